From an optimization exercise on the open Yosys and OpenROAD flow, aimed at small area and a short achievable clock period; shortcuts taken in it are not production practice.
Where RTL was checked, it was by simulation tests only, not by an equivalence proof against the original.
Order is by start time. A run may have started before the one above it ended, and the first run may already hold edits.
Not every run is shown, and edits may drop behaviour that the tests do not exercise.
Function not checked in runs 2 to 11, 14, 33, 34, 36, 37, 45, 47, 48, 50, 51 and 56: the RTL went through the layout flow alone.

File: flow/run.sh
#!/bin/bash
# synth_recipe.tcl (not shown) runs the flow's synth.tcl, then flattens the netlist and writes it again
# the make line also repeats each setting of config.mk as NAME=value (left out here)
make -C /OpenROAD-flow-scripts/flow DESIGN_CONFIG=/design/flow/config.mk WORK_HOME=/design/flow/orfs CLKGATE_MAP_FILE= SYNTH_SCRIPT=/design/flow/synth_recipe.tcl finish
File: flow/config.mk
export PLATFORM = sky130hd
export DESIGN_NAME = sqrt_16s
export DESIGN_NICKNAME = sqrt_16s
export VERILOG_FILES = /design/flow/design.v
export SDC_FILE = /design/flow/constraint.sdc
export NUM_CORES = 4
export LEC_CHECK = 0
export CAP_MARGIN = 20
export CORE_MARGIN = 2
export CORE_UTILIZATION = 40
export SLEW_MARGIN = 20
File: flow/constraint.sdc
create_clock -name core_clock -period 3.0 [get_ports {clk}]
set_input_delay 0.6000 -clock core_clock [delete_from_list [all_inputs] [get_ports {clk}]]
set_output_delay 0.6000 -clock core_clock [all_outputs]
set_load 0.01 [all_outputs]
File: flow/design.v
module sqrt_stage
#(
    parameter integer DATA_W = 16,
    parameter integer STAGE  = 1
)
(
    input               clk,
    input  [DATA_W-1:0] data_i,
    input   [STAGE-1:0] rem_i,
    input   [STAGE-1:0] res_i,
    input               vld_i,
    output [DATA_W-1:0] data_o,
    output    [STAGE:0] rem_o,
    output    [STAGE:0] res_o,
    output              vld_o
);
    wire [STAGE+1:0] w_A = { rem_i, data_i[DATA_W-1:DATA_W-2] };
    wire [STAGE+1:0] w_B = { res_i, 2'b01 };
    wire [STAGE+1:0] w_diff = w_A - w_B;
    reg [DATA_W-1:0] r_data;  
    reg    [STAGE:0] r_rem;   
    reg    [STAGE:0] r_res;   
    reg              r_vld;   
    always@(posedge clk) begin
        if (vld_i) begin
            r_data <= { data_i[DATA_W-3:0], 2'b00 };
            if (w_diff[STAGE+1]) begin
                r_rem <=  w_A[STAGE:0];
                r_res <= { res_i, 1'b0 };
            end
            else begin
                r_rem <= w_diff[STAGE:0];
                r_res <= { res_i, 1'b1 };
            end
        end
        r_vld <= vld_i;
    end
    assign data_o = r_data;
    assign rem_o  = r_rem;
    assign res_o  = r_res;
    assign vld_o  = r_vld;
endmodule
module sqrt_16s
#(
    parameter [15:0] OFFSET = 16'h0000
)
(
    input         clk,
    input  [15:0] data_i,
    input         vld_i,
    output [15:0] data_o,
    output        vld_o
);
wire [31:0] w_data_p0 = { data_i, OFFSET };
wire [31:0] w_data_p1;
wire  [1:0] w_rem_p1;
wire  [1:0] w_res_p1;
wire        w_vld_p1;
sqrt_stage
#(
    .DATA_W (32),
    .STAGE  (1)
)
U_sqrt_p1
(
    .clk    (clk),
    .data_i (w_data_p0),
    .rem_i  (1'b0),
    .res_i  (1'b0),
    .vld_i  (vld_i),
    .data_o (w_data_p1),
    .rem_o  (w_rem_p1),
    .res_o  (w_res_p1),
    .vld_o  (w_vld_p1)
);
wire [31:0] w_data_p2;
wire  [2:0] w_rem_p2;
wire  [2:0] w_res_p2;
wire        w_vld_p2;
sqrt_stage
#(
    .DATA_W (32),
    .STAGE  (2)
)
U_sqrt_p2
(
    .clk    (clk),
    .data_i (w_data_p1),
    .rem_i  (w_rem_p1),
    .res_i  (w_res_p1),
    .vld_i  (w_vld_p1),
    .data_o (w_data_p2),
    .rem_o  (w_rem_p2),
    .res_o  (w_res_p2),
    .vld_o  (w_vld_p2)
);
wire [31:0] w_data_p3;
wire  [3:0] w_rem_p3;
wire  [3:0] w_res_p3;
wire        w_vld_p3;
sqrt_stage
#(
    .DATA_W (32),
    .STAGE  (3)
)
U_sqrt_p3
(
    .clk    (clk),
    .data_i (w_data_p2),
    .rem_i  (w_rem_p2),
    .res_i  (w_res_p2),
    .vld_i  (w_vld_p2),
    .data_o (w_data_p3),
    .rem_o  (w_rem_p3),
    .res_o  (w_res_p3),
    .vld_o  (w_vld_p3)
);
wire [31:0] w_data_p4;
wire  [4:0] w_rem_p4;
wire  [4:0] w_res_p4;
wire        w_vld_p4;
sqrt_stage
#(
    .DATA_W (32),
    .STAGE  (4)
)
U_sqrt_p4
(
    .clk    (clk),
    .data_i (w_data_p3),
    .rem_i  (w_rem_p3),
    .res_i  (w_res_p3),
    .vld_i  (w_vld_p3),
    .data_o (w_data_p4),
    .rem_o  (w_rem_p4),
    .res_o  (w_res_p4),
    .vld_o  (w_vld_p4)
);
wire [31:0] w_data_p5;
wire  [5:0] w_rem_p5;
wire  [5:0] w_res_p5;
wire        w_vld_p5;
sqrt_stage
#(
    .DATA_W (32),
    .STAGE  (5)
)
U_sqrt_p5
(
    .clk    (clk),
    .data_i (w_data_p4),
    .rem_i  (w_rem_p4),
    .res_i  (w_res_p4),
    .vld_i  (w_vld_p4),
    .data_o (w_data_p5),
    .rem_o  (w_rem_p5),
    .res_o  (w_res_p5),
    .vld_o  (w_vld_p5)
);
wire [31:0] w_data_p6;
wire  [6:0] w_rem_p6;
wire  [6:0] w_res_p6;
wire        w_vld_p6;
sqrt_stage
#(
    .DATA_W (32),
    .STAGE  (6)
)
U_sqrt_p6
(
    .clk    (clk),
    .data_i (w_data_p5),
    .rem_i  (w_rem_p5),
    .res_i  (w_res_p5),
    .vld_i  (w_vld_p5),
    .data_o (w_data_p6),
    .rem_o  (w_rem_p6),
    .res_o  (w_res_p6),
    .vld_o  (w_vld_p6)
);
wire [31:0] w_data_p7;
wire  [7:0] w_rem_p7;
wire  [7:0] w_res_p7;
wire        w_vld_p7;
sqrt_stage
#(
    .DATA_W (32),
    .STAGE  (7)
)
U_sqrt_p7
(
    .clk    (clk),
    .data_i (w_data_p6),
    .rem_i  (w_rem_p6),
    .res_i  (w_res_p6),
    .vld_i  (w_vld_p6),
    .data_o (w_data_p7),
    .rem_o  (w_rem_p7),
    .res_o  (w_res_p7),
    .vld_o  (w_vld_p7)
);
wire [31:0] w_data_p8;
wire  [8:0] w_rem_p8;
wire  [8:0] w_res_p8;
wire        w_vld_p8;
sqrt_stage
#(
    .DATA_W (32),
    .STAGE  (8)
)
U_sqrt_p8
(
    .clk    (clk),
    .data_i (w_data_p7),
    .rem_i  (w_rem_p7),
    .res_i  (w_res_p7),
    .vld_i  (w_vld_p7),
    .data_o (w_data_p8),
    .rem_o  (w_rem_p8),
    .res_o  (w_res_p8),
    .vld_o  (w_vld_p8)
);
wire [31:0] w_data_p9;
wire  [9:0] w_rem_p9;
wire  [9:0] w_res_p9;
wire        w_vld_p9;
sqrt_stage
#(
    .DATA_W (32),
    .STAGE  (9)
)
U_sqrt_p9
(
    .clk    (clk),
    .data_i (w_data_p8),
    .rem_i  (w_rem_p8),
    .res_i  (w_res_p8),
    .vld_i  (w_vld_p8),
    .data_o (w_data_p9),
    .rem_o  (w_rem_p9),
    .res_o  (w_res_p9),
    .vld_o  (w_vld_p9)
);
wire [31:0] w_data_p10;
wire [10:0] w_rem_p10;
wire [10:0] w_res_p10;
wire        w_vld_p10;
sqrt_stage
#(
    .DATA_W (32),
    .STAGE  (10)
)
U_sqrt_p10
(
    .clk    (clk),
    .data_i (w_data_p9),
    .rem_i  (w_rem_p9),
    .res_i  (w_res_p9),
    .vld_i  (w_vld_p9),
    .data_o (w_data_p10),
    .rem_o  (w_rem_p10),
    .res_o  (w_res_p10),
    .vld_o  (w_vld_p10)
);
wire [31:0] w_data_p11;
wire [11:0] w_rem_p11;
wire [11:0] w_res_p11;
wire        w_vld_p11;
sqrt_stage
#(
    .DATA_W (32),
    .STAGE  (11)
)
U_sqrt_p11
(
    .clk    (clk),
    .data_i (w_data_p10),
    .rem_i  (w_rem_p10),
    .res_i  (w_res_p10),
    .vld_i  (w_vld_p10),
    .data_o (w_data_p11),
    .rem_o  (w_rem_p11),
    .res_o  (w_res_p11),
    .vld_o  (w_vld_p11)
);
wire [31:0] w_data_p12;
wire [12:0] w_rem_p12;
wire [12:0] w_res_p12;
wire        w_vld_p12;
sqrt_stage
#(
    .DATA_W (32),
    .STAGE  (12)
)
U_sqrt_p12
(
    .clk    (clk),
    .data_i (w_data_p11),
    .rem_i  (w_rem_p11),
    .res_i  (w_res_p11),
    .vld_i  (w_vld_p11),
    .data_o (w_data_p12),
    .rem_o  (w_rem_p12),
    .res_o  (w_res_p12),
    .vld_o  (w_vld_p12)
);
wire [31:0] w_data_p13;
wire [13:0] w_rem_p13;
wire [13:0] w_res_p13;
wire        w_vld_p13;
sqrt_stage
#(
    .DATA_W (32),
    .STAGE  (13)
)
U_sqrt_p13
(
    .clk    (clk),
    .data_i (w_data_p12),
    .rem_i  (w_rem_p12),
    .res_i  (w_res_p12),
    .vld_i  (w_vld_p12),
    .data_o (w_data_p13),
    .rem_o  (w_rem_p13),
    .res_o  (w_res_p13),
    .vld_o  (w_vld_p13)
);
wire [31:0] w_data_p14;
wire [14:0] w_rem_p14;
wire [14:0] w_res_p14;
wire        w_vld_p14;
sqrt_stage
#(
    .DATA_W (32),
    .STAGE  (14)
)
U_sqrt_p14
(
    .clk    (clk),
    .data_i (w_data_p13),
    .rem_i  (w_rem_p13),
    .res_i  (w_res_p13),
    .vld_i  (w_vld_p13),
    .data_o (w_data_p14),
    .rem_o  (w_rem_p14),
    .res_o  (w_res_p14),
    .vld_o  (w_vld_p14)
);
wire [31:0] w_data_p15;
wire [15:0] w_rem_p15;
wire [15:0] w_res_p15;
wire        w_vld_p15;
sqrt_stage
#(
    .DATA_W (32),
    .STAGE  (15)
)
U_sqrt_p15
(
    .clk    (clk),
    .data_i (w_data_p14),
    .rem_i  (w_rem_p14),
    .res_i  (w_res_p14),
    .vld_i  (w_vld_p14),
    .data_o (w_data_p15),
    .rem_o  (w_rem_p15),
    .res_o  (w_res_p15),
    .vld_o  (w_vld_p15)
);
/*verilator lint_off UNUSED*/
wire [31:0] w_data_p16;
wire [16:0] w_rem_p16;
wire [16:0] w_res_p16;
wire        w_vld_p16;
/*verilator lint_on UNUSED*/
sqrt_stage
#(
    .DATA_W (32),
    .STAGE  (16)
)
U_sqrt_p16
(
    .clk    (clk),
    .data_i (w_data_p15),
    .rem_i  (w_rem_p15),
    .res_i  (w_res_p15),
    .vld_i  (w_vld_p15),
    .data_o (w_data_p16),
    .rem_o  (w_rem_p16),
    .res_o  (w_res_p16),
    .vld_o  (w_vld_p16)
);
assign data_o = w_res_p16[15:0];
assign vld_o  = w_vld_p16;
endmodule
==> flow_summary_export.csv, run 1 <==
group,metric,value,unit
synthesis,syn_nets,1448,
synthesis,synth_edf_count,320,
sta,max_slew.worst_pin.slew,1010,ps
cts,clk_pin_slew,60,ps
setup_path,critical_path.max_stage_delay,440,ps
floorplan,core,42000,um2
placement,place.gp.congestion,0.820,
setup_path,cpLargestDelayFamily,"compound AO/OA/AOI/OAI gates",
synthesis,synth_xor_area_share,4.55,%
synthesis,synth_top_cell_area_share,56.2,%
synthesis,synth_cell_type_count,68,
placement,place_area,18200,um2
routing,wl_met2,14400,um
sta,hold_viol,0,
floorplan,die_h,211,um
run,drv_cap,0,
cts,cts_buffers,37,
sta,hold_ws,416,ps
cts,cts_tree,"yes",
sta,fmax,344,MHz
routing,wl_met1,12800,um
synthesis,synth_cells,1297,
status,status,"timing/DRC/antenna clean",
setup_path,worstSetupStartpointType,"flop",
setup_path,cp.required,3290,ps
cells_and_area,nNetsFinal,1535,
setup_path,path_buf_inv,1,
cts,htreeDepth,2,
setup_path,endpoint_kind,"flop",
sta,skew,9.14,ps
synthesis,avgSynthCellArea,13.2,um2
synthesis,synth_top_cell_by_area,"edfxtp_1",
floorplan,start_util,40.7,%
synthesis,synth_flop_cell,"edfxtp_1",
routing,initialDrtViolationCount,424,
sta,rsz0062_at_grt,"true",
sta,setup_viol,0,
routing,drt-vias-per-instance,5.05,
routing,met3_length,980,um
synthesis,synth_compound_area_share,9.33,%
synthesis,syn-cell-area,17100,um2
synthesis,async_flop_share,0,%
global_route,grt_pass1_wl,49100,um
setup_path,crit_chain,"ha_2 > fa_2 > a211oi_2 > o21bai_1 > or4_4 > a221oi_4 > xnor2_2 > buf_4 > mux2_4",
synthesis,synth-simple-area-share,6.40,%
global_route,grt-ovfl-total,0,
setup_path,critPathMaxFanout,3,
synthesis,synthTopCellsByArea,"edfxtp_1, ha_1, mux2_2",
floorplan,die_area,44400,um2
floorplan,die_w,211,um
floorplan,rows,75,
routing,routed-via-count,9851,
min_path,hold_path_class,"flop to flop",
cts,cts_sinks,336,
routing,dr.pass1.iters,5,
setup_path,crit_type,"flop to flop",
cells_and_area,layout_common_cells,"edfxtp_1, inv_1, ha_1",
cells_and_area,area_growth,13.8,%
placement,hpwl,21600,um
setup_path,critPathSlowestCell,"or4_4",
cts,insertion_delay,540,ps
synthesis,seq_area_frac_synth,58.1,%
cells_and_area,design_area,19500,um2
routing,drc_errors,0,
cells_and_area,drive_gt1_share,14.0,%
floorplan,pin_count,35,
global_route,grt_start_max_net_pins,32,
synthesis,ys_ff_latch,336,
sta,final.period_utilization,96.8,%
global_route,grt_pass1_vias,10172,
synthesis,synth_top_family_by_area,"adder cells",
routing,antenna_left,0,
cts,cts_hold_buf,0,
synthesis,yosysWarnings,16,
routing,routed_wl,29100,um
cts,cts_root_buf,"clkbuf_16",
global_route,antenna_found_initial,0,
routing,top_layer_used,"met4",
synthesis,synthAdderAreaFrac,10.0,%
sta,finalMaxSlewViolations,0,
cts,cts_buffer_depth,3,
cells_and_area,diodes,0,
routing,post_drt_wl_per_cell,14.9,um
sta,layout_min_cycle_time,2900,ps
setup_path,cp.arrival,3190,ps
global_route,grt_usage,13.6,%
synthesis,yosys-mux-area-fraction,7.44,%
placement,io_buffers,34,
sta,relSlewSlack,32.8,%
cells_and_area,mostFrequentLayoutCell,"edfxtp_1",
-- kinds of logic after synthesis --
group	count (synthesis)
AO/OA/AOI/OAI	230
XOR/XNOR	88
adder cells (fa/ha/maj)	133
buffers and inverters	182
flip-flops	336
multiplexers	112
AND/OR/NAND/NOR	216
-- synth_stat cells, types with 14 or more instances --
library cell / instances
nor2_1: 63
nand3_1: 17
xor2_1: 14
mux2_2: 85
edfxtp_1: 320
nor3_1: 22
a21o_1: 25
xnor2_1: 73
nor2b_1: 21
nand2_1: 39
mux2i_1: 18
inv_1: 167
a21oi_1: 51
ha_1: 126
dfxtp_1: 16
o21ai_0: 46
o21a_1: 23
-- final cells by class --
type	count	area, um2
Sequential cell	336	9930
Inverter	170	641
Tap cell	539	674
Multi-Input combinational cell	779	6490
Clock buffer	50	985
Fill cell	3761	22600
Clock inverter	17	188
Timing Repair Buffer	60	548
-- metal layers --
metal,GRT usage (%),vias to the layer above
li1,-,4948
met1,16.4,4687
met2,24.2,154
met3,2.68,62
met4,5.17,0
met5,0,-
-- final timing paths --
path / startpoint / endpoint / slack, ps / cells after the start
worst max-delay path: U_sqrt_p10.r_rem[0] / U_sqrt_p11.r_rem[9] / 100 / 9
worst min register to register: U_sqrt_p1.r_data[28] / U_sqrt_p2.r_data[30] / 420 / 0
worst max register to register: U_sqrt_p10.r_rem[0] / U_sqrt_p11.r_rem[9] / 100 / 9
worst min-delay path: U_sqrt_p1.r_data[28] / U_sqrt_p2.r_data[30] / 420 / 0
-- metrics by stage --
| step | std cells | utilization (%) | TNS, ps | setup slack, ps |
|---|---|---|---|---|
| after detailed placement | 1881 | 43.4 | 0 | 5.81 |
| after global placement | 1881 | 43.4 | 0 | 33.4 |
| after CTS | 1948 | 46.2 | 0 | 11.5 |
| final | 1951 | 46.3 | 0 | 95.9 |
| after floorplan | 1297 | - | 0 | 22.5 |
| after global routing | 1951 | 46.3 | -412 | -54.0 |
-- flip-flops by register name, summed over array words and instances, names as in the netlist, 13 cells and up --
signal / flops
U_sqrt_p14.r_rem: 14
U_sqrt_p13.r_rem: 13
U_sqrt_p13.r_res: 13
U_sqrt_p16.r_res: 16
U_sqrt_p1.r_data: 14
U_sqrt_p14.r_res: 14
U_sqrt_p15.r_rem: 15
U_sqrt_p15.r_res: 15
-- what timing repair did --
item	4_1_cts	5_1_grt
pin swaps	0	6
endpoints found under the setup margin	13	35
gates resized for setup	1	6
buffers inserted	0	3
Power of run 1 is not shown: the default activity estimate is doubtful for this run.
==> run 2, diff against run 1 <==
==> flow/design.v (replaced) <==
module sqrt_16s (
    input         clk,
    input  [15:0] data_i,
    input         vld_i,
    output [15:0] data_o,
    output        vld_o
);
    wire [2:0] a1 = {data_i[15:14]};
    wire [2:0] b1 = 2'b01;
    wire [2:0] d1 = a1 - b1;
    wire [0:0] q1 = ~d1[2];
    wire [1:0] r1 = d1[2] ? a1[1:0] : d1[1:0];
    wire [13:0] x1 = data_i[13:0];
    wire [3:0] a2 = {r1, x1[13:12]};
    wire [3:0] b2 = {q1, 2'b01};
    wire [3:0] d2 = a2 - b2;
    wire [1:0] q2 = {q1, ~d2[3]};
    wire [2:0] r2 = d2[3] ? a2[2:0] : d2[2:0];
    wire [11:0] x2 = x1[11:0];
    wire [4:0] a3 = {r2, x2[11:10]};
    wire [4:0] b3 = {q2, 2'b01};
    wire [4:0] d3 = a3 - b3;
    wire [2:0] q3 = {q2, ~d3[4]};
    wire [3:0] r3 = d3[4] ? a3[3:0] : d3[3:0];
    wire [9:0] x3 = x2[9:0];
    reg  [2:0] q_r3;
    always @(posedge clk) q_r3 <= q3;
    reg  [3:0] r_r3;
    always @(posedge clk) r_r3 <= r3;
    reg  [9:0] x_r3;
    always @(posedge clk) x_r3 <= x3;
    reg         v_r3;
    always @(posedge clk) v_r3 <= vld_i;
    wire [5:0] a4 = {r_r3, x_r3[9:8]};
    wire [5:0] b4 = {q_r3, 2'b01};
    wire [5:0] d4 = a4 - b4;
    wire [3:0] q4 = {q_r3, ~d4[5]};
    wire [4:0] r4 = d4[5] ? a4[4:0] : d4[4:0];
    wire [7:0] x4 = x_r3[7:0];
    wire [6:0] a5 = {r4, x4[7:6]};
    wire [6:0] b5 = {q4, 2'b01};
    wire [6:0] d5 = a5 - b5;
    wire [4:0] q5 = {q4, ~d5[6]};
    wire [5:0] r5 = d5[6] ? a5[5:0] : d5[5:0];
    wire [5:0] x5 = x4[5:0];
    wire [7:0] a6 = {r5, x5[5:4]};
    wire [7:0] b6 = {q5, 2'b01};
    wire [7:0] d6 = a6 - b6;
    wire [5:0] q6 = {q5, ~d6[7]};
    wire [6:0] r6 = d6[7] ? a6[6:0] : d6[6:0];
    wire [3:0] x6 = x5[3:0];
    reg  [5:0] q_r6;
    always @(posedge clk) q_r6 <= q6;
    reg  [6:0] r_r6;
    always @(posedge clk) r_r6 <= r6;
    reg  [3:0] x_r6;
    always @(posedge clk) x_r6 <= x6;
    reg         v_r6;
    always @(posedge clk) v_r6 <= v_r3;
    wire [8:0] a7 = {r_r6, x_r6[3:2]};
    wire [8:0] b7 = {q_r6, 2'b01};
    wire [8:0] d7 = a7 - b7;
    wire [6:0] q7 = {q_r6, ~d7[8]};
    wire [7:0] r7 = d7[8] ? a7[7:0] : d7[7:0];
    wire [1:0] x7 = x_r6[1:0];
    wire [9:0] a8 = {r7, x7[1:0]};
    wire [9:0] b8 = {q7, 2'b01};
    wire [9:0] d8 = a8 - b8;
    wire [7:0] q8 = {q7, ~d8[9]};
    wire [8:0] r8 = d8[9] ? a8[8:0] : d8[8:0];
    wire [10:0] a9 = {r8, 2'b00};
    wire [10:0] b9 = {q8, 2'b01};
    wire [10:0] d9 = a9 - b9;
    wire [8:0] q9 = {q8, ~d9[10]};
    wire [9:0] r9 = d9[10] ? a9[9:0] : d9[9:0];
    reg  [8:0] q_r9;
    always @(posedge clk) q_r9 <= q9;
    reg  [9:0] r_r9;
    always @(posedge clk) r_r9 <= r9;
    reg         v_r9;
    always @(posedge clk) v_r9 <= v_r6;
    wire [11:0] a10 = {r_r9, 2'b00};
    wire [11:0] b10 = {q_r9, 2'b01};
    wire [11:0] d10 = a10 - b10;
    wire [9:0] q10 = {q_r9, ~d10[11]};
    wire [10:0] r10 = d10[11] ? a10[10:0] : d10[10:0];
    wire [12:0] a11 = {r10, 2'b00};
    wire [12:0] b11 = {q10, 2'b01};
    wire [12:0] d11 = a11 - b11;
    wire [10:0] q11 = {q10, ~d11[12]};
    wire [11:0] r11 = d11[12] ? a11[11:0] : d11[11:0];
    wire [13:0] a12 = {r11, 2'b00};
    wire [13:0] b12 = {q11, 2'b01};
    wire [13:0] d12 = a12 - b12;
    wire [11:0] q12 = {q11, ~d12[13]};
    wire [12:0] r12 = d12[13] ? a12[12:0] : d12[12:0];
    reg  [11:0] q_r12;
    always @(posedge clk) q_r12 <= q12;
    reg  [12:0] r_r12;
    always @(posedge clk) r_r12 <= r12;
    reg         v_r12;
    always @(posedge clk) v_r12 <= v_r9;
    wire [14:0] a13 = {r_r12, 2'b00};
    wire [14:0] b13 = {q_r12, 2'b01};
    wire [14:0] d13 = a13 - b13;
    wire [12:0] q13 = {q_r12, ~d13[14]};
    wire [13:0] r13 = d13[14] ? a13[13:0] : d13[13:0];
    wire [15:0] a14 = {r13, 2'b00};
    wire [15:0] b14 = {q13, 2'b01};
    wire [15:0] d14 = a14 - b14;
    wire [13:0] q14 = {q13, ~d14[15]};
    wire [14:0] r14 = d14[15] ? a14[14:0] : d14[14:0];
    reg  [13:0] q_r14;
    always @(posedge clk) q_r14 <= q14;
    reg  [14:0] r_r14;
    always @(posedge clk) r_r14 <= r14;
    reg         v_r14;
    always @(posedge clk) v_r14 <= v_r12;
    wire [16:0] a15 = {r_r14, 2'b00};
    wire [16:0] b15 = {q_r14, 2'b01};
    wire [16:0] d15 = a15 - b15;
    wire [14:0] q15 = {q_r14, ~d15[16]};
    wire [15:0] r15 = d15[16] ? a15[15:0] : d15[15:0];
    wire [17:0] a16 = {r15, 2'b00};
    wire [17:0] b16 = {q15, 2'b01};
    wire [17:0] d16 = a16 - b16;
    wire [15:0] q16 = {q15, ~d16[17]};
    reg  [15:0] q_r16;
    always @(posedge clk) q_r16 <= q16;
    reg         v_r16;
    always @(posedge clk) v_r16 <= v_r14;
    assign data_o = q_r16;
    assign vld_o  = v_r16;
endmodule
==> run 2 against run 1 <==
Non-clock buffer count up 368. Sequential share of layout area decreased by 33 points. Final cell count down 15%. Flip-flop and latch count down 210. Setup slack worse by 2500 ps. Clock-buffer cell count down 28. Register-to-register slack got worse by 2500 ps. Routed wire length decreased by 19%. The layout now fails its checks (negative setup slack). Worst hold slack got worse by 89 ps. Largest cell class is now multi-input gates. First-iteration DRC count is 42% lower. Via count fell by 17%.
==> flow_summary_export.csv, run 2 <==
group,metric,value,unit
synthesis,synth_flop_cell,"dfxtp_1",
setup_path,cpLargestDelayFamily,"compound AO/OA/AOI/OAI gates",
synthesis,syn_nets,1087,
synthesis,syn-cell-area,8730,um2
routing,drt-vias-per-instance,4.92,
sta,hold_viol,0,
synthesis,yosysWarnings,1,
floorplan,die_area,23000,um2
sta,final.period_utilization,180,%
cts,cts_buffer_depth,2,
placement,placedCellCount,1574,
synthesis,yosys-top-cells-count,"dfxtp_1, ha_1, inv_1",
global_route,grt-ovfl-total,0,
global_route,antenna_found_initial,0,
min_path,hold_path_class,"flop to flop",
setup_path,crit_chain,"inv_4 > ha_4 > a211oi_4 > o21ai_2 > a2111o_1 > and3_4 > mux2_4 > ha_4 > a211oi_4 > o211ai_1 > buf_4 > a41oi_4 > xnor2_4 > mux2_4 > ha_4 > a21oi_4 > o21ai_1 > a211o_1 > o31a_1 > a21o_1 > a21oi_2 > xnor2_2 > buf_4 > mux2_2",
synthesis,synth_top_cell_area_share,28.9,%
cells_and_area,area_growth,61.7,%
synthesis,synthTopCellsByArea,"dfxtp_1, ha_1, mux2_2",
routing,routed_wl,23400,um
sta,fin_ws,-2410,ps
cells_and_area,nNetsFinal,1520,
cts,cts_sinks,126,
global_route,grt_pass1_wl,36900,um
synthesis,synth_cells,942,
cells_and_area,nFillCells,1733,
routing,initialDrtViolationCount,248,
setup_path,endpoint_kind,"flop",
routing,drc_errors,0,
global_route,grt_pass1_vias,8369,
setup_path,critPathSlowestCell,"a2111o_1",
global_route,grt_usage,20.2,%
cts,cts_root_buf,"clkbuf_16",
setup_path,crit_type,"flop to flop",
cells_and_area,stdcell_count,1668,
sta,finalMaxSlewViolations,0,
cells_and_area,top_regs,"q_r16: 16 flops, q_r14: 14 flops, r_r14: 14 flops",
setup_path,cp.arrival,5720,ps
cells_and_area,mostFrequentLayoutCell,"buf_4",
setup_path,critical_path.max_stage_delay,380,ps
floorplan,pin_count,35,
sta,rsz0062_at_grt,"true",
cts,cts_tree,"yes",
cells_and_area,regMostFlops,"q_r16",
floorplan,rows,54,
routing,dr.pass1.iters,4,
status,status,"failed layout checks",
routing,routed-via-count,8200,
synthesis,synth_cell_type_count,78,
floorplan,die_w,152,um
cts,cts_buffers,17,
setup_path,crit_path_frequent_cell,"ha_4",
setup_path,worstSetupStartpointType,"flop",
floorplan,start_util,40.4,%
run,drv_cap,0,
cells_and_area,diodes,0,
setup_path,path_buf_inv,3,
synthesis,seq_area_frac_synth,28.9,%
placement,hpwl,17000,um
routing,antenna_left,0,
synthesis,synth_top_cell_by_area,"dfxtp_1",
floorplan,die_h,152,um
floorplan,core,21600,um2
routing,post_drt_wl_per_cell,14.1,um
cts,insertion_delay,420,ps
placement,place.gp.congestion,0.820,
synthesis,synth_edf_count,0,
sta,relSlewSlack,68.2,%
synthesis,avgSynthCellArea,9.27,um2
sta,max_slew.worst_pin.slew,464,ps
placement,dp_slack,-2640,ps
sta,layout_min_cycle_time,5410,ps
cells_and_area,layout_common_cells,"buf_4, dfxtp_1, ha_1",
synthesis,synth_most_common_cell,"dfxtp_1",
cells_and_area,largest_register_ffs,16,
setup_path,cp.required,3310,ps
sta,fmax,185,MHz
sta,setup_viol,50,
status,so_faults,"negative setup slack",
cts,clk_pin_slew,60,ps
setup_path,critPathMaxFanout,7,
placement,io_buffers,34,
cts,htreeDepth,4,
sta,skew,10.5,ps
synthesis,ys_ff_latch,126,
synthesis,async_flop_share,0,%
global_route,grt_start_max_net_pins,17,
cts,cts_hold_buf,0,
cells_and_area,fin_util,65.3,%
cells_and_area,drive_gt1_share,47.8,%
run 2: cell types whose count changed after synthesis, sizes merged, moves of 10 or more:
cell,change
dfxtp,+110
nor2,-10
inv,-73
nor2b,-12
o21a,-16
mux2,-28
a21o,+11
a21oi,+15
edfxtp,-320
xor2,+17
run 2: through the flow:
step	hold slack, ps	instance area (um2)	setup TNS, ps
floorplan	310	9380	-105890
finish	326	14100	-99180
global placement	311	12400	-107300
detailed placement	312	12400	-109550
CTS	326	13800	-99910
global route	332	14100	-110540
run 2: repair_timing:
| item | 4_1_cts | 5_1_grt |
|---|---|---|
| endpoints found under the setup margin | 49 | 50 |
| gates resized for setup | 79 | 54 |
| setup buffers | 50 | 16 |
| pin swaps | 68 | 32 |
run 2: final timing paths:
| path | from | to | slack [ps] | cells after the start |
|---|---|---|---|---|
| hold / removal | x_r3[0] | x_r6[0] | 330 | 0 |
| setup / recovery | q_r9[1] | r_r12[12] | -2410 | 24 |
| setup reg to reg | q_r9[1] | r_r12[12] | -2410 | 24 |
| hold reg to reg | x_r3[0] | x_r6[0] | 330 | 0 |
run 2: routing by layer:
| metal | part of all wire, % | wire [um] | global-route usage (%) |
|---|---|---|---|
| met1 | 42 | 9840 | 22.1 |
| met4 | 3.4 | 805 | 9.31 |
| met3 | 2.3 | 534 | 3.98 |
| met5 | 0 | 0 | 0 |
| met2 | 52 | 12300 | 37.5 |
run 2: kinds of logic after synthesis:
family / count (synthesis) / share of synthesized area [%]
fa+ha+maj: 127 / 18.6
xor+xnor: 101 / 10.6
compound gates: 212 / 16.2
flops: 126 / 28.9
simple gates: 188 / 10.7
buf+inv: 111 / 4.95
mux: 77 / 10.0
run 2: area by class of cell:
| type | count | area [um2] | area share (%) |
|---|---|---|---|
| Clock buffer | 22 | 474 | 3.36 |
| Clock inverter | 10 | 150 | 1.06 |
| Inverter | 97 | 377 | 2.67 |
| Multi-Input combinational cell | 705 | 6800 | 48.2 |
| Sequential cell | 126 | 2540 | 18.0 |
| Tap cell | 280 | 350 | 2.48 |
| Timing Repair Buffer | 428 | 3420 | 24.2 |
Power of run 2 is left out: the tool's default activity adds up to more than one toggle a clock period on the data nets, which glitch-free logic cannot reach.
==> run 3, diff against run 2 <==
==> flow/design.v (replaced) <==
module sqrt_16s (
    input         clk,
    input  [15:0] data_i,
    input         vld_i,
    output [15:0] data_o,
    output        vld_o
);
    wire [2:0] a1 = {data_i[15:14]};
    wire [2:0] b1 = 2'b01;
    wire [2:0] d1 = a1 - b1;
    wire [0:0] q1 = ~d1[2];
    wire [1:0] r1 = d1[2] ? a1[1:0] : d1[1:0];
    wire [13:0] x1 = data_i[13:0];
    reg         q_r1;
    always @(posedge clk) q_r1 <= q1;
    reg  [1:0] r_r1;
    always @(posedge clk) r_r1 <= r1;
    reg  [13:0] x_r1;
    always @(posedge clk) x_r1 <= x1;
    reg         v_r1;
    always @(posedge clk) v_r1 <= vld_i;
    wire [3:0] a2 = {r_r1, x_r1[13:12]};
    wire [3:0] b2 = {q_r1, 2'b01};
    wire [3:0] d2 = a2 - b2;
    wire [1:0] q2 = {q_r1, ~d2[3]};
    wire [2:0] r2 = d2[3] ? a2[2:0] : d2[2:0];
    wire [11:0] x2 = x_r1[11:0];
    reg  [1:0] q_r2;
    always @(posedge clk) q_r2 <= q2;
    reg  [2:0] r_r2;
    always @(posedge clk) r_r2 <= r2;
    reg  [11:0] x_r2;
    always @(posedge clk) x_r2 <= x2;
    reg         v_r2;
    always @(posedge clk) v_r2 <= v_r1;
    wire [4:0] a3 = {r_r2, x_r2[11:10]};
    wire [4:0] b3 = {q_r2, 2'b01};
    wire [4:0] d3 = a3 - b3;
    wire [2:0] q3 = {q_r2, ~d3[4]};
    wire [3:0] r3 = d3[4] ? a3[3:0] : d3[3:0];
    wire [9:0] x3 = x_r2[9:0];
    reg  [2:0] q_r3;
    always @(posedge clk) q_r3 <= q3;
    reg  [3:0] r_r3;
    always @(posedge clk) r_r3 <= r3;
    reg  [9:0] x_r3;
    always @(posedge clk) x_r3 <= x3;
    reg         v_r3;
    always @(posedge clk) v_r3 <= v_r2;
    wire [5:0] a4 = {r_r3, x_r3[9:8]};
    wire [5:0] b4 = {q_r3, 2'b01};
    wire [5:0] d4 = a4 - b4;
    wire [3:0] q4 = {q_r3, ~d4[5]};
    wire [4:0] r4 = d4[5] ? a4[4:0] : d4[4:0];
    wire [7:0] x4 = x_r3[7:0];
    reg  [3:0] q_r4;
    always @(posedge clk) q_r4 <= q4;
    reg  [4:0] r_r4;
    always @(posedge clk) r_r4 <= r4;
    reg  [7:0] x_r4;
    always @(posedge clk) x_r4 <= x4;
    reg         v_r4;
    always @(posedge clk) v_r4 <= v_r3;
    wire [6:0] a5 = {r_r4, x_r4[7:6]};
    wire [6:0] b5 = {q_r4, 2'b01};
    wire [6:0] d5 = a5 - b5;
    wire [4:0] q5 = {q_r4, ~d5[6]};
    wire [5:0] r5 = d5[6] ? a5[5:0] : d5[5:0];
    wire [5:0] x5 = x_r4[5:0];
    reg  [4:0] q_r5;
    always @(posedge clk) q_r5 <= q5;
    reg  [5:0] r_r5;
    always @(posedge clk) r_r5 <= r5;
    reg  [5:0] x_r5;
    always @(posedge clk) x_r5 <= x5;
    reg         v_r5;
    always @(posedge clk) v_r5 <= v_r4;
    wire [7:0] a6 = {r_r5, x_r5[5:4]};
    wire [7:0] b6 = {q_r5, 2'b01};
    wire [7:0] d6 = a6 - b6;
    wire [5:0] q6 = {q_r5, ~d6[7]};
    wire [6:0] r6 = d6[7] ? a6[6:0] : d6[6:0];
    wire [3:0] x6 = x_r5[3:0];
    reg  [5:0] q_r6;
    always @(posedge clk) q_r6 <= q6;
    reg  [6:0] r_r6;
    always @(posedge clk) r_r6 <= r6;
    reg  [3:0] x_r6;
    always @(posedge clk) x_r6 <= x6;
    reg         v_r6;
    always @(posedge clk) v_r6 <= v_r5;
    wire [8:0] a7 = {r_r6, x_r6[3:2]};
    wire [8:0] b7 = {q_r6, 2'b01};
    wire [8:0] d7 = a7 - b7;
    wire [6:0] q7 = {q_r6, ~d7[8]};
    wire [7:0] r7 = d7[8] ? a7[7:0] : d7[7:0];
    wire [1:0] x7 = x_r6[1:0];
    reg  [6:0] q_r7;
    always @(posedge clk) q_r7 <= q7;
    reg  [7:0] r_r7;
    always @(posedge clk) r_r7 <= r7;
    reg  [1:0] x_r7;
    always @(posedge clk) x_r7 <= x7;
    reg         v_r7;
    always @(posedge clk) v_r7 <= v_r6;
    wire [9:0] a8 = {r_r7, x_r7[1:0]};
    wire [9:0] b8 = {q_r7, 2'b01};
    wire [9:0] d8 = a8 - b8;
    wire [7:0] q8 = {q_r7, ~d8[9]};
    wire [8:0] r8 = d8[9] ? a8[8:0] : d8[8:0];
    reg  [7:0] q_r8;
    always @(posedge clk) q_r8 <= q8;
    reg  [8:0] r_r8;
    always @(posedge clk) r_r8 <= r8;
    reg         v_r8;
    always @(posedge clk) v_r8 <= v_r7;
    wire [10:0] a9 = {r_r8, 2'b00};
    wire [10:0] b9 = {q_r8, 2'b01};
    wire [10:0] d9 = a9 - b9;
    wire [8:0] q9 = {q_r8, ~d9[10]};
    wire [9:0] r9 = d9[10] ? a9[9:0] : d9[9:0];
    reg  [8:0] q_r9;
    always @(posedge clk) q_r9 <= q9;
    reg  [9:0] r_r9;
    always @(posedge clk) r_r9 <= r9;
    reg         v_r9;
    always @(posedge clk) v_r9 <= v_r8;
    wire [11:0] a10 = {r_r9, 2'b00};
    wire [11:0] b10 = {q_r9, 2'b01};
    wire [11:0] d10 = a10 - b10;
    wire [9:0] q10 = {q_r9, ~d10[11]};
    wire [10:0] r10 = d10[11] ? a10[10:0] : d10[10:0];
    reg  [9:0] q_r10;
    always @(posedge clk) q_r10 <= q10;
    reg  [10:0] r_r10;
    always @(posedge clk) r_r10 <= r10;
    reg         v_r10;
    always @(posedge clk) v_r10 <= v_r9;
    wire [12:0] a11 = {r_r10, 2'b00};
    wire [12:0] b11 = {q_r10, 2'b01};
    wire [12:0] d11 = a11 - b11;
    wire [10:0] q11 = {q_r10, ~d11[12]};
    wire [11:0] r11 = d11[12] ? a11[11:0] : d11[11:0];
    reg  [10:0] q_r11;
    always @(posedge clk) q_r11 <= q11;
    reg  [11:0] r_r11;
    always @(posedge clk) r_r11 <= r11;
    reg         v_r11;
    always @(posedge clk) v_r11 <= v_r10;
    wire [13:0] a12 = {r_r11, 2'b00};
    wire [13:0] b12 = {q_r11, 2'b01};
    wire [13:0] d12 = a12 - b12;
    wire [11:0] q12 = {q_r11, ~d12[13]};
    wire [12:0] r12 = d12[13] ? a12[12:0] : d12[12:0];
    reg  [11:0] q_r12;
    always @(posedge clk) q_r12 <= q12;
    reg  [12:0] r_r12;
    always @(posedge clk) r_r12 <= r12;
    reg         v_r12;
    always @(posedge clk) v_r12 <= v_r11;
    wire [14:0] a13 = {r_r12, 2'b00};
    wire [14:0] b13 = {q_r12, 2'b01};
    wire [14:0] d13 = a13 - b13;
    wire [12:0] q13 = {q_r12, ~d13[14]};
    wire [13:0] r13 = d13[14] ? a13[13:0] : d13[13:0];
    reg  [12:0] q_r13;
    always @(posedge clk) q_r13 <= q13;
    reg  [13:0] r_r13;
    always @(posedge clk) r_r13 <= r13;
    reg         v_r13;
    always @(posedge clk) v_r13 <= v_r12;
    wire [15:0] a14 = {r_r13, 2'b00};
    wire [15:0] b14 = {q_r13, 2'b01};
    wire [15:0] d14 = a14 - b14;
    wire [13:0] q14 = {q_r13, ~d14[15]};
    wire [14:0] r14 = d14[15] ? a14[14:0] : d14[14:0];
    reg  [13:0] q_r14;
    always @(posedge clk) q_r14 <= q14;
    reg  [14:0] r_r14;
    always @(posedge clk) r_r14 <= r14;
    reg         v_r14;
    always @(posedge clk) v_r14 <= v_r13;
    wire [16:0] a15 = {r_r14, 2'b00};
    wire [16:0] b15 = {q_r14, 2'b01};
    wire [16:0] d15 = a15 - b15;
    wire [14:0] q15 = {q_r14, ~d15[16]};
    wire [15:0] r15 = d15[16] ? a15[15:0] : d15[15:0];
    reg  [14:0] q_r15;
    always @(posedge clk) q_r15 <= q15;
    reg  [15:0] r_r15;
    always @(posedge clk) r_r15 <= r15;
    reg         v_r15;
    always @(posedge clk) v_r15 <= v_r14;
    wire [17:0] a16 = {r_r15, 2'b00};
    wire [17:0] b16 = {q_r15, 2'b01};
    wire [17:0] d16 = a16 - b16;
    wire [15:0] q16 = {q_r15, ~d16[17]};
    reg  [15:0] q_r16;
    always @(posedge clk) q_r16 <= q16;
    reg         v_r16;
    always @(posedge clk) v_r16 <= v_r15;
    assign data_o = q_r16;
    assign vld_o  = v_r16;
endmodule
--- a/flow/config.mk
+++ b/flow/config.mk
@@ -6,4 +6,5 @@
 export NUM_CORES = 4
 export LEC_CHECK = 0
+export ABC_AREA = 1
 export CAP_MARGIN = 20
 export CORE_MARGIN = 2
==> run 3 against run 2 <==
The run now finishes clean. Final cell count grew 47%. First-iteration DRC count up 83%. Maximum frequency increased by 130%. Design area increased by 19%. Clock skew is 0.98 ps lower. Highest routed layer unchanged.
==> flow_summary_export.csv, run 3 <==
group,metric,value,unit
sta,finalMaxSlewViolations,0,
cells_and_area,area_growth,13.8,%
synthesis,synth_top_cell_area_share,45.4,%
setup_path,rrSetupSlack,610,ps
cts,htreeDepth,2,
cells_and_area,fin_util,46.2,%
cells_and_area,stdcell_count,2444,
setup_path,crit_start,"r_r10[0]",
synthesis,yosysWarnings,1,
sta,setup_viol,0,
synthesis,synth_most_common_cell,"nand2_1",
synthesis,synth_top_cell_by_area,"dfxtp_1",
routing,antenna_left,0,
floorplan,die_area,38600,um2
routing,post_drt_wl_per_cell,12.4,um
floorplan,rows,70,
setup_path,r2r-end,"r_r11[8]",
placement,place.gp.congestion,0.884,
sta,rsz0062_at_grt,"false",
global_route,grt-ovfl-total,0,
run,drv_cap,0,
setup_path,cp.arrival,2850,ps
cells_and_area,layout_common_cells,"nand2_1, dfxtp_1, inv_1",
placement,placedCellCount,2379,
cts,clk_pin_slew,60,ps
placement,hpwl,24100,um
sta,layout_min_cycle_time,2390,ps
sta,hold_ws,321,ps
routing,routed_wl,30300,um
global_route,grt_usage,16.4,%
floorplan,die_h,197,um
sta,relSlewSlack,65.7,%
routing,drc_errors,0,
routing,routed-via-count,11397,
min_path,hold_path_class,"flop to flop",
floorplan,core,36500,um2
synthesis,syn-cell-area,14800,um2
setup_path,endpoint_kind,"flop",
cells_and_area,drive_gt1_share,5.47,%
cells_and_area,top_regs,"q_r16: 16 flops, q_r15: 15 flops, r_r15: 15 flops",
cts,cts_tree,"yes",
cts,cts_resized,0,
synthesis,synth_cells,1888,
synthesis,yosys-top-cells-count,"nand2_1, dfxtp_1, inv_1",
synthesis,seq_area_frac_synth,45.4,%
cells_and_area,regMostFlops,"q_r16",
cts,insertion_delay,530,ps
cts,cts_hold_buf,0,
synthesis,synthTopCellsByArea,"dfxtp_1, nand2_1, ha_1",
synthesis,ys_ff_latch,336,
synthesis,syn_nets,2039,
cells_and_area,mostFrequentLayoutCell,"nand2_1",
sta,final.period_utilization,79.6,%
cts,cts_root_buf,"clkbuf_16",
cts,cts_sinks,336,
cells_and_area,diodes,0,
synthesis,synth_cell_type_count,37,
setup_path,worstSetupStartpointType,"flop",
cts,cts_buffers,37,
sta,fmax,419,MHz
sta,hold_viol,0,
global_route,antenna_found_initial,0,
sta,setup_tns,0,ps
setup_path,cp.required,3470,ps
min_path,min_from,"x_r3[4]",
floorplan,start_util,40.6,%
cts,cts_buffer_depth,3,
global_route,grt_pass1_vias,11264,
synthesis,synth_flop_cell,"dfxtp_1",
cts,cts_setup_buffers,0,
synthesis,synth_edf_count,0,
status,status,"timing/DRC/antenna clean",
setup_path,r2r-start,"r_r10[0]",
synthesis,async_flop_share,0,%
floorplan,pin_count,35,
floorplan,die_w,197,um
setup_path,critPathMaxFanout,11,
min_path,hold_depth,0,
routing,initialDrtViolationCount,453,
sta,max_slew.worst_pin.slew,513,ps
cells_and_area,largest_register_ffs,16,
min_path,holdPathEnd,"x_r4[4]",
cells_and_area,nNetsFinal,2101,
routing,drt-vias-per-instance,4.66,
setup_path,reg2reg_depth,11,
synthesis,avgSynthCellArea,7.85,um2
placement,io_buffers,34,
setup_path,crit_type,"flop to flop",
global_route,grt_start_max_net_pins,16,
routing,dr.pass1.iters,6,
sta,skew,9.53,ps
global_route,grt_pass1_wl,52000,um
[run 3: logic make-up after synthesis]
| family | synth area share (%) |
|---|---|
| simple gates | 26.2 |
| fa+ha+maj | 11.6 |
| buf+inv | 8.47 |
| flops | 45.4 |
| xor+xnor | 3.90 |
| compound gates | 4.52 |
[run 3: worst max-delay path by stage]
| stage | endpoint | cells after the start |
|---|---|---|
| finish | r_r11[8] | 11 |
| detailed placement | r_r13[13] | 11 |
| global route | r_r11[6] | 12 |
| global placement | r_r13[4] | 11 |
| CTS | r_r13[13] | 11 |
| floorplan | r_r13[7] | 12 |
[run 3: layout make-up]
| cell class | instances | area, um2 |
|---|---|---|
| clock buffers | 43 | 978 |
| clock inverters | 22 | 221 |
| fillers | 3612 | 19700 |
| inverters | 310 | 1160 |
| multi-input cells | 1230 | 6840 |
| flip-flops and latches | 336 | 6730 |
| well taps | 468 | 586 |
| repair buffers | 35 | 348 |
[run 3: stage by stage]
| stage | setup slack, ps | area, um2 |
|---|---|---|
| after floorplan | 1070 | 14800 |
| after global placement | 722 | 15700 |
| after detailed placement | 636 | 15700 |
| after CTS | 633 | 16900 |
| after global routing | 337 | 16900 |
| final | 612 | 16900 |
[run 3: critical path, stage by stage (launching register included)]
cell      delay (ps)
dfxtp_1          360
ha_1             280
fa_1             420
nand2_1           90
nand2_1           80
nand3b_1          90
nand2_1           80
nand2_1           90
nand3_1          280
nand2_1          390
nand2_1           90
nand2_1           70
[run 3: metal layers]
layer  GRT usage, %  share of wire (%)
met5              0                  0
met4           6.85                3.4
met3           2.70                3.6
met2           29.4                 48
met1           19.5                 45
Power of run 3 is left out for the same reason.
==> run 4, diff against run 3 <==
--- a/flow/config.mk
+++ b/flow/config.mk
@@ -10,3 +10,4 @@
 export CORE_MARGIN = 2
 export CORE_UTILIZATION = 40
+export SETUP_SLACK_MARGIN = 1.6
 export SLEW_MARGIN = 20
==> run 4 against run 3 <==
Non-clock buffer count rose by 154. Die area did not move. Routed wire length rose by 26%. Maximum frequency rose by 27%. Highest routed layer unchanged. Setup slack improved by 510 ps. Via count rose by 11%. Utilization rose by 14 points. Synthesized cell count did not move. Global-route usage rose by 2.9 points. Critical endpoint is now r_r13[7]. Critical path type unchanged. Clock-buffer cell count rose by 14. Design area rose by 31%. Clock skew rose by 8.2 ps.
==> flow_summary_export.csv, run 4 <==
group,metric,value,unit
status,status,"timing/DRC/antenna clean",
min_path,min_from,"x_r1[3]",
cts,insertion_delay,560,ps
sta,final.period_utilization,62.7,%
setup_path,cp-endpoint,"r_r13[7]",
global_route,grt_start_max_net_pins,15,
setup_path,r2r-end,"r_r13[7]",
cts,cts_sinks,336,
synthesis,synth_most_common_cell,"nand2_1",
synthesis,synth_cells,1888,
global_route,grt_usage,19.4,%
synthesis,synth_cell_type_count,37,
sta,max_slew.worst_pin.slew,395,ps
synthesis,async_flop_share,0,%
setup_path,crit_type,"flop to flop",
routing,drc_errors,0,
setup_path,cp.required,3490,ps
sta,setup_tns,0,ps
global_route,antenna_found_initial,0,
cells_and_area,regMostFlops,"q_r16",
synthesis,syn_nets,2039,
cts,htreeDepth,2,
floorplan,rows,70,
global_route,grt_pass1_vias,12699,
synthesis,syn-cell-area,14800,um2
synthesis,synthTopCellsByArea,"dfxtp_1, nand2_1, ha_1",
cells_and_area,nNetsFinal,2274,
floorplan,core,36500,um2
routing,post_drt_wl_per_cell,14.5,um
sta,hold_viol,0,
sta,rsz0062_at_grt,"true",
setup_path,worstSetupStartpointType,"flop",
setup_path,r2r-start,"r_r12[0]",
cells_and_area,top_regs,"q_r16: 16 flops, q_r15: 15 flops, r_r15: 15 flops",
min_path,hold_path_class,"flop to flop",
synthesis,seq_area_frac_synth,45.4,%
cts,cts_root_buf,"clkbuf_16",
cells_and_area,fin_util,60.6,%
synthesis,yosys-top-cells-count,"nand2_1, dfxtp_1, inv_1",
sta,skew,17.8,ps
routing,routed-via-count,12613,
setup_path,rrSetupSlack,1120,ps
synthesis,synth_top_cell_by_area,"dfxtp_1",
setup_path,reg2reg_depth,12,
cells_and_area,area_growth,49.2,%
routing,drt-vias-per-instance,4.82,
setup_path,crit_start,"r_r12[0]",
routing,initialDrtViolationCount,444,
floorplan,die_area,38600,um2
cells_and_area,layout_common_cells,"nand2_1, inv_1, dfxtp_1",
cts,clk_pin_slew,60,ps
synthesis,yosysWarnings,1,
min_path,hold_depth,0,
cells_and_area,diodes,0,
global_route,grt-ovfl-total,0,
sta,finalMaxSlewViolations,0,
sta,hold_ws,320,ps
cts,cts_buffers,37,
floorplan,pin_count,35,
global_route,grt_pass1_wl,60500,um
placement,hpwl,24600,um
setup_path,endpoint_kind,"flop",
floorplan,die_h,197,um
synthesis,synth_flop_cell,"dfxtp_1",
cells_and_area,largest_register_ffs,16,
synthesis,synth_top_cell_area_share,45.4,%
synthesis,avgSynthCellArea,7.85,um2
cts,cts_buffer_depth,3,
setup_path,cp.arrival,2380,ps
placement,io_buffers,34,
synthesis,synth_edf_count,0,
setup_path,critPathMaxFanout,5,
cts,cts_tree,"yes",
routing,routed_wl,38100,um
cells_and_area,mostFrequentLayoutCell,"nand2_1",
run,drv_cap,0,
sta,layout_min_cycle_time,1880,ps
placement,place.gp.congestion,0.842,
sta,fmax,531,MHz
routing,dr.pass1.iters,5,
sta,relSlewSlack,73.6,%
floorplan,start_util,40.6,%
synthesis,ys_ff_latch,336,
sta,setup_viol,0,
floorplan,die_w,197,um
cells_and_area,drive_gt1_share,44.4,%
routing,antenna_left,0,
## run 4: changes by cell type in the layout (fill, tap and decap cells not counted), sizes merged
cell	delta
clkinv	-6
nand3	+3
clkbuf	+14
nand2	+16
clkdlybuf4s50	-17
buf	+171
clkinvlp	-3
inv	-3
## run 4: worst min path at each step
stage                   end
finish              x_r2[3]
global route        x_r3[5]
CTS                 x_r6[0]
detailed placement  x_r6[0]
global placement       v_r6
floorplan             v_r10
## run 4: cell families after synthesis
logic type	Yosys count	share of synthesized area, %
simple gates	910	26.2
fa+ha+maj	133	11.6
buf+inv	322	8.47
xor+xnor	66	3.90
compound gates	121	4.52
flops	336	45.4
## run 4: timing repair
action	in CTS	in global routing
endpoints found under the setup margin	157	157
resized for setup	507	303
hold buffers	0	0
pin swaps	184	172
buffers inserted	115	37
cloned	19	2
## run 4: cell type report
| class | instances | area, um2 |
|---|---|---|
| Clock buffer | 57 | 1100 |
| Clock inverter | 10 | 158 |
| Fill cell | 2945 | 14400 |
| Inverter | 310 | 1170 |
| Multi-Input combinational cell | 1249 | 10600 |
| Sequential cell | 336 | 6920 |
| Tap cell | 468 | 586 |
| Timing Repair Buffer | 189 | 1600 |
## run 4: worst max-delay path, cell delays in order, from the launching register on
cell and delay, ps:
dfxtp_4 360, ha_4 140, inv_2 40, fa_2 350
inv_2 80, nand3_2 80, nand3_4 110, nand3_4 90
nand4_1 130, buf_6 170, buf_6 140, nand3_2 70
nand2_1 70
## run 4: through the flow
step	worst slack [ps]	cell area (um2)	instances
after floorplan	1270	15900	1888
after global placement	547	16700	2379
after detailed placement	457	16700	2379
after CTS	1170	20600	2580
after global routing	1030	22100	2619
final	1120	22100	2619
## run 4: metal layers
metal  global-route usage, %  routed length, um
met3                    3.56               1260
met5                       0                  0
met1                    21.3              15200
met2                    36.4              20400
met4                    7.97               1240
Power of run 4 is left out for the same reason.
## Run 5: large edit since run 4, in outline
flow/design.v: 204 -> 809 lines; modules unchanged: 0
  sqrt_16s: edited, 204 -> 809 lines, shown in part
==> module sqrt_16s, changes in run 5, first 50 of 872 lines <==
@@ -6,11 +6,18 @@
     output        vld_o
 );
-    wire [2:0] a1 = {data_i[15:14]};
-    wire [2:0] b1 = 2'b01;
-    wire [2:0] d1 = a1 - b1;
-    wire [0:0] q1 = ~d1[2];
-    wire [1:0] r1 = d1[2] ? a1[1:0] : d1[1:0];
+    wire [2:0] a1 = {1'b0, data_i[15:14]};
+    wire [2:0] b1 = 3'b001;
+    wire [2:0] g1_0 = ~a1 & b1;
+    wire [2:0] p1_0 = ~(a1 ^ b1);
+    wire g1_1_1 = g1_0[1] | (p1_0[1] & g1_0[0]);
+    wire p1_1_1 = p1_0[1] & p1_0[0];
+    wire g1_2_2 = g1_0[2] | (p1_0[2] & g1_1_1);
+    wire p1_2_2 = p1_0[2] & p1_1_1;
+    wire s1 = g1_2_2;
+    wire [1:0] c1 = {g1_0[0], 1'b0};
+    wire [1:0] r1 = a1[1:0] ^ ({2{~s1}} & (b1[1:0] ^ c1));
+    wire [0:0] q1 = ~s1;
     wire [13:0] x1 = data_i[13:0];
-    reg         q_r1;
+    reg  [0:0] q_r1;
     always @(posedge clk) q_r1 <= q1;
     reg  [1:0] r_r1;
@@ -18,11 +25,22 @@
     reg  [13:0] x_r1;
     always @(posedge clk) x_r1 <= x1;
-    reg         v_r1;
+    reg  [0:0] v_r1;
     always @(posedge clk) v_r1 <= vld_i;
     wire [3:0] a2 = {r_r1, x_r1[13:12]};
-    wire [3:0] b2 = {q_r1, 2'b01};
-    wire [3:0] d2 = a2 - b2;
-    wire [1:0] q2 = {q_r1, ~d2[3]};
-    wire [2:0] r2 = d2[3] ? a2[2:0] : d2[2:0];
+    wire [3:0] b2 = {1'b0, q_r1, 2'b01};
+    wire [3:0] g2_0 = ~a2 & b2;
+    wire [3:0] p2_0 = ~(a2 ^ b2);
+    wire g2_1_1 = g2_0[1] | (p2_0[1] & g2_0[0]);
+    wire p2_1_1 = p2_0[1] & p2_0[0];
+    wire g2_1_3 = g2_0[3] | (p2_0[3] & g2_0[2]);
+    wire p2_1_3 = p2_0[3] & p2_0[2];
+    wire g2_2_2 = g2_0[2] | (p2_0[2] & g2_1_1);
+    wire p2_2_2 = p2_0[2] & p2_1_1;
+    wire g2_2_3 = g2_1_3 | (p2_1_3 & g2_1_1);
+    wire p2_2_3 = p2_1_3 & p2_1_1;
+    wire s2 = g2_2_3;
+    wire [2:0] c2 = {g2_1_1, g2_0[0], 1'b0};
+    wire [2:0] r2 = a2[2:0] ^ ({3{~s2}} & (b2[2:0] ^ c2));
--- a/flow/config.mk
+++ b/flow/config.mk
@@ -10,4 +10,3 @@
 export CORE_MARGIN = 2
 export CORE_UTILIZATION = 40
-export SETUP_SLACK_MARGIN = 1.6
 export SLEW_MARGIN = 20
==> run 5 against run 4 <==
Still clean. Area after synthesis is 8.4% lower. Routed wire length is 44% lower. Design area is 29% lower. Worst hold slack barely moved. Via count fell by 24%. Critical endpoint is now r_r14[12]. Highest routed layer unchanged.
==> flow_summary_export.csv, run 5 <==
group,metric,value,unit
routing,routed_wl,21300,um
routing,antenna_left,0,
setup_path,cp.arrival,2550,ps
synthesis,syn_nets,1737,
setup_path,critical_path.max_stage_delay,410,ps
cells_and_area,regMostFlops,"q_r16",
synthesis,synth_top_cell_by_area,"dfxtp_1",
sta,setup_tns,0,ps
floorplan,pin_count,35,
run,drv_cap,0,
routing,drt-vias-per-instance,4.46,
setup_path,crit_path_frequent_cell,"nand2_1",
cts,cts_sinks,329,
routing,drc_errors,0,
floorplan,die_h,188,um
cts,cts_tree,"yes",
routing,routed-via-count,9561,
global_route,grt_pass1_wl,38200,um
cells_and_area,top_regs,"q_r16: 16 flops, q_r15: 15 flops",
cells_and_area,mostFrequentLayoutCell,"nand2_1",
cells_and_area,design_area,15700,um2
placement,place.gp.congestion,0.822,
synthesis,yosysWarnings,1,
global_route,grt_pass1_vias,9473,
sta,layout_min_cycle_time,2160,ps
setup_path,worstSetupStartpointType,"flop",
synthesis,syn-cell-area,13600,um2
cts,cts_buffers,38,
sta,relSlewSlack,63.7,%
cts,clk_pin_slew,60,ps
cells_and_area,diodes,0,
routing,dr.pass1.iters,5,
setup_path,crit_chain,"inv_1 > ha_1 > nand2_1 > nand2_1 > nand2_1 > nand2_1 > nand2_1 > nand2_1 > nor2_1 > buf_4 > nand3_1 > nand2_1 > nand2_1",
synthesis,ys_ff_latch,329,
setup_path,endpoint_kind,"flop",
cts,cts_resized,0,
setup_path,crit_type,"flop to flop",
cells_and_area,nFillCells,3147,
global_route,antenna_found_initial,0,
setup_path,critPathSlowestCell,"nor2_1",
global_route,grt-ovfl-total,0,
floorplan,die_w,188,um
cells_and_area,area_growth,15.6,%
global_route,grt_start_max_net_pins,28,
cts,cts_hold_buf,0,
cts,htreeDepth,2,
sta,max_slew.worst_pin.slew,544,ps
floorplan,rows,67,
placement,dp_slack,805,ps
sta,skew,24.6,ps
floorplan,core,33400,um2
cts,cts_root_buf,"clkbuf_16",
synthesis,avgSynthCellArea,8.46,um2
synthesis,synth_edf_count,0,
synthesis,synth_top_cell_area_share,48.5,%
synthesis,synth_most_common_cell,"nand2_1",
sta,setup_viol,0,
synthesis,synth_flop_cell,"dfxtp_1",
setup_path,critPathMaxFanout,13,
sta,finalMaxSlewViolations,0,
cts,cts_buffer_depth,3,
synthesis,synth_cells,1605,
status,status,"timing/DRC/antenna clean",
synthesis,seq_area_frac_synth,48.5,%
cells_and_area,largest_register_ffs,16,
synthesis,synthTopCellsByArea,"dfxtp_1, nand2_1, ha_1",
placement,hpwl,16300,um
cts,cts_setup_buffers,0,
synthesis,yosys-top-cells-count,"nand2_1, dfxtp_1, inv_1",
synthesis,synth_cell_type_count,34,
cells_and_area,drive_gt1_share,6.42,%
sta,fin_ws,838,ps
cts,insertion_delay,510,ps
min_path,hold_path_class,"flop to flop",
synthesis,async_flop_share,0,%
placement,place_area,14400,um2
placement,io_buffers,34,
sta,hold_viol,0,
sta,rsz0062_at_grt,"false",
setup_path,cpLargestDelayFamily,"simple AND/OR/NAND/NOR gates",
cells_and_area,nNetsFinal,1804,
floorplan,start_util,40.6,%
sta,fmax,463,MHz
routing,post_drt_wl_per_cell,9.95,um
sta,final.period_utilization,72.1,%
global_route,grt_usage,12.6,%
floorplan,die_area,35400,um2
routing,initialDrtViolationCount,223,
cells_and_area,layout_common_cells,"nand2_1, dfxtp_1, inv_1",
sta,hold_ws,320,ps
setup_path,path_buf_inv,2,
setup_path,cp.required,3390,ps
## run 5: cell types whose count changed after synthesis, moves of 11 or more
cell | previous run | this run
inv_1 | 309 | 271
nand2_1 | 566 | 445
nand3_1 | 182 | 83
nor2_1 | 87 | 62
o21ai_0 | 22 | 11
nand3b_1 | 4 | 38
xor2_1 | 45 | 82
nand2_2 | 24 | 12
ha_1 | 126 | 114
xnor2_1 | 21 | 7
a21oi_1 | 71 | 51
nand4_1 | 26 | 42
## run 5: layout make-up
type | instances | area, um2 | share of cell area (%)
multi-input combinational | 992 | 5870 | 37.4
timing repair buffer | 35 | 348 | 2.22
clock inverter | 20 | 280 | 1.79
sequential | 329 | 6590 | 41.9
tap | 448 | 561 | 3.57
inverter | 276 | 1040 | 6.60
clock buffer | 45 | 1020 | 6.48
## run 5: routing by layer
layer | vias up | track usage, % | share of wire [%]
li1 | 5161 | - | -
met1 | 4231 | 12.4 | 41
met2 | 112 | 25.0 | 51
met3 | 57 | 2.42 | 3.6
met4 | 0 | 5.78 | 3.7
met5 | - | 0 | 0
## run 5: kinds of logic (layout without fill, tap and decap cells)
kind of cell / after synthesis / count (layout) / synth area share (%)
simple gates: 706 / 706 / 23.3
flops: 329 / 329 / 48.5
buf+inv: 284 / 376 / 8.26
fa+ha+maj: 114 / 114 / 10.5
xor+xnor: 89 / 89 / 5.74
compound gates: 83 / 83 / 3.72
## run 5: stage by stage
stage / cells / util (%)
after CTS: 2145 / 46.9
final: 2145 / 46.9
after floorplan: 1605 / -
after detailed placement: 2080 / 43.1
after global placement: 2080 / 43.1
after global routing: 2145 / 46.9
## run 5: path summary, 6_finish.rpt
path                            startpoint         to  slack, ps  cells after the start
worst min register to register    x_r1[10]   x_r2[10]        320                      0
worst max-delay path              r_r13[7]  r_r14[12]        840                     13
worst max register to register    r_r13[7]  r_r14[12]        840                     13
worst min-delay path              x_r1[10]   x_r2[10]        320                      0
Power of run 5 is not shown: the default activity estimate is doubtful for this run.
--- run 6: outline of the changes from run 5 ---
flow/design.v: 809 -> 731 lines; modules unchanged: 0
  sqrt_16s: edited, 809 -> 731 lines, shown in part
==> module sqrt_16s, changes in run 6, first 45 of 746 lines <==
@@ -12,7 +12,7 @@
     wire g1_1_1 = g1_0[1] | (p1_0[1] & g1_0[0]);
     wire p1_1_1 = p1_0[1] & p1_0[0];
-    wire g1_2_2 = g1_0[2] | (p1_0[2] & g1_1_1);
-    wire p1_2_2 = p1_0[2] & p1_1_1;
-    wire s1 = g1_2_2;
+    wire g1_4_2 = g1_0[2] | (p1_0[2] & g1_1_1);
+    wire p1_4_2 = p1_0[2] & p1_1_1;
+    wire s1 = g1_4_2;
     wire [1:0] c1 = {g1_0[0], 1'b0};
     wire [1:0] r1 = a1[1:0] ^ ({2{~s1}} & (b1[1:0] ^ c1));
@@ -35,8 +35,8 @@
     wire g2_1_3 = g2_0[3] | (p2_0[3] & g2_0[2]);
     wire p2_1_3 = p2_0[3] & p2_0[2];
-    wire g2_2_2 = g2_0[2] | (p2_0[2] & g2_1_1);
-    wire p2_2_2 = p2_0[2] & p2_1_1;
     wire g2_2_3 = g2_1_3 | (p2_1_3 & g2_1_1);
     wire p2_2_3 = p2_1_3 & p2_1_1;
+    wire g2_4_2 = g2_0[2] | (p2_0[2] & g2_1_1);
+    wire p2_4_2 = p2_0[2] & p2_1_1;
     wire s2 = g2_2_3;
     wire [2:0] c2 = {g2_1_1, g2_0[0], 1'b0};
@@ -60,12 +60,12 @@
     wire g3_1_3 = g3_0[3] | (p3_0[3] & g3_0[2]);
     wire p3_1_3 = p3_0[3] & p3_0[2];
-    wire g3_2_2 = g3_0[2] | (p3_0[2] & g3_1_1);
-    wire p3_2_2 = p3_0[2] & p3_1_1;
     wire g3_2_3 = g3_1_3 | (p3_1_3 & g3_1_1);
     wire p3_2_3 = p3_1_3 & p3_1_1;
-    wire g3_3_4 = g3_0[4] | (p3_0[4] & g3_2_3);
-    wire p3_3_4 = p3_0[4] & p3_2_3;
-    wire s3 = g3_3_4;
-    wire [3:0] c3 = {g3_2_2, g3_1_1, g3_0[0], 1'b0};
+    wire g3_6_2 = g3_0[2] | (p3_0[2] & g3_1_1);
+    wire p3_6_2 = p3_0[2] & p3_1_1;
+    wire g3_6_4 = g3_0[4] | (p3_0[4] & g3_2_3);
+    wire p3_6_4 = p3_0[4] & p3_2_3;
+    wire s3 = g3_6_4;
+    wire [3:0] c3 = {g3_6_2, g3_1_1, g3_0[0], 1'b0};
     wire [3:0] r3 = a3[3:0] ^ ({4{~s3}} & (b3[3:0] ^ c3));
     wire [2:0] q3 = {q_r2, ~s3};
@@ -89,14 +89,14 @@
     wire g4_1_5 = g4_0[5] | (p4_0[5] & g4_0[4]);
     wire p4_1_5 = p4_0[5] & p4_0[4];
-    wire g4_2_2 = g4_0[2] | (p4_0[2] & g4_1_1);
==> run 6 against run 5 <==
Synthesized cell count down 16%. Clock skew down 9.8 ps. Utilization about the same. Non-clock buffer count down 1. Routed wire length down 12%. Clock-buffer cell count up 8. Final cell count down 14%. Sequential share of layout area up 2.5 points. Global-route usage down 0.70 points. Setup slack better by 120 ps.
==> flow_summary_export.csv, run 6 <==
group,metric,value,unit
global_route,grt_usage,11.9,%
setup_path,cp.arrival,2430,ps
cts,cts_sinks,329,
floorplan,start_util,40.7,%
cells_and_area,largest_register_ffs,16,
synthesis,ys_ff_latch,329,
routing,top_layer_used,"met4",
floorplan,die_h,183,um
placement,placedCellCount,1785,
sta,fmax,491,MHz
synthesis,avgSynthCellArea,9.49,um2
cts,cts_resized,0,
cells_and_area,fin_util,46.9,%
synthesis,synth_cells,1353,
cells_and_area,drive_gt1_share,7.97,%
sta,rsz0062_at_grt,"false",
setup_path,critical_path.max_stage_delay,340,ps
cells_and_area,area_growth,15.4,%
min_path,min_from,"x_r1[4]",
floorplan,core,31600,um2
routing,wl_met1,7830,um
cts,insertion_delay,510,ps
routing,routed-via-count,8164,
cts,clk_pin_slew,60,ps
status,status,"timing/DRC/antenna clean",
setup_path,cpLargestDelayFamily,"compound AO/OA/AOI/OAI gates",
run,drv_cap,0,
setup_path,critPathSlowestCell,"dfxtp_1",
setup_path,reg2reg_depth,9,
placement,hpwl,14200,um
synthesis,synth_flop_cell,"dfxtp_1",
synthesis,synth_top_cell_by_area,"dfxtp_1",
global_route,grt_pass1_vias,7917,
global_route,antenna_found_initial,0,
cts,cts_buffers,35,
routing,initialDrtViolationCount,209,
cells_and_area,regMostFlops,"q_r16",
min_path,hold_depth,0,
sta,max_slew.worst_pin.slew,604,ps
cts,cts_root_buf,"clkbuf_16",
cells_and_area,top_regs,"q_r16: 16 flops, q_r15: 15 flops",
routing,wl_met2,9450,um
cells_and_area,mostFrequentLayoutCell,"dfxtp_1",
cells_and_area,diodes,0,
cells_and_area,nFillCells,2963,
setup_path,endpoint_kind,"flop",
synthesis,synth_cell_type_count,44,
setup_path,cp.required,3400,ps
floorplan,die_w,183,um
synthesis,synthTopCellsByArea,"dfxtp_1, ha_1, xor2_1",
synthesis,synth_top_cell_area_share,51.3,%
min_path,hold_path_class,"flop to flop",
routing,antenna_left,0,
synthesis,synth_most_common_cell,"dfxtp_1",
global_route,grt_pass1_wl,33300,um
placement,io_buffers,34,
synthesis,async_flop_share,0,%
cells_and_area,nNetsFinal,1552,
sta,finalMaxSlewViolations,0,
synthesis,synth_edf_count,0,
sta,setup_viol,0,
cts,cts_setup_buffers,0,
synthesis,seq_area_frac_synth,51.3,%
setup_path,worstSetupStartpointType,"flop",
synthesis,yosysWarnings,1,
min_path,holdPathEnd,"x_r2[4]",
cells_and_area,stdcell_count,1845,
sta,hold_viol,0,
routing,drc_errors,0,
cts,cts_tree,"yes",
floorplan,rows,65,
global_route,grt_start_max_net_pins,17,
floorplan,pin_count,35,
cts,htreeDepth,2,
cts,cts_hold_buf,0,
sta,setup_tns,0,ps
synthesis,yosys-top-cells-count,"dfxtp_1, nand2_1, inv_1",
routing,drt-vias-per-instance,4.42,
synthesis,syn_nets,1485,
sta,hold_ws,320,ps
setup_path,critPathMaxFanout,10,
setup_path,crit_type,"flop to flop",
setup_path,rrSetupSlack,960,ps
sta,skew,14.8,ps
synthesis,syn-cell-area,12800,um2
setup_path,crit_chain,"inv_1 > ha_1 > a21oi_4 > o21ai_4 > a21boi_4 > o21ai_4 > a21boi_4 > nand2_1 > xor2_1",
cts,cts_buffer_depth,3,
routing,dr.pass1.iters,5,
setup_path,path_buf_inv,1,
routing,post_drt_wl_per_cell,10.1,um
global_route,grt-ovfl-total,0,
sta,layout_min_cycle_time,2040,ps
floorplan,die_area,33500,um2
placement,place.gp.congestion,0.804,
setup_path,r2r-end,"r_r12[6]",
cells_and_area,layout_common_cells,"dfxtp_1, nand2_1, inv_1",
setup_path,r2r-start,"r_r11[3]",
routing,met3_length,717,um
routing,routed_wl,18700,um
sta,relSlewSlack,59.6,%
sta,final.period_utilization,68.0,%
run 6: cell types whose count changed in the layout (fill, tap and decap cells not counted), moves of 16 or more:
cell	delta
xor2_1	+38
nand4_1	-21
nor2_1	-25
or2_2	+16
inv_1	-47
nand3_1	-25
nand3b_1	-28
nand2_1	-194
run 6: stage by stage:
| step | instance area, um2 | setup slack (ps) |
|---|---|---|
| finish | 14800 | 961 |
| global route | 14800 | 759 |
| CTS | 14800 | 947 |
| detailed placement | 13600 | 958 |
| global placement | 13600 | 1000 |
| floorplan | 12800 | 1210 |
run 6: per-layer routing:
layer,GRT usage [%],vias to the layer above
met5,0,-
met4,5.60,0
met1,12.3,3629
met2,22.6,103
li1,-,4374
met3,2.74,58
run 6: worst reg2reg max path, cell delays in order, from the launching register on:
cell      delay [ps]
dfxtp_1          340
inv_1             50
ha_1             340
a21oi_4          180
o21ai_4           90
a21boi_4         230
o21ai_4          100
a21boi_4         310
nand2_1          120
xor2_1           150
run 6: cell type report:
class | count | area (um2) | area share, %
clock buffer | 53 | 1030 | 6.98
sequential | 329 | 6590 | 44.5
timing repair buffer | 34 | 340 | 2.30
tap | 402 | 503 | 3.40
multi-input combinational | 793 | 5350 | 36.2
clock inverter | 7 | 139 | 0.938
inverter | 227 | 852 | 5.75
run 6: kinds of logic after synthesis:
family / Yosys count / share of synthesized area [%]
and+or+nand+nor: 434 / 15.4
DFF: 329 / 51.3
buffers and inverters: 231 / 6.99
xor gates and xnor gates: 135 / 9.21
adders and majority gates: 114 / 11.1
AOI/OAI and AO/OA: 110 / 6.00
run 6: worst max-delay path by stage:
stage,from,endpoint,slack (ps),cells after the start
finish,r_r11[3],r_r12[6],960,9
CTS,r_r12[3],r_r13[5],950,13
global placement,r_r4[0],r_r5[1],1000,12
global route,r_r4[0],r_r5[1],760,12
floorplan,r_r11[3],r_r12[4],1210,9
detailed placement,r_r12[3],r_r13[5],960,13
Power of run 6 is not shown: the default activity estimate is doubtful for this run.
## Run 7: large edit since run 6, in outline
flow/design.v: 731 -> 809 lines; modules unchanged: 0
  sqrt_16s: edited, 731 -> 809 lines, shown in part
==> module sqrt_16s, changes in run 7, first 46 of 853 lines <==
@@ -9,10 +9,10 @@
     wire [2:0] b1 = 3'b001;
     wire [2:0] g1_0 = ~a1 & b1;
-    wire [2:0] p1_0 = ~(a1 ^ b1);
+    wire [2:0] p1_0 = ~a1 | b1;
     wire g1_1_1 = g1_0[1] | (p1_0[1] & g1_0[0]);
     wire p1_1_1 = p1_0[1] & p1_0[0];
-    wire g1_4_2 = g1_0[2] | (p1_0[2] & g1_1_1);
-    wire p1_4_2 = p1_0[2] & p1_1_1;
-    wire s1 = g1_4_2;
+    wire g1_2_2 = g1_0[2] | (p1_0[2] & g1_1_1);
+    wire p1_2_2 = p1_0[2] & p1_1_1;
+    wire s1 = g1_2_2;
     wire [1:0] c1 = {g1_0[0], 1'b0};
     wire [1:0] r1 = a1[1:0] ^ ({2{~s1}} & (b1[1:0] ^ c1));
@@ -30,13 +30,13 @@
     wire [3:0] b2 = {1'b0, q_r1, 2'b01};
     wire [3:0] g2_0 = ~a2 & b2;
-    wire [3:0] p2_0 = ~(a2 ^ b2);
+    wire [3:0] p2_0 = ~a2 | b2;
     wire g2_1_1 = g2_0[1] | (p2_0[1] & g2_0[0]);
     wire p2_1_1 = p2_0[1] & p2_0[0];
     wire g2_1_3 = g2_0[3] | (p2_0[3] & g2_0[2]);
     wire p2_1_3 = p2_0[3] & p2_0[2];
+    wire g2_2_2 = g2_0[2] | (p2_0[2] & g2_1_1);
+    wire p2_2_2 = p2_0[2] & p2_1_1;
     wire g2_2_3 = g2_1_3 | (p2_1_3 & g2_1_1);
     wire p2_2_3 = p2_1_3 & p2_1_1;
-    wire g2_4_2 = g2_0[2] | (p2_0[2] & g2_1_1);
-    wire p2_4_2 = p2_0[2] & p2_1_1;
     wire s2 = g2_2_3;
     wire [2:0] c2 = {g2_1_1, g2_0[0], 1'b0};
@@ -55,17 +55,17 @@
     wire [4:0] b3 = {1'b0, q_r2, 2'b01};
     wire [4:0] g3_0 = ~a3 & b3;
-    wire [4:0] p3_0 = ~(a3 ^ b3);
+    wire [4:0] p3_0 = ~a3 | b3;
     wire g3_1_1 = g3_0[1] | (p3_0[1] & g3_0[0]);
     wire p3_1_1 = p3_0[1] & p3_0[0];
     wire g3_1_3 = g3_0[3] | (p3_0[3] & g3_0[2]);
     wire p3_1_3 = p3_0[3] & p3_0[2];
+    wire g3_2_2 = g3_0[2] | (p3_0[2] & g3_1_1);
+    wire p3_2_2 = p3_0[2] & p3_1_1;
     wire g3_2_3 = g3_1_3 | (p3_1_3 & g3_1_1);
     wire p3_2_3 = p3_1_3 & p3_1_1;
-    wire g3_6_2 = g3_0[2] | (p3_0[2] & g3_1_1);
==> run 7 against run 6 <==
Still clean. Setup slack better by 97 ps. Global-route usage up 1.1 points. Area after synthesis down 0.93%. Routed wire length up 11%. Design area down 0.34%. Clock-buffer cell count down 6. Utilization up 0.084 points. Register-to-register slack better by 210 ps. Final cell count up 14%. Maximum frequency up 5.0%. Via count up 16%. Sequential share of layout area up 0.15 points. Critical path type is now flop to primary output. Highest routed layer unchanged.
==> flow_summary_export.csv, run 7 <==
group,metric,value,unit
status,status,"timing/DRC/antenna clean",
setup_path,crit_type,"flop to primary output",
sta,layout_min_cycle_time,1940,ps
floorplan,start_util,40.5,%
global_route,antenna_found_initial,0,
min_path,hold_path_class,"flop to flop",
synthesis,yosys-top-cells-count,"nand2_1, dfxtp_1, inv_1",
synthesis,syn-cell-area,12700,um2
cts,htreeDepth,2,
setup_path,critical_path.max_stage_delay,530,ps
sta,max_slew.worst_pin.slew,503,ps
sta,finalMaxSlewViolations,0,
synthesis,synthAdderAreaFrac,0.689,%
cts,cts_setup_buffers,0,
synthesis,yosysWarnings,1,
cts,clk_pin_slew,60,ps
min_path,holdPathEnd,"x_r2[10]",
floorplan,pin_count,35,
synthesis,synth-simple-area-share,27.0,%
global_route,grt_pass1_wl,36500,um
routing,drt-vias-per-instance,4.51,
floorplan,die_w,182,um
floorplan,die_area,33200,um2
setup_path,critPathMaxFanout,1,
cells_and_area,area_growth,16.0,%
floorplan,die_h,182,um
sta,hold_ws,323,ps
sta,rsz0062_at_grt,"false",
cts,cts_buffer_depth,3,
setup_path,cp.arrival,1340,ps
routing,routed_wl,20800,um
sta,relSlewSlack,66.4,%
placement,hpwl,15600,um
setup_path,reg2reg_depth,11,
routing,post_drt_wl_per_cell,9.86,um
global_route,grt_use_met1,13.9,%
global_route,grt_use_met2,24.5,%
placement,io_buffers,34,
cells_and_area,stdcell_count,2106,
setup_path,rrSetupSlack,1170,ps
placement,place.gp.congestion,0.820,
setup_path,r2r-end,"r_r15[5]",
cells_and_area,top_regs,"q_r16: 16 flops, q_r15: 15 flops",
cells_and_area,largest_register_ffs,16,
synthesis,async_flop_share,0,%
cells_and_area,fin_util,47.0,%
routing,initialDrtViolationCount,314,
cells_and_area,mostFrequentLayoutCell,"nand2_1",
setup_path,cp.required,2400,ps
setup_path,crit_chain,"clkdlybuf4s50_1",
global_route,grt_usage,13.0,%
setup_path,path_buf_inv,1,
routing,drc_errors,0,
cts,cts_sinks,329,
sta,setup_tns,0,ps
cells_and_area,diodes,0,
sta,hold_viol,0,
synthesis,synth_top_cell_area_share,51.8,%
cts,insertion_delay,510,ps
synthesis,synth_flop_cell,"dfxtp_1",
cts,cts_root_buf,"clkbuf_16",
global_route,use_met3,2.26,%
sta,setup_viol,0,
synthesis,synth_top_family_by_area,"simple AND/OR/NAND/NOR gates",
min_path,min_from,"x_r1[10]",
synthesis,synth_compound_area_share,5.42,%
floorplan,rows,65,
synthesis,synth_most_common_cell,"nand2_1",
cts,cts_resized,0,
sta,fmax,515,MHz
cells_and_area,regMostFlops,"q_r16",
synthesis,synthTopCellsByArea,"dfxtp_1, nand2_1, inv_1",
setup_path,critPathSlowestCell,"clkdlybuf4s50_1",
synthesis,yosys-mux-area-fraction,0,%
synthesis,synth_edf_count,0,
routing,routed-via-count,9491,
global_route,grt-ovfl-total,0,
routing,dr.pass1.iters,5,
cells_and_area,nNetsFinal,1704,
global_route,grt_pass1_vias,8832,
cts,cts_tree,"yes",
sta,skew,16.7,ps
synthesis,syn_nets,1636,
synthesis,ys_ff_latch,329,
cts,cts_hold_buf,0,
setup_path,endpoint_kind,"primary output",
synthesis,synth_cell_type_count,39,
sta,final.period_utilization,64.7,%
routing,antenna_left,0,
placement,placedCellCount,2042,
min_path,hold_depth,0,
global_route,grt_start_max_net_pins,24,
synthesis,avgSynthCellArea,7.89,um2
cells_and_area,drive_gt1_share,8.80,%
synthesis,synth_xor_area_share,6.88,%
setup_path,cpLargestDelayFamily,"buffers and inverters",
synthesis,seq_area_frac_synth,51.8,%
cts,cts_buffers,37,
run,drv_cap,0,
floorplan,core,31400,um2
cells_and_area,layout_common_cells,"nand2_1, dfxtp_1, inv_1",
global_route,grt_busiest_layer,"met2",
synthesis,synth_top_cell_by_area,"dfxtp_1",
synthesis,synth_cells,1611,
setup_path,worstSetupStartpointType,"flop",
setup_path,r2r-start,"q_r14[8]",
-- run 7: cell types whose count changed after synthesis, moves of 7 or more --
cell | before | now
nand4_1 | 21 | 40
o21ai_0 | 10 | 39
a21oi_1 | 58 | 35
ha_1 | 114 | 7
nand3_1 | 58 | 115
a21o_1 | 10 | 0
inv_1 | 224 | 239
inv_2 | 3 | 26
o21ai_1 | 0 | 10
nand2_1 | 251 | 482
nor2_1 | 37 | 90
or2_2 | 21 | 12
xor2_1 | 120 | 90
xnor2_1 | 15 | 8
-- run 7: layout make-up --
class                   count  area, um2
flip-flops and latches    329       6590
fillers                  2975      16600
clock inverters            17        204
well taps                 402        503
multi-input cells        1011       5080
inverters                 266        998
clock buffers              47       1040
repair buffers             34        340
-- run 7: how the worst max path moves through the flow --
stage | cells after the start | to | from
finish | 1 | data_o[9] | q_r16[9]
global route | 9 | r_r12[5] | q_r11[1]
CTS | 1 | data_o[9] | q_r16[9]
detailed placement | 11 | r_r15[5] | q_r14[8]
global placement | 11 | r_r15[4] | q_r14[8]
floorplan | 10 | r_r4[1] | x_r3[8]
-- run 7: logic make-up (layout without fill, tap and decap cells) --
logic type,Yosys count,count (layout)
fa+ha+maj,7,7
simple gates,791,791
compound gates,114,114
xor+xnor,99,99
flops,329,329
buf+inv,271,364
-- run 7: metal layers --
| layer | part of all wire, % | wire length [um] | vias up |
|---|---|---|---|
| met4 | 3.9 | 818 | 0 |
| met2 | 51 | 10600 | 119 |
| li1 | - | - | 5116 |
| met1 | 42 | 8800 | 4192 |
| met5 | 0 | 0 | - |
| met3 | 2.9 | 594 | 64 |
-- run 7: metrics by stage --
step,instance area (um2),setup WS [ps]
after floorplan,12700,1400
after global placement,13500,1200
after detailed placement,13500,1160
after CTS,14800,1020
after global routing,14800,894
final,14800,1060
Power of run 7 is not shown: the default activity estimate is doubtful for this run.
--- run 8: outline of the changes from run 7 ---
flow/design.v: 809 -> 731 lines; modules unchanged: 0
  sqrt_16s: edited, 809 -> 731 lines, shown in part
==> module sqrt_16s, changes in run 8, first 45 of 746 lines <==
@@ -12,7 +12,7 @@
     wire g1_1_1 = g1_0[1] | (p1_0[1] & g1_0[0]);
     wire p1_1_1 = p1_0[1] & p1_0[0];
-    wire g1_2_2 = g1_0[2] | (p1_0[2] & g1_1_1);
-    wire p1_2_2 = p1_0[2] & p1_1_1;
-    wire s1 = g1_2_2;
+    wire g1_4_2 = g1_0[2] | (p1_0[2] & g1_1_1);
+    wire p1_4_2 = p1_0[2] & p1_1_1;
+    wire s1 = g1_4_2;
     wire [1:0] c1 = {g1_0[0], 1'b0};
     wire [1:0] r1 = a1[1:0] ^ ({2{~s1}} & (b1[1:0] ^ c1));
@@ -35,8 +35,8 @@
     wire g2_1_3 = g2_0[3] | (p2_0[3] & g2_0[2]);
     wire p2_1_3 = p2_0[3] & p2_0[2];
-    wire g2_2_2 = g2_0[2] | (p2_0[2] & g2_1_1);
-    wire p2_2_2 = p2_0[2] & p2_1_1;
     wire g2_2_3 = g2_1_3 | (p2_1_3 & g2_1_1);
     wire p2_2_3 = p2_1_3 & p2_1_1;
+    wire g2_4_2 = g2_0[2] | (p2_0[2] & g2_1_1);
+    wire p2_4_2 = p2_0[2] & p2_1_1;
     wire s2 = g2_2_3;
     wire [2:0] c2 = {g2_1_1, g2_0[0], 1'b0};
@@ -60,12 +60,12 @@
     wire g3_1_3 = g3_0[3] | (p3_0[3] & g3_0[2]);
     wire p3_1_3 = p3_0[3] & p3_0[2];
-    wire g3_2_2 = g3_0[2] | (p3_0[2] & g3_1_1);
-    wire p3_2_2 = p3_0[2] & p3_1_1;
     wire g3_2_3 = g3_1_3 | (p3_1_3 & g3_1_1);
     wire p3_2_3 = p3_1_3 & p3_1_1;
-    wire g3_3_4 = g3_0[4] | (p3_0[4] & g3_2_3);
-    wire p3_3_4 = p3_0[4] & p3_2_3;
-    wire s3 = g3_3_4;
-    wire [3:0] c3 = {g3_2_2, g3_1_1, g3_0[0], 1'b0};
+    wire g3_6_2 = g3_0[2] | (p3_0[2] & g3_1_1);
+    wire p3_6_2 = p3_0[2] & p3_1_1;
+    wire g3_6_4 = g3_0[4] | (p3_0[4] & g3_2_3);
+    wire p3_6_4 = p3_0[4] & p3_2_3;
+    wire s3 = g3_6_4;
+    wire [3:0] c3 = {g3_6_2, g3_1_1, g3_0[0], 1'b0};
     wire [3:0] r3 = a3[3:0] ^ ({4{~s3}} & (b3[3:0] ^ c3));
     wire [2:0] q3 = {q_r2, ~s3};
@@ -89,14 +89,14 @@
     wire g4_1_5 = g4_0[5] | (p4_0[5] & g4_0[4]);
     wire p4_1_5 = p4_0[5] & p4_0[4];
-    wire g4_2_2 = g4_0[2] | (p4_0[2] & g4_1_1);
==> run 8 against run 7 <==
Via count fell by 9.1%. Global-route usage fell by 0.22 points. Worst hold slack got worse by 0.87 ps. Die area fell by 2.7%. Critical path type unchanged. Maximum frequency fell by 0.81%. Clock skew rose by 12 ps. Flip-flop and latch count did not move. First-iteration DRC count fell by 1.6%. Final cell count fell by 7.9%.
==> flow_summary_export.csv, run 8 <==
group,metric,value,unit
setup_path,crit_chain,"clkdlybuf4s50_1",
synthesis,synth_cells,1450,
cells_and_area,regMostFlops,"q_r16",
synthesis,yosysWarnings,1,
global_route,use_met3,2.17,%
synthesis,synth_edf_count,0,
placement,dp_slack,1070,ps
floorplan,pin_count,35,
sta,finalMaxSlewViolations,0,
synthesis,synth_compound_area_share,6.46,%
cells_and_area,area_growth,16.5,%
routing,dr.pass1.iters,6,
sta,rsz0062_at_grt,"false",
cts,cts_sinks,329,
sta,fin_ws,1040,ps
synthesis,synth_top_cell_by_area,"dfxtp_1",
sta,setup_viol,0,
cts,cts_resized,0,
sta,skew,29.0,ps
synthesis,syn_nets,1475,
placement,place_area,13100,um2
setup_path,crit_type,"flop to primary output",
setup_path,path_buf_inv,1,
floorplan,die_h,180,um
global_route,grt_use_met2,24.9,%
sta,final.period_utilization,65.2,%
run,drv_cap,0,
placement,io_buffers,34,
global_route,grt_pass1_wl,35400,um
synthesis,avgSynthCellArea,8.53,um2
sta,relSlewSlack,71.2,%
cts,htreeDepth,2,
synthesis,synth_top_family_by_area,"simple AND/OR/NAND/NOR gates",
synthesis,ys_ff_latch,329,
setup_path,cpLargestDelayFamily,"buffers and inverters",
setup_path,critical_path.max_stage_delay,530,ps
cells_and_area,largest_register_ffs,16,
setup_path,critPathSlowestCell,"clkdlybuf4s50_1",
cts,cts_buffers,38,
cts,cts_root_buf,"clkbuf_16",
synthesis,async_flop_share,0,%
sta,max_slew.worst_pin.slew,428,ps
floorplan,rows,64,
cells_and_area,design_area,14400,um2
cts,cts_tree,"yes",
synthesis,synth-simple-area-share,22.5,%
setup_path,worstSetupStartpointType,"flop",
cells_and_area,nNetsFinal,1544,
routing,antenna_left,0,
sta,fmax,511,MHz
global_route,grt-ovfl-total,0,
synthesis,synth_cell_type_count,53,
sta,setup_tns,0,ps
synthesis,yosys-top-cells-count,"dfxtp_1, nand2_1, inv_1",
global_route,antenna_found_initial,0,
setup_path,critPathMaxFanout,1,
cells_and_area,mostFrequentLayoutCell,"dfxtp_1",
cts,clk_pin_slew,60,ps
cts,insertion_delay,530,ps
synthesis,synth_flop_cell,"dfxtp_1",
cts,cts_setup_buffers,0,
floorplan,start_util,40.6,%
floorplan,die_area,32400,um2
status,status,"timing/DRC/antenna clean",
placement,place.gp.congestion,0.771,
routing,initialDrtViolationCount,309,
min_path,hold_path_class,"flop to flop",
synthesis,synth_top_cell_area_share,53.2,%
synthesis,seq_area_frac_synth,53.2,%
setup_path,endpoint_kind,"primary output",
global_route,grt_pass1_vias,8281,
synthesis,synth_most_common_cell,"dfxtp_1",
global_route,grt_usage,12.7,%
floorplan,core,30500,um2
synthesis,yosys-mux-area-fraction,0,%
setup_path,cp.arrival,1360,ps
cts,cts_buffer_depth,3,
synthesis,synthAdderAreaFrac,1.04,%
routing,drc_errors,0,
global_route,grt_busiest_layer,"met2",
global_route,grt_use_met1,13.4,%
routing,routed_wl,20000,um
floorplan,die_w,180,um
setup_path,cp.required,2400,ps
placement,hpwl,15000,um
routing,drt-vias-per-instance,4.45,
cells_and_area,layout_common_cells,"dfxtp_1, nand2_1, inv_1",
sta,hold_ws,322,ps
sta,hold_viol,0,
sta,layout_min_cycle_time,1960,ps
cells_and_area,nFillCells,2910,
cells_and_area,drive_gt1_share,10.3,%
routing,routed-via-count,8630,
synthesis,synth_xor_area_share,8.49,%
synthesis,synthTopCellsByArea,"dfxtp_1, nand2_1, inv_1",
global_route,grt_start_max_net_pins,17,
cells_and_area,top_regs,"q_r16: 16 flops, q_r15: 15 flops",
synthesis,syn-cell-area,12400,um2
cells_and_area,diodes,0,
cts,cts_hold_buf,0,
routing,post_drt_wl_per_cell,10.3,um
-- run 8: cell types whose count changed after synthesis, moves of 13 or more --
cell / before / now
nand2_1: 482 / 326
inv_2: 26 / 10
xnor2_1: 8 / 21
nand4_1: 40 / 15
o21ai_0: 39 / 60
nand3_1: 115 / 86
-- run 8: area by class of cell --
class | instances | area [um2] | share of cell area, %
clock inverters | 14 | 218 | 1.51
well taps | 396 | 495 | 3.44
inverters | 250 | 941 | 6.53
clock buffers | 50 | 1070 | 7.40
repair buffers | 34 | 340 | 2.36
flip-flops and latches | 329 | 6590 | 45.7
multi-input cells | 866 | 4770 | 33.1
-- run 8: worst reg2reg max path, stage by stage, from the launching register on --
cell and delay (ps):
dfxtp_1 300, inv_1 80, nand2_1 120, a21oi_2 180
nand2_2 90, a21oi_4 200, nand3_2 90, nand2_1 90
nand2_1 110, nand2_2 90, inv_2 90, ha_1 200
xor2_1 140
-- run 8: layer usage --
metal  share of wire, %  routed length (um)
met5                  0                   0
met2                 53               10600
met1                 41                8170
met4                2.9                 579
met3                3.0                 602
-- run 8: kinds of logic (layout without fill, tap and decap cells) --
family	Yosys count	after routing
XOR/XNOR	119	119
AND/OR/NAND/NOR	604	604
flip-flops	329	329
buffers and inverters	255	348
AO/OA/AOI/OAI	132	132
adder cells (fa/ha/maj)	11	11
-- run 8: per-stage QoR --
step | std cells | utilization (%)
final | 1939 | 47.2
after global routing | 1939 | 47.2
after CTS | 1939 | 47.2
after detailed placement | 1875 | 43.0
after global placement | 1875 | 43.0
after floorplan | 1450 | -
-- run 8: final timing paths --
check / cells past startpoint / startpoint / slack, ps / to
worst max-delay path: 1 / q_r16[7] / 1040 / data_o[7]
worst min register to register: 0 / x_r4[0] / 320 / x_r5[0]
worst min-delay path: 0 / x_r4[0] / 320 / x_r5[0]
worst max register to register: 12 / x_r7[0] / 1120 / r_r8[1]
Power of run 8 is not shown: the default activity estimate is doubtful for this run.
==> run 9, diff against run 8 <==
--- a/flow/config.mk
+++ b/flow/config.mk
@@ -10,3 +10,4 @@
 export CORE_MARGIN = 2
 export CORE_UTILIZATION = 40
+export CTS_BUF_LIST = sky130_fd_sc_hd__clkbuf_4 sky130_fd_sc_hd__clkbuf_8
 export SLEW_MARGIN = 20
==> run 9 against run 8 <==
Final cell count grew 2.0%. Worst hold slack gained 0.82 ps. Clock skew grew 0.78 ps. Routed wire length grew 0.63%. Setup slack lost 60 ps. Maximum frequency shrank 3.0%. Register-to-register slack is essentially flat. Critical path type unchanged. Die area is the same. Utilization grew 0.18 points. Area after synthesis is the same.
==> flow_summary_export.csv, run 9 <==
group,metric,value,unit
setup_path,r2r-end,"r_r8[1]",
cts,htreeDepth,2,
routing,initialDrtViolationCount,334,
floorplan,die_area,32400,um2
setup_path,path_buf_inv,1,
cts,clk_pin_slew,60,ps
synthesis,synth_top_cell_area_share,53.2,%
routing,routed-via-count,8691,
cts,insertion_delay,590,ps
sta,finalMaxSlewViolations,0,
cts,cts_tree,"yes",
setup_path,cpLargestDelayFamily,"buffers and inverters",
cells_and_area,drive_gt1_share,12.8,%
floorplan,die_h,180,um
synthesis,synth_most_common_cell,"dfxtp_1",
cts,cts_buffers,55,
cts,cts_setup_buffers,0,
global_route,grt_start_max_net_pins,17,
sta,fmax,496,MHz
setup_path,reg2reg_depth,12,
cells_and_area,nNetsFinal,1561,
cells_and_area,top_regs,"q_r16: 16 flops, q_r15: 15 flops",
floorplan,core,30500,um2
sta,hold_viol,0,
min_path,hold_depth,0,
status,status,"timing/DRC/antenna clean",
min_path,hold_path_class,"flop to flop",
placement,place.gp.congestion,0.771,
cts,cts_root_buf,"clkbuf_8",
global_route,grt_pass1_vias,8380,
global_route,antenna_found_initial,0,
synthesis,yosys-top-cells-count,"dfxtp_1, nand2_1, inv_1",
cts,cts_sinks,329,
cells_and_area,regMostFlops,"q_r16",
global_route,grt_usage,12.8,%
floorplan,pin_count,35,
setup_path,rrSetupSlack,1120,ps
placement,io_buffers,34,
sta,final.period_utilization,67.2,%
setup_path,cp.required,2400,ps
synthesis,synth_flop_cell,"dfxtp_1",
synthesis,synth_top_cell_by_area,"dfxtp_1",
global_route,grt_pass1_wl,35600,um
setup_path,path_depth,1,
cts,cts_resized,0,
sta,max_slew.worst_pin.slew,430,ps
sta,setup_tns,0,ps
sta,skew,29.8,ps
synthesis,seq_area_frac_synth,53.2,%
synthesis,ys_ff_latch,329,
setup_path,cp-endpoint,"data_o[7]",
synthesis,yosysWarnings,1,
routing,drc_errors,0,
global_route,grt-ovfl-total,0,
setup_path,critical_path.max_stage_delay,530,ps
floorplan,start_util,40.6,%
synthesis,synth_cell_type_count,53,
setup_path,crit_start,"q_r16[7]",
routing,antenna_left,0,
sta,relSlewSlack,71.0,%
sta,layout_min_cycle_time,2020,ps
setup_path,endpoint_kind,"primary output",
cells_and_area,mostFrequentLayoutCell,"dfxtp_1",
synthesis,syn-cell-area,12400,um2
synthesis,syn_nets,1475,
placement,hpwl,15000,um
floorplan,rows,64,
setup_path,r2r-start,"x_r7[0]",
cells_and_area,layout_common_cells,"dfxtp_1, nand2_1, inv_1",
routing,drt-vias-per-instance,4.39,
routing,post_drt_wl_per_cell,10.2,um
cells_and_area,diodes,0,
cells_and_area,largest_register_ffs,16,
setup_path,critPathSlowestCell,"clkdlybuf4s50_1",
run,drv_cap,0,
synthesis,async_flop_share,0,%
cts,cts_hold_buf,0,
routing,routed_wl,20100,um
cells_and_area,area_growth,17.0,%
cts,cts_buffer_depth,3,
setup_path,critPathMaxFanout,1,
setup_path,worstSetupStartpointType,"flop",
synthesis,synth_cells,1450,
sta,rsz0062_at_grt,"false",
synthesis,avgSynthCellArea,8.53,um2
setup_path,crit_chain,"clkdlybuf4s50_1",
synthesis,synthTopCellsByArea,"dfxtp_1, nand2_1, inv_1",
floorplan,die_w,180,um
setup_path,crit_type,"flop to primary output",
routing,dr.pass1.iters,5,
sta,setup_viol,0,
synthesis,synth_edf_count,0,
setup_path,cp.arrival,1420,ps
[run 9: cell families (layout without fill, tap and decap cells)]
kind of cell	count (synthesis)	after routing	share of synthesized area, %
compound gates	132	132	6.46
flops	329	329	53.2
buf+inv	255	387	8.23
xor+xnor	119	119	8.49
fa+ha+maj	11	11	1.04
simple gates	604	604	22.5
[run 9: cell type report]
type | instances | area, um2
clock inverter | 13 | 188
clock buffer | 90 | 1150
inverter | 250 | 941
timing repair buffer | 34 | 340
tap | 396 | 495
multi-input combinational | 866 | 4770
sequential | 329 | 6590
fill | 2901 | 16000
[run 9: metrics by stage]
stage                     hold WS (ps)  cell area (um2)  utilization [%]  std cells  setup WS [ps]
after floorplan                    310            12400                -       1450           1400
after CTS                          319            14500             47.4       1978            919
after detailed placement           312            13100             43.0       1875           1070
after global routing               326            14500             47.4       1978            904
after global placement             310            13100             43.0       1875           1070
final                              323            14500             47.4       1978            983
[run 9: worst min-delay path by stage]
stage | from | endpoint | slack, ps
after floorplan | v_r9 | v_r10 | 310
after global placement | v_r2 | v_r3 | 310
after detailed placement | v_r9 | v_r10 | 310
after CTS | x_r4[0] | x_r5[0] | 320
after global routing | v_r6 | v_r7 | 330
final | v_r6 | v_r7 | 320
[run 9: per-layer routing]
layer / part of all wire (%) / wire length (um) / GRT usage, %
met1: 41 / 8180 / 13.4
met2: 52 / 10500 / 24.6
met3: 4.1 / 818 / 2.94
met4: 2.7 / 544 / 4.94
met5: 0 / 0 / 0
Power of run 9 is not shown: the default activity estimate is doubtful for this run.
==> run 10, diff against run 9 <==
--- a/flow/config.mk
+++ b/flow/config.mk
@@ -10,4 +10,4 @@
 export CORE_MARGIN = 2
 export CORE_UTILIZATION = 40
-export CTS_BUF_LIST = sky130_fd_sc_hd__clkbuf_4 sky130_fd_sc_hd__clkbuf_8
+export SETUP_SLACK_MARGIN = 1.1
 export SLEW_MARGIN = 20
==> run 10 against run 9 <==
Largest cell class unchanged. Final cell count is 1.8% lower. Sequential share of layout area is 0.11 points lower. Critical path type is now flop to flop. Die area stayed put. Routed wire length is 0.33% higher. Flip-flop and latch count stayed put.
==> flow_summary_export.csv, run 10 <==
group,metric,value,unit
status,status,"timing/DRC/antenna clean",
cts,cts_tree,"yes",
sta,setup_viol,0,
cells_and_area,top_regs,"q_r16: 16 flops, q_r15: 15 flops",
setup_path,critPathSlowestCell,"dfxtp_1",
sta,final.period_utilization,59.0,%
routing,drt-vias-per-instance,4.46,
cells_and_area,regMostFlops,"q_r16",
cells_and_area,fin_util,47.6,%
synthesis,synth_flop_cell,"dfxtp_1",
cts,cts_sinks,329,
routing,dr.pass1.iters,4,
synthesis,synthTopCellsByArea,"dfxtp_1, nand2_1, inv_1",
sta,hold_ws,322,ps
cells_and_area,drive_gt1_share,11.4,%
global_route,grt-ovfl-total,0,
setup_path,critical_path.max_stage_delay,380,ps
placement,io_buffers,34,
sta,fin_ws,1230,ps
run,drv_cap,0,
sta,relSlewSlack,63.0,%
synthesis,avgSynthCellArea,8.53,um2
setup_path,cp.arrival,2170,ps
synthesis,yosys-top-cells-count,"dfxtp_1, nand2_1, inv_1",
synthesis,ys_ff_latch,329,
synthesis,synth_top_cell_by_area,"dfxtp_1",
routing,drc_errors,0,
synthesis,async_flop_share,0,%
cells_and_area,mostFrequentLayoutCell,"dfxtp_1",
cts,cts_root_buf,"clkbuf_16",
setup_path,cp.required,3400,ps
global_route,grt_busiest_layer,"met2",
min_path,hold_path_class,"flop to flop",
cells_and_area,layout_common_cells,"dfxtp_1, nand2_1, inv_1",
sta,hold_viol,0,
cells_and_area,diodes,0,
sta,layout_min_cycle_time,1770,ps
floorplan,die_h,180,um
cells_and_area,nNetsFinal,1547,
global_route,grt_use_met2,24.9,%
global_route,grt_usage,12.7,%
synthesis,synth_top_cell_area_share,53.2,%
global_route,grt_start_max_net_pins,17,
cells_and_area,largest_register_ffs,16,
synthesis,synth_edf_count,0,
sta,skew,28.3,ps
setup_path,crit_chain,"nand2_1 > a21oi_2 > nand2_2 > a21oi_4 > nand3_2 > nand2_2 > nand2_2 > nand2_2 > inv_4 > ha_1 > xor2_1",
routing,antenna_left,0,
setup_path,crit_start,"q_r7[0]",
sta,rsz0062_at_grt,"true",
placement,hpwl,15000,um
routing,routed-via-count,8654,
setup_path,reg2reg_depth,11,
global_route,grt_pass1_wl,35400,um
global_route,grt_use_met1,13.3,%
sta,setup_tns,0,ps
floorplan,die_area,32400,um2
synthesis,synth_cell_type_count,53,
sta,fmax,565,MHz
floorplan,core,30500,um2
global_route,use_met3,2.19,%
sta,max_slew.worst_pin.slew,555,ps
synthesis,synth_cells,1450,
floorplan,start_util,40.6,%
global_route,antenna_found_initial,0,
cts,cts_buffer_depth,3,
setup_path,r2r-start,"q_r7[0]",
routing,post_drt_wl_per_cell,10.4,um
cells_and_area,area_growth,17.3,%
global_route,grt_pass1_vias,8290,
cts,cts_buffers,38,
routing,initialDrtViolationCount,317,
floorplan,die_w,180,um
routing,routed_wl,20100,um
min_path,holdPathEnd,"x_r5[0]",
min_path,min_from,"x_r4[0]",
placement,place.gp.congestion,0.771,
setup_path,rrSetupSlack,1230,ps
cts,cts_hold_buf,0,
floorplan,pin_count,35,
cts,clk_pin_slew,60,ps
setup_path,endpoint_kind,"flop",
cts,insertion_delay,530,ps
setup_path,critPathMaxFanout,7,
setup_path,worstSetupStartpointType,"flop",
placement,dp_slack,1070,ps
setup_path,crit_path_frequent_cell,"nand2_2",
synthesis,syn-cell-area,12400,um2
min_path,hold_depth,0,
sta,finalMaxSlewViolations,0,
cts,htreeDepth,2,
setup_path,r2r-end,"r_r8[1]",
synthesis,synth_most_common_cell,"dfxtp_1",
synthesis,seq_area_frac_synth,53.2,%
synthesis,yosysWarnings,1,
setup_path,crit_type,"flop to flop",
synthesis,syn_nets,1475,
floorplan,rows,64,
==> run 10: cell count changes in the layout (fill, tap and decap cells not counted), sizes merged <==
| cell | change |
|---|---|
| buf | +3 |
| clkbuf | -40 |
| clkdlybuf4s50 | -17 |
| dlygate4sd2 | +17 |
| inv | -1 |
| clkinv | +2 |
==> run 10: per-layer routing <==
metal / up-vias / wire length, um
met1: 3902 / 8260
met3: 40 / 592
met4: 0 / 565
met2: 100 / 10700
li1: 4612 / -
met5: - / 0
==> run 10: worst max path at each step <==
| stage | depth (start not counted) | endpoint | slack (ps) |
|---|---|---|---|
| after detailed placement | 12 | r_r8[1] | 1070 |
| after global routing | 14 | r_r14[14] | 1060 |
| after CTS | 12 | r_r8[1] | 1120 |
| after global placement | 12 | r_r8[1] | 1070 |
| final | 11 | r_r8[1] | 1230 |
| after floorplan | 12 | r_r8[1] | 1400 |
==> run 10: area by class of cell <==
type,instances,area [um2]
Timing Repair Buffer,37,342
Fill cell,2908,16000
Clock inverter,14,218
Sequential cell,329,6590
Inverter,250,948
Tap cell,396,495
Multi-Input combinational cell,866,4850
Clock buffer,50,1070
==> run 10: critical path, delay by kind of cell, from the launching register on <==
kind | cells | cell delay, ps
buf+inv | 1 | 70
compound gates | 2 | 340
xor+xnor | 1 | 140
simple gates | 6 | 530
fa+ha+maj | 1 | 190
flops | 1 | 380
==> run 10: metrics by stage <==
stage | cell area [um2] | instances
final | 14500 | 1942
after global routing | 14500 | 1942
after CTS | 14400 | 1940
after detailed placement | 13100 | 1875
after global placement | 13100 | 1875
after floorplan | 12400 | 1450
==> run 10: cells by family after synthesis <==
logic type,Yosys count,synth area share (%)
buffers and inverters,255,8.23
XOR/XNOR,119,8.49
flip-flops,329,53.2
adder cells (fa/ha/maj),11,1.04
AO/OA/AOI/OAI,132,6.46
AND/OR/NAND/NOR,604,22.5
==> run 10: timing repair <==
action	4_1_cts	5_1_grt
setup buffers	1	2
gates resized for setup	19	28
pin swaps	2	3
setup endpoints to repair	18	43
Power of run 10 is not shown: the default activity estimate is doubtful for this run.
==> run 11, diff against run 10 <==
--- a/flow/design.v
+++ b/flow/design.v
@@ -6,100 +6,270 @@
     output        vld_o
 );
-    wire [2:0] a1 = {1'b0, data_i[15:14]};
-    wire [2:0] b1 = 3'b001;
-    wire [2:0] g1_0 = ~a1 & b1;
-    wire [2:0] p1_0 = ~a1 | b1;
-    wire g1_1_1 = g1_0[1] | (p1_0[1] & g1_0[0]);
-    wire p1_1_1 = p1_0[1] & p1_0[0];
-    wire g1_4_2 = g1_0[2] | (p1_0[2] & g1_1_1);
-    wire p1_4_2 = p1_0[2] & p1_1_1;
-    wire s1 = g1_4_2;
-    wire [1:0] c1 = {g1_0[0], 1'b0};
-    wire [1:0] r1 = a1[1:0] ^ ({2{~s1}} & (b1[1:0] ^ c1));
-    wire [0:0] q1 = ~s1;
-    wire [13:0] x1 = data_i[13:0];
-    reg  [0:0] q_r1;
-    always @(posedge clk) q_r1 <= q1;
-    reg  [1:0] r_r1;
-    always @(posedge clk) r_r1 <= r1;
-    reg  [13:0] x_r1;
-    always @(posedge clk) x_r1 <= x1;
-    reg  [0:0] v_r1;
-    always @(posedge clk) v_r1 <= vld_i;
-    wire [3:0] a2 = {r_r1, x_r1[13:12]};
-    wire [3:0] b2 = {1'b0, q_r1, 2'b01};
-    wire [3:0] g2_0 = ~a2 & b2;
-    wire [3:0] p2_0 = ~a2 | b2;
-    wire g2_1_1 = g2_0[1] | (p2_0[1] & g2_0[0]);
-    wire p2_1_1 = p2_0[1] & p2_0[0];
-    wire g2_1_3 = g2_0[3] | (p2_0[3] & g2_0[2]);
-    wire p2_1_3 = p2_0[3] & p2_0[2];
-    wire g2_2_3 = g2_1_3 | (p2_1_3 & g2_1_1);
-    wire p2_2_3 = p2_1_3 & p2_1_1;
-    wire g2_4_2 = g2_0[2] | (p2_0[2] & g2_1_1);
-    wire p2_4_2 = p2_0[2] & p2_1_1;
-    wire s2 = g2_2_3;
-    wire [2:0] c2 = {g2_1_1, g2_0[0], 1'b0};
-    wire [2:0] r2 = a2[2:0] ^ ({3{~s2}} & (b2[2:0] ^ c2));
-    wire [1:0] q2 = {q_r1, ~s2};
-    wire [11:0] x2 = x_r1[11:0];
-    reg  [1:0] q_r2;
-    always @(posedge clk) q_r2 <= q2;
-    reg  [2:0] r_r2;
-    always @(posedge clk) r_r2 <= r2;
-    reg  [11:0] x_r2;
-    always @(posedge clk) x_r2 <= x2;
-    reg  [0:0] v_r2;
-    always @(posedge clk) v_r2 <= v_r1;
-    wire [4:0] a3 = {r_r2, x_r2[11:10]};
-    wire [4:0] b3 = {1'b0, q_r2, 2'b01};
-    wire [4:0] g3_0 = ~a3 & b3;
-    wire [4:0] p3_0 = ~a3 | b3;
-    wire g3_1_1 = g3_0[1] | (p3_0[1] & g3_0[0]);
-    wire p3_1_1 = p3_0[1] & p3_0[0];
-    wire g3_1_3 = g3_0[3] | (p3_0[3] & g3_0[2]);
-    wire p3_1_3 = p3_0[3] & p3_0[2];
-    wire g3_2_3 = g3_1_3 | (p3_1_3 & g3_1_1);
-    wire p3_2_3 = p3_1_3 & p3_1_1;
-    wire g3_6_2 = g3_0[2] | (p3_0[2] & g3_1_1);
-    wire p3_6_2 = p3_0[2] & p3_1_1;
-    wire g3_6_4 = g3_0[4] | (p3_0[4] & g3_2_3);
-    wire p3_6_4 = p3_0[4] & p3_2_3;
-    wire s3 = g3_6_4;
-    wire [3:0] c3 = {g3_6_2, g3_1_1, g3_0[0], 1'b0};
-    wire [3:0] r3 = a3[3:0] ^ ({4{~s3}} & (b3[3:0] ^ c3));
-    wire [2:0] q3 = {q_r2, ~s3};
-    wire [9:0] x3 = x_r2[9:0];
-    reg  [2:0] q_r3;
-    always @(posedge clk) q_r3 <= q3;
-    reg  [3:0] r_r3;
-    always @(posedge clk) r_r3 <= r3;
-    reg  [9:0] x_r3;
-    always @(posedge clk) x_r3 <= x3;
-    reg  [0:0] v_r3;
-    always @(posedge clk) v_r3 <= v_r2;
-    wire [5:0] a4 = {r_r3, x_r3[9:8]};
-    wire [5:0] b4 = {1'b0, q_r3, 2'b01};
-    wire [5:0] g4_0 = ~a4 & b4;
-    wire [5:0] p4_0 = ~a4 | b4;
-    wire g4_1_1 = g4_0[1] | (p4_0[1] & g4_0[0]);
-    wire p4_1_1 = p4_0[1] & p4_0[0];
-    wire g4_1_3 = g4_0[3] | (p4_0[3] & g4_0[2]);
-    wire p4_1_3 = p4_0[3] & p4_0[2];
-    wire g4_1_5 = g4_0[5] | (p4_0[5] & g4_0[4]);
-    wire p4_1_5 = p4_0[5] & p4_0[4];
-    wire g4_2_3 = g4_1_3 | (p4_1_3 & g4_1_1);
-    wire p4_2_3 = p4_1_3 & p4_1_1;
-    wire g4_5_5 = g4_1_5 | (p4_1_5 & g4_2_3);
-    wire p4_5_5 = p4_1_5 & p4_2_3;
-    wire g4_6_2 = g4_0[2] | (p4_0[2] & g4_1_1);
-    wire p4_6_2 = p4_0[2] & p4_1_1;
-    wire g4_6_4 = g4_0[4] | (p4_0[4] & g4_2_3);
-    wire p4_6_4 = p4_0[4] & p4_2_3;
-    wire s4 = g4_5_5;
-    wire [4:0] c4 = {g4_2_3, g4_6_2, g4_1_1, g4_0[0], 1'b0};
-    wire [4:0] r4 = a4[4:0] ^ ({5{~s4}} & (b4[4:0] ^ c4));
-    wire [3:0] q4 = {q_r3, ~s4};
-    wire [7:0] x4 = x_r3[7:0];
+    function [8:0] tbl4;
+        input [7:0] v;
+        case (v)
+            8'd0: tbl4 = {4'd0, 5'd0};
+            8'd1: tbl4 = {4'd1, 5'd0};
+            8'd2: tbl4 = {4'd1, 5'd1};
+            8'd3: tbl4 = {4'd1, 5'd2};
+            8'd4: tbl4 = {4'd2, 5'd0};
+            8'd5: tbl4 = {4'd2, 5'd1};
+            8'd6: tbl4 = {4'd2, 5'd2};
+            8'd7: tbl4 = {4'd2, 5'd3};
+            8'd8: tbl4 = {4'd2, 5'd4};
+            8'd9: tbl4 = {4'd3, 5'd0};
+            8'd10: tbl4 = {4'd3, 5'd1};
+            8'd11: tbl4 = {4'd3, 5'd2};
+            8'd12: tbl4 = {4'd3, 5'd3};
+            8'd13: tbl4 = {4'd3, 5'd4};
+            8'd14: tbl4 = {4'd3, 5'd5};
+            8'd15: tbl4 = {4'd3, 5'd6};
+            8'd16: tbl4 = {4'd4, 5'd0};
+            8'd17: tbl4 = {4'd4, 5'd1};
+            8'd18: tbl4 = {4'd4, 5'd2};
+            8'd19: tbl4 = {4'd4, 5'd3};
+            8'd20: tbl4 = {4'd4, 5'd4};
+            8'd21: tbl4 = {4'd4, 5'd5};
+            8'd22: tbl4 = {4'd4, 5'd6};
+            8'd23: tbl4 = {4'd4, 5'd7};
+            8'd24: tbl4 = {4'd4, 5'd8};
+            8'd25: tbl4 = {4'd5, 5'd0};
+            8'd26: tbl4 = {4'd5, 5'd1};
+            8'd27: tbl4 = {4'd5, 5'd2};
+            8'd28: tbl4 = {4'd5, 5'd3};
+            8'd29: tbl4 = {4'd5, 5'd4};
+            8'd30: tbl4 = {4'd5, 5'd5};
+            8'd31: tbl4 = {4'd5, 5'd6};
+            8'd32: tbl4 = {4'd5, 5'd7};
+            8'd33: tbl4 = {4'd5, 5'd8};
+            8'd34: tbl4 = {4'd5, 5'd9};
+            8'd35: tbl4 = {4'd5, 5'd10};
+            8'd36: tbl4 = {4'd6, 5'd0};
+            8'd37: tbl4 = {4'd6, 5'd1};
+            8'd38: tbl4 = {4'd6, 5'd2};
+            8'd39: tbl4 = {4'd6, 5'd3};
+            8'd40: tbl4 = {4'd6, 5'd4};
+            8'd41: tbl4 = {4'd6, 5'd5};
+            8'd42: tbl4 = {4'd6, 5'd6};
+            8'd43: tbl4 = {4'd6, 5'd7};
+            8'd44: tbl4 = {4'd6, 5'd8};
+            8'd45: tbl4 = {4'd6, 5'd9};
+            8'd46: tbl4 = {4'd6, 5'd10};
+            8'd47: tbl4 = {4'd6, 5'd11};
+            8'd48: tbl4 = {4'd6, 5'd12};
+            8'd49: tbl4 = {4'd7, 5'd0};
+            8'd50: tbl4 = {4'd7, 5'd1};
+            8'd51: tbl4 = {4'd7, 5'd2};
+            8'd52: tbl4 = {4'd7, 5'd3};
+            8'd53: tbl4 = {4'd7, 5'd4};
+            8'd54: tbl4 = {4'd7, 5'd5};
+            8'd55: tbl4 = {4'd7, 5'd6};
+            8'd56: tbl4 = {4'd7, 5'd7};
+            8'd57: tbl4 = {4'd7, 5'd8};
+            8'd58: tbl4 = {4'd7, 5'd9};
+            8'd59: tbl4 = {4'd7, 5'd10};
+            8'd60: tbl4 = {4'd7, 5'd11};
+            8'd61: tbl4 = {4'd7, 5'd12};
+            8'd62: tbl4 = {4'd7, 5'd13};
+            8'd63: tbl4 = {4'd7, 5'd14};
+            8'd64: tbl4 = {4'd8, 5'd0};
+            8'd65: tbl4 = {4'd8, 5'd1};
+            8'd66: tbl4 = {4'd8, 5'd2};
+            8'd67: tbl4 = {4'd8, 5'd3};
+            8'd68: tbl4 = {4'd8, 5'd4};
+            8'd69: tbl4 = {4'd8, 5'd5};
+            8'd70: tbl4 = {4'd8, 5'd6};
+            8'd71: tbl4 = {4'd8, 5'd7};
+            8'd72: tbl4 = {4'd8, 5'd8};
+            8'd73: tbl4 = {4'd8, 5'd9};
+            8'd74: tbl4 = {4'd8, 5'd10};
+            8'd75: tbl4 = {4'd8, 5'd11};
+            8'd76: tbl4 = {4'd8, 5'd12};
+            8'd77: tbl4 = {4'd8, 5'd13};
+            8'd78: tbl4 = {4'd8, 5'd14};
+            8'd79: tbl4 = {4'd8, 5'd15};
+            8'd80: tbl4 = {4'd8, 5'd16};
+            8'd81: tbl4 = {4'd9, 5'd0};
+            8'd82: tbl4 = {4'd9, 5'd1};
+            8'd83: tbl4 = {4'd9, 5'd2};
+            8'd84: tbl4 = {4'd9, 5'd3};
+            8'd85: tbl4 = {4'd9, 5'd4};
+            8'd86: tbl4 = {4'd9, 5'd5};
+            8'd87: tbl4 = {4'd9, 5'd6};
+            8'd88: tbl4 = {4'd9, 5'd7};
+            8'd89: tbl4 = {4'd9, 5'd8};
+            8'd90: tbl4 = {4'd9, 5'd9};
+            8'd91: tbl4 = {4'd9, 5'd10};
+            8'd92: tbl4 = {4'd9, 5'd11};
+            8'd93: tbl4 = {4'd9, 5'd12};
+            8'd94: tbl4 = {4'd9, 5'd13};
+            8'd95: tbl4 = {4'd9, 5'd14};
+            8'd96: tbl4 = {4'd9, 5'd15};
+            8'd97: tbl4 = {4'd9, 5'd16};
+            8'd98: tbl4 = {4'd9, 5'd17};
+            8'd99: tbl4 = {4'd9, 5'd18};
+            8'd100: tbl4 = {4'd10, 5'd0};
+            8'd101: tbl4 = {4'd10, 5'd1};
+            8'd102: tbl4 = {4'd10, 5'd2};
+            8'd103: tbl4 = {4'd10, 5'd3};
+            8'd104: tbl4 = {4'd10, 5'd4};
+            8'd105: tbl4 = {4'd10, 5'd5};
+            8'd106: tbl4 = {4'd10, 5'd6};
+            8'd107: tbl4 = {4'd10, 5'd7};
+            8'd108: tbl4 = {4'd10, 5'd8};
+            8'd109: tbl4 = {4'd10, 5'd9};
+            8'd110: tbl4 = {4'd10, 5'd10};
+            8'd111: tbl4 = {4'd10, 5'd11};
+            8'd112: tbl4 = {4'd10, 5'd12};
+            8'd113: tbl4 = {4'd10, 5'd13};
+            8'd114: tbl4 = {4'd10, 5'd14};
+            8'd115: tbl4 = {4'd10, 5'd15};
+            8'd116: tbl4 = {4'd10, 5'd16};
+            8'd117: tbl4 = {4'd10, 5'd17};
+            8'd118: tbl4 = {4'd10, 5'd18};
+            8'd119: tbl4 = {4'd10, 5'd19};
+            8'd120: tbl4 = {4'd10, 5'd20};
+            8'd121: tbl4 = {4'd11, 5'd0};
+            8'd122: tbl4 = {4'd11, 5'd1};
+            8'd123: tbl4 = {4'd11, 5'd2};
+            8'd124: tbl4 = {4'd11, 5'd3};
+            8'd125: tbl4 = {4'd11, 5'd4};
+            8'd126: tbl4 = {4'd11, 5'd5};
+            8'd127: tbl4 = {4'd11, 5'd6};
+            8'd128: tbl4 = {4'd11, 5'd7};
+            8'd129: tbl4 = {4'd11, 5'd8};
+            8'd130: tbl4 = {4'd11, 5'd9};
+            8'd131: tbl4 = {4'd11, 5'd10};
+            8'd132: tbl4 = {4'd11, 5'd11};
+            8'd133: tbl4 = {4'd11, 5'd12};
+            8'd134: tbl4 = {4'd11, 5'd13};
+            8'd135: tbl4 = {4'd11, 5'd14};
+            8'd136: tbl4 = {4'd11, 5'd15};
+            8'd137: tbl4 = {4'd11, 5'd16};
+            8'd138: tbl4 = {4'd11, 5'd17};
+            8'd139: tbl4 = {4'd11, 5'd18};
+            8'd140: tbl4 = {4'd11, 5'd19};
+            8'd141: tbl4 = {4'd11, 5'd20};
+            8'd142: tbl4 = {4'd11, 5'd21};
+            8'd143: tbl4 = {4'd11, 5'd22};
+            8'd144: tbl4 = {4'd12, 5'd0};
+            8'd145: tbl4 = {4'd12, 5'd1};
+            8'd146: tbl4 = {4'd12, 5'd2};
+            8'd147: tbl4 = {4'd12, 5'd3};
+            8'd148: tbl4 = {4'd12, 5'd4};
+            8'd149: tbl4 = {4'd12, 5'd5};
+            8'd150: tbl4 = {4'd12, 5'd6};
+            8'd151: tbl4 = {4'd12, 5'd7};
+            8'd152: tbl4 = {4'd12, 5'd8};
+            8'd153: tbl4 = {4'd12, 5'd9};
+            8'd154: tbl4 = {4'd12, 5'd10};
+            8'd155: tbl4 = {4'd12, 5'd11};
+            8'd156: tbl4 = {4'd12, 5'd12};
+            8'd157: tbl4 = {4'd12, 5'd13};
+            8'd158: tbl4 = {4'd12, 5'd14};
+            8'd159: tbl4 = {4'd12, 5'd15};
+            8'd160: tbl4 = {4'd12, 5'd16};
+            8'd161: tbl4 = {4'd12, 5'd17};
+            8'd162: tbl4 = {4'd12, 5'd18};
+            8'd163: tbl4 = {4'd12, 5'd19};
+            8'd164: tbl4 = {4'd12, 5'd20};
+            8'd165: tbl4 = {4'd12, 5'd21};
+            8'd166: tbl4 = {4'd12, 5'd22};
+            8'd167: tbl4 = {4'd12, 5'd23};
+            8'd168: tbl4 = {4'd12, 5'd24};
+            8'd169: tbl4 = {4'd13, 5'd0};
+            8'd170: tbl4 = {4'd13, 5'd1};
+            8'd171: tbl4 = {4'd13, 5'd2};
+            8'd172: tbl4 = {4'd13, 5'd3};
+            8'd173: tbl4 = {4'd13, 5'd4};
+            8'd174: tbl4 = {4'd13, 5'd5};
+            8'd175: tbl4 = {4'd13, 5'd6};
+            8'd176: tbl4 = {4'd13, 5'd7};
+            8'd177: tbl4 = {4'd13, 5'd8};
+            8'd178: tbl4 = {4'd13, 5'd9};
+            8'd179: tbl4 = {4'd13, 5'd10};
+            8'd180: tbl4 = {4'd13, 5'd11};
+            8'd181: tbl4 = {4'd13, 5'd12};
+            8'd182: tbl4 = {4'd13, 5'd13};
+            8'd183: tbl4 = {4'd13, 5'd14};
+            8'd184: tbl4 = {4'd13, 5'd15};
+            8'd185: tbl4 = {4'd13, 5'd16};
+            8'd186: tbl4 = {4'd13, 5'd17};
+            8'd187: tbl4 = {4'd13, 5'd18};
+            8'd188: tbl4 = {4'd13, 5'd19};
+            8'd189: tbl4 = {4'd13, 5'd20};
+            8'd190: tbl4 = {4'd13, 5'd21};
+            8'd191: tbl4 = {4'd13, 5'd22};
+            8'd192: tbl4 = {4'd13, 5'd23};
+            8'd193: tbl4 = {4'd13, 5'd24};
+            8'd194: tbl4 = {4'd13, 5'd25};
+            8'd195: tbl4 = {4'd13, 5'd26};
+            8'd196: tbl4 = {4'd14, 5'd0};
+            8'd197: tbl4 = {4'd14, 5'd1};
+            8'd198: tbl4 = {4'd14, 5'd2};
+            8'd199: tbl4 = {4'd14, 5'd3};
+            8'd200: tbl4 = {4'd14, 5'd4};
+            8'd201: tbl4 = {4'd14, 5'd5};
+            8'd202: tbl4 = {4'd14, 5'd6};
+            8'd203: tbl4 = {4'd14, 5'd7};
+            8'd204: tbl4 = {4'd14, 5'd8};
+            8'd205: tbl4 = {4'd14, 5'd9};
+            8'd206: tbl4 = {4'd14, 5'd10};
+            8'd207: tbl4 = {4'd14, 5'd11};
+            8'd208: tbl4 = {4'd14, 5'd12};
+            8'd209: tbl4 = {4'd14, 5'd13};
+            8'd210: tbl4 = {4'd14, 5'd14};
+            8'd211: tbl4 = {4'd14, 5'd15};
+            8'd212: tbl4 = {4'd14, 5'd16};
+            8'd213: tbl4 = {4'd14, 5'd17};
+            8'd214: tbl4 = {4'd14, 5'd18};
+            8'd215: tbl4 = {4'd14, 5'd19};
+            8'd216: tbl4 = {4'd14, 5'd20};
+            8'd217: tbl4 = {4'd14, 5'd21};
+            8'd218: tbl4 = {4'd14, 5'd22};
+            8'd219: tbl4 = {4'd14, 5'd23};
+            8'd220: tbl4 = {4'd14, 5'd24};
+            8'd221: tbl4 = {4'd14, 5'd25};
+            8'd222: tbl4 = {4'd14, 5'd26};
+            8'd223: tbl4 = {4'd14, 5'd27};
+            8'd224: tbl4 = {4'd14, 5'd28};
+            8'd225: tbl4 = {4'd15, 5'd0};
+            8'd226: tbl4 = {4'd15, 5'd1};
+            8'd227: tbl4 = {4'd15, 5'd2};
+            8'd228: tbl4 = {4'd15, 5'd3};
+            8'd229: tbl4 = {4'd15, 5'd4};
+            8'd230: tbl4 = {4'd15, 5'd5};
+            8'd231: tbl4 = {4'd15, 5'd6};
+            8'd232: tbl4 = {4'd15, 5'd7};
+            8'd233: tbl4 = {4'd15, 5'd8};
+            8'd234: tbl4 = {4'd15, 5'd9};
+            8'd235: tbl4 = {4'd15, 5'd10};
+            8'd236: tbl4 = {4'd15, 5'd11};
+            8'd237: tbl4 = {4'd15, 5'd12};
+            8'd238: tbl4 = {4'd15, 5'd13};
+            8'd239: tbl4 = {4'd15, 5'd14};
+            8'd240: tbl4 = {4'd15, 5'd15};
+            8'd241: tbl4 = {4'd15, 5'd16};
+            8'd242: tbl4 = {4'd15, 5'd17};
+            8'd243: tbl4 = {4'd15, 5'd18};
+            8'd244: tbl4 = {4'd15, 5'd19};
+            8'd245: tbl4 = {4'd15, 5'd20};
+            8'd246: tbl4 = {4'd15, 5'd21};
+            8'd247: tbl4 = {4'd15, 5'd22};
+            8'd248: tbl4 = {4'd15, 5'd23};
+            8'd249: tbl4 = {4'd15, 5'd24};
+            8'd250: tbl4 = {4'd15, 5'd25};
+            8'd251: tbl4 = {4'd15, 5'd26};
+            8'd252: tbl4 = {4'd15, 5'd27};
+            8'd253: tbl4 = {4'd15, 5'd28};
+            8'd254: tbl4 = {4'd15, 5'd29};
+            8'd255: tbl4 = {4'd15, 5'd30};
+            default: tbl4 = 9'bx;
+        endcase
+    endfunction
+    wire [8:0] t4 = tbl4(data_i[15:8]);
+    wire [3:0] q4 = t4[8:5];
+    wire [4:0] r4 = t4[4:0];
+    wire [7:0] x4 = data_i[7:0];
     reg  [3:0] q_r4;
     always @(posedge clk) q_r4 <= q4;
@@ -109,5 +279,5 @@
     always @(posedge clk) x_r4 <= x4;
     reg  [0:0] v_r4;
-    always @(posedge clk) v_r4 <= v_r3;
+    always @(posedge clk) v_r4 <= vld_i;
     wire [6:0] a5 = {r_r4, x_r4[7:6]};
     wire [6:0] b5 = {1'b0, q_r4, 2'b01};
--- a/flow/config.mk
+++ b/flow/config.mk
@@ -10,4 +10,4 @@
 export CORE_MARGIN = 2
 export CORE_UTILIZATION = 40
-export SETUP_SLACK_MARGIN = 1.1
+export SETUP_SLACK_MARGIN = 1.4
 export SLEW_MARGIN = 20
==> run 11 against run 10 <==
Flip-flop and latch count is 54 lower. Sequential share of layout area is 9.5 points lower. Setup slack better by 47 ps. Die area is 4.5% lower. Area after synthesis is 4.6% lower. Global-route usage is 2.2 points higher. Clock-buffer cell count is 9 lower. Register-to-register slack better by 50 ps. Synthesized cell count is 4.7% higher. Maximum frequency is 2.7% higher. Worst hold slack worse by 1.5 ps.
==> flow_summary_export.csv, run 11 <==
group,metric,value,unit
sta,setup_viol,0,
cts,cts_tree,"yes",
setup_path,cp.required,3430,ps
floorplan,die_h,176,um
synthesis,async_flop_share,0,%
cts,cts_root_buf,"clkbuf_16",
cts,cts_buffer_depth,3,
floorplan,rows,62,
cts,htreeDepth,1,
sta,relSlewSlack,58.4,%
sta,rsz0062_at_grt,"true",
sta,hold_viol,0,
cells_and_area,layout_common_cells,"nand2_1, inv_1, dfxtp_1",
cells_and_area,area_growth,32.4,%
min_path,min_from,"x_r5[1]",
floorplan,die_w,176,um
synthesis,seq_area_frac_synth,46.6,%
synthesis,yosysWarnings,1,
sta,layout_min_cycle_time,1720,ps
setup_path,critPathSlowestCell,"dfxtp_1",
cts,cts_hold_buf,0,
cts,cts_buffers,29,
routing,drt-vias-per-instance,4.69,
placement,hpwl,15600,um
routing,routed-via-count,9773,
synthesis,synth_edf_count,0,
setup_path,crit_type,"flop to flop",
cells_and_area,fin_util,54.2,%
global_route,grt_use_met1,15.3,%
setup_path,crit_path_frequent_cell,"nand2_4",
synthesis,synth_top_cell_by_area,"dfxtp_1",
synthesis,syn_nets,1546,
routing,post_drt_wl_per_cell,11.8,um
sta,final.period_utilization,57.5,%
cells_and_area,nNetsFinal,1707,
synthesis,yosys-top-cells-count,"nand2_1, dfxtp_1, inv_1",
routing,routed_wl,24600,um
run,drv_cap,0,
synthesis,syn-cell-area,11800,um2
synthesis,synth_most_common_cell,"nand2_1",
sta,setup_tns,0,ps
setup_path,endpoint_kind,"flop",
floorplan,pin_count,35,
setup_path,r2r-start,"r_r11[2]",
setup_path,cp.arrival,2160,ps
min_path,hold_path_class,"flop to flop",
synthesis,synth_cell_type_count,54,
sta,finalMaxSlewViolations,0,
routing,drc_errors,0,
global_route,grt_busiest_layer,"met2",
placement,io_buffers,34,
cells_and_area,diodes,0,
cells_and_area,stdcell_count,2085,
cts,clk_pin_slew,60,ps
cells_and_area,seqCellArea,5610,um2
global_route,grt_pass1_vias,9093,
cells_and_area,regMostFlops,"q_r16",
global_route,use_met3,2.27,%
synthesis,synth_top_cell_area_share,46.6,%
cts,insertion_delay,540,ps
synthesis,synthTopCellsByArea,"dfxtp_1, nand2_1, inv_1",
global_route,grt_pass1_wl,39000,um
cells_and_area,multi_input_area,6460,um2
floorplan,core,28900,um2
cells_and_area,mostFrequentLayoutCell,"nand2_1",
synthesis,ys_ff_latch,275,
cells_and_area,largest_register_ffs,16,
routing,initialDrtViolationCount,434,
setup_path,crit_chain,"inv_1 > nand3_1 > o21ai_2 > nand2_2 > nand3_4 > nand3_4 > nand2_4 > nand2_4 > nand2_4 > clkinvlp_4 > or2_1",
setup_path,worstSetupStartpointType,"flop",
sta,fmax,580,MHz
global_route,grt_usage,15.0,%
cells_and_area,top_regs,"q_r16: 16 flops, q_r15: 15 flops",
cells_and_area,nFillCells,2579,
setup_path,crit_start,"r_r11[2]",
synthesis,synth_cells,1518,
placement,place.gp.congestion,0.799,
synthesis,synth_flop_cell,"dfxtp_1",
floorplan,start_util,40.9,%
routing,antenna_left,0,
setup_path,critPathMaxFanout,4,
setup_path,critical_path.max_stage_delay,300,ps
synthesis,avgSynthCellArea,7.78,um2
cells_and_area,drive_gt1_share,35.4,%
floorplan,die_area,30900,um2
global_route,grt_start_max_net_pins,24,
routing,dr.pass1.iters,5,
placement,placedCellCount,1923,
global_route,grt_use_met2,30.2,%
global_route,antenna_found_initial,0,
global_route,grt-ovfl-total,0,
cts,cts_sinks,275,
sta,max_slew.worst_pin.slew,624,ps
status,status,"timing/DRC/antenna clean",
sta,skew,18.8,ps
[run 11: cell types whose count changed after synthesis, moves of 5 or more]
cell / delta
nand2_1: +34
dfxtp_1: -54
o21ai_0: +16
a21oi_1: +18
clkbuf_1: +6
xor2_1: -8
nand3_1: +24
o211ai_1: +5
inv_1: +5
[run 11: layout make-up]
cell class	count	area share (%)
inverter	258	6.39
timing repair inverter	2	0.120
clock buffer	41	5.25
tap	384	3.07
multi-input combinational	973	41.3
timing repair buffer	140	7.18
clock inverter	12	0.800
sequential	275	35.9
[run 11: kinds of logic after synthesis]
logic type               count (synthesis)  share of synthesized area (%)
flip-flops                             275                           46.6
AND/OR/NAND/NOR                        656                           25.0
adder cells (fa/ha/maj)                 13                           1.31
buffers and inverters                  274                           9.18
XOR/XNOR                               109                           8.15
AO/OA/AOI/OAI                          191                           9.72
[run 11: metrics by stage]
stage / hold slack (ps) / cell area [um2] / setup slack (ps)
after floorplan: 310 / 11800 / 1280
after global placement: 310 / 12600 / 507
after detailed placement: 312 / 12600 / 491
after CTS: 324 / 14400 / 1310
after global routing: 329 / 15600 / 1200
final: 320 / 15600 / 1280
[run 11: what timing repair did]
action	in CTS	in global routing
endpoints found under the setup margin	123	126
pin swaps	56	116
gates resized for setup	234	330
gates cloned	6	0
buffers inserted	60	43
[run 11: per-layer routing]
layer / wire length, um / vias up
met5: 0 / -
li1: - / 5097
met2: 13400 / 174
met1: 9480 / 4424
met3: 782 / 78
met4: 944 / 0
[run 11: path summary, 6_finish.rpt]
| path | slack, ps | cells after the start | endpoint |
|---|---|---|---|
| worst max-delay path | 1280 | 11 | r_r12[2] |
| worst min-delay path | 320 | 0 | x_r6[1] |
| worst max register to register | 1280 | 11 | r_r12[2] |
| worst min register to register | 320 | 0 | x_r6[1] |
[run 11: worst max-delay path, delay by kind of cell, from the launching register on]
| kind | cells | cell delay [ps] |
|---|---|---|
| simple gates | 8 | 900 |
| flops | 1 | 300 |
| buf+inv | 2 | 300 |
| compound gates | 1 | 110 |
Power of run 11 is not shown: the default activity estimate is doubtful for this run.
==> run 12, diff against run 11 <==
--- a/flow/design.v
+++ b/flow/design.v
@@ -6,270 +6,109 @@
     output        vld_o
 );
-    function [8:0] tbl4;
-        input [7:0] v;
+    function [6:0] tbl3;
+        input [5:0] v;
         case (v)
-            8'd0: tbl4 = {4'd0, 5'd0};
-            8'd1: tbl4 = {4'd1, 5'd0};
-            8'd2: tbl4 = {4'd1, 5'd1};
-            8'd3: tbl4 = {4'd1, 5'd2};
-            8'd4: tbl4 = {4'd2, 5'd0};
-            8'd5: tbl4 = {4'd2, 5'd1};
-            8'd6: tbl4 = {4'd2, 5'd2};
-            8'd7: tbl4 = {4'd2, 5'd3};
-            8'd8: tbl4 = {4'd2, 5'd4};
-            8'd9: tbl4 = {4'd3, 5'd0};
-            8'd10: tbl4 = {4'd3, 5'd1};
-            8'd11: tbl4 = {4'd3, 5'd2};
-            8'd12: tbl4 = {4'd3, 5'd3};
-            8'd13: tbl4 = {4'd3, 5'd4};
-            8'd14: tbl4 = {4'd3, 5'd5};
-            8'd15: tbl4 = {4'd3, 5'd6};
-            8'd16: tbl4 = {4'd4, 5'd0};
-            8'd17: tbl4 = {4'd4, 5'd1};
-            8'd18: tbl4 = {4'd4, 5'd2};
-            8'd19: tbl4 = {4'd4, 5'd3};
-            8'd20: tbl4 = {4'd4, 5'd4};
-            8'd21: tbl4 = {4'd4, 5'd5};
-            8'd22: tbl4 = {4'd4, 5'd6};
-            8'd23: tbl4 = {4'd4, 5'd7};
-            8'd24: tbl4 = {4'd4, 5'd8};
-            8'd25: tbl4 = {4'd5, 5'd0};
-            8'd26: tbl4 = {4'd5, 5'd1};
-            8'd27: tbl4 = {4'd5, 5'd2};
-            8'd28: tbl4 = {4'd5, 5'd3};
-            8'd29: tbl4 = {4'd5, 5'd4};
-            8'd30: tbl4 = {4'd5, 5'd5};
-            8'd31: tbl4 = {4'd5, 5'd6};
-            8'd32: tbl4 = {4'd5, 5'd7};
-            8'd33: tbl4 = {4'd5, 5'd8};
-            8'd34: tbl4 = {4'd5, 5'd9};
-            8'd35: tbl4 = {4'd5, 5'd10};
-            8'd36: tbl4 = {4'd6, 5'd0};
-            8'd37: tbl4 = {4'd6, 5'd1};
-            8'd38: tbl4 = {4'd6, 5'd2};
-            8'd39: tbl4 = {4'd6, 5'd3};
-            8'd40: tbl4 = {4'd6, 5'd4};
-            8'd41: tbl4 = {4'd6, 5'd5};
-            8'd42: tbl4 = {4'd6, 5'd6};
-            8'd43: tbl4 = {4'd6, 5'd7};
-            8'd44: tbl4 = {4'd6, 5'd8};
-            8'd45: tbl4 = {4'd6, 5'd9};
-            8'd46: tbl4 = {4'd6, 5'd10};
-            8'd47: tbl4 = {4'd6, 5'd11};
-            8'd48: tbl4 = {4'd6, 5'd12};
-            8'd49: tbl4 = {4'd7, 5'd0};
-            8'd50: tbl4 = {4'd7, 5'd1};
-            8'd51: tbl4 = {4'd7, 5'd2};
-            8'd52: tbl4 = {4'd7, 5'd3};
-            8'd53: tbl4 = {4'd7, 5'd4};
-            8'd54: tbl4 = {4'd7, 5'd5};
-            8'd55: tbl4 = {4'd7, 5'd6};
-            8'd56: tbl4 = {4'd7, 5'd7};
-            8'd57: tbl4 = {4'd7, 5'd8};
-            8'd58: tbl4 = {4'd7, 5'd9};
-            8'd59: tbl4 = {4'd7, 5'd10};
-            8'd60: tbl4 = {4'd7, 5'd11};
-            8'd61: tbl4 = {4'd7, 5'd12};
-            8'd62: tbl4 = {4'd7, 5'd13};
-            8'd63: tbl4 = {4'd7, 5'd14};
-            8'd64: tbl4 = {4'd8, 5'd0};
-            8'd65: tbl4 = {4'd8, 5'd1};
-            8'd66: tbl4 = {4'd8, 5'd2};
-            8'd67: tbl4 = {4'd8, 5'd3};
-            8'd68: tbl4 = {4'd8, 5'd4};
-            8'd69: tbl4 = {4'd8, 5'd5};
-            8'd70: tbl4 = {4'd8, 5'd6};
-            8'd71: tbl4 = {4'd8, 5'd7};
-            8'd72: tbl4 = {4'd8, 5'd8};
-            8'd73: tbl4 = {4'd8, 5'd9};
-            8'd74: tbl4 = {4'd8, 5'd10};
-            8'd75: tbl4 = {4'd8, 5'd11};
-            8'd76: tbl4 = {4'd8, 5'd12};
-            8'd77: tbl4 = {4'd8, 5'd13};
-            8'd78: tbl4 = {4'd8, 5'd14};
-            8'd79: tbl4 = {4'd8, 5'd15};
-            8'd80: tbl4 = {4'd8, 5'd16};
-            8'd81: tbl4 = {4'd9, 5'd0};
-            8'd82: tbl4 = {4'd9, 5'd1};
-            8'd83: tbl4 = {4'd9, 5'd2};
-            8'd84: tbl4 = {4'd9, 5'd3};
-            8'd85: tbl4 = {4'd9, 5'd4};
-            8'd86: tbl4 = {4'd9, 5'd5};
-            8'd87: tbl4 = {4'd9, 5'd6};
-            8'd88: tbl4 = {4'd9, 5'd7};
-            8'd89: tbl4 = {4'd9, 5'd8};
-            8'd90: tbl4 = {4'd9, 5'd9};
-            8'd91: tbl4 = {4'd9, 5'd10};
-            8'd92: tbl4 = {4'd9, 5'd11};
-            8'd93: tbl4 = {4'd9, 5'd12};
-            8'd94: tbl4 = {4'd9, 5'd13};
-            8'd95: tbl4 = {4'd9, 5'd14};
-            8'd96: tbl4 = {4'd9, 5'd15};
-            8'd97: tbl4 = {4'd9, 5'd16};
-            8'd98: tbl4 = {4'd9, 5'd17};
-            8'd99: tbl4 = {4'd9, 5'd18};
-            8'd100: tbl4 = {4'd10, 5'd0};
-            8'd101: tbl4 = {4'd10, 5'd1};
-            8'd102: tbl4 = {4'd10, 5'd2};
-            8'd103: tbl4 = {4'd10, 5'd3};
-            8'd104: tbl4 = {4'd10, 5'd4};
-            8'd105: tbl4 = {4'd10, 5'd5};
-            8'd106: tbl4 = {4'd10, 5'd6};
-            8'd107: tbl4 = {4'd10, 5'd7};
-            8'd108: tbl4 = {4'd10, 5'd8};
-            8'd109: tbl4 = {4'd10, 5'd9};
-            8'd110: tbl4 = {4'd10, 5'd10};
-            8'd111: tbl4 = {4'd10, 5'd11};
-            8'd112: tbl4 = {4'd10, 5'd12};
-            8'd113: tbl4 = {4'd10, 5'd13};
-            8'd114: tbl4 = {4'd10, 5'd14};
-            8'd115: tbl4 = {4'd10, 5'd15};
-            8'd116: tbl4 = {4'd10, 5'd16};
-            8'd117: tbl4 = {4'd10, 5'd17};
-            8'd118: tbl4 = {4'd10, 5'd18};
-            8'd119: tbl4 = {4'd10, 5'd19};
-            8'd120: tbl4 = {4'd10, 5'd20};
-            8'd121: tbl4 = {4'd11, 5'd0};
-            8'd122: tbl4 = {4'd11, 5'd1};
-            8'd123: tbl4 = {4'd11, 5'd2};
-            8'd124: tbl4 = {4'd11, 5'd3};
-            8'd125: tbl4 = {4'd11, 5'd4};
-            8'd126: tbl4 = {4'd11, 5'd5};
-            8'd127: tbl4 = {4'd11, 5'd6};
-            8'd128: tbl4 = {4'd11, 5'd7};
-            8'd129: tbl4 = {4'd11, 5'd8};
-            8'd130: tbl4 = {4'd11, 5'd9};
-            8'd131: tbl4 = {4'd11, 5'd10};
-            8'd132: tbl4 = {4'd11, 5'd11};
-            8'd133: tbl4 = {4'd11, 5'd12};
-            8'd134: tbl4 = {4'd11, 5'd13};
-            8'd135: tbl4 = {4'd11, 5'd14};
-            8'd136: tbl4 = {4'd11, 5'd15};
-            8'd137: tbl4 = {4'd11, 5'd16};
-            8'd138: tbl4 = {4'd11, 5'd17};
-            8'd139: tbl4 = {4'd11, 5'd18};
-            8'd140: tbl4 = {4'd11, 5'd19};
-            8'd141: tbl4 = {4'd11, 5'd20};
-            8'd142: tbl4 = {4'd11, 5'd21};
-            8'd143: tbl4 = {4'd11, 5'd22};
-            8'd144: tbl4 = {4'd12, 5'd0};
-            8'd145: tbl4 = {4'd12, 5'd1};
-            8'd146: tbl4 = {4'd12, 5'd2};
-            8'd147: tbl4 = {4'd12, 5'd3};
-            8'd148: tbl4 = {4'd12, 5'd4};
-            8'd149: tbl4 = {4'd12, 5'd5};
-            8'd150: tbl4 = {4'd12, 5'd6};
-            8'd151: tbl4 = {4'd12, 5'd7};
-            8'd152: tbl4 = {4'd12, 5'd8};
-            8'd153: tbl4 = {4'd12, 5'd9};
-            8'd154: tbl4 = {4'd12, 5'd10};
-            8'd155: tbl4 = {4'd12, 5'd11};
-            8'd156: tbl4 = {4'd12, 5'd12};
-            8'd157: tbl4 = {4'd12, 5'd13};
-            8'd158: tbl4 = {4'd12, 5'd14};
-            8'd159: tbl4 = {4'd12, 5'd15};
-            8'd160: tbl4 = {4'd12, 5'd16};
-            8'd161: tbl4 = {4'd12, 5'd17};
-            8'd162: tbl4 = {4'd12, 5'd18};
-            8'd163: tbl4 = {4'd12, 5'd19};
-            8'd164: tbl4 = {4'd12, 5'd20};
-            8'd165: tbl4 = {4'd12, 5'd21};
-            8'd166: tbl4 = {4'd12, 5'd22};
-            8'd167: tbl4 = {4'd12, 5'd23};
-            8'd168: tbl4 = {4'd12, 5'd24};
-            8'd169: tbl4 = {4'd13, 5'd0};
-            8'd170: tbl4 = {4'd13, 5'd1};
-            8'd171: tbl4 = {4'd13, 5'd2};
-            8'd172: tbl4 = {4'd13, 5'd3};
-            8'd173: tbl4 = {4'd13, 5'd4};
-            8'd174: tbl4 = {4'd13, 5'd5};
-            8'd175: tbl4 = {4'd13, 5'd6};
-            8'd176: tbl4 = {4'd13, 5'd7};
-            8'd177: tbl4 = {4'd13, 5'd8};
-            8'd178: tbl4 = {4'd13, 5'd9};
-            8'd179: tbl4 = {4'd13, 5'd10};
-            8'd180: tbl4 = {4'd13, 5'd11};
-            8'd181: tbl4 = {4'd13, 5'd12};
-            8'd182: tbl4 = {4'd13, 5'd13};
-            8'd183: tbl4 = {4'd13, 5'd14};
-            8'd184: tbl4 = {4'd13, 5'd15};
-            8'd185: tbl4 = {4'd13, 5'd16};
-            8'd186: tbl4 = {4'd13, 5'd17};
-            8'd187: tbl4 = {4'd13, 5'd18};
-            8'd188: tbl4 = {4'd13, 5'd19};
-            8'd189: tbl4 = {4'd13, 5'd20};
-            8'd190: tbl4 = {4'd13, 5'd21};
-            8'd191: tbl4 = {4'd13, 5'd22};
-            8'd192: tbl4 = {4'd13, 5'd23};
-            8'd193: tbl4 = {4'd13, 5'd24};
-            8'd194: tbl4 = {4'd13, 5'd25};
-            8'd195: tbl4 = {4'd13, 5'd26};
-            8'd196: tbl4 = {4'd14, 5'd0};
-            8'd197: tbl4 = {4'd14, 5'd1};
-            8'd198: tbl4 = {4'd14, 5'd2};
-            8'd199: tbl4 = {4'd14, 5'd3};
-            8'd200: tbl4 = {4'd14, 5'd4};
-            8'd201: tbl4 = {4'd14, 5'd5};
-            8'd202: tbl4 = {4'd14, 5'd6};
-            8'd203: tbl4 = {4'd14, 5'd7};
-            8'd204: tbl4 = {4'd14, 5'd8};
-            8'd205: tbl4 = {4'd14, 5'd9};
-            8'd206: tbl4 = {4'd14, 5'd10};
-            8'd207: tbl4 = {4'd14, 5'd11};
-            8'd208: tbl4 = {4'd14, 5'd12};
-            8'd209: tbl4 = {4'd14, 5'd13};
-            8'd210: tbl4 = {4'd14, 5'd14};
-            8'd211: tbl4 = {4'd14, 5'd15};
-            8'd212: tbl4 = {4'd14, 5'd16};
-            8'd213: tbl4 = {4'd14, 5'd17};
-            8'd214: tbl4 = {4'd14, 5'd18};
-            8'd215: tbl4 = {4'd14, 5'd19};
-            8'd216: tbl4 = {4'd14, 5'd20};
-            8'd217: tbl4 = {4'd14, 5'd21};
-            8'd218: tbl4 = {4'd14, 5'd22};
-            8'd219: tbl4 = {4'd14, 5'd23};
-            8'd220: tbl4 = {4'd14, 5'd24};
-            8'd221: tbl4 = {4'd14, 5'd25};
-            8'd222: tbl4 = {4'd14, 5'd26};
-            8'd223: tbl4 = {4'd14, 5'd27};
-            8'd224: tbl4 = {4'd14, 5'd28};
-            8'd225: tbl4 = {4'd15, 5'd0};
-            8'd226: tbl4 = {4'd15, 5'd1};
-            8'd227: tbl4 = {4'd15, 5'd2};
-            8'd228: tbl4 = {4'd15, 5'd3};
-            8'd229: tbl4 = {4'd15, 5'd4};
-            8'd230: tbl4 = {4'd15, 5'd5};
-            8'd231: tbl4 = {4'd15, 5'd6};
-            8'd232: tbl4 = {4'd15, 5'd7};
-            8'd233: tbl4 = {4'd15, 5'd8};
-            8'd234: tbl4 = {4'd15, 5'd9};
-            8'd235: tbl4 = {4'd15, 5'd10};
-            8'd236: tbl4 = {4'd15, 5'd11};
-            8'd237: tbl4 = {4'd15, 5'd12};
-            8'd238: tbl4 = {4'd15, 5'd13};
-            8'd239: tbl4 = {4'd15, 5'd14};
-            8'd240: tbl4 = {4'd15, 5'd15};
-            8'd241: tbl4 = {4'd15, 5'd16};
-            8'd242: tbl4 = {4'd15, 5'd17};
-            8'd243: tbl4 = {4'd15, 5'd18};
-            8'd244: tbl4 = {4'd15, 5'd19};
-            8'd245: tbl4 = {4'd15, 5'd20};
-            8'd246: tbl4 = {4'd15, 5'd21};
-            8'd247: tbl4 = {4'd15, 5'd22};
-            8'd248: tbl4 = {4'd15, 5'd23};
-            8'd249: tbl4 = {4'd15, 5'd24};
-            8'd250: tbl4 = {4'd15, 5'd25};
-            8'd251: tbl4 = {4'd15, 5'd26};
-            8'd252: tbl4 = {4'd15, 5'd27};
-            8'd253: tbl4 = {4'd15, 5'd28};
-            8'd254: tbl4 = {4'd15, 5'd29};
-            8'd255: tbl4 = {4'd15, 5'd30};
-            default: tbl4 = 9'bx;
+            6'd0: tbl3 = {3'd0, 4'd0};
+            6'd1: tbl3 = {3'd1, 4'd0};
+            6'd2: tbl3 = {3'd1, 4'd1};
+            6'd3: tbl3 = {3'd1, 4'd2};
+            6'd4: tbl3 = {3'd2, 4'd0};
+            6'd5: tbl3 = {3'd2, 4'd1};
+            6'd6: tbl3 = {3'd2, 4'd2};
+            6'd7: tbl3 = {3'd2, 4'd3};
+            6'd8: tbl3 = {3'd2, 4'd4};
+            6'd9: tbl3 = {3'd3, 4'd0};
+            6'd10: tbl3 = {3'd3, 4'd1};
+            6'd11: tbl3 = {3'd3, 4'd2};
+            6'd12: tbl3 = {3'd3, 4'd3};
+            6'd13: tbl3 = {3'd3, 4'd4};
+            6'd14: tbl3 = {3'd3, 4'd5};
+            6'd15: tbl3 = {3'd3, 4'd6};
+            6'd16: tbl3 = {3'd4, 4'd0};
+            6'd17: tbl3 = {3'd4, 4'd1};
+            6'd18: tbl3 = {3'd4, 4'd2};
+            6'd19: tbl3 = {3'd4, 4'd3};
+            6'd20: tbl3 = {3'd4, 4'd4};
+            6'd21: tbl3 = {3'd4, 4'd5};
+            6'd22: tbl3 = {3'd4, 4'd6};
+            6'd23: tbl3 = {3'd4, 4'd7};
+            6'd24: tbl3 = {3'd4, 4'd8};
+            6'd25: tbl3 = {3'd5, 4'd0};
+            6'd26: tbl3 = {3'd5, 4'd1};
+            6'd27: tbl3 = {3'd5, 4'd2};
+            6'd28: tbl3 = {3'd5, 4'd3};
+            6'd29: tbl3 = {3'd5, 4'd4};
+            6'd30: tbl3 = {3'd5, 4'd5};
+            6'd31: tbl3 = {3'd5, 4'd6};
+            6'd32: tbl3 = {3'd5, 4'd7};
+            6'd33: tbl3 = {3'd5, 4'd8};
+            6'd34: tbl3 = {3'd5, 4'd9};
+            6'd35: tbl3 = {3'd5, 4'd10};
+            6'd36: tbl3 = {3'd6, 4'd0};
+            6'd37: tbl3 = {3'd6, 4'd1};
+            6'd38: tbl3 = {3'd6, 4'd2};
+            6'd39: tbl3 = {3'd6, 4'd3};
+            6'd40: tbl3 = {3'd6, 4'd4};
+            6'd41: tbl3 = {3'd6, 4'd5};
+            6'd42: tbl3 = {3'd6, 4'd6};
+            6'd43: tbl3 = {3'd6, 4'd7};
+            6'd44: tbl3 = {3'd6, 4'd8};
+            6'd45: tbl3 = {3'd6, 4'd9};
+            6'd46: tbl3 = {3'd6, 4'd10};
+            6'd47: tbl3 = {3'd6, 4'd11};
+            6'd48: tbl3 = {3'd6, 4'd12};
+            6'd49: tbl3 = {3'd7, 4'd0};
+            6'd50: tbl3 = {3'd7, 4'd1};
+            6'd51: tbl3 = {3'd7, 4'd2};
+            6'd52: tbl3 = {3'd7, 4'd3};
+            6'd53: tbl3 = {3'd7, 4'd4};
+            6'd54: tbl3 = {3'd7, 4'd5};
+            6'd55: tbl3 = {3'd7, 4'd6};
+            6'd56: tbl3 = {3'd7, 4'd7};
+            6'd57: tbl3 = {3'd7, 4'd8};
+            6'd58: tbl3 = {3'd7, 4'd9};
+            6'd59: tbl3 = {3'd7, 4'd10};
+            6'd60: tbl3 = {3'd7, 4'd11};
+            6'd61: tbl3 = {3'd7, 4'd12};
+            6'd62: tbl3 = {3'd7, 4'd13};
+            6'd63: tbl3 = {3'd7, 4'd14};
+            default: tbl3 = 7'bx;
         endcase
     endfunction
-    wire [8:0] t4 = tbl4(data_i[15:8]);
-    wire [3:0] q4 = t4[8:5];
-    wire [4:0] r4 = t4[4:0];
-    wire [7:0] x4 = data_i[7:0];
+    wire [6:0] t3 = tbl3(data_i[15:10]);
+    wire [2:0] q3 = t3[6:4];
+    wire [3:0] r3 = t3[3:0];
+    wire [9:0] x3 = data_i[9:0];
+    reg  [2:0] q_r3;
+    always @(posedge clk) q_r3 <= q3;
+    reg  [3:0] r_r3;
+    always @(posedge clk) r_r3 <= r3;
+    reg  [9:0] x_r3;
+    always @(posedge clk) x_r3 <= x3;
+    reg  [0:0] v_r3;
+    always @(posedge clk) v_r3 <= vld_i;
+    wire [5:0] a4 = {r_r3, x_r3[9:8]};
+    wire [5:0] b4 = {1'b0, q_r3, 2'b01};
+    wire [5:0] g4_0 = ~a4 & b4;
+    wire [5:0] p4_0 = ~a4 | b4;
+    wire g4_1_1 = g4_0[1] | (p4_0[1] & g4_0[0]);
+    wire p4_1_1 = p4_0[1] & p4_0[0];
+    wire g4_1_3 = g4_0[3] | (p4_0[3] & g4_0[2]);
+    wire p4_1_3 = p4_0[3] & p4_0[2];
+    wire g4_1_5 = g4_0[5] | (p4_0[5] & g4_0[4]);
+    wire p4_1_5 = p4_0[5] & p4_0[4];
+    wire g4_2_3 = g4_1_3 | (p4_1_3 & g4_1_1);
+    wire p4_2_3 = p4_1_3 & p4_1_1;
+    wire g4_5_5 = g4_1_5 | (p4_1_5 & g4_2_3);
+    wire p4_5_5 = p4_1_5 & p4_2_3;
+    wire g4_6_2 = g4_0[2] | (p4_0[2] & g4_1_1);
+    wire p4_6_2 = p4_0[2] & p4_1_1;
+    wire g4_6_4 = g4_0[4] | (p4_0[4] & g4_2_3);
+    wire p4_6_4 = p4_0[4] & p4_2_3;
+    wire s4 = g4_5_5;
+    wire [4:0] c4 = {g4_2_3, g4_6_2, g4_1_1, g4_0[0], 1'b0};
+    wire [4:0] r4 = a4[4:0] ^ ({5{~s4}} & (b4[4:0] ^ c4));
+    wire [3:0] q4 = {q_r3, ~s4};
+    wire [7:0] x4 = x_r3[7:0];
     reg  [3:0] q_r4;
     always @(posedge clk) q_r4 <= q4;
@@ -279,5 +118,5 @@
     always @(posedge clk) x_r4 <= x4;
     reg  [0:0] v_r4;
-    always @(posedge clk) v_r4 <= vld_i;
+    always @(posedge clk) v_r4 <= v_r3;
     wire [6:0] a5 = {r_r4, x_r4[7:6]};
     wire [6:0] b5 = {1'b0, q_r4, 2'b01};
==> run 12 against run 11 <==
Final cell count is 3.9% lower. Highest routed layer unchanged. Still clean on timing, DRC and antenna. Clock skew is 0.92 ps higher. Worst hold slack worse by 11 ps. Synthesized cell count is 4.5% lower. Maximum frequency is 4.2% higher. First-iteration DRC count is 31% lower. Setup slack better by 69 ps. Area after synthesis is 0.52% lower. Flip-flop and latch count is 18 higher. Die area is 0.51% lower. Critical endpoint is now r_r7[1]. Sequential share of layout area is 2.5 points higher.
==> flow_summary_export.csv, run 12 <==
group,metric,value,unit
status,status,"timing/DRC/antenna clean",
global_route,grt_usage,13.6,%
synthesis,yosysWarnings,1,
setup_path,worstSetupStartpointType,"flop",
setup_path,crit_type,"flop to flop",
cells_and_area,top_regs,"q_r16: 16 flops, q_r15: 15 flops",
cells_and_area,diodes,0,
synthesis,synth_top_cell_by_area,"dfxtp_1",
synthesis,synth_cell_type_count,48,
synthesis,synth_cells,1449,
placement,hpwl,13900,um
sta,layout_min_cycle_time,1660,ps
sta,skew,19.8,ps
floorplan,pin_count,35,
sta,setup_tns,0,ps
sta,max_slew.worst_pin.slew,649,ps
floorplan,start_util,40.8,%
synthesis,seq_area_frac_synth,50.0,%
cells_and_area,largest_register_ffs,16,
sta,fin_ws,1340,ps
routing,dr.pass1.iters,6,
synthesis,synth_most_common_cell,"nand2_1",
setup_path,critical_path.max_stage_delay,310,ps
global_route,grt-ovfl-total,0,
routing,drc_errors,0,
setup_path,path_buf_inv,1,
routing,wl_met1,8220,um
cts,cts_root_buf,"clkbuf_16",
routing,wl_met2,12400,um
setup_path,cpLargestDelayFamily,"simple AND/OR/NAND/NOR gates",
floorplan,core,28800,um2
routing,top_layer_used,"met4",
floorplan,die_w,175,um
routing,routed-via-count,9141,
sta,fmax,604,MHz
floorplan,die_area,30700,um2
routing,antenna_left,0,
synthesis,synth_flop_cell,"dfxtp_1",
setup_path,cp.required,3430,ps
sta,finalMaxSlewViolations,0,
sta,hold_viol,0,
global_route,antenna_found_initial,0,
synthesis,ys_ff_latch,293,
routing,drt-vias-per-instance,4.56,
cells_and_area,mostFrequentLayoutCell,"nand2_1",
routing,initialDrtViolationCount,299,
cts,htreeDepth,1,
sta,setup_viol,0,
setup_path,endpoint_kind,"flop",
cts,cts_buffers,30,
sta,relSlewSlack,56.7,%
cells_and_area,nNetsFinal,1625,
placement,io_buffers,34,
synthesis,async_flop_share,0,%
cells_and_area,layout_common_cells,"nand2_1, dfxtp_1, inv_1",
synthesis,synth_edf_count,0,
cts,cts_buffer_depth,3,
cts,clk_pin_slew,60,ps
synthesis,synthTopCellsByArea,"dfxtp_1, nand2_1, inv_1",
routing,met3_length,590,um
floorplan,rows,62,
cells_and_area,drive_gt1_share,34.4,%
setup_path,critPathSlowestCell,"dfxtp_2",
setup_path,crit_path_frequent_cell,"nand2_2",
synthesis,avgSynthCellArea,8.10,um2
global_route,grt_pass1_wl,35600,um
synthesis,syn-cell-area,11700,um2
routing,routed_wl,22000,um
placement,place.gp.congestion,0.780,
synthesis,synth_top_cell_area_share,50.0,%
cts,insertion_delay,550,ps
setup_path,crit_chain,"inv_2 > nand2_2 > a21oi_4 > nand2_2 > a21oi_4 > nand3_2 > nand2_2 > nand2_4 > ha_4 > xor2_1",
min_path,hold_path_class,"flop to flop",
sta,final.period_utilization,55.2,%
setup_path,cp.arrival,2090,ps
floorplan,die_h,175,um
cts,cts_tree,"yes",
cells_and_area,area_growth,32.0,%
sta,rsz0062_at_grt,"true",
cells_and_area,regMostFlops,"q_r16",
run,drv_cap,0,
global_route,grt_start_max_net_pins,15,
cts,cts_hold_buf,0,
placement,dp_slack,813,ps
synthesis,syn_nets,1476,
setup_path,critPathMaxFanout,6,
cts,cts_sinks,293,
routing,post_drt_wl_per_cell,11.0,um
synthesis,yosys-top-cells-count,"nand2_1, dfxtp_1, inv_1",
global_route,grt_pass1_vias,8680,
run 12: what timing repair did:
action,CTS,global route
pin swaps,61,142
gates resized for setup,241,294
endpoints found under the setup margin,112,123
cloned,6,0
endpoints found under the hold margin,0,0
buffers inserted,41,43
run 12: kinds of logic (layout without fill, tap and decap cells):
logic type	Yosys count	count (layout)	synth area share (%)
simple gates	613	617	23.5
flops	293	293	50.0
buf+inv	258	425	8.69
compound gates	159	159	8.03
xor+xnor	114	114	8.57
fa+ha+maj	12	12	1.21
run 12: final cells by class:
| type | instances | area, um2 |
|---|---|---|
| tap | 384 | 480 |
| clock inverter | 10 | 131 |
| multi-input combinational | 902 | 6140 |
| timing repair buffer | 118 | 927 |
| fill | 2524 | 13300 |
| timing repair inverter | 2 | 22.5 |
| inverter | 251 | 970 |
| clock buffer | 44 | 885 |
| sequential | 293 | 5950 |
run 12: final timing paths:
check        depth (start not counted)    start  slack [ps]  endpoint
max                                 10  r_r6[0]        1340   r_r7[1]
min                                  0    v_r13         310     v_r14
max reg2reg                         10  r_r6[0]        1340   r_r7[1]
min reg2reg                          0    v_r13         310     v_r14
run 12: per-stage QoR:
step	std cells	hold slack (ps)	area (um2)	util (%)
final	2004	310	15500	53.9
after global routing	2004	328	15500	53.9
after CTS	1961	324	14300	49.6
after detailed placement	1860	312	12500	43.4
after global placement	1860	310	12500	43.4
after floorplan	1449	310	11700	-
run 12: per-layer routing:
layer	track usage [%]	vias up
li1	-	4804
met1	12.7	4153
met2	28.1	125
met3	2.16	59
met4	6.28	0
met5	0	-
Power of run 12 is not shown: the default activity estimate is doubtful for this run.
==> run 13, diff against run 12 <==
--- a/flow/config.mk
+++ b/flow/config.mk
@@ -10,4 +10,4 @@
 export CORE_MARGIN = 2
 export CORE_UTILIZATION = 40
-export SETUP_SLACK_MARGIN = 1.4
+export SETUP_SLACK_MARGIN = 1.1
 export SLEW_MARGIN = 20
==> run 13 against run 12 <==
Flip-flop and latch count unchanged. Sequential share of layout area is 4.7 points higher. Clock skew increased by 1.0 ps. Routed wire length shrank 17%. Synthesized cell count unchanged. Non-clock buffer count down 81. Utilization shrank 6.6 points.
==> flow_summary_export.csv, run 13 <==
group,metric,value,unit
global_route,grt_start_max_net_pins,17,
floorplan,die_area,30700,um2
global_route,use_met3,2.08,%
floorplan,die_h,175,um
floorplan,die_w,175,um
synthesis,synth_edf_count,0,
placement,hpwl,13900,um
cts,cts_hold_buf,0,
synthesis,synth_most_common_cell,"nand2_1",
synthesis,synth_cell_type_count,48,
setup_path,endpoint_kind,"flop",
cells_and_area,mostFrequentLayoutCell,"nand2_1",
setup_path,cp.arrival,2190,ps
synthesis,async_flop_share,0,%
synthesis,synth_flop_cell,"dfxtp_1",
cells_and_area,largest_register_ffs,16,
synthesis,yosys-top-cells-count,"nand2_1, dfxtp_1, inv_1",
routing,drc_errors,0,
setup_path,cp.required,3430,ps
floorplan,core,28800,um2
cts,cts_buffers,30,
setup_path,crit_start,"x_r7[0]",
cells_and_area,fin_util,47.3,%
sta,finalMaxSlewViolations,0,
sta,final.period_utilization,58.7,%
routing,initialDrtViolationCount,260,
floorplan,pin_count,35,
cells_and_area,area_growth,15.9,%
cts,htreeDepth,1,
min_path,hold_path_class,"flop to flop",
setup_path,crit_type,"flop to flop",
cells_and_area,layout_common_cells,"nand2_1, dfxtp_1, inv_1",
synthesis,synth_cells,1449,
sta,hold_viol,0,
global_route,grt_use_met1,12.2,%
cts,cts_buffer_depth,3,
status,status,"timing/DRC/antenna clean",
cells_and_area,regMostFlops,"q_r16",
synthesis,avgSynthCellArea,8.10,um2
sta,rsz0062_at_grt,"true",
floorplan,rows,62,
routing,dr.pass1.iters,4,
setup_path,reg2reg_depth,12,
run,drv_cap,0,
synthesis,syn_nets,1476,
sta,skew,20.8,ps
synthesis,seq_area_frac_synth,50.0,%
floorplan,start_util,40.8,%
sta,setup_tns,0,ps
cells_and_area,nNetsFinal,1538,
cts,insertion_delay,550,ps
cts,clk_pin_slew,60,ps
setup_path,worstSetupStartpointType,"flop",
cells_and_area,top_regs,"q_r16: 16 flops, q_r15: 15 flops",
synthesis,yosysWarnings,1,
sta,max_slew.worst_pin.slew,675,ps
cts,cts_tree,"yes",
cells_and_area,diodes,0,
cts,cts_sinks,293,
global_route,grt_pass1_vias,8134,
sta,fmax,568,MHz
sta,setup_viol,0,
global_route,antenna_found_initial,0,
synthesis,synth_top_cell_area_share,50.0,%
setup_path,r2r-end,"r_r8[1]",
cts,cts_root_buf,"clkbuf_16",
sta,layout_min_cycle_time,1760,ps
global_route,grt_pass1_wl,32900,um
routing,antenna_left,0,
synthesis,synthTopCellsByArea,"dfxtp_1, nand2_1, inv_1",
routing,routed-via-count,8471,
placement,dp_slack,813,ps
setup_path,cp-endpoint,"r_r8[1]",
sta,fin_ws,1240,ps
sta,relSlewSlack,55.0,%
synthesis,ys_ff_latch,293,
global_route,grt_use_met2,25.5,%
routing,drt-vias-per-instance,4.42,
global_route,grt_usage,12.4,%
global_route,grt-ovfl-total,0,
setup_path,rrSetupSlack,1240,ps
global_route,grt_busiest_layer,"met2",
setup_path,critPathMaxFanout,7,
synthesis,synth_top_cell_by_area,"dfxtp_1",
synthesis,syn-cell-area,11700,um2
placement,place.gp.congestion,0.780,
setup_path,r2r-start,"x_r7[0]",
cells_and_area,drive_gt1_share,9.65,%
routing,post_drt_wl_per_cell,9.52,um
placement,io_buffers,34,
routing,routed_wl,18200,um
[run 13: cell counts after synthesis]
Identical to the previous run, type by type.
[run 13: worst min path at each step]
stage / cells after the start / slack, ps / end / from
floorplan: 0 / 310 / v_r10 / v_r9
global placement: 0 / 310 / x_r6[1] / x_r5[1]
detailed placement: 0 / 310 / x_r4[5] / x_r3[5]
CTS: 0 / 320 / v_r8 / v_r7
global route: 0 / 330 / v_r8 / v_r7
finish: 0 / 310 / v_r14 / v_r13
[run 13: cell type report]
cell class                 instances  area [um2]
multi-input combinational        898        4950
inverter                         251         952
tap                              384         480
sequential                       293        5870
fill                            2722       15200
clock buffer                      44         885
clock inverter                    10         131
timing repair buffer              37         342
[run 13: critical path: stages (launching register included)]
cell	delay [ps]
dfxtp_1	300
inv_1	80
nand2_2	70
a21oi_2	170
nand2_2	90
a21oi_4	200
nand3_2	100
nand2_2	80
nand2_1	80
nand2_2	80
inv_2	80
ha_1	190
xor2_1	130
[run 13: per-layer routing]
layer,vias up,routed length [um]
li1,4612,-
met1,3712,7230
met2,105,9840
met3,42,571
met4,0,599
met5,-,0
[run 13: through the flow]
stage / instance area (um2) / hold slack (ps) / instances
5_1_grt: 13600 / 326 / 1917
3_5_place_dp: 12500 / 312 / 1860
4_1_cts: 13500 / 324 / 1914
2_1_floorplan: 11700 / 310 / 1449
6_report: 13600 / 311 / 1917
3_3_place_gp: 12500 / 310 / 1860
[run 13: repair_timing]
item                       in CTS  in global routing
gates resized for setup        17                 26
setup endpoints to repair      17                 40
pin swaps                       0                  4
setup buffers                   0                  3
[run 13: cell families after synthesis]
kind of cell / synth area share, %
AOI/OAI and AO/OA: 8.03
xor gates and xnor gates: 8.57
adders and majority gates: 1.21
buffers and inverters: 8.69
DFF: 50.0
and+or+nand+nor: 23.5
Power of run 13 is not shown: the default activity estimate is doubtful for this run.
==> run 14, diff against run 13 <==
==> flow/design.v: back to that of run 11 <==
==> run 14 against run 13 <==
Still clean on timing, DRC and antenna. Worst hold slack better by 13 ps. Non-clock buffer count up 10. Design area up 0.33%. Maximum frequency down 0.72%.
==> flow_summary_export.csv, run 14 <==
group,metric,value,unit
status,status,"timing/DRC/antenna clean",
sta,fmax,564,MHz
cts,insertion_delay,550,ps
synthesis,synth_most_common_cell,"nand2_1",
synthesis,synth_flop_cell,"dfxtp_1",
setup_path,critPathMaxFanout,7,
cells_and_area,layout_common_cells,"nand2_1, dfxtp_1, inv_1",
cells_and_area,top_regs,"q_r16: 16 flops, q_r15: 15 flops",
cts,cts_tree,"yes",
setup_path,critical_path.max_stage_delay,390,ps
global_route,grt_usage,13.7,%
synthesis,synthTopCellsByArea,"dfxtp_1, nand2_1, inv_1",
cells_and_area,nNetsFinal,1609,
global_route,antenna_found_initial,0,
cts,cts_sinks,275,
sta,setup_viol,0,
sta,rsz0062_at_grt,"false",
cts,cts_root_buf,"clkbuf_16",
synthesis,synth_top_cell_by_area,"dfxtp_1",
floorplan,die_h,176,um
global_route,grt-ovfl-total,0,
synthesis,synth_cell_type_count,54,
sta,finalMaxSlewViolations,0,
synthesis,synth_edf_count,0,
sta,final.period_utilization,59.1,%
setup_path,worstSetupStartpointType,"flop",
cts,clk_pin_slew,60,ps
sta,layout_min_cycle_time,1770,ps
min_path,holdPathEnd,"v_r15",
cells_and_area,largest_register_ffs,16,
synthesis,avgSynthCellArea,7.78,um2
setup_path,r2r-end,"r_r8[1]",
setup_path,crit_chain,"nor2_1 > a21oi_4 > nand2_2 > a21oi_4 > nand3_2 > nand2_2 > nand2_2 > nand2_4 > inv_4 > ha_1 > xor2_1",
synthesis,synth_top_cell_area_share,46.6,%
min_path,hold_path_class,"flop to flop",
setup_path,cp.arrival,2190,ps
setup_path,path_buf_inv,1,
setup_path,crit_path_frequent_cell,"nand2_2",
routing,drt-vias-per-instance,4.57,
floorplan,core,28900,um2
synthesis,yosys-top-cells-count,"nand2_1, dfxtp_1, inv_1",
floorplan,die_w,176,um
sta,skew,28.9,ps
setup_path,reg2reg_depth,11,
setup_path,r2r-start,"q_r7[0]",
min_path,min_from,"v_r14",
routing,routed_wl,21200,um
synthesis,async_flop_share,0,%
cells_and_area,nFillCells,2845,
global_route,grt_start_max_net_pins,20,
synthesis,ys_ff_latch,275,
cells_and_area,diodes,0,
routing,post_drt_wl_per_cell,10.7,um
placement,hpwl,15800,um
setup_path,crit_type,"flop to flop",
routing,initialDrtViolationCount,410,
floorplan,pin_count,35,
cells_and_area,regMostFlops,"q_r16",
routing,drc_errors,0,
setup_path,rrSetupSlack,1230,ps
cells_and_area,mostFrequentLayoutCell,"nand2_1",
setup_path,crit_start,"q_r7[0]",
setup_path,endpoint_kind,"flop",
setup_path,cpLargestDelayFamily,"simple AND/OR/NAND/NOR gates",
synthesis,syn_nets,1546,
floorplan,die_area,30900,um2
sta,hold_viol,0,
routing,routed-via-count,9094,
sta,max_slew.worst_pin.slew,839,ps
sta,setup_tns,0,ps
synthesis,synth_cells,1518,
floorplan,start_util,40.9,%
placement,io_buffers,34,
cells_and_area,seqCellArea,5510,um2
synthesis,seq_area_frac_synth,46.6,%
routing,antenna_left,0,
global_route,grt_pass1_vias,8568,
sta,relSlewSlack,44.1,%
setup_path,cp.required,3420,ps
cts,cts_buffers,29,
cts,cts_buffer_depth,3,
setup_path,critPathSlowestCell,"dfxtp_1",
synthesis,syn-cell-area,11800,um2
run,drv_cap,0,
cells_and_area,area_growth,15.7,%
cells_and_area,multi_input_area,5330,um2
floorplan,rows,62,
synthesis,yosysWarnings,1,
min_path,hold_depth,0,
cts,htreeDepth,1,
routing,dr.pass1.iters,5,
global_route,grt_pass1_wl,36000,um
placement,place.gp.congestion,0.856,
cells_and_area,drive_gt1_share,10.8,%
## run 14: cell count changes in the layout (fill, tap and decap cells not counted), sizes merged, moves of 4 or more
cell           change
xor2               -4
o21ai             +11
buf               +10
nand3             +18
nand4              +4
inv                +8
o211ai             +5
clkdlybuf4s50      -5
dfxtp             -18
nand2             +20
a21oi              +6
## run 14: logic make-up (layout without fill, tap and decap cells)
kind of cell,after synthesis,in the layout,share of synthesized area [%]
AO/OA/AOI/OAI,191,191,9.72
XOR/XNOR,109,109,8.15
adder cells (fa/ha/maj),13,13,1.31
buffers and inverters,274,359,9.18
flip-flops,275,275,46.6
AND/OR/NAND/NOR,656,657,25.0
## run 14: worst max path at each step
stage	endpoint	slack, ps	cells past startpoint
2_1_floorplan	r_r4[2]	1220	9
3_3_place_gp	r_r4[2]	360	9
4_1_cts	r_r7[1]	1110	9
3_5_place_dp	r_r4[1]	380	10
6_report	r_r8[1]	1230	11
5_1_grt	r_r8[1]	1060	12
## run 14: metal layers
layer	global-route usage [%]	wire length, um	share of wire [%]	vias to the layer above
li1	-	-	-	4882
met5	0	0	0	-
met1	14.1	8650	41	4029
met2	27.6	11200	53	131
met4	4.51	612	2.9	0
met3	2.23	719	3.4	52
## run 14: final cells by class
class	count	share of cell area, %
clock buffer	41	6.16
clock inverter	13	0.770
inverter	258	7.16
multi-input combinational	970	39.0
sequential	275	40.3
tap	384	3.52
timing repair buffer	47	3.04
## run 14: metrics by stage
stage / utilization (%) / setup slack, ps / area, um2 / std cells / hold slack [ps]
after CTS: 46.7 / 1110 / 13500 / 1980 / 326
final: 47.3 / 1230 / 13700 / 1988 / 324
after detailed placement: 43.5 / 384 / 12600 / 1926 / 312
after floorplan: - / 1220 / 11800 / 1518 / 310
after global routing: 47.3 / 1060 / 13700 / 1988 / 331
after global placement: 43.5 / 359 / 12600 / 1926 / 310
## run 14: timing repair
| action | in CTS | in global routing |
|---|---|---|
| buffers inserted | 0 | 7 |
| setup endpoints to repair | 23 | 35 |
| cloned | 0 | 1 |
| pin swaps | 1 | 7 |
| hold buffers | 0 | 0 |
| resized for setup | 27 | 33 |
Power of run 14 is not shown: the default activity estimate is doubtful for this run.
==> run 15, diff against run 14 <==
==> flow/design.v: back to that of run 12 <==
--- a/flow/config.mk
+++ b/flow/config.mk
@@ -10,4 +10,7 @@
 export CORE_MARGIN = 2
 export CORE_UTILIZATION = 40
+export CTS_BUF_LIST = sky130_fd_sc_hd__clkbuf_8
+export CTS_CLUSTER_DIAMETER = 60
+export CTS_CLUSTER_SIZE = 25
 export SETUP_SLACK_MARGIN = 1.1
 export SLEW_MARGIN = 20
==> run 15 against run 14 <==
Setup slack gained 4.7 ps. Final cell count shrank 3.8%. Non-clock buffer count shrank 9. Critical path type unchanged. Critical endpoint is now r_r5[1].
==> flow_summary_export.csv, run 15 <==
group,metric,value,unit
cts,clk_pin_slew,110,ps
routing,antenna_left,0,
routing,routed_wl,18100,um
routing,top_layer_used,"met4",
cts,insertion_delay,570,ps
sta,skew,19.5,ps
placement,hpwl,13900,um
cells_and_area,diodes,0,
routing,initialDrtViolationCount,299,
cells_and_area,multi_input_area,4960,um2
run,drv_cap,0,
cells_and_area,stdcell_count,1912,
sta,rsz0062_at_grt,"false",
floorplan,pin_count,35,
placement,placedCellCount,1860,
placement,place.gp.congestion,0.780,
floorplan,die_area,30700,um2
sta,setup_viol,0,
routing,drc_errors,0,
cells_and_area,seqCellArea,5880,um2
global_route,grt_usage,12.4,%
cells_and_area,nNetsFinal,1535,
setup_path,cp.required,3500,ps
routing,routed-via-count,8488,
cells_and_area,mostFrequentLayoutCell,"nand2_1",
synthesis,synth_cells,1449,
floorplan,core,28800,um2
global_route,grt_pass1_vias,8107,
setup_path,cp.arrival,2270,ps
routing,drt-vias-per-instance,4.44,
global_route,grt_start_max_net_pins,23,
cts,cts_buffers,26,
floorplan,die_w,175,um
sta,max_slew.worst_pin.slew,752,ps
status,status,"timing/DRC/antenna clean",
synthesis,yosys-top-cells-count,"nand2_1, dfxtp_1, inv_1",
routing,wl_met2,9700,um
cts,cts_hold_buf,0,
cells_and_area,layout_common_cells,"nand2_1, dfxtp_1, inv_1",
synthesis,syn-cell-area,11700,um2
cells_and_area,nFillCells,2747,
sta,setup_tns,0,ps
synthesis,syn_nets,1476,
synthesis,yosysWarnings,1,
synthesis,avgSynthCellArea,8.10,um2
synthesis,synth_top_cell_by_area,"dfxtp_1",
synthesis,synth_cell_type_count,48,
setup_path,crit_type,"flop to flop",
cts,cts_root_buf,"clkbuf_8",
cts,cts_sinks,293,
sta,relSlewSlack,49.9,%
setup_path,critPathMaxFanout,5,
setup_path,endpoint_kind,"flop",
synthesis,seq_area_frac_synth,50.0,%
sta,fmax,566,MHz
sta,final.period_utilization,58.9,%
sta,layout_min_cycle_time,1770,ps
synthesis,synth_most_common_cell,"nand2_1",
cells_and_area,fin_util,46.1,%
global_route,antenna_found_initial,0,
global_route,grt_pass1_wl,32700,um
cells_and_area,drive_gt1_share,10.3,%
routing,dr.pass1.iters,4,
cts,htreeDepth,1,
sta,finalMaxSlewViolations,0,
cts,cts_tree,"yes",
floorplan,die_h,175,um
floorplan,start_util,40.8,%
synthesis,synth_edf_count,0,
routing,post_drt_wl_per_cell,9.48,um
floorplan,rows,62,
cts,cts_buffer_depth,3,
synthesis,ys_ff_latch,293,
setup_path,worstSetupStartpointType,"flop",
cells_and_area,top_regs,"q_r16: 16 flops, q_r15: 15 flops",
min_path,hold_path_class,"flop to flop",
routing,met3_length,609,um
synthesis,async_flop_share,0,%
synthesis,synth_flop_cell,"dfxtp_1",
cells_and_area,largest_register_ffs,16,
placement,io_buffers,34,
routing,wl_met1,7160,um
global_route,grt-ovfl-total,0,
cells_and_area,area_growth,12.9,%
synthesis,synth_top_cell_area_share,50.0,%
synthesis,synthTopCellsByArea,"dfxtp_1, nand2_1, inv_1",
sta,hold_viol,0,
cells_and_area,regMostFlops,"q_r16",
==> run 15: path summary, 6_finish.rpt <==
check / cells after the start / to / slack [ps] / from
worst min register to register: 0 / v_r14 / 330 / v_r13
worst min-delay path: 0 / v_r14 / 330 / v_r13
worst max-delay path: 9 / r_r5[1] / 1230 / x_r4[7]
worst max register to register: 9 / r_r5[1] / 1230 / x_r4[7]
==> run 15: worst max-delay path: stages (launching register included) <==
cell     delay (ps)
dfxtp_1         370
nor2_1           70
o21ai_1          80
nand2_1         100
maj3_1          400
nand3_1          90
nand3_1          70
nand2_1         180
ha_1            200
xor2_1          150
==> run 15: per-layer routing <==
layer  GRT usage (%)  vias to the layer above
li1                -                     4609
met3            2.27                       43
met1            12.1                     3729
met5               0                        -
met2            25.1                      107
met4            4.90                        0
==> run 15: cells by family after synthesis <==
kind of cell | Yosys count | share of synthesized area (%)
AOI/OAI and AO/OA | 159 | 8.03
xor gates and xnor gates | 114 | 8.57
adders and majority gates | 12 | 1.21
buffers and inverters | 258 | 8.69
DFF | 293 | 50.0
and+or+nand+nor | 613 | 23.5
==> run 15: cell type report <==
cell class,instances,share of cell area (%)
clock buffers,28,2.91
clock inverters,20,1.97
inverters,251,7.18
multi-input cells,898,37.4
flip-flops and latches,293,44.3
well taps,384,3.62
repair buffers,38,2.63
==> run 15: metrics by stage <==
stage               area, um2  worst slack (ps)  hold WS, ps
CTS                     13100              1150          334
global placement        12500               900          310
finish                  13300              1230          325
detailed placement      12500               813          312
global route            13300              1080          328
floorplan               11700              1400          310
==> run 15: what timing repair did <==
action                     in CTS  in global routing
setup endpoints to repair      17                 43
cloned                          0                  0
setup buffers                   0                  4
resized for setup              17                 33
pin swaps                       0                  6
Power of run 15 is not shown: the default activity estimate is doubtful for this run.
==> run 16, diff against run 15 <==
--- a/flow/config.mk
+++ b/flow/config.mk
@@ -12,5 +12,5 @@
 export CTS_BUF_LIST = sky130_fd_sc_hd__clkbuf_8
 export CTS_CLUSTER_DIAMETER = 60
-export CTS_CLUSTER_SIZE = 25
-export SETUP_SLACK_MARGIN = 1.1
+export CTS_CLUSTER_SIZE = 20
+export SETUP_SLACK_MARGIN = 1.3
 export SLEW_MARGIN = 20
==> run 16 against run 15 <==
Still clean. Routed wire length is 16% higher. Setup slack improved by 110 ps. First-iteration DRC count fell by 7.4%. Synthesized cell count is the same. Critical path type unchanged. Largest cell class unchanged.
==> flow_summary_export.csv, run 16 <==
group,metric,value,unit
status,status,"timing/DRC/antenna clean",
global_route,grt_start_max_net_pins,21,
sta,hold_viol,0,
routing,dr.pass1.iters,4,
cts,cts_sinks,293,
synthesis,yosysWarnings,1,
synthesis,yosys-top-cells-count,"nand2_1, dfxtp_1, inv_1",
synthesis,seq_area_frac_synth,50.0,%
sta,max_slew.worst_pin.slew,650,ps
sta,fin_ws,1340,ps
setup_path,critPathMaxFanout,7,
synthesis,synthTopCellsByArea,"dfxtp_1, nand2_1, inv_1",
cells_and_area,largest_register_ffs,16,
floorplan,die_area,30700,um2
setup_path,critPathSlowestCell,"dfxtp_2",
floorplan,die_h,175,um
setup_path,crit_type,"flop to flop",
cells_and_area,area_growth,23.7,%
setup_path,cp.required,3470,ps
sta,skew,25.6,ps
placement,place.gp.congestion,0.780,
floorplan,rows,62,
setup_path,endpoint_kind,"flop",
setup_path,path_buf_inv,1,
synthesis,synth_top_cell_area_share,50.0,%
synthesis,avgSynthCellArea,8.10,um2
floorplan,core,28800,um2
floorplan,die_w,175,um
sta,fmax,604,MHz
global_route,grt_pass1_wl,33200,um
setup_path,crit_chain,"nor2_4 > nand2_2 > o21ai_4 > nand2_2 > a21oi_4 > nand2_2 > nand2_2 > a21oi_4 > buf_12 > ha_4 > xor2_1",
cts,cts_hold_buf,0,
cts,clk_pin_slew,100,ps
cells_and_area,top_regs,"q_r16: 16 flops, q_r15: 15 flops",
synthesis,synth_edf_count,0,
cells_and_area,nFillCells,2676,
placement,io_buffers,34,
setup_path,crit_path_frequent_cell,"nand2_2",
cells_and_area,mostFrequentLayoutCell,"nand2_1",
cts,cts_tree,"yes",
setup_path,r2r-start,"x_r5[4]",
routing,initialDrtViolationCount,277,
cells_and_area,drive_gt1_share,25.9,%
setup_path,critical_path.max_stage_delay,350,ps
synthesis,synth_cells,1449,
cells_and_area,nNetsFinal,1609,
routing,routed-via-count,9001,
synthesis,synth_top_cell_by_area,"dfxtp_1",
synthesis,synth_flop_cell,"dfxtp_1",
sta,relSlewSlack,56.6,%
setup_path,cpLargestDelayFamily,"simple AND/OR/NAND/NOR gates",
routing,drt-vias-per-instance,4.53,
cts,insertion_delay,570,ps
setup_path,crit_start,"x_r5[4]",
synthesis,async_flop_share,0,%
setup_path,worstSetupStartpointType,"flop",
synthesis,syn_nets,1476,
routing,antenna_left,0,
sta,finalMaxSlewViolations,0,
global_route,antenna_found_initial,0,
sta,setup_viol,0,
routing,drc_errors,0,
global_route,grt_usage,12.5,%
synthesis,syn-cell-area,11700,um2
sta,layout_min_cycle_time,1660,ps
global_route,grt_pass1_vias,8249,
floorplan,pin_count,35,
synthesis,synth_cell_type_count,48,
routing,wl_met1,7870,um
routing,top_layer_used,"met4",
sta,rsz0062_at_grt,"true",
cts,cts_root_buf,"clkbuf_8",
placement,hpwl,13900,um
sta,final.period_utilization,55.2,%
cells_and_area,layout_common_cells,"nand2_1, dfxtp_1, inv_1",
cts,cts_buffer_depth,3,
cells_and_area,regMostFlops,"q_r16",
routing,met3_length,604,um
min_path,min_from,"x_r3[4]",
synthesis,ys_ff_latch,293,
cts,htreeDepth,1,
cells_and_area,diodes,0,
routing,routed_wl,21000,um
sta,setup_tns,0,ps
setup_path,cp.arrival,2130,ps
routing,wl_met2,11900,um
run,drv_cap,0,
global_route,grt-ovfl-total,0,
floorplan,start_util,40.8,%
synthesis,synth_most_common_cell,"nand2_1",
routing,post_drt_wl_per_cell,10.6,um
placement,dp_slack,813,ps
min_path,hold_path_class,"flop to flop",
cts,cts_buffers,26,
run 16: worst paths after layout:
path	to	cells after the start	slack, ps
max	r_r6[1]	11	1340
max reg2reg	r_r6[1]	11	1340
min reg2reg	x_r4[4]	0	330
min	x_r4[4]	0	330
run 16: cell families (layout without fill, tap and decap cells):
group	Yosys count	count (layout)	synth area share [%]
adders and majority gates	12	12	1.21
DFF	293	293	50.0
and+or+nand+nor	613	618	23.5
xor gates and xnor gates	114	114	8.57
buffers and inverters	258	405	8.69
AOI/OAI and AO/OA	159	159	8.03
run 16: timing repair:
item	in CTS	in global routing
endpoints found under the setup margin	74	100
hold endpoints to repair	0	0
buffers inserted	15	56
pin swaps	19	82
gates resized for setup	110	247
gates cloned	1	6
run 16: layout make-up:
class                      count  area (um2)  share of cell area, %
timing repair inverter         2        12.5                 0.0861
timing repair buffer         105         820                   5.64
tap                          384         480                   3.31
multi-input combinational    903        5740                   39.5
inverter                     251         962                   6.62
sequential                   293        5930                   40.8
clock inverter                18         181                   1.25
clock buffer                  29         399                   2.75
run 16: metal layers:
metal,track usage (%),vias to the layer above
li1,-,4773
met1,12.1,4066
met2,25.7,112
met3,2.27,50
met4,5.03,0
met5,0,-
run 16: through the flow:
| step | hold slack (ps) | instance area, um2 | instances | util (%) |
|---|---|---|---|---|
| 2_1_floorplan | 310 | 11700 | 1449 | - |
| 3_3_place_gp | 310 | 12500 | 1860 | 43.4 |
| 3_5_place_dp | 312 | 12500 | 1860 | 43.4 |
| 4_1_cts | 322 | 13200 | 1923 | 46.0 |
| 5_1_grt | 322 | 14500 | 1985 | 50.5 |
| 6_report | 327 | 14500 | 1985 | 50.5 |
Power of run 16 is not shown: the default activity estimate is doubtful for this run.
==> run 17, diff against run 16 <==
==> flow/flow/run.sh (new file) <==
#!/bin/bash
bash standard.sh > standard.log 2>&1
==> flow/standard.sh (new file) <==
#!/bin/bash
# synth_recipe.tcl (not shown) runs the flow's synth.tcl, then flattens the netlist and writes it again
# the make line also repeats each setting of config.mk as NAME=value (left out here)
make -C /OpenROAD-flow-scripts/flow DESIGN_CONFIG=/design/flow/config.mk WORK_HOME=/design/flow/orfs CLKGATE_MAP_FILE= SYNTH_SCRIPT=/design/flow/synth_recipe.tcl "${@:-finish}"
--- a/flow/config.mk
+++ b/flow/config.mk
@@ -10,7 +10,4 @@
 export CORE_MARGIN = 2
 export CORE_UTILIZATION = 40
-export CTS_BUF_LIST = sky130_fd_sc_hd__clkbuf_8
-export CTS_CLUSTER_DIAMETER = 60
-export CTS_CLUSTER_SIZE = 20
-export SETUP_SLACK_MARGIN = 1.3
+export SETUP_SLACK_MARGIN = 1.1
 export SLEW_MARGIN = 20
removed: flow/run.sh
==> run 17 against run 16 <==
Still clean. Setup slack worse by 100 ps. Worst hold slack got worse by 16 ps. Design area down 6.3%. Clock-buffer cell count increased by 15. Non-clock buffer count shrank 68. Sequential share of layout area rose by 2.3 points. Clock skew is 4.9 ps lower. Die area is the same. Area after synthesis unchanged. Utilization down 3.2 points. Register-to-register slack worse by 100 ps. Highest routed layer unchanged.
==> flow_summary_export.csv, run 17 <==
group,metric,value,unit
synthesis,synthTopCellsByArea,"dfxtp_1, nand2_1, inv_1",
cts,cts_buffers,30,
sta,fin_ws,1240,ps
cts,cts_root_buf,"clkbuf_16",
sta,setup_viol,0,
synthesis,synth_edf_count,0,
cts,clk_pin_slew,60,ps
cts,cts_hold_buf,0,
cells_and_area,nNetsFinal,1538,
routing,initialDrtViolationCount,260,
sta,finalMaxSlewViolations,0,
sta,fmax,568,MHz
placement,place.gp.congestion,0.780,
floorplan,die_h,175,um
cells_and_area,top_regs,"q_r16: 16 flops, q_r15: 15 flops",
cts,insertion_delay,550,ps
synthesis,yosysWarnings,1,
cells_and_area,mostFrequentLayoutCell,"nand2_1",
floorplan,die_area,30700,um2
sta,layout_min_cycle_time,1760,ps
sta,hold_ws,311,ps
cts,cts_sinks,293,
placement,hpwl,13900,um
setup_path,reg2reg_depth,12,
placement,dp_slack,813,ps
routing,routed_wl,18200,um
sta,setup_tns,0,ps
cells_and_area,area_growth,15.9,%
synthesis,synth_top_family_by_area,"simple AND/OR/NAND/NOR gates",
global_route,grt_pass1_wl,32900,um
cts,cts_buffer_depth,3,
global_route,grt-ovfl-total,0,
sta,relSlewSlack,55.0,%
synthesis,synth_top_cell_by_area,"dfxtp_1",
global_route,grt_start_max_net_pins,17,
cells_and_area,nFillCells,2722,
synthesis,synthAdderAreaFrac,1.21,%
synthesis,synth_flop_cell,"dfxtp_1",
placement,io_buffers,34,
status,status,"timing/DRC/antenna clean",
floorplan,core,28800,um2
synthesis,synth_top_cell_area_share,50.0,%
floorplan,pin_count,35,
setup_path,rrSetupSlack,1240,ps
cells_and_area,largest_register_ffs,16,
setup_path,endpoint_kind,"flop",
sta,skew,20.8,ps
sta,max_slew.worst_pin.slew,675,ps
routing,drc_errors,0,
run,drv_cap,0,
synthesis,syn-cell-area,11700,um2
global_route,grt_pass1_vias,8134,
routing,dr.pass1.iters,4,
synthesis,ys_ff_latch,293,
floorplan,start_util,40.8,%
setup_path,r2r-end,"r_r8[1]",
sta,final.period_utilization,58.7,%
setup_path,cp.arrival,2190,ps
min_path,min_from,"v_r13",
floorplan,die_w,175,um
routing,post_drt_wl_per_cell,9.52,um
synthesis,avgSynthCellArea,8.10,um2
synthesis,async_flop_share,0,%
cts,cts_tree,"yes",
setup_path,crit_type,"flop to flop",
cts,htreeDepth,1,
cells_and_area,diodes,0,
routing,antenna_left,0,
min_path,holdPathEnd,"v_r14",
cells_and_area,layout_common_cells,"nand2_1, dfxtp_1, inv_1",
setup_path,cp.required,3430,ps
synthesis,yosys-mux-area-fraction,0,%
setup_path,r2r-start,"x_r7[0]",
cells_and_area,regMostFlops,"q_r16",
sta,rsz0062_at_grt,"true",
setup_path,critPathMaxFanout,7,
sta,hold_viol,0,
min_path,hold_path_class,"flop to flop",
synthesis,synth-simple-area-share,23.5,%
synthesis,seq_area_frac_synth,50.0,%
synthesis,syn_nets,1476,
synthesis,synth_xor_area_share,8.57,%
routing,routed-via-count,8471,
global_route,grt_usage,12.4,%
synthesis,synth_cell_type_count,48,
synthesis,synth_most_common_cell,"nand2_1",
setup_path,worstSetupStartpointType,"flop",
floorplan,rows,62,
cells_and_area,drive_gt1_share,9.65,%
global_route,antenna_found_initial,0,
synthesis,synth_compound_area_share,8.03,%
synthesis,synth_cells,1449,
synthesis,yosys-top-cells-count,"nand2_1, dfxtp_1, inv_1",
routing,drt-vias-per-instance,4.42,
min_path,hold_depth,0,
-- run 17: cell counts after synthesis --
No cell type changed its count.
-- run 17: logic make-up after synthesis --
kind of cell,Yosys count
DFF,293
buffers and inverters,258
and+or+nand+nor,613
AOI/OAI and AO/OA,159
xor gates and xnor gates,114
adders and majority gates,12
-- run 17: area by class of cell --
cell class	count	area (um2)	area share [%]
inverter	251	952	6.99
sequential	293	5870	43.1
clock inverter	10	131	0.965
tap	384	480	3.53
clock buffer	44	885	6.50
multi-input combinational	898	4950	36.4
timing repair buffer	37	342	2.51
-- run 17: critical path: stages, from the launching register on --
cell and delay (ps):
dfxtp_1 300, inv_1 80, nand2_2 70, a21oi_2 170, nand2_2 90, a21oi_4 200, nand3_2 100, nand2_2 80
nand2_1 80, nand2_2 80, inv_2 80, ha_1 190, xor2_1 130
-- run 17: routing by layer --
layer	up-vias	GRT usage (%)	routed length, um
met4	0	4.62	599
met5	-	0	0
met2	105	25.5	9840
li1	4612	-	-
met3	42	2.08	571
met1	3712	12.2	7230
-- run 17: repair_timing --
item                                    in CTS  in global routing
pin swaps                                    0                  4
gates resized for setup                     17                 26
endpoints found under the setup margin      17                 40
setup buffers                                0                  3
hold endpoints to repair                     0                  0
-- run 17: how the worst max path moves through the flow --
stage               depth (start not counted)  startpoint  slack [ps]       to
detailed placement                          7  data_i[10]         810  r_r3[2]
CTS                                        10     r_r6[0]        1160  r_r7[1]
finish                                     12     x_r7[0]        1240  r_r8[1]
floorplan                                  12     r_r7[0]        1400  r_r8[1]
global route                               10     r_r7[5]        1070  r_r8[1]
global placement                            7  data_i[10]         900  r_r3[2]
-- run 17: metrics by stage --
stage | util (%) | instance area (um2) | cells
floorplan | - | 11700 | 1449
global placement | 43.4 | 12500 | 1860
detailed placement | 43.4 | 12500 | 1860
CTS | 46.8 | 13500 | 1914
global route | 47.3 | 13600 | 1917
finish | 47.3 | 13600 | 1917
Power of run 17 is not shown: the default activity estimate is doubtful for this run.
==> run 18, diff against run 17 <==
==> flow/run.sh (new file) <==
#!/bin/bash
# synth_recipe.tcl (not shown) runs the flow's synth.tcl, then flattens the netlist and writes it again
# the make line also repeats each setting of config.mk as NAME=value (left out here)
make -C /OpenROAD-flow-scripts/flow DESIGN_CONFIG=/design/flow/config.mk WORK_HOME=/design/flow/orfs CLKGATE_MAP_FILE= SYNTH_SCRIPT=/design/flow/synth_recipe.tcl finish
--- a/flow/config.mk
+++ b/flow/config.mk
@@ -10,4 +10,4 @@
 export CORE_MARGIN = 2
 export CORE_UTILIZATION = 40
-export SETUP_SLACK_MARGIN = 1.1
+export SETUP_SLACK_MARGIN = 1.2
 export SLEW_MARGIN = 20
removed: flow/flow/run.sh
removed: flow/standard.sh
==> run 18 against run 17 <==
Area after synthesis did not move. First-iteration DRC count rose by 3.5%. Critical endpoint is now data_o[7]. Die area did not move. Critical path depth fell by 11. Utilization rose by 1.1 points.
==> flow_summary_export.csv, run 18 <==
group,metric,value,unit
global_route,grt_usage,12.4,%
sta,hold_ws,312,ps
placement,place.gp.congestion,0.780,
min_path,hold_depth,0,
routing,dr.pass1.iters,4,
cts,cts_sinks,293,
setup_path,worstSetupStartpointType,"flop",
floorplan,rows,62,
cts,insertion_delay,550,ps
routing,post_drt_wl_per_cell,9.74,um
floorplan,core,28800,um2
setup_path,cp.required,2400,ps
setup_path,path_depth,1,
setup_path,cpLargestDelayFamily,"flip-flops",
synthesis,syn-cell-area,11700,um2
sta,setup_viol,0,
synthesis,async_flop_share,0,%
synthesis,avgSynthCellArea,8.10,um2
synthesis,synthTopCellsByArea,"dfxtp_1, nand2_1, inv_1",
global_route,grt_pass1_vias,8138,
synthesis,synth_edf_count,0,
cts,cts_buffer_depth,3,
synthesis,synth_cells,1449,
floorplan,pin_count,35,
floorplan,die_h,175,um
sta,fmax,583,MHz
setup_path,cp.arrival,1110,ps
sta,rsz0062_at_grt,"true",
sta,relSlewSlack,28.1,%
cells_and_area,drive_gt1_share,14.1,%
synthesis,ys_ff_latch,293,
cells_and_area,design_area,13900,um2
routing,drc_errors,0,
placement,hpwl,13900,um
global_route,grt-ovfl-total,0,
routing,routed-via-count,8634,
floorplan,start_util,40.8,%
routing,antenna_left,0,
cts,cts_tree,"yes",
sta,skew,20.3,ps
setup_path,crit_type,"flop to primary output",
floorplan,die_w,175,um
synthesis,synth_top_cell_by_area,"dfxtp_1",
cts,cts_hold_buf,0,
setup_path,critPathMaxFanout,1,
setup_path,critical_path.max_stage_delay,300,ps
routing,routed_wl,18900,um
sta,layout_min_cycle_time,1710,ps
status,status,"timing/DRC/antenna clean",
global_route,antenna_found_initial,0,
cts,htreeDepth,1,
sta,finalMaxSlewViolations,0,
synthesis,synth_cell_type_count,48,
synthesis,seq_area_frac_synth,50.0,%
cells_and_area,largest_register_ffs,16,
cts,cts_root_buf,"clkbuf_16",
min_path,hold_path_class,"flop to flop",
synthesis,yosys-top-cells-count,"nand2_1, dfxtp_1, inv_1",
placement,place_area,12500,um2
cells_and_area,nNetsFinal,1556,
global_route,grt_start_max_net_pins,17,
setup_path,crit_chain,"dlygate4sd2_1",
setup_path,path_buf_inv,1,
cts,clk_pin_slew,60,ps
cts,cts_buffers,30,
synthesis,synth_top_cell_area_share,50.0,%
cells_and_area,top_regs,"q_r16: 16 flops, q_r15: 15 flops",
setup_path,reg2reg_depth,5,
synthesis,synth_flop_cell,"dfxtp_1",
synthesis,syn_nets,1476,
cells_and_area,mostFrequentLayoutCell,"nand2_1",
synthesis,synth_most_common_cell,"nand2_1",
sta,hold_viol,0,
setup_path,endpoint_kind,"primary output",
synthesis,yosysWarnings,1,
cells_and_area,layout_common_cells,"nand2_1, dfxtp_1, inv_1",
sta,max_slew.worst_pin.slew,1080,ps
routing,initialDrtViolationCount,269,
run,drv_cap,0,
global_route,grt_pass1_wl,32900,um
cells_and_area,diodes,0,
setup_path,critPathSlowestCell,"dfxtp_1",
cells_and_area,area_growth,18.7,%
cells_and_area,nFillCells,2696,
placement,io_buffers,34,
routing,drt-vias-per-instance,4.46,
floorplan,die_area,30700,um2
sta,final.period_utilization,57.1,%
cells_and_area,regMostFlops,"q_r16",
sta,setup_tns,0,ps
## run 18: stage by stage
step | cells | worst slack (ps) | utilization [%]
2_1_floorplan | 1449 | 1400 | -
3_3_place_gp | 1860 | 900 | 43.4
3_5_place_dp | 1860 | 813 | 43.4
4_1_cts | 1914 | 1210 | 46.9
5_1_grt | 1935 | 1160 | 48.4
6_report | 1935 | 1290 | 48.4
## run 18: cells by family after synthesis
family | after synthesis | synth area share (%)
AOI/OAI and AO/OA | 159 | 8.03
buffers and inverters | 258 | 8.69
xor gates and xnor gates | 114 | 8.57
adders and majority gates | 12 | 1.21
DFF | 293 | 50.0
and+or+nand+nor | 613 | 23.5
## run 18: layout make-up
cell class	count	area [um2]	area share, %
Sequential cell	293	5880	42.2
Inverter	251	960	6.89
Multi-Input combinational cell	900	5140	36.8
Tap cell	384	480	3.45
Timing Repair Buffer	53	462	3.31
Clock inverter	10	131	0.943
Clock buffer	44	885	6.35
## run 18: final timing paths
| path | endpoint | from | slack, ps |
|---|---|---|---|
| min reg2reg | v_r14 | v_r13 | 310 |
| max reg2reg | r_r13[7] | q_r12[11] | 1300 |
| max | data_o[7] | q_r16[7] | 1290 |
| min | v_r14 | v_r13 | 310 |
## run 18: metal layers
metal / share of wire, % / wire length (um) / global-route usage (%) / vias to the layer above
met3: 3.1 / 578 / 2.08 / 48
met5: 0 / 0 / 0 / -
met4: 3.5 / 659 / 4.62 / 0
li1: - / - / - / 4662
met1: 39 / 7380 / 12.2 / 3820
met2: 54 / 10200 / 25.5 / 104
## run 18: what timing repair did
action,CTS,global route
gates resized for setup,19,90
hold endpoints to repair,0,0
buffers inserted,0,19
endpoints found under the setup margin,20,89
gates cloned,0,2
pin swaps,0,27
Power of run 18 is not shown: the default activity estimate is doubtful for this run.
==> run 19, diff against run 18 <==
==> flow/flow/run.sh (new file) <==
#!/bin/bash
# The standard layout, with buf_2 port buffers and a clock tree without dummy loads.
bash standard.sh \
  "BUFFER_PORTS_ARGS=-buffer_cell sky130_fd_sc_hd__buf_2" \
  "CTS_ARGS=-sink_clustering_enable -repair_clock_nets -dont_use_dummy_load -buf_list sky130_fd_sc_hd__clkbuf_8 -sink_clustering_size 20 -sink_clustering_max_diameter 60" \
  RECOVER_POWER=100 \
  finish > standard.log 2>&1
==> flow/standard.sh (new file) <==
#!/bin/bash
# synth_recipe.tcl (not shown) runs the flow's synth.tcl, then flattens the netlist and writes it again
# the make line also repeats each setting of config.mk as NAME=value (left out here)
make -C /OpenROAD-flow-scripts/flow DESIGN_CONFIG=/design/flow/config.mk WORK_HOME=/design/flow/orfs CLKGATE_MAP_FILE= SYNTH_SCRIPT=/design/flow/synth_recipe.tcl "${@:-finish}"
removed: flow/run.sh
==> run 19 against run 18 <==
Clock skew increased by 24 ps. Utilization down 4.3 points. Register-to-register slack worse by 510 ps. Non-clock buffer count decreased by 1. Via count is 0.78% lower. Die area did not move. Area after synthesis is the same. Flip-flop and latch count stayed put. Critical endpoint is now r_r14[10].
==> flow_summary_export.csv, run 19 <==
group,metric,value,unit
status,status,"timing/DRC/antenna clean",
setup_path,reg2reg_depth,11,
cells_and_area,diodes,0,
synthesis,synth_cells,1449,
sta,finalMaxSlewViolations,0,
routing,initialDrtViolationCount,314,
sta,final.period_utilization,73.7,%
cts,cts_buffers,23,
global_route,grt_busiest_layer,"met2",
synthesis,synth_most_common_cell,"nand2_1",
global_route,grt_pass1_vias,7864,
synthesis,ys_ff_latch,293,
setup_path,cp-endpoint,"r_r14[10]",
setup_path,critPathMaxFanout,14,
floorplan,die_h,175,um
synthesis,synth_top_cell_by_area,"dfxtp_1",
sta,setup_viol,0,
sta,hold_viol,0,
sta,skew,44.2,ps
floorplan,pin_count,35,
global_route,grt_pass1_wl,33000,um
cells_and_area,mostFrequentLayoutCell,"nand2_1",
placement,hpwl,14700,um
synthesis,syn_nets,1476,
floorplan,start_util,40.8,%
cts,cts_tree,"yes",
cells_and_area,seqCellArea,5880,um2
global_route,grt_use_met1,13.0,%
run,drv_cap,0,
cts,htreeDepth,1,
synthesis,seq_area_frac_synth,50.0,%
synthesis,yosys-top-cells-count,"nand2_1, dfxtp_1, inv_1",
synthesis,avgSynthCellArea,8.10,um2
cts,clk_pin_slew,110,ps
setup_path,endpoint_kind,"flop",
routing,drt-vias-per-instance,4.50,
floorplan,rows,62,
routing,drc_errors,0,
synthesis,syn-cell-area,11700,um2
cts,cts_hold_buf,0,
sta,fmax,453,MHz
cts,insertion_delay,550,ps
setup_path,crit_start,"q_r13[7]",
sta,setup_tns,0,ps
routing,routed_wl,19700,um
cells_and_area,area_growth,8.18,%
cells_and_area,largest_register_ffs,16,
global_route,grt_usage,12.6,%
synthesis,synth_flop_cell,"dfxtp_1",
min_path,hold_path_class,"input port to flop",
sta,relSlewSlack,53.2,%
routing,dr.pass1.iters,4,
placement,place.gp.congestion,0.826,
synthesis,synth_top_cell_area_share,50.0,%
synthesis,async_flop_share,0,%
routing,antenna_left,0,
routing,routed-via-count,8567,
setup_path,cp.arrival,2630,ps
setup_path,worstSetupStartpointType,"flop",
sta,rsz0062_at_grt,"true",
floorplan,die_area,30700,um2
floorplan,core,28800,um2
cells_and_area,top_regs,"q_r16: 16 flops, q_r15: 15 flops",
setup_path,r2r-start,"q_r13[7]",
setup_path,rrSetupSlack,790,ps
cells_and_area,multi_input_area,4790,um2
cells_and_area,nFillCells,2869,
global_route,use_met3,2.08,%
sta,max_slew.worst_pin.slew,695,ps
synthesis,synthTopCellsByArea,"dfxtp_1, nand2_1, inv_1",
sta,layout_min_cycle_time,2210,ps
cts,cts_root_buf,"clkbuf_8",
synthesis,synth_cell_type_count,48,
floorplan,die_w,175,um
synthesis,synth_edf_count,0,
cells_and_area,layout_common_cells,"nand2_1, dfxtp_1, inv_1",
cts,cts_sinks,293,
cells_and_area,nNetsFinal,1549,
cells_and_area,fin_util,44.1,%
cells_and_area,regMostFlops,"q_r16",
global_route,grt_start_max_net_pins,21,
placement,io_buffers,34,
cts,cts_buffer_depth,3,
setup_path,crit_type,"flop to flop",
cells_and_area,drive_gt1_share,8.88,%
synthesis,yosysWarnings,1,
global_route,grt-ovfl-total,0,
global_route,antenna_found_initial,0,
setup_path,cp.required,3420,ps
routing,post_drt_wl_per_cell,10.3,um
global_route,grt_use_met2,25.3,%
sta,hold_ws,151,ps
setup_path,r2r-end,"r_r14[10]",
-- run 19: how the worst min path moves through the flow --
stage | from | endpoint | slack, ps | cells past startpoint
after floorplan | v_r9 | v_r10 | 310 | 0
after global placement | x_r5[1] | x_r6[1] | 310 | 0
after detailed placement | x_r5[2] | x_r6[2] | 310 | 0
after CTS | vld_i | v_r3 | 110 | 1
after global routing | data_i[2] | x_r3[2] | 100 | 1
final | data_i[0] | x_r3[0] | 150 | 1
-- run 19: cell families after synthesis --
kind of cell | Yosys count | synth area share, %
AO/OA/AOI/OAI | 159 | 8.03
flip-flops | 293 | 50.0
AND/OR/NAND/NOR | 613 | 23.5
adder cells (fa/ha/maj) | 12 | 1.21
XOR/XNOR | 114 | 8.57
buffers and inverters | 258 | 8.69
-- run 19: layer usage --
layer	share of wire [%]	routed length, um
met5	0	0
met4	3.4	676
met3	2.9	574
met2	53	10500
met1	40	7940
-- run 19: what timing repair did --
action,4_1_cts,5_1_grt
setup endpoints to repair,6,84
gates resized for setup,4,97
gates cloned,0,3
setup buffers,0,18
pin swaps,2,26
-- run 19: area by class of cell --
cell class | instances | share of cell area, %
clock buffer | 23 | 2.49
multi-input combinational | 900 | 37.7
tap | 384 | 3.78
sequential | 293 | 46.3
inverter | 251 | 7.48
timing repair inverter | 1 | 0.0394
timing repair buffer | 52 | 2.21
-- run 19: through the flow --
stage / instances / worst slack, ps / cell area [um2]
floorplan: 1449 / 1400 / 11700
global placement: 1860 / 1220 / 12300
detailed placement: 1860 / 1160 / 12300
CTS: 1883 / 1170 / 12600
global route: 1904 / 585 / 12700
finish: 1904 / 790 / 12700
-- run 19: worst max-delay path, stage by stage, from the launching register on --
cell and delay (ps):
dfxtp_1 330, inv_1 110, nand2_2 70, a21oi_1 270
nor2_2 50, nor2_1 230, inv_2 40, a21oi_1 210
nand2_4 110, clkinvlp_2 350, nand3_1 140, xor2_1 160
Power of run 19 is not shown: the default activity estimate is doubtful for this run.
==> run 20, diff against run 19 <==
--- a/flow/flow/run.sh
+++ b/flow/flow/run.sh
@@ -4,4 +4,3 @@
   "BUFFER_PORTS_ARGS=-buffer_cell sky130_fd_sc_hd__buf_2" \
   "CTS_ARGS=-sink_clustering_enable -repair_clock_nets -dont_use_dummy_load -buf_list sky130_fd_sc_hd__clkbuf_8 -sink_clustering_size 20 -sink_clustering_max_diameter 60" \
-  RECOVER_POWER=100 \
   finish > standard.log 2>&1
==> run 20 against run 19 <==
Design area up 3.0%. Critical endpoint is now r_r7[1]. Die area did not move. Largest cell class unchanged. Final cell count unchanged.
==> flow_summary_export.csv, run 20 <==
group,metric,value,unit
setup_path,crit_type,"flop to flop",
global_route,grt_use_met1,13.0,%
synthesis,syn_nets,1476,
routing,antenna_left,0,
cells_and_area,largest_register_ffs,16,
placement,io_buffers,34,
setup_path,cp.arrival,2160,ps
cells_and_area,regMostFlops,"q_r16",
setup_path,r2r-start,"x_r6[2]",
sta,fmax,573,MHz
global_route,grt_pass1_wl,33000,um
setup_path,crit_chain,"inv_1 > nand2_1 > a21oi_2 > nand2_2 > a21oi_4 > nand3_1 > nand2_2 > nand2_4 > ha_1 > xor2_1",
cells_and_area,diodes,0,
synthesis,synth_cell_type_count,48,
placement,hpwl,14700,um
routing,routed_wl,19700,um
setup_path,critPathSlowestCell,"dfxtp_1",
routing,post_drt_wl_per_cell,10.3,um
global_route,use_met3,2.08,%
min_path,min_from,"data_i[0]",
setup_path,cp.required,3410,ps
routing,top_layer_used,"met4",
cts,cts_buffers,23,
synthesis,synth_most_common_cell,"nand2_1",
run,drv_cap,0,
cells_and_area,nNetsFinal,1549,
sta,max_slew.worst_pin.slew,712,ps
synthesis,synth_edf_count,0,
routing,drc_errors,0,
floorplan,die_h,175,um
cts,cts_root_buf,"clkbuf_8",
synthesis,synth_flop_cell,"dfxtp_1",
synthesis,synth_top_cell_by_area,"dfxtp_1",
cells_and_area,nFillCells,2792,
synthesis,yosys-top-cells-count,"nand2_1, dfxtp_1, inv_1",
min_path,hold_path_class,"input port to flop",
sta,layout_min_cycle_time,1750,ps
global_route,grt_pass1_vias,7864,
sta,skew,45.2,ps
sta,relSlewSlack,52.6,%
floorplan,pin_count,35,
routing,drt-vias-per-instance,4.49,
floorplan,start_util,40.8,%
cells_and_area,top_regs,"q_r16: 16 flops, q_r15: 15 flops",
synthesis,yosysWarnings,1,
setup_path,r2r-end,"r_r7[1]",
routing,initialDrtViolationCount,322,
min_path,holdPathEnd,"x_r3[0]",
global_route,antenna_found_initial,0,
setup_path,reg2reg_depth,10,
placement,place.gp.congestion,0.826,
min_path,hold_depth,1,
cts,cts_buffer_depth,3,
cts,htreeDepth,1,
sta,finalMaxSlewViolations,0,
cts,clk_pin_slew,110,ps
synthesis,synth_cells,1449,
cells_and_area,area_growth,11.4,%
floorplan,rows,62,
setup_path,critical_path.max_stage_delay,310,ps
floorplan,core,28800,um2
setup_path,worstSetupStartpointType,"flop",
sta,setup_viol,0,
floorplan,die_w,175,um
cells_and_area,drive_gt1_share,15.5,%
placement,placedCellCount,1860,
synthesis,synth_top_cell_area_share,50.0,%
synthesis,ys_ff_latch,293,
synthesis,async_flop_share,0,%
global_route,grt_busiest_layer,"met2",
synthesis,synthTopCellsByArea,"dfxtp_1, nand2_1, inv_1",
routing,wl_met2,10500,um
cts,cts_sinks,293,
synthesis,seq_area_frac_synth,50.0,%
global_route,grt_usage,12.6,%
global_route,grt_use_met2,25.3,%
status,status,"timing/DRC/antenna clean",
cts,cts_tree,"yes",
sta,setup_tns,0,ps
cells_and_area,stdcell_count,1904,
global_route,grt-ovfl-total,0,
sta,hold_viol,0,
routing,dr.pass1.iters,4,
synthesis,avgSynthCellArea,8.10,um2
cells_and_area,mostFrequentLayoutCell,"nand2_1",
routing,wl_met1,7920,um
routing,routed-via-count,8542,
cells_and_area,layout_common_cells,"nand2_1, dfxtp_1, inv_1",
synthesis,syn-cell-area,11700,um2
setup_path,rrSetupSlack,1250,ps
setup_path,critPathMaxFanout,11,
global_route,grt_start_max_net_pins,21,
sta,rsz0062_at_grt,"true",
cts,insertion_delay,550,ps
floorplan,die_area,30700,um2
sta,final.period_utilization,58.2,%
setup_path,endpoint_kind,"flop",
routing,met3_length,552,um
setup_path,crit_path_frequent_cell,"nand2_2",
run 20: changes by cell type in the layout (fill, tap and decap cells not counted), sizes merged:
cell / previous run / this run
buf: 32 / 52
clkbuf: 43 / 23
clkinvlp: 3 / 1
inv: 249 / 251
run 20: per-stage QoR:
stage	util, %	hold slack (ps)	instance area (um2)	worst slack (ps)
6_report	45.5	150	13100	1250
5_1_grt	45.5	97.9	13100	1090
3_5_place_dp	42.8	312	12300	1160
2_1_floorplan	-	310	11700	1400
3_3_place_gp	42.8	310	12300	1220
4_1_cts	43.9	105	12600	1170
run 20: critical path, delay by kind of cell, from the launching register on:
kind                       cells  cell delay (ps)
xor gates and xnor gates       1              140
and+or+nand+nor                5              520
AOI/OAI and AO/OA              2              370
DFF                            1              310
buffers and inverters          1               70
adders and majority gates      1              210
run 20: what timing repair did:
action / 4_1_cts / 5_1_grt
setup buffers: 0 / 18
pin swaps: 2 / 26
gates resized for setup: 4 / 97
hold buffers: 0 / 0
endpoints found under the setup margin: 6 / 84
gates cloned: 0 / 3
run 20: layout make-up:
cell class	count	area, um2	area share (%)
flip-flops and latches	293	5900	45.1
multi-input cells	900	5120	39.1
inverters	251	957	7.32
well taps	384	480	3.67
clock buffers	23	317	2.42
repair buffers	52	305	2.33
repair inverters	1	7.51	0.0574
run 20: kinds of logic (layout without fill, tap and decap cells):
family / after synthesis / after routing / share of synthesized area [%]
XOR/XNOR: 114 / 114 / 8.57
flip-flops: 293 / 293 / 50.0
AO/OA/AOI/OAI: 159 / 159 / 8.03
AND/OR/NAND/NOR: 613 / 615 / 23.5
adder cells (fa/ha/maj): 12 / 12 / 1.21
buffers and inverters: 258 / 327 / 8.69
run 20: worst max-delay path by stage:
stage,to,slack (ps),start
final,r_r7[1],1250,x_r6[2]
after floorplan,r_r8[1],1400,r_r7[0]
after CTS,r_r7[1],1170,r_r6[0]
after global routing,r_r7[1],1090,x_r6[2]
after detailed placement,r_r7[1],1160,q_r6[0]
after global placement,r_r8[1],1220,q_r7[0]
Power of run 20 is not shown: the default activity estimate is doubtful for this run.
==> run 21, diff against run 20 <==
--- a/flow/design.v
+++ b/flow/design.v
@@ -80,14 +80,6 @@
     wire [3:0] r3 = t3[3:0];
     wire [9:0] x3 = data_i[9:0];
-    reg  [2:0] q_r3;
-    always @(posedge clk) q_r3 <= q3;
-    reg  [3:0] r_r3;
-    always @(posedge clk) r_r3 <= r3;
-    reg  [9:0] x_r3;
-    always @(posedge clk) x_r3 <= x3;
-    reg  [0:0] v_r3;
-    always @(posedge clk) v_r3 <= vld_i;
-    wire [5:0] a4 = {r_r3, x_r3[9:8]};
-    wire [5:0] b4 = {1'b0, q_r3, 2'b01};
+    wire [5:0] a4 = {r3, x3[9:8]};
+    wire [5:0] b4 = {1'b0, q3, 2'b01};
     wire [5:0] g4_0 = ~a4 & b4;
     wire [5:0] p4_0 = ~a4 | b4;
@@ -109,6 +101,6 @@
     wire [4:0] c4 = {g4_2_3, g4_6_2, g4_1_1, g4_0[0], 1'b0};
     wire [4:0] r4 = a4[4:0] ^ ({5{~s4}} & (b4[4:0] ^ c4));
-    wire [3:0] q4 = {q_r3, ~s4};
-    wire [7:0] x4 = x_r3[7:0];
+    wire [3:0] q4 = {q3, ~s4};
+    wire [7:0] x4 = x3[7:0];
     reg  [3:0] q_r4;
     always @(posedge clk) q_r4 <= q4;
@@ -118,5 +110,5 @@
     always @(posedge clk) x_r4 <= x4;
     reg  [0:0] v_r4;
-    always @(posedge clk) v_r4 <= v_r3;
+    always @(posedge clk) v_r4 <= vld_i;
     wire [6:0] a5 = {r_r4, x_r4[7:6]};
     wire [6:0] b5 = {1'b0, q_r4, 2'b01};
==> flow/flow/run.sh (replaced) <==
#!/bin/bash
# The standard layout, with buf_2 port buffers and a clock tree without dummy loads.
bash standard.sh \
  "BUFFER_PORTS_ARGS=-buffer_cell sky130_fd_sc_hd__buf_2" \
  "CTS_ARGS=-sink_clustering_enable -repair_clock_nets -dont_use_dummy_load -buf_list sky130_fd_sc_hd__clkbuf_16 -sink_clustering_size 24 -sink_clustering_max_diameter 60" \
  finish > standard.log 2>&1
==> run 21 against run 20 <==
Routed wire length is 1.9% lower. Flip-flop and latch count fell by 18. Global-route usage decreased by 0.44 points. Sequential share of layout area down 3.1 points. Still clean on timing, DRC and antenna. Worst hold slack better by 49 ps. Setup slack worse by 35 ps. Synthesized cell count is 0.41% lower. Final cell count decreased by 0.21%. Clock skew grew 1.2 ps. Via count is 0.55% higher. Design area is 0.81% higher.
==> flow_summary_export.csv, run 21 <==
group,metric,value,unit
setup_path,path_buf_inv,1,
cells_and_area,mostFrequentLayoutCell,"nand2_1",
sta,setup_viol,0,
floorplan,die_w,173,um
synthesis,synth_flop_cell,"dfxtp_1",
sta,rsz0062_at_grt,"true",
setup_path,crit_type,"input port to flop",
sta,hold_viol,0,
sta,relSlewSlack,41.6,%
synthesis,yosysWarnings,1,
status,status,"timing/DRC/antenna clean",
synthesis,synth_cell_type_count,41,
synthesis,synth_top_cell_area_share,48.4,%
cts,cts_buffers,21,
cells_and_area,diodes,0,
synthesis,syn_nets,1470,
setup_path,worstSetupStartpointType,"input port",
routing,initialDrtViolationCount,276,
cells_and_area,seqCellArea,5540,um2
routing,dr.pass1.iters,4,
floorplan,core,27900,um2
global_route,grt-ovfl-total,0,
cts,cts_buffer_depth,3,
synthesis,synthTopCellsByArea,"dfxtp_1, nand2_1, inv_1",
synthesis,seq_area_frac_synth,48.4,%
cells_and_area,regMostFlops,"q_r16",
cells_and_area,nNetsFinal,1551,
cells_and_area,drive_gt1_share,17.8,%
setup_path,r2r-end,"r_r8[1]",
setup_path,reg2reg_depth,12,
cells_and_area,multi_input_area,5270,um2
setup_path,r2r-start,"r_r7[0]",
setup_path,crit_start,"data_i[11]",
routing,drt-vias-per-instance,4.52,
cts,cts_root_buf,"clkbuf_16",
synthesis,synth_top_cell_by_area,"dfxtp_1",
floorplan,die_area,29800,um2
placement,io_buffers,34,
global_route,antenna_found_initial,0,
sta,finalMaxSlewViolations,0,
setup_path,critical_path.max_stage_delay,250,ps
min_path,hold_depth,1,
cells_and_area,top_regs,"q_r16: 16 flops, q_r15: 15 flops",
setup_path,rrSetupSlack,1280,ps
cells_and_area,area_growth,16.0,%
sta,fmax,562,MHz
placement,place.gp.congestion,0.821,
routing,antenna_left,0,
synthesis,ys_ff_latch,275,
cells_and_area,design_area,13200,um2
floorplan,rows,61,
synthesis,async_flop_share,0,%
synthesis,yosys-top-cells-count,"nand2_1, dfxtp_1, inv_1",
sta,skew,46.4,ps
setup_path,cp-endpoint,"r_r4[1]",
synthesis,synth_cells,1443,
min_path,hold_path_class,"input port to flop",
setup_path,path_depth,13,
synthesis,syn-cell-area,11400,um2
routing,post_drt_wl_per_cell,10.2,um
routing,routed_wl,19300,um
synthesis,avgSynthCellArea,7.88,um2
global_route,grt_usage,12.2,%
cells_and_area,layout_common_cells,"nand2_1, dfxtp_1, inv_1",
placement,dp_slack,636,ps
floorplan,pin_count,35,
routing,routed-via-count,8589,
sta,setup_tns,0,ps
synthesis,synth_most_common_cell,"nand2_1",
cts,clk_pin_slew,80,ps
cts,insertion_delay,510,ps
setup_path,cp.arrival,2130,ps
global_route,grt_pass1_vias,8022,
sta,hold_ws,199,ps
global_route,grt_pass1_wl,31500,um
cells_and_area,largest_register_ffs,16,
sta,max_slew.worst_pin.slew,876,ps
sta,layout_min_cycle_time,1780,ps
cts,cts_tree,"yes",
sta,fin_ws,1220,ps
synthesis,synth_edf_count,0,
global_route,grt_start_max_net_pins,24,
setup_path,cp.required,3350,ps
setup_path,critPathMaxFanout,6,
placement,hpwl,13900,um
setup_path,critPathSlowestCell,"or2_4",
floorplan,die_h,173,um
placement,place_area,12000,um2
cells_and_area,nFillCells,2672,
routing,drc_errors,0,
run,drv_cap,0,
cts,cts_sinks,275,
setup_path,crit_chain,"buf_8 > ha_4 > or2_4 > o21ai_2 > nand3_1 > o211ai_1 > nand2_1 > nand2_2 > nand2_2 > nand3_2 > nand2_4 > ha_4 > xor2_1",
cts,cts_hold_buf,0,
setup_path,cpLargestDelayFamily,"simple AND/OR/NAND/NOR gates",
setup_path,endpoint_kind,"flop",
cts,htreeDepth,1,
floorplan,start_util,40.8,%
sta,final.period_utilization,59.4,%
[run 21: cell count changes after synthesis, sizes merged, moves of 2 or more]
cell    change
nand2      +21
nor2        -6
o211ai      +2
clkbuf      -2
o21ai       -5
dfxtp      -18
a21oi       -8
nand3      +11
buf         +2
xor2        -3
inv         +2
a31oi       -2
[run 21: final cells by class]
class / count / area share (%)
repair inverters: 1 / 0.0474
repair buffers: 60 / 2.91
flip-flops and latches: 275 / 42.0
well taps: 378 / 3.59
inverters: 253 / 7.57
multi-input cells: 912 / 39.9
clock buffers: 21 / 3.98
[run 21: per-stage QoR]
stage,std cells,utilization [%]
CTS,1871,45.3
detailed placement,1848,43.2
floorplan,1443,-
global placement,1848,43.2
finish,1900,47.3
global route,1900,47.3
[run 21: worst min path at each step]
stage                    to      start
detailed placement    v_r14      v_r13
floorplan             v_r10       v_r9
global placement      v_r11      v_r10
finish              x_r4[1]  data_i[1]
CTS                 x_r4[3]  data_i[3]
global route        x_r4[4]  data_i[4]
[run 21: timing repair]
item	in CTS	in global routing
cloned	0	5
pin swaps	6	44
buffers inserted	2	24
resized for setup	14	120
endpoints found under the hold margin	0	0
setup endpoints to repair	25	88
[run 21: cells by family after synthesis]
group / count (synthesis) / share of synthesized area [%]
AND/OR/NAND/NOR: 639 / 25.0
flip-flops: 275 / 48.4
buffers and inverters: 260 / 8.99
AO/OA/AOI/OAI: 146 / 7.74
XOR/XNOR: 111 / 8.55
adder cells (fa/ha/maj): 12 / 1.25
[run 21: layer usage]
metal	GRT usage [%]	wire (um)
met1	11.0	7440
met2	25.8	10700
met3	1.91	501
met4	5.48	686
met5	0	0
Power of run 21 is not shown: the default activity estimate is doubtful for this run.
==> run 22, diff against run 21 <==
==> flow/flow/run.sh (replaced) <==
#!/bin/bash
# The standard layout, with buf_2 port buffers and a clock tree without dummy loads.
bash standard.sh \
  "BUFFER_PORTS_ARGS=-buffer_cell sky130_fd_sc_hd__buf_2" \
  "CTS_ARGS=-sink_clustering_enable -repair_clock_nets -dont_use_dummy_load -buf_list sky130_fd_sc_hd__clkbuf_8 -sink_clustering_size 14 -sink_clustering_max_diameter 50" \
  finish > standard.log 2>&1
==> run 22 against run 21 <==
Clock skew grew 5.2 ps. First-iteration DRC count rose by 4.7%. Global-route usage decreased by 0.090 points. Critical endpoint unchanged. Design area fell by 2.0%. Register-to-register slack lost 30 ps. Maximum frequency grew 1.7%. Routed wire length down 0.93%. Flip-flop and latch count unchanged. Sequential share of layout area rose by 0.80 points. Still clean. Area after synthesis unchanged. Setup slack better by 30 ps.
==> flow_summary_export.csv, run 22 <==
group,metric,value,unit
synthesis,synth_most_common_cell,"nand2_1",
synthesis,synth_cell_type_count,41,
synthesis,syn_nets,1470,
setup_path,worstSetupStartpointType,"input port",
routing,antenna_left,0,
cells_and_area,largest_register_ffs,16,
synthesis,avgSynthCellArea,7.88,um2
setup_path,critPathMaxFanout,6,
sta,relSlewSlack,28.1,%
cells_and_area,multi_input_area,5190,um2
sta,hold_viol,0,
cells_and_area,nNetsFinal,1554,
global_route,grt_pass1_wl,31300,um
floorplan,rows,61,
floorplan,die_w,173,um
cells_and_area,mostFrequentLayoutCell,"nand2_1",
placement,place_area,12000,um2
synthesis,synthTopCellsByArea,"dfxtp_1, nand2_1, inv_1",
floorplan,core,27900,um2
global_route,grt-ovfl-total,0,
sta,skew,51.6,ps
floorplan,start_util,40.8,%
global_route,antenna_found_initial,0,
sta,fmax,571,MHz
routing,routed-via-count,8586,
status,status,"timing/DRC/antenna clean",
min_path,min_from,"data_i[6]",
synthesis,syn-cell-area,11400,um2
cts,cts_root_buf,"clkbuf_8",
cts,htreeDepth,1,
setup_path,endpoint_kind,"flop",
sta,rsz0062_at_grt,"true",
floorplan,die_h,173,um
sta,max_slew.worst_pin.slew,1080,ps
synthesis,synth_edf_count,0,
cts,cts_tree,"yes",
placement,hpwl,13900,um
cts,cts_sinks,275,
setup_path,crit_chain,"buf_2 > ha_4 > or2_4 > o21ai_1 > nand3_1 > o211ai_1 > nand2_1 > nand2_2 > nand2_2 > nand3_2 > nand2_4 > ha_4 > xor2_1",
cts,insertion_delay,550,ps
synthesis,async_flop_share,0,%
cts,cts_buffers,28,
cells_and_area,nFillCells,2703,
cts,cts_hold_buf,0,
setup_path,r2r-start,"q_r5[0]",
cells_and_area,diodes,0,
cells_and_area,top_regs,"q_r16: 16 flops, q_r15: 15 flops",
setup_path,cp.arrival,2210,ps
floorplan,pin_count,35,
routing,drc_errors,0,
floorplan,die_area,29800,um2
routing,drt-vias-per-instance,4.51,
synthesis,synth_top_cell_area_share,48.4,%
cells_and_area,area_growth,13.7,%
cts,cts_buffer_depth,3,
synthesis,synth_flop_cell,"dfxtp_1",
cells_and_area,design_area,12900,um2
cells_and_area,drive_gt1_share,16.5,%
setup_path,cp.required,3460,ps
setup_path,crit_type,"input port to flop",
global_route,grt_start_max_net_pins,17,
sta,final.period_utilization,58.4,%
placement,io_buffers,34,
synthesis,yosys-top-cells-count,"nand2_1, dfxtp_1, inv_1",
routing,routed_wl,19100,um
cells_and_area,layout_common_cells,"nand2_1, dfxtp_1, inv_1",
setup_path,critical_path.max_stage_delay,240,ps
global_route,grt_pass1_vias,8013,
synthesis,yosysWarnings,1,
cells_and_area,seqCellArea,5530,um2
synthesis,seq_area_frac_synth,48.4,%
routing,dr.pass1.iters,4,
placement,place.gp.congestion,0.821,
setup_path,critPathSlowestCell,"or2_4",
cells_and_area,regMostFlops,"q_r16",
routing,initialDrtViolationCount,289,
cts,clk_pin_slew,90,ps
min_path,hold_path_class,"input port to flop",
sta,layout_min_cycle_time,1750,ps
sta,finalMaxSlewViolations,0,
synthesis,synth_cells,1443,
synthesis,ys_ff_latch,275,
synthesis,synth_top_cell_by_area,"dfxtp_1",
sta,setup_tns,0,ps
global_route,grt_usage,12.1,%
run,drv_cap,0,
sta,setup_viol,0,
setup_path,crit_start,"data_i[10]",
routing,post_drt_wl_per_cell,10.1,um
==> run 22: kinds of logic after synthesis <==
kind of cell	share of synthesized area, %
buffers and inverters	8.99
AND/OR/NAND/NOR	25.0
AO/OA/AOI/OAI	7.74
flip-flops	48.4
XOR/XNOR	8.55
adder cells (fa/ha/maj)	1.25
==> run 22: worst max-delay path: cells and delay by family <==
kind / cells / cell delay (ps)
AND/OR/NAND/NOR: 7 / 760
adder cells (fa/ha/maj): 2 / 350
AO/OA/AOI/OAI: 2 / 190
buffers and inverters: 1 / 180
XOR/XNOR: 1 / 130
==> run 22: repair_timing <==
action / in CTS / in global routing
endpoints found under the setup margin: 21 / 91
pin swaps: 6 / 37
buffers inserted: 2 / 21
gates resized for setup: 9 / 93
cloned: 0 / 4
==> run 22: layout make-up <==
class / count / area share [%]
flip-flops and latches: 275 / 42.8
multi-input cells: 911 / 40.2
inverters: 253 / 7.68
well taps: 378 / 3.66
clock buffers: 28 / 2.98
repair buffers: 57 / 2.67
repair inverters: 1 / 0.0484
==> run 22: through the flow <==
step	hold slack [ps]	util (%)	setup WS, ps	cells
after global placement	310	43.2	678	1848
after floorplan	310	-	1050	1443
after global routing	103	46.4	1110	1903
after detailed placement	312	43.2	636	1848
final	143	46.4	1250	1903
after CTS	103	44.7	1200	1878
==> run 22: path summary, 6_finish.rpt <==
kind / slack (ps) / end / cells after the start
worst min-delay path: 140 / x_r4[6] / 1
worst max register to register: 1250 / r_r6[1] / 11
worst min register to register: 300 / v_r14 / 0
worst max-delay path: 1250 / r_r4[1] / 13
==> run 22: metal layers <==
layer / global-route usage, % / up-vias / share of wire [%]
met4: 5.16 / 0 / 3.5
met2: 25.4 / 100 / 54
met3: 2.18 / 51 / 3.2
li1: - / 4615 / -
met1: 11.1 / 3820 / 39
met5: 0 / - / 0
Power of run 22 is not shown: the default activity estimate is doubtful for this run.
==> run 23, diff against run 22 <==
--- a/flow/config.mk
+++ b/flow/config.mk
@@ -10,4 +10,4 @@
 export CORE_MARGIN = 2
 export CORE_UTILIZATION = 40
-export SETUP_SLACK_MARGIN = 1.2
+export SETUP_SLACK_MARGIN = 1.3
 export SLEW_MARGIN = 20
==> run 23 against run 22 <==
Sequential share of layout area is 2.5 points lower. Critical endpoint is now r_r6[1]. Non-clock buffer count is 47 higher. Synthesized cell count stayed put. Routed wire length is 6.1% higher. Via count is 3.5% higher. Largest cell class is now multi-input gates.
==> flow_summary_export.csv, run 23 <==
group,metric,value,unit
cts,cts_buffers,28,
cells_and_area,diodes,0,
synthesis,avgSynthCellArea,7.88,um2
cts,htreeDepth,1,
placement,place.gp.congestion,0.821,
synthesis,synth_top_family_by_area,"simple AND/OR/NAND/NOR gates",
cells_and_area,nNetsFinal,1602,
cts,cts_buffer_depth,3,
cells_and_area,regMostFlops,"q_r16",
synthesis,synth_cell_type_count,41,
sta,setup_viol,0,
synthesis,async_flop_share,0,%
setup_path,critPathMaxFanout,5,
synthesis,synth_flop_cell,"dfxtp_1",
placement,io_buffers,34,
global_route,antenna_found_initial,0,
routing,initialDrtViolationCount,280,
floorplan,die_w,173,um
routing,antenna_left,0,
cells_and_area,seqCellArea,5570,um2
synthesis,synth_cells,1443,
sta,max_slew.worst_pin.slew,656,ps
sta,rsz0062_at_grt,"true",
synthesis,seq_area_frac_synth,48.4,%
cells_and_area,nFillCells,2621,
sta,fmax,598,MHz
floorplan,rows,61,
setup_path,crit_type,"flop to flop",
synthesis,synth_edf_count,0,
routing,drc_errors,0,
cells_and_area,layout_common_cells,"nand2_1, dfxtp_1, inv_1",
global_route,grt_pass1_vias,8219,
routing,drt-vias-per-instance,4.56,
synthesis,synth_xor_area_share,8.55,%
floorplan,core,27900,um2
global_route,grt_usage,12.4,%
sta,final.period_utilization,55.7,%
routing,routed_wl,20300,um
global_route,grt_pass1_wl,32100,um
synthesis,synthAdderAreaFrac,1.25,%
synthesis,synth-simple-area-share,25.0,%
synthesis,syn_nets,1470,
cells_and_area,area_growth,21.7,%
cts,cts_root_buf,"clkbuf_8",
cells_and_area,largest_register_ffs,16,
synthesis,yosysWarnings,1,
synthesis,yosys-mux-area-fraction,0,%
sta,layout_min_cycle_time,1670,ps
routing,dr.pass1.iters,4,
routing,routed-via-count,8887,
synthesis,syn-cell-area,11400,um2
min_path,hold_path_class,"input port to flop",
synthesis,synth_top_cell_by_area,"dfxtp_1",
synthesis,synth_compound_area_share,7.74,%
placement,hpwl,13900,um
cts,cts_hold_buf,0,
sta,finalMaxSlewViolations,0,
cells_and_area,drive_gt1_share,26.8,%
sta,setup_tns,0,ps
cts,cts_tree,"yes",
floorplan,die_h,173,um
setup_path,endpoint_kind,"flop",
run,drv_cap,0,
setup_path,cp.arrival,2120,ps
synthesis,synth_top_cell_area_share,48.4,%
cts,cts_sinks,275,
cts,insertion_delay,560,ps
sta,hold_viol,0,
synthesis,synthTopCellsByArea,"dfxtp_1, nand2_1, inv_1",
synthesis,synth_most_common_cell,"nand2_1",
routing,post_drt_wl_per_cell,10.4,um
cells_and_area,multi_input_area,5650,um2
cts,clk_pin_slew,80,ps
setup_path,cp.required,3450,ps
status,status,"timing/DRC/antenna clean",
global_route,grt-ovfl-total,0,
global_route,grt_start_max_net_pins,17,
floorplan,die_area,29800,um2
synthesis,yosys-top-cells-count,"nand2_1, dfxtp_1, inv_1",
sta,skew,51.6,ps
setup_path,worstSetupStartpointType,"flop",
floorplan,pin_count,35,
floorplan,start_util,40.8,%
synthesis,ys_ff_latch,275,
sta,relSlewSlack,56.3,%
cells_and_area,mostFrequentLayoutCell,"nand2_1",
cells_and_area,top_regs,"q_r16: 16 flops, q_r15: 15 flops",
## run 23: cell type report
cell class,count,share of cell area (%)
multi-input combinational,912,40.8
clock buffer,28,2.78
timing repair buffer,104,5.45
timing repair inverter,1,0.0452
tap,378,3.42
inverter,253,7.21
sequential,275,40.2
## run 23: worst paths after layout
| path | startpoint | endpoint | slack (ps) | cells past startpoint |
|---|---|---|---|---|
| setup reg to reg | x_r5[5] | r_r6[1] | 1330 | 11 |
| setup / recovery | x_r5[5] | r_r6[1] | 1330 | 11 |
| hold / removal | data_i[7] | x_r4[7] | 140 | 1 |
| hold reg to reg | v_r13 | v_r14 | 300 | 0 |
## run 23: per-layer routing
layer / share of wire, % / track usage (%) / vias up
met3: 3.3 / 2.15 / 62
met2: 55 / 26.2 / 123
li1: - / - / 4726
met1: 38 / 11.2 / 3976
met5: 0 / 0 / -
met4: 4.0 / 5.31 / 0
## run 23: metrics by stage
step	std cells	utilization, %	setup WS (ps)	instance area, um2	hold WS, ps
2_1_floorplan	1443	-	1050	11500	310
3_3_place_gp	1848	43.2	678	12000	310
3_5_place_dp	1848	43.2	636	12000	312
4_1_cts	1900	45.9	1280	12800	103
5_1_grt	1951	49.7	1220	13800	104
6_report	1951	49.7	1330	13800	139
## run 23: repair_timing
item	CTS	global route
pin swaps	24	93
cloned	0	5
gates resized for setup	69	216
setup endpoints to repair	79	105
buffers inserted	24	46
## run 23: kinds of logic (layout without fill, tap and decap cells)
family / after synthesis / after routing
buf+inv: 260 / 386
fa+ha+maj: 12 / 12
xor+xnor: 111 / 111
compound gates: 146 / 146
flops: 275 / 275
simple gates: 639 / 643
## run 23: critical path, stage by stage (launching register included)
cell and delay, ps:
dfxtp_2 340, nor2_4 120, nand2_2 70, o21ai_4 80
nand2_2 100, a21oi_4 170, nand2_2 90, nand2_4 80
a21oi_4 70, buf_12 150, ha_4 150, xor2_1 130
Power of run 23 is not shown: the default activity estimate is doubtful for this run.
==> run 24, diff against run 23 <==
--- a/flow/config.mk
+++ b/flow/config.mk
@@ -10,4 +10,4 @@
 export CORE_MARGIN = 2
 export CORE_UTILIZATION = 40
-export SETUP_SLACK_MARGIN = 1.3
+export SETUP_SLACK_MARGIN = 0.9
 export SLEW_MARGIN = 20
==> run 24 against run 23 <==
Still clean. Global-route usage fell by 0.064 points. Clock skew fell by 13 ps. Register-to-register slack got worse by 210 ps. Critical path depth grew 1. Maximum frequency is 11% lower. Design area decreased by 11%. Worst hold slack got worse by 8.2 ps. Area after synthesis did not move. Setup slack worse by 210 ps.
==> flow_summary_export.csv, run 24 <==
group,metric,value,unit
status,status,"timing/DRC/antenna clean",
placement,io_buffers,34,
synthesis,syn_nets,1470,
cts,insertion_delay,560,ps
synthesis,synth_edf_count,0,
setup_path,cp.arrival,2330,ps
floorplan,die_h,173,um
sta,hold_viol,0,
synthesis,seq_area_frac_synth,48.4,%
synthesis,synth_top_cell_by_area,"dfxtp_1",
synthesis,synth_cell_type_count,41,
synthesis,avgSynthCellArea,7.88,um2
sta,relSlewSlack,67.2,%
setup_path,crit_type,"flop to flop",
cts,cts_hold_buf,0,
synthesis,synth_most_common_cell,"nand2_1",
setup_path,critPathMaxFanout,7,
sta,max_slew.worst_pin.slew,491,ps
cells_and_area,diodes,0,
sta,fin_ws,1120,ps
setup_path,cp.required,3450,ps
cts,clk_pin_slew,80,ps
sta,rsz0062_at_grt,"false",
synthesis,yosysWarnings,1,
floorplan,start_util,40.8,%
placement,hpwl,14100,um
sta,layout_min_cycle_time,1880,ps
global_route,antenna_found_initial,0,
setup_path,rrSetupSlack,1120,ps
setup_path,cp-endpoint,"r_r8[1]",
routing,antenna_left,0,
cts,cts_resized,0,
synthesis,synth_cells,1443,
placement,place.gp.congestion,0.820,
cts,cts_buffer_depth,3,
floorplan,pin_count,35,
synthesis,synth_top_cell_area_share,48.4,%
cts,cts_setup_buffers,0,
cells_and_area,top_regs,"q_r16: 16 flops, q_r15: 15 flops",
sta,setup_tns,0,ps
cells_and_area,regMostFlops,"q_r16",
floorplan,die_area,29800,um2
synthesis,synthTopCellsByArea,"dfxtp_1, nand2_1, inv_1",
min_path,hold_path_class,"input port to flop",
cts,cts_root_buf,"clkbuf_8",
cts,cts_buffers,30,
cells_and_area,drive_gt1_share,10.1,%
global_route,grt_pass1_wl,31900,um
sta,final.period_utilization,62.6,%
routing,initialDrtViolationCount,346,
synthesis,async_flop_share,0,%
global_route,grt_start_max_net_pins,17,
synthesis,yosys-top-cells-count,"nand2_1, dfxtp_1, inv_1",
setup_path,endpoint_kind,"flop",
run,drv_cap,0,
cts,cts_sinks,275,
routing,routed_wl,18300,um
synthesis,ys_ff_latch,275,
setup_path,reg2reg_depth,12,
cts,cts_tree,"yes",
setup_path,r2r-start,"x_r7[0]",
sta,finalMaxSlewViolations,0,
floorplan,rows,61,
global_route,grt-ovfl-total,0,
routing,drt-vias-per-instance,4.43,
placement,dp_slack,622,ps
routing,drc_errors,0,
global_route,grt_pass1_vias,7689,
floorplan,core,27900,um2
cells_and_area,largest_register_ffs,16,
setup_path,worstSetupStartpointType,"flop",
floorplan,die_w,173,um
cells_and_area,nNetsFinal,1529,
sta,setup_viol,0,
sta,fmax,532,MHz
global_route,grt_usage,12.3,%
routing,post_drt_wl_per_cell,9.74,um
cts,htreeDepth,1,
cells_and_area,area_growth,8.67,%
cells_and_area,mostFrequentLayoutCell,"nand2_1",
synthesis,synth_flop_cell,"dfxtp_1",
sta,skew,38.6,ps
placement,placedCellCount,1848,
synthesis,syn-cell-area,11400,um2
routing,dr.pass1.iters,5,
setup_path,crit_start,"x_r7[0]",
setup_path,r2r-end,"r_r8[1]",
cells_and_area,stdcell_count,1878,
routing,routed-via-count,8316,
cells_and_area,layout_common_cells,"nand2_1, dfxtp_1, inv_1",
[run 24: cell types whose count changed in the layout (fill, tap and decap cells not counted), sizes merged]
cell and change:
buf -69, clkbuf +1, inv -1, nand2 -4
[run 24: how the worst min path moves through the flow]
stage	slack [ps]	cells past startpoint	start	to
after CTS	90	1	vld_i	v_r4
after global routing	80	1	vld_i	v_r4
after global placement	310	0	v_r12	v_r13
after detailed placement	310	0	v_r11	v_r12
after floorplan	310	0	v_r9	v_r10
final	130	1	vld_i	v_r4
[run 24: area by class of cell]
class,instances,area [um2]
clock buffers,30,413
fillers,2736,15500
inverters,253,950
multi-input cells,908,4840
flip-flops and latches,275,5510
well taps,378,473
repair buffers,34,170
[run 24: cell families (layout without fill, tap and decap cells)]
group / count (synthesis) / after routing / synth area share (%)
AO/OA/AOI/OAI: 146 / 146 / 7.74
AND/OR/NAND/NOR: 639 / 639 / 25.0
buffers and inverters: 260 / 317 / 8.99
adder cells (fa/ha/maj): 12 / 12 / 1.25
flip-flops: 275 / 275 / 48.4
XOR/XNOR: 111 / 111 / 8.55
[run 24: layer usage]
metal / up-vias / track usage [%] / wire, um
met5: - / 0 / 0
met4: 0 / 3.60 / 451
met3: 34 / 2.09 / 594
met2: 103 / 24.6 / 9470
met1: 3627 / 13.1 / 7770
li1: 4552 / - / -
[run 24: stage by stage]
| stage | hold slack [ps] | utilization, % | instance area (um2) |
|---|---|---|---|
| detailed placement | 312 | 42.9 | 11900 |
| floorplan | 310 | - | 11400 |
| global placement | 310 | 42.9 | 11900 |
| finish | 131 | 44.3 | 12400 |
| CTS | 91.0 | 44.3 | 12400 |
| global route | 83.8 | 44.3 | 12400 |
[run 24: critical path: stages (launching register included)]
cell and delay (ps):
dfxtp_1 320, inv_1 70, nand2_1 90, a21oi_2 150, nand2_1 120, a21oi_4 200
nand3_1 130, nand2_1 100, nand2_1 110, nand2_2 90, inv_2 80, ha_1 190
xor2_1 140
Power of run 24 is not shown: the default activity estimate is doubtful for this run.
==> run 25, diff against run 24 <==
--- a/flow/config.mk
+++ b/flow/config.mk
@@ -10,4 +10,4 @@
 export CORE_MARGIN = 2
 export CORE_UTILIZATION = 40
-export SETUP_SLACK_MARGIN = 0.9
+export SETUP_SLACK_MARGIN = 1.0
 export SLEW_MARGIN = 20
==> run 25 against run 24 <==
Still clean. Non-clock buffer count grew 2. Clock-buffer cell count is the same. Die area is the same. Utilization grew 0.34 points. Worst hold slack gained 7.3 ps. Register-to-register slack gained 40 ps. Via count grew 0.40%. Setup slack gained 41 ps. Design area grew 0.76%. Sequential share of layout area shrank 0.33 points. Critical path depth is the same.
==> flow_summary_export.csv, run 25 <==
group,metric,value,unit
status,status,"timing/DRC/antenna clean",
synthesis,async_flop_share,0,%
sta,hold_viol,0,
cells_and_area,drive_gt1_share,11.1,%
sta,rsz0062_at_grt,"true",
cts,cts_buffers,30,
floorplan,rows,61,
synthesis,ys_ff_latch,275,
synthesis,synth_edf_count,0,
cts,cts_buffer_depth,3,
routing,routed_wl,18200,um
global_route,grt_usage,12.4,%
cts,htreeDepth,1,
setup_path,reg2reg_depth,12,
cells_and_area,nNetsFinal,1531,
synthesis,synthTopCellsByArea,"dfxtp_1, nand2_1, inv_1",
floorplan,pin_count,35,
cts,cts_tree,"yes",
synthesis,synth_top_cell_by_area,"dfxtp_1",
setup_path,worstSetupStartpointType,"flop",
sta,setup_viol,0,
synthesis,synth_most_common_cell,"nand2_1",
routing,drt-vias-per-instance,4.44,
global_route,grt_pass1_wl,32100,um
run,drv_cap,0,
floorplan,die_h,173,um
min_path,hold_depth,1,
setup_path,cp.required,3450,ps
sta,finalMaxSlewViolations,0,
cells_and_area,diodes,0,
global_route,grt_pass1_vias,7821,
sta,max_slew.worst_pin.slew,587,ps
placement,dp_slack,670,ps
cells_and_area,mostFrequentLayoutCell,"nand2_1",
synthesis,synth_cells,1443,
floorplan,die_area,29800,um2
floorplan,die_w,173,um
cts,clk_pin_slew,80,ps
cells_and_area,regMostFlops,"q_r16",
cts,cts_sinks,275,
sta,hold_ws,138,ps
cts,insertion_delay,560,ps
setup_path,rrSetupSlack,1160,ps
routing,routed-via-count,8349,
setup_path,endpoint_kind,"flop",
min_path,holdPathEnd,"x_r4[2]",
synthesis,avgSynthCellArea,7.88,um2
cells_and_area,area_growth,9.50,%
sta,final.period_utilization,61.3,%
synthesis,yosys-top-cells-count,"nand2_1, dfxtp_1, inv_1",
routing,drc_errors,0,
cells_and_area,layout_common_cells,"nand2_1, dfxtp_1, inv_1",
setup_path,cp.arrival,2290,ps
placement,hpwl,14100,um
setup_path,crit_type,"flop to flop",
floorplan,start_util,40.8,%
min_path,min_from,"data_i[2]",
floorplan,core,27900,um2
cells_and_area,nFillCells,2728,
placement,place.gp.congestion,0.794,
routing,post_drt_wl_per_cell,9.69,um
cells_and_area,fin_util,44.7,%
min_path,hold_path_class,"input port to flop",
synthesis,syn-cell-area,11400,um2
setup_path,critPathMaxFanout,7,
cells_and_area,top_regs,"q_r16: 16 flops, q_r15: 15 flops",
global_route,antenna_found_initial,0,
sta,skew,39.5,ps
sta,relSlewSlack,60.9,%
cells_and_area,multi_input_area,4920,um2
placement,io_buffers,34,
cells_and_area,seqCellArea,5510,um2
routing,antenna_left,0,
sta,layout_min_cycle_time,1840,ps
synthesis,synth_cell_type_count,41,
synthesis,synth_flop_cell,"dfxtp_1",
synthesis,synth_top_cell_area_share,48.4,%
routing,initialDrtViolationCount,291,
setup_path,r2r-start,"x_r7[0]",
cells_and_area,largest_register_ffs,16,
sta,fmax,544,MHz
sta,fin_ws,1160,ps
routing,dr.pass1.iters,4,
sta,setup_tns,0,ps
setup_path,r2r-end,"r_r8[1]",
synthesis,yosysWarnings,1,
synthesis,seq_area_frac_synth,48.4,%
cts,cts_root_buf,"clkbuf_8",
synthesis,syn_nets,1470,
global_route,grt-ovfl-total,0,
global_route,grt_start_max_net_pins,17,
[run 25: cell counts after synthesis]
Identical to the previous run, type by type.
[run 25: repair_timing]
| action | in CTS | in global routing |
|---|---|---|
| hold buffers | 0 | 0 |
| endpoints found under the setup margin | 0 | 18 |
| resized for setup | 0 | 12 |
| buffers inserted | 0 | 2 |
[run 25: cell type report]
class / count / area share (%)
clock buffers: 30 / 3.32
inverters: 253 / 7.63
multi-input cells: 908 / 39.5
flip-flops and latches: 275 / 44.2
well taps: 378 / 3.80
repair buffers: 36 / 1.49
[run 25: per-layer routing]
layer	vias up	global-route usage [%]	wire length [um]
met5	-	0	0
met2	106	23.7	9120
met4	0	4.67	595
li1	4570	-	-
met3	43	2.07	523
met1	3630	13.6	7980
[run 25: per-stage QoR]
step	area, um2	cells
floorplan	11400	1443
global placement	12000	1848
detailed placement	12000	1848
CTS	12400	1878
global route	12400	1880
finish	12400	1880
[run 25: worst max-delay path by stage]
stage / startpoint / endpoint / slack [ps] / depth (start not counted)
after floorplan: data_i[10] / r_r4[1] / 1020 / 12
after global placement: data_i[11] / r_r4[1] / 750 / 13
after detailed placement: data_i[11] / r_r4[1] / 670 / 13
after CTS: x_r7[0] / r_r8[1] / 1080 / 12
after global routing: x_r7[0] / r_r8[1] / 980 / 12
final: x_r7[0] / r_r8[1] / 1160 / 12
[run 25: logic make-up after synthesis]
logic type      count (synthesis)  synth area share, %
buf+inv                       260                 8.99
compound gates                146                 7.74
simple gates                  639                 25.0
fa+ha+maj                      12                 1.25
xor+xnor                      111                 8.55
flops                         275                 48.4
[run 25: critical path, cell delays in order (launching register included)]
cell and delay, ps:
dfxtp_1 320, inv_1 70, nand2_1 90, a21oi_2 180, nand2_2 90, a21oi_4 210, nand3_2 110, nand2_2 90
nand2_2 80, nand2_2 80, inv_2 80, ha_1 200, xor2_1 140
Power of run 25 is not shown: the default activity estimate is doubtful for this run.
==> run 26, diff against run 25 <==
--- a/flow/config.mk
+++ b/flow/config.mk
@@ -10,4 +10,4 @@
 export CORE_MARGIN = 2
 export CORE_UTILIZATION = 40
-export SETUP_SLACK_MARGIN = 1.0
+export SETUP_SLACK_MARGIN = 1.1
 export SLEW_MARGIN = 20
==> run 26 against run 25 <==
Area after synthesis is the same. First-iteration DRC count grew 9.3%. Design area grew 1.4%. Synthesized cell count is the same. Critical path type unchanged. Setup slack gained 79 ps. Still clean on timing, DRC and antenna.
==> flow_summary_export.csv, run 26 <==
group,metric,value,unit
sta,layout_min_cycle_time,1760,ps
placement,place.gp.congestion,0.793,
routing,dr.pass1.iters,6,
floorplan,core,27900,um2
cts,cts_sinks,275,
floorplan,die_w,173,um
cts,cts_tree,"yes",
routing,post_drt_wl_per_cell,10.1,um
cells_and_area,diodes,0,
setup_path,r2r-end,"r_r8[1]",
cts,cts_buffers,29,
sta,final.period_utilization,58.6,%
cells_and_area,layout_common_cells,"nand2_1, dfxtp_1, inv_1",
routing,routed-via-count,8364,
min_path,min_from,"vld_i",
setup_path,worstSetupStartpointType,"flop",
synthesis,syn-cell-area,11400,um2
setup_path,reg2reg_depth,12,
global_route,grt_start_max_net_pins,17,
cts,cts_buffer_depth,3,
setup_path,cp.required,3440,ps
cells_and_area,area_growth,11.0,%
synthesis,yosysWarnings,1,
routing,routed_wl,18900,um
synthesis,synth_edf_count,0,
min_path,holdPathEnd,"v_r4",
cts,htreeDepth,1,
cells_and_area,seqCellArea,5510,um2
sta,skew,71.2,ps
cells_and_area,nNetsFinal,1534,
synthesis,synth_cell_type_count,41,
synthesis,synthTopCellsByArea,"dfxtp_1, nand2_1, inv_1",
placement,dp_slack,663,ps
global_route,grt_pass1_vias,7819,
placement,hpwl,14500,um
sta,relSlewSlack,51.4,%
sta,finalMaxSlewViolations,0,
global_route,antenna_found_initial,0,
setup_path,critPathMaxFanout,7,
synthesis,syn_nets,1470,
synthesis,async_flop_share,0,%
cells_and_area,mostFrequentLayoutCell,"nand2_1",
global_route,grt_usage,12.7,%
cts,cts_hold_buf,0,
cts,clk_pin_slew,90,ps
cts,cts_root_buf,"clkbuf_8",
floorplan,pin_count,35,
global_route,grt_pass1_wl,32800,um
synthesis,synth_top_cell_by_area,"dfxtp_1",
sta,setup_tns,0,ps
cells_and_area,nFillCells,2741,
sta,setup_viol,0,
floorplan,die_h,173,um
setup_path,cp.arrival,2200,ps
cells_and_area,drive_gt1_share,12.8,%
sta,rsz0062_at_grt,"false",
cells_and_area,top_regs,"q_r16: 16 flops, q_r15: 15 flops",
sta,hold_viol,0,
cells_and_area,largest_register_ffs,16,
synthesis,ys_ff_latch,275,
status,status,"timing/DRC/antenna clean",
sta,fin_ws,1240,ps
floorplan,die_area,29800,um2
cells_and_area,regMostFlops,"q_r16",
setup_path,rrSetupSlack,1240,ps
run,drv_cap,0,
sta,max_slew.worst_pin.slew,729,ps
synthesis,synth_cells,1443,
cells_and_area,multi_input_area,5050,um2
routing,initialDrtViolationCount,318,
synthesis,synth_flop_cell,"dfxtp_1",
setup_path,crit_type,"flop to flop",
synthesis,synth_most_common_cell,"nand2_1",
synthesis,seq_area_frac_synth,48.4,%
cts,insertion_delay,580,ps
setup_path,endpoint_kind,"flop",
sta,fmax,569,MHz
routing,drt-vias-per-instance,4.44,
floorplan,rows,61,
global_route,grt-ovfl-total,0,
routing,antenna_left,0,
synthesis,yosys-top-cells-count,"nand2_1, dfxtp_1, inv_1",
synthesis,avgSynthCellArea,7.88,um2
synthesis,synth_top_cell_area_share,48.4,%
routing,drc_errors,0,
placement,io_buffers,34,
min_path,hold_depth,1,
floorplan,start_util,40.8,%
min_path,hold_path_class,"input port to flop",
setup_path,r2r-start,"x_r7[0]",
## run 26: cell counts after synthesis
No cell type changed its count.
## run 26: what timing repair did
action | CTS | global route
setup endpoints to repair | 0 | 72
setup buffers | 0 | 6
gates resized for setup | 0 | 51
## run 26: logic make-up (layout without fill, tap and decap cells)
family,Yosys count,count (layout),share of synthesized area (%)
DFF,275,275,48.4
adders and majority gates,12,12,1.25
buffers and inverters,260,322,8.99
xor gates and xnor gates,111,111,8.55
and+or+nand+nor,639,639,25.0
AOI/OAI and AO/OA,146,146,7.74
## run 26: worst max path at each step
stage                           from       end  cells past startpoint
after floorplan           data_i[10]   r_r4[1]                     12
after global placement    data_i[11]   r_r4[1]                     13
after detailed placement  data_i[11]   r_r4[1]                     13
after CTS                    q_r7[0]   r_r8[1]                     11
after global routing        q_r11[4]  r_r12[2]                     12
final                        x_r7[0]   r_r8[1]                     12
## run 26: worst max-delay path, cell delays in order (launching register included)
cell and delay [ps]:
dfxtp_1 310, inv_2 60, nand2_2 60, a21oi_2 170
nand2_2 100, a21oi_4 210, nand3_2 120, nand2_2 100
nand2_4 70, nand2_4 80, inv_4 60, ha_1 190
xor2_1 140
## run 26: metrics by stage
stage	hold slack (ps)	area [um2]	util [%]	instances
2_1_floorplan	310	11400	-	1443
3_3_place_gp	310	12000	43.1	1848
3_5_place_dp	312	12000	43.1	1848
4_1_cts	113	12400	44.5	1877
5_1_grt	110	12600	45.3	1883
6_report	149	12600	45.3	1883
## run 26: layout make-up
class / count / share of cell area [%]
well taps: 378 / 3.75
repair buffers: 40 / 1.70
flip-flops and latches: 275 / 43.7
multi-input cells: 908 / 40.0
clock buffers: 29 / 3.16
inverters: 253 / 7.68
## run 26: per-layer routing
metal	share of wire, %	global-route usage, %
met1	43	13.7
met2	51	24.5
met3	2.8	2.02
met4	3.9	5.13
met5	0	0
Power of run 26 is not shown: the default activity estimate is doubtful for this run.
==> run 27, diff against run 26 <==
--- a/flow/config.mk
+++ b/flow/config.mk
@@ -9,5 +9,5 @@
 export CAP_MARGIN = 20
 export CORE_MARGIN = 2
-export CORE_UTILIZATION = 40
+export CORE_UTILIZATION = 60
 export SETUP_SLACK_MARGIN = 1.1
 export SLEW_MARGIN = 20
==> run 27 against run 26 <==
Still clean. Global-route usage up 6.9 points. Routed wire length down 0.73%. Setup slack worse by 28 ps. First-iteration DRC count down 20%. Register-to-register slack worse by 30 ps. Die area down 33%. Maximum frequency down 1.6%. Synthesized cell count unchanged. Utilization up 21 points. Flip-flop and latch count unchanged. Non-clock buffer count unchanged. Sequential share of layout area up 0.66 points. Largest cell class unchanged.
==> flow_summary_export.csv, run 27 <==
group,metric,value,unit
status,status,"timing/DRC/antenna clean",
cells_and_area,largest_register_ffs,16,
synthesis,synth_top_cell_area_share,48.4,%
cts,cts_setup_buffers,0,
setup_path,r2r-start,"q_r6[0]",
sta,setup_tns,0,ps
sta,hold_viol,0,
setup_path,worstSetupStartpointType,"flop",
floorplan,start_util,61.0,%
routing,post_drt_wl_per_cell,10.8,um
cells_and_area,area_growth,9.34,%
setup_path,endpoint_kind,"flop",
synthesis,yosysWarnings,1,
synthesis,synth_cell_type_count,41,
run,drv_cap,0,
synthesis,async_flop_share,0,%
floorplan,pin_count,35,
synthesis,synth_cells,1443,
global_route,grt_pass1_wl,33000,um
sta,max_slew.worst_pin.slew,658,ps
sta,final.period_utilization,59.6,%
synthesis,synth_edf_count,0,
floorplan,die_area,20100,um2
sta,skew,51.2,ps
routing,routed-via-count,8434,
setup_path,crit_start,"q_r6[0]",
setup_path,cp.arrival,2210,ps
cts,cts_hold_buf,0,
cts,cts_tree,"yes",
setup_path,reg2reg_depth,9,
min_path,holdPathEnd,"x_r4[4]",
setup_path,crit_type,"flop to flop",
routing,drt-vias-per-instance,4.85,
floorplan,rows,50,
sta,relSlewSlack,56.2,%
cts,cts_buffer_depth,3,
placement,hpwl,14300,um
synthesis,synth_top_cell_by_area,"dfxtp_1",
cts,htreeDepth,1,
cells_and_area,layout_common_cells,"nand2_1, dfxtp_1, inv_1",
setup_path,cp.required,3420,ps
synthesis,synthTopCellsByArea,"dfxtp_1, nand2_1, inv_1",
placement,io_buffers,34,
floorplan,core,18600,um2
global_route,grt_usage,19.5,%
cts,cts_root_buf,"clkbuf_8",
cts,insertion_delay,570,ps
sta,setup_viol,0,
cts,cts_resized,3,
synthesis,yosys-top-cells-count,"nand2_1, dfxtp_1, inv_1",
cells_and_area,fin_util,66.7,%
cells_and_area,diodes,0,
placement,place.gp.congestion,0.814,
routing,antenna_left,0,
synthesis,syn-cell-area,11400,um2
synthesis,ys_ff_latch,275,
setup_path,critPathMaxFanout,11,
cts,clk_pin_slew,80,ps
setup_path,r2r-end,"r_r7[1]",
min_path,min_from,"data_i[4]",
sta,layout_min_cycle_time,1790,ps
sta,finalMaxSlewViolations,0,
min_path,hold_path_class,"input port to flop",
floorplan,die_h,142,um
synthesis,avgSynthCellArea,7.88,um2
synthesis,synth_flop_cell,"dfxtp_1",
floorplan,die_w,142,um
synthesis,synth_most_common_cell,"nand2_1",
cts,cts_buffers,29,
global_route,grt-ovfl-total,0,
cells_and_area,nFillCells,1566,
synthesis,seq_area_frac_synth,48.4,%
global_route,grt_pass1_vias,7952,
cells_and_area,drive_gt1_share,13.0,%
routing,initialDrtViolationCount,253,
cells_and_area,mostFrequentLayoutCell,"nand2_1",
global_route,grt_start_max_net_pins,17,
routing,routed_wl,18800,um
global_route,antenna_found_initial,0,
routing,dr.pass1.iters,4,
cells_and_area,regMostFlops,"q_r16",
sta,rsz0062_at_grt,"true",
synthesis,syn_nets,1470,
setup_path,rrSetupSlack,1210,ps
sta,fmax,560,MHz
setup_path,cp-endpoint,"r_r7[1]",
cts,cts_sinks,275,
cells_and_area,nNetsFinal,1534,
min_path,hold_depth,1,
routing,drc_errors,0,
cells_and_area,top_regs,"q_r16: 16 flops, q_r15: 15 flops",
==> run 27: changes by cell type in the layout (fill, tap and decap cells not counted), moves of 2 or more <==
| cell | previous run | this run |
|---|---|---|
| nand2_2 | 28 | 32 |
| o21ai_1 | 7 | 10 |
| a21oi_1 | 35 | 33 |
| dfxtp_1 | 268 | 270 |
| dfxtp_2 | 7 | 5 |
| nand2_1 | 346 | 344 |
| o21ai_0 | 65 | 63 |
| o21ai_4 | 3 | 1 |
==> run 27: cells by family (layout without fill, tap and decap cells) <==
group                      count (synthesis)  count (layout)  share of synthesized area (%)
buffers and inverters                    260             322                           8.99
xor gates and xnor gates                 111             111                           8.55
adders and majority gates                 12              12                           1.25
and+or+nand+nor                          639             639                           25.0
DFF                                      275             275                           48.4
AOI/OAI and AO/OA                        146             146                           7.74
==> run 27: metrics by stage <==
step / hold WS (ps) / setup WS (ps) / cell area [um2] / cells
floorplan: 310 / 1050 / 11400 / 1443
finish: 123 / 1210 / 12400 / 1739
global route: 89.6 / 1070 / 12400 / 1739
global placement: 312 / 742 / 11800 / 1704
CTS: 75.7 / 1100 / 12200 / 1733
detailed placement: 312 / 694 / 11800 / 1704
==> run 27: worst max-delay path, stage by stage, from the launching register on <==
cell and delay (ps):
dfxtp_1 400, nand2_1 100, a21oi_2 170, nand2_1 110, a21oi_4 180, nand3_1 80, nand2_1 110, nand2_4 110
ha_1 210, xor2_1 150
==> run 27: layer usage <==
| layer | vias to the layer above | global-route usage [%] | share of wire [%] |
|---|---|---|---|
| met3 | 27 | 3.31 | 3.5 |
| met1 | 3716 | 21.2 | 42 |
| met5 | - | 0 | 0 |
| met2 | 105 | 38.5 | 53 |
| li1 | 4586 | - | - |
| met4 | 0 | 5.95 | 1.8 |
==> run 27: final cells by class <==
class / instances / area (um2) / area share [%]
flip-flops and latches: 275 / 5510 / 44.3
multi-input cells: 908 / 5040 / 40.6
inverters: 253 / 970 / 7.80
clock buffers: 29 / 399 / 3.21
well taps: 234 / 293 / 2.36
repair buffers: 40 / 215 / 1.73
Power of run 27 is not shown: the default activity estimate is doubtful for this run.
==> run 28, diff against run 27 <==
--- a/flow/config.mk
+++ b/flow/config.mk
@@ -9,5 +9,5 @@
 export CAP_MARGIN = 20
 export CORE_MARGIN = 2
-export CORE_UTILIZATION = 60
+export CORE_UTILIZATION = 75
 export SETUP_SLACK_MARGIN = 1.1
 export SLEW_MARGIN = 20
==> run 28 against run 27 <==
Setup slack worse by 120 ps. Routed wire length up 11%. Register-to-register slack got worse by 120 ps. Flip-flop and latch count unchanged. Global-route usage up 5.5 points. Final cell count fell by 2.9%. Die area decreased by 19%. Utilization is 17 points higher. Maximum frequency decreased by 6.4%.
==> flow_summary_export.csv, run 28 <==
group,metric,value,unit
synthesis,yosys-mux-area-fraction,0,%
sta,fmax,524,MHz
sta,relSlewSlack,61.9,%
setup_path,critPathMaxFanout,9,
min_path,hold_path_class,"input port to flop",
routing,post_drt_wl_per_cell,12.3,um
routing,antenna_left,0,
global_route,antenna_found_initial,0,
synthesis,async_flop_share,0,%
global_route,grt_pass1_wl,34500,um
floorplan,die_area,16200,um2
cts,cts_buffer_depth,3,
synthesis,synthAdderAreaFrac,1.25,%
min_path,hold_depth,1,
setup_path,cp.required,3430,ps
cells_and_area,nNetsFinal,1534,
floorplan,die_w,127,um
sta,finalMaxSlewViolations,0,
synthesis,synthTopCellsByArea,"dfxtp_1, nand2_1, inv_1",
synthesis,synth_top_cell_by_area,"dfxtp_1",
routing,dr.pass1.iters,5,
routing,routed-via-count,8797,
sta,setup_tns,0,ps
setup_path,crit_type,"flop to flop",
sta,max_slew.worst_pin.slew,571,ps
floorplan,pin_count,35,
cts,insertion_delay,540,ps
cts,cts_root_buf,"clkbuf_8",
floorplan,die_h,127,um
synthesis,yosys-top-cells-count,"nand2_1, dfxtp_1, inv_1",
synthesis,synth_cells,1443,
cells_and_area,largest_register_ffs,16,
global_route,grt_pass1_vias,8507,
floorplan,start_util,77.6,%
synthesis,ys_ff_latch,275,
synthesis,synth_top_cell_area_share,48.4,%
floorplan,core,14600,um2
setup_path,reg2reg_depth,10,
sta,final.period_utilization,63.6,%
cells_and_area,regMostFlops,"q_r16",
cts,cts_tree,"yes",
cts,cts_sinks,275,
cells_and_area,diodes,0,
cells_and_area,area_growth,8.36,%
cts,htreeDepth,1,
placement,io_buffers,34,
floorplan,rows,44,
routing,drt-vias-per-instance,5.21,
synthesis,synth-simple-area-share,25.0,%
cells_and_area,top_regs,"q_r16: 16 flops, q_r15: 15 flops",
routing,initialDrtViolationCount,440,
synthesis,syn_nets,1470,
run,drv_cap,0,
setup_path,rrSetupSlack,1090,ps
cts,cts_buffers,25,
synthesis,synth_xor_area_share,8.55,%
placement,hpwl,15000,um
sta,hold_viol,0,
global_route,grt-ovfl-total,0,
setup_path,worstSetupStartpointType,"flop",
cts,clk_pin_slew,80,ps
routing,routed_wl,20800,um
synthesis,yosysWarnings,1,
global_route,grt_usage,25.0,%
synthesis,synth_edf_count,0,
synthesis,seq_area_frac_synth,48.4,%
synthesis,avgSynthCellArea,7.88,um2
synthesis,synth_compound_area_share,7.74,%
cells_and_area,mostFrequentLayoutCell,"nand2_1",
sta,rsz0062_at_grt,"true",
synthesis,synth_flop_cell,"dfxtp_1",
placement,place.gp.congestion,0.849,
synthesis,synth_top_family_by_area,"simple AND/OR/NAND/NOR gates",
status,status,"timing/DRC/antenna clean",
setup_path,endpoint_kind,"flop",
routing,drc_errors,0,
synthesis,synth_most_common_cell,"nand2_1",
sta,layout_min_cycle_time,1910,ps
cells_and_area,drive_gt1_share,12.5,%
sta,setup_viol,0,
synthesis,syn-cell-area,11400,um2
cells_and_area,layout_common_cells,"nand2_1, dfxtp_1, inv_1",
global_route,grt_start_max_net_pins,17,
sta,skew,29.6,ps
setup_path,cp.arrival,2340,ps
synthesis,synth_cell_type_count,41,
==> run 28: changes by cell type in the layout (fill, tap and decap cells not counted), moves of 4 or more <==
| cell | change |
|---|---|
| nand2_1 | +5 |
| buf_4 | +4 |
| clkbuf_8 | -4 |
| nand2_2 | -4 |
==> run 28: layout make-up <==
| cell class | instances | area [um2] |
|---|---|---|
| multi-input combinational | 908 | 5030 |
| fill | 900 | 2320 |
| clock buffer | 25 | 344 |
| timing repair buffer | 44 | 245 |
| sequential | 275 | 5510 |
| inverter | 253 | 962 |
| tap | 184 | 230 |
==> run 28: worst max-delay path, stage by stage (launching register included) <==
cell,delay (ps)
dfxtp_1,340
inv_1,90
nand2_1,140
a21oi_2,250
nand2_2,120
a21oi_4,220
nand3_1,90
nand2_1,120
nand2_4,110
ha_1,200
xor2_1,140
==> run 28: timing repair <==
item	4_1_cts	5_1_grt
hold buffers	0	0
pin swaps	1	10
setup buffers	1	9
resized for setup	6	33
endpoints found under the setup margin	6	68
==> run 28: kinds of logic (layout without fill, tap and decap cells) <==
logic type | count (synthesis) | in the layout
compound gates | 146 | 146
simple gates | 639 | 639
fa+ha+maj | 12 | 12
flops | 275 | 275
buf+inv | 260 | 322
xor+xnor | 111 | 111
==> run 28: worst paths after layout <==
| path | from | endpoint |
|---|---|---|
| setup reg to reg | x_r6[2] | r_r7[1] |
| setup / recovery | x_r6[2] | r_r7[1] |
| hold reg to reg | v_r8 | v_r9 |
| hold / removal | data_i[0] | x_r4[0] |
==> run 28: metal layers <==
layer | vias to the layer above | GRT usage (%) | share of wire (%)
li1 | 4585 | - | -
met2 | 160 | 51.1 | 55
met5 | - | 0 | 0
met1 | 4012 | 26.0 | 39
met3 | 40 | 3.14 | 3.2
met4 | 0 | 8.40 | 2.2
==> run 28: metrics by stage <==
stage	worst slack, ps	util (%)	hold slack (ps)	cells	instance area (um2)
after floorplan	1050	-	310	1443	11400
final	1090	84.1	153	1689	12300
after detailed placement	716	80.3	313	1654	11800
after global placement	757	80.3	311	1654	11800
after global routing	969	84.1	131	1689	12300
after CTS	1120	82.9	132	1680	12100
Power of run 28 is not shown: the default activity estimate is doubtful for this run.
==> run 29, diff against run 28 <==
--- a/flow/flow/run.sh
+++ b/flow/flow/run.sh
@@ -1,4 +1,5 @@
 #!/bin/bash
-# The standard layout, with buf_2 port buffers and a clock tree without dummy loads.
+# The standard layout (standard.sh: ORFS synthesis to final), with buf_2
+# cells as the port buffers and a clock tree of clkbuf_8 without dummy loads.
 bash standard.sh \
   "BUFFER_PORTS_ARGS=-buffer_cell sky130_fd_sc_hd__buf_2" \
--- a/flow/config.mk
+++ b/flow/config.mk
@@ -9,5 +9,6 @@
 export CAP_MARGIN = 20
 export CORE_MARGIN = 2
-export CORE_UTILIZATION = 75
+export CORE_UTILIZATION = 40
+export PLACE_DENSITY = 0.8
 export SETUP_SLACK_MARGIN = 1.1
 export SLEW_MARGIN = 20
==> run 29 against run 28 <==
Still clean. Flip-flop and latch count stayed put. Synthesized cell count stayed put. Critical endpoint is now r_r8[0]. Area after synthesis stayed put. Worst hold slack better by 8.8 ps. Clock-buffer cell count stayed put. Design area is 2.0% higher. Utilization is 39 points lower. Non-clock buffer count is 4 lower. First-iteration DRC count is 27% lower. Clock skew is 22 ps higher. Critical path depth is 2 higher. Via count is 2.0% lower.
==> flow_summary_export.csv, run 29 <==
group,metric,value,unit
cells_and_area,diodes,0,
synthesis,yosysWarnings,1,
synthesis,synth_cell_type_count,41,
floorplan,die_area,29800,um2
cells_and_area,area_growth,10.5,%
cts,clk_pin_slew,80,ps
setup_path,r2r-start,"x_r7[1]",
cts,cts_buffer_depth,3,
synthesis,avgSynthCellArea,7.88,um2
global_route,grt_busiest_layer,"met2",
setup_path,endpoint_kind,"flop",
setup_path,crit_type,"flop to flop",
setup_path,critPathMaxFanout,7,
cells_and_area,nFillCells,2622,
routing,initialDrtViolationCount,321,
synthesis,ys_ff_latch,275,
floorplan,start_util,40.8,%
floorplan,core,27900,um2
cts,cts_buffers,25,
placement,hpwl,14100,um
run,drv_cap,0,
cts,cts_root_buf,"clkbuf_8",
global_route,grt_start_max_net_pins,17,
cells_and_area,layout_common_cells,"nand2_1, dfxtp_1, inv_1",
synthesis,syn_nets,1470,
sta,setup_viol,0,
placement,dp_slack,671,ps
synthesis,synth_top_cell_area_share,48.4,%
sta,fin_ws,1220,ps
sta,final.period_utilization,59.5,%
sta,setup_tns,0,ps
sta,max_slew.worst_pin.slew,679,ps
cells_and_area,design_area,12600,um2
synthesis,synth_top_cell_by_area,"dfxtp_1",
floorplan,pin_count,35,
cells_and_area,nNetsFinal,1530,
global_route,grt_use_met2,26.4,%
cells_and_area,largest_register_ffs,16,
synthesis,yosys-top-cells-count,"nand2_1, dfxtp_1, inv_1",
synthesis,synthTopCellsByArea,"dfxtp_1, nand2_1, inv_1",
sta,hold_ws,161,ps
routing,routed_wl,18600,um
cts,cts_hold_buf,0,
cells_and_area,regMostFlops,"q_r16",
floorplan,rows,61,
sta,relSlewSlack,54.7,%
sta,hold_viol,0,
routing,drt-vias-per-instance,4.59,
placement,place_area,12000,um2
placement,io_buffers,34,
cells_and_area,drive_gt1_share,12.9,%
cells_and_area,top_regs,"q_r16: 16 flops, q_r15: 15 flops",
sta,layout_min_cycle_time,1780,ps
sta,fmax,560,MHz
sta,finalMaxSlewViolations,0,
routing,drc_errors,0,
global_route,antenna_found_initial,0,
min_path,hold_path_class,"input port to flop",
synthesis,synth_edf_count,0,
floorplan,die_w,173,um
global_route,use_met3,1.96,%
cells_and_area,mostFrequentLayoutCell,"nand2_1",
setup_path,worstSetupStartpointType,"flop",
sta,rsz0062_at_grt,"true",
setup_path,crit_start,"x_r7[1]",
routing,dr.pass1.iters,5,
sta,skew,51.9,ps
placement,place.gp.congestion,0.828,
floorplan,die_h,173,um
synthesis,seq_area_frac_synth,48.4,%
routing,antenna_left,0,
synthesis,synth_cells,1443,
routing,post_drt_wl_per_cell,9.92,um
min_path,min_from,"data_i[4]",
setup_path,cp.arrival,2220,ps
cts,cts_tree,"yes",
cts,htreeDepth,1,
status,status,"timing/DRC/antenna clean",
cts,insertion_delay,550,ps
global_route,grt-ovfl-total,0,
synthesis,syn-cell-area,11400,um2
setup_path,cp.required,3440,ps
global_route,grt_use_met1,11.9,%
global_route,grt_usage,12.5,%
synthesis,synth_most_common_cell,"nand2_1",
routing,routed-via-count,8625,
synthesis,async_flop_share,0,%
cts,cts_sinks,275,
global_route,grt_pass1_vias,8374,
synthesis,synth_flop_cell,"dfxtp_1",
global_route,grt_pass1_wl,32900,um
-- run 29: area by class of cell --
cell class / count / area [um2] / area share, %
sequential: 275 / 5520 / 43.9
clock buffer: 25 / 344 / 2.74
tap: 378 / 473 / 3.76
multi-input combinational: 908 / 5040 / 40.2
inverter: 253 / 970 / 7.72
timing repair buffer: 40 / 215 / 1.71
-- run 29: per-layer routing --
layer  part of all wire (%)  wire length, um  vias up
met5                      0                0        -
met4                    3.3              610        0
met3                    3.2              588       52
met2                     56            10400      132
met1                     38             7090     3866
li1                       -                -     4575
-- run 29: kinds of logic (layout without fill, tap and decap cells) --
| group | count (synthesis) | count (layout) | synth area share (%) |
|---|---|---|---|
| AND/OR/NAND/NOR | 639 | 639 | 25.0 |
| flip-flops | 275 | 275 | 48.4 |
| buffers and inverters | 260 | 318 | 8.99 |
| AO/OA/AOI/OAI | 146 | 146 | 7.74 |
| XOR/XNOR | 111 | 111 | 8.55 |
| adder cells (fa/ha/maj) | 12 | 12 | 1.25 |
-- run 29: final timing paths --
kind	end	slack, ps	cells past startpoint
worst max-delay path	r_r8[0]	1220	12
worst min-delay path	x_r4[4]	160	1
worst max register to register	r_r8[0]	1220	12
worst min register to register	v_r15	270	0
-- run 29: repair_timing --
action / 4_1_cts / 5_1_grt
resized for setup: 1 / 52
setup endpoints to repair: 4 / 68
pin swaps: 0 / 16
endpoints found under the hold margin: 0 / 0
setup buffers: 0 / 6
-- run 29: stage by stage --
step / std cells / utilization [%]
floorplan: 1443 / -
global placement: 1848 / 43.1
detailed placement: 1848 / 43.1
CTS: 1873 / 44.3
global route: 1879 / 45.1
finish: 1879 / 45.1
-- run 29: worst max-delay path: stages (launching register included) --
cell and delay, ps:
dfxtp_2 320, inv_1 50, nand2_2 60, a21oi_2 180, nand2_2 100, a21oi_4 200, nand3_2 110, nand2_2 80
nand2_1 70, nand2_2 110, inv_4 60, ha_2 310, inv_1 30
Power of run 29 is not shown: the default activity estimate is doubtful for this run.
==> run 30, diff against run 29 <==
--- a/flow/config.mk
+++ b/flow/config.mk
@@ -10,5 +10,5 @@
 export CORE_MARGIN = 2
 export CORE_UTILIZATION = 40
-export PLACE_DENSITY = 0.8
+export PLACE_DENSITY = 0.4
 export SETUP_SLACK_MARGIN = 1.1
 export SLEW_MARGIN = 20
==> run 30 against run 29 <==
Still clean. Synthesized cell count unchanged. Setup slack gained 8.0 ps. Design area is 1.8% higher. Critical path depth grew 3. Clock skew up 7.6 ps. Via count is 3.0% lower. Flip-flop and latch count did not move. Utilization grew 0.83 points. Clock-buffer cell count is 9 higher. Die area is the same. Global-route usage rose by 1.6 points. Final cell count rose by 0.96%.
==> flow_summary_export.csv, run 30 <==
group,metric,value,unit
routing,antenna_left,0,
cells_and_area,area_growth,12.6,%
synthesis,synthTopCellsByArea,"dfxtp_1, nand2_1, inv_1",
cts,cts_buffer_depth,3,
routing,post_drt_wl_per_cell,10.9,um
floorplan,rows,61,
sta,finalMaxSlewViolations,0,
cells_and_area,mostFrequentLayoutCell,"nand2_1",
setup_path,cp.arrival,2200,ps
min_path,min_from,"data_i[1]",
setup_path,critical_path.max_stage_delay,170,ps
synthesis,synth_top_cell_area_share,48.4,%
placement,hpwl,15900,um
sta,skew,59.5,ps
min_path,hold_depth,1,
cts,insertion_delay,530,ps
setup_path,cpLargestDelayFamily,"simple AND/OR/NAND/NOR gates",
cells_and_area,top_regs,"q_r16: 16 flops, q_r15: 15 flops",
setup_path,r2r-start,"q_r13[0]",
cts,cts_hold_buf,0,
cells_and_area,regMostFlops,"q_r16",
synthesis,synth_cells,1443,
synthesis,async_flop_share,0,%
global_route,antenna_found_initial,0,
global_route,grt_pass1_wl,35500,um
min_path,hold_path_class,"input port to flop",
setup_path,cp.required,3420,ps
setup_path,critPathMaxFanout,6,
setup_path,critPathSlowestCell,"o21ai_2",
synthesis,yosys-top-cells-count,"nand2_1, dfxtp_1, inv_1",
setup_path,path_buf_inv,2,
sta,setup_viol,0,
synthesis,synth_top_cell_by_area,"dfxtp_1",
synthesis,synth_cell_type_count,41,
sta,fin_ws,1220,ps
sta,final.period_utilization,59.2,%
routing,initialDrtViolationCount,280,
status,status,"timing/DRC/antenna clean",
cells_and_area,largest_register_ffs,16,
setup_path,crit_type,"input port to flop",
setup_path,reg2reg_depth,10,
cells_and_area,drive_gt1_share,14.1,%
placement,placedCellCount,1848,
cts,cts_tree,"yes",
floorplan,pin_count,35,
routing,drc_errors,0,
cts,htreeDepth,2,
synthesis,syn-cell-area,11400,um2
setup_path,rrSetupSlack,1230,ps
sta,rsz0062_at_grt,"true",
routing,dr.pass1.iters,7,
global_route,grt_start_max_net_pins,17,
floorplan,core,27900,um2
sta,setup_tns,0,ps
setup_path,crit_chain,"buf_2 > inv_4 > ha_4 > nand2_2 > nor2_2 > nor2_2 > nand2_2 > nand2_4 > o21ai_2 > nand3_2 > nand2_2 > nand3_2 > nand2_4 > ha_4 > xor2_1",
cts,cts_root_buf,"clkbuf_8",
floorplan,start_util,40.8,%
synthesis,synth_most_common_cell,"nand2_1",
cells_and_area,nNetsFinal,1548,
routing,routed_wl,20600,um
synthesis,yosysWarnings,1,
synthesis,synth_edf_count,0,
routing,drt-vias-per-instance,4.41,
cells_and_area,fin_util,45.9,%
cells_and_area,layout_common_cells,"nand2_1, dfxtp_1, inv_1",
cts,cts_buffers,34,
sta,relSlewSlack,68.5,%
cells_and_area,stdcell_count,1897,
floorplan,die_h,173,um
synthesis,avgSynthCellArea,7.88,um2
setup_path,endpoint_kind,"flop",
setup_path,crit_path_frequent_cell,"nand2_2",
global_route,grt_pass1_vias,7809,
routing,routed-via-count,8370,
global_route,grt_usage,14.1,%
run,drv_cap,0,
sta,max_slew.worst_pin.slew,472,ps
placement,place.gp.congestion,0.770,
cts,clk_pin_slew,80,ps
sta,hold_viol,0,
setup_path,worstSetupStartpointType,"input port",
placement,dp_slack,669,ps
synthesis,ys_ff_latch,275,
floorplan,die_w,173,um
sta,layout_min_cycle_time,1780,ps
cts,cts_sinks,275,
min_path,holdPathEnd,"x_r4[1]",
setup_path,r2r-end,"r_r14[9]",
synthesis,seq_area_frac_synth,48.4,%
synthesis,syn_nets,1470,
placement,io_buffers,34,
sta,fmax,563,MHz
global_route,grt-ovfl-total,0,
cells_and_area,diodes,0,
synthesis,synth_flop_cell,"dfxtp_1",
floorplan,die_area,29800,um2
==> run 30: cell counts after synthesis <==
No cell type changed its count.
==> run 30: worst max-delay path by stage <==
| stage | start | to | slack (ps) | cells after the start |
|---|---|---|---|---|
| after global placement | data_i[11] | r_r4[1] | 720 | 13 |
| after CTS | q_r13[0] | r_r14[10] | 1100 | 10 |
| after floorplan | data_i[10] | r_r4[1] | 1050 | 12 |
| final | data_i[11] | r_r4[1] | 1220 | 15 |
| after detailed placement | data_i[11] | r_r4[1] | 670 | 13 |
| after global routing | q_r13[0] | r_r14[9] | 1050 | 10 |
==> run 30: logic make-up after synthesis <==
logic type               after synthesis  share of synthesized area [%]
adder cells (fa/ha/maj)               12                           1.25
XOR/XNOR                             111                           8.55
flip-flops                           275                           48.4
AND/OR/NAND/NOR                      639                           25.0
AO/OA/AOI/OAI                        146                           7.74
buffers and inverters                260                           8.99
==> run 30: cell type report <==
class | count | area [um2]
repair buffers | 49 | 283
well taps | 378 | 473
multi-input cells | 908 | 5080
inverters | 253 | 975
flip-flops and latches | 275 | 5520
fillers | 2814 | 15100
clock buffers | 34 | 468
==> run 30: routing by layer <==
layer  wire [um]  GRT usage (%)  vias up  share of wire, %
li1            -              -     4598                 -
met1        9420           16.8     3642                46
met2        9900           25.2       87                48
met3         724           2.57       43               3.5
met4         602           5.16        0               2.9
met5           0              0        -                 0
==> run 30: what timing repair did <==
action	4_1_cts	5_1_grt
resized for setup	7	58
setup endpoints to repair	28	75
setup buffers	1	14
gates cloned	0	0
pin swaps	1	19
endpoints found under the hold margin	0	0
==> run 30: metrics by stage <==
stage / area [um2] / hold slack [ps]
after global routing: 12800 / 136
after detailed placement: 12000 / 312
after global placement: 12000 / 310
after floorplan: 11400 / 310
after CTS: 12500 / 136
final: 12800 / 177
Power of run 30 is not shown: the default activity estimate is doubtful for this run.
==> run 31, diff against run 30 <==
--- a/flow/config.mk
+++ b/flow/config.mk
@@ -10,5 +10,5 @@
 export CORE_MARGIN = 2
 export CORE_UTILIZATION = 40
-export PLACE_DENSITY = 0.4
+export GPL_TIMING_DRIVEN = 0
 export SETUP_SLACK_MARGIN = 1.1
 export SLEW_MARGIN = 20
==> run 31 against run 30 <==
First-iteration DRC count up 18%. Register-to-register slack about the same. Largest cell class unchanged. Sequential share of layout area grew 0.079 points.
==> flow_summary_export.csv, run 31 <==
group,metric,value,unit
synthesis,ys_ff_latch,275,
sta,rsz0062_at_grt,"true",
setup_path,endpoint_kind,"flop",
cells_and_area,nFillCells,2705,
sta,final.period_utilization,59.2,%
floorplan,rows,61,
setup_path,crit_chain,"inv_1 > nand2_2 > a21oi_4 > nand2_2 > a21oi_4 > nand3_2 > nand2_1 > nand2_2 > nand2_2 > inv_2 > ha_1 > xor2_1",
routing,routed_wl,18700,um
placement,place.gp.congestion,0.831,
global_route,grt_usage,12.6,%
cells_and_area,area_growth,12.2,%
sta,layout_min_cycle_time,1770,ps
synthesis,synth_top_cell_area_share,48.4,%
synthesis,yosysWarnings,1,
floorplan,pin_count,35,
setup_path,worstSetupStartpointType,"flop",
global_route,grt_pass1_vias,8017,
global_route,grt-ovfl-total,0,
run,drv_cap,0,
cells_and_area,seqCellArea,5510,um2
setup_path,critPathMaxFanout,7,
routing,routed-via-count,8490,
synthesis,synth_edf_count,0,
min_path,hold_path_class,"input port to flop",
cts,cts_root_buf,"clkbuf_8",
floorplan,core,27900,um2
sta,skew,65.1,ps
sta,relSlewSlack,45.2,%
cells_and_area,stdcell_count,1899,
synthesis,seq_area_frac_synth,48.4,%
cts,insertion_delay,590,ps
placement,place_area,12100,um2
floorplan,start_util,40.8,%
setup_path,critical_path.max_stage_delay,300,ps
cts,cts_buffers,30,
routing,initialDrtViolationCount,331,
cts,htreeDepth,1,
sta,fmax,563,MHz
cts,cts_tree,"yes",
cts,cts_buffer_depth,3,
routing,drt-vias-per-instance,4.47,
synthesis,synth_cell_type_count,41,
setup_path,reg2reg_depth,12,
cells_and_area,diodes,0,
global_route,grt_pass1_wl,32300,um
synthesis,async_flop_share,0,%
cells_and_area,multi_input_area,5040,um2
min_path,hold_depth,1,
sta,hold_viol,0,
synthesis,syn-cell-area,11400,um2
synthesis,synth_top_cell_by_area,"dfxtp_1",
cells_and_area,layout_common_cells,"nand2_1, dfxtp_1, inv_1",
synthesis,synth_most_common_cell,"nand2_1",
routing,drc_errors,0,
cells_and_area,drive_gt1_share,13.7,%
setup_path,cp.arrival,2210,ps
setup_path,cp.required,3430,ps
floorplan,die_w,173,um
floorplan,die_area,29800,um2
cells_and_area,design_area,12800,um2
cts,cts_hold_buf,0,
routing,dr.pass1.iters,4,
setup_path,crit_type,"flop to flop",
cells_and_area,mostFrequentLayoutCell,"nand2_1",
cells_and_area,largest_register_ffs,16,
synthesis,synthTopCellsByArea,"dfxtp_1, nand2_1, inv_1",
routing,antenna_left,0,
setup_path,crit_path_frequent_cell,"nand2_2",
synthesis,synth_flop_cell,"dfxtp_1",
status,status,"timing/DRC/antenna clean",
cells_and_area,regMostFlops,"q_r16",
synthesis,syn_nets,1470,
global_route,antenna_found_initial,0,
synthesis,synth_cells,1443,
cts,cts_sinks,275,
floorplan,die_h,173,um
setup_path,critPathSlowestCell,"dfxtp_1",
global_route,grt_start_max_net_pins,16,
sta,max_slew.worst_pin.slew,822,ps
synthesis,avgSynthCellArea,7.88,um2
placement,io_buffers,33,
sta,finalMaxSlewViolations,0,
cells_and_area,nNetsFinal,1550,
placement,hpwl,14400,um
synthesis,yosys-top-cells-count,"nand2_1, dfxtp_1, inv_1",
sta,setup_tns,0,ps
sta,setup_viol,0,
placement,placedCellCount,1854,
cts,clk_pin_slew,90,ps
cells_and_area,top_regs,"q_r16: 16 flops, q_r15: 15 flops",
sta,hold_ws,148,ps
routing,post_drt_wl_per_cell,9.84,um
[run 31: critical path: cells and delay by family, from the launching register on]
| family | cells | cell delay [ps] |
|---|---|---|
| and+or+nand+nor | 6 | 540 |
| AOI/OAI and AO/OA | 2 | 370 |
| DFF | 1 | 300 |
| adders and majority gates | 1 | 190 |
| buffers and inverters | 2 | 150 |
| xor gates and xnor gates | 1 | 140 |
[run 31: path summary, 6_finish.rpt]
path / to / from / slack, ps
setup / recovery: r_r8[1] / x_r7[0] / 1230
hold / removal: v_r4 / vld_i / 150
hold reg to reg: v_r11 / v_r10 / 280
setup reg to reg: r_r8[1] / x_r7[0] / 1230
[run 31: logic make-up after synthesis]
family,after synthesis,share of synthesized area [%]
buf+inv,260,8.99
flops,275,48.4
simple gates,639,25.0
compound gates,146,7.74
fa+ha+maj,12,1.25
xor+xnor,111,8.55
[run 31: layout make-up]
class / instances / share of cell area (%)
Multi-Input combinational cell: 908 / 39.5
Tap cell: 378 / 3.71
Inverter: 253 / 7.56
Clock buffer: 30 / 3.24
Timing Repair Buffer: 48 / 2.18
Buffer: 7 / 0.628
Sequential cell: 275 / 43.2
[run 31: layer usage]
layer	vias up	routed length (um)	GRT usage, %
met4	0	998	6.59
met3	62	580	2.09
met2	111	9460	24.5
li1	4598	-	-
met1	3719	7650	12.7
met5	-	0	0
[run 31: what timing repair did]
| item | 4_1_cts | 5_1_grt |
|---|---|---|
| setup endpoints to repair | 1 | 56 |
| hold endpoints to repair | 0 | 0 |
| pin swaps | 0 | 17 |
| setup buffers | 0 | 15 |
| resized for setup | 1 | 46 |
[run 31: stage by stage]
step	setup WS, ps	utilization (%)
detailed placement	686	43.3
floorplan	1050	-
CTS	1120	44.8
finish	1230	45.8
global placement	697	43.3
global route	1080	45.8
Power of run 31 is not shown: the default activity estimate is doubtful for this run.
==> run 32, diff against run 31 <==
--- a/flow/config.mk
+++ b/flow/config.mk
@@ -10,5 +10,4 @@
 export CORE_MARGIN = 2
 export CORE_UTILIZATION = 40
-export GPL_TIMING_DRIVEN = 0
-export SETUP_SLACK_MARGIN = 1.1
+export SETUP_SLACK_MARGIN = 1.15
 export SLEW_MARGIN = 20
==> run 32 against run 31 <==
Still clean on timing, DRC and antenna. Setup slack gained 31 ps. Flip-flop and latch count is the same. Clock skew shrank 19 ps. Final cell count shrank 0.16%. Routed wire length grew 2.1%. Design area grew 0.82%.
==> flow_summary_export.csv, run 32 <==
group,metric,value,unit
global_route,grt_pass1_vias,7843,
cts,insertion_delay,560,ps
sta,max_slew.worst_pin.slew,1060,ps
floorplan,die_h,173,um
cts,clk_pin_slew,90,ps
synthesis,synth_cells,1443,
cts,htreeDepth,1,
placement,io_buffers,34,
floorplan,die_area,29800,um2
global_route,grt_pass1_wl,32300,um
sta,fmax,574,MHz
cts,cts_buffers,28,
global_route,antenna_found_initial,0,
routing,drc_errors,0,
routing,drt-vias-per-instance,4.46,
sta,finalMaxSlewViolations,0,
synthesis,synth_xor_area_share,8.55,%
synthesis,synth_top_family_by_area,"simple AND/OR/NAND/NOR gates",
synthesis,async_flop_share,0,%
floorplan,start_util,40.8,%
sta,relSlewSlack,29.5,%
setup_path,cp.required,3440,ps
synthesis,synth_compound_area_share,7.74,%
synthesis,synth_edf_count,0,
placement,hpwl,13900,um
global_route,grt_usage,12.5,%
placement,place.gp.congestion,0.815,
synthesis,synthTopCellsByArea,"dfxtp_1, nand2_1, inv_1",
synthesis,syn_nets,1470,
synthesis,synth_cell_type_count,41,
synthesis,yosys-mux-area-fraction,0,%
cells_and_area,mostFrequentLayoutCell,"nand2_1",
sta,rsz0062_at_grt,"true",
synthesis,synthAdderAreaFrac,1.25,%
min_path,hold_path_class,"input port to flop",
global_route,grt_start_max_net_pins,17,
synthesis,synth-simple-area-share,25.0,%
setup_path,cp.arrival,2190,ps
placement,dp_slack,609,ps
run,drv_cap,0,
sta,hold_viol,0,
status,status,"timing/DRC/antenna clean",
routing,post_drt_wl_per_cell,10.1,um
sta,setup_tns,0,ps
routing,dr.pass1.iters,4,
cts,cts_buffer_depth,3,
synthesis,yosysWarnings,1,
cells_and_area,largest_register_ffs,16,
routing,routed-via-count,8464,
cells_and_area,drive_gt1_share,15.2,%
cells_and_area,top_regs,"q_r16: 16 flops, q_r15: 15 flops",
synthesis,synth_top_cell_by_area,"dfxtp_1",
setup_path,endpoint_kind,"flop",
routing,routed_wl,19100,um
cells_and_area,layout_common_cells,"nand2_1, dfxtp_1, inv_1",
sta,fin_ws,1260,ps
routing,initialDrtViolationCount,261,
cells_and_area,regMostFlops,"q_r16",
cts,cts_tree,"yes",
floorplan,core,27900,um2
floorplan,die_w,173,um
synthesis,syn-cell-area,11400,um2
synthesis,seq_area_frac_synth,48.4,%
sta,setup_viol,0,
synthesis,synth_top_cell_area_share,48.4,%
sta,skew,46.0,ps
cts,cts_hold_buf,0,
routing,antenna_left,0,
cells_and_area,diodes,0,
synthesis,avgSynthCellArea,7.88,um2
setup_path,worstSetupStartpointType,"flop",
setup_path,critPathMaxFanout,5,
floorplan,rows,61,
setup_path,crit_type,"flop to flop",
cts,cts_sinks,275,
cells_and_area,area_growth,13.2,%
synthesis,synth_flop_cell,"dfxtp_1",
floorplan,pin_count,35,
synthesis,yosys-top-cells-count,"nand2_1, dfxtp_1, inv_1",
synthesis,synth_most_common_cell,"nand2_1",
cells_and_area,nNetsFinal,1547,
synthesis,ys_ff_latch,275,
sta,layout_min_cycle_time,1740,ps
global_route,grt-ovfl-total,0,
sta,final.period_utilization,58.1,%
cts,cts_root_buf,"clkbuf_8",
run 32: path summary, 6_finish.rpt:
| check | to | depth (start not counted) | slack, ps | startpoint |
|---|---|---|---|---|
| max reg2reg | r_r7[1] | 10 | 1260 | x_r6[2] |
| max | r_r7[1] | 10 | 1260 | x_r6[2] |
| min | x_r4[7] | 1 | 140 | data_i[7] |
| min reg2reg | v_r16 | 0 | 330 | v_r15 |
run 32: layer usage:
metal  vias up  routed length [um]  GRT usage, %  part of all wire, %
met3        32                 594          2.44                  3.1
li1       4605                   -             -                    -
met5         -                   0             0                    0
met2        85               10000          24.8                   52
met4         0                 398          4.10                  2.1
met1      3742                8100          12.9                   42
run 32: area by class of cell:
type	instances	area, um2
Timing Repair Buffer	50	295
Multi-Input combinational cell	911	5190
Clock buffer	28	385
Fill cell	2707	15000
Timing Repair inverter	1	5.00
Inverter	253	993
Sequential cell	275	5520
Tap cell	378	473
run 32: timing repair:
| action | 4_1_cts | 5_1_grt |
|---|---|---|
| pin swaps | 3 | 24 |
| buffers inserted | 0 | 16 |
| gates resized for setup | 10 | 85 |
| setup endpoints to repair | 11 | 86 |
| gates cloned | 0 | 4 |
run 32: per-stage QoR:
| step | instance area [um2] | cells | hold WS [ps] | util [%] |
|---|---|---|---|---|
| 2_1_floorplan | 11500 | 1443 | 310 | - |
| 3_3_place_gp | 12000 | 1848 | 310 | 43.2 |
| 3_5_place_dp | 12000 | 1848 | 313 | 43.2 |
| 4_1_cts | 12400 | 1876 | 107 | 44.7 |
| 5_1_grt | 12900 | 1896 | 109 | 46.2 |
| 6_report | 12900 | 1896 | 136 | 46.2 |
run 32: kinds of logic after synthesis:
kind of cell | after synthesis
simple gates | 639
flops | 275
buf+inv | 260
compound gates | 146
xor+xnor | 111
fa+ha+maj | 12
run 32: critical path: stages, from the launching register on:
cell and delay (ps):
dfxtp_1 310, inv_2 80, nand2_2 70, a21oi_2 180, nand2_2 90, a21oi_4 230
nand3_2 130, nand2_4 140, nand2_8 90, ha_4 170, xor2_1 140
Power of run 32 is not shown: the default activity estimate is doubtful for this run.
==> run 33, diff against run 32 <==
--- a/flow/design.v
+++ b/flow/design.v
@@ -105,11 +105,11 @@
     reg  [3:0] q_r4;
     always @(posedge clk) q_r4 <= q4;
-    reg  [4:0] r_r4;
-    always @(posedge clk) r_r4 <= r4;
+    reg  [4:0] nr_r4;
+    always @(posedge clk) nr_r4 <= ~r4;
     reg  [7:0] x_r4;
     always @(posedge clk) x_r4 <= x4;
     reg  [0:0] v_r4;
     always @(posedge clk) v_r4 <= vld_i;
-    wire [6:0] a5 = {r_r4, x_r4[7:6]};
+    wire [6:0] a5 = {(~nr_r4), x_r4[7:6]};
     wire [6:0] b5 = {1'b0, q_r4, 2'b01};
     wire [6:0] g5_0 = ~a5 & b5;
@@ -138,11 +138,11 @@
     reg  [4:0] q_r5;
     always @(posedge clk) q_r5 <= q5;
-    reg  [5:0] r_r5;
-    always @(posedge clk) r_r5 <= r5;
+    reg  [5:0] nr_r5;
+    always @(posedge clk) nr_r5 <= ~r5;
     reg  [5:0] x_r5;
     always @(posedge clk) x_r5 <= x5;
     reg  [0:0] v_r5;
     always @(posedge clk) v_r5 <= v_r4;
-    wire [7:0] a6 = {r_r5, x_r5[5:4]};
+    wire [7:0] a6 = {(~nr_r5), x_r5[5:4]};
     wire [7:0] b6 = {1'b0, q_r5, 2'b01};
     wire [7:0] g6_0 = ~a6 & b6;
@@ -177,11 +177,11 @@
     reg  [5:0] q_r6;
     always @(posedge clk) q_r6 <= q6;
-    reg  [6:0] r_r6;
-    always @(posedge clk) r_r6 <= r6;
+    reg  [6:0] nr_r6;
+    always @(posedge clk) nr_r6 <= ~r6;
     reg  [3:0] x_r6;
     always @(posedge clk) x_r6 <= x6;
     reg  [0:0] v_r6;
     always @(posedge clk) v_r6 <= v_r5;
-    wire [8:0] a7 = {r_r6, x_r6[3:2]};
+    wire [8:0] a7 = {(~nr_r6), x_r6[3:2]};
     wire [8:0] b7 = {1'b0, q_r6, 2'b01};
     wire [8:0] g7_0 = ~a7 & b7;
@@ -218,11 +218,11 @@
     reg  [6:0] q_r7;
     always @(posedge clk) q_r7 <= q7;
-    reg  [7:0] r_r7;
-    always @(posedge clk) r_r7 <= r7;
+    reg  [7:0] nr_r7;
+    always @(posedge clk) nr_r7 <= ~r7;
     reg  [1:0] x_r7;
     always @(posedge clk) x_r7 <= x7;
     reg  [0:0] v_r7;
     always @(posedge clk) v_r7 <= v_r6;
-    wire [9:0] a8 = {r_r7, x_r7[1:0]};
+    wire [9:0] a8 = {(~nr_r7), x_r7[1:0]};
     wire [9:0] b8 = {1'b0, q_r7, 2'b01};
     wire [9:0] g8_0 = ~a8 & b8;
@@ -262,9 +262,9 @@
     reg  [7:0] q_r8;
     always @(posedge clk) q_r8 <= q8;
-    reg  [8:0] r_r8;
-    always @(posedge clk) r_r8 <= r8;
+    reg  [8:0] nr_r8;
+    always @(posedge clk) nr_r8 <= ~r8;
     reg  [0:0] v_r8;
     always @(posedge clk) v_r8 <= v_r7;
-    wire [10:0] a9 = {r_r8, 2'b00};
+    wire [10:0] a9 = {(~nr_r8), 2'b00};
     wire [10:0] b9 = {1'b0, q_r8, 2'b01};
     wire [10:0] g9_0 = ~a9 & b9;
@@ -306,9 +306,9 @@
     reg  [8:0] q_r9;
     always @(posedge clk) q_r9 <= q9;
-    reg  [9:0] r_r9;
-    always @(posedge clk) r_r9 <= r9;
+    reg  [9:0] nr_r9;
+    always @(posedge clk) nr_r9 <= ~r9;
     reg  [0:0] v_r9;
     always @(posedge clk) v_r9 <= v_r8;
-    wire [11:0] a10 = {r_r9, 2'b00};
+    wire [11:0] a10 = {(~nr_r9), 2'b00};
     wire [11:0] b10 = {1'b0, q_r9, 2'b01};
     wire [11:0] g10_0 = ~a10 & b10;
@@ -356,9 +356,9 @@
     reg  [9:0] q_r10;
     always @(posedge clk) q_r10 <= q10;
-    reg  [10:0] r_r10;
-    always @(posedge clk) r_r10 <= r10;
+    reg  [10:0] nr_r10;
+    always @(posedge clk) nr_r10 <= ~r10;
     reg  [0:0] v_r10;
     always @(posedge clk) v_r10 <= v_r9;
-    wire [12:0] a11 = {r_r10, 2'b00};
+    wire [12:0] a11 = {(~nr_r10), 2'b00};
     wire [12:0] b11 = {1'b0, q_r10, 2'b01};
     wire [12:0] g11_0 = ~a11 & b11;
@@ -408,9 +408,9 @@
     reg  [10:0] q_r11;
     always @(posedge clk) q_r11 <= q11;
-    reg  [11:0] r_r11;
-    always @(posedge clk) r_r11 <= r11;
+    reg  [11:0] nr_r11;
+    always @(posedge clk) nr_r11 <= ~r11;
     reg  [0:0] v_r11;
     always @(posedge clk) v_r11 <= v_r10;
-    wire [13:0] a12 = {r_r11, 2'b00};
+    wire [13:0] a12 = {(~nr_r11), 2'b00};
     wire [13:0] b12 = {1'b0, q_r11, 2'b01};
     wire [13:0] g12_0 = ~a12 & b12;
@@ -464,9 +464,9 @@
     reg  [11:0] q_r12;
     always @(posedge clk) q_r12 <= q12;
-    reg  [12:0] r_r12;
-    always @(posedge clk) r_r12 <= r12;
+    reg  [12:0] nr_r12;
+    always @(posedge clk) nr_r12 <= ~r12;
     reg  [0:0] v_r12;
     always @(posedge clk) v_r12 <= v_r11;
-    wire [14:0] a13 = {r_r12, 2'b00};
+    wire [14:0] a13 = {(~nr_r12), 2'b00};
     wire [14:0] b13 = {1'b0, q_r12, 2'b01};
     wire [14:0] g13_0 = ~a13 & b13;
@@ -522,9 +522,9 @@
     reg  [12:0] q_r13;
     always @(posedge clk) q_r13 <= q13;
-    reg  [13:0] r_r13;
-    always @(posedge clk) r_r13 <= r13;
+    reg  [13:0] nr_r13;
+    always @(posedge clk) nr_r13 <= ~r13;
     reg  [0:0] v_r13;
     always @(posedge clk) v_r13 <= v_r12;
-    wire [15:0] a14 = {r_r13, 2'b00};
+    wire [15:0] a14 = {(~nr_r13), 2'b00};
     wire [15:0] b14 = {1'b0, q_r13, 2'b01};
     wire [15:0] g14_0 = ~a14 & b14;
@@ -588,9 +588,9 @@
     reg  [13:0] q_r14;
     always @(posedge clk) q_r14 <= q14;
-    reg  [14:0] r_r14;
-    always @(posedge clk) r_r14 <= r14;
+    reg  [14:0] nr_r14;
+    always @(posedge clk) nr_r14 <= ~r14;
     reg  [0:0] v_r14;
     always @(posedge clk) v_r14 <= v_r13;
-    wire [16:0] a15 = {r_r14, 2'b00};
+    wire [16:0] a15 = {(~nr_r14), 2'b00};
     wire [16:0] b15 = {1'b0, q_r14, 2'b01};
     wire [16:0] g15_0 = ~a15 & b15;
@@ -656,9 +656,9 @@
     reg  [14:0] q_r15;
     always @(posedge clk) q_r15 <= q15;
-    reg  [15:0] r_r15;
-    always @(posedge clk) r_r15 <= r15;
+    reg  [15:0] nr_r15;
+    always @(posedge clk) nr_r15 <= ~r15;
     reg  [0:0] v_r15;
     always @(posedge clk) v_r15 <= v_r14;
-    wire [17:0] a16 = {r_r15, 2'b00};
+    wire [17:0] a16 = {(~nr_r15), 2'b00};
     wire [17:0] b16 = {1'b0, q_r15, 2'b01};
     wire [17:0] g16_0 = ~a16 & b16;
--- a/flow/config.mk
+++ b/flow/config.mk
@@ -10,4 +10,4 @@
 export CORE_MARGIN = 2
 export CORE_UTILIZATION = 40
-export SETUP_SLACK_MARGIN = 1.15
+export SETUP_SLACK_MARGIN = 1.1
 export SLEW_MARGIN = 20
==> run 33 against run 32 <==
Design area fell by 1.6%. Still clean on timing, DRC and antenna. Largest cell class unchanged. Maximum frequency fell by 1.1%. Flip-flop and latch count rose by 7. Final cell count fell by 2.4%. Via count fell by 0.44%. Die area fell by 0.15%. Critical endpoint is now nr_r4[0].
==> flow_summary_export.csv, run 33 <==
group,metric,value,unit
min_path,hold_path_class,"input port to flop",
setup_path,worstSetupStartpointType,"input port",
synthesis,async_flop_share,0,%
cts,cts_sinks,282,
cts,cts_root_buf,"clkbuf_8",
placement,io_buffers,34,
floorplan,die_w,172,um
floorplan,rows,61,
status,status,"timing/DRC/antenna clean",
setup_path,endpoint_kind,"flop",
cells_and_area,top_regs,"q_r16: 16 flops, nr_r15: 15 flops, q_r15: 15 flops",
cells_and_area,nFillCells,2674,
sta,fmax,567,MHz
routing,drc_errors,0,
routing,routed_wl,17900,um
cells_and_area,largest_register_ffs,16,
cts,insertion_delay,530,ps
setup_path,cp.arrival,2150,ps
cells_and_area,nNetsFinal,1502,
cts,cts_buffer_depth,3,
routing,post_drt_wl_per_cell,9.66,um
sta,max_slew.worst_pin.slew,682,ps
sta,setup_viol,0,
sta,finalMaxSlewViolations,0,
sta,skew,54.0,ps
setup_path,cp.required,3390,ps
routing,routed-via-count,8427,
cells_and_area,drive_gt1_share,13.6,%
synthesis,syn-cell-area,11400,um2
global_route,grt_usage,12.6,%
cts,cts_hold_buf,0,
sta,layout_min_cycle_time,1760,ps
placement,place.gp.congestion,0.796,
setup_path,crit_type,"input port to flop",
synthesis,ys_ff_latch,282,
cells_and_area,layout_common_cells,"nand2_1, dfxtp_1, inv_1",
cts,clk_pin_slew,80,ps
sta,relSlewSlack,54.4,%
synthesis,seq_area_frac_synth,49.7,%
synthesis,synth_cells,1404,
synthesis,syn_nets,1431,
floorplan,die_h,172,um
routing,antenna_left,0,
sta,rsz0062_at_grt,"true",
cells_and_area,regMostFlops,"q_r16",
global_route,grt_start_max_net_pins,25,
synthesis,yosysWarnings,1,
floorplan,pin_count,35,
routing,initialDrtViolationCount,246,
synthesis,synth_cell_type_count,48,
sta,setup_tns,0,ps
cells_and_area,mostFrequentLayoutCell,"nand2_1",
synthesis,yosys-top-cells-count,"nand2_1, dfxtp_1, inv_1",
cts,cts_buffers,34,
synthesis,synth_most_common_cell,"nand2_1",
placement,hpwl,13300,um
floorplan,start_util,40.7,%
synthesis,avgSynthCellArea,8.08,um2
floorplan,die_area,29700,um2
setup_path,critPathMaxFanout,8,
cells_and_area,area_growth,11.5,%
global_route,grt_pass1_vias,7885,
cts,cts_tree,"yes",
synthesis,synth_edf_count,0,
synthesis,synth_flop_cell,"dfxtp_1",
routing,drt-vias-per-instance,4.55,
cells_and_area,diodes,0,
run,drv_cap,0,
synthesis,synthTopCellsByArea,"dfxtp_1, nand2_1, xor2_1",
sta,hold_viol,0,
sta,final.period_utilization,58.8,%
cts,htreeDepth,2,
synthesis,synth_top_cell_by_area,"dfxtp_1",
synthesis,synth_top_cell_area_share,49.7,%
global_route,grt-ovfl-total,0,
floorplan,core,27900,um2
routing,dr.pass1.iters,4,
global_route,antenna_found_initial,0,
global_route,grt_pass1_wl,31500,um
## run 33: cell types whose count changed after synthesis, sizes merged, moves of 6 or more
cell / previous run / this run
inv: 253 / 153
nor2: 82 / 132
nand3: 118 / 89
a21oi: 44 / 67
o21ai: 78 / 55
xnor2: 21 / 44
xor2: 90 / 74
nand2: 385 / 395
dfxtp: 275 / 282
nand3b: 11 / 18
a31oi: 1 / 7
o21a: 1 / 7
## run 33: worst paths after layout
kind	start	endpoint	slack, ps	depth (start not counted)
worst max-delay path	data_i[11]	nr_r4[0]	1240	12
worst min-delay path	data_i[3]	x_r4[3]	180	1
worst max register to register	q_r11[3]	nr_r12[3]	1250	13
worst min register to register	v_r12	v_r13	290	0
## run 33: final cells by class
type,count,area [um2],share of cell area [%]
flip-flops and latches,282,5660,44.7
repair buffers,45,253,2.00
multi-input cells,959,5200,41.1
inverters,153,599,4.73
well taps,378,473,3.74
clock buffers,34,468,3.70
## run 33: metrics by stage
stage	util [%]	hold slack [ps]	cell area (um2)	cells	worst slack, ps
final	45.4	177	12700	1851	1240
after global routing	45.4	134	12700	1851	1060
after CTS	44.7	138	12500	1839	1140
after detailed placement	43.0	312	12000	1805	708
after global placement	43.0	310	12000	1805	758
after floorplan	-	310	11500	1404	1060
## run 33: per-layer routing
metal  global-route usage (%)  vias to the layer above  wire, um
li1                         -                     4551         -
met1                     12.3                     3745      7090
met2                     25.1                       93      9550
met3                     2.88                       38       706
met4                     5.48                        0       532
met5                        0                        -         0
## run 33: cells by family after synthesis
| group | share of synthesized area (%) |
|---|---|
| fa+ha+maj | 1.09 |
| compound gates | 7.89 |
| simple gates | 26.0 |
| buf+inv | 6.11 |
| flops | 49.7 |
| xor+xnor | 9.17 |
## run 33: critical path, stage by stage
cell and delay [ps]:
buf_2 140, inv_4 100, ha_4 160, nand2_1 70
o21ai_0 80, nand2_1 80, nand2_2 100, nand3_1 90
nand3_2 90, nand3_2 110, a21oi_4 290, ha_4 240
## run 33: repair_timing
item	4_1_cts	5_1_grt
buffers inserted	0	11
pin swaps	0	10
gates resized for setup	4	39
cloned	0	1
setup endpoints to repair	6	58
Power of run 33 is not shown: the default activity estimate is doubtful for this run.
==> run 34, diff against run 33 <==
==> flow/design.v: back to that of run 11 <==
==> run 34 against run 33 <==
Utilization down 0.65 points. Global-route usage grew 1.0 points. Final cell count is 5.9% higher. Die area increased by 3.9%. Register-to-register slack lost 50 ps. Routed wire length grew 16%. Area after synthesis increased by 4.0%. Sequential share of layout area shrank 2.1 points. Setup slack worse by 35 ps. Worst hold slack worse by 34 ps. Synthesized cell count up 8.1%. Highest routed layer unchanged.
==> flow_summary_export.csv, run 34 <==
group,metric,value,unit
status,status,"timing/DRC/antenna clean",
setup_path,cp.required,3430,ps
routing,initialDrtViolationCount,352,
synthesis,synth_top_cell_by_area,"dfxtp_1",
cells_and_area,fin_util,44.8,%
synthesis,synth_cell_type_count,54,
synthesis,async_flop_share,0,%
cts,cts_tree,"yes",
placement,place.gp.congestion,0.830,
synthesis,synth_cells,1518,
cells_and_area,regMostFlops,"q_r16",
placement,io_buffers,34,
cts,cts_hold_buf,0,
setup_path,worstSetupStartpointType,"flop",
cells_and_area,drive_gt1_share,11.3,%
cells_and_area,top_regs,"q_r16: 16 flops, q_r15: 15 flops",
cells_and_area,area_growth,9.52,%
cts,cts_buffers,30,
synthesis,syn_nets,1546,
floorplan,core,28900,um2
routing,post_drt_wl_per_cell,10.6,um
synthesis,yosysWarnings,1,
synthesis,synth_flop_cell,"dfxtp_1",
floorplan,start_util,40.9,%
global_route,grt_use_met2,26.9,%
cells_and_area,design_area,12900,um2
synthesis,avgSynthCellArea,7.78,um2
synthesis,yosys-top-cells-count,"nand2_1, dfxtp_1, inv_1",
run,drv_cap,0,
global_route,use_met3,2.14,%
floorplan,die_h,176,um
sta,finalMaxSlewViolations,0,
setup_path,critPathMaxFanout,7,
setup_path,cp.arrival,2230,ps
cts,clk_pin_slew,80,ps
global_route,antenna_found_initial,0,
synthesis,synthTopCellsByArea,"dfxtp_1, nand2_1, inv_1",
placement,place_area,12400,um2
global_route,grt_pass1_wl,35600,um
synthesis,synth_top_cell_area_share,46.6,%
global_route,grt_start_max_net_pins,24,
synthesis,ys_ff_latch,275,
cts,cts_root_buf,"clkbuf_8",
routing,drt-vias-per-instance,4.59,
cts,cts_buffer_depth,3,
cells_and_area,seqCellArea,5520,um2
placement,hpwl,16000,um
cts,htreeDepth,1,
floorplan,die_area,30900,um2
synthesis,synth_most_common_cell,"nand2_1",
sta,setup_tns,0,ps
cells_and_area,diodes,0,
global_route,grt_use_met1,14.3,%
synthesis,synth_edf_count,0,
routing,antenna_left,0,
cells_and_area,mostFrequentLayoutCell,"nand2_1",
sta,final.period_utilization,59.9,%
global_route,grt_usage,13.6,%
routing,routed_wl,20800,um
cells_and_area,layout_common_cells,"nand2_1, dfxtp_1, inv_1",
cts,insertion_delay,570,ps
synthesis,syn-cell-area,11800,um2
sta,setup_viol,0,
cts,cts_sinks,275,
floorplan,pin_count,35,
routing,drc_errors,0,
sta,relSlewSlack,52.9,%
floorplan,rows,62,
setup_path,endpoint_kind,"flop",
placement,dp_slack,798,ps
sta,layout_min_cycle_time,1800,ps
routing,dr.pass1.iters,5,
floorplan,die_w,176,um
global_route,grt_pass1_vias,8447,
global_route,grt_busiest_layer,"met2",
cells_and_area,stdcell_count,1960,
sta,fin_ws,1200,ps
sta,hold_ws,143,ps
min_path,hold_path_class,"input port to flop",
placement,placedCellCount,1924,
routing,routed-via-count,9000,
cells_and_area,nNetsFinal,1606,
synthesis,seq_area_frac_synth,46.6,%
setup_path,crit_type,"flop to flop",
sta,rsz0062_at_grt,"false",
sta,skew,43.3,ps
cells_and_area,nFillCells,2886,
cells_and_area,largest_register_ffs,16,
sta,hold_viol,0,
sta,max_slew.worst_pin.slew,706,ps
global_route,grt-ovfl-total,0,
cells_and_area,multi_input_area,5300,um2
sta,fmax,556,MHz
[run 34: cell count changes after synthesis, moves of 7 or more]
cell | previous run | this run
dfxtp_1 | 282 | 275
o21ai_0 | 45 | 76
xnor2_1 | 44 | 19
nand3_1 | 84 | 110
nand3b_1 | 18 | 11
nand2_1 | 367 | 360
nor2_1 | 128 | 83
nand3_2 | 5 | 15
inv_1 | 145 | 244
xor2_1 | 73 | 89
a21oi_1 | 60 | 49
[run 34: cell type report]
class / count / area share, %
Inverter: 258 / 7.57
Multi-Input combinational cell: 969 / 41.0
Tap cell: 384 / 3.72
Timing Repair Buffer: 44 / 1.90
Clock buffer: 30 / 3.19
Sequential cell: 275 / 42.7
[run 34: logic make-up (layout without fill, tap and decap cells)]
| logic type | Yosys count | count (layout) | synth area share, % |
|---|---|---|---|
| fa+ha+maj | 13 | 13 | 1.31 |
| compound gates | 191 | 191 | 9.72 |
| buf+inv | 274 | 332 | 9.18 |
| flops | 275 | 275 | 46.6 |
| simple gates | 656 | 656 | 25.0 |
| xor+xnor | 109 | 109 | 8.15 |
[run 34: worst paths after layout]
check	slack, ps	cells after the start	end	from
max	1200	12	r_r8[0]	x_r7[0]
min	140	1	x_r4[1]	data_i[1]
max reg2reg	1200	12	r_r8[0]	x_r7[0]
min reg2reg	330	0	v_r7	v_r6
[run 34: worst max-delay path: stages, from the launching register on]
cell and delay [ps]:
dfxtp_1 310, inv_1 80, nand2_2 70, a21oi_2 170
nand2_2 100, a21oi_4 200, nand3_2 120, nand2_2 90
nand2_2 70, nand2_2 90, inv_4 60, ha_1 280
inv_1 40
[run 34: what timing repair did]
item                                    4_1_cts  5_1_grt
endpoints found under the hold margin         0        0
endpoints found under the setup margin        0       34
gates resized for setup                       0       28
setup buffers                                 0        6
[run 34: metal layers]
layer,vias to the layer above,share of wire (%)
li1,4855,-
met1,3993,42
met2,104,52
met3,48,2.9
met4,0,3.6
met5,-,0
Power of run 34 is not shown: the default activity estimate is doubtful for this run.
==> run 35, diff against run 34 <==
==> flow/design.v: back to that of run 12 <==
==> run 35 against run 34 <==
Still clean. Non-clock buffer count decreased by 5. Register-to-register slack got worse by 20 ps. Sequential share of layout area increased by 3.0 points. Worst hold slack got worse by 16 ps. Global-route usage decreased by 0.90 points. Flip-flop and latch count increased by 18. Design area decreased by 0.66%. Setup slack got worse by 18 ps. Maximum frequency decreased by 0.99%. Critical path type unchanged. Highest routed layer unchanged.
==> flow_summary_export.csv, run 35 <==
group,metric,value,unit
synthesis,synth_top_cell_area_share,50.0,%
sta,layout_min_cycle_time,1820,ps
synthesis,synth_top_family_by_area,"simple AND/OR/NAND/NOR gates",
synthesis,ys_ff_latch,293,
setup_path,worstSetupStartpointType,"flop",
synthesis,synth_compound_area_share,8.03,%
sta,final.period_utilization,60.5,%
cts,insertion_delay,570,ps
synthesis,async_flop_share,0,%
global_route,grt_pass1_vias,7964,
sta,fmax,551,MHz
floorplan,core,28800,um2
global_route,grt_start_max_net_pins,17,
sta,skew,32.9,ps
floorplan,die_w,175,um
global_route,grt_pass1_wl,33300,um
sta,setup_tns,0,ps
cts,cts_sinks,293,
setup_path,r2r-end,"r_r8[1]",
synthesis,synthTopCellsByArea,"dfxtp_1, nand2_1, inv_1",
sta,rsz0062_at_grt,"true",
routing,drc_errors,0,
synthesis,synth_cell_type_count,48,
setup_path,cp.arrival,2260,ps
global_route,grt_usage,12.7,%
sta,relSlewSlack,75.1,%
synthesis,avgSynthCellArea,8.10,um2
synthesis,synth_top_cell_by_area,"dfxtp_1",
setup_path,crit_start,"q_r7[0]",
setup_path,endpoint_kind,"flop",
cts,cts_tree,"yes",
placement,hpwl,14700,um
setup_path,rrSetupSlack,1180,ps
sta,hold_viol,0,
placement,io_buffers,34,
synthesis,syn-cell-area,11700,um2
floorplan,die_area,30700,um2
cells_and_area,top_regs,"q_r16: 16 flops, q_r15: 15 flops",
cells_and_area,mostFrequentLayoutCell,"nand2_1",
synthesis,synth_most_common_cell,"nand2_1",
floorplan,rows,62,
synthesis,synthAdderAreaFrac,1.21,%
synthesis,seq_area_frac_synth,50.0,%
cells_and_area,regMostFlops,"q_r16",
run,drv_cap,0,
routing,dr.pass1.iters,4,
status,status,"timing/DRC/antenna clean",
cells_and_area,area_growth,9.37,%
sta,setup_viol,0,
sta,finalMaxSlewViolations,0,
synthesis,synth-simple-area-share,23.5,%
sta,max_slew.worst_pin.slew,370,ps
min_path,hold_path_class,"input port to flop",
cells_and_area,nNetsFinal,1541,
cells_and_area,layout_common_cells,"nand2_1, dfxtp_1, inv_1",
routing,drt-vias-per-instance,4.47,
setup_path,cp.required,3450,ps
routing,routed-via-count,8480,
routing,antenna_left,0,
routing,routed_wl,19400,um
cts,cts_buffer_depth,3,
synthesis,yosysWarnings,1,
cells_and_area,largest_register_ffs,16,
synthesis,yosys-top-cells-count,"nand2_1, dfxtp_1, inv_1",
floorplan,die_h,175,um
cts,clk_pin_slew,80,ps
setup_path,reg2reg_depth,11,
routing,initialDrtViolationCount,326,
cells_and_area,drive_gt1_share,11.1,%
setup_path,cp-endpoint,"r_r8[1]",
cts,cts_buffers,31,
cts,htreeDepth,1,
setup_path,critPathMaxFanout,7,
cts,cts_root_buf,"clkbuf_8",
synthesis,synth_flop_cell,"dfxtp_1",
synthesis,syn_nets,1476,
synthesis,synth_xor_area_share,8.57,%
global_route,antenna_found_initial,0,
setup_path,r2r-start,"q_r7[0]",
setup_path,crit_type,"flop to flop",
routing,post_drt_wl_per_cell,10.2,um
global_route,grt-ovfl-total,0,
floorplan,pin_count,35,
synthesis,yosys-mux-area-fraction,0,%
synthesis,synth_cells,1449,
synthesis,synth_edf_count,0,
min_path,hold_depth,1,
floorplan,start_util,40.8,%
placement,place.gp.congestion,0.826,
cells_and_area,diodes,0,
[run 35: cell types whose count changed in the layout (fill, tap and decap cells not counted), moves of 5 or more]
cell     previous run  this run
inv_1             244       237
nand3_1           110        92
dfxtp_1           267       291
o21ai_0            75        68
a21oi_1            48        43
nand2_1           354       335
dfxtp_2             8         2
buf_4              10         5
[run 35: logic make-up (layout without fill, tap and decap cells)]
family          Yosys count  count (layout)
simple gates            613             613
buf+inv                 258             321
compound gates          159             159
xor+xnor                114             114
flops                   293             293
fa+ha+maj                12              12
[run 35: worst min path at each step]
| stage | start | endpoint | slack, ps |
|---|---|---|---|
| 6_report | vld_i | v_r3 | 130 |
| 5_1_grt | data_i[2] | x_r3[2] | 70 |
| 4_1_cts | vld_i | v_r3 | 70 |
| 3_5_place_dp | x_r5[2] | x_r6[2] | 310 |
| 3_3_place_gp | x_r5[1] | x_r6[1] | 310 |
| 2_1_floorplan | v_r9 | v_r10 | 310 |
[run 35: critical path: stages (launching register included)]
cell and delay [ps]:
dfxtp_1 400, nand2_1 110, a21oi_4 150, nand2_2 100
a21oi_4 210, nand3_2 110, nand2_2 80, nand2_2 60
nand2_2 100, inv_4 70, ha_1 190, xor2_1 140
[run 35: what timing repair did]
action	CTS	global route
resized for setup	0	17
setup buffers	0	5
setup endpoints to repair	0	16
hold buffers	0	0
[run 35: per-stage QoR]
step                instance area (um2)  cells  hold WS [ps]  utilization (%)  setup WS (ps)
floorplan                         11700   1449           310                -           1400
global placement                  12300   1860           310             42.8           1220
detailed placement                12300   1860           312             42.8           1160
CTS                               12700   1891          69.5             44.3           1160
global route                      12800   1896          73.9             44.6           1070
finish                            12800   1896           127             44.6           1180
[run 35: layer usage]
layer	track usage [%]	vias to the layer above	wire, um
met2	25.3	101	10200
met5	0	-	0
li1	-	4598	-
met4	4.86	0	640
met3	2.21	40	580
met1	13.1	3741	7970
[run 35: cell type report]
cell class / instances / area [um2]
Timing Repair Buffer: 39 / 208
Tap cell: 384 / 480
Fill cell: 2829 / 15900
Inverter: 251 / 950
Clock buffer: 31 / 427
Multi-Input combinational cell: 898 / 4910
Sequential cell: 293 / 5870
Power of run 35 is not shown: the default activity estimate is doubtful for this run.
==> run 36: too many edits to list; what changed since run 35 <==
flow/design.v: 740 -> 810 lines; modules unchanged: 0
  sqrt_16s: edited, 740 -> 810 lines, shown in part
==> module sqrt_16s, changes in run 36, first 49 of 734 lines <==
@@ -80,14 +80,6 @@
     wire [3:0] r3 = t3[3:0];
     wire [9:0] x3 = data_i[9:0];
-    reg  [2:0] q_r3;
-    always @(posedge clk) q_r3 <= q3;
-    reg  [3:0] r_r3;
-    always @(posedge clk) r_r3 <= r3;
-    reg  [9:0] x_r3;
-    always @(posedge clk) x_r3 <= x3;
-    reg  [0:0] v_r3;
-    always @(posedge clk) v_r3 <= vld_i;
-    wire [5:0] a4 = {r_r3, x_r3[9:8]};
-    wire [5:0] b4 = {1'b0, q_r3, 2'b01};
+    wire [5:0] a4 = {r3, x3[9:8]};
+    wire [5:0] b4 = {1'b0, q3, 2'b01};
     wire [5:0] g4_0 = ~a4 & b4;
     wire [5:0] p4_0 = ~a4 | b4;
@@ -98,17 +90,17 @@
     wire g4_1_5 = g4_0[5] | (p4_0[5] & g4_0[4]);
     wire p4_1_5 = p4_0[5] & p4_0[4];
+    wire g4_2_2 = g4_0[2] | (p4_0[2] & g4_1_1);
+    wire p4_2_2 = p4_0[2] & p4_1_1;
     wire g4_2_3 = g4_1_3 | (p4_1_3 & g4_1_1);
     wire p4_2_3 = p4_1_3 & p4_1_1;
-    wire g4_5_5 = g4_1_5 | (p4_1_5 & g4_2_3);
-    wire p4_5_5 = p4_1_5 & p4_2_3;
-    wire g4_6_2 = g4_0[2] | (p4_0[2] & g4_1_1);
-    wire p4_6_2 = p4_0[2] & p4_1_1;
-    wire g4_6_4 = g4_0[4] | (p4_0[4] & g4_2_3);
-    wire p4_6_4 = p4_0[4] & p4_2_3;
-    wire s4 = g4_5_5;
-    wire [4:0] c4 = {g4_2_3, g4_6_2, g4_1_1, g4_0[0], 1'b0};
+    wire g4_3_4 = g4_0[4] | (p4_0[4] & g4_2_3);
+    wire p4_3_4 = p4_0[4] & p4_2_3;
+    wire g4_3_5 = g4_1_5 | (p4_1_5 & g4_2_3);
+    wire p4_3_5 = p4_1_5 & p4_2_3;
+    wire s4 = g4_3_5;
+    wire [4:0] c4 = {g4_2_3, g4_2_2, g4_1_1, g4_0[0], 1'b0};
     wire [4:0] r4 = a4[4:0] ^ ({5{~s4}} & (b4[4:0] ^ c4));
-    wire [3:0] q4 = {q_r3, ~s4};
-    wire [7:0] x4 = x_r3[7:0];
+    wire [3:0] q4 = {q3, ~s4};
+    wire [7:0] x4 = x3[7:0];
     reg  [3:0] q_r4;
     always @(posedge clk) q_r4 <= q4;
@@ -118,5 +110,5 @@
     always @(posedge clk) x_r4 <= x4;
     reg  [0:0] v_r4;
-    always @(posedge clk) v_r4 <= v_r3;
==> run 36 against run 35 <==
Worst hold slack gained 20 ps. Maximum frequency shrank 1.8%. Highest routed layer unchanged. Synthesized cell count grew 6.3%. Still clean on timing, DRC and antenna.
==> flow_summary_export.csv, run 36 <==
group,metric,value,unit
setup_path,endpoint_kind,"flop",
sta,skew,63.2,ps
cells_and_area,regMostFlops,"q_r16",
synthesis,synthTopCellsByArea,"dfxtp_1, nand2_1, inv_1",
floorplan,die_h,177,um
routing,post_drt_wl_per_cell,9.66,um
cts,cts_buffers,31,
global_route,grt_use_met1,13.5,%
floorplan,pin_count,35,
synthesis,synth_top_cell_area_share,46.2,%
setup_path,path_buf_inv,4,
placement,place.gp.congestion,0.807,
setup_path,worstSetupStartpointType,"input port",
synthesis,synth_edf_count,0,
status,status,"timing/DRC/antenna clean",
cells_and_area,largest_register_ffs,16,
floorplan,rows,63,
global_route,grt_busiest_layer,"met2",
floorplan,die_area,31200,um2
routing,initialDrtViolationCount,261,
routing,drc_errors,0,
synthesis,seq_area_frac_synth,46.2,%
floorplan,core,29500,um2
setup_path,cpLargestDelayFamily,"simple AND/OR/NAND/NOR gates",
sta,setup_tns,0,ps
sta,final.period_utilization,61.6,%
run,drv_cap,0,
synthesis,avgSynthCellArea,7.74,um2
floorplan,die_w,177,um
cells_and_area,drive_gt1_share,14.0,%
placement,dp_slack,624,ps
synthesis,synth_top_cell_by_area,"dfxtp_1",
setup_path,cp.arrival,2300,ps
placement,place_area,12500,um2
global_route,use_met3,2.15,%
cts,clk_pin_slew,80,ps
cts,cts_buffer_depth,3,
synthesis,ys_ff_latch,275,
routing,routed_wl,19300,um
setup_path,crit_chain,"clkbuf_4 > clkinvlp_4 > ha_4 > inv_4 > nor2_4 > nor2_4 > o21ai_4 > nand2_2 > nand2_2 > nand2_2 > nand2_4 > nand3_2 > nand2_4 > ha_2 > inv_1",
floorplan,start_util,40.5,%
cts,cts_sinks,275,
sta,max_slew.worst_pin.slew,391,ps
synthesis,async_flop_share,0,%
cells_and_area,mostFrequentLayoutCell,"nand2_1",
global_route,grt_start_max_net_pins,19,
cells_and_area,diodes,0,
global_route,grt_use_met2,24.6,%
synthesis,synth_cell_type_count,57,
setup_path,cp.required,3450,ps
min_path,hold_path_class,"input port to flop",
sta,hold_viol,0,
cts,htreeDepth,1,
cts,insertion_delay,590,ps
sta,finalMaxSlewViolations,0,
cells_and_area,design_area,13200,um2
global_route,antenna_found_initial,0,
cells_and_area,layout_common_cells,"nand2_1, dfxtp_1, inv_1",
setup_path,critPathSlowestCell,"ha_2",
sta,setup_viol,0,
global_route,grt_usage,12.6,%
setup_path,critPathMaxFanout,6,
synthesis,yosys-top-cells-count,"nand2_1, dfxtp_1, inv_1",
cells_and_area,area_growth,10.3,%
global_route,grt-ovfl-total,0,
routing,routed-via-count,9022,
cts,cts_root_buf,"clkbuf_8",
placement,hpwl,14900,um
setup_path,crit_type,"input port to flop",
routing,drt-vias-per-instance,4.51,
cells_and_area,fin_util,44.6,%
cells_and_area,nFillCells,2960,
sta,fmax,541,MHz
cts,cts_hold_buf,0,
routing,antenna_left,0,
synthesis,synth_most_common_cell,"nand2_1",
synthesis,yosysWarnings,1,
synthesis,synth_flop_cell,"dfxtp_1",
sta,relSlewSlack,73.8,%
sta,rsz0062_at_grt,"true",
setup_path,crit_path_frequent_cell,"nand2_2",
synthesis,syn_nets,1568,
sta,layout_min_cycle_time,1850,ps
cells_and_area,nNetsFinal,1640,
global_route,grt_pass1_vias,8292,
synthesis,synth_cells,1541,
setup_path,critical_path.max_stage_delay,310,ps
routing,dr.pass1.iters,5,
synthesis,syn-cell-area,11900,um2
global_route,grt_pass1_wl,33700,um
cells_and_area,top_regs,"q_r16: 16 flops, q_r15: 15 flops",
placement,io_buffers,34,
cts,cts_tree,"yes",
sta,fin_ws,1150,ps
run 36: changes by cell type in the layout (fill, tap and decap cells not counted), moves of 7 or more:
cell     previous run  this run
nand2_1           335       397
nor2_1             80       108
dfxtp_1           291       273
nand3_1            92       107
o21ai_0            68        53
xor2_1             93        78
a21oi_1            43        36
buf_4               5        12
inv_2              11        18
nand4_2             0         7
nor2_4              0         7
run 36: logic make-up after synthesis:
| group | share of synthesized area [%] |
|---|---|
| XOR/XNOR | 6.76 |
| AO/OA/AOI/OAI | 7.92 |
| adder cells (fa/ha/maj) | 1.31 |
| AND/OR/NAND/NOR | 28.6 |
| flip-flops | 46.2 |
| buffers and inverters | 9.21 |
run 36: metrics by stage:
stage               hold WS (ps)  instances
CTS                          102       1988
floorplan                    310       1541
global placement             310       1957
global route                 106       2001
finish                       147       2001
detailed placement           312       1957
run 36: cell type report:
| type | instances | area, um2 | area share [%] |
|---|---|---|---|
| Timing Repair Buffer | 47 | 283 | 2.15 |
| Inverter | 266 | 1020 | 7.75 |
| Sequential cell | 275 | 5510 | 41.9 |
| Tap cell | 390 | 488 | 3.71 |
| Multi-Input combinational cell | 992 | 5430 | 41.3 |
| Clock buffer | 31 | 427 | 3.24 |
run 36: timing repair:
item,4_1_cts,5_1_grt
gates resized for setup,0,32
endpoints found under the setup margin,0,17
setup buffers,0,13
run 36: final timing paths:
path | slack [ps] | start | cells past startpoint | end
hold reg to reg | 270 | v_r9 | 0 | v_r10
hold / removal | 150 | data_i[4] | 1 | x_r4[4]
setup reg to reg | 1170 | r_r7[0] | 12 | r_r8[0]
setup / recovery | 1150 | data_i[10] | 15 | r_r4[0]
run 36: metal layers:
metal | vias up | part of all wire (%)
met1 | 3962 | 43
li1 | 4918 | -
met5 | - | 0
met4 | 0 | 3.5
met3 | 44 | 3.1
met2 | 98 | 51
Power of run 36 is not shown: the default activity estimate is doubtful for this run.
--- run 37: outline of the changes from run 36 ---
flow/design.v: 810 -> 711 lines; modules unchanged: 0
  sqrt_16s: edited, 810 -> 711 lines, shown in part
==> module sqrt_16s as of run 37, first 52 of 711 lines <==
module sqrt_16s (
    input         clk,
    input  [15:0] data_i,
    input         vld_i,
    output [15:0] data_o,
    output        vld_o
);
    function [4:0] tbl2;
        input [3:0] v;
        case (v)
            4'd0: tbl2 = {2'd0, 3'd0};
            4'd1: tbl2 = {2'd1, 3'd0};
            4'd2: tbl2 = {2'd1, 3'd1};
            4'd3: tbl2 = {2'd1, 3'd2};
            4'd4: tbl2 = {2'd2, 3'd0};
            4'd5: tbl2 = {2'd2, 3'd1};
            4'd6: tbl2 = {2'd2, 3'd2};
            4'd7: tbl2 = {2'd2, 3'd3};
            4'd8: tbl2 = {2'd2, 3'd4};
            4'd9: tbl2 = {2'd3, 3'd0};
            4'd10: tbl2 = {2'd3, 3'd1};
            4'd11: tbl2 = {2'd3, 3'd2};
            4'd12: tbl2 = {2'd3, 3'd3};
            4'd13: tbl2 = {2'd3, 3'd4};
            4'd14: tbl2 = {2'd3, 3'd5};
            4'd15: tbl2 = {2'd3, 3'd6};
            default: tbl2 = 5'bx;
        endcase
    endfunction
    wire [4:0] t2 = tbl2(data_i[15:12]);
    wire [1:0] q2 = t2[4:3];
    wire [2:0] r2 = t2[2:0];
    wire [11:0] x2 = data_i[11:0];
    wire [4:0] a3 = {r2, x2[11:10]};
    wire [4:0] b3 = {1'b0, q2, 2'b01};
    wire [4:0] g3_0 = ~a3 & b3;
    wire [4:0] p3_0 = ~a3 | b3;
    wire g3_1_1 = g3_0[1] | (p3_0[1] & g3_0[0]);
    wire p3_1_1 = p3_0[1] & p3_0[0];
    wire g3_1_3 = g3_0[3] | (p3_0[3] & g3_0[2]);
    wire p3_1_3 = p3_0[3] & p3_0[2];
    wire g3_2_3 = g3_1_3 | (p3_1_3 & g3_1_1);
    wire p3_2_3 = p3_1_3 & p3_1_1;
    wire g3_6_2 = g3_0[2] | (p3_0[2] & g3_1_1);
    wire p3_6_2 = p3_0[2] & p3_1_1;
    wire g3_6_4 = g3_0[4] | (p3_0[4] & g3_2_3);
    wire p3_6_4 = p3_0[4] & p3_2_3;
    wire s3 = g3_6_4;
    wire [3:0] c3 = {g3_6_2, g3_1_1, g3_0[0], 1'b0};
    wire [3:0] r3 = a3[3:0] ^ ({4{~s3}} & (b3[3:0] ^ c3));
    wire [2:0] q3 = {q2, ~s3};
    wire [9:0] x3 = x2[9:0];
==> run 37 against run 36 <==
Critical path depth is 4 lower. Largest cell class unchanged. Critical endpoint is now r_r3[0]. First-iteration DRC count is 4.6% higher. Utilization grew 0.19 points. Clock-buffer cell count grew 4.
==> flow_summary_export.csv, run 37 <==
group,metric,value,unit
sta,fmax,563,MHz
sta,final.period_utilization,59.2,%
cells_and_area,area_growth,10.3,%
placement,place.gp.congestion,0.766,
cts,insertion_delay,530,ps
min_path,hold_path_class,"input port to flop",
setup_path,critPathSlowestCell,"ha_4",
cells_and_area,nNetsFinal,1516,
setup_path,critical_path.max_stage_delay,310,ps
routing,routed-via-count,8333,
routing,antenna_left,0,
routing,routed_wl,18100,um
run,drv_cap,0,
floorplan,die_w,175,um
cells_and_area,regMostFlops,"q_r16",
placement,io_buffers,34,
min_path,hold_depth,1,
routing,drt-vias-per-instance,4.46,
setup_path,r2r-end,"r_r8[1]",
sta,skew,59.4,ps
setup_path,critPathMaxFanout,4,
synthesis,avgSynthCellArea,8.21,um2
global_route,grt_start_max_net_pins,17,
cells_and_area,stdcell_count,1870,
min_path,holdPathEnd,"x_r3[7]",
sta,hold_viol,0,
synthesis,yosys-top-cells-count,"nand2_1, dfxtp_1, inv_1",
placement,placedCellCount,1832,
placement,place_area,12300,um2
global_route,antenna_found_initial,0,
sta,rsz0062_at_grt,"true",
cts,cts_hold_buf,0,
cells_and_area,drive_gt1_share,12.8,%
routing,drc_errors,0,
sta,hold_ws,161,ps
cells_and_area,diodes,0,
global_route,grt-ovfl-total,0,
setup_path,rrSetupSlack,1250,ps
floorplan,die_h,175,um
synthesis,synth_top_cell_area_share,50.3,%
synthesis,synth_cells,1420,
synthesis,ys_ff_latch,293,
cts,cts_buffer_depth,3,
sta,setup_viol,0,
sta,fin_ws,1220,ps
placement,hpwl,13700,um
synthesis,synth_cell_type_count,50,
sta,max_slew.worst_pin.slew,595,ps
setup_path,crit_type,"input port to flop",
setup_path,crit_chain,"buf_2 > inv_12 > ha_4 > o21a_1 > nand2_1 > a21oi_1 > or2_1 > nand2_1 > nand3_2 > ha_4 > inv_2",
setup_path,r2r-start,"q_r7[0]",
cells_and_area,top_regs,"q_r16: 16 flops, q_r15: 15 flops",
cts,htreeDepth,2,
synthesis,synth_most_common_cell,"nand2_1",
routing,post_drt_wl_per_cell,9.69,um
cells_and_area,layout_common_cells,"nand2_1, dfxtp_1, inv_1",
synthesis,synth_edf_count,0,
setup_path,cp.arrival,2190,ps
cells_and_area,design_area,12900,um2
routing,initialDrtViolationCount,273,
floorplan,pin_count,35,
synthesis,yosysWarnings,1,
cells_and_area,largest_register_ffs,16,
sta,setup_tns,0,ps
synthesis,syn_nets,1448,
cells_and_area,fin_util,44.8,%
synthesis,synthTopCellsByArea,"dfxtp_1, nand2_1, inv_1",
sta,layout_min_cycle_time,1780,ps
cts,cts_sinks,293,
cts,cts_buffers,35,
synthesis,async_flop_share,0,%
floorplan,die_area,30500,um2
cts,clk_pin_slew,80,ps
setup_path,reg2reg_depth,11,
global_route,grt_usage,12.3,%
synthesis,synth_flop_cell,"dfxtp_1",
synthesis,synth_top_cell_by_area,"dfxtp_1",
floorplan,rows,62,
setup_path,cp.required,3410,ps
min_path,min_from,"data_i[7]",
global_route,grt_pass1_vias,7951,
floorplan,core,28700,um2
setup_path,endpoint_kind,"flop",
cts,cts_tree,"yes",
setup_path,worstSetupStartpointType,"input port",
synthesis,syn-cell-area,11700,um2
sta,finalMaxSlewViolations,0,
global_route,grt_pass1_wl,32000,um
cts,cts_root_buf,"clkbuf_8",
sta,relSlewSlack,60.3,%
cells_and_area,mostFrequentLayoutCell,"nand2_1",
status,status,"timing/DRC/antenna clean",
placement,dp_slack,665,ps
routing,dr.pass1.iters,9,
synthesis,seq_area_frac_synth,50.3,%
floorplan,start_util,40.6,%
run 37: layout make-up:
cell class | count | area (um2)
timing repair buffer | 37 | 193
inverter | 250 | 966
clock buffer | 35 | 482
tap | 384 | 480
sequential | 293 | 5870
fill | 2790 | 15800
multi-input combinational | 871 | 4870
run 37: cells by family (layout without fill, tap and decap cells):
| group | Yosys count | in the layout | share of synthesized area, % |
|---|---|---|---|
| XOR/XNOR | 116 | 116 | 8.78 |
| flip-flops | 293 | 293 | 50.3 |
| AO/OA/AOI/OAI | 139 | 139 | 7.22 |
| buffers and inverters | 256 | 322 | 8.70 |
| AND/OR/NAND/NOR | 602 | 602 | 23.6 |
| adder cells (fa/ha/maj) | 14 | 14 | 1.44 |
run 37: per-layer routing:
| metal | GRT usage (%) | vias up | routed length (um) |
|---|---|---|---|
| met5 | 0 | - | 0 |
| met4 | 5.49 | 0 | 707 |
| met3 | 3.33 | 59 | 727 |
| met2 | 23.7 | 113 | 9440 |
| met1 | 12.3 | 3669 | 7250 |
| li1 | - | 4492 | - |
run 37: critical path, delay by kind of cell:
| family | cells | cell delay [ps] |
|---|---|---|
| fa+ha+maj | 2 | 460 |
| simple gates | 4 | 580 |
| compound gates | 2 | 300 |
| buf+inv | 3 | 240 |
run 37: worst max path at each step:
stage | from | slack (ps) | endpoint | cells after the start
3_3_place_gp | data_i[13] | 740 | r_r3[1] | 11
5_1_grt | x_r5[4] | 1070 | r_r6[1] | 10
4_1_cts | r_r11[5] | 1180 | r_r12[4] | 12
3_5_place_dp | data_i[13] | 670 | r_r3[1] | 11
6_report | data_i[13] | 1220 | r_r3[0] | 11
2_1_floorplan | data_i[13] | 1030 | r_r3[1] | 10
run 37: repair_timing:
| item | in CTS | in global routing |
|---|---|---|
| setup endpoints to repair | 0 | 29 |
| buffers inserted | 0 | 3 |
| gates resized for setup | 0 | 21 |
Power of run 37 is not shown: the default activity estimate is doubtful for this run.
==> run 38, diff against run 37 <==
==> flow/design.v: back to that of run 21 <==
--- a/flow/config.mk
+++ b/flow/config.mk
@@ -10,4 +10,5 @@
 export CORE_MARGIN = 2
 export CORE_UTILIZATION = 40
-export SETUP_SLACK_MARGIN = 1.1
+export PLACE_DENSITY = 0.8
+export SETUP_SLACK_MARGIN = 1.2
 export SLEW_MARGIN = 20
==> run 38 against run 37 <==
Sequential share of layout area down 2.9 points. Non-clock buffer count up 18. Synthesized cell count up 1.6%. Critical path depth down 1.
==> flow_summary_export.csv, run 38 <==
group,metric,value,unit
status,status,"timing/DRC/antenna clean",
cells_and_area,fin_util,46.4,%
cts,cts_sinks,275,
routing,drt-vias-per-instance,4.66,
setup_path,cp.arrival,2140,ps
global_route,grt_pass1_vias,8428,
global_route,grt_pass1_wl,32600,um
synthesis,synthTopCellsByArea,"dfxtp_1, nand2_1, inv_1",
synthesis,synth_cells,1443,
synthesis,yosysWarnings,1,
setup_path,critPathSlowestCell,"dfxtp_1",
min_path,hold_path_class,"input port to flop",
synthesis,synth_top_cell_by_area,"dfxtp_1",
routing,routed-via-count,8855,
setup_path,rrSetupSlack,1270,ps
floorplan,rows,61,
setup_path,critical_path.max_stage_delay,360,ps
sta,final.period_utilization,57.8,%
sta,hold_ws,135,ps
global_route,antenna_found_initial,0,
global_route,grt_usage,12.4,%
synthesis,seq_area_frac_synth,48.4,%
cells_and_area,largest_register_ffs,16,
setup_path,worstSetupStartpointType,"flop",
placement,dp_slack,619,ps
cells_and_area,area_growth,13.7,%
setup_path,crit_chain,"inv_1 > nand2_2 > a21oi_1 > a21oi_1 > o21ai_0 > nor2_1 > nand2_2 > nand2_8 > nand3_1 > xor2_1",
floorplan,start_util,40.8,%
sta,max_slew.worst_pin.slew,921,ps
global_route,grt-ovfl-total,0,
synthesis,yosys-top-cells-count,"nand2_1, dfxtp_1, inv_1",
floorplan,pin_count,35,
global_route,grt_start_max_net_pins,17,
sta,setup_viol,0,
placement,place.gp.congestion,0.832,
sta,skew,46.8,ps
sta,fin_ws,1270,ps
setup_path,reg2reg_depth,10,
floorplan,die_w,173,um
cells_and_area,nNetsFinal,1551,
cells_and_area,drive_gt1_share,16.6,%
cells_and_area,stdcell_count,1900,
setup_path,r2r-start,"r_r14[10]",
cells_and_area,design_area,12900,um2
routing,initialDrtViolationCount,404,
min_path,min_from,"data_i[5]",
synthesis,synth_edf_count,0,
sta,setup_tns,0,ps
run,drv_cap,0,
cts,clk_pin_slew,80,ps
synthesis,synth_cell_type_count,41,
sta,finalMaxSlewViolations,0,
synthesis,avgSynthCellArea,7.88,um2
cts,htreeDepth,1,
setup_path,endpoint_kind,"flop",
sta,rsz0062_at_grt,"true",
cells_and_area,multi_input_area,5230,um2
setup_path,cp.required,3410,ps
cells_and_area,layout_common_cells,"nand2_1, dfxtp_1, inv_1",
min_path,holdPathEnd,"x_r4[5]",
setup_path,crit_type,"flop to flop",
placement,hpwl,14000,um
setup_path,r2r-end,"r_r15[12]",
cts,cts_root_buf,"clkbuf_8",
cells_and_area,diodes,0,
synthesis,syn_nets,1470,
synthesis,ys_ff_latch,275,
floorplan,core,27900,um2
min_path,hold_depth,1,
synthesis,synth_most_common_cell,"nand2_1",
sta,fmax,577,MHz
cells_and_area,mostFrequentLayoutCell,"nand2_1",
cells_and_area,nFillCells,2580,
floorplan,die_h,173,um
floorplan,die_area,29800,um2
synthesis,synth_flop_cell,"dfxtp_1",
routing,routed_wl,19600,um
cts,cts_buffers,27,
placement,placedCellCount,1848,
cells_and_area,seqCellArea,5530,um2
sta,hold_viol,0,
routing,drc_errors,0,
synthesis,syn-cell-area,11400,um2
sta,relSlewSlack,38.6,%
routing,antenna_left,0,
routing,dr.pass1.iters,6,
sta,layout_min_cycle_time,1730,ps
placement,place_area,12000,um2
synthesis,async_flop_share,0,%
cts,cts_buffer_depth,3,
cells_and_area,top_regs,"q_r16: 16 flops, q_r15: 15 flops",
synthesis,synth_top_cell_area_share,48.4,%
routing,post_drt_wl_per_cell,10.3,um
cts,insertion_delay,560,ps
placement,io_buffers,34,
cells_and_area,regMostFlops,"q_r16",
setup_path,critPathMaxFanout,8,
cts,cts_tree,"yes",
==> run 38: changes by cell type after synthesis, sizes merged, moves of 3 or more <==
cell,before,now
inv,250,253
xor2,94,90
a21oi,41,44
dfxtp,293,275
nand2,356,385
nand3,105,118
==> run 38: critical path: cells and delay by family, from the launching register on <==
kind | cells | cell delay (ps)
and+or+nand+nor | 5 | 610
AOI/OAI and AO/OA | 3 | 420
DFF | 1 | 360
xor gates and xnor gates | 1 | 150
buffers and inverters | 1 | 90
==> run 38: kinds of logic (layout without fill, tap and decap cells) <==
group / Yosys count / count (layout) / share of synthesized area, %
xor gates and xnor gates: 111 / 111 / 8.55
DFF: 275 / 275 / 48.4
adders and majority gates: 12 / 12 / 1.25
AOI/OAI and AO/OA: 146 / 146 / 7.74
buffers and inverters: 260 / 336 / 8.99
and+or+nand+nor: 639 / 642 / 25.0
==> run 38: cell type report <==
| class | count | share of cell area [%] |
|---|---|---|
| multi-input combinational | 911 | 40.4 |
| sequential | 275 | 42.7 |
| timing repair inverter | 1 | 0.0484 |
| inverter | 253 | 7.68 |
| tap | 378 | 3.66 |
| timing repair buffer | 55 | 2.57 |
| clock buffer | 27 | 2.87 |
==> run 38: worst max-delay path by stage <==
stage | startpoint | end | slack (ps)
2_1_floorplan | data_i[10] | r_r4[1] | 1050
3_3_place_gp | data_i[11] | r_r4[1] | 700
3_5_place_dp | data_i[11] | r_r4[1] | 620
4_1_cts | x_r7[1] | r_r8[1] | 1200
5_1_grt | q_r9[3] | r_r10[3] | 1130
6_report | r_r14[10] | r_r15[12] | 1270
==> run 38: per-layer routing <==
metal	GRT usage [%]	wire [um]
met1	11.4	7120
met2	26.0	11100
met3	1.80	631
met4	5.80	670
met5	0	0
==> run 38: what timing repair did <==
| item | CTS | global route |
|---|---|---|
| endpoints found under the setup margin | 17 | 96 |
| pin swaps | 4 | 40 |
| gates cloned | 0 | 4 |
| hold buffers | 0 | 0 |
| gates resized for setup | 9 | 104 |
| buffers inserted | 2 | 19 |
Power of run 38 is not shown: the default activity estimate is doubtful for this run.
==> run 39, diff against run 38 <==
==> flow/flow/run.sh (replaced) <==
#!/bin/bash
# The standard layout (standard.sh: ORFS synthesis to final), with buf_2
# cells as the port buffers and a clock tree of clkbuf_8 without dummy loads.
bash standard.sh \
  "BUFFER_PORTS_ARGS=-buffer_cell sky130_fd_sc_hd__buf_2" \
  "CTS_ARGS=-sink_clustering_enable -repair_clock_nets -dont_use_dummy_load -buf_list sky130_fd_sc_hd__clkbuf_8 -sink_clustering_size 10 -sink_clustering_max_diameter 40" \
  finish > standard.log 2>&1
--- a/flow/config.mk
+++ b/flow/config.mk
@@ -10,5 +10,4 @@
 export CORE_MARGIN = 2
 export CORE_UTILIZATION = 40
-export PLACE_DENSITY = 0.8
-export SETUP_SLACK_MARGIN = 1.2
+export SETUP_SLACK_MARGIN = 1.1
 export SLEW_MARGIN = 20
==> run 39 against run 38 <==
Still clean on timing, DRC and antenna. Global-route usage is 0.55 points higher. Clock-buffer cell count is 12 higher. Synthesized cell count stayed put. Maximum frequency is 3.8% lower. Critical path type is now input port to flop.
==> flow_summary_export.csv, run 39 <==
group,metric,value,unit
sta,final.period_utilization,60.1,%
sta,max_slew.worst_pin.slew,677,ps
routing,drc_errors,0,
global_route,grt_busiest_layer,"met2",
synthesis,synth_flop_cell,"dfxtp_1",
cells_and_area,diodes,0,
routing,initialDrtViolationCount,290,
synthesis,synth_cell_type_count,41,
synthesis,synth_cells,1443,
floorplan,pin_count,35,
floorplan,die_area,29800,um2
min_path,holdPathEnd,"x_r4[3]",
floorplan,die_h,173,um
global_route,grt_pass1_wl,32900,um
synthesis,syn_nets,1470,
floorplan,die_w,173,um
placement,hpwl,14500,um
cells_and_area,largest_register_ffs,16,
floorplan,rows,61,
global_route,use_met3,2.57,%
cts,cts_buffer_depth,3,
routing,post_drt_wl_per_cell,10.0,um
synthesis,synth_top_cell_by_area,"dfxtp_1",
sta,hold_viol,0,
cells_and_area,layout_common_cells,"nand2_1, dfxtp_1, inv_1",
cts,clk_pin_slew,60,ps
cts,insertion_delay,530,ps
global_route,grt_use_met2,24.4,%
setup_path,critPathMaxFanout,6,
setup_path,crit_start,"data_i[11]",
cts,cts_buffers,39,
sta,setup_tns,0,ps
floorplan,core,27900,um2
setup_path,endpoint_kind,"flop",
run,drv_cap,0,
setup_path,cp.required,3430,ps
placement,place.gp.congestion,0.793,
synthesis,synthTopCellsByArea,"dfxtp_1, nand2_1, inv_1",
setup_path,crit_type,"input port to flop",
global_route,antenna_found_initial,0,
sta,relSlewSlack,54.8,%
setup_path,cp.arrival,2230,ps
cells_and_area,top_regs,"q_r16: 16 flops, q_r15: 15 flops",
cells_and_area,mostFrequentLayoutCell,"nand2_1",
synthesis,seq_area_frac_synth,48.4,%
routing,dr.pass1.iters,4,
setup_path,worstSetupStartpointType,"input port",
routing,drt-vias-per-instance,4.44,
min_path,min_from,"data_i[3]",
global_route,grt_usage,12.9,%
cells_and_area,area_growth,12.5,%
synthesis,yosys-top-cells-count,"nand2_1, dfxtp_1, inv_1",
sta,hold_ws,186,ps
global_route,grt_pass1_vias,7823,
cts,cts_sinks,275,
sta,setup_viol,0,
global_route,grt-ovfl-total,0,
cells_and_area,drive_gt1_share,13.4,%
cts,cts_tree,"yes",
min_path,hold_path_class,"input port to flop",
floorplan,start_util,40.8,%
sta,fmax,555,MHz
synthesis,synth_most_common_cell,"nand2_1",
synthesis,async_flop_share,0,%
synthesis,synth_edf_count,0,
setup_path,r2r-end,"r_r8[1]",
sta,layout_min_cycle_time,1800,ps
synthesis,synth_top_cell_area_share,48.4,%
cells_and_area,regMostFlops,"q_r16",
routing,routed_wl,19000,um
cts,cts_root_buf,"clkbuf_8",
routing,routed-via-count,8409,
global_route,grt_start_max_net_pins,17,
synthesis,ys_ff_latch,275,
cts,htreeDepth,2,
synthesis,syn-cell-area,11400,um2
sta,finalMaxSlewViolations,0,
sta,rsz0062_at_grt,"false",
synthesis,yosysWarnings,1,
setup_path,reg2reg_depth,12,
global_route,grt_use_met1,13.8,%
routing,antenna_left,0,
setup_path,r2r-start,"x_r7[0]",
sta,skew,43.4,ps
setup_path,rrSetupSlack,1220,ps
synthesis,avgSynthCellArea,7.88,um2
cells_and_area,nNetsFinal,1544,
min_path,hold_depth,1,
status,status,"timing/DRC/antenna clean",
placement,io_buffers,34,
cts,cts_hold_buf,0,
## run 39: cell families (layout without fill, tap and decap cells)
kind of cell | Yosys count | count (layout) | share of synthesized area, %
xor+xnor | 111 | 111 | 8.55
fa+ha+maj | 12 | 12 | 1.25
flops | 275 | 275 | 48.4
simple gates | 639 | 639 | 25.0
buf+inv | 260 | 332 | 8.99
compound gates | 146 | 146 | 7.74
## run 39: how the worst max path moves through the flow
stage / end / slack [ps]
after floorplan: r_r4[1] / 1050
after global placement: r_r4[1] / 740
after detailed placement: r_r4[1] / 660
after CTS: r_r8[1] / 1110
after global routing: r_r8[1] / 1090
final: r_r4[1] / 1200
## run 39: critical path, stage by stage
cell and delay, ps:
clkbuf_4 160, inv_4 90, ha_4 150, nand2_2 90
nor2_4 90, nor2_2 40, nand2_2 70, nand2_4 70
o21ai_4 160, nand3_2 100, nand2_2 110, nand3_2 90
nand2_4 120, ha_4 130, xor2_1 150
## run 39: final cells by class
| class | instances | area, um2 |
|---|---|---|
| Fill cell | 2739 | 15100 |
| Clock buffer | 39 | 537 |
| Multi-Input combinational cell | 908 | 5070 |
| Inverter | 253 | 970 |
| Tap cell | 378 | 473 |
| Timing Repair Buffer | 40 | 220 |
| Sequential cell | 275 | 5510 |
## run 39: stage by stage
step	utilization (%)	setup slack, ps	std cells	cell area, um2
3_3_place_gp	43.1	743	1848	12000
2_1_floorplan	-	1050	1443	11400
5_1_grt	45.9	1090	1893	12800
6_report	45.9	1200	1893	12800
3_5_place_dp	43.1	663	1848	12000
4_1_cts	45.0	1110	1887	12500
## run 39: per-layer routing
metal | up-vias | routed length, um | part of all wire (%)
li1 | 4587 | - | -
met1 | 3656 | 7940 | 42
met2 | 116 | 9720 | 51
met3 | 50 | 685 | 3.6
met4 | 0 | 663 | 3.5
met5 | - | 0 | 0
## run 39: timing repair
| item | in CTS | in global routing |
|---|---|---|
| resized for setup | 2 | 53 |
| setup endpoints to repair | 1 | 74 |
| buffers inserted | 0 | 6 |
| pin swaps | 1 | 14 |
Power of run 39 is not shown: the default activity estimate is doubtful for this run.
==> run 40, diff against run 39 <==
==> flow/flow/run.sh (replaced) <==
#!/bin/bash
# The standard layout (standard.sh: ORFS synthesis to final), with buf_2
# cells as the port buffers and a clock tree of clkbuf_8 without dummy loads.
bash standard.sh \
  "BUFFER_PORTS_ARGS=-buffer_cell sky130_fd_sc_hd__buf_2" \
  "CTS_ARGS=-sink_clustering_enable -repair_clock_nets -dont_use_dummy_load -buf_list sky130_fd_sc_hd__clkbuf_8 -sink_clustering_size 18 -sink_clustering_max_diameter 50" \
  finish > standard.log 2>&1
==> run 40 against run 39 <==
Register-to-register slack about the same. Via count down 0.65%. Die area is the same. Still clean. Worst hold slack lost 42 ps. Maximum frequency increased by 2.1%. Final cell count down 0.53%. Clock-buffer cell count fell by 10. Area after synthesis stayed put. Global-route usage is 0.22 points lower. Utilization shrank 0.59 points. Non-clock buffer count did not move. First-iteration DRC count is 22% higher.
==> flow_summary_export.csv, run 40 <==
group,metric,value,unit
global_route,grt_usage,12.7,%
global_route,grt_start_max_net_pins,19,
min_path,hold_path_class,"input port to flop",
synthesis,syn-cell-area,11400,um2
synthesis,synth_most_common_cell,"nand2_1",
synthesis,syn_nets,1470,
cts,insertion_delay,590,ps
sta,hold_ws,144,ps
min_path,hold_depth,1,
cells_and_area,diodes,0,
run,drv_cap,0,
cts,clk_pin_slew,90,ps
cells_and_area,area_growth,11.0,%
cells_and_area,mostFrequentLayoutCell,"nand2_1",
cts,cts_root_buf,"clkbuf_8",
setup_path,critPathMaxFanout,7,
floorplan,die_w,173,um
cells_and_area,multi_input_area,5050,um2
global_route,antenna_found_initial,0,
global_route,grt-ovfl-total,0,
synthesis,synth_edf_count,0,
synthesis,seq_area_frac_synth,48.4,%
synthesis,synth_cell_type_count,41,
routing,routed_wl,18900,um
placement,hpwl,14500,um
synthesis,synthTopCellsByArea,"dfxtp_1, nand2_1, inv_1",
status,status,"timing/DRC/antenna clean",
cells_and_area,largest_register_ffs,16,
sta,setup_tns,0,ps
synthesis,async_flop_share,0,%
synthesis,yosysWarnings,1,
global_route,grt_pass1_wl,32800,um
cells_and_area,nFillCells,2734,
setup_path,crit_type,"flop to flop",
cts,cts_buffers,29,
floorplan,die_area,29800,um2
sta,final.period_utilization,58.9,%
sta,layout_min_cycle_time,1770,ps
synthesis,synth_cells,1443,
setup_path,worstSetupStartpointType,"flop",
routing,post_drt_wl_per_cell,10.0,um
synthesis,avgSynthCellArea,7.88,um2
sta,fmax,566,MHz
floorplan,pin_count,35,
setup_path,cp.arrival,2210,ps
cells_and_area,layout_common_cells,"nand2_1, dfxtp_1, inv_1",
floorplan,start_util,40.8,%
cts,htreeDepth,1,
cts,cts_sinks,275,
sta,setup_viol,0,
sta,skew,71.4,ps
synthesis,synth_top_cell_area_share,48.4,%
cts,cts_tree,"yes",
setup_path,rrSetupSlack,1230,ps
routing,antenna_left,0,
routing,initialDrtViolationCount,353,
placement,placedCellCount,1848,
sta,rsz0062_at_grt,"true",
cells_and_area,stdcell_count,1883,
synthesis,synth_top_cell_by_area,"dfxtp_1",
sta,hold_viol,0,
setup_path,endpoint_kind,"flop",
cts,cts_buffer_depth,3,
setup_path,cp.required,3440,ps
setup_path,reg2reg_depth,12,
sta,max_slew.worst_pin.slew,728,ps
placement,io_buffers,34,
routing,dr.pass1.iters,5,
cells_and_area,fin_util,45.3,%
cells_and_area,seqCellArea,5510,um2
routing,routed-via-count,8354,
cells_and_area,drive_gt1_share,12.9,%
floorplan,core,27900,um2
placement,place.gp.congestion,0.793,
sta,relSlewSlack,51.5,%
cells_and_area,regMostFlops,"q_r16",
cells_and_area,nNetsFinal,1534,
global_route,grt_pass1_vias,7825,
routing,drc_errors,0,
synthesis,ys_ff_latch,275,
cells_and_area,top_regs,"q_r16: 16 flops, q_r15: 15 flops",
floorplan,rows,61,
floorplan,die_h,173,um
routing,drt-vias-per-instance,4.44,
synthesis,synth_flop_cell,"dfxtp_1",
synthesis,yosys-top-cells-count,"nand2_1, dfxtp_1, inv_1",
sta,finalMaxSlewViolations,0,
-- run 40: metrics by stage --
| stage | setup WS (ps) | cell area (um2) |
|---|---|---|
| finish | 1230 | 12600 |
| global route | 1090 | 12600 |
| CTS | 1100 | 12400 |
| detailed placement | 663 | 12000 |
| global placement | 743 | 12000 |
| floorplan | 1050 | 11400 |
-- run 40: timing repair --
action / in CTS / in global routing
gates resized for setup: 0 / 51
hold buffers: 0 / 0
endpoints found under the setup margin: 0 / 75
buffers inserted: 0 / 6
-- run 40: routing by layer --
metal | wire length (um) | track usage [%]
met1 | 7990 | 13.7
met2 | 9560 | 24.4
met3 | 542 | 2.09
met4 | 759 | 5.27
met5 | 0 | 0
-- run 40: worst max-delay path, stage by stage (launching register included) --
cell     delay (ps)
dfxtp_1         310
inv_2            60
nand2_2          60
a21oi_2         170
nand2_2         100
a21oi_4         210
nand3_2         120
nand2_2         100
nand2_4          70
nand2_4          80
inv_4            60
ha_1            190
xor2_1          140
-- run 40: logic make-up (layout without fill, tap and decap cells) --
| family | Yosys count | count (layout) | synth area share [%] |
|---|---|---|---|
| AOI/OAI and AO/OA | 146 | 146 | 7.74 |
| xor gates and xnor gates | 111 | 111 | 8.55 |
| adders and majority gates | 12 | 12 | 1.25 |
| buffers and inverters | 260 | 322 | 8.99 |
| DFF | 275 | 275 | 48.4 |
| and+or+nand+nor | 639 | 639 | 25.0 |
-- run 40: final timing paths --
| check | startpoint | end |
|---|---|---|
| max | x_r7[0] | r_r8[1] |
| min | data_i[0] | x_r4[0] |
| max reg2reg | x_r7[0] | r_r8[1] |
| min reg2reg | v_r14 | v_r15 |
-- run 40: final cells by class --
type                            count  area share (%)
Clock buffer                       29            3.16
Inverter                          253            7.68
Sequential cell                   275            43.7
Multi-Input combinational cell    908            40.0
Timing Repair Buffer               40            1.70
Tap cell                          378            3.75
Power of run 40 is not shown: the default activity estimate is doubtful for this run.
==> run 41, diff against run 40 <==
==> flow/flow/run.sh (replaced) <==
#!/bin/bash
# The standard layout (standard.sh: ORFS synthesis to final), with buf_2
# cells as the port buffers and a clock tree of clkbuf_8 without dummy loads.
bash standard.sh \
  "BUFFER_PORTS_ARGS=-buffer_cell sky130_fd_sc_hd__buf_2" \
  "CTS_ARGS=-sink_clustering_enable -repair_clock_nets -dont_use_dummy_load -buf_list {sky130_fd_sc_hd__clkbuf_4 sky130_fd_sc_hd__clkbuf_8} -sink_clustering_size 14 -sink_clustering_max_diameter 50" \
  finish > standard.log 2>&1
==> run 41 against run 40 <==
Critical endpoint unchanged. Critical path type unchanged. Flip-flop and latch count stayed put. Final cell count stayed put. Setup slack better by 7.6 ps. Die area stayed put. Critical path depth stayed put. Non-clock buffer count stayed put. Clock skew hardly changed. Clock-buffer cell count stayed put. Global-route usage hardly changed. Register-to-register slack hardly changed. Synthesized cell count stayed put.
==> flow_summary_export.csv, run 41 <==
group,metric,value,unit
status,status,"timing/DRC/antenna clean",
cells_and_area,nFillCells,2741,
cts,cts_buffers,29,
synthesis,synth_flop_cell,"dfxtp_1",
synthesis,synth_cell_type_count,41,
setup_path,worstSetupStartpointType,"flop",
synthesis,synth_cells,1443,
global_route,grt_usage,12.7,%
cells_and_area,mostFrequentLayoutCell,"nand2_1",
cells_and_area,area_growth,11.0,%
cells_and_area,stdcell_count,1883,
global_route,grt-ovfl-total,0,
cts,cts_sinks,275,
sta,final.period_utilization,58.6,%
sta,finalMaxSlewViolations,0,
cells_and_area,diodes,0,
floorplan,die_area,29800,um2
global_route,grt_pass1_vias,7819,
cells_and_area,top_regs,"q_r16: 16 flops, q_r15: 15 flops",
cts,cts_buffer_depth,3,
synthesis,synth_compound_area_share,7.74,%
cts,clk_pin_slew,90,ps
synthesis,syn_nets,1470,
cells_and_area,nNetsFinal,1534,
synthesis,synth_most_common_cell,"nand2_1",
routing,drc_errors,0,
synthesis,synth_top_cell_area_share,48.4,%
floorplan,rows,61,
synthesis,synthAdderAreaFrac,1.25,%
synthesis,synth_xor_area_share,8.55,%
setup_path,crit_type,"flop to flop",
cells_and_area,largest_register_ffs,16,
synthesis,syn-cell-area,11400,um2
setup_path,cp.required,3440,ps
sta,layout_min_cycle_time,1760,ps
routing,drt-vias-per-instance,4.44,
cts,cts_tree,"yes",
synthesis,ys_ff_latch,275,
synthesis,synth_top_cell_by_area,"dfxtp_1",
synthesis,avgSynthCellArea,7.88,um2
run,drv_cap,0,
sta,setup_viol,0,
floorplan,pin_count,35,
routing,post_drt_wl_per_cell,10.1,um
synthesis,synthTopCellsByArea,"dfxtp_1, nand2_1, inv_1",
sta,skew,71.2,ps
synthesis,async_flop_share,0,%
setup_path,endpoint_kind,"flop",
global_route,grt_use_met2,24.5,%
sta,rsz0062_at_grt,"false",
min_path,hold_path_class,"input port to flop",
floorplan,die_h,173,um
global_route,use_met3,2.02,%
cts,cts_hold_buf,0,
synthesis,synth_edf_count,0,
setup_path,critPathMaxFanout,7,
floorplan,start_util,40.8,%
placement,place.gp.congestion,0.793,
routing,dr.pass1.iters,6,
cells_and_area,regMostFlops,"q_r16",
routing,antenna_left,0,
global_route,antenna_found_initial,0,
synthesis,yosysWarnings,1,
global_route,grt_pass1_wl,32800,um
global_route,grt_use_met1,13.7,%
setup_path,cp.arrival,2200,ps
synthesis,synth-simple-area-share,25.0,%
sta,fmax,569,MHz
cells_and_area,multi_input_area,5050,um2
synthesis,yosys-mux-area-fraction,0,%
sta,setup_tns,0,ps
sta,hold_viol,0,
routing,initialDrtViolationCount,318,
placement,hpwl,14500,um
cts,insertion_delay,580,ps
synthesis,yosys-top-cells-count,"nand2_1, dfxtp_1, inv_1",
cells_and_area,drive_gt1_share,12.8,%
cells_and_area,seqCellArea,5510,um2
global_route,grt_busiest_layer,"met2",
routing,routed_wl,18900,um
floorplan,core,27900,um2
sta,relSlewSlack,51.4,%
routing,routed-via-count,8364,
sta,max_slew.worst_pin.slew,729,ps
floorplan,die_w,173,um
cells_and_area,layout_common_cells,"nand2_1, dfxtp_1, inv_1",
placement,io_buffers,34,
cts,cts_root_buf,"clkbuf_8",
synthesis,synth_top_family_by_area,"simple AND/OR/NAND/NOR gates",
global_route,grt_start_max_net_pins,17,
placement,placedCellCount,1848,
synthesis,seq_area_frac_synth,48.4,%
cts,htreeDepth,1,
run 41: critical path, stage by stage (launching register included):
cell	delay, ps
dfxtp_1	310
inv_2	60
nand2_2	60
a21oi_2	170
nand2_2	100
a21oi_4	210
nand3_2	120
nand2_2	100
nand2_4	70
nand2_4	80
inv_4	60
ha_1	190
xor2_1	140
run 41: cell families (layout without fill, tap and decap cells):
group | after synthesis | in the layout
and+or+nand+nor | 639 | 639
adders and majority gates | 12 | 12
DFF | 275 | 275
AOI/OAI and AO/OA | 146 | 146
buffers and inverters | 260 | 322
xor gates and xnor gates | 111 | 111
run 41: worst paths after layout:
path | start | end | slack, ps | cells past startpoint
worst max-delay path | x_r7[0] | r_r8[1] | 1240 | 12
worst min-delay path | vld_i | v_r4 | 150 | 1
worst max register to register | x_r7[0] | r_r8[1] | 1240 | 12
worst min register to register | v_r14 | v_r15 | 310 | 0
run 41: cell type report:
| class | count | share of cell area, % |
|---|---|---|
| tap | 378 | 3.75 |
| timing repair buffer | 40 | 1.70 |
| multi-input combinational | 908 | 40.0 |
| sequential | 275 | 43.7 |
| clock buffer | 29 | 3.16 |
| inverter | 253 | 7.68 |
run 41: metal layers:
metal | part of all wire, % | routed length, um
met5 | 0 | 0
met4 | 3.9 | 737
met3 | 2.8 | 532
met2 | 51 | 9600
met1 | 43 | 8060
run 41: per-stage QoR:
step | area (um2) | hold slack, ps | util [%] | setup slack, ps
global placement | 12000 | 310 | 43.1 | 743
CTS | 12400 | 113 | 44.5 | 1110
floorplan | 11400 | 310 | - | 1050
finish | 12600 | 149 | 45.3 | 1240
detailed placement | 12000 | 312 | 43.1 | 663
global route | 12600 | 110 | 45.3 | 1080
run 41: what timing repair did:
action | 4_1_cts | 5_1_grt
endpoints found under the setup margin | 0 | 72
buffers inserted | 0 | 6
gates resized for setup | 0 | 51
Power of run 41 is not shown: the default activity estimate is doubtful for this run.
==> run 42, diff against run 41 <==
==> flow/flow/run.sh (replaced) <==
#!/bin/bash
# The standard layout (standard.sh: ORFS synthesis to final), with buf_2
# cells as the port buffers and a clock tree of clkbuf_8 without dummy loads.
bash standard.sh \
  "BUFFER_PORTS_ARGS=-buffer_cell sky130_fd_sc_hd__buf_2" \
  "CTS_ARGS=-sink_clustering_enable -repair_clock_nets -dont_use_dummy_load -buf_list sky130_fd_sc_hd__clkbuf_8 -sink_clustering_size 14 -sink_clustering_max_diameter 50" \
  finish > standard.log 2>&1
--- a/flow/config.mk
+++ b/flow/config.mk
@@ -10,4 +10,4 @@
 export CORE_MARGIN = 2
 export CORE_UTILIZATION = 40
-export SETUP_SLACK_MARGIN = 1.1
+export SETUP_SLACK_MARGIN = 1.05
 export SLEW_MARGIN = 20
==> run 42 against run 41 <==
Setup slack worse by 29 ps. Final cell count down 0.27%. Clock-buffer cell count unchanged. Critical endpoint unchanged. Design area down 0.84%. Die area unchanged. Largest cell class unchanged. Still clean. Worst hold slack better by 2.5 ps.
==> flow_summary_export.csv, run 42 <==
group,metric,value,unit
routing,post_drt_wl_per_cell,9.99,um
synthesis,syn_nets,1470,
synthesis,yosys-top-cells-count,"nand2_1, dfxtp_1, inv_1",
setup_path,worstSetupStartpointType,"flop",
cells_and_area,diodes,0,
cells_and_area,area_growth,10.1,%
cells_and_area,nFillCells,2753,
setup_path,crit_path_frequent_cell,"nand2_2",
synthesis,synth_edf_count,0,
sta,hold_viol,0,
setup_path,crit_chain,"inv_2 > nand2_2 > a21oi_2 > nand2_2 > a21oi_4 > nand3_2 > nand2_2 > nand2_2 > nand2_2 > inv_2 > ha_1 > xor2_1",
min_path,hold_path_class,"input port to flop",
cells_and_area,top_regs,"q_r16: 16 flops, q_r15: 15 flops",
synthesis,syn-cell-area,11400,um2
synthesis,synthTopCellsByArea,"dfxtp_1, nand2_1, inv_1",
placement,hpwl,14500,um
floorplan,die_w,173,um
floorplan,die_h,173,um
synthesis,ys_ff_latch,275,
setup_path,crit_type,"flop to flop",
setup_path,critical_path.max_stage_delay,310,ps
sta,setup_tns,0,ps
cts,clk_pin_slew,90,ps
placement,io_buffers,34,
cells_and_area,largest_register_ffs,16,
cts,cts_hold_buf,0,
cts,cts_buffer_depth,3,
cts,cts_buffers,29,
sta,relSlewSlack,51.5,%
cts,cts_sinks,275,
global_route,grt_pass1_wl,32800,um
routing,routed-via-count,8335,
synthesis,synth_cells,1443,
setup_path,critPathMaxFanout,7,
synthesis,synth_top_cell_area_share,48.4,%
setup_path,cp.arrival,2220,ps
routing,initialDrtViolationCount,343,
sta,fmax,559,MHz
synthesis,avgSynthCellArea,7.88,um2
synthesis,synth_cell_type_count,41,
sta,setup_viol,0,
floorplan,core,27900,um2
cells_and_area,drive_gt1_share,11.7,%
sta,finalMaxSlewViolations,0,
global_route,grt_usage,12.7,%
global_route,grt-ovfl-total,0,
floorplan,die_area,29800,um2
floorplan,rows,61,
routing,dr.pass1.iters,5,
cts,insertion_delay,580,ps
routing,routed_wl,18800,um
cells_and_area,nNetsFinal,1529,
global_route,antenna_found_initial,0,
sta,final.period_utilization,59.6,%
cts,cts_tree,"yes",
global_route,grt_start_max_net_pins,17,
sta,rsz0062_at_grt,"true",
setup_path,endpoint_kind,"flop",
setup_path,critPathSlowestCell,"dfxtp_1",
cts,cts_root_buf,"clkbuf_8",
cts,htreeDepth,1,
cells_and_area,mostFrequentLayoutCell,"nand2_1",
global_route,grt_pass1_vias,7819,
sta,max_slew.worst_pin.slew,728,ps
synthesis,synth_most_common_cell,"nand2_1",
cells_and_area,layout_common_cells,"nand2_1, dfxtp_1, inv_1",
routing,antenna_left,0,
synthesis,synth_flop_cell,"dfxtp_1",
floorplan,start_util,40.8,%
sta,skew,71.2,ps
setup_path,rrSetupSlack,1210,ps
synthesis,async_flop_share,0,%
routing,drt-vias-per-instance,4.44,
routing,drc_errors,0,
sta,layout_min_cycle_time,1790,ps
floorplan,pin_count,35,
status,status,"timing/DRC/antenna clean",
synthesis,yosysWarnings,1,
setup_path,cp.required,3440,ps
placement,place.gp.congestion,0.793,
run,drv_cap,0,
cells_and_area,regMostFlops,"q_r16",
synthesis,synth_top_cell_by_area,"dfxtp_1",
synthesis,seq_area_frac_synth,48.4,%
## run 42: cell counts after synthesis
No cell type changed its count.
## run 42: final timing paths
path                start       to  depth (start not counted)
setup reg to reg  x_r7[0]  r_r8[1]                         12
hold reg to reg     v_r14    v_r15                          0
setup / recovery  x_r7[0]  r_r8[1]                         12
hold / removal      vld_i     v_r4                          1
## run 42: kinds of logic after synthesis
group / count (synthesis) / synth area share (%)
compound gates: 146 / 7.74
xor+xnor: 111 / 8.55
fa+ha+maj: 12 / 1.25
buf+inv: 260 / 8.99
flops: 275 / 48.4
simple gates: 639 / 25.0
## run 42: metrics by stage
stage	setup slack, ps	util [%]	hold slack (ps)	instance area [um2]	std cells
finish	1210	44.9	151	12500	1878
detailed placement	663	43.1	312	12000	1848
floorplan	1050	-	310	11400	1443
global placement	743	43.1	310	12000	1848
CTS	1110	44.5	113	12400	1877
global route	1050	44.9	110	12500	1878
## run 42: worst max-delay path, delay by kind of cell, from the launching register on
| family | cells | cell delay (ps) |
|---|---|---|
| compound gates | 2 | 380 |
| xor+xnor | 1 | 140 |
| simple gates | 6 | 530 |
| flops | 1 | 310 |
| buf+inv | 2 | 140 |
| fa+ha+maj | 1 | 190 |
## run 42: cell type report
cell class / count / area, um2 / share of cell area, %
Multi-Input combinational cell: 908 / 5000 / 39.9
Timing Repair Buffer: 35 / 178 / 1.42
Clock buffer: 29 / 399 / 3.19
Inverter: 253 / 962 / 7.69
Tap cell: 378 / 473 / 3.78
Sequential cell: 275 / 5510 / 44.0
## run 42: metal layers
metal,track usage (%),part of all wire [%]
met5,0,0
met4,5.13,4.2
met3,2.02,2.7
met2,24.5,51
met1,13.7,43
## run 42: what timing repair did
action,in CTS,in global routing
gates resized for setup,0,28
endpoints found under the setup margin,0,43
buffers inserted,0,1
endpoints found under the hold margin,0,0
Power of run 42 is not shown: the default activity estimate is doubtful for this run.
==> run 43, diff against run 42 <==
--- a/flow/config.mk
+++ b/flow/config.mk
@@ -10,4 +10,5 @@
 export CORE_MARGIN = 2
 export CORE_UTILIZATION = 40
-export SETUP_SLACK_MARGIN = 1.05
+export GPL_ROUTABILITY_DRIVEN = 0
+export SETUP_SLACK_MARGIN = 1.1
 export SLEW_MARGIN = 20
==> run 43 against run 42 <==
Still clean. Die area is the same. Worst hold slack lost 2.5 ps. Design area grew 0.85%. Non-clock buffer count grew 5. Sequential share of layout area shrank 0.33 points. Routed wire length grew 0.85%. Clock-buffer cell count is the same. Area after synthesis is the same. Final cell count grew 0.27%. Critical endpoint unchanged.
==> flow_summary_export.csv, run 43 <==
group,metric,value,unit
status,status,"timing/DRC/antenna clean",
sta,rsz0062_at_grt,"false",
placement,io_buffers,34,
synthesis,ys_ff_latch,275,
routing,routed-via-count,8364,
routing,top_layer_used,"met4",
cts,cts_buffers,29,
sta,setup_tns,0,ps
cts,clk_pin_slew,90,ps
synthesis,syn-cell-area,11400,um2
placement,hpwl,14500,um
floorplan,start_util,40.8,%
synthesis,synthTopCellsByArea,"dfxtp_1, nand2_1, inv_1",
routing,dr.pass1.iters,6,
synthesis,seq_area_frac_synth,48.4,%
setup_path,cp-endpoint,"r_r8[1]",
global_route,grt_usage,12.7,%
global_route,grt_pass1_vias,7819,
cells_and_area,mostFrequentLayoutCell,"nand2_1",
routing,wl_met1,8060,um
routing,wl_met2,9600,um
setup_path,cp.required,3440,ps
setup_path,crit_type,"flop to flop",
setup_path,crit_start,"x_r7[0]",
cells_and_area,layout_common_cells,"nand2_1, dfxtp_1, inv_1",
sta,max_slew.worst_pin.slew,729,ps
sta,layout_min_cycle_time,1760,ps
synthesis,yosysWarnings,1,
cells_and_area,area_growth,11.0,%
setup_path,cpLargestDelayFamily,"simple AND/OR/NAND/NOR gates",
cells_and_area,top_regs,"q_r16: 16 flops, q_r15: 15 flops",
sta,skew,71.2,ps
setup_path,path_buf_inv,2,
global_route,grt_start_max_net_pins,17,
setup_path,endpoint_kind,"flop",
cells_and_area,nNetsFinal,1534,
routing,met3_length,532,um
sta,relSlewSlack,51.4,%
cts,cts_hold_buf,0,
synthesis,synth_cell_type_count,41,
cts,htreeDepth,1,
synthesis,synth_edf_count,0,
synthesis,synth_most_common_cell,"nand2_1",
setup_path,rrSetupSlack,1240,ps
placement,placedCellCount,1848,
cells_and_area,drive_gt1_share,12.8,%
cells_and_area,largest_register_ffs,16,
floorplan,rows,61,
min_path,hold_path_class,"input port to flop",
routing,routed_wl,18900,um
cts,cts_buffer_depth,3,
setup_path,path_depth,12,
floorplan,core,27900,um2
setup_path,cp.arrival,2200,ps
synthesis,yosys-top-cells-count,"nand2_1, dfxtp_1, inv_1",
synthesis,synth_cells,1443,
setup_path,crit_chain,"inv_2 > nand2_2 > a21oi_2 > nand2_2 > a21oi_4 > nand3_2 > nand2_2 > nand2_4 > nand2_4 > inv_4 > ha_1 > xor2_1",
floorplan,pin_count,35,
sta,fmax,569,MHz
cells_and_area,stdcell_count,1883,
floorplan,die_area,29800,um2
synthesis,synth_top_cell_area_share,48.4,%
sta,hold_viol,0,
setup_path,critical_path.max_stage_delay,310,ps
global_route,grt-ovfl-total,0,
cells_and_area,fin_util,45.3,%
cells_and_area,diodes,0,
cts,cts_tree,"yes",
setup_path,reg2reg_depth,12,
sta,finalMaxSlewViolations,0,
cts,cts_sinks,275,
routing,drt-vias-per-instance,4.44,
cts,insertion_delay,580,ps
setup_path,critPathMaxFanout,7,
cells_and_area,regMostFlops,"q_r16",
sta,setup_viol,0,
setup_path,r2r-start,"x_r7[0]",
floorplan,die_w,173,um
min_path,hold_depth,1,
setup_path,r2r-end,"r_r8[1]",
routing,initialDrtViolationCount,318,
run,drv_cap,0,
routing,post_drt_wl_per_cell,10.1,um
synthesis,avgSynthCellArea,7.88,um2
floorplan,die_h,173,um
synthesis,syn_nets,1470,
cts,cts_root_buf,"clkbuf_8",
routing,antenna_left,0,
setup_path,critPathSlowestCell,"dfxtp_1",
global_route,antenna_found_initial,0,
global_route,grt_pass1_wl,32800,um
setup_path,worstSetupStartpointType,"flop",
routing,drc_errors,0,
synthesis,async_flop_share,0,%
synthesis,synth_top_cell_by_area,"dfxtp_1",
sta,final.period_utilization,58.6,%
setup_path,crit_path_frequent_cell,"nand2_2",
synthesis,synth_flop_cell,"dfxtp_1",
-- run 43: cell counts after synthesis --
Identical to the previous run, type by type.
-- run 43: worst min-delay path by stage --
stage / startpoint / endpoint / slack, ps
floorplan: v_r9 / v_r10 / 310
global placement: x_r5[3] / x_r6[3] / 310
detailed placement: x_r5[2] / x_r6[2] / 310
CTS: data_i[3] / x_r4[3] / 110
global route: vld_i / v_r4 / 110
finish: vld_i / v_r4 / 150
-- run 43: logic make-up after synthesis --
group / after synthesis / share of synthesized area (%)
simple gates: 639 / 25.0
flops: 275 / 48.4
buf+inv: 260 / 8.99
compound gates: 146 / 7.74
xor+xnor: 111 / 8.55
fa+ha+maj: 12 / 1.25
-- run 43: stage by stage --
stage               hold slack [ps]  instance area, um2  worst slack, ps
floorplan                       310               11400             1050
detailed placement              312               12000              663
CTS                             113               12400             1110
finish                          149               12600             1240
global placement                310               12000              743
global route                    110               12600             1080
-- run 43: area by class of cell --
type | count | area (um2)
Multi-Input combinational cell | 908 | 5050
Inverter | 253 | 970
Timing Repair Buffer | 40 | 215
Sequential cell | 275 | 5510
Tap cell | 378 | 473
Fill cell | 2741 | 15200
Clock buffer | 29 | 399
-- run 43: worst reg2reg max path, stage by stage, from the launching register on --
cell     delay [ps]
dfxtp_1         310
inv_2            60
nand2_2          60
a21oi_2         170
nand2_2         100
a21oi_4         210
nand3_2         120
nand2_2         100
nand2_4          70
nand2_4          80
inv_4            60
ha_1            190
xor2_1          140
-- run 43: layer usage --
metal / GRT usage [%] / vias up
li1: - / 4567
met1: 13.7 / 3661
met2: 24.5 / 98
met3: 2.02 / 38
met4: 5.13 / 0
met5: 0 / -
-- run 43: what timing repair did --
action,in CTS,in global routing
gates resized for setup,0,51
endpoints found under the setup margin,0,72
buffers inserted,0,6
Power of run 43 is not shown: the default activity estimate is doubtful for this run.
==> run 44, diff against run 43 <==
--- a/flow/config.mk
+++ b/flow/config.mk
@@ -9,6 +9,5 @@
 export CAP_MARGIN = 20
 export CORE_MARGIN = 2
-export CORE_UTILIZATION = 40
-export GPL_ROUTABILITY_DRIVEN = 0
+export CORE_UTILIZATION = 50
 export SETUP_SLACK_MARGIN = 1.1
 export SLEW_MARGIN = 20
==> run 44 against run 43 <==
Global-route usage up 3.0 points. Area after synthesis unchanged. Clock-buffer cell count increased by 1. Design area is 1.0% lower. Still clean on timing, DRC and antenna. Via count barely moved.
==> flow_summary_export.csv, run 44 <==
group,metric,value,unit
global_route,grt_start_max_net_pins,17,
cts,insertion_delay,570,ps
floorplan,die_area,24000,um2
setup_path,rrSetupSlack,1190,ps
min_path,hold_path_class,"input port to flop",
synthesis,synth_cell_type_count,41,
sta,rsz0062_at_grt,"true",
sta,hold_viol,0,
placement,place.gp.congestion,0.808,
routing,antenna_left,0,
routing,post_drt_wl_per_cell,10.2,um
synthesis,async_flop_share,0,%
cells_and_area,drive_gt1_share,12.6,%
sta,relSlewSlack,50.3,%
sta,max_slew.worst_pin.slew,746,ps
cts,htreeDepth,1,
cells_and_area,top_regs,"q_r16: 16 flops, q_r15: 15 flops",
synthesis,yosysWarnings,1,
cells_and_area,largest_register_ffs,16,
sta,finalMaxSlewViolations,0,
placement,hpwl,14100,um
cells_and_area,regMostFlops,"q_r16",
min_path,holdPathEnd,"v_r4",
synthesis,ys_ff_latch,275,
routing,routed_wl,18200,um
sta,fin_ws,1190,ps
cts,cts_buffers,30,
synthesis,synth_top_cell_area_share,48.4,%
min_path,min_from,"vld_i",
cts,cts_tree,"yes",
setup_path,crit_path_frequent_cell,"nand2_2",
synthesis,syn-cell-area,11400,um2
setup_path,crit_chain,"inv_1 > nand2_2 > a21oi_4 > nand2_2 > a21oi_4 > nand3_2 > nand2_2 > nand2_2 > nand2_2 > inv_4 > ha_2 > inv_1",
min_path,hold_depth,1,
cells_and_area,diodes,0,
setup_path,cp.required,3420,ps
routing,dr.pass1.iters,4,
setup_path,r2r-end,"r_r8[0]",
sta,skew,70.3,ps
routing,drt-vias-per-instance,4.67,
cts,cts_root_buf,"clkbuf_8",
synthesis,synth_top_cell_by_area,"dfxtp_1",
synthesis,synth_edf_count,0,
placement,io_buffers,34,
synthesis,avgSynthCellArea,7.88,um2
setup_path,endpoint_kind,"flop",
sta,setup_tns,0,ps
sta,final.period_utilization,60.3,%
run,drv_cap,0,
status,status,"timing/DRC/antenna clean",
setup_path,crit_type,"flop to flop",
cts,clk_pin_slew,80,ps
synthesis,synth_flop_cell,"dfxtp_1",
floorplan,pin_count,35,
synthesis,syn_nets,1470,
setup_path,cpLargestDelayFamily,"simple AND/OR/NAND/NOR gates",
cells_and_area,mostFrequentLayoutCell,"nand2_1",
setup_path,critPathSlowestCell,"dfxtp_2",
setup_path,critical_path.max_stage_delay,320,ps
synthesis,yosys-top-cells-count,"nand2_1, dfxtp_1, inv_1",
global_route,grt_pass1_wl,31900,um
global_route,antenna_found_initial,0,
routing,routed-via-count,8368,
synthesis,synth_cells,1443,
placement,dp_slack,679,ps
synthesis,synthTopCellsByArea,"dfxtp_1, nand2_1, inv_1",
cells_and_area,nNetsFinal,1535,
floorplan,core,22500,um2
setup_path,critPathMaxFanout,7,
floorplan,die_h,155,um
cells_and_area,area_growth,9.93,%
floorplan,rows,55,
routing,initialDrtViolationCount,300,
sta,fmax,553,MHz
cells_and_area,layout_common_cells,"nand2_1, dfxtp_1, inv_1",
floorplan,die_w,155,um
synthesis,seq_area_frac_synth,48.4,%
setup_path,path_buf_inv,3,
synthesis,synth_most_common_cell,"nand2_1",
sta,layout_min_cycle_time,1810,ps
cts,cts_buffer_depth,3,
routing,drc_errors,0,
floorplan,start_util,50.5,%
cts,cts_sinks,275,
setup_path,r2r-start,"x_r7[1]",
sta,setup_viol,0,
setup_path,worstSetupStartpointType,"flop",
global_route,grt_usage,15.7,%
global_route,grt-ovfl-total,0,
global_route,grt_pass1_vias,7858,
setup_path,reg2reg_depth,12,
setup_path,cp.arrival,2220,ps
-- run 44: cell counts after synthesis --
No cell type changed its count.
-- run 44: per-layer routing --
layer | vias to the layer above | share of wire [%] | GRT usage, %
met3 | 37 | 2.9 | 2.75
met2 | 94 | 51 | 31.3
met4 | 0 | 2.7 | 4.37
met5 | - | 0 | 0
met1 | 3667 | 43 | 16.7
li1 | 4570 | - | -
-- run 44: worst max-delay path by stage --
stage                    start      end  slack, ps  depth (start not counted)
global placement    data_i[10]  r_r4[1]        730                         13
global route           x_r7[1]  r_r8[0]       1070                         12
detailed placement  data_i[10]  r_r4[1]        680                         13
CTS                    x_r6[2]  r_r7[1]       1110                         10
finish                 x_r7[1]  r_r8[0]       1190                         12
floorplan           data_i[10]  r_r4[1]       1050                         12
-- run 44: cell families after synthesis --
logic type	synth area share [%]
buffers and inverters	8.99
XOR/XNOR	8.55
adder cells (fa/ha/maj)	1.25
AND/OR/NAND/NOR	25.0
flip-flops	48.4
AO/OA/AOI/OAI	7.74
-- run 44: area by class of cell --
class	count	area (um2)
well taps	285	357
fillers	2068	10000
clock buffers	30	413
flip-flops and latches	275	5510
repair buffers	40	215
inverters	253	970
multi-input cells	908	5030
-- run 44: metrics by stage --
| step | cells | util (%) | hold slack [ps] | instance area [um2] |
|---|---|---|---|---|
| floorplan | 1443 | - | 310 | 11400 |
| global placement | 1755 | 52.8 | 309 | 11900 |
| detailed placement | 1755 | 52.8 | 312 | 11900 |
| CTS | 1785 | 54.7 | 77.5 | 12300 |
| global route | 1791 | 55.5 | 87.3 | 12500 |
| finish | 1791 | 55.5 | 122 | 12500 |
-- run 44: repair_timing --
action,in CTS,in global routing
setup buffers,0,6
hold buffers,0,0
gates resized for setup,1,44
setup endpoints to repair,1,71
pin swaps,0,9
Power of run 44 is not shown: the default activity estimate is doubtful for this run.
==> run 45, diff against run 44 <==
==> flow/design.v: back to that of run 33 <==
==> flow/flow/run.sh (replaced) <==
#!/bin/bash
# The standard layout (standard.sh: ORFS synthesis to final), with buf_2
# cells as the port buffers and a clock tree of clkbuf_8 without dummy loads.
bash standard.sh \
  "BUFFER_PORTS_ARGS=-buffer_cell sky130_fd_sc_hd__buf_2" \
  "CTS_ARGS=-sink_clustering_enable -repair_clock_nets -dont_use_dummy_load -buf_list sky130_fd_sc_hd__clkbuf_8 -sink_clustering_size 18 -sink_clustering_max_diameter 50" \
  finish > standard.log 2>&1
--- a/flow/config.mk
+++ b/flow/config.mk
@@ -9,5 +9,5 @@
 export CAP_MARGIN = 20
 export CORE_MARGIN = 2
-export CORE_UTILIZATION = 50
+export CORE_UTILIZATION = 40
 export SETUP_SLACK_MARGIN = 1.1
 export SLEW_MARGIN = 20
==> run 45 against run 44 <==
Die area rose by 24%. First-iteration DRC count fell by 21%. Final cell count rose by 3.1%. Flip-flop and latch count rose by 7. Sequential share of layout area rose by 0.78 points. Maximum frequency rose by 2.4%. Via count rose by 0.27%. Critical path depth did not move. Critical path type unchanged. Clock skew fell by 11 ps. Area after synthesis fell by 0.15%. Highest routed layer unchanged. Utilization fell by 10 points.
==> flow_summary_export.csv, run 45 <==
group,metric,value,unit
floorplan,die_h,172,um
routing,routed-via-count,8391,
cells_and_area,largest_register_ffs,16,
cts,htreeDepth,1,
cells_and_area,nNetsFinal,1498,
setup_path,cpLargestDelayFamily,"simple AND/OR/NAND/NOR gates",
synthesis,synth_flop_cell,"dfxtp_1",
sta,setup_viol,0,
sta,relSlewSlack,51.4,%
setup_path,worstSetupStartpointType,"flop",
sta,setup_tns,0,ps
placement,place.gp.congestion,0.796,
routing,initialDrtViolationCount,237,
synthesis,synth_cells,1404,
synthesis,syn-cell-area,11400,um2
global_route,grt_usage,12.4,%
cells_and_area,layout_common_cells,"nand2_1, dfxtp_1, inv_1",
setup_path,crit_type,"flop to flop",
sta,final.period_utilization,58.9,%
global_route,grt-ovfl-total,0,
setup_path,critPathSlowestCell,"dfxtp_2",
synthesis,synthTopCellsByArea,"dfxtp_1, nand2_1, xor2_1",
routing,drc_errors,0,
synthesis,synth_edf_count,0,
routing,routed_wl,17800,um
synthesis,yosysWarnings,1,
setup_path,path_buf_inv,1,
floorplan,rows,61,
synthesis,seq_area_frac_synth,49.7,%
sta,layout_min_cycle_time,1770,ps
min_path,hold_path_class,"input port to flop",
global_route,antenna_found_initial,0,
routing,post_drt_wl_per_cell,9.63,um
setup_path,crit_chain,"nor2_2 > inv_1 > nand2_1 > nand2_1 > a21oi_2 > nand2_1 > nand2_1 > nand2_1 > nand2_2 > a21boi_4 > ha_1 > xnor2_1",
floorplan,start_util,40.7,%
synthesis,synth_most_common_cell,"nand2_1",
cts,cts_buffers,31,
setup_path,endpoint_kind,"flop",
placement,hpwl,13300,um
synthesis,synth_cell_type_count,48,
setup_path,cp.arrival,2220,ps
synthesis,avgSynthCellArea,8.08,um2
floorplan,die_area,29700,um2
sta,rsz0062_at_grt,"true",
synthesis,yosys-top-cells-count,"nand2_1, dfxtp_1, inv_1",
cts,cts_sinks,282,
synthesis,synth_top_cell_by_area,"dfxtp_1",
cells_and_area,top_regs,"q_r16: 16 flops, nr_r15: 15 flops, q_r15: 15 flops",
cells_and_area,area_growth,11.2,%
sta,hold_viol,0,
global_route,grt_pass1_vias,7868,
placement,io_buffers,34,
cts,cts_root_buf,"clkbuf_8",
cells_and_area,mostFrequentLayoutCell,"nand2_1",
cts,insertion_delay,590,ps
sta,fmax,566,MHz
setup_path,critPathMaxFanout,7,
synthesis,synth_top_cell_area_share,49.7,%
setup_path,crit_path_frequent_cell,"nand2_1",
cts,clk_pin_slew,100,ps
synthesis,ys_ff_latch,282,
routing,drt-vias-per-instance,4.54,
cts,cts_hold_buf,0,
setup_path,cp.required,3450,ps
floorplan,core,27900,um2
sta,skew,58.8,ps
setup_path,critical_path.max_stage_delay,350,ps
cells_and_area,drive_gt1_share,13.5,%
routing,dr.pass1.iters,4,
run,drv_cap,0,
cells_and_area,diodes,0,
synthesis,syn_nets,1431,
global_route,grt_pass1_wl,31300,um
status,status,"timing/DRC/antenna clean",
cells_and_area,regMostFlops,"q_r16",
floorplan,pin_count,35,
global_route,grt_start_max_net_pins,25,
routing,antenna_left,0,
cts,cts_tree,"yes",
floorplan,die_w,172,um
sta,max_slew.worst_pin.slew,726,ps
synthesis,async_flop_share,0,%
sta,finalMaxSlewViolations,0,
cts,cts_buffer_depth,3,
-- run 45: cell families after synthesis --
logic type | after synthesis | share of synthesized area [%]
and+or+nand+nor | 677 | 26.0
buffers and inverters | 164 | 6.11
xor gates and xnor gates | 118 | 9.17
adders and majority gates | 10 | 1.09
DFF | 282 | 49.7
AOI/OAI and AO/OA | 153 | 7.89
-- run 45: area by class of cell --
type                            count  area, um2
Inverter                          153        602
Clock buffer                       31        427
Multi-Input combinational cell    959       5210
Timing Repair Buffer               44        245
Tap cell                          378        473
Sequential cell                   282       5670
Fill cell                        2693      15200
-- run 45: worst paths after layout --
| kind | slack (ps) | startpoint | to | cells past startpoint |
|---|---|---|---|---|
| max reg2reg | 1230 | x_r7[1] | nr_r8[1] | 12 |
| min | 110 | data_i[1] | x_r4[1] | 1 |
| min reg2reg | 290 | v_r12 | v_r13 | 0 |
| max | 1230 | x_r7[1] | nr_r8[1] | 12 |
-- run 45: worst register-to-register path, stage by stage, from the launching register on --
cell and delay [ps]:
dfxtp_2 350, nor2_2 110, inv_1 50, nand2_1 50
nand2_1 90, a21oi_2 180, nand2_1 90, nand2_1 90
nand2_1 80, nand2_2 110, a21boi_4 100, ha_1 200
xnor2_1 120
-- run 45: what timing repair did --
item | 4_1_cts | 5_1_grt
setup endpoints to repair | 6 | 60
gates cloned | 0 | 1
buffers inserted | 0 | 10
pin swaps | 0 | 11
resized for setup | 4 | 43
-- run 45: stage by stage --
stage | cell area, um2 | utilization (%) | setup slack, ps | hold WS, ps | std cells
2_1_floorplan | 11500 | - | 1060 | 310 | 1404
3_3_place_gp | 12000 | 43.0 | 758 | 310 | 1805
3_5_place_dp | 12000 | 43.0 | 708 | 312 | 1805
4_1_cts | 12400 | 44.6 | 1100 | 67.1 | 1836
5_1_grt | 12600 | 45.3 | 1050 | 56.9 | 1847
6_report | 12600 | 45.3 | 1230 | 109 | 1847
-- run 45: metal layers --
layer  vias to the layer above  wire length [um]  track usage (%)
li1                       4543                 -                -
met1                      3706              7010             12.1
met2                        96              9410             25.1
met3                        46               619             2.29
met4                         0               753             5.04
met5                         -                 0                0
Power of run 45 is not shown: the default activity estimate is doubtful for this run.
==> run 46, diff against run 45 <==
==> flow/design.v: back to that of run 21 <==
==> flow/flow/run.sh (replaced) <==
#!/bin/bash
# The standard layout (standard.sh: ORFS from synthesis to the final layout) with:
#  - ADDER_MAP_FILE empty: Yosys does not extract full/half-adder cells, so ABC maps
#    all the logic itself (the registers are the same as in the standard synthesis);
#  - buf_2 cells as the input and output port buffers;
#  - a clock tree of clkbuf_8 cells without dummy loads.
# Everything ORFS prints goes to standard.log in this folder; each step's own log stays
# under orfs/logs/.
bash standard.sh \
  "ADDER_MAP_FILE=" \
  "BUFFER_PORTS_ARGS=-buffer_cell sky130_fd_sc_hd__buf_2" \
  "CTS_ARGS=-sink_clustering_enable -repair_clock_nets -dont_use_dummy_load -buf_list sky130_fd_sc_hd__clkbuf_8 -sink_clustering_size 14 -sink_clustering_max_diameter 50" \
  finish > standard.log 2>&1
==> run 46 against run 45 <==
Setup slack worse by 13 ps. Critical path depth unchanged. Die area down 0.67%. Global-route usage up 0.43 points. Area after synthesis down 0.68%. Synthesized cell count up 1.1%. Sequential share of layout area down 0.15 points. Flip-flop and latch count down 7. Clock-buffer cell count down 4. Utilization down 1.0 points. Non-clock buffer count down 4. Critical path type unchanged. Largest cell class unchanged.
==> flow_summary_export.csv, run 46 <==
group,metric,value,unit
synthesis,ys_ff_latch,275,
synthesis,synthTopCellsByArea,"dfxtp_1, nand2_1, inv_1",
routing,post_drt_wl_per_cell,9.92,um
setup_path,rrSetupSlack,1220,ps
min_path,hold_path_class,"input port to flop",
min_path,min_from,"data_i[6]",
global_route,antenna_found_initial,0,
synthesis,synth_cells,1420,
setup_path,reg2reg_depth,12,
cts,cts_tree,"yes",
global_route,grt_use_met1,12.9,%
setup_path,cpLargestDelayFamily,"simple AND/OR/NAND/NOR gates",
setup_path,worstSetupStartpointType,"flop",
cells_and_area,regMostFlops,"q_r16",
cts,cts_buffer_depth,3,
synthesis,synth_edf_count,0,
cells_and_area,drive_gt1_share,10.9,%
synthesis,avgSynthCellArea,7.94,um2
setup_path,crit_path_frequent_cell,"nand2_1",
synthesis,synth_top_cell_by_area,"dfxtp_1",
setup_path,critPathSlowestCell,"dfxtp_1",
sta,final.period_utilization,59.4,%
routing,routed_wl,18400,um
routing,routed-via-count,8226,
global_route,grt-ovfl-total,0,
cts,cts_buffers,27,
cells_and_area,nNetsFinal,1500,
cts,cts_root_buf,"clkbuf_8",
setup_path,cp.arrival,2220,ps
global_route,grt_use_met2,26.2,%
synthesis,synth_cell_type_count,46,
sta,setup_tns,0,ps
global_route,use_met3,2.22,%
sta,fmax,562,MHz
cells_and_area,mostFrequentLayoutCell,"nand2_1",
global_route,grt_usage,12.8,%
floorplan,die_h,172,um
run,drv_cap,0,
sta,relSlewSlack,70.1,%
routing,initialDrtViolationCount,288,
synthesis,synth_most_common_cell,"nand2_1",
floorplan,die_area,29500,um2
cells_and_area,area_growth,9.16,%
sta,skew,46.5,ps
synthesis,seq_area_frac_synth,48.8,%
global_route,grt_pass1_wl,31700,um
floorplan,rows,61,
global_route,grt_start_max_net_pins,20,
synthesis,yosys-top-cells-count,"nand2_1, dfxtp_1, inv_1",
placement,hpwl,14400,um
sta,max_slew.worst_pin.slew,444,ps
setup_path,critical_path.max_stage_delay,340,ps
floorplan,pin_count,35,
routing,dr.pass1.iters,4,
setup_path,r2r-start,"q_r11[3]",
setup_path,cp.required,3440,ps
setup_path,critPathMaxFanout,7,
global_route,grt_pass1_vias,7664,
setup_path,endpoint_kind,"flop",
setup_path,crit_chain,"inv_1 > nand2_1 > inv_1 > o21ai_0 > nand2_1 > nand3b_4 > nand3_1 > nand2_2 > a21boi_4 > buf_4 > nand2_1 > xor2_1",
routing,antenna_left,0,
cells_and_area,diodes,0,
floorplan,die_w,172,um
status,status,"timing/DRC/antenna clean",
global_route,grt_busiest_layer,"met2",
sta,hold_viol,0,
routing,drt-vias-per-instance,4.43,
placement,io_buffers,34,
setup_path,crit_start,"q_r11[3]",
sta,finalMaxSlewViolations,0,
cts,cts_hold_buf,0,
cts,clk_pin_slew,80,ps
floorplan,start_util,40.6,%
cells_and_area,layout_common_cells,"nand2_1, dfxtp_1, inv_1",
placement,place.gp.congestion,0.787,
cts,insertion_delay,550,ps
sta,layout_min_cycle_time,1780,ps
cells_and_area,largest_register_ffs,16,
sta,rsz0062_at_grt,"true",
synthesis,syn_nets,1438,
min_path,holdPathEnd,"x_r4[6]",
synthesis,yosysWarnings,1,
setup_path,path_buf_inv,3,
synthesis,syn-cell-area,11300,um2
cts,cts_sinks,275,
synthesis,async_flop_share,0,%
cells_and_area,top_regs,"q_r16: 16 flops, q_r15: 15 flops",
setup_path,r2r-end,"r_r12[4]",
sta,setup_viol,0,
synthesis,synth_top_cell_area_share,48.8,%
synthesis,synth_flop_cell,"dfxtp_1",
setup_path,crit_type,"flop to flop",
min_path,hold_depth,1,
routing,drc_errors,0,
floorplan,core,27800,um2
cts,htreeDepth,1,
==> run 46: changes by cell type after synthesis, sizes merged, moves of 9 or more <==
cell    before  now
inv        153  246
ha           9    0
a21oi       67   46
nand2      395  374
nor2       132   90
xnor2       44   28
o21ai       55   94
xor2        74   95
nand3b      18    7
==> run 46: worst max path at each step <==
stage | endpoint | depth (start not counted)
2_1_floorplan | r_r4[2] | 13
3_3_place_gp | r_r4[4] | 15
3_5_place_dp | r_r4[1] | 15
4_1_cts | r_r12[9] | 12
5_1_grt | r_r12[9] | 12
6_report | r_r12[4] | 12
==> run 46: cell type report <==
| cell class | instances | area [um2] |
|---|---|---|
| fillers | 2781 | 15500 |
| flip-flops and latches | 275 | 5510 |
| multi-input cells | 892 | 4810 |
| inverters | 246 | 926 |
| well taps | 378 | 473 |
| clock buffers | 27 | 372 |
| repair buffers | 40 | 215 |
==> run 46: metrics by stage <==
| step | hold slack, ps | worst slack (ps) | std cells | utilization [%] | instance area (um2) |
|---|---|---|---|---|---|
| 5_1_grt | 102 | 1030 | 1858 | 44.3 | 12300 |
| 6_report | 144 | 1220 | 1858 | 44.3 | 12300 |
| 2_1_floorplan | 310 | 1230 | 1420 | - | 11300 |
| 4_1_cts | 105 | 1150 | 1851 | 44.0 | 12200 |
| 3_3_place_gp | 311 | 1020 | 1824 | 42.6 | 11800 |
| 3_5_place_dp | 312 | 971 | 1824 | 42.6 | 11800 |
==> run 46: cell families (layout without fill, tap and decap cells) <==
kind of cell	after synthesis	after routing	synth area share [%]
adder cells (fa/ha/maj)	1	1	0.0999
buffers and inverters	254	313	8.97
AND/OR/NAND/NOR	599	600	23.6
flip-flops	275	275	48.8
AO/OA/AOI/OAI	168	168	8.88
XOR/XNOR	123	123	9.62
==> run 46: timing repair <==
action	CTS	global route
endpoints found under the hold margin	0	0
endpoints found under the setup margin	3	42
gates resized for setup	1	9
buffers inserted	0	6
cloned	0	1
pin swaps	0	4
==> run 46: per-layer routing <==
metal / part of all wire (%) / vias to the layer above
li1: - / 4497
met1: 42 / 3595
met2: 52 / 94
met3: 3.1 / 40
met4: 3.2 / 0
met5: 0 / -
Power of run 46 is not shown: the default activity estimate is doubtful for this run.
==> run 47, diff against run 46 <==
==> flow/design.v: back to that of run 36 <==
==> run 47 against run 46 <==
Design area increased by 0.45%. Utilization up 0.32 points. First-iteration DRC count increased by 17%. Register-to-register slack improved by 30 ps. Still clean on timing, DRC and antenna. Flip-flop and latch count stayed put.
==> flow_summary_export.csv, run 47 <==
group,metric,value,unit
synthesis,synth_most_common_cell,"nand2_1",
setup_path,cpLargestDelayFamily,"simple AND/OR/NAND/NOR gates",
cells_and_area,stdcell_count,1907,
placement,place.gp.congestion,0.825,
routing,routed-via-count,8624,
global_route,grt_use_met1,13.3,%
synthesis,synth_top_cell_by_area,"dfxtp_1",
synthesis,ys_ff_latch,275,
cells_and_area,drive_gt1_share,9.16,%
cts,cts_hold_buf,0,
synthesis,synth_edf_count,0,
floorplan,core,27700,um2
sta,final.period_utilization,58.3,%
global_route,grt_busiest_layer,"met2",
routing,antenna_left,0,
sta,max_slew.worst_pin.slew,350,ps
routing,post_drt_wl_per_cell,9.86,um
global_route,grt_usage,12.9,%
min_path,hold_path_class,"input port to flop",
synthesis,yosysWarnings,1,
cells_and_area,top_regs,"q_r16: 16 flops, q_r15: 15 flops",
sta,fin_ws,1250,ps
floorplan,pin_count,35,
setup_path,reg2reg_depth,11,
cells_and_area,nNetsFinal,1549,
synthesis,seq_area_frac_synth,49.1,%
floorplan,die_area,29400,um2
sta,fmax,572,MHz
routing,dr.pass1.iters,5,
min_path,hold_depth,1,
global_route,grt_pass1_wl,32000,um
floorplan,rows,61,
synthesis,syn-cell-area,11200,um2
sta,relSlewSlack,76.4,%
global_route,grt_pass1_vias,7712,
synthesis,synth_cell_type_count,35,
placement,placedCellCount,1874,
global_route,grt-ovfl-total,0,
global_route,antenna_found_initial,0,
cells_and_area,largest_register_ffs,16,
run,drv_cap,0,
cts,clk_pin_slew,80,ps
floorplan,start_util,40.4,%
cells_and_area,mostFrequentLayoutCell,"nand2_1",
cells_and_area,diodes,0,
floorplan,die_h,171,um
global_route,use_met3,2.28,%
synthesis,avgSynthCellArea,7.64,um2
setup_path,critical_path.max_stage_delay,340,ps
cts,cts_buffers,29,
setup_path,endpoint_kind,"flop",
routing,routed_wl,18800,um
synthesis,synth_top_cell_area_share,49.1,%
sta,setup_tns,0,ps
setup_path,path_buf_inv,2,
setup_path,cp.arrival,2180,ps
synthesis,synth_flop_cell,"dfxtp_1",
placement,io_buffers,34,
synthesis,synthTopCellsByArea,"dfxtp_1, nand2_1, inv_1",
cells_and_area,fin_util,44.6,%
sta,setup_viol,0,
cts,cts_root_buf,"clkbuf_8",
cells_and_area,area_growth,10.3,%
cts,cts_buffer_depth,3,
cells_and_area,layout_common_cells,"nand2_1, dfxtp_1, inv_1",
sta,finalMaxSlewViolations,0,
sta,hold_viol,0,
cts,cts_sinks,275,
global_route,grt_use_met2,25.8,%
status,status,"timing/DRC/antenna clean",
global_route,grt_start_max_net_pins,23,
setup_path,critPathSlowestCell,"dfxtp_1",
setup_path,crit_chain,"nor2_2 > o21ai_1 > nand2_1 > nand2_1 > a21oi_4 > nand2_1 > nand2_4 > inv_2 > nand3_1 > xor2_1 > inv_1",
setup_path,path_depth,11,
cts,cts_tree,"yes",
synthesis,async_flop_share,0,%
sta,skew,30.9,ps
setup_path,crit_path_frequent_cell,"nand2_1",
sta,layout_min_cycle_time,1750,ps
cells_and_area,regMostFlops,"q_r16",
routing,drc_errors,0,
floorplan,die_w,171,um
setup_path,critPathMaxFanout,5,
synthesis,syn_nets,1484,
placement,hpwl,14400,um
sta,rsz0062_at_grt,"true",
routing,initialDrtViolationCount,336,
setup_path,crit_type,"flop to flop",
routing,drt-vias-per-instance,4.52,
synthesis,yosys-top-cells-count,"nand2_1, dfxtp_1, inv_1",
synthesis,synth_cells,1466,
setup_path,cp.required,3430,ps
cts,htreeDepth,1,
cts,insertion_delay,560,ps
placement,dp_slack,915,ps
setup_path,worstSetupStartpointType,"flop",
run 47: cell count changes after synthesis, moves of 6 or more:
cell | previous run | this run
o211ai_1 | 6 | 0
nand2_1 | 339 | 369
nand2_2 | 30 | 10
nor2_1 | 85 | 127
xor2_1 | 94 | 87
a21oi_1 | 39 | 50
inv_2 | 9 | 15
o21ai_0 | 73 | 58
nand3_1 | 85 | 114
inv_1 | 236 | 216
run 47: layer usage:
| metal | vias to the layer above | wire, um |
|---|---|---|
| li1 | 4666 | - |
| met1 | 3815 | 7930 |
| met2 | 110 | 9750 |
| met3 | 33 | 620 |
| met4 | 0 | 507 |
| met5 | - | 0 |
run 47: what timing repair did:
item | CTS | global route
gates resized for setup | 6 | 22
pin swaps | 0 | 4
gates cloned | 0 | 0
setup buffers | 0 | 4
setup endpoints to repair | 25 | 68
run 47: cell families (layout without fill, tap and decap cells):
logic type      after synthesis  after routing  synth area share (%)
xor+xnor                    116            116                  9.07
buf+inv                     236            299                  7.97
flops                       275            275                  49.1
simple gates                691            691                  26.5
compound gates              148            148                  7.30
run 47: area by class of cell:
| cell class | instances | area [um2] |
|---|---|---|
| Sequential cell | 275 | 5510 |
| Inverter | 232 | 886 |
| Multi-Input combinational cell | 955 | 4900 |
| Clock buffer | 29 | 399 |
| Fill cell | 2757 | 15300 |
| Tap cell | 378 | 473 |
| Timing Repair Buffer | 38 | 200 |
run 47: worst paths after layout:
path | endpoint | start | slack [ps]
max reg2reg | r_r6[6] | x_r5[4] | 1250
max | r_r6[6] | x_r5[4] | 1250
min | x_r4[1] | data_i[1] | 140
min reg2reg | v_r9 | v_r8 | 300
run 47: stage by stage:
stage               cell area (um2)  hold slack, ps
CTS                           12200            88.8
global route                  12400            88.4
floorplan                     11200             310
detailed placement            11800             312
global placement              11800             310
finish                        12400             137
Power of run 47 is not shown: the default activity estimate is doubtful for this run.
==> run 48, diff against run 47 <==
==> flow/design.v: back to that of run 33 <==
==> run 48 against run 47 <==
Synthesized cell count down 5.8%. Die area about the same. Maximum frequency up 0.14%. Critical path type unchanged. Largest cell class unchanged.
==> flow_summary_export.csv, run 48 <==
group,metric,value,unit
cells_and_area,top_regs,"q_r16: 16 flops, nr_r15: 15 flops, q_r15: 15 flops",
cts,insertion_delay,570,ps
cells_and_area,mostFrequentLayoutCell,"nand2_1",
floorplan,rows,61,
floorplan,core,27700,um2
min_path,hold_path_class,"input port to flop",
sta,relSlewSlack,76.2,%
floorplan,die_w,171,um
setup_path,r2r-end,"nr_r14[3]",
synthesis,synth_cells,1381,
sta,skew,47.5,ps
run,drv_cap,0,
cells_and_area,layout_common_cells,"nand2_1, dfxtp_1, inv_1",
cts,clk_pin_slew,90,ps
setup_path,crit_path_frequent_cell,"nor2_1",
cts,cts_root_buf,"clkbuf_8",
sta,fmax,573,MHz
global_route,grt_start_max_net_pins,25,
cts,cts_sinks,282,
setup_path,r2r-start,"q_r13[11]",
routing,initialDrtViolationCount,343,
setup_path,path_buf_inv,0,
synthesis,synth_cell_type_count,45,
setup_path,reg2reg_depth,9,
setup_path,endpoint_kind,"flop",
synthesis,synth_edf_count,0,
synthesis,synth_top_cell_by_area,"dfxtp_1",
cts,cts_buffers,29,
synthesis,ys_ff_latch,282,
synthesis,avgSynthCellArea,8.11,um2
synthesis,synth_flop_cell,"dfxtp_1",
cells_and_area,largest_register_ffs,16,
global_route,grt_pass1_vias,7752,
global_route,grt_pass1_wl,31400,um
sta,final.period_utilization,58.2,%
setup_path,crit_chain,"nor2_1 > nor2_1 > a21oi_1 > o21ai_0 > nor2_1 > nand2_4 > or2_4 > nand2_2 > xor2_1",
sta,layout_min_cycle_time,1750,ps
setup_path,rrSetupSlack,1250,ps
cts,cts_hold_buf,0,
placement,hpwl,13100,um
setup_path,path_depth,9,
cts,htreeDepth,1,
setup_path,cpLargestDelayFamily,"simple AND/OR/NAND/NOR gates",
cells_and_area,nFillCells,2728,
sta,setup_tns,0,ps
synthesis,async_flop_share,0,%
floorplan,die_h,171,um
placement,place.gp.congestion,0.819,
global_route,grt_usage,12.5,%
cells_and_area,drive_gt1_share,10.7,%
status,status,"timing/DRC/antenna clean",
sta,hold_viol,0,
setup_path,cp.required,3520,ps
sta,max_slew.worst_pin.slew,353,ps
sta,rsz0062_at_grt,"true",
routing,routed-via-count,8283,
setup_path,critPathMaxFanout,7,
placement,io_buffers,34,
synthesis,synth_top_cell_area_share,50.4,%
synthesis,syn_nets,1399,
synthesis,syn-cell-area,11200,um2
synthesis,yosysWarnings,1,
sta,finalMaxSlewViolations,0,
setup_path,crit_start,"q_r13[11]",
setup_path,critPathSlowestCell,"dfxtp_1",
routing,post_drt_wl_per_cell,9.60,um
floorplan,start_util,40.4,%
setup_path,worstSetupStartpointType,"flop",
synthesis,synth_most_common_cell,"nand2_1",
cells_and_area,diodes,0,
synthesis,yosys-top-cells-count,"nand2_1, dfxtp_1, inv_1",
routing,antenna_left,0,
setup_path,cp.arrival,2260,ps
cells_and_area,regMostFlops,"q_r16",
cells_and_area,nNetsFinal,1464,
global_route,antenna_found_initial,0,
setup_path,critical_path.max_stage_delay,340,ps
floorplan,die_area,29300,um2
routing,drc_errors,0,
routing,drt-vias-per-instance,4.55,
setup_path,crit_type,"flop to flop",
synthesis,synthTopCellsByArea,"dfxtp_1, nand2_1, xor2_1",
routing,routed_wl,17500,um
global_route,grt-ovfl-total,0,
routing,dr.pass1.iters,5,
floorplan,pin_count,35,
cells_and_area,area_growth,10.0,%
synthesis,seq_area_frac_synth,50.4,%
cts,cts_buffer_depth,3,
cts,cts_tree,"yes",
sta,setup_viol,0,
setup_path,cp-endpoint,"nr_r14[3]",
## run 48: cell types whose count changed after synthesis, sizes merged, moves of 9 or more
cell,previous run,this run
xor2,87,78
nand2,380,365
o21ai,78,68
xnor2,29,50
nand3,119,94
inv,231,146
## run 48: logic make-up after synthesis
kind of cell | share of synthesized area (%)
compound gates | 8.30
xor+xnor | 10.0
fa+ha+maj | 0.0894
buf+inv | 5.45
flops | 50.4
simple gates | 25.7
## run 48: how the worst min path moves through the flow
stage | cells after the start | to | slack (ps) | from
2_1_floorplan | 0 | v_r10 | 310 | v_r9
3_3_place_gp | 0 | x_r6[1] | 310 | x_r5[1]
3_5_place_dp | 0 | x_r6[3] | 310 | x_r5[3]
4_1_cts | 1 | x_r4[7] | 110 | data_i[7]
5_1_grt | 1 | x_r4[6] | 100 | data_i[6]
6_report | 1 | x_r4[7] | 150 | data_i[7]
## run 48: timing repair
action / in CTS / in global routing
endpoints found under the setup margin: 18 / 87
gates cloned: 0 / 0
resized for setup: 0 / 26
pin swaps: 2 / 5
setup buffers: 3 / 4
## run 48: routing by layer
metal	part of all wire, %	track usage (%)
met5	0	0
met4	3.3	4.97
met3	3.1	2.25
met2	51	24.3
met1	43	13.4
## run 48: layout make-up
class / instances / area (um2) / share of cell area, %
clock buffer: 29 / 399 / 3.24
inverter: 146 / 553 / 4.49
multi-input combinational: 946 / 5000 / 40.6
sequential: 282 / 5650 / 45.9
tap: 378 / 473 / 3.84
timing repair buffer: 41 / 235 / 1.91
## run 48: metrics by stage
stage	hold WS, ps	instances	cell area [um2]	util, %	setup WS (ps)
2_1_floorplan	310	1381	11200	-	1150
3_3_place_gp	310	1786	11800	42.5	882
3_5_place_dp	312	1786	11800	42.5	839
4_1_cts	107	1818	12200	44.1	1100
5_1_grt	102	1822	12300	44.4	1060
6_report	149	1822	12300	44.4	1250
Power of run 48 is not shown: the default activity estimate is doubtful for this run.
==> run 49, diff against run 48 <==
==> flow/design.v: back to that of run 21 <==
--- a/flow/config.mk
+++ b/flow/config.mk
@@ -10,4 +10,4 @@
 export CORE_MARGIN = 2
 export CORE_UTILIZATION = 40
-export SETUP_SLACK_MARGIN = 1.1
+export SETUP_SLACK_MARGIN = 1.3
 export SLEW_MARGIN = 20
==> run 49 against run 48 <==
Routed wire length increased by 14%. Via count increased by 4.3%. Global-route usage increased by 0.72 points. Final cell count increased by 4.3%. Utilization increased by 3.2 points. First-iteration DRC count decreased by 10%. Critical path depth unchanged. Worst hold slack got worse by 19 ps. Clock-buffer cell count unchanged. Setup slack improved by 89 ps. Flip-flop and latch count decreased by 7. Sequential share of layout area decreased by 3.8 points.
==> flow_summary_export.csv, run 49 <==
group,metric,value,unit
synthesis,synth_flop_cell,"dfxtp_1",
synthesis,avgSynthCellArea,7.94,um2
synthesis,synth_most_common_cell,"nand2_1",
global_route,grt_start_max_net_pins,20,
cells_and_area,largest_register_ffs,16,
floorplan,die_area,29500,um2
setup_path,cp.arrival,2100,ps
synthesis,syn_nets,1438,
sta,rsz0062_at_grt,"true",
floorplan,core,27800,um2
routing,initialDrtViolationCount,307,
cts,clk_pin_slew,90,ps
floorplan,die_h,172,um
sta,hold_viol,0,
cts,cts_root_buf,"clkbuf_8",
cells_and_area,nNetsFinal,1542,
placement,dp_slack,964,ps
cells_and_area,mostFrequentLayoutCell,"nand2_1",
placement,place.gp.congestion,0.791,
cts,cts_tree,"yes",
sta,relSlewSlack,59.8,%
routing,antenna_left,0,
synthesis,syn-cell-area,11300,um2
global_route,grt_usage,13.3,%
routing,dr.pass1.iters,5,
sta,skew,35.2,ps
run,drv_cap,0,
sta,final.period_utilization,55.3,%
synthesis,yosysWarnings,1,
cells_and_area,drive_gt1_share,23.6,%
synthesis,synthTopCellsByArea,"dfxtp_1, nand2_1, inv_1",
setup_path,worstSetupStartpointType,"flop",
cts,cts_buffers,29,
synthesis,seq_area_frac_synth,48.8,%
setup_path,endpoint_kind,"flop",
setup_path,cp.required,3440,ps
synthesis,yosys-top-cells-count,"nand2_1, dfxtp_1, inv_1",
sta,max_slew.worst_pin.slew,602,ps
synthesis,synth_cell_type_count,46,
sta,setup_tns,0,ps
cells_and_area,diodes,0,
cts,insertion_delay,560,ps
floorplan,pin_count,35,
sta,fin_ws,1340,ps
cells_and_area,top_regs,"q_r16: 16 flops, q_r15: 15 flops",
cells_and_area,area_growth,17.3,%
placement,io_buffers,34,
setup_path,crit_type,"flop to flop",
routing,drt-vias-per-instance,4.55,
sta,layout_min_cycle_time,1660,ps
sta,fmax,603,MHz
cts,cts_buffer_depth,3,
synthesis,synth_top_cell_by_area,"dfxtp_1",
cells_and_area,design_area,13200,um2
synthesis,synth_cells,1420,
routing,routed-via-count,8643,
sta,setup_viol,0,
placement,place_area,11900,um2
global_route,antenna_found_initial,0,
routing,routed_wl,19900,um
floorplan,rows,61,
synthesis,synth_top_cell_area_share,48.8,%
sta,finalMaxSlewViolations,0,
global_route,grt_pass1_wl,33000,um
status,status,"timing/DRC/antenna clean",
cts,cts_sinks,275,
min_path,hold_path_class,"input port to flop",
global_route,grt-ovfl-total,0,
routing,post_drt_wl_per_cell,10.5,um
cells_and_area,regMostFlops,"q_r16",
setup_path,critPathMaxFanout,8,
floorplan,start_util,40.6,%
synthesis,ys_ff_latch,275,
synthesis,async_flop_share,0,%
placement,hpwl,14300,um
cells_and_area,layout_common_cells,"nand2_1, dfxtp_1, inv_1",
synthesis,synth_edf_count,0,
global_route,grt_pass1_vias,8001,
cts,htreeDepth,1,
floorplan,die_w,172,um
routing,drc_errors,0,
-- run 49: layout make-up --
class                   instances  area, um2
repair inverters                1       6.26
multi-input cells             896       5340
repair buffers                 75        502
well taps                     378        473
clock buffers                  29        399
fillers                      2698      14600
flip-flops and latches        275       5570
inverters                     246        946
-- run 49: cells by family after synthesis --
kind of cell               count (synthesis)  synth area share, %
AOI/OAI and AO/OA                        168                 8.88
and+or+nand+nor                          599                 23.6
adders and majority gates                  1               0.0999
DFF                                      275                 48.8
xor gates and xnor gates                 123                 9.62
buffers and inverters                    254                 8.97
-- run 49: timing repair --
item	in CTS	in global routing
gates resized for setup	35	192
buffers inserted	8	33
setup endpoints to repair	58	97
hold endpoints to repair	0	0
hold buffers	0	0
pin swaps	10	60
cloned	1	5
-- run 49: per-layer routing --
| layer | GRT usage [%] | vias to the layer above | wire length [um] |
|---|---|---|---|
| met1 | 13.4 | 3859 | 8010 |
| met5 | 0 | - | 0 |
| met4 | 6.07 | 0 | 754 |
| met2 | 26.3 | 133 | 10500 |
| li1 | - | 4598 | - |
| met3 | 2.27 | 53 | 629 |
-- run 49: stage by stage --
step	hold WS (ps)	util, %	cells
floorplan	310	-	1420
global placement	311	42.7	1824
detailed placement	312	42.7	1824
CTS	88.4	44.8	1862
global route	97.0	47.6	1900
finish	130	47.6	1900
-- run 49: worst paths after layout --
kind,end,cells after the start,slack (ps),from
hold reg to reg,v_r12,0,290,v_r11
setup / recovery,r_r12[7],9,1340,r_r11[9]
setup reg to reg,r_r12[7],9,1340,r_r11[9]
hold / removal,x_r4[7],1,130,data_i[7]
-- run 49: worst max-delay path: stages, from the launching register on --
cell	delay, ps
dfxtp_1	370
inv_1	90
o21ai_1	130
inv_1	100
a21oi_2	180
nand2_4	80
a21boi_4	230
buf_12	180
nand2_2	60
xor2_1	130
Power of run 49 is not shown: the default activity estimate is doubtful for this run.
==> run 50, diff against run 49 <==
==> flow/design.v: back to that of run 33 <==
--- a/flow/config.mk
+++ b/flow/config.mk
@@ -10,4 +10,4 @@
 export CORE_MARGIN = 2
 export CORE_UTILIZATION = 40
-export SETUP_SLACK_MARGIN = 1.3
+export SETUP_SLACK_MARGIN = 1.2
 export SLEW_MARGIN = 20
==> run 50 against run 49 <==
Synthesized cell count down 2.7%. Critical endpoint is now nr_r9[7]. Utilization down 1.5 points. Setup slack worse by 77 ps. Routed wire length down 4.4%. Design area down 3.5%. Global-route usage down 0.51 points. Clock skew up 10 ps. Worst hold slack better by 8.0 ps. Area after synthesis down 0.70%. Final cell count down 2.8%.
==> flow_summary_export.csv, run 50 <==
group,metric,value,unit
sta,fmax,577,MHz
cells_and_area,layout_common_cells,"nand2_1, dfxtp_1, inv_1",
global_route,grt_start_max_net_pins,25,
cells_and_area,area_growth,14.0,%
cells_and_area,fin_util,46.1,%
floorplan,pin_count,35,
synthesis,async_flop_share,0,%
sta,max_slew.worst_pin.slew,653,ps
sta,relSlewSlack,56.4,%
routing,initialDrtViolationCount,218,
cts,cts_buffer_depth,3,
setup_path,critical_path.max_stage_delay,360,ps
setup_path,worstSetupStartpointType,"flop",
cts,cts_tree,"yes",
routing,post_drt_wl_per_cell,10.3,um
run,drv_cap,0,
setup_path,r2r-start,"q_r8[2]",
placement,dp_slack,823,ps
cts,insertion_delay,570,ps
setup_path,reg2reg_depth,11,
setup_path,crit_chain,"nor2_1 > nor2_1 > nand2_1 > o211ai_1 > buf_4 > buf_4 > o21bai_1 > xor2_1 > nor2_1 > nand2_1 > nand2_1",
cells_and_area,drive_gt1_share,16.1,%
cells_and_area,top_regs,"q_r16: 16 flops, nr_r15: 15 flops, q_r15: 15 flops",
synthesis,seq_area_frac_synth,50.4,%
cts,htreeDepth,1,
floorplan,core,27700,um2
synthesis,ys_ff_latch,282,
sta,finalMaxSlewViolations,0,
cells_and_area,mostFrequentLayoutCell,"nand2_1",
placement,place.gp.congestion,0.809,
cts,clk_pin_slew,80,ps
floorplan,rows,61,
setup_path,crit_type,"flop to flop",
setup_path,r2r-end,"nr_r9[7]",
floorplan,start_util,40.4,%
sta,hold_viol,0,
synthesis,synth_top_cell_area_share,50.4,%
sta,rsz0062_at_grt,"true",
routing,antenna_left,0,
sta,setup_tns,0,ps
setup_path,cp.required,3440,ps
min_path,min_from,"data_i[2]",
min_path,hold_depth,1,
placement,io_buffers,34,
setup_path,endpoint_kind,"flop",
synthesis,synth_most_common_cell,"nand2_1",
synthesis,yosys-top-cells-count,"nand2_1, dfxtp_1, inv_1",
min_path,hold_path_class,"input port to flop",
floorplan,die_w,171,um
sta,setup_viol,0,
synthesis,synth_edf_count,0,
min_path,holdPathEnd,"x_r4[2]",
synthesis,syn-cell-area,11200,um2
synthesis,synth_cell_type_count,45,
floorplan,die_h,171,um
cts,cts_buffers,30,
routing,drc_errors,0,
sta,layout_min_cycle_time,1730,ps
routing,routed-via-count,8478,
synthesis,synth_flop_cell,"dfxtp_1",
setup_path,critPathMaxFanout,5,
cells_and_area,diodes,0,
cells_and_area,nNetsFinal,1488,
status,status,"timing/DRC/antenna clean",
sta,skew,45.1,ps
global_route,grt_usage,12.8,%
global_route,antenna_found_initial,0,
cells_and_area,regMostFlops,"q_r16",
synthesis,avgSynthCellArea,8.11,um2
floorplan,die_area,29300,um2
setup_path,rrSetupSlack,1270,ps
sta,fin_ws,1270,ps
cts,cts_root_buf,"clkbuf_8",
sta,final.period_utilization,57.8,%
routing,routed_wl,19000,um
setup_path,crit_start,"q_r8[2]",
synthesis,synthTopCellsByArea,"dfxtp_1, nand2_1, xor2_1",
global_route,grt_pass1_wl,31700,um
setup_path,cp.arrival,2170,ps
cells_and_area,largest_register_ffs,16,
global_route,grt_pass1_vias,7720,
placement,hpwl,13400,um
synthesis,syn_nets,1399,
cts,cts_sinks,282,
synthesis,synth_top_cell_by_area,"dfxtp_1",
synthesis,synth_cells,1381,
setup_path,critPathSlowestCell,"dfxtp_1",
routing,dr.pass1.iters,4,
routing,drt-vias-per-instance,4.59,
global_route,grt-ovfl-total,0,
synthesis,yosysWarnings,1,
[run 50: critical path, delay by kind of cell, from the launching register on]
family	cells	cell delay [ps]
AND/OR/NAND/NOR	6	500
flip-flops	1	360
XOR/XNOR	1	190
buffers and inverters	2	300
AO/OA/AOI/OAI	2	280
[run 50: final cells by class]
| cell class | count | area, um2 |
|---|---|---|
| clock buffers | 30 | 413 |
| fillers | 2711 | 14900 |
| inverters | 146 | 553 |
| multi-input cells | 950 | 5250 |
| flip-flops and latches | 282 | 5680 |
| well taps | 378 | 473 |
| repair buffers | 59 | 388 |
| repair inverters | 1 | 7.51 |
[run 50: timing repair]
item / 4_1_cts / 5_1_grt
cloned: 1 / 5
hold buffers: 0 / 0
resized for setup: 11 / 93
pin swaps: 5 / 30
setup endpoints to repair: 50 / 97
setup buffers: 5 / 19
[run 50: kinds of logic (layout without fill, tap and decap cells)]
| logic type | Yosys count | count (layout) | share of synthesized area, % |
|---|---|---|---|
| XOR/XNOR | 128 | 128 | 10.0 |
| flip-flops | 282 | 282 | 50.4 |
| buffers and inverters | 153 | 236 | 5.45 |
| AO/OA/AOI/OAI | 157 | 157 | 8.30 |
| AND/OR/NAND/NOR | 660 | 664 | 25.7 |
| adder cells (fa/ha/maj) | 1 | 1 | 0.0894 |
[run 50: how the worst max path moves through the flow]
stage               depth (start not counted)        to
finish                                     11  nr_r9[7]
global route                               11  nr_r9[7]
CTS                                        10  nr_r6[5]
detailed placement                         13  nr_r4[0]
global placement                           13  nr_r4[0]
floorplan                                  15  nr_r4[0]
[run 50: metal layers]
| metal | global-route usage (%) | vias to the layer above | share of wire (%) |
|---|---|---|---|
| met5 | 0 | - | 0 |
| met4 | 4.64 | 0 | 3.1 |
| met3 | 2.51 | 45 | 3.1 |
| met2 | 25.4 | 110 | 54 |
| met1 | 13.0 | 3786 | 40 |
| li1 | - | 4537 | - |
[run 50: metrics by stage]
stage	cells	area [um2]	hold slack [ps]
detailed placement	1786	11800	312
global placement	1786	11800	310
global route	1846	12800	89.1
floorplan	1381	11200	310
CTS	1822	12300	92.8
finish	1846	12800	138
Power of run 50 is not shown: the default activity estimate is doubtful for this run.
==> run 51, diff against run 50 <==
==> flow/design.v: back to that of run 36 <==
==> run 51 against run 50 <==
Die area about the same. Clock-buffer cell count unchanged. Critical path depth unchanged. Flip-flop and latch count down 7. Still clean on timing, DRC and antenna. Largest cell class unchanged. Maximum frequency up 0.63%. Via count up 2.5%. Worst hold slack worse by 17 ps. Area after synthesis about the same.
==> flow_summary_export.csv, run 51 <==
group,metric,value,unit
setup_path,reg2reg_depth,11,
synthesis,syn_nets,1484,
global_route,grt_usage,13.2,%
cells_and_area,nNetsFinal,1560,
synthesis,synth_edf_count,0,
routing,drc_errors,0,
global_route,grt-ovfl-total,0,
min_path,hold_path_class,"input port to flop",
sta,skew,45.0,ps
placement,place.gp.congestion,0.815,
sta,layout_min_cycle_time,1720,ps
routing,routed_wl,19500,um
routing,routed-via-count,8689,
synthesis,synth_most_common_cell,"nand2_1",
placement,io_buffers,34,
synthesis,avgSynthCellArea,7.64,um2
cells_and_area,largest_register_ffs,16,
floorplan,die_w,171,um
setup_path,cp.required,3470,ps
synthesis,seq_area_frac_synth,49.1,%
setup_path,cpLargestDelayFamily,"simple AND/OR/NAND/NOR gates",
cts,cts_buffer_depth,3,
cts,insertion_delay,570,ps
synthesis,synth_cell_type_count,35,
setup_path,path_buf_inv,2,
min_path,hold_depth,1,
synthesis,async_flop_share,0,%
sta,fmax,580,MHz
cts,htreeDepth,1,
placement,hpwl,14300,um
cts,cts_buffers,30,
setup_path,worstSetupStartpointType,"flop",
synthesis,synth_top_cell_by_area,"dfxtp_1",
cells_and_area,area_growth,12.7,%
synthesis,synth_top_cell_area_share,49.1,%
sta,relSlewSlack,73.7,%
floorplan,start_util,40.4,%
setup_path,cp.arrival,2190,ps
setup_path,critical_path.max_stage_delay,340,ps
routing,post_drt_wl_per_cell,10.1,um
setup_path,critPathMaxFanout,5,
setup_path,crit_chain,"nor2_2 > o21ai_1 > nand2_1 > nand2_2 > a21oi_4 > nand2_2 > nand2_4 > inv_2 > nand3_1 > xor2_2 > inv_1",
floorplan,core,27700,um2
synthesis,synth_flop_cell,"dfxtp_1",
synthesis,yosys-top-cells-count,"nand2_1, dfxtp_1, inv_1",
setup_path,crit_type,"flop to flop",
floorplan,die_h,171,um
cells_and_area,diodes,0,
sta,rsz0062_at_grt,"true",
setup_path,critPathSlowestCell,"dfxtp_1",
setup_path,r2r-start,"x_r5[5]",
cts,cts_root_buf,"clkbuf_8",
sta,setup_tns,0,ps
routing,dr.pass1.iters,5,
sta,finalMaxSlewViolations,0,
synthesis,syn-cell-area,11200,um2
cts,clk_pin_slew,90,ps
run,drv_cap,0,
cells_and_area,drive_gt1_share,12.5,%
global_route,grt_pass1_vias,8006,
floorplan,rows,61,
routing,antenna_left,0,
status,status,"timing/DRC/antenna clean",
cells_and_area,regMostFlops,"q_r16",
synthesis,synthTopCellsByArea,"dfxtp_1, nand2_1, inv_1",
global_route,grt_pass1_wl,32900,um
synthesis,yosysWarnings,1,
cells_and_area,top_regs,"q_r16: 16 flops, q_r15: 15 flops",
global_route,grt_start_max_net_pins,23,
routing,drt-vias-per-instance,4.53,
setup_path,r2r-end,"r_r6[6]",
setup_path,rrSetupSlack,1280,ps
cts,cts_sinks,275,
cts,cts_tree,"yes",
global_route,antenna_found_initial,0,
sta,hold_viol,0,
setup_path,crit_path_frequent_cell,"nand2_2",
routing,initialDrtViolationCount,319,
cells_and_area,mostFrequentLayoutCell,"nand2_1",
sta,final.period_utilization,57.4,%
sta,setup_viol,0,
sta,max_slew.worst_pin.slew,390,ps
cells_and_area,layout_common_cells,"nand2_1, dfxtp_1, inv_1",
setup_path,endpoint_kind,"flop",
min_path,holdPathEnd,"x_r4[0]",
floorplan,die_area,29400,um2
cts,cts_hold_buf,0,
synthesis,ys_ff_latch,275,
synthesis,synth_cells,1466,
min_path,min_from,"data_i[0]",
floorplan,pin_count,35,
==> run 51: cell types whose count changed after synthesis, moves of 7 or more <==
cell,before,now
inv_1,139,216
dfxtp_1,282,275
o21ai_1,5,19
nand2_1,347,369
xnor2_1,50,29
nand3_1,91,114
xor2_1,78,87
nor2_1,134,127
or2_1,0,9
inv_2,7,15
==> run 51: worst max path at each step <==
stage	end	slack (ps)	start	cells after the start
after detailed placement	r_r4[1]	910	data_i[11]	13
after CTS	r_r10[6]	1210	q_r9[0]	11
after global placement	r_r4[4]	960	data_i[11]	13
final	r_r6[6]	1280	x_r5[5]	11
after global routing	r_r9[5]	1160	q_r8[0]	13
after floorplan	r_r4[4]	1200	data_i[11]	12
==> run 51: layout make-up <==
class	instances	area, um2
flip-flops and latches	275	5520
well taps	378	473
repair buffers	46	260
fillers	2679	15100
inverters	232	895
clock buffers	30	413
multi-input cells	957	5070
==> run 51: logic make-up after synthesis <==
logic type / Yosys count / synth area share [%]
AOI/OAI and AO/OA: 148 / 7.30
xor gates and xnor gates: 116 / 9.07
DFF: 275 / 49.1
buffers and inverters: 236 / 7.97
and+or+nand+nor: 691 / 26.5
==> run 51: routing by layer <==
layer  up-vias  global-route usage, %  part of all wire [%]
li1       4692                      -                     -
met1      3845                   14.0                    42
met2       107                   26.1                    52
met3        45                   2.23                   3.0
met4         0                   4.50                   3.0
met5         -                      0                     0
==> run 51: stage by stage <==
| step | instance area (um2) | hold WS (ps) | cells | worst slack, ps | util [%] |
|---|---|---|---|---|---|
| floorplan | 11200 | 310 | 1466 | 1200 | - |
| global placement | 11800 | 310 | 1874 | 957 | 42.7 |
| finish | 12600 | 122 | 1918 | 1280 | 45.6 |
| global route | 12600 | 84.3 | 1918 | 1160 | 45.6 |
| CTS | 12300 | 83.3 | 1904 | 1210 | 44.4 |
| detailed placement | 11800 | 312 | 1874 | 907 | 42.7 |
==> run 51: timing repair <==
item | CTS | global route
pin swaps | 0 | 17
setup buffers | 0 | 12
cloned | 0 | 2
resized for setup | 17 | 61
endpoints found under the setup margin | 45 | 90
Power of run 51 is not shown: the default activity estimate is doubtful for this run.
==> run 52, diff against run 51 <==
==> flow/design.v: back to that of run 21 <==
--- a/flow/config.mk
+++ b/flow/config.mk
@@ -10,4 +10,4 @@
 export CORE_MARGIN = 2
 export CORE_UTILIZATION = 40
-export SETUP_SLACK_MARGIN = 1.2
+export SETUP_SLACK_MARGIN = 1.25
 export SLEW_MARGIN = 20
==> run 52 against run 51 <==
Clock skew decreased by 11 ps. Maximum frequency increased by 0.78%. First-iteration DRC count decreased by 8.8%. Via count decreased by 1.8%. Routed wire length increased by 1.2%. Register-to-register slack about the same. Area after synthesis increased by 0.63%. Global-route usage decreased by 0.13 points. Synthesized cell count decreased by 3.1%. Die area increased by 0.61%. Design area increased by 2.3%. Sequential share of layout area decreased by 0.79 points. Critical path type unchanged. Largest cell class unchanged. Highest routed layer unchanged.
==> flow_summary_export.csv, run 52 <==
group,metric,value,unit
cts,htreeDepth,1,
floorplan,rows,61,
global_route,grt_usage,13.1,%
cts,clk_pin_slew,80,ps
synthesis,yosysWarnings,1,
synthesis,synth_top_cell_area_share,48.8,%
setup_path,crit_start,"r_r12[4]",
cts,cts_root_buf,"clkbuf_8",
routing,routed_wl,19700,um
synthesis,synth_top_cell_by_area,"dfxtp_1",
synthesis,yosys-top-cells-count,"nand2_1, dfxtp_1, inv_1",
synthesis,seq_area_frac_synth,48.8,%
placement,hpwl,14300,um
run,drv_cap,0,
synthesis,syn-cell-area,11300,um2
setup_path,r2r-start,"r_r12[4]",
global_route,grt_pass1_vias,7921,
synthesis,synth_cell_type_count,46,
setup_path,crit_type,"flop to flop",
status,status,"timing/DRC/antenna clean",
cells_and_area,nFillCells,2752,
routing,drc_errors,0,
synthesis,ys_ff_latch,275,
sta,rsz0062_at_grt,"true",
setup_path,worstSetupStartpointType,"flop",
floorplan,start_util,40.6,%
floorplan,die_area,29500,um2
sta,max_slew.worst_pin.slew,390,ps
synthesis,synth_cells,1420,
setup_path,reg2reg_depth,12,
min_path,min_from,"data_i[0]",
cts,insertion_delay,570,ps
setup_path,endpoint_kind,"flop",
synthesis,synth_edf_count,0,
synthesis,synth_flop_cell,"dfxtp_1",
cells_and_area,area_growth,14.6,%
cells_and_area,regMostFlops,"q_r16",
setup_path,cp.arrival,2140,ps
routing,antenna_left,0,
synthesis,synthTopCellsByArea,"dfxtp_1, nand2_1, inv_1",
routing,routed-via-count,8531,
sta,finalMaxSlewViolations,0,
sta,skew,34.1,ps
cts,cts_tree,"yes",
cells_and_area,diodes,0,
floorplan,die_h,172,um
sta,setup_tns,0,ps
setup_path,critPathMaxFanout,7,
min_path,holdPathEnd,"x_r4[0]",
floorplan,pin_count,35,
global_route,grt-ovfl-total,0,
cts,cts_buffer_depth,3,
placement,io_buffers,34,
routing,dr.pass1.iters,4,
cts,cts_sinks,275,
cells_and_area,layout_common_cells,"nand2_1, dfxtp_1, inv_1",
synthesis,syn_nets,1438,
global_route,antenna_found_initial,0,
synthesis,avgSynthCellArea,7.94,um2
cells_and_area,top_regs,"q_r16: 16 flops, q_r15: 15 flops",
cells_and_area,mostFrequentLayoutCell,"nand2_1",
cells_and_area,nNetsFinal,1528,
setup_path,rrSetupSlack,1290,ps
floorplan,core,27800,um2
global_route,grt_pass1_wl,32400,um
synthesis,async_flop_share,0,%
synthesis,synth_most_common_cell,"nand2_1",
routing,initialDrtViolationCount,291,
routing,drt-vias-per-instance,4.52,
setup_path,cp-endpoint,"r_r13[12]",
cells_and_area,drive_gt1_share,19.0,%
cells_and_area,largest_register_ffs,16,
cts,cts_buffers,28,
floorplan,die_w,172,um
sta,setup_viol,0,
placement,place.gp.congestion,0.804,
sta,fmax,585,MHz
min_path,hold_depth,1,
sta,final.period_utilization,57.0,%
sta,relSlewSlack,73.9,%
routing,post_drt_wl_per_cell,10.4,um
global_route,grt_start_max_net_pins,20,
setup_path,r2r-end,"r_r13[12]",
sta,layout_min_cycle_time,1710,ps
sta,hold_viol,0,
min_path,hold_path_class,"input port to flop",
setup_path,cp.required,3430,ps
==> run 52: layout make-up <==
class	instances	area (um2)	share of cell area [%]
sequential	275	5540	42.9
multi-input combinational	895	5160	40.0
inverter	246	948	7.34
tap	378	473	3.66
timing repair buffer	63	395	3.06
clock buffer	28	385	2.98
timing repair inverter	1	8.76	0.0678
==> run 52: routing by layer <==
metal / vias up / wire length (um) / GRT usage, %
met5: - / 0 / 0
met4: 0 / 748 / 5.41
met3: 52 / 561 / 2.24
met2: 104 / 10400 / 26.0
met1: 3816 / 7930 / 13.2
li1: 4559 / - / -
==> run 52: through the flow <==
stage | hold WS [ps] | worst slack, ps | instance area, um2 | instances | utilization (%)
floorplan | 310 | 1250 | 11300 | 1420 | -
global placement | 310 | 982 | 11900 | 1824 | 42.7
detailed placement | 312 | 954 | 11900 | 1824 | 42.7
CTS | 100 | 1250 | 12300 | 1854 | 44.3
global route | 102 | 1200 | 12900 | 1886 | 46.5
finish | 145 | 1290 | 12900 | 1886 | 46.5
==> run 52: what timing repair did <==
action | 4_1_cts | 5_1_grt
gates cloned | 1 | 4
endpoints found under the setup margin | 32 | 90
buffers inserted | 1 | 28
pin swaps | 4 | 45
gates resized for setup | 10 | 142
hold buffers | 0 | 0
==> run 52: kinds of logic (layout without fill, tap and decap cells) <==
logic type / after synthesis / count (layout) / share of synthesized area, %
AOI/OAI and AO/OA: 168 / 168 / 8.88
xor gates and xnor gates: 123 / 123 / 9.62
adders and majority gates: 1 / 1 / 0.0999
buffers and inverters: 254 / 338 / 8.97
DFF: 275 / 275 / 48.8
and+or+nand+nor: 599 / 603 / 23.6
==> run 52: worst max-delay path, stage by stage, from the launching register on <==
cell,delay [ps]
dfxtp_2,350
inv_2,60
nand2_2,60
a21oi_1,50
a21oi_2,150
nand3_2,150
nand2_2,130
nand2_2,70
nand2_2,90
nand2_4,100
nand2_8,150
nand2_2,70
xnor2_1,120
Power of run 52 is not shown: the default activity estimate is doubtful for this run.
==> run 53, diff against run 52 <==
--- a/flow/config.mk
+++ b/flow/config.mk
@@ -10,4 +10,4 @@
 export CORE_MARGIN = 2
 export CORE_UTILIZATION = 40
-export SETUP_SLACK_MARGIN = 1.25
+export SETUP_SLACK_MARGIN = 1.2
 export SLEW_MARGIN = 20
==> run 53 against run 52 <==
Non-clock buffer count shrank 18. Register-to-register slack better by 30 ps. Maximum frequency increased by 1.6%. Final cell count down 1.1%. Critical path depth stayed put. Clock-buffer cell count down 1. Critical path type unchanged.
==> flow_summary_export.csv, run 53 <==
group,metric,value,unit
synthesis,synthTopCellsByArea,"dfxtp_1, nand2_1, inv_1",
synthesis,synth_cell_type_count,46,
cells_and_area,area_growth,11.2,%
min_path,hold_depth,1,
setup_path,reg2reg_depth,12,
floorplan,start_util,40.6,%
cts,cts_buffer_depth,3,
synthesis,yosys-top-cells-count,"nand2_1, dfxtp_1, inv_1",
global_route,antenna_found_initial,0,
cts,cts_root_buf,"clkbuf_8",
synthesis,synth_most_common_cell,"nand2_1",
synthesis,avgSynthCellArea,7.94,um2
synthesis,synth_cells,1420,
sta,fmax,594,MHz
floorplan,die_area,29500,um2
floorplan,rows,61,
cells_and_area,nNetsFinal,1507,
placement,hpwl,14400,um
setup_path,path_buf_inv,3,
global_route,use_met3,2.20,%
cts,htreeDepth,1,
synthesis,ys_ff_latch,275,
routing,initialDrtViolationCount,289,
sta,max_slew.worst_pin.slew,441,ps
setup_path,critPathMaxFanout,8,
global_route,grt_pass1_vias,7680,
cts,clk_pin_slew,80,ps
cts,cts_hold_buf,0,
placement,place.gp.congestion,0.787,
sta,relSlewSlack,70.5,%
cells_and_area,layout_common_cells,"nand2_1, dfxtp_1, inv_1",
routing,dr.pass1.iters,4,
cells_and_area,nFillCells,2767,
synthesis,syn_nets,1438,
synthesis,synth_flop_cell,"dfxtp_1",
sta,rsz0062_at_grt,"true",
cells_and_area,largest_register_ffs,16,
synthesis,syn-cell-area,11300,um2
cts,cts_tree,"yes",
global_route,grt_start_max_net_pins,20,
setup_path,path_depth,12,
cts,insertion_delay,550,ps
routing,routed_wl,19000,um
routing,drt-vias-per-instance,4.46,
sta,layout_min_cycle_time,1680,ps
sta,setup_viol,0,
setup_path,worstSetupStartpointType,"flop",
cts,cts_sinks,275,
cells_and_area,top_regs,"q_r16: 16 flops, q_r15: 15 flops",
setup_path,critical_path.max_stage_delay,340,ps
sta,skew,45.8,ps
synthesis,synth_edf_count,0,
cells_and_area,regMostFlops,"q_r16",
routing,routed-via-count,8323,
floorplan,die_h,172,um
sta,finalMaxSlewViolations,0,
global_route,grt_use_met2,26.2,%
setup_path,cpLargestDelayFamily,"simple AND/OR/NAND/NOR gates",
routing,post_drt_wl_per_cell,10.2,um
setup_path,crit_path_frequent_cell,"nand2_1",
setup_path,cp.arrival,2100,ps
setup_path,crit_type,"flop to flop",
placement,io_buffers,34,
global_route,grt_use_met1,12.9,%
synthesis,synth_top_cell_area_share,48.8,%
setup_path,crit_chain,"inv_1 > nand2_1 > inv_1 > o21ai_0 > nand2_1 > nand3b_4 > nand3_2 > nand2_4 > a21boi_4 > buf_12 > nand2_1 > xor2_1",
global_route,grt_usage,12.9,%
routing,drc_errors,0,
min_path,hold_path_class,"input port to flop",
sta,fin_ws,1320,ps
floorplan,die_w,172,um
floorplan,pin_count,35,
setup_path,cp.required,3410,ps
placement,dp_slack,971,ps
sta,hold_viol,0,
synthesis,synth_top_cell_by_area,"dfxtp_1",
cts,cts_buffers,27,
routing,antenna_left,0,
status,status,"timing/DRC/antenna clean",
cells_and_area,diodes,0,
run,drv_cap,0,
global_route,grt_pass1_wl,31800,um
global_route,grt_busiest_layer,"met2",
sta,setup_tns,0,ps
sta,final.period_utilization,56.1,%
setup_path,critPathSlowestCell,"dfxtp_2",
floorplan,core,27800,um2
cells_and_area,mostFrequentLayoutCell,"nand2_1",
cells_and_area,drive_gt1_share,13.5,%
synthesis,yosysWarnings,1,
global_route,grt-ovfl-total,0,
setup_path,endpoint_kind,"flop",
synthesis,async_flop_share,0,%
synthesis,seq_area_frac_synth,48.8,%
## run 53: cell counts after synthesis
Identical to the previous run, type by type.
## run 53: cells by family after synthesis
kind of cell             share of synthesized area, %
XOR/XNOR                                         9.62
AO/OA/AOI/OAI                                    8.88
flip-flops                                       48.8
adder cells (fa/ha/maj)                        0.0999
AND/OR/NAND/NOR                                  23.6
buffers and inverters                            8.97
## run 53: repair_timing
item | in CTS | in global routing
pin swaps | 1 | 17
setup buffers | 2 | 9
gates resized for setup | 2 | 60
setup endpoints to repair | 11 | 80
gates cloned | 0 | 3
## run 53: through the flow
| stage | area (um2) | util (%) | cells | hold WS, ps |
|---|---|---|---|---|
| after floorplan | 11300 | - | 1420 | 310 |
| after global placement | 11800 | 42.6 | 1824 | 311 |
| after detailed placement | 11800 | 42.6 | 1824 | 312 |
| after CTS | 12200 | 44.1 | 1853 | 105 |
| after global routing | 12500 | 45.1 | 1865 | 101 |
| final | 12500 | 45.1 | 1865 | 146 |
## run 53: final cells by class
type,instances,area (um2),share of cell area (%)
Multi-Input combinational cell,894,4980,39.7
Sequential cell,275,5520,44.0
Inverter,246,933,7.44
Tap cell,378,473,3.77
Timing Repair Buffer,45,265,2.12
Clock buffer,27,372,2.96
## run 53: routing by layer
layer	part of all wire, %	up-vias	wire [um]
li1	-	4516	-
met1	41	3656	7810
met2	52	111	9970
met3	3.1	40	596
met4	3.2	0	616
met5	0	-	0
## run 53: worst paths after layout
path              from  endpoint  slack, ps
min          data_i[6]   x_r4[6]        150
min reg2reg      v_r10     v_r11        290
max reg2reg   q_r11[3]  r_r12[7]       1320
max           q_r11[3]  r_r12[7]       1320
Power of run 53 is not shown: the default activity estimate is doubtful for this run.
==> run 54, diff against run 53 <==
--- a/flow/flow/run.sh
+++ b/flow/flow/run.sh
@@ -8,5 +8,5 @@
 # under orfs/logs/.
 bash standard.sh \
-  "ADDER_MAP_FILE=" \
+  "ADDER_MAP_FILE=" "SETUP_MOVE_SEQUENCE=unbuffer,sizeup,swap" \
   "BUFFER_PORTS_ARGS=-buffer_cell sky130_fd_sc_hd__buf_2" \
   "CTS_ARGS=-sink_clustering_enable -repair_clock_nets -dont_use_dummy_load -buf_list sky130_fd_sc_hd__clkbuf_8 -sink_clustering_size 14 -sink_clustering_max_diameter 50" \
--- a/flow/config.mk
+++ b/flow/config.mk
@@ -10,4 +10,4 @@
 export CORE_MARGIN = 2
 export CORE_UTILIZATION = 40
-export SETUP_SLACK_MARGIN = 1.2
+export SETUP_SLACK_MARGIN = 1.3
 export SLEW_MARGIN = 20
==> run 54 against run 53 <==
Still clean. Critical path depth down 2. Die area unchanged. Clock skew down 14 ps. Synthesized cell count unchanged. Flip-flop and latch count unchanged. Maximum frequency down 3.5%. Routed wire length up 0.62%. Final cell count down 0.64%. Clock-buffer cell count up 2. Critical path type unchanged. Critical endpoint is now r_r12[9].
==> flow_summary_export.csv, run 54 <==
group,metric,value,unit
status,status,"timing/DRC/antenna clean",
synthesis,yosysWarnings,1,
routing,drt-vias-per-instance,4.55,
synthesis,synth_top_cell_by_area,"dfxtp_1",
cts,cts_setup_buffers,0,
routing,routed_wl,19100,um
cells_and_area,regMostFlops,"q_r16",
cells_and_area,largest_register_ffs,16,
sta,max_slew.worst_pin.slew,370,ps
synthesis,synth_edf_count,0,
cells_and_area,diodes,0,
cells_and_area,top_regs,"q_r16: 16 flops, q_r15: 15 flops",
routing,post_drt_wl_per_cell,10.3,um
synthesis,seq_area_frac_synth,48.8,%
cts,cts_hold_buf,0,
floorplan,die_w,172,um
cells_and_area,nNetsFinal,1495,
synthesis,synth_cell_type_count,46,
sta,layout_min_cycle_time,1740,ps
cells_and_area,drive_gt1_share,24.3,%
setup_path,critical_path.max_stage_delay,380,ps
setup_path,endpoint_kind,"flop",
routing,dr.pass1.iters,4,
synthesis,synth_top_cell_area_share,48.8,%
global_route,grt-ovfl-total,0,
routing,initialDrtViolationCount,350,
cts,cts_buffer_depth,3,
floorplan,pin_count,35,
cts,cts_tree,"yes",
cts,cts_buffers,29,
synthesis,synthTopCellsByArea,"dfxtp_1, nand2_1, inv_1",
setup_path,cp.arrival,2190,ps
cells_and_area,mostFrequentLayoutCell,"nand2_1",
setup_path,cp.required,3440,ps
sta,setup_viol,0,
global_route,grt_pass1_wl,33000,um
run,drv_cap,0,
synthesis,async_flop_share,0,%
global_route,grt_start_max_net_pins,20,
cts,clk_pin_slew,80,ps
sta,setup_tns,0,ps
synthesis,synth_flop_cell,"dfxtp_1",
setup_path,crit_chain,"o21ai_4 > inv_1 > nand2_2 > nand3b_4 > nand3_4 > nand2_4 > a21boi_4 > inv_2 > o21ai_1 > nand2_1",
placement,place.gp.congestion,0.791,
synthesis,avgSynthCellArea,7.94,um2
placement,io_buffers,34,
sta,rsz0062_at_grt,"true",
global_route,grt_pass1_vias,7994,
cells_and_area,area_growth,15.6,%
setup_path,worstSetupStartpointType,"flop",
synthesis,synth_cells,1420,
sta,fmax,573,MHz
global_route,grt_usage,13.2,%
synthesis,synth_most_common_cell,"nand2_1",
floorplan,start_util,40.6,%
cts,cts_root_buf,"clkbuf_8",
floorplan,core,27800,um2
cells_and_area,layout_common_cells,"nand2_1, dfxtp_1, inv_1",
cts,cts_sinks,275,
routing,routed-via-count,8424,
sta,skew,31.5,ps
routing,antenna_left,0,
synthesis,syn_nets,1438,
sta,final.period_utilization,58.2,%
setup_path,crit_type,"flop to flop",
synthesis,ys_ff_latch,275,
floorplan,die_h,172,um
synthesis,yosys-top-cells-count,"nand2_1, dfxtp_1, inv_1",
cts,htreeDepth,1,
floorplan,rows,61,
synthesis,syn-cell-area,11300,um2
setup_path,critPathMaxFanout,12,
sta,finalMaxSlewViolations,0,
sta,hold_viol,0,
placement,hpwl,14300,um
cts,insertion_delay,560,ps
setup_path,critPathSlowestCell,"dfxtp_1",
routing,drc_errors,0,
sta,relSlewSlack,75.3,%
global_route,antenna_found_initial,0,
floorplan,die_area,29500,um2
min_path,hold_path_class,"input port to flop",
## run 54: cell count changes in the layout (fill, tap and decap cells not counted), sizes merged
| cell | delta |
|---|---|
| clkinv | +1 |
| inv | -1 |
| nand2 | -3 |
| clkbuf | +2 |
| buf | -11 |
## run 54: layout make-up
type                            count  area, um2
Fill cell                        2713      14800
Sequential cell                   275       5580
Multi-Input combinational cell    891       5450
Inverter                          246        958
Tap cell                          378        473
Clock buffer                       29        399
Timing Repair Buffer               34        170
## run 54: routing by layer
layer / routed length, um / up-vias / global-route usage, % / part of all wire [%]
met5: 0 / - / 0 / 0
met4: 762 / 0 / 5.63 / 4.0
met3: 589 / 53 / 2.31 / 3.1
met2: 9980 / 118 / 26.2 / 52
met1: 7780 / 3753 / 13.4 / 41
li1: - / 4500 / - / -
## run 54: timing repair
item,CTS,global route
gates resized for setup,56,228
setup endpoints to repair,58,97
pin swaps,16,81
## run 54: through the flow
stage	util [%]	area, um2	hold WS, ps	instances	setup slack [ps]
2_1_floorplan	-	11300	310	1420	1250
3_3_place_gp	42.7	11900	311	1824	1010
3_5_place_dp	42.7	11900	312	1824	964
4_1_cts	44.7	12400	88.4	1853	1270
5_1_grt	46.9	13000	98.0	1853	1180
6_report	46.9	13000	136	1853	1260
## run 54: cell families after synthesis
logic type | Yosys count | synth area share [%]
flip-flops | 275 | 48.8
XOR/XNOR | 123 | 9.62
AND/OR/NAND/NOR | 599 | 23.6
adder cells (fa/ha/maj) | 1 | 0.0999
buffers and inverters | 254 | 8.97
AO/OA/AOI/OAI | 168 | 8.88
## run 54: final timing paths
check             from  endpoint  slack, ps  depth (start not counted)
max reg2reg   q_r11[5]  r_r12[9]       1260                         10
min reg2reg      v_r11     v_r12        290                          0
min          data_i[7]   x_r4[7]        140                          1
max           q_r11[5]  r_r12[9]       1260                         10
## run 54: critical path, delay by kind of cell, from the launching register on
| family | cells | cell delay, ps |
|---|---|---|
| compound gates | 3 | 660 |
| simple gates | 5 | 420 |
| flops | 1 | 380 |
| buf+inv | 2 | 180 |
Power of run 54 is not shown: the default activity estimate is doubtful for this run.
==> run 55, diff against run 54 <==
--- a/flow/config.mk
+++ b/flow/config.mk
@@ -10,4 +10,4 @@
 export CORE_MARGIN = 2
 export CORE_UTILIZATION = 40
-export SETUP_SLACK_MARGIN = 1.3
+export SETUP_SLACK_MARGIN = 1.2
 export SLEW_MARGIN = 20
==> run 55 against run 54 <==
Clock skew rose by 15 ps. Critical endpoint is now r_r12[8]. Largest cell class unchanged. Still clean on timing, DRC and antenna. Global-route usage down 0.31 points. Setup slack improved by 51 ps.
==> flow_summary_export.csv, run 55 <==
group,metric,value,unit
placement,io_buffers,34,
sta,layout_min_cycle_time,1690,ps
min_path,hold_path_class,"input port to flop",
cells_and_area,largest_register_ffs,16,
routing,initialDrtViolationCount,286,
cells_and_area,diodes,0,
routing,post_drt_wl_per_cell,10.1,um
placement,place.gp.congestion,0.787,
synthesis,synth-simple-area-share,23.6,%
cells_and_area,drive_gt1_share,14.7,%
synthesis,synth_xor_area_share,9.62,%
synthesis,syn_nets,1438,
cts,cts_tree,"yes",
cts,cts_hold_buf,0,
global_route,grt_usage,12.9,%
synthesis,syn-cell-area,11300,um2
setup_path,cp.required,3410,ps
cells_and_area,nNetsFinal,1493,
synthesis,synth_top_family_by_area,"simple AND/OR/NAND/NOR gates",
synthesis,synth_flop_cell,"dfxtp_1",
sta,setup_tns,0,ps
synthesis,synth_cell_type_count,46,
cts,cts_root_buf,"clkbuf_8",
synthesis,synthTopCellsByArea,"dfxtp_1, nand2_1, inv_1",
sta,finalMaxSlewViolations,0,
setup_path,critPathMaxFanout,12,
synthesis,synth_top_cell_by_area,"dfxtp_1",
routing,antenna_left,0,
sta,fin_ws,1310,ps
cts,cts_sinks,275,
sta,fmax,590,MHz
setup_path,endpoint_kind,"flop",
synthesis,yosys-mux-area-fraction,0,%
cells_and_area,regMostFlops,"q_r16",
global_route,antenna_found_initial,0,
synthesis,yosysWarnings,1,
sta,hold_viol,0,
synthesis,synth_top_cell_area_share,48.8,%
synthesis,seq_area_frac_synth,48.8,%
sta,relSlewSlack,74.8,%
synthesis,async_flop_share,0,%
floorplan,die_h,172,um
cells_and_area,layout_common_cells,"nand2_1, dfxtp_1, inv_1",
cts,clk_pin_slew,80,ps
synthesis,synth_edf_count,0,
placement,dp_slack,971,ps
sta,max_slew.worst_pin.slew,377,ps
synthesis,synth_most_common_cell,"nand2_1",
cells_and_area,area_growth,10.6,%
cells_and_area,top_regs,"q_r16: 16 flops, q_r15: 15 flops",
cts,cts_buffers,27,
global_route,grt_pass1_wl,31900,um
synthesis,ys_ff_latch,275,
routing,drt-vias-per-instance,4.45,
cts,htreeDepth,1,
floorplan,start_util,40.6,%
floorplan,die_w,172,um
synthesis,synthAdderAreaFrac,0.0999,%
synthesis,yosys-top-cells-count,"nand2_1, dfxtp_1, inv_1",
cts,insertion_delay,550,ps
sta,final.period_utilization,56.5,%
cts,cts_buffer_depth,3,
routing,dr.pass1.iters,4,
floorplan,pin_count,35,
global_route,grt_pass1_vias,7652,
cells_and_area,mostFrequentLayoutCell,"nand2_1",
sta,rsz0062_at_grt,"true",
routing,drc_errors,0,
floorplan,core,27800,um2
placement,hpwl,14400,um
sta,setup_viol,0,
cells_and_area,nFillCells,2780,
synthesis,synth_cells,1420,
global_route,grt-ovfl-total,0,
status,status,"timing/DRC/antenna clean",
global_route,grt_start_max_net_pins,20,
floorplan,die_area,29500,um2
setup_path,crit_type,"flop to flop",
routing,routed-via-count,8246,
run,drv_cap,0,
setup_path,worstSetupStartpointType,"flop",
sta,skew,46.5,ps
setup_path,cp.arrival,2110,ps
synthesis,synth_compound_area_share,8.88,%
floorplan,rows,61,
synthesis,avgSynthCellArea,7.94,um2
routing,routed_wl,18600,um
-- run 55: cell types whose count changed in the layout (fill, tap and decap cells not counted), sizes merged --
cell,before,now
clkbuf,29,27
clkinv,1,0
inv,245,246
-- run 55: worst paths after layout --
kind,start,end,slack (ps),cells after the start
worst max-delay path,q_r11[3],r_r12[8],1310,11
worst min-delay path,data_i[6],x_r4[6],140,1
worst max register to register,q_r11[3],r_r12[8],1310,11
worst min register to register,v_r10,v_r11,290,0
-- run 55: routing by layer --
layer,track usage [%],vias up,wire length (um)
li1,-,4487,-
met1,13.0,3614,7730
met2,26.5,110,9740
met3,2.22,35,621
met4,3.95,0,548
met5,0,-,0
-- run 55: through the flow --
stage / cell area [um2] / util, % / cells / hold slack [ps]
floorplan: 11300 / - / 1420 / 310
global route: 12500 / 44.9 / 1851 / 102
CTS: 12200 / 44.0 / 1851 / 105
detailed placement: 11800 / 42.6 / 1824 / 312
finish: 12500 / 44.9 / 1851 / 143
global placement: 11800 / 42.6 / 1824 / 311
-- run 55: area by class of cell --
class / count / area [um2] / share of cell area [%]
Timing Repair Buffer: 34 / 170 / 1.36
Multi-Input combinational cell: 891 / 4990 / 40.0
Clock buffer: 27 / 372 / 2.98
Sequential cell: 275 / 5540 / 44.4
Inverter: 246 / 933 / 7.48
Tap cell: 378 / 473 / 3.79
-- run 55: cells by family (layout without fill, tap and decap cells) --
| group | Yosys count | in the layout |
|---|---|---|
| and+or+nand+nor | 599 | 599 |
| xor gates and xnor gates | 123 | 123 |
| DFF | 275 | 275 |
| buffers and inverters | 254 | 307 |
| adders and majority gates | 1 | 1 |
| AOI/OAI and AO/OA | 168 | 168 |
-- run 55: critical path, stage by stage (launching register included) --
cell      delay (ps)
dfxtp_4          360
inv_2             60
nand2_2           50
inv_2             50
o21ai_1           60
nand2_2          100
nand3b_4         120
nand3_4           90
nand2_4           70
a21boi_4         350
nand2_1          110
xor2_1           150
-- run 55: timing repair --
item	CTS	global route
buffers inserted	0	0
pin swaps	1	23
resized for setup	4	97
endpoints found under the setup margin	11	81
cloned	0	0
endpoints found under the hold margin	0	0
Power of run 55 is not shown: the default activity estimate is doubtful for this run.
==> run 56, diff against run 55 <==
==> flow/design.v: back to that of run 33 <==
==> run 56 against run 55 <==
Design area grew 1.2%. Die area shrank 0.69%. Setup slack lost 130 ps. Critical path type unchanged. Critical endpoint is now nr_r12[3]. Largest cell class unchanged.
==> flow_summary_export.csv, run 56 <==
group,metric,value,unit
routing,routed_wl,18000,um
global_route,antenna_found_initial,0,
routing,routed-via-count,8338,
synthesis,yosysWarnings,1,
cells_and_area,design_area,12600,um2
synthesis,synth_cell_type_count,45,
cts,cts_hold_buf,0,
synthesis,synth_cells,1381,
sta,relSlewSlack,67.5,%
global_route,grt-ovfl-total,0,
placement,placedCellCount,1786,
synthesis,synth_xor_area_share,10.0,%
cts,cts_tree,"yes",
sta,final.period_utilization,60.8,%
sta,setup_viol,0,
floorplan,pin_count,35,
cts,htreeDepth,1,
cells_and_area,nFillCells,2729,
routing,drt-vias-per-instance,4.59,
sta,rsz0062_at_grt,"true",
placement,place_area,11800,um2
setup_path,crit_chain,"or2_2 > o21ai_2 > o21ai_4 > nand2_2 > nand2_2 > a21boi_4 > nand2_1 > xor2_1",
cells_and_area,regMostFlops,"q_r16",
routing,initialDrtViolationCount,230,
cts,cts_buffer_depth,3,
cells_and_area,mostFrequentLayoutCell,"nand2_1",
synthesis,yosys-mux-area-fraction,0,%
setup_path,crit_type,"flop to flop",
floorplan,rows,61,
setup_path,cpLargestDelayFamily,"compound AO/OA/AOI/OAI gates",
cts,insertion_delay,570,ps
synthesis,synth_most_common_cell,"nand2_1",
setup_path,r2r-start,"q_r11[4]",
synthesis,syn-cell-area,11200,um2
run,drv_cap,0,
setup_path,path_buf_inv,0,
synthesis,synthTopCellsByArea,"dfxtp_1, nand2_1, xor2_1",
cells_and_area,seqCellArea,5700,um2
routing,antenna_left,0,
setup_path,critPathMaxFanout,14,
cells_and_area,area_growth,12.8,%
setup_path,critPathSlowestCell,"a21boi_4",
global_route,grt_start_max_net_pins,25,
cells_and_area,top_regs,"q_r16: 16 flops, nr_r15: 15 flops, q_r15: 15 flops",
placement,io_buffers,34,
min_path,min_from,"data_i[7]",
setup_path,endpoint_kind,"flop",
setup_path,crit_path_frequent_cell,"nand2_2",
min_path,hold_path_class,"input port to flop",
floorplan,core,27700,um2
placement,place.gp.congestion,0.809,
floorplan,die_h,171,um
synthesis,synth_top_family_by_area,"simple AND/OR/NAND/NOR gates",
floorplan,start_util,40.4,%
sta,layout_min_cycle_time,1820,ps
cells_and_area,nNetsFinal,1458,
cts,cts_sinks,282,
synthesis,synth_top_cell_area_share,50.4,%
global_route,grt_pass1_vias,7720,
synthesis,synth_edf_count,0,
synthesis,synthAdderAreaFrac,0.0894,%
setup_path,critical_path.max_stage_delay,420,ps
cells_and_area,largest_register_ffs,16,
sta,fmax,548,MHz
synthesis,seq_area_frac_synth,50.4,%
synthesis,synth_top_cell_by_area,"dfxtp_1",
floorplan,die_w,171,um
floorplan,die_area,29300,um2
setup_path,worstSetupStartpointType,"flop",
routing,dr.pass1.iters,4,
sta,skew,41.7,ps
setup_path,crit_start,"q_r11[4]",
cells_and_area,stdcell_count,1816,
cts,cts_root_buf,"clkbuf_8",
synthesis,avgSynthCellArea,8.11,um2
cells_and_area,diodes,0,
sta,setup_tns,0,ps
synthesis,synth-simple-area-share,25.7,%
routing,drc_errors,0,
sta,max_slew.worst_pin.slew,486,ps
sta,hold_viol,0,
global_route,grt_pass1_wl,31600,um
setup_path,rrSetupSlack,1180,ps
cts,cts_buffers,30,
synthesis,yosys-top-cells-count,"nand2_1, dfxtp_1, inv_1",
routing,post_drt_wl_per_cell,9.90,um
synthesis,syn_nets,1399,
status,status,"timing/DRC/antenna clean",
global_route,grt_usage,12.7,%
cells_and_area,multi_input_area,5320,um2
sta,finalMaxSlewViolations,0,
cells_and_area,drive_gt1_share,16.3,%
setup_path,cp.required,3450,ps
cts,cts_setup_buffers,0,
cells_and_area,layout_common_cells,"nand2_1, dfxtp_1, inv_1",
synthesis,ys_ff_latch,282,
cts,clk_pin_slew,80,ps
placement,hpwl,13400,um
synthesis,synth_compound_area_share,8.30,%
setup_path,cp.arrival,2280,ps
synthesis,synth_flop_cell,"dfxtp_1",
synthesis,async_flop_share,0,%
==> run 56: changes by cell type after synthesis, sizes merged, moves of 9 or more <==
cell    before  now
a21oi       46   57
inv        246  146
nand2      374  365
nand3b       7   16
nor2        90  138
o21ai       94   68
xnor2       28   50
xor2        95   78
==> run 56: final timing paths <==
path | end | cells past startpoint
hold / removal | x_r4[7] | 1
setup / recovery | nr_r12[3] | 8
hold reg to reg | x_r6[1] | 0
setup reg to reg | nr_r12[3] | 8
==> run 56: per-layer routing <==
layer	wire (um)	part of all wire, %	vias to the layer above	GRT usage (%)
li1	-	-	4474	-
met1	7390	41	3720	13.0
met2	9530	53	106	25.3
met3	587	3.3	38	2.51
met4	479	2.7	0	4.20
met5	0	0	-	0
==> run 56: per-stage QoR <==
step | utilization (%) | setup WS (ps) | hold slack [ps]
detailed placement | 42.6 | 823 | 312
global route | 45.6 | 1050 | 89.1
CTS | 44.4 | 1180 | 92.8
global placement | 42.6 | 921 | 310
floorplan | - | 1200 | 310
finish | 45.6 | 1180 | 137
==> run 56: logic make-up after synthesis <==
kind of cell	count (synthesis)
simple gates	660
buf+inv	153
flops	282
xor+xnor	128
fa+ha+maj	1
compound gates	157
==> run 56: timing repair <==
action | in CTS | in global routing
gates resized for setup | 33 | 115
pin swaps | 17 | 45
setup endpoints to repair | 50 | 95
cloned | 0 | 0
==> run 56: final cells by class <==
cell class | count | area share [%]
sequential | 282 | 45.1
tap | 378 | 3.75
clock buffer | 30 | 3.27
timing repair buffer | 34 | 1.35
inverter | 146 | 4.44
multi-input combinational | 946 | 42.1
Power of run 56 is not shown: the default activity estimate is doubtful for this run.
==> run 57, diff against run 56 <==
==> flow/design.v: back to that of run 21 <==
--- a/flow/flow/run.sh
+++ b/flow/flow/run.sh
@@ -10,4 +10,4 @@
   "ADDER_MAP_FILE=" "SETUP_MOVE_SEQUENCE=unbuffer,sizeup,swap" \
   "BUFFER_PORTS_ARGS=-buffer_cell sky130_fd_sc_hd__buf_2" \
-  "CTS_ARGS=-sink_clustering_enable -repair_clock_nets -dont_use_dummy_load -buf_list sky130_fd_sc_hd__clkbuf_8 -sink_clustering_size 14 -sink_clustering_max_diameter 50" \
+  "CTS_ARGS=-sink_clustering_enable -repair_clock_nets -dont_use_dummy_load -buf_list sky130_fd_sc_hd__clkbuf_8 -sink_clustering_size 14 -sink_clustering_max_diameter 50 -balance_levels" \
   finish > standard.log 2>&1
==> run 57 against run 56 <==
Clock-buffer cell count is 3 lower. Design area is 1.2% lower. Critical endpoint is now r_r12[8]. Largest cell class unchanged. Synthesized cell count is 2.8% higher. Still clean. First-iteration DRC count is 24% higher. Critical path depth is 3 higher.
==> flow_summary_export.csv, run 57 <==
group,metric,value,unit
status,status,"timing/DRC/antenna clean",
cts,htreeDepth,1,
synthesis,async_flop_share,0,%
setup_path,critPathMaxFanout,12,
cells_and_area,diodes,0,
setup_path,rrSetupSlack,1310,ps
setup_path,cp.arrival,2110,ps
placement,hpwl,14400,um
floorplan,die_w,172,um
placement,io_buffers,34,
cells_and_area,nNetsFinal,1493,
sta,relSlewSlack,74.8,%
routing,dr.pass1.iters,4,
floorplan,die_h,172,um
setup_path,cp.required,3410,ps
synthesis,avgSynthCellArea,7.94,um2
cts,cts_setup_buffers,0,
synthesis,seq_area_frac_synth,48.8,%
sta,rsz0062_at_grt,"true",
routing,initialDrtViolationCount,286,
routing,top_layer_used,"met4",
synthesis,synth_edf_count,0,
synthesis,synth_flop_cell,"dfxtp_1",
cts,cts_buffer_depth,3,
sta,setup_viol,0,
routing,met3_length,621,um
routing,wl_met1,7730,um
sta,hold_viol,0,
synthesis,synth_cell_type_count,46,
synthesis,synth_most_common_cell,"nand2_1",
synthesis,synth_top_cell_by_area,"dfxtp_1",
min_path,min_from,"data_i[6]",
routing,routed_wl,18600,um
cells_and_area,area_growth,10.6,%
global_route,grt_pass1_vias,7652,
setup_path,crit_type,"flop to flop",
synthesis,ys_ff_latch,275,
routing,drt-vias-per-instance,4.45,
cts,cts_tree,"yes",
floorplan,rows,61,
cts,cts_buffers,27,
global_route,grt-ovfl-total,0,
sta,hold_ws,143,ps
setup_path,crit_start,"q_r11[3]",
routing,wl_met2,9740,um
setup_path,critical_path.max_stage_delay,360,ps
global_route,antenna_found_initial,0,
cts,clk_pin_slew,80,ps
min_path,hold_path_class,"input port to flop",
setup_path,crit_chain,"inv_2 > nand2_2 > inv_2 > o21ai_1 > nand2_2 > nand3b_4 > nand3_4 > nand2_4 > a21boi_4 > nand2_1 > xor2_1",
cells_and_area,design_area,12500,um2
routing,drc_errors,0,
synthesis,yosysWarnings,1,
floorplan,die_area,29500,um2
setup_path,critPathSlowestCell,"dfxtp_4",
global_route,grt_pass1_wl,31900,um
global_route,grt_usage,12.9,%
setup_path,r2r-start,"q_r11[3]",
placement,place_area,11800,um2
floorplan,start_util,40.6,%
routing,post_drt_wl_per_cell,10.1,um
floorplan,core,27800,um2
floorplan,pin_count,35,
routing,routed-via-count,8246,
run,drv_cap,0,
cells_and_area,drive_gt1_share,14.7,%
cells_and_area,regMostFlops,"q_r16",
cts,cts_sinks,275,
synthesis,synth_cells,1420,
setup_path,cpLargestDelayFamily,"simple AND/OR/NAND/NOR gates",
global_route,grt_start_max_net_pins,20,
cells_and_area,layout_common_cells,"nand2_1, dfxtp_1, inv_1",
setup_path,worstSetupStartpointType,"flop",
cts,insertion_delay,550,ps
setup_path,reg2reg_depth,11,
placement,place.gp.congestion,0.787,
sta,fmax,590,MHz
synthesis,yosys-top-cells-count,"nand2_1, dfxtp_1, inv_1",
synthesis,syn_nets,1438,
sta,finalMaxSlewViolations,0,
synthesis,syn-cell-area,11300,um2
setup_path,endpoint_kind,"flop",
sta,skew,46.5,ps
sta,final.period_utilization,56.5,%
synthesis,synth_top_cell_area_share,48.8,%
setup_path,path_buf_inv,2,
cells_and_area,mostFrequentLayoutCell,"nand2_1",
cells_and_area,top_regs,"q_r16: 16 flops, q_r15: 15 flops",
sta,max_slew.worst_pin.slew,377,ps
routing,antenna_left,0,
min_path,hold_depth,1,
cts,cts_hold_buf,0,
cts,cts_root_buf,"clkbuf_8",
sta,setup_tns,0,ps
setup_path,r2r-end,"r_r12[8]",
synthesis,synthTopCellsByArea,"dfxtp_1, nand2_1, inv_1",
min_path,holdPathEnd,"x_r4[6]",
sta,layout_min_cycle_time,1690,ps
cells_and_area,largest_register_ffs,16,
==> run 57: changes by cell type after synthesis, sizes merged, moves of 9 or more <==
| cell | before | now |
|---|---|---|
| inv | 146 | 246 |
| nor2 | 138 | 90 |
| o21ai | 68 | 94 |
| xnor2 | 50 | 28 |
| xor2 | 78 | 95 |
| a21oi | 57 | 46 |
| nand2 | 365 | 374 |
| nand3b | 16 | 7 |
==> run 57: worst max path at each step <==
stage,to,slack (ps),cells past startpoint
finish,r_r12[8],1310,11
floorplan,r_r4[2],1230,13
global placement,r_r4[4],1020,15
global route,r_r12[7],1170,10
detailed placement,r_r4[1],970,15
CTS,r_r11[10],1200,13
==> run 57: per-stage QoR <==
step           cells  utilization [%]  worst slack (ps)
6_report        1851             44.9              1310
5_1_grt         1851             44.9              1170
4_1_cts         1851             44.0              1200
3_5_place_dp    1824             42.6               971
3_3_place_gp    1824             42.6              1020
2_1_floorplan   1420                -              1230
==> run 57: layout make-up <==
| cell class | count | area (um2) |
|---|---|---|
| Inverter | 246 | 933 |
| Clock buffer | 27 | 372 |
| Tap cell | 378 | 473 |
| Sequential cell | 275 | 5540 |
| Timing Repair Buffer | 34 | 170 |
| Fill cell | 2780 | 15300 |
| Multi-Input combinational cell | 891 | 4990 |
==> run 57: repair_timing <==
item / CTS / global route
pin swaps: 1 / 23
endpoints found under the setup margin: 11 / 81
gates resized for setup: 4 / 97
==> run 57: cell families (layout without fill, tap and decap cells) <==
logic type | Yosys count | after routing | share of synthesized area (%)
AND/OR/NAND/NOR | 599 | 599 | 23.6
flip-flops | 275 | 275 | 48.8
buffers and inverters | 254 | 307 | 8.97
AO/OA/AOI/OAI | 168 | 168 | 8.88
XOR/XNOR | 123 | 123 | 9.62
adder cells (fa/ha/maj) | 1 | 1 | 0.0999
==> run 57: metal layers <==
metal | global-route usage [%] | up-vias
met5 | 0 | -
met4 | 3.95 | 0
met3 | 2.22 | 35
met2 | 26.5 | 110
met1 | 13.0 | 3614
li1 | - | 4487
Power of run 57 is not shown: the default activity estimate is doubtful for this run.
==> run 58, diff against run 57 <==
--- a/flow/flow/run.sh
+++ b/flow/flow/run.sh
@@ -10,4 +10,4 @@
   "ADDER_MAP_FILE=" "SETUP_MOVE_SEQUENCE=unbuffer,sizeup,swap" \
   "BUFFER_PORTS_ARGS=-buffer_cell sky130_fd_sc_hd__buf_2" \
-  "CTS_ARGS=-sink_clustering_enable -repair_clock_nets -dont_use_dummy_load -buf_list sky130_fd_sc_hd__clkbuf_8 -sink_clustering_size 14 -sink_clustering_max_diameter 50 -balance_levels" \
+  "CTS_ARGS=-sink_clustering_enable -repair_clock_nets -dont_use_dummy_load -buf_list sky130_fd_sc_hd__clkbuf_8 -sink_clustering_size 14 -sink_clustering_max_diameter 35" \
   finish > standard.log 2>&1
==> run 58 against run 57 <==
Non-clock buffer count did not move. Clock-buffer cell count grew 14. Setup slack worse by 1.1 ps. Critical path type unchanged. Area after synthesis did not move. Design area up 1.6%. Maximum frequency is essentially flat. Register-to-register slack is essentially flat. Routed wire length grew 0.98%. Sequential share of layout area fell by 0.78 points. First-iteration DRC count is 3.8% higher. Via count rose by 1.1%. Worst hold slack better by 30 ps.
==> flow_summary_export.csv, run 58 <==
group,metric,value,unit
setup_path,reg2reg_depth,11,
sta,max_slew.worst_pin.slew,360,ps
synthesis,synth_most_common_cell,"nand2_1",
cts,cts_buffer_depth,3,
synthesis,synthTopCellsByArea,"dfxtp_1, nand2_1, inv_1",
cts,cts_root_buf,"clkbuf_8",
setup_path,cp.arrival,2150,ps
setup_path,path_depth,11,
floorplan,start_util,40.6,%
placement,place.gp.congestion,0.787,
floorplan,rows,61,
cells_and_area,top_regs,"q_r16: 16 flops, q_r15: 15 flops",
sta,finalMaxSlewViolations,0,
floorplan,die_area,29500,um2
routing,initialDrtViolationCount,297,
cts,insertion_delay,540,ps
setup_path,cp-endpoint,"r_r7[1]",
sta,final.period_utilization,56.5,%
global_route,grt_start_max_net_pins,20,
sta,relSlewSlack,75.9,%
setup_path,worstSetupStartpointType,"flop",
global_route,grt_pass1_wl,31800,um
floorplan,core,27800,um2
setup_path,crit_start,"q_r6[0]",
cts,cts_buffers,41,
synthesis,synth_cells,1420,
synthesis,yosysWarnings,1,
setup_path,crit_chain,"nand2_1 > a21oi_2 > nand2_1 > nand2_1 > nand4_2 > nand2_1 > nand2_1 > nand2_2 > nand2_4 > nand2_1 > xor2_1",
cells_and_area,area_growth,12.4,%
setup_path,critPathSlowestCell,"dfxtp_1",
sta,hold_viol,0,
global_route,grt_pass1_vias,7719,
cells_and_area,layout_common_cells,"nand2_1, dfxtp_1, inv_1",
setup_path,critical_path.max_stage_delay,400,ps
synthesis,synth_top_cell_area_share,48.8,%
routing,antenna_left,0,
setup_path,critPathMaxFanout,11,
sta,rsz0062_at_grt,"true",
setup_path,endpoint_kind,"flop",
cells_and_area,regMostFlops,"q_r16",
synthesis,synth_top_cell_by_area,"dfxtp_1",
setup_path,r2r-end,"r_r7[1]",
min_path,hold_path_class,"input port to flop",
cells_and_area,diodes,0,
cts,clk_pin_slew,80,ps
cells_and_area,drive_gt1_share,15.6,%
setup_path,crit_type,"flop to flop",
routing,routed_wl,18800,um
placement,hpwl,14400,um
cts,htreeDepth,2,
global_route,grt_usage,13.0,%
setup_path,cp.required,3450,ps
run,drv_cap,0,
cells_and_area,nNetsFinal,1507,
setup_path,r2r-start,"q_r6[0]",
synthesis,synth_edf_count,0,
placement,io_buffers,34,
synthesis,synth_cell_type_count,46,
synthesis,syn_nets,1438,
cells_and_area,mostFrequentLayoutCell,"nand2_1",
cts,cts_setup_buffers,0,
setup_path,cpLargestDelayFamily,"simple AND/OR/NAND/NOR gates",
synthesis,async_flop_share,0,%
cts,cts_sinks,275,
global_route,antenna_found_initial,0,
routing,dr.pass1.iters,4,
routing,drt-vias-per-instance,4.47,
sta,layout_min_cycle_time,1700,ps
sta,fmax,590,MHz
cells_and_area,fin_util,45.6,%
routing,drc_errors,0,
synthesis,synth_flop_cell,"dfxtp_1",
synthesis,syn-cell-area,11300,um2
status,status,"timing/DRC/antenna clean",
setup_path,rrSetupSlack,1300,ps
routing,routed-via-count,8336,
synthesis,seq_area_frac_synth,48.8,%
floorplan,die_w,172,um
floorplan,die_h,172,um
setup_path,path_buf_inv,0,
setup_path,crit_path_frequent_cell,"nand2_1",
global_route,grt-ovfl-total,0,
floorplan,pin_count,35,
sta,skew,51.5,ps
cts,cts_tree,"yes",
cells_and_area,largest_register_ffs,16,
sta,setup_viol,0,
synthesis,ys_ff_latch,275,
synthesis,yosys-top-cells-count,"nand2_1, dfxtp_1, inv_1",
sta,setup_tns,0,ps
synthesis,avgSynthCellArea,7.94,um2
routing,post_drt_wl_per_cell,10.1,um
run 58: layout make-up:
type / instances / area, um2
inverters: 246 / 933
flip-flops and latches: 275 / 5530
repair buffers: 34 / 170
multi-input cells: 891 / 5000
fillers: 2745 / 15100
clock buffers: 41 / 564
well taps: 378 / 473
run 58: worst min path at each step:
| stage | from | end | slack, ps | cells past startpoint |
|---|---|---|---|---|
| final | data_i[5] | x_r4[5] | 170 | 1 |
| after detailed placement | v_r4 | v_r5 | 310 | 0 |
| after global placement | x_r4[1] | x_r5[1] | 310 | 0 |
| after CTS | data_i[7] | x_r4[7] | 140 | 1 |
| after floorplan | v_r9 | v_r10 | 310 | 0 |
| after global routing | data_i[5] | x_r4[5] | 140 | 1 |
run 58: what timing repair did:
| action | in CTS | in global routing |
|---|---|---|
| endpoints found under the setup margin | 13 | 79 |
| pin swaps | 1 | 23 |
| hold buffers | 0 | 0 |
| resized for setup | 5 | 99 |
run 58: logic make-up after synthesis:
| group | synth area share [%] |
|---|---|
| compound gates | 8.88 |
| xor+xnor | 9.62 |
| fa+ha+maj | 0.0999 |
| buf+inv | 8.97 |
| flops | 48.8 |
| simple gates | 23.6 |
run 58: metrics by stage:
stage | hold slack, ps | cells | instance area, um2 | setup slack (ps)
floorplan | 310 | 1420 | 11300 | 1230
global placement | 311 | 1824 | 11800 | 1020
detailed placement | 312 | 1824 | 11800 | 971
CTS | 142 | 1865 | 12400 | 1170
global route | 142 | 1865 | 12700 | 1180
finish | 174 | 1865 | 12700 | 1300
run 58: metal layers:
layer  GRT usage, %  vias to the layer above  wire length, um
li1               -                     4521                -
met1           12.8                     3651             7750
met2           25.9                      117             9800
met3           2.88                       47              737
met4           5.63                        0              542
met5              0                        -                0
run 58: worst reg2reg max path: stages, from the launching register on:
cell and delay [ps]:
dfxtp_1 400, nand2_1 100, a21oi_2 170, nand2_1 100, nand2_1 90, nand4_2 100
nand2_1 120, nand2_1 70, nand2_2 100, nand2_4 120, nand2_1 120, xor2_1 150
Power of run 58 is not shown: the default activity estimate is doubtful for this run.

## afterwards: timing with drivers on the ports
Ports are ideal in the flow. The routed layouts listed here were re-timed in OpenROAD. Step 1, drivers: a clkbuf_16 drives clk and a buf_2 each remaining input, both assumed. Step 2 moves the port delays by t, midway between the first and last clock arrival at a register: inputs arrive t later, outputs are due t later. That takes back most of the time a late clock gives input paths. a / b / c = ideal ports / drivers / drivers and shift; a / b = the first two.
| run | shift t [ns] | slack for setup (ns) | latest minus earliest clock arrival (ns) |
|---|---|---|---|
| run 1 | 0.589 | 0.096 / 0.096 / 0.096 | 0.011 / 0.011 |
| run 2 | 0.468 | -2.411 / -2.411 / -2.411 | 0.011 / 0.010 |
| run 3 | 0.576 | 0.612 / 0.612 / 0.612 | 0.013 / 0.014 |
| run 4 | 0.603 | 1.118 / 1.118 / 1.118 | 0.024 / 0.024 |
| run 5 | 0.548 | 0.838 / 0.838 / 0.838 | 0.026 / 0.027 |
| run 6 | 0.553 | 0.961 / 0.961 / 0.961 | 0.020 / 0.020 |
| run 7 | 0.552 | 1.058 / 1.009 / 1.172 | 0.019 / 0.019 |
| run 8 | 0.561 | 1.043 / 0.993 / 1.120 | 0.029 / 0.030 |
| run 9 | 0.617 | 0.983 / 0.937 / 1.119 | 0.031 / 0.031 |
| run 10 | 0.561 | 1.229 / 1.229 / 1.229 | 0.029 / 0.029 |
| run 11 | 0.577 | 1.276 / 1.276 / 0.992 | 0.020 / 0.020 |
| run 12 | 0.591 | 1.345 / 1.345 / 0.936 | 0.024 / 0.023 |
| run 13 | 0.583 | 1.240 / 1.240 / 0.791 | 0.022 / 0.022 |
| run 14 | 0.585 | 1.227 / 1.227 / 0.707 | 0.029 / 0.029 |
| run 15 | 0.603 | 1.232 / 1.216 / 0.809 | 0.025 / 0.025 |
| run 16 | 0.603 | 1.343 / 1.343 / 0.812 | 0.031 / 0.030 |
| run 17 | 0.583 | 1.240 / 1.240 / 0.791 | 0.022 / 0.022 |
| run 18 | 0.584 | 1.286 / 1.239 / 0.783 | 0.024 / 0.024 |
| run 19 | 0.577 | 0.790 / 0.790 / 0.790 | 0.050 / 0.051 |
| run 20 | 0.576 | 1.254 / 1.254 / 1.254 | 0.053 / 0.053 |
| run 21 | 0.532 | 1.219 / 1.227 / 0.695 | 0.058 / 0.057 |
| run 22 | 0.575 | 1.249 / 1.250 / 0.701 | 0.053 / 0.053 |
| run 23 | 0.576 | 1.328 / 1.328 / 0.802 | 0.054 / 0.054 |
| run 24 | 0.587 | 1.121 / 1.121 / 0.633 | 0.039 / 0.039 |
| run 25 | 0.583 | 1.162 / 1.162 / 0.668 | 0.055 / 0.054 |
| run 26 | 0.590 | 1.241 / 1.241 / 0.681 | 0.079 / 0.079 |
| run 27 | 0.583 | 1.213 / 1.213 / 0.719 | 0.053 / 0.053 |
| run 28 | 0.565 | 1.091 / 1.091 / 0.711 | 0.033 / 0.033 |
| run 29 | 0.568 | 1.216 / 1.216 / 0.686 | 0.054 / 0.053 |
| run 30 | 0.546 | 1.224 / 1.229 / 0.703 | 0.063 / 0.063 |
| run 31 | 0.591 | 1.225 / 1.225 / 0.677 | 0.077 / 0.078 |
| run 32 | 0.583 | 1.256 / 1.256 / 0.690 | 0.064 / 0.064 |
| run 33 | 0.542 | 1.237 / 1.253 / 0.720 | 0.055 / 0.056 |
| run 34 | 0.587 | 1.202 / 1.202 / 0.803 | 0.053 / 0.052 |
| run 35 | 0.593 | 1.184 / 1.184 / 1.184 | 0.036 / 0.036 |
| run 36 | 0.598 | 1.152 / 1.171 / 0.578 | 0.086 / 0.086 |
| run 37 | 0.550 | 1.224 / 1.245 / 0.695 | 0.059 / 0.060 |
| run 38 | 0.580 | 1.265 / 1.265 / 0.744 | 0.049 / 0.049 |
| run 39 | 0.556 | 1.197 / 1.220 / 0.664 | 0.058 / 0.058 |
| run 40 | 0.596 | 1.234 / 1.234 / 0.682 | 0.085 / 0.085 |
| run 41 | 0.590 | 1.241 / 1.241 / 0.681 | 0.079 / 0.079 |
| run 42 | 0.587 | 1.212 / 1.212 / 0.657 | 0.079 / 0.079 |
| run 43 | 0.590 | 1.241 / 1.241 / 0.681 | 0.079 / 0.079 |
| run 44 | 0.580 | 1.191 / 1.191 / 0.649 | 0.074 / 0.074 |
| run 45 | 0.600 | 1.233 / 1.233 / 0.701 | 0.059 / 0.060 |
| run 46 | 0.570 | 1.219 / 1.219 / 0.995 | 0.046 / 0.047 |
| run 47 | 0.591 | 1.251 / 1.251 / 0.906 | 0.042 / 0.042 |
| run 48 | 0.585 | 1.253 / 1.253 / 0.837 | 0.078 / 0.078 |
| run 49 | 0.586 | 1.342 / 1.342 / 0.967 | 0.036 / 0.036 |
| run 50 | 0.589 | 1.266 / 1.266 / 0.826 | 0.058 / 0.058 |
| run 51 | 0.593 | 1.277 / 1.277 / 0.914 | 0.045 / 0.045 |
| run 52 | 0.591 | 1.290 / 1.290 / 0.934 | 0.035 / 0.035 |
| run 53 | 0.570 | 1.317 / 1.317 / 0.996 | 0.046 / 0.046 |
| run 54 | 0.585 | 1.255 / 1.255 / 0.969 | 0.032 / 0.033 |
| run 55 | 0.571 | 1.306 / 1.306 / 0.990 | 0.046 / 0.047 |
| run 56 | 0.589 | 1.176 / 1.176 / 0.828 | 0.057 / 0.057 |
| run 57 | 0.571 | 1.306 / 1.306 / 0.990 | 0.046 / 0.047 |
| run 58 | 0.559 | 1.305 / 1.305 / 0.968 | 0.057 / 0.057 |
The setup slack of run 36, which loses most, moves by +0.019 ns with the drivers and by -0.574 ns with both steps.
